This design comes from an exercise in tuning for small area and a short achievable clock period on the open sky130 flow, not from production work.
Where RTL was checked, it was by simulation tests only, not by an equivalence proof against the original.
Runs are listed by start time; runs that overlapped did not see each other's results, and the first one shown may already differ from the original design.
The series may have gaps, and a smaller design here may also do less where the tests do not look.
For run 24, only the layout was checked, not whether the RTL still works.
No driver is modelled on the clock port, so clocking that relies on it looks cheaper here than on a real chip.

==> flow/run.sh <==
#!/bin/bash
# synth_recipe.tcl (not shown) runs the flow's synth.tcl, then flattens the netlist and writes it again
# the make line also repeats each setting of config.mk as NAME=value (left out here)
make -C /OpenROAD-flow-scripts/flow DESIGN_CONFIG=/design/flow/config.mk WORK_HOME=/design/flow/orfs CLKGATE_MAP_FILE= SYNTH_SCRIPT=/design/flow/synth_recipe.tcl finish
==> flow/constraint.sdc <==
create_clock -name core_clock -period 13.0 [get_ports {clk}]
set_input_delay 2.6000 -clock core_clock [delete_from_list [all_inputs] [get_ports {clk}]]
set_output_delay 2.6000 -clock core_clock [all_outputs]
set_load 0.01 [all_outputs]
==> flow/design.v <==
module rotational_cordic_stage #(parameter rot, i, n) (
  output logic signed [n:0] xprime, yprime,
  output logic signed [15:0] theta_out,
  input logic signed [n:0] x, y,
  input logic signed [15:0] theta
);
logic sigma;
assign sigma = theta[15] === 1;
assign theta_out = sigma ? theta + rot : theta - rot;
assign xprime = sigma ? x + (y >>> i) : x - (y >>> i);
assign yprime = sigma ? y - (x >>> i) : y + (x >>> i);
endmodule
module rotational_cordic (
  output logic data_out_rot,
  output logic [15:0] xprime,
  output logic [15:0] yprime,
  input logic [15:0] x,
  input logic [15:0] y,
  input logic [15:0] theta,
  input logic clk, reset, start
);
parameter logic [255:0] rot_lut = {
	16'd12868,	 
	16'd7596,	 
	16'd4014,	 
	16'd2037,	 
	16'd1023,	 
	16'd512,	 
	16'd256,	 
	16'd128,	 
	16'd64,		 
	16'd32,		 
	16'd16,		 
	16'd8,		 
	16'd4,		 
	16'd2,		 
	16'd1,		 
	16'd0		 
};
parameter k = 0.607252935;
parameter int k_scaled = 9949;	 
parameter stages = 16;
parameter n = 16;
logic signed [n:0] r_x[stages], r_y[stages];
logic signed [15:0] r_theta[stages];
logic r_data_out[stages];
assign r_x[0] = {x[15], x};
assign r_y[0] = {y[15], y};
assign r_theta[0] = theta;
assign r_data_out[0] = start;
logic signed [n:0] x_out[stages], y_out[stages];
logic signed [15:0] theta_out[stages];
assign data_out_rot = r_data_out[stages - 1];
logic signed [n:0] x_prime, y_prime;
assign x_prime = x_out[stages - 1] * k_scaled /  (1 << 14);
assign y_prime = y_out[stages - 1] * k_scaled /  (1 << 14);
assign xprime = {x_prime[n], x_prime[n - 2:0]};
assign yprime = {y_prime[n], y_prime[n - 2:0]};
genvar i;
generate
for (i = 0; i < stages - 1; i++)
begin: registers
	always_ff @(posedge clk, posedge reset)
		if (reset)
		begin
			r_x[i + 1] <= 0;
			r_y[i + 1] <= 0;
			r_theta[i + 1] <= 0;
			r_data_out[i + 1] <= 0;
		end
		else
		begin
			r_x[i + 1] <= x_out[i];
			r_y[i + 1] <= y_out[i];
			r_theta[i + 1] <= theta_out[i];
			r_data_out[i + 1] <= r_data_out[i];
		end
end
for (i = 0; i < stages; i++)
begin: calcStages
	rotational_cordic_stage #(.rot(rot_lut[16*(15-i) +: 16]), .i(i), .n(n)) s0 (
		.x(r_x[i]), .y(r_y[i]), .theta(r_theta[i]),
		.xprime(x_out[i]), .yprime(y_out[i]), .theta_out(theta_out[i]), .*
	);
end
endgenerate
endmodule
==> flow/config.mk <==
export PLATFORM = sky130hd
export DESIGN_NAME = rotational_cordic
export DESIGN_NICKNAME = rotational_cordic
export VERILOG_FILES = /design/flow/design.v
export SDC_FILE = /design/flow/constraint.sdc
export NUM_CORES = 4
export LEC_CHECK = 0
export CAP_MARGIN = 20
export CORE_MARGIN = 2
export CORE_UTILIZATION = 40
export SLEW_MARGIN = 20
==> results of run 1 <==
## synthesized netlist by cell type, drive strengths merged, types with 42 or more instances
cell	number
nand3	59
a21o	223
clkbuf	81
a21oi	612
inv	783
dfrtp	749
o21ai	285
nand2b	44
o21a	65
nand2	322
o21bai	185
a21boi	47
nor3	187
a31oi	42
fa	252
xnor2	689
mux2i	47
ha	966
o41ai	57
nor2	480
xor2	231
nor2b	85
## area by class of cell
type                            instances  share of cell area
Multi-Input combinational cell       5399               0.601
Sequential cell                       749               0.254
Inverter                              789              0.0402
Tap cell                             2189              0.0371
Clock buffer                          116              0.0345
Timing Repair Buffer                  193              0.0237
Clock inverter                         50             0.00960
Antenna cell                            1           0.0000339
## metal layers
layer / wire [um] / vias up / GRT usage
met2: 77800 / 749 / 0.334
met4: 4540 / 0 / 0.0546
met1: 66800 / 23435 / 0.224
met5: 0 / - / 0
li1: - / 24717 / -
met3: 4740 / 231 / 0.0199
## cell families (layout without fill, tap and decap cells)
group / after synthesis / in the layout / synth area share
flops: 749 / 749 / 0.283
simple gates: 1444 / 1444 / 0.104
other cells: 0 / 1 / 0
mux: 71 / 71 / 0.0112
buf+inv: 896 / 1148 / 0.0509
fa+ha+maj: 1219 / 1219 / 0.259
xor+xnor: 922 / 922 / 0.123
compound gates: 1743 / 1743 / 0.169
## what timing repair did
| action | 4_1_cts | 5_1_grt |
|---|---|---|
| pin swaps | 6 | 20 |
| hold buffers | 0 | 0 |
| gates resized for setup | 20 | 72 |
| setup buffers | 4 | 18 |
| setup endpoints to repair | 25 | 28 |
## state kept, by name, summed over array words and instances (netlist names)
name and count:
r_y 255, r_x 254, r_theta 225, r_data_out 15
## worst min-delay path by stage
stage	end	slack (ns)	cells after the start
2_1_floorplan	r_data_out[10]$_DFF_PP0_	0.33	0
3_3_place_gp	r_theta[7][1]$_DFF_PP0_	0.33	0
3_5_place_dp	r_data_out[5]$_DFF_PP0_	0.33	0
4_1_cts	r_data_out[5]$_DFF_PP0_	0.35	0
5_1_grt	r_data_out[3]$_DFF_PP0_	0.35	0
6_report	r_data_out[8]$_DFF_PP0_	0.35	0
## through the flow
| step | TNS, ns | worst slack [ns] | instances | hold WS [ns] |
|---|---|---|---|---|
| after floorplan | 0 | 0.133 | 7044 | 0.331 |
| after global placement | 0 | 0.584 | 9296 | 0.332 |
| after detailed placement | 0 | 0.432 | 9296 | 0.335 |
| after CTS | 0 | 0.00754 | 9466 | 0.347 |
| after global routing | -0.126 | -0.0765 | 9485 | 0.352 |
| final | 0 | 0.398 | 9486 | 0.345 |
## worst max-delay path, delay by kind of cell, from the launching register on
family,cells,cell delay [ns]
AND/OR/NAND/NOR,6,1.70
AO/OA/AOI/OAI,10,1.87
multiplexers,1,0.24
adder cells (fa/ha/maj),10,3.49
flip-flops,1,0.38
XOR/XNOR,3,0.49
buffers and inverters,9,1.12
==> results.py, run 1 <==
metrics = {
    "synth": {
        "synth_edf_count": 0,
        "ys_top_cells_by_area": "dfrtp_1, ha_1, xnor2_1",
        "ys_seq_area_frac": 0.283,
        "synthCells": 7044,
        "synth_area_leader_cell": "dfrtp_1",
        "synthFlopType": "dfrtp_1",
        "synth_cell_types": 89,
        "synth_top_area_frac": 0.283,
        "synth_async_sr_flop_share": 1.00,
        "yosys_warnings": 12,
        "synth-seq-cells": 749,
        "syn_avg_cell_area_um2": 9.39,
        "syn-cell-area_um2": 66200,
    },
    "drt": {
        "vias_per_cell": 5.18,
        "first_pass_iters": 5,
        "ant_nets": 0,
        "vias": 49132,
        "detail_route.wl_per_cell_um": 16.2,
        "detail_route.wirelength_mm": 154,
        "drt_iter0_drc": 2202,
        "drc": 0,
    },
    "critical_path": {
        "r2r-start": "r_theta[14][15]$_DFF_PP0_",
        "r2r_cells": 12,
        "cpMaxStageDelayCell": "fa_1",
        "crit_required_ns": 10.40,
        "start_kind": "register",
        "crit_start": "r_y[15][16]$_DFF_PP0_",
        "r2r_slack_ns": 8.56,
        "cp-endpoint": "xprime[15]",
        "end_kind": "output port",
        "crit_type": "reg2out",
        "critPathMaxStageDelay_ns": 0.56,
        "r2r_end": "r_x[15][15]$_DFF_PP0_",
        "worstPathMaxFanout": 7,
        "worst_ep_arrival_time_ns": 10.00,
    },
    "timing": {
        "rsz0062_at_grt": "yes",
        "fmax_ghz": 0.0794,
        "period_share": 0.969,
        "tightest_slew_ns": 1.07,
        "slew_headroom": 0.285,
        "setup_viol": 0,
        "fin_crit_ns": 12.60,
        "fin_worst_skew_ns": 0.0425,
        "finalHoldViolCount": 0,
        "slew_viol_final": 0,
    },
    "global_route": {
        "grt_use_total": 0.182,
        "grt_pass1_wl_mm": 253,
        "grt_max_degree": 181,
        "grt_overflow": 0,
        "antenna_found_initial": 0,
        "grt_pass1_vias": 49757,
    },
    "layout": {
        "postLayoutCellArea_um2": 73900,
        "fillers": 15642,
        "layout_commonest_cell": "ha_1",
        "final_nets": 8490,
        "drive_above_1_share": 0.0565,
        "multi_input_area_um2": 44400,
        "final_cell_mix": "ha_1, inv_1, dfrtp_1, xnor2_1, a21oi_1",
        "syn_to_final_growth_pct": 11.6,
        "seq_area_um2": 18700,
        "fin_util": 0.449,
    },
    "clocking": {
        "clk_path_buf_depth": 3,
        "cts_root_buffer": "clkbuf_16",
        "cts_tree": "yes",
        "clk_latency_ns": 0.73,
        "numCtsBuffers": 89,
        "clk_pin_slew_worst_paths_ns": 0.06,
        "htreeDepth": 3,
        "clock_sinks": 749,
    },
    "min_path": {
        "min-delay-start": "r_data_out[7]$_DFF_PP0_",
        "worstHoldPathType": "reg2reg",
    },
    "place": {
        "place_congestion": 0.920,
        "io_buffers": 83,
        "dp.final_hpwl_mm": 126,
        "placed_area_um2": 70000,
    },
    "run": {
        "maxCapViolCount": 0,
    },
    "floorplan": {
        "coreArea_um2": 165000,
        "dieArea_um2": 169000,
        "die_x_um": 411,
        "rows": 149,
        "ios": 84,
        "fp.dieH_um": 411,
        "start_util": 0.402,
    },
    "run_status": {
        "status": "complete, no violations",
    },
}
Power of run 1 is left out: the tool's default activity adds up to more than one toggle a clock period on the data nets, which glitch-free logic cannot reach.
--- run 2: outline of the changes from run 1 ---
flow/design.v: 87 -> 4422 lines; modules unchanged: 0
  rotational_cordic: edited, 75 -> 4422 lines, shown in part
  removed: rotational_cordic_stage
==> module rotational_cordic, changes in run 2, first 70 of 4480 lines <==
@@ -8,68 +8,4415 @@
   input logic clk, reset, start
 );
-parameter logic [255:0] rot_lut = {
-	16'd12868,	 
-	16'd7596,	 
-	16'd4014,	 
-	16'd2037,	 
-	16'd1023,	 
-	16'd512,	 
-	16'd256,	 
-	16'd128,	 
-	16'd64,		 
-	16'd32,		 
-	16'd16,		 
-	16'd8,		 
-	16'd4,		 
-	16'd2,		 
-	16'd1,		 
-	16'd0		 
-};
-parameter k = 0.607252935;
-parameter int k_scaled = 9949;	 
-parameter stages = 16;
-parameter n = 16;
-logic signed [n:0] r_x[stages], r_y[stages];
-logic signed [15:0] r_theta[stages];
-logic r_data_out[stages];
-assign r_x[0] = {x[15], x};
-assign r_y[0] = {y[15], y};
-assign r_theta[0] = theta;
-assign r_data_out[0] = start;
-logic signed [n:0] x_out[stages], y_out[stages];
-logic signed [15:0] theta_out[stages];
-assign data_out_rot = r_data_out[stages - 1];
-logic signed [n:0] x_prime, y_prime;
-assign x_prime = x_out[stages - 1] * k_scaled /  (1 << 14);
-assign y_prime = y_out[stages - 1] * k_scaled /  (1 << 14);
-assign xprime = {x_prime[n], x_prime[n - 2:0]};
-assign yprime = {y_prime[n], y_prime[n - 2:0]};
-genvar i;
-generate
-for (i = 0; i < stages - 1; i++)
-begin: registers
-	always_ff @(posedge clk, posedge reset)
-		if (reset)
-		begin
-			r_x[i + 1] <= 0;
-			r_y[i + 1] <= 0;
-			r_theta[i + 1] <= 0;
-			r_data_out[i + 1] <= 0;
-		end
-		else
-		begin
-			r_x[i + 1] <= x_out[i];
-			r_y[i + 1] <= y_out[i];
-			r_theta[i + 1] <= theta_out[i];
-			r_data_out[i + 1] <= r_data_out[i];
-		end
-end
-for (i = 0; i < stages; i++)
-begin: calcStages
-	rotational_cordic_stage #(.rot(rot_lut[16*(15-i) +: 16]), .i(i), .n(n)) s0 (
-		.x(r_x[i]), .y(r_y[i]), .theta(r_theta[i]),
-		.xprime(x_out[i]), .yprime(y_out[i]), .theta_out(theta_out[i]), .*
-	);
+logic v0, n0_v;
+logic signed [16:0] x0, n0_x;
+logic signed [16:0] y0, n0_y;
+logic [15:0] t0, n0_t;
==> run 2 against run 1 <==
  * Still clean on timing, DRC and antenna
  * Maximum frequency rose to 3.1 times the previous value
  * Hold slack worse by 0.024 ns
  * Synthesized cell count fell by 35%
  * Core utilization is 0.65 points higher
  * Via count decreased by 39%
  * Critical path depth decreased by 38
  * Clock skew down 0.016 ns
  * Sequential share of layout area is 5.8 points higher
  * Highest routed layer unchanged
==> results.py, run 2 <==
metrics = {
    "clocking": {
        "clk_pin_slew_worst_paths_ns": 0.06,
        "clk_latency_ns": 0.68,
        "post-cts-setup-buffer-count": 0,
        "numCtsBuffers": 96,
        "clock_sinks": 843,
        "ctsHoldBuffers": 0,
        "cts_tree": "yes",
        "ctsResizeCount": 0,
        "htreeDepth": 3,
        "cts_root_buffer": "clkbuf_16",
        "clk_path_buf_depth": 3,
    },
    "floorplan": {
        "die_x_um": 351,
        "start_util": 0.402,
        "rows": 127,
        "coreArea_um2": 119000,
        "fp.dieH_um": 351,
        "dieArea_um2": 123000,
        "ios": 84,
    },
    "synth": {
        "ys_top_cells_by_area": "dfxtp_1, ha_1, fa_1",
        "synth-seq-cells": 843,
        "synthAdderAreaFrac": 0.279,
        "synthXorXnorAreaFrac": 0.151,
        "yosysMostFrequentCell": "dfxtp_1",
        "synth_async_sr_flop_share": 0.0225,
        "synth_edf_count": 0,
        "synth_top_family_by_area": "adder cells",
        "synth_commonest_cells": "dfxtp_1, ha_1, inv_1",
        "synthFlopType": "dfxtp_1",
        "syn-cell-area_um2": 48100,
        "synth_cell_types": 65,
        "synth_top_area_frac": 0.343,
        "synthCells": 4601,
        "synth-compound-area-share": 0.105,
        "ys_seq_area_frac": 0.353,
        "synth_area_leader_cell": "dfxtp_1",
        "synth_mux_area_frac": 0.00461,
        "yosys_warnings": 1,
        "synth_simple_gate_area_share": 0.0578,
        "syn_avg_cell_area_um2": 10.4,
    },
    "layout": {
        "fin_util": 0.455,
        "final_nets": 5741,
        "syn_to_final_growth_pct": 13.2,
        "antenna_cells": 0,
        "layout_commonest_cell": "dfxtp_1",
        "final_cell_mix": "dfxtp_1, ha_1, inv_1, xnor2_1, xor2_1",
        "drive_above_1_share": 0.0442,
    },
    "critical_path": {
        "start_kind": "register",
        "r2r-start": "t4[15]$_DFF_P_",
        "r2r_end": "t5[7]$_DFF_P_",
        "r2r_slack_ns": 9.43,
        "cpMaxStageDelayCell": "clkdlybuf4s50_1",
        "r2r_cells": 10,
        "worstPathMaxFanout": 1,
        "worst_ep_arrival_time_ns": 1.51,
        "crit_chain": "clkdlybuf4s50_1",
        "end_kind": "output port",
        "crit_buf_inv": 1,
        "critPathMaxStageDelay_ns": 0.53,
        "cp_top_family": "buffers and inverters",
        "crit_required_ns": 10.40,
        "crit_type": "reg2out",
    },
    "timing": {
        "final.setup.worst_slack_ns": 8.89,
        "slew_headroom": 0.326,
        "fin_worst_skew_ns": 0.0270,
        "fmax_ghz": 0.243,
        "slew_viol_final": 0,
        "finalHoldViolCount": 0,
        "tightest_slew_ns": 1.00,
        "finalSetupTns_ns": 0,
        "rsz0062_at_grt": "no",
        "setup_viol": 0,
        "period_share": 0.316,
        "fin_crit_ns": 4.11,
    },
    "drt": {
        "ant_nets": 0,
        "first_pass_iters": 4,
        "drt_iter0_drc": 852,
        "detail_route.wl_per_cell_um": 13.5,
        "vias": 29907,
        "detail_route.wirelength_mm": 86.9,
        "vias_per_cell": 4.63,
        "drc": 0,
    },
    "min_path": {
        "min-delay-start": "t6[6]$_DFF_P_",
        "hold_depth": 0,
        "min_to": "t7[6]$_DFF_P_",
        "worstHoldPathType": "reg2reg",
    },
    "global_route": {
        "grt_overflow": 0,
        "antenna_found_initial": 0,
        "grt_pass1_vias": 30670,
        "grt_pass1_wl_mm": 147,
        "grt_max_degree": 41,
        "grt_use_total": 0.145,
    },
    "place": {
        "dp.final_hpwl_mm": 70.5,
        "io_buffers": 83,
        "place_congestion": 0.827,
        "dp_worst_setup_slack_ns": 9.42,
    },
    "run_status": {
        "status": "complete, no violations",
    },
    "run": {
        "maxCapViolCount": 0,
    },
}
[run 2: changes by cell type in the layout (fill, tap and decap cells not counted), moves of 248 or more]
cell     previous run  this run
a21oi_1           602       354
dfrtp_1           749        19
dfxtp_1             0       819
ha_1              947       679
nand2_1           321        71
nor2_1            478       181
[run 2: kinds of logic (layout without fill, tap and decap cells)]
logic type / after synthesis / after routing
AO/OA/AOI/OAI: 799 / 799
XOR/XNOR: 830 / 830
adder cells (fa/ha/maj): 926 / 926
buffers and inverters: 628 / 870
flip-flops: 843 / 843
multiplexers: 22 / 22
other: 1 / 2
AND/OR/NAND/NOR: 552 / 552
[run 2: metrics by stage]
stage | hold slack (ns) | instances | area, um2
finish | 0.321 | 6456 | 54400
global route | 0.321 | 6456 | 54400
CTS | 0.322 | 6456 | 54400
detailed placement | 0.312 | 6279 | 50900
global placement | 0.310 | 6279 | 50900
floorplan | 0.310 | 4602 | 48100
[run 2: final cells by class]
type / instances / area (um2)
well taps: 1612 / 2020
repair buffers: 105 / 996
clock inverters: 49 / 712
fillers: 11268 / 65100
inverters: 588 / 2210
clock buffers: 128 / 2760
multi-input cells: 3131 / 28700
flip-flops and latches: 843 / 17000
[run 2: worst max path at each step]
| stage | slack, ns | depth (start not counted) | startpoint | endpoint |
|---|---|---|---|---|
| floorplan | 9.51 | 12 | t4[15]$_DFF_P_ | t5[4]$_DFF_P_ |
| global placement | 9.50 | 10 | t4[15]$_DFF_P_ | t5[4]$_DFF_P_ |
| detailed placement | 9.42 | 10 | t4[15]$_DFF_P_ | t5[7]$_DFF_P_ |
| CTS | 8.82 | 1 | xo18[3]$_DFF_P_ | xprime[3] |
| global route | 8.81 | 1 | yo18[2]$_DFF_P_ | yprime[2] |
| finish | 8.89 | 1 | xo18[3]$_DFF_P_ | xprime[3] |
[run 2: layer usage]
metal / vias up / GRT usage / wire length (um)
met1: 13990 / 0.172 / 38000
met3: 123 / 0.0231 / 2240
li1: 15550 / - / -
met5: - / 0 / 0
met4: 0 / 0.0412 / 1980
met2: 244 / 0.268 / 44700
Power of run 2 is left out for the same reason.
==> inputs of run 3 (changes only) <==
==> flow/flow/run.sh (new file) <==
#!/bin/bash
set -euo pipefail
export BUFFER_PORTS_ARGS="-buffer_cell sky130_fd_sc_hd__buf_2"
export SETUP_SLACK_MARGIN=9.4
bash standard.sh finish > standard.log 2>&1
==> flow/standard.sh (new file) <==
#!/bin/bash
# synth_recipe.tcl (not shown) runs the flow's synth.tcl, then flattens the netlist and writes it again
# the make line also repeats each setting of config.mk as NAME=value (left out here)
make -C /OpenROAD-flow-scripts/flow DESIGN_CONFIG=/design/flow/config.mk WORK_HOME=/design/flow/orfs CLKGATE_MAP_FILE= SYNTH_SCRIPT=/design/flow/synth_recipe.tcl "${@:-finish}"
removed: flow/run.sh
==> run 3 against run 2 <==
  * Maximum frequency up 9.8%
  * Non-clock buffer count down 3
  * Sequential cell count unchanged
  * Critical endpoint is now data_out_rot
  * Highest routed layer unchanged
==> results.py, run 3 <==
metrics = {
    "run_status": {
        "status": "complete, no violations",
    },
    "drt": {
        "drt_iter0_drc": 946,
        "vias": 30020,
        "ant_nets": 0,
        "drc": 0,
        "vias_per_cell": 4.65,
        "detail_route.wl_per_cell_um": 13.6,
        "first_pass_iters": 6,
        "detail_route.wirelength_mm": 87.7,
    },
    "synth": {
        "synth_async_sr_flop_share": 0.0225,
        "synth-seq-cells": 843,
        "syn-cell-area_um2": 48100,
        "syn_avg_cell_area_um2": 10.4,
        "yosys_warnings": 1,
        "synth_area_leader_cell": "dfxtp_1",
        "synth_edf_count": 0,
        "ys_seq_area_frac": 0.353,
        "synthCells": 4601,
        "yosysMostFrequentCell": "dfxtp_1",
        "synthFlopType": "dfxtp_1",
        "ys_top_cells_by_area": "dfxtp_1, ha_1, fa_1",
        "synth_commonest_cells": "dfxtp_1, ha_1, inv_1",
        "synth_top_area_frac": 0.343,
        "synth_cell_types": 65,
    },
    "floorplan": {
        "die_x_um": 351,
        "rows": 127,
        "start_util": 0.402,
        "dieArea_um2": 123000,
        "coreArea_um2": 119000,
        "ios": 84,
        "fp.dieH_um": 351,
    },
    "critical_path": {
        "crit_type": "reg2out",
        "crit_required_ns": 10.40,
        "start_kind": "register",
        "crit_buf_inv": 1,
        "crit_chain": "buf_2",
        "end_kind": "output port",
        "worstPathMaxFanout": 1,
        "worst_ep_arrival_time_ns": 1.15,
        "cp_top_family": "flip-flops",
        "critPathMaxStageDelay_ns": 0.35,
        "cpMaxStageDelayCell": "dfrtp_1",
    },
    "clocking": {
        "clk_pin_slew_worst_paths_ns": 0.06,
        "clock_sinks": 843,
        "cts_tree": "yes",
        "cts_root_buffer": "clkbuf_16",
        "clk_latency_ns": 0.72,
        "numCtsBuffers": 97,
        "clk_path_buf_depth": 3,
        "htreeDepth": 3,
    },
    "global_route": {
        "antenna_found_initial": 1,
        "grt_use_total": 0.146,
        "grt_pass1_wl_mm": 147,
        "grt_max_degree": 41,
        "grt_overflow": 0,
        "grt_pass1_vias": 30795,
    },
    "timing": {
        "fmax_ghz": 0.267,
        "period_share": 0.288,
        "fin_worst_skew_ns": 0.0505,
        "fin_crit_ns": 3.75,
        "finalSetupTns_ns": 0,
        "slew_headroom": 0.267,
        "slew_viol_final": 0,
        "tightest_slew_ns": 1.09,
        "rsz0062_at_grt": "yes",
        "setup_viol": 0,
        "finalHoldViolCount": 0,
    },
    "place": {
        "dp.final_hpwl_mm": 70.4,
        "place_congestion": 0.835,
        "place_inst": 6273,
        "io_buffers": 83,
    },
    "layout": {
        "layout.cells.non_filler": 6454,
        "final_cell_mix": "dfxtp_1, ha_1, inv_1, xnor2_1, xor2_1",
        "fin_util": 0.452,
        "final_nets": 5739,
        "layout_commonest_cell": "dfxtp_1",
        "antenna_cells": 0,
        "syn_to_final_growth_pct": 12.4,
        "drive_above_1_share": 0.0657,
    },
    "run": {
        "maxCapViolCount": 0,
    },
    "min_path": {
        "worstHoldPathType": "reg2reg",
    },
}
==> run 3: area by class of cell <==
type	instances	area (um2)
Tap cell	1612	2020
Sequential cell	843	17000
Fill cell	11318	65500
Timing Repair Buffer	102	652
Inverter	588	2210
Multi-Input combinational cell	3131	28800
Clock inverter	45	566
Clock buffer	133	2790
==> run 3: per-layer routing <==
layer	global-route usage	routed length, um	up-vias
li1	-	-	15599
met1	0.173	38800	13984
met2	0.267	44000	276
met3	0.0249	2440	161
met4	0.0469	2470	0
met5	0	0	-
==> run 3: per-stage QoR <==
step                hold WS, ns  instance area [um2]  worst slack, ns
floorplan                 0.310                48100             9.51
global placement          0.310                50500             9.48
detailed placement        0.312                50500             9.44
CTS                       0.276                53900             9.18
global route              0.293                54000             9.16
finish                    0.289                54000             9.25
==> run 3: worst paths after layout <==
kind | start | endpoint | slack [ns] | depth (start not counted)
setup / recovery | v18$_DFF_PP0_ | data_out_rot | 9.25 | 1
hold / removal | t8[1]$_DFF_P_ | t9[1]$_DFF_P_ | 0.29 | 0
setup reg to reg | x16[4]$_DFF_P_ | xk17$_DFF_P_ | 9.68 | 12
hold reg to reg | t8[1]$_DFF_P_ | t9[1]$_DFF_P_ | 0.29 | 0
max in group asynchronous | reset | v17$_DFF_PP0_ | 10.56 | 2
min in group asynchronous | reset | v4$_DFF_PP0_ | 1.97 | 2
==> run 3: timing repair <==
item,CTS,global route
setup buffers,0,3
endpoints found under the setup margin,41,39
resized for setup,14,29
hold buffers,0,0
==> run 3: logic make-up (layout without fill, tap and decap cells) <==
family	after synthesis	after routing	synth area share
and+or+nand+nor	552	552	0.0578
xor gates and xnor gates	830	830	0.151
DFF	843	843	0.353
AOI/OAI and AO/OA	799	799	0.105
adders and majority gates	926	926	0.279
muxes	22	22	0.00461
other	1	2	0.0000780
buffers and inverters	628	868	0.0491
Power of run 3 is left out for the same reason.
==> inputs of run 4 (changes only) <==
==> flow/flow/run.sh (replaced) <==
#!/bin/bash
set -euo pipefail
export BUFFER_PORTS_ARGS="-buffer_cell sky130_fd_sc_hd__buf_2"
bash standard.sh finish > standard.log 2>&1
==> run 4 against run 3 <==
  * Critical path depth did not move
  * Critical path type unchanged
  * Highest routed layer unchanged
  * Hold slack barely moved
  * Die area did not move
  * Still clean
  * Final area fell by 0.34%
==> results.py, run 4 <==
metrics = {
    "synth": {
        "synth_commonest_cells": "dfxtp_1, ha_1, inv_1",
        "ys_seq_area_frac": 0.353,
        "synth_area_leader_cell": "dfxtp_1",
        "yosysMostFrequentCell": "dfxtp_1",
        "syn-cell-area_um2": 48100,
        "synth_cell_types": 65,
        "synthCells": 4601,
        "synth_async_sr_flop_share": 0.0225,
        "synth-seq-cells": 843,
        "yosys_warnings": 1,
        "syn_avg_cell_area_um2": 10.4,
        "synthFlopType": "dfxtp_1",
        "synth_top_area_frac": 0.343,
        "ys_top_cells_by_area": "dfxtp_1, ha_1, fa_1",
        "synth_edf_count": 0,
    },
    "global_route": {
        "grt_use_total": 0.146,
        "grt_overflow": 0,
        "antenna_found_initial": 1,
        "grt_pass1_vias": 30782,
        "grt_max_degree": 41,
        "grt_pass1_wl_mm": 147,
    },
    "drt": {
        "detail_route.wl_per_cell_um": 13.6,
        "drc": 0,
        "vias": 30009,
        "detail_route.wirelength_mm": 87.7,
        "drt_iter0_drc": 882,
        "ant_nets": 0,
        "first_pass_iters": 6,
        "vias_per_cell": 4.65,
    },
    "floorplan": {
        "die_x_um": 351,
        "fp.dieH_um": 351,
        "rows": 127,
        "ios": 84,
        "dieArea_um2": 123000,
        "start_util": 0.402,
        "coreArea_um2": 119000,
    },
    "critical_path": {
        "crit_required_ns": 10.40,
        "start_kind": "register",
        "r2r_end": "t5[6]$_DFF_P_",
        "cp_top_family": "flip-flops",
        "worst_ep_arrival_time_ns": 1.17,
        "worstPathMaxFanout": 1,
        "critPathMaxStageDelay_ns": 0.33,
        "crit_type": "reg2out",
        "r2r_cells": 10,
        "r2r-start": "t4[15]$_DFF_P_",
        "cpMaxStageDelayCell": "dfxtp_1",
        "r2r_slack_ns": 9.41,
        "end_kind": "output port",
        "crit_chain": "buf_2",
        "crit_buf_inv": 1,
    },
    "timing": {
        "setup_viol": 0,
        "finalHoldViolCount": 0,
        "finalSetupTns_ns": 0,
        "tightest_slew_ns": 1.09,
        "slew_headroom": 0.266,
        "slew_viol_final": 0,
        "fmax_ghz": 0.265,
        "period_share": 0.290,
        "rsz0062_at_grt": "no",
        "fin_worst_skew_ns": 0.0505,
        "fin_crit_ns": 3.77,
    },
    "min_path": {
        "min-delay-start": "t8[1]$_DFF_P_",
        "min_to": "t9[1]$_DFF_P_",
        "worstHoldPathType": "reg2reg",
        "hold_depth": 0,
    },
    "run_status": {
        "status": "complete, no violations",
    },
    "clocking": {
        "ctsHoldBuffers": 0,
        "clk_latency_ns": 0.72,
        "clk_path_buf_depth": 3,
        "post-cts-setup-buffer-count": 0,
        "ctsResizeCount": 0,
        "htreeDepth": 3,
        "cts_root_buffer": "clkbuf_16",
        "cts_tree": "yes",
        "clk_pin_slew_worst_paths_ns": 0.06,
        "clock_sinks": 843,
        "numCtsBuffers": 97,
    },
    "place": {
        "dp.final_hpwl_mm": 70.4,
        "place_congestion": 0.835,
        "io_buffers": 83,
        "place_inst": 6273,
    },
    "layout": {
        "layout.cells.non_filler": 6451,
        "layout_commonest_cell": "dfxtp_1",
        "drive_above_1_share": 0.0597,
        "syn_to_final_growth_pct": 12.0,
        "final_cell_mix": "dfxtp_1, ha_1, inv_1, xnor2_1, xor2_1",
        "final_nets": 5736,
        "antenna_cells": 0,
    },
    "run": {
        "maxCapViolCount": 0,
    },
}
run 4: worst max path at each step:
| stage | slack [ns] | cells after the start | end | start |
|---|---|---|---|---|
| finish | 9.23 | 1 | yprime[0] | yo18[0]$_DFF_P_ |
| global route | 9.06 | 10 | t5[6]$_DFF_P_ | t4[15]$_DFF_P_ |
| CTS | 9.14 | 1 | yprime[0] | yo18[0]$_DFF_P_ |
| detailed placement | 9.44 | 8 | xs17[5]$_DFF_P_ | x16[16]$_DFF_P_ |
| global placement | 9.48 | 8 | xs17[5]$_DFF_P_ | x16[16]$_DFF_P_ |
| floorplan | 9.51 | 12 | t5[4]$_DFF_P_ | t4[15]$_DFF_P_ |
run 4: stage by stage:
| stage | worst slack [ns] | hold WS, ns | util | cell area, um2 |
|---|---|---|---|---|
| 6_report | 9.23 | 0.288 | 0.450 | 53800 |
| 5_1_grt | 9.06 | 0.293 | 0.450 | 53800 |
| 4_1_cts | 9.14 | 0.276 | 0.450 | 53800 |
| 3_5_place_dp | 9.44 | 0.312 | 0.422 | 50500 |
| 3_3_place_gp | 9.48 | 0.310 | 0.422 | 50500 |
| 2_1_floorplan | 9.51 | 0.310 | - | 48100 |
run 4: final cells by class:
class / instances / area (um2)
Fill cell: 11339 / 65700
Multi-Input combinational cell: 3131 / 28700
Sequential cell: 843 / 17000
Clock buffer: 133 / 2790
Inverter: 588 / 2210
Tap cell: 1612 / 2020
Clock inverter: 45 / 566
Timing Repair Buffer: 99 / 536
run 4: cells by family after synthesis:
logic type / count (synthesis) / share of synthesized area
compound gates: 799 / 0.105
xor+xnor: 830 / 0.151
fa+ha+maj: 926 / 0.279
buf+inv: 628 / 0.0491
flops: 843 / 0.353
mux: 22 / 0.00461
other cells: 1 / 0.0000780
simple gates: 552 / 0.0578
run 4: per-layer routing:
| metal | GRT usage | share of wire |
|---|---|---|
| met2 | 0.267 | 0.50 |
| met4 | 0.0469 | 0.028 |
| met3 | 0.0249 | 0.028 |
| met1 | 0.173 | 0.44 |
| met5 | 0 | 0 |
Power of run 4 is left out for the same reason.
==> inputs of run 5 (changes only) <==
==> flow/flow/run.sh (replaced) <==
#!/bin/bash
set -euo pipefail
export BUFFER_PORTS_ARGS="-buffer_cell sky130_fd_sc_hd__buf_2"
export SETUP_SLACK_MARGIN=9.4
bash standard.sh finish > standard.log 2>&1
--- a/flow/config.mk
+++ b/flow/config.mk
@@ -8,4 +8,4 @@
 export CAP_MARGIN = 20
 export CORE_MARGIN = 2
-export CORE_UTILIZATION = 40
+export CORE_UTILIZATION = 65
 export SLEW_MARGIN = 20
==> run 5 against run 4 <==
  * Non-clock buffer count fell by 5
  * Synthesized cell count did not move
  * Clock-buffer cell count down 18
  * Core utilization increased by 28 points
  * Critical endpoint is now data_out_rot
  * Largest cell class unchanged
==> results.py, run 5 <==
metrics = {
    "layout": {
        "layout_commonest_cell": "dfxtp_1",
        "fin_util": 0.727,
        "final_nets": 5724,
        "drive_above_1_share": 0.0630,
        "antenna_cells": 0,
        "final_cell_mix": "dfxtp_1, ha_1, inv_1, xnor2_1, xor2_1",
        "syn_to_final_growth_pct": 10.6,
    },
    "timing": {
        "rsz0062_at_grt": "yes",
        "tightest_slew_ns": 1.08,
        "period_share": 0.286,
        "setup_viol": 0,
        "slew_viol_final": 0,
        "slew_headroom": 0.277,
        "fmax_ghz": 0.269,
        "finalHoldViolCount": 0,
        "fin_crit_ns": 3.72,
        "fin_worst_skew_ns": 0.0184,
        "finalSetupTns_ns": 0,
    },
    "synth": {
        "synth_area_leader_cell": "dfxtp_1",
        "synth-seq-cells": 843,
        "synth_mux_area_frac": 0.00461,
        "synth_cell_types": 65,
        "synthXorXnorAreaFrac": 0.151,
        "syn-cell-area_um2": 48100,
        "ys_top_cells_by_area": "dfxtp_1, ha_1, fa_1",
        "synth_async_sr_flop_share": 0.0225,
        "synth-compound-area-share": 0.105,
        "ys_seq_area_frac": 0.353,
        "syn_avg_cell_area_um2": 10.4,
        "synthCells": 4601,
        "yosys_warnings": 1,
        "synth_edf_count": 0,
        "synth_commonest_cells": "dfxtp_1, ha_1, inv_1",
        "synthFlopType": "dfxtp_1",
        "synth_top_family_by_area": "adder cells",
        "yosysMostFrequentCell": "dfxtp_1",
        "synth_simple_gate_area_share": 0.0578,
        "synth_top_area_frac": 0.343,
        "synthAdderAreaFrac": 0.279,
    },
    "drt": {
        "drt_iter0_drc": 1211,
        "detail_route.wirelength_mm": 86.7,
        "first_pass_iters": 15,
        "ant_nets": 0,
        "vias_per_cell": 5.22,
        "drc": 0,
        "detail_route.wl_per_cell_um": 15.0,
        "vias": 30209,
    },
    "floorplan": {
        "die_x_um": 276,
        "fp.dieH_um": 276,
        "ios": 84,
        "coreArea_um2": 73100,
        "dieArea_um2": 76100,
        "start_util": 0.658,
        "rows": 99,
    },
    "critical_path": {
        "cpMaxStageDelayCell": "dfrtp_1",
        "crit_buf_inv": 1,
        "crit_chain": "buf_6",
        "crit_required_ns": 10.40,
        "end_kind": "output port",
        "start_kind": "register",
        "cp_top_family": "flip-flops",
        "crit_type": "reg2out",
        "critPathMaxStageDelay_ns": 0.37,
        "worst_ep_arrival_time_ns": 1.12,
        "worstPathMaxFanout": 1,
    },
    "clocking": {
        "clk_latency_ns": 0.64,
        "post-cts-setup-buffer-count": 0,
        "clk_pin_slew_worst_paths_ns": 0.06,
        "cts_tree": "yes",
        "cts_root_buffer": "clkbuf_16",
        "numCtsBuffers": 90,
        "clk_path_buf_depth": 3,
        "ctsHoldBuffers": 0,
        "clock_sinks": 843,
        "htreeDepth": 3,
    },
    "global_route": {
        "grt_overflow": 0,
        "grt_use_total": 0.234,
        "grt_pass1_wl_mm": 146,
        "grt_pass1_vias": 30970,
        "grt_max_degree": 41,
        "antenna_found_initial": 1,
    },
    "min_path": {
        "worstHoldPathType": "reg2reg",
    },
    "place": {
        "place_congestion": 0.851,
        "dp.final_hpwl_mm": 69.1,
        "io_buffers": 83,
    },
    "run_status": {
        "status": "complete, no violations",
    },
    "run": {
        "maxCapViolCount": 0,
    },
}
[run 5: cell counts after synthesis]
Identical to the previous run, type by type.
[run 5: cell families after synthesis]
kind of cell               Yosys count
AOI/OAI and AO/OA                  799
xor gates and xnor gates           830
adders and majority gates          926
buffers and inverters              628
DFF                                843
muxes                               22
other                                1
and+or+nand+nor                    552
[run 5: stage by stage]
step                      area (um2)  setup WS [ns]  hold WS (ns)  std cells
after floorplan                48100           9.51         0.310       4602
after global placement         49600           9.49         0.310       5614
after detailed placement       49600           9.37         0.312       5615
after CTS                      53000           9.24         0.327       5783
after global routing           53200           9.25         0.326       5783
final                          53200           9.28         0.323       5783
[run 5: timing repair]
action                                  CTS  global route
resized for setup                         3            48
endpoints found under the setup margin   42            54
endpoints found under the hold margin     0             0
[run 5: path summary, 6_finish.rpt]
kind / from / endpoint / slack [ns] / cells past startpoint
max: v18$_DFF_PP0_ / data_out_rot / 9.28 / 1
min: t6[2]$_DFF_P_ / t7[2]$_DFF_P_ / 0.32 / 0
min in group asynchronous: reset / v2$_DFF_PP0_ / 2.06 / 2
max reg2reg: y16[7]$_DFF_P_ / yk17$_DFF_P_ / 9.62 / 12
min reg2reg: t6[2]$_DFF_P_ / t7[2]$_DFF_P_ / 0.32 / 0
max in group asynchronous: reset / v15$_DFF_PP0_ / 10.52 / 2
[run 5: cell type report]
type | count | area [um2]
clock buffer | 115 | 2520
clock inverter | 53 | 818
fill | 5566 | 19900
inverter | 588 | 2210
multi-input combinational | 3131 | 28800
sequential | 843 | 17000
tap | 959 | 1200
timing repair buffer | 94 | 633
[run 5: layer usage]
layer / part of all wire / wire length [um] / vias up / GRT usage
met5: 0 / 0 / - / 0
met4: 0.023 / 1990 / 0 / 0.0664
met3: 0.029 / 2540 / 134 / 0.0316
met2: 0.48 / 41900 / 316 / 0.407
met1: 0.46 / 40300 / 14247 / 0.306
li1: - / - / 15512 / -
[run 5: worst register-to-register path, cell delays in order, from the launching register on]
cell,delay (ns)
dfxtp_1,0.43
inv_1,0.17
fa_1,0.48
ha_1,0.28
inv_1,0.04
fa_1,0.47
inv_1,0.04
ha_1,0.27
ha_1,0.22
a2111oi_0,0.36
o21ai_1,0.15
a221oi_1,0.25
o21ai_1,0.10
Power of run 5 is left out for the same reason.
==> inputs of run 6 (changes only) <==
--- a/flow/config.mk
+++ b/flow/config.mk
@@ -9,3 +9,5 @@
 export CORE_MARGIN = 2
 export CORE_UTILIZATION = 65
+export CTS_CLUSTER_DIAMETER = 45
+export CTS_CLUSTER_SIZE = 32
 export SLEW_MARGIN = 20
==> run 6 against run 5 <==
  * Still clean on timing, DRC and antenna
  * Clock skew grew 0.0076 ns
  * Maximum frequency shrank 0.49%
  * Sequential cell count is the same
  * Synthesized cell count is the same
  * Final area grew 0.62%
  * Sequential share of layout area shrank 0.19 points
  * Hold slack lost 0.0025 ns
  * Synthesized area is the same
==> results.py, run 6 <==
metrics = {
    "drt": {
        "detail_route.wl_per_cell_um": 15.0,
        "vias_per_cell": 5.23,
        "ant_nets": 0,
        "vias": 30358,
        "drt_iter0_drc": 1155,
        "detail_route.wirelength_mm": 87.3,
        "first_pass_iters": 16,
        "drc": 0,
    },
    "global_route": {
        "grt_max_degree": 41,
        "grt_pass1_vias": 31135,
        "grt_use_total": 0.236,
        "grt_pass1_wl_mm": 148,
        "antenna_found_initial": 1,
        "grt_overflow": 0,
    },
    "floorplan": {
        "rows": 99,
        "fp.dieH_um": 276,
        "dieArea_um2": 76100,
        "start_util": 0.658,
        "die_x_um": 276,
        "ios": 84,
        "coreArea_um2": 73100,
    },
    "run": {
        "maxCapViolCount": 0,
    },
    "layout": {
        "multi_input_area_um2": 28800,
        "final_nets": 5736,
        "layout_commonest_cell": "dfxtp_1",
        "seq_area_um2": 17000,
        "drive_above_1_share": 0.0693,
        "syn_to_final_growth_pct": 11.3,
        "final_cell_mix": "dfxtp_1, ha_1, inv_1, xnor2_1, xor2_1",
        "postLayoutCellArea_um2": 53500,
        "antenna_cells": 0,
        "layout.cells.non_filler": 5805,
        "fillers": 5525,
    },
    "synth": {
        "syn-cell-area_um2": 48100,
        "ys_top_cells_by_area": "dfxtp_1, ha_1, fa_1",
        "ys_seq_area_frac": 0.353,
        "synthFlopType": "dfxtp_1",
        "synth_area_leader_cell": "dfxtp_1",
        "synthCells": 4601,
        "syn_avg_cell_area_um2": 10.4,
        "synth_top_area_frac": 0.343,
        "synth_commonest_cells": "dfxtp_1, ha_1, inv_1",
        "yosys_warnings": 1,
        "synth_cell_types": 65,
        "yosysMostFrequentCell": "dfxtp_1",
        "synth_edf_count": 0,
        "synth_async_sr_flop_share": 0.0225,
        "synth-seq-cells": 843,
    },
    "timing": {
        "slew_viol_final": 0,
        "rsz0062_at_grt": "yes",
        "finalSetupTns_ns": 0,
        "final.setup.worst_slack_ns": 9.26,
        "finalHoldViolCount": 0,
        "tightest_slew_ns": 1.08,
        "fmax_ghz": 0.268,
        "period_share": 0.288,
        "setup_viol": 0,
        "fin_worst_skew_ns": 0.0260,
        "fin_crit_ns": 3.74,
        "slew_headroom": 0.282,
    },
    "critical_path": {
        "crit_required_ns": 10.40,
        "crit_type": "reg2out",
        "r2r-start": "y16[4]$_DFF_P_",
        "cp_top_family": "flip-flops",
        "crit_buf_inv": 1,
        "worstPathMaxFanout": 1,
        "crit_start": "v18$_DFF_PP0_",
        "critPathMaxStageDelay_ns": 0.37,
        "worst_ep_arrival_time_ns": 1.14,
        "cpMaxStageDelayCell": "dfrtp_1",
        "crit_chain": "buf_6",
        "cp.depth": 1,
        "r2r_cells": 12,
        "end_kind": "output port",
        "start_kind": "register",
    },
    "place": {
        "dp.final_hpwl_mm": 69.1,
        "place_congestion": 0.851,
        "io_buffers": 83,
        "place_inst": 5615,
        "dp_worst_setup_slack_ns": 9.37,
        "placed_area_um2": 49600,
    },
    "clocking": {
        "clk_pin_slew_worst_paths_ns": 0.07,
        "cts_root_buffer": "clkbuf_16",
        "clk_path_buf_depth": 3,
        "htreeDepth": 3,
        "cts_tree": "yes",
        "numCtsBuffers": 102,
        "clock_sinks": 843,
        "clk_latency_ns": 0.65,
    },
    "run_status": {
        "status": "complete, no violations",
    },
    "min_path": {
        "hold_depth": 0,
        "min-delay-start": "t8[2]$_DFF_P_",
        "worstHoldPathType": "reg2reg",
    },
}
==> run 6: cell counts after synthesis <==
Identical to the previous run, type by type.
==> run 6: logic make-up after synthesis <==
family | Yosys count | synth area share
xor+xnor | 830 | 0.151
buf+inv | 628 | 0.0491
other cells | 1 | 0.0000780
simple gates | 552 | 0.0578
flops | 843 | 0.353
compound gates | 799 | 0.105
fa+ha+maj | 926 | 0.279
mux | 22 | 0.00461
==> run 6: final cells by class <==
type	count	area share
tap	959	0.0224
inverter	588	0.0413
sequential	843	0.318
multi-input combinational	3131	0.538
clock buffer	109	0.0496
timing repair buffer	94	0.0118
clock inverter	81	0.0189
==> run 6: metal layers <==
metal,vias up,part of all wire,track usage
li1,15574,-,-
met1,14341,0.46,0.308
met2,313,0.49,0.408
met3,130,0.030,0.0365
met4,0,0.022,0.0623
met5,-,0,0
==> run 6: what timing repair did <==
item	CTS	global route
cloned	0	0
setup endpoints to repair	42	54
hold buffers	0	0
buffers inserted	0	0
gates resized for setup	5	47
==> run 6: path summary, 6_finish.rpt <==
kind,to,slack (ns)
worst max-delay path,data_out_rot,9.26
worst min-delay path,t9[2]$_DFF_P_,0.32
worst max register to register,yk17$_DFF_P_,9.64
worst min register to register,t9[2]$_DFF_P_,0.32
max in group asynchronous,v7$_DFF_PP0_,10.53
min in group asynchronous,v1$_DFF_PP0_,2.04
==> run 6: through the flow <==
stage	hold slack, ns	util
floorplan	0.310	-
global placement	0.310	0.679
detailed placement	0.312	0.679
CTS	0.320	0.729
global route	0.331	0.732
finish	0.320	0.732
Power of run 6 is left out for the same reason.
==> inputs of run 7 (changes only) <==
--- a/flow/config.mk
+++ b/flow/config.mk
@@ -9,5 +9,5 @@
 export CORE_MARGIN = 2
 export CORE_UTILIZATION = 65
-export CTS_CLUSTER_DIAMETER = 45
-export CTS_CLUSTER_SIZE = 32
+export CTS_CLUSTER_DIAMETER = 60
+export CTS_CLUSTER_SIZE = 25
 export SLEW_MARGIN = 20
==> run 7 against run 6 <==
  * Sequential share of layout area rose by 0.70 points
  * Global-route usage fell by 0.36 points
  * Via count fell by 1.1%
  * Non-clock buffer count rose by 1
  * Synthesized cell count did not move
  * Clock skew rose by 0.0044 ns
  * Setup slack improved by 0.027 ns
  * Synthesized area did not move
==> results.py, run 7 <==
metrics = {
    "run_status": {
        "status": "complete, no violations",
    },
    "drt": {
        "detail_route.wl_per_cell_um": 15.0,
        "first_pass_iters": 16,
        "ant_nets": 0,
        "drt_iter0_drc": 1149,
        "detail_route.wirelength_mm": 85.9,
        "drc": 0,
        "vias": 30032,
        "vias_per_cell": 5.23,
    },
    "global_route": {
        "antenna_found_initial": 1,
        "grt_max_degree": 41,
        "grt_use_total": 0.232,
        "grt_overflow": 0,
        "grt_pass1_vias": 30630,
        "grt_pass1_wl_mm": 145,
    },
    "clocking": {
        "clk_path_buf_depth": 3,
        "numCtsBuffers": 68,
        "cts_root_buffer": "clkbuf_16",
        "clock_sinks": 843,
        "cts_tree": "yes",
        "clk_latency_ns": 0.62,
        "htreeDepth": 3,
        "clk_pin_slew_worst_paths_ns": 0.09,
    },
    "synth": {
        "synthCells": 4601,
        "synth_cell_types": 65,
        "yosysMostFrequentCell": "dfxtp_1",
        "synth_edf_count": 0,
        "ys_top_cells_by_area": "dfxtp_1, ha_1, fa_1",
        "ys_seq_area_frac": 0.353,
        "synth-seq-cells": 843,
        "synth_commonest_cells": "dfxtp_1, ha_1, inv_1",
        "syn_avg_cell_area_um2": 10.4,
        "synthFlopType": "dfxtp_1",
        "synth_area_leader_cell": "dfxtp_1",
        "synth_top_area_frac": 0.343,
        "synth_async_sr_flop_share": 0.0225,
        "yosys_warnings": 1,
        "syn-cell-area_um2": 48100,
    },
    "timing": {
        "fin_worst_skew_ns": 0.0304,
        "final.setup.worst_slack_ns": 9.29,
        "finalSetupTns_ns": 0,
        "setup_viol": 0,
        "fin_crit_ns": 3.71,
        "fmax_ghz": 0.270,
        "rsz0062_at_grt": "yes",
        "slew_viol_final": 0,
        "tightest_slew_ns": 1.07,
        "slew_headroom": 0.281,
        "period_share": 0.285,
        "finalHoldViolCount": 0,
    },
    "layout": {
        "multi_input_area_um2": 28800,
        "fin_util": 0.716,
        "final_nets": 5703,
        "seq_area_um2": 17000,
        "layout.cells.non_filler": 5740,
        "fillers": 5666,
        "antenna_cells": 0,
        "layout_commonest_cell": "dfxtp_1",
        "final_cell_mix": "dfxtp_1, ha_1, inv_1, xnor2_1, xor2_1",
        "drive_above_1_share": 0.0565,
        "syn_to_final_growth_pct": 8.92,
    },
    "critical_path": {
        "cpMaxStageDelayCell": "dfrtp_1",
        "end_kind": "output port",
        "worst_ep_arrival_time_ns": 1.11,
        "start_kind": "register",
        "crit_start": "v18$_DFF_PP0_",
        "crit_type": "reg2out",
        "cp-endpoint": "data_out_rot",
        "r2r-start": "y16[4]$_DFF_P_",
        "cp.depth": 1,
        "r2r_cells": 12,
        "cp_top_family": "flip-flops",
        "crit_chain": "buf_6",
        "crit_buf_inv": 1,
        "worstPathMaxFanout": 1,
        "r2r_end": "yk17$_DFF_P_",
        "r2r_slack_ns": 9.64,
        "crit_required_ns": 10.40,
        "critPathMaxStageDelay_ns": 0.38,
    },
    "place": {
        "dp_worst_setup_slack_ns": 9.37,
        "io_buffers": 83,
        "place_inst": 5615,
        "place_congestion": 0.851,
        "dp.final_hpwl_mm": 69.1,
    },
    "floorplan": {
        "die_x_um": 276,
        "rows": 99,
        "coreArea_um2": 73100,
        "ios": 84,
        "fp.dieH_um": 276,
        "start_util": 0.658,
        "dieArea_um2": 76100,
    },
    "min_path": {
        "worstHoldPathType": "reg2reg",
        "hold_depth": 0,
    },
    "run": {
        "maxCapViolCount": 0,
    },
}
[run 7: cell counts after synthesis]
Identical to the previous run, type by type.
[run 7: what timing repair did]
action	in CTS	in global routing
pin swaps	0	0
setup endpoints to repair	42	52
hold buffers	0	0
gates resized for setup	3	50
setup buffers	0	1
[run 7: how the worst min path moves through the flow]
| stage | startpoint | endpoint | slack [ns] |
|---|---|---|---|
| global placement | t7[1]$_DFF_P_ | t8[1]$_DFF_P_ | 0.31 |
| finish | t8[1]$_DFF_P_ | t9[1]$_DFF_P_ | 0.31 |
| CTS | t8[1]$_DFF_P_ | t9[1]$_DFF_P_ | 0.31 |
| global route | t8[1]$_DFF_P_ | t9[1]$_DFF_P_ | 0.32 |
| detailed placement | t12[0]$_DFF_P_ | t13[0]$_DFF_P_ | 0.31 |
| floorplan | t9[0]$_DFF_P_ | t10[0]$_DFF_P_ | 0.31 |
[run 7: metal layers]
metal  vias to the layer above  track usage  wire, um  part of all wire
met4                         0       0.0628      1720             0.020
met1                     14124        0.306     40000              0.47
met5                         -            0         0                 0
li1                      15468            -         -                 -
met3                       121       0.0290      2590             0.030
met2                       319        0.403     41600              0.48
[run 7: layout make-up]
cell class              instances  share of cell area
clock buffers                  79              0.0357
clock inverters                45              0.0123
flip-flops and latches        843               0.325
inverters                     588              0.0422
multi-input cells            3131               0.549
repair buffers                 95              0.0122
well taps                     959              0.0229
[run 7: cell families after synthesis]
family | Yosys count | synth area share
flops | 843 | 0.353
fa+ha+maj | 926 | 0.279
xor+xnor | 830 | 0.151
other cells | 1 | 0.0000780
compound gates | 799 | 0.105
buf+inv | 628 | 0.0491
simple gates | 552 | 0.0578
mux | 22 | 0.00461
[run 7: per-stage QoR]
step / instance area (um2) / hold WS (ns)
floorplan: 48100 / 0.310
global placement: 49600 / 0.310
detailed placement: 49600 / 0.312
CTS: 52100 / 0.311
global route: 52300 / 0.319
finish: 52300 / 0.312
Power of run 7 is left out for the same reason.
==> inputs of run 8 (changes only) <==
--- a/flow/design.v
+++ b/flow/design.v
@@ -19,13 +19,13 @@
 logic signed [16:0] x2, n2_x;
 logic signed [16:0] y2, n2_y;
-logic [15:0] t2, n2_t;
+logic [14:0] t2, n2_t;
 logic v3, n3_v;
 logic signed [16:0] x3, n3_x;
 logic signed [16:0] y3, n3_y;
-logic [15:0] t3, n3_t;
+logic [14:0] t3, n3_t;
 logic v4, n4_v;
 logic signed [16:0] x4, n4_x;
 logic signed [16:0] y4, n4_y;
-logic [15:0] t4, n4_t;
+logic [13:0] t4, n4_t;
 logic v5, n5_v;
 logic signed [16:0] x5, n5_x;
@@ -346,5 +346,7 @@
 assign ey0 = ey0_p ^ ey0_c[16:0];
 assign n1_x = ex0; assign n1_y = ey0;
-assign n1_t = s0 ? t0 + 16'd12868 : t0 - 16'd12868;
+logic [15:0] ta0; assign ta0 = s0 ? 16'd12868 : 16'd52668;
+logic [15:0] tf0; assign tf0 = t0 + ta0;
+assign n1_t = tf0[15:0];
 assign n2_v = v1;
 logic s1; assign s1 = t1[15];
@@ -604,7 +606,9 @@
 assign ey1 = ey1_p ^ ey1_c[16:0];
 assign n2_x = ex1; assign n2_y = ey1;
-assign n2_t = s1 ? t1 + 16'd7596 : t1 - 16'd7596;
+logic [15:0] ta1; assign ta1 = s1 ? 16'd7596 : 16'd57940;
+logic [15:0] tf1; assign tf1 = t1 + ta1;
+assign n2_t = tf1[14:0];
 assign n3_v = v2;
-logic s2; assign s2 = t2[15];
+logic s2; assign s2 = t2[14];
 logic signed [16:0] hx2, hy2;
 assign hx2 = y2 >>> 2;
@@ -862,7 +866,9 @@
 assign ey2 = ey2_p ^ ey2_c[16:0];
 assign n3_x = ex2; assign n3_y = ey2;
-assign n3_t = s2 ? t2 + 16'd4014 : t2 - 16'd4014;
+logic [14:0] ta2; assign ta2 = s2 ? 15'd4014 : 15'd28754;
+logic [14:0] tf2; assign tf2 = t2 + ta2;
+assign n3_t = tf2[14:0];
 assign n4_v = v3;
-logic s3; assign s3 = t3[15];
+logic s3; assign s3 = t3[14];
 logic signed [16:0] hx3, hy3;
 assign hx3 = y3 >>> 3;
@@ -1120,7 +1126,9 @@
 assign ey3 = ey3_p ^ ey3_c[16:0];
 assign n4_x = ex3; assign n4_y = ey3;
-assign n4_t = s3 ? t3 + 16'd2037 : t3 - 16'd2037;
+logic [14:0] ta3; assign ta3 = s3 ? 15'd2037 : 15'd30731;
+logic [14:0] tf3; assign tf3 = t3 + ta3;
+assign n4_t = tf3[13:0];
 assign n5_v = v4;
-logic s4; assign s4 = t4[15];
+logic s4; assign s4 = t4[13];
 logic signed [16:0] hx4, hy4;
 assign hx4 = y4 >>> 4;
@@ -1378,6 +1386,8 @@
 assign ey4 = ey4_p ^ ey4_c[16:0];
 assign n5_x = ex4; assign n5_y = ey4;
-logic [15:0] t5f; assign t5f = s4 ? t4 + 16'd1023 : t4 - 16'd1023;
-assign n5_t = (t5f[15:10] == 6'b000000 || t5f[15:10] == 6'b111111) ? {~t5f[10], t5f[9:0]} : {11{~t5f[15]}};
+logic [13:0] ta4; assign ta4 = s4 ? 14'd1023 : 14'd15361;
+logic [13:0] tf4; assign tf4 = t4 + ta4;
+logic [13:0] t5f; assign t5f = tf4;
+assign n5_t = (t5f[13:10] == 4'b0000 || t5f[13:10] == 4'b1111) ? {~t5f[10], t5f[9:0]} : {11{~t5f[13]}};
 assign n6_v = v5;
 logic s5; assign s5 = ~t5[10];
@@ -4218,64 +4228,566 @@
 assign n16_x = ex15; assign n16_y = ey15;
 assign n17_v = v16;
-logic signed [31:0] xe; assign xe = x16;
-logic [31:0] xm0; assign xm0 = xe <<< 13;
-logic [31:0] xm1; assign xm1 = xe <<< 11;
-logic [31:0] xm2; assign xm2 = ~(xe <<< 8);
-logic [31:0] xm3; assign xm3 = ~(xe <<< 5);
-logic [31:0] xm4; assign xm4 = ~(xe <<< 2);
-logic [31:0] xm5; assign xm5 = xe <<< 0;
-logic [31:0] xm6; assign xm6 = {18'd0, {14{x16[16]}}} + 32'd3;
-logic [30:0] xk_s1, xk_c1;
-assign xk_s1 = xm0 ^ xm1 ^ xm2;
-assign xk_c1 = (xm0 & xm1) | (xm0 & xm2) | (xm1 & xm2);
-logic [30:0] xk_c1s; assign xk_c1s = {xk_c1[29:0], 1'b0};
-logic [30:0] xk_s2, xk_c2;
-assign xk_s2 = xm3 ^ xm4 ^ xm5;
-assign xk_c2 = (xm3 & xm4) | (xm3 & xm5) | (xm4 & xm5);
-logic [30:0] xk_c2s; assign xk_c2s = {xk_c2[29:0], 1'b0};
-logic [30:0] xk_s3, xk_c3;
-assign xk_s3 = xk_s1 ^ xk_c1s ^ xk_s2;
-assign xk_c3 = (xk_s1 & xk_c1s) | (xk_s1 & xk_s2) | (xk_c1s & xk_s2);
-logic [30:0] xk_c3s; assign xk_c3s = {xk_c3[29:0], 1'b0};
-logic [30:0] xk_s4, xk_c4;
-assign xk_s4 = xk_s3 ^ xk_c3s ^ xk_c2s;
-assign xk_c4 = (xk_s3 & xk_c3s) | (xk_s3 & xk_c2s) | (xk_c3s & xk_c2s);
-logic [30:0] xk_c4s; assign xk_c4s = {xk_c4[29:0], 1'b0};
-logic [30:0] xk_s5, xk_c5;
-assign xk_s5 = xk_s4 ^ xk_c4s ^ xm6;
-assign xk_c5 = (xk_s4 & xk_c4s) | (xk_s4 & xm6) | (xk_c4s & xm6);
-logic [30:0] xk_c5s; assign xk_c5s = {xk_c5[29:0], 1'b0};
-logic [14:0] xlo; assign xlo = {1'b0, xk_s5[13:0]} + {1'b0, xk_c5s[13:0]};
-assign n17_xs = xk_s5[30:14]; assign n17_xc = xk_c5s[30:14]; assign n17_xk = xlo[14];
-logic signed [31:0] ye; assign ye = y16;
-logic [31:0] ym0; assign ym0 = ye <<< 13;
-logic [31:0] ym1; assign ym1 = ye <<< 11;
-logic [31:0] ym2; assign ym2 = ~(ye <<< 8);
-logic [31:0] ym3; assign ym3 = ~(ye <<< 5);
-logic [31:0] ym4; assign ym4 = ~(ye <<< 2);
-logic [31:0] ym5; assign ym5 = ye <<< 0;
-logic [31:0] ym6; assign ym6 = {18'd0, {14{y16[16]}}} + 32'd3;
-logic [30:0] yk_s1, yk_c1;
-assign yk_s1 = ym0 ^ ym1 ^ ym2;
-assign yk_c1 = (ym0 & ym1) | (ym0 & ym2) | (ym1 & ym2);
-logic [30:0] yk_c1s; assign yk_c1s = {yk_c1[29:0], 1'b0};
-logic [30:0] yk_s2, yk_c2;
-assign yk_s2 = ym3 ^ ym4 ^ ym5;
-assign yk_c2 = (ym3 & ym4) | (ym3 & ym5) | (ym4 & ym5);
-logic [30:0] yk_c2s; assign yk_c2s = {yk_c2[29:0], 1'b0};
-logic [30:0] yk_s3, yk_c3;
-assign yk_s3 = yk_s1 ^ yk_c1s ^ yk_s2;
-assign yk_c3 = (yk_s1 & yk_c1s) | (yk_s1 & yk_s2) | (yk_c1s & yk_s2);
-logic [30:0] yk_c3s; assign yk_c3s = {yk_c3[29:0], 1'b0};
-logic [30:0] yk_s4, yk_c4;
-assign yk_s4 = yk_s3 ^ yk_c3s ^ yk_c2s;
-assign yk_c4 = (yk_s3 & yk_c3s) | (yk_s3 & yk_c2s) | (yk_c3s & yk_c2s);
-logic [30:0] yk_c4s; assign yk_c4s = {yk_c4[29:0], 1'b0};
-logic [30:0] yk_s5, yk_c5;
-assign yk_s5 = yk_s4 ^ yk_c4s ^ ym6;
-assign yk_c5 = (yk_s4 & yk_c4s) | (yk_s4 & ym6) | (yk_c4s & ym6);
-logic [30:0] yk_c5s; assign yk_c5s = {yk_c5[29:0], 1'b0};
-logic [14:0] ylo; assign ylo = {1'b0, yk_s5[13:0]} + {1'b0, yk_c5s[13:0]};
-assign n17_ys = yk_s5[30:14]; assign n17_yc = yk_c5s[30:14]; assign n17_yk = ylo[14];
+logic [16:0] xu; assign xu = x16 ^ 17'h10000;
+logic [30:0] xm0; assign xm0 = {1'd0, xu, 13'd0};
+logic [30:0] xm1; assign xm1 = {3'd0, xu, 11'd0};
+logic [30:0] xm2; assign xm2 = {6'd0, ~xu, 8'd0};
+logic [30:0] xm3; assign xm3 = {9'd0, ~xu, 5'd0};
+logic [30:0] xm4; assign xm4 = {12'd0, ~xu, 2'd0};
+logic [30:0] xm5; assign xm5 = {14'd0, xu};
+logic [30:0] xm6; assign xm6 = {17'd0, {14{x16[16]}}};
+logic [30:0] xm7; assign xm7 = 31'd1457193252;
+logic xd_s1, xd_c1;
+assign xd_s1 = xu[0] ^ xu[2];
+assign xd_c1 = xu[0] & xu[2];
+logic xd_s2, xd_c2;
+assign xd_s2 = xu[1] ^ xu[3];
+assign xd_c2 = xu[1] & xu[3];
+logic xd_s3, xd_c3;
+assign xd_s3 = xu[2] ^ xu[4];
+assign xd_c3 = xu[2] & xu[4];
+logic xd_s4, xd_c4;
+assign xd_s4 = xu[3] ^ xu[5] ^ ~xu[8];
+assign xd_c4 = (xu[3] & xu[5]) | (xu[3] & ~xu[8]) | (xu[5] & ~xu[8]);
+logic xd_s5, xd_c5;
+assign xd_s5 = xu[4] ^ xu[6];
+assign xd_c5 = xu[4] & xu[6];
+logic xd_s6, xd_c6;
+assign xd_s6 = ~xu[0] ^ ~xu[3];
+assign xd_c6 = ~xu[0] & ~xu[3];
+logic xd_s7, xd_c7;
+assign xd_s7 = ~xu[1] ^ ~xu[4];
+assign xd_c7 = ~xu[1] & ~xu[4];
+logic xd_s8, xd_c8;
+assign xd_s8 = ~xu[2] ^ ~xu[5];
+assign xd_c8 = ~xu[2] & ~xu[5];
+logic xd_s9, xd_c9;
+assign xd_s9 = ~xu[0] ^ ~xu[3] ^ ~xu[6];
+assign xd_c9 = (~xu[0] & ~xu[3]) | (~xu[0] & ~xu[6]) | (~xu[3] & ~xu[6]);
+logic xd_s10, xd_c10;
+assign xd_s10 = xu[8] ^ x16[16];
+assign xd_c10 = xu[8] & x16[16];
+logic xd_s11, xd_c11;
+assign xd_s11 = ~xu[1] ^ ~xu[4] ^ ~xu[7];
+assign xd_c11 = (~xu[1] & ~xu[4]) | (~xu[1] & ~xu[7]) | (~xu[4] & ~xu[7]);
+logic xd_s12, xd_c12;
+assign xd_s12 = xu[9] ^ x16[16];
+assign xd_c12 = xu[9] & x16[16];
+logic xd_s13, xd_c13;
+assign xd_s13 = ~xu[2] ^ ~xu[5] ^ ~xu[8];
+assign xd_c13 = (~xu[2] & ~xu[5]) | (~xu[2] & ~xu[8]) | (~xu[5] & ~xu[8]);
+logic xd_s14, xd_c14;
+assign xd_s14 = xu[10] ^ x16[16];
+assign xd_c14 = xu[10] & x16[16];
+logic xd_s15, xd_c15;
+assign xd_s15 = xu[0] ^ ~xu[3] ^ ~xu[6];
+assign xd_c15 = (xu[0] & ~xu[3]) | (xu[0] & ~xu[6]) | (~xu[3] & ~xu[6]);
+logic xd_s16, xd_c16;
+assign xd_s16 = ~xu[9] ^ xu[11] ^ x16[16];
+assign xd_c16 = (~xu[9] & xu[11]) | (~xu[9] & x16[16]) | (xu[11] & x16[16]);
+logic xd_s17, xd_c17;
+assign xd_s17 = xu[1] ^ ~xu[4] ^ ~xu[7];
+assign xd_c17 = (xu[1] & ~xu[4]) | (xu[1] & ~xu[7]) | (~xu[4] & ~xu[7]);
+logic xd_s18, xd_c18;
+assign xd_s18 = ~xu[10] ^ xu[12] ^ x16[16];
+assign xd_c18 = (~xu[10] & xu[12]) | (~xu[10] & x16[16]) | (xu[12] & x16[16]);
+logic xd_s19, xd_c19;
+assign xd_s19 = xd_s1 ^ ~xu[5] ^ ~xu[8];
+assign xd_c19 = (xd_s1 & ~xu[5]) | (xd_s1 & ~xu[8]) | (~xu[5] & ~xu[8]);
+logic xd_s20, xd_c20;
+assign xd_s20 = ~xu[11] ^ xu[13] ^ x16[16];
+assign xd_c20 = (~xu[11] & xu[13]) | (~xu[11] & x16[16]) | (xu[13] & x16[16]);
+logic xd_s21, xd_c21;
+assign xd_s21 = xd_s2 ^ ~xu[6] ^ ~xu[9];
+assign xd_c21 = (xd_s2 & ~xu[6]) | (xd_s2 & ~xu[9]) | (~xu[6] & ~xu[9]);
+logic xd_s22, xd_c22;
+assign xd_s22 = ~xu[12] ^ xu[14] ^ xd_c1;
+assign xd_c22 = (~xu[12] & xu[14]) | (~xu[12] & xd_c1) | (xu[14] & xd_c1);
+logic xd_s23, xd_c23;
+assign xd_s23 = xd_s3 ^ ~xu[7] ^ ~xu[10];
+assign xd_c23 = (xd_s3 & ~xu[7]) | (xd_s3 & ~xu[10]) | (~xu[7] & ~xu[10]);
+logic xd_s24, xd_c24;
+assign xd_s24 = ~xu[13] ^ xu[15] ^ xd_c2;
+assign xd_c24 = (~xu[13] & xu[15]) | (~xu[13] & xd_c2) | (xu[15] & xd_c2);
+logic xd_s25, xd_c25;
+assign xd_s25 = xd_s4 ^ ~xu[11] ^ ~xu[14];
+assign xd_c25 = (xd_s4 & ~xu[11]) | (xd_s4 & ~xu[14]) | (~xu[11] & ~xu[14]);
+logic xd_s26, xd_c26;
+assign xd_s26 = xu[16] ^ 1'b1 ^ xd_c3;
+assign xd_c26 = (xu[16] & 1'b1) | (xu[16] & xd_c3) | (1'b1 & xd_c3);
+logic xd_s27, xd_c27;
+assign xd_s27 = xd_s5 ^ ~xu[9] ^ ~xu[12];
+assign xd_c27 = (xd_s5 & ~xu[9]) | (xd_s5 & ~xu[12]) | (~xu[9] & ~xu[12]);
+logic xd_s28, xd_c28;
+assign xd_s28 = ~xu[15] ^ 1'b1 ^ xd_c4;
+assign xd_c28 = (~xu[15] & 1'b1) | (~xu[15] & xd_c4) | (1'b1 & xd_c4);
+logic xd_s29, xd_c29;
+assign xd_s29 = xu[5] ^ xu[7] ^ ~xu[10];
+assign xd_c29 = (xu[5] & xu[7]) | (xu[5] & ~xu[10]) | (xu[7] & ~xu[10]);
+logic xd_s30, xd_c30;
+assign xd_s30 = ~xu[13] ^ ~xu[16] ^ xd_c5;
+assign xd_c30 = (~xu[13] & ~xu[16]) | (~xu[13] & xd_c5) | (~xu[16] & xd_c5);
+logic xd_s31, xd_c31;
+assign xd_s31 = xu[6] ^ xu[8] ^ ~xu[11];
+assign xd_c31 = (xu[6] & xu[8]) | (xu[6] & ~xu[11]) | (xu[8] & ~xu[11]);
+logic xd_s32, xd_c32;
+assign xd_s32 = ~xu[14] ^ 1'b1;
+assign xd_c32 = ~xu[14] & 1'b1;
+logic xd_s33, xd_c33;
+assign xd_s33 = xu[7] ^ xu[9] ^ ~xu[12];
+assign xd_c33 = (xu[7] & xu[9]) | (xu[7] & ~xu[12]) | (xu[9] & ~xu[12]);
+logic xd_s34, xd_c34;
+assign xd_s34 = ~xu[15] ^ 1'b1;
+assign xd_c34 = ~xu[15] & 1'b1;
+logic xd_s35, xd_c35;
+assign xd_s35 = xu[8] ^ xu[10] ^ ~xu[13];
+assign xd_c35 = (xu[8] & xu[10]) | (xu[8] & ~xu[13]) | (xu[10] & ~xu[13]);
+logic xd_s36, xd_c36;
+assign xd_s36 = xu[9] ^ xu[11];
+assign xd_c36 = xu[9] & xu[11];
+logic xd_s37, xd_c37;
+assign xd_s37 = xu[10] ^ xu[12];
+assign xd_c37 = xu[10] & xu[12];
+logic xd_s38, xd_c38;
+assign xd_s38 = ~xu[0] ^ xu[2];
+assign xd_c38 = ~xu[0] & xu[2];
+logic xd_s39, xd_c39;
+assign xd_s39 = ~xu[1] ^ xu[3];
+assign xd_c39 = ~xu[1] & xu[3];
+logic xd_s40, xd_c40;
+assign xd_s40 = ~xu[2] ^ xu[4];
+assign xd_c40 = ~xu[2] & xu[4];
+logic xd_s41, xd_c41;
+assign xd_s41 = xd_s6 ^ xu[5] ^ x16[16];
+assign xd_c41 = (xd_s6 & xu[5]) | (xd_s6 & x16[16]) | (xu[5] & x16[16]);
+logic xd_s42, xd_c42;
+assign xd_s42 = xd_s7 ^ xu[6] ^ x16[16];
+assign xd_c42 = (xd_s7 & xu[6]) | (xd_s7 & x16[16]) | (xu[6] & x16[16]);
+logic xd_s43, xd_c43;
+assign xd_s43 = xd_s8 ^ xu[7] ^ x16[16];
+assign xd_c43 = (xd_s8 & xu[7]) | (xd_s8 & x16[16]) | (xu[7] & x16[16]);
+logic xd_s44, xd_c44;
+assign xd_s44 = xd_s9 ^ xd_s10 ^ 1'b1;
+assign xd_c44 = (xd_s9 & xd_s10) | (xd_s9 & 1'b1) | (xd_s10 & 1'b1);
+logic xd_s45, xd_c45;
+assign xd_s45 = xd_s11 ^ xd_s12 ^ xd_c9;
+assign xd_c45 = (xd_s11 & xd_s12) | (xd_s11 & xd_c9) | (xd_s12 & xd_c9);
+logic xd_s46, xd_c46;
+assign xd_s46 = xd_s13 ^ xd_s14 ^ xd_c11;
+assign xd_c46 = (xd_s13 & xd_s14) | (xd_s13 & xd_c11) | (xd_s14 & xd_c11);
+logic xd_s47, xd_c47;
+assign xd_s47 = xd_s15 ^ xd_s16 ^ xd_c13;
+assign xd_c47 = (xd_s15 & xd_s16) | (xd_s15 & xd_c13) | (xd_s16 & xd_c13);
+logic xd_s48, xd_c48;
+assign xd_s48 = xd_s17 ^ xd_s18 ^ xd_c15;
+assign xd_c48 = (xd_s17 & xd_s18) | (xd_s17 & xd_c15) | (xd_s18 & xd_c15);
+logic xd_s49, xd_c49;
+assign xd_s49 = xd_s19 ^ xd_s20 ^ xd_c17;
+assign xd_c49 = (xd_s19 & xd_s20) | (xd_s19 & xd_c17) | (xd_s20 & xd_c17);
+logic xd_s50, xd_c50;
+assign xd_s50 = xd_s21 ^ xd_s22 ^ xd_c19;
+assign xd_c50 = (xd_s21 & xd_s22) | (xd_s21 & xd_c19) | (xd_s22 & xd_c19);
+logic xd_s51, xd_c51;
+assign xd_s51 = xd_s23 ^ xd_s24 ^ xd_c21;
+assign xd_c51 = (xd_s23 & xd_s24) | (xd_s23 & xd_c21) | (xd_s24 & xd_c21);
+logic xd_s52, xd_c52;
+assign xd_s52 = xd_s25 ^ xd_s26 ^ xd_c23;
+assign xd_c52 = (xd_s25 & xd_s26) | (xd_s25 & xd_c23) | (xd_s26 & xd_c23);
+logic xd_s53, xd_c53;
+assign xd_s53 = xd_s27 ^ xd_s28 ^ xd_c25;
+assign xd_c53 = (xd_s27 & xd_s28) | (xd_s27 & xd_c25) | (xd_s28 & xd_c25);
+logic xd_s54, xd_c54;
+assign xd_s54 = xd_s29 ^ xd_s30 ^ xd_c27;
+assign xd_c54 = (xd_s29 & xd_s30) | (xd_s29 & xd_c27) | (xd_s30 & xd_c27);
+logic xd_s55, xd_c55;
+assign xd_s55 = xd_s31 ^ xd_s32 ^ xd_c29;
+assign xd_c55 = (xd_s31 & xd_s32) | (xd_s31 & xd_c29) | (xd_s32 & xd_c29);
+logic xd_s56, xd_c56;
+assign xd_s56 = xd_s33 ^ xd_s34 ^ xd_c31;
+assign xd_c56 = (xd_s33 & xd_s34) | (xd_s33 & xd_c31) | (xd_s34 & xd_c31);
+logic xd_s57, xd_c57;
+assign xd_s57 = xd_s35 ^ ~xu[16] ^ xd_c33;
+assign xd_c57 = (xd_s35 & ~xu[16]) | (xd_s35 & xd_c33) | (~xu[16] & xd_c33);
+logic xd_s58, xd_c58;
+assign xd_s58 = xd_s36 ^ ~xu[14] ^ 1'b1;
+assign xd_c58 = (xd_s36 & ~xu[14]) | (xd_s36 & 1'b1) | (~xu[14] & 1'b1);
+logic xd_s59, xd_c59;
+assign xd_s59 = xd_s37 ^ ~xu[15] ^ 1'b1;
+assign xd_c59 = (xd_s37 & ~xu[15]) | (xd_s37 & 1'b1) | (~xu[15] & 1'b1);
+logic xd_s60, xd_c60;
+assign xd_s60 = xu[11] ^ xu[13] ^ ~xu[16];
+assign xd_c60 = (xu[11] & xu[13]) | (xu[11] & ~xu[16]) | (xu[13] & ~xu[16]);
+logic xd_s61, xd_c61;
+assign xd_s61 = xu[12] ^ xu[14];
+assign xd_c61 = xu[12] & xu[14];
+logic xd_s62, xd_c62;
+assign xd_s62 = xu[13] ^ xu[15];
+assign xd_c62 = xu[13] & xu[15];
+logic xd_s63, xd_c63;
+assign xd_s63 = xd_s38 ^ x16[16];
+assign xd_c63 = xd_s38 & x16[16];
+logic xd_s64, xd_c64;
+assign xd_s64 = xd_s39 ^ x16[16] ^ xd_c38;
+assign xd_c64 = (xd_s39 & x16[16]) | (xd_s39 & xd_c38) | (x16[16] & xd_c38);
+logic xd_s65, xd_c65;
+assign xd_s65 = xd_s40 ^ x16[16] ^ xd_c39;
+assign xd_c65 = (xd_s40 & x16[16]) | (xd_s40 & xd_c39) | (x16[16] & xd_c39);
+logic xd_s66, xd_c66;
+assign xd_s66 = xd_s41 ^ 1'b1 ^ xd_c40;
+assign xd_c66 = (xd_s41 & 1'b1) | (xd_s41 & xd_c40) | (1'b1 & xd_c40);
+logic xd_s67, xd_c67;
+assign xd_s67 = xd_s42 ^ xd_c6 ^ xd_c41;
+assign xd_c67 = (xd_s42 & xd_c6) | (xd_s42 & xd_c41) | (xd_c6 & xd_c41);
+logic xd_s68, xd_c68;
+assign xd_s68 = xd_s43 ^ xd_c7 ^ xd_c42;
+assign xd_c68 = (xd_s43 & xd_c7) | (xd_s43 & xd_c42) | (xd_c7 & xd_c42);
+logic xd_s69, xd_c69;
+assign xd_s69 = xd_s44 ^ xd_c8 ^ xd_c43;
+assign xd_c69 = (xd_s44 & xd_c8) | (xd_s44 & xd_c43) | (xd_c8 & xd_c43);
+logic xd_s70, xd_c70;
+assign xd_s70 = xd_s45 ^ xd_c10 ^ xd_c44;
+assign xd_c70 = (xd_s45 & xd_c10) | (xd_s45 & xd_c44) | (xd_c10 & xd_c44);
+logic xd_s71, xd_c71;
+assign xd_s71 = xd_s46 ^ xd_c12 ^ xd_c45;
+assign xd_c71 = (xd_s46 & xd_c12) | (xd_s46 & xd_c45) | (xd_c12 & xd_c45);
+logic xd_s72, xd_c72;
+assign xd_s72 = xd_s47 ^ xd_c14 ^ xd_c46;
+assign xd_c72 = (xd_s47 & xd_c14) | (xd_s47 & xd_c46) | (xd_c14 & xd_c46);
+logic xd_s73, xd_c73;
+assign xd_s73 = xd_s48 ^ xd_c16 ^ xd_c47;
+assign xd_c73 = (xd_s48 & xd_c16) | (xd_s48 & xd_c47) | (xd_c16 & xd_c47);
+logic xd_s74, xd_c74;
+assign xd_s74 = xd_s49 ^ xd_c18 ^ xd_c48;
+assign xd_c74 = (xd_s49 & xd_c18) | (xd_s49 & xd_c48) | (xd_c18 & xd_c48);
+logic xd_s75, xd_c75;
+assign xd_s75 = xd_s50 ^ xd_c20 ^ xd_c49;
+assign xd_c75 = (xd_s50 & xd_c20) | (xd_s50 & xd_c49) | (xd_c20 & xd_c49);
+logic xd_s76, xd_c76;
+assign xd_s76 = xd_s51 ^ xd_c22 ^ xd_c50;
+assign xd_c76 = (xd_s51 & xd_c22) | (xd_s51 & xd_c50) | (xd_c22 & xd_c50);
+logic xd_s77, xd_c77;
+assign xd_s77 = xd_s52 ^ xd_c24 ^ xd_c51;
+assign xd_c77 = (xd_s52 & xd_c24) | (xd_s52 & xd_c51) | (xd_c24 & xd_c51);
+logic xd_s78, xd_c78;
+assign xd_s78 = xd_s53 ^ xd_c26 ^ xd_c52;
+assign xd_c78 = (xd_s53 & xd_c26) | (xd_s53 & xd_c52) | (xd_c26 & xd_c52);
+logic xd_s79, xd_c79;
+assign xd_s79 = xd_s54 ^ xd_c28 ^ xd_c53;
+assign xd_c79 = (xd_s54 & xd_c28) | (xd_s54 & xd_c53) | (xd_c28 & xd_c53);
+logic xd_s80, xd_c80;
+assign xd_s80 = xd_s55 ^ xd_c30 ^ xd_c54;
+assign xd_c80 = (xd_s55 & xd_c30) | (xd_s55 & xd_c54) | (xd_c30 & xd_c54);
+logic xd_s81, xd_c81;
+assign xd_s81 = xd_s56 ^ xd_c32 ^ xd_c55;
+assign xd_c81 = (xd_s56 & xd_c32) | (xd_s56 & xd_c55) | (xd_c32 & xd_c55);
+logic xd_s82, xd_c82;
+assign xd_s82 = xd_s57 ^ xd_c34 ^ xd_c56;
+assign xd_c82 = (xd_s57 & xd_c34) | (xd_s57 & xd_c56) | (xd_c34 & xd_c56);
+logic xd_s83, xd_c83;
+assign xd_s83 = xd_s58 ^ xd_c35 ^ xd_c57;
+assign xd_c83 = (xd_s58 & xd_c35) | (xd_s58 & xd_c57) | (xd_c35 & xd_c57);
+logic xd_s84, xd_c84;
+assign xd_s84 = xd_s59 ^ xd_c36 ^ xd_c58;
+assign xd_c84 = (xd_s59 & xd_c36) | (xd_s59 & xd_c58) | (xd_c36 & xd_c58);
+logic xd_s85, xd_c85;
+assign xd_s85 = xd_s60 ^ xd_c37 ^ xd_c59;
+assign xd_c85 = (xd_s60 & xd_c37) | (xd_s60 & xd_c59) | (xd_c37 & xd_c59);
+logic xd_s86, xd_c86;
+assign xd_s86 = xd_s61 ^ 1'b1 ^ xd_c60;
+assign xd_c86 = (xd_s61 & 1'b1) | (xd_s61 & xd_c60) | (1'b1 & xd_c60);
+logic xd_s87, xd_c87;
+assign xd_s87 = xd_s62 ^ 1'b1 ^ xd_c61;
+assign xd_c87 = (xd_s62 & 1'b1) | (xd_s62 & xd_c61) | (1'b1 & xd_c61);
+logic xd_s88, xd_c88;
+assign xd_s88 = xu[14] ^ xu[16] ^ xd_c62;
+assign xd_c88 = (xu[14] & xu[16]) | (xu[14] & xd_c62) | (xu[16] & xd_c62);
+logic xd_s89, xd_c89;
+assign xd_s89 = xu[15] ^ 1'b1;
+assign xd_c89 = xu[15] & 1'b1;
+logic [30:0] xra, xrb;
+assign xra = {1'b1, xu[16], xd_s89, xd_s88, xd_s87, xd_s86, xd_s85, xd_s84, xd_s83, xd_s82, xd_s81, xd_s80, xd_s79, xd_s78, xd_s77, xd_s76, xd_s75, xd_s74, xd_s73, xd_s72, xd_s71, xd_s70, xd_s69, xd_s68, xd_s67, xd_s66, xd_s65, xd_s64, xd_s63, xu[1], xu[0]};
+assign xrb = {1'b0, xd_c89, xd_c88, xd_c87, xd_c86, xd_c85, xd_c84, xd_c83, xd_c82, xd_c81, xd_c80, xd_c79, xd_c78, xd_c77, xd_c76, xd_c75, xd_c74, xd_c73, xd_c72, xd_c71, xd_c70, xd_c69, xd_c68, xd_c67, xd_c66, xd_c65, xd_c64, xd_c63, 1'b1, x16[16], x16[16]};
+logic [14:0] xlo; assign xlo = {1'b0, xra[13:0]} + {1'b0, xrb[13:0]};
+assign n17_xs = xra[30:14]; assign n17_xc = xrb[30:14]; assign n17_xk = xlo[14];
+logic [16:0] yu; assign yu = y16 ^ 17'h10000;
+logic [30:0] ym0; assign ym0 = {1'd0, yu, 13'd0};
+logic [30:0] ym1; assign ym1 = {3'd0, yu, 11'd0};
+logic [30:0] ym2; assign ym2 = {6'd0, ~yu, 8'd0};
+logic [30:0] ym3; assign ym3 = {9'd0, ~yu, 5'd0};
+logic [30:0] ym4; assign ym4 = {12'd0, ~yu, 2'd0};
+logic [30:0] ym5; assign ym5 = {14'd0, yu};
+logic [30:0] ym6; assign ym6 = {17'd0, {14{y16[16]}}};
+logic [30:0] ym7; assign ym7 = 31'd1457193252;
+logic yd_s1, yd_c1;
+assign yd_s1 = yu[0] ^ yu[2];
+assign yd_c1 = yu[0] & yu[2];
+logic yd_s2, yd_c2;
+assign yd_s2 = yu[1] ^ yu[3];
+assign yd_c2 = yu[1] & yu[3];
+logic yd_s3, yd_c3;
+assign yd_s3 = yu[2] ^ yu[4];
+assign yd_c3 = yu[2] & yu[4];
+logic yd_s4, yd_c4;
+assign yd_s4 = yu[3] ^ yu[5] ^ ~yu[8];
+assign yd_c4 = (yu[3] & yu[5]) | (yu[3] & ~yu[8]) | (yu[5] & ~yu[8]);
+logic yd_s5, yd_c5;
+assign yd_s5 = yu[4] ^ yu[6];
+assign yd_c5 = yu[4] & yu[6];
+logic yd_s6, yd_c6;
+assign yd_s6 = ~yu[0] ^ ~yu[3];
+assign yd_c6 = ~yu[0] & ~yu[3];
+logic yd_s7, yd_c7;
+assign yd_s7 = ~yu[1] ^ ~yu[4];
+assign yd_c7 = ~yu[1] & ~yu[4];
+logic yd_s8, yd_c8;
+assign yd_s8 = ~yu[2] ^ ~yu[5];
+assign yd_c8 = ~yu[2] & ~yu[5];
+logic yd_s9, yd_c9;
+assign yd_s9 = ~yu[0] ^ ~yu[3] ^ ~yu[6];
+assign yd_c9 = (~yu[0] & ~yu[3]) | (~yu[0] & ~yu[6]) | (~yu[3] & ~yu[6]);
+logic yd_s10, yd_c10;
+assign yd_s10 = yu[8] ^ y16[16];
+assign yd_c10 = yu[8] & y16[16];
+logic yd_s11, yd_c11;
+assign yd_s11 = ~yu[1] ^ ~yu[4] ^ ~yu[7];
+assign yd_c11 = (~yu[1] & ~yu[4]) | (~yu[1] & ~yu[7]) | (~yu[4] & ~yu[7]);
+logic yd_s12, yd_c12;
+assign yd_s12 = yu[9] ^ y16[16];
+assign yd_c12 = yu[9] & y16[16];
+logic yd_s13, yd_c13;
+assign yd_s13 = ~yu[2] ^ ~yu[5] ^ ~yu[8];
+assign yd_c13 = (~yu[2] & ~yu[5]) | (~yu[2] & ~yu[8]) | (~yu[5] & ~yu[8]);
+logic yd_s14, yd_c14;
+assign yd_s14 = yu[10] ^ y16[16];
+assign yd_c14 = yu[10] & y16[16];
+logic yd_s15, yd_c15;
+assign yd_s15 = yu[0] ^ ~yu[3] ^ ~yu[6];
+assign yd_c15 = (yu[0] & ~yu[3]) | (yu[0] & ~yu[6]) | (~yu[3] & ~yu[6]);
+logic yd_s16, yd_c16;
+assign yd_s16 = ~yu[9] ^ yu[11] ^ y16[16];
+assign yd_c16 = (~yu[9] & yu[11]) | (~yu[9] & y16[16]) | (yu[11] & y16[16]);
+logic yd_s17, yd_c17;
+assign yd_s17 = yu[1] ^ ~yu[4] ^ ~yu[7];
+assign yd_c17 = (yu[1] & ~yu[4]) | (yu[1] & ~yu[7]) | (~yu[4] & ~yu[7]);
+logic yd_s18, yd_c18;
+assign yd_s18 = ~yu[10] ^ yu[12] ^ y16[16];
+assign yd_c18 = (~yu[10] & yu[12]) | (~yu[10] & y16[16]) | (yu[12] & y16[16]);
+logic yd_s19, yd_c19;
+assign yd_s19 = yd_s1 ^ ~yu[5] ^ ~yu[8];
+assign yd_c19 = (yd_s1 & ~yu[5]) | (yd_s1 & ~yu[8]) | (~yu[5] & ~yu[8]);
+logic yd_s20, yd_c20;
+assign yd_s20 = ~yu[11] ^ yu[13] ^ y16[16];
+assign yd_c20 = (~yu[11] & yu[13]) | (~yu[11] & y16[16]) | (yu[13] & y16[16]);
+logic yd_s21, yd_c21;
+assign yd_s21 = yd_s2 ^ ~yu[6] ^ ~yu[9];
+assign yd_c21 = (yd_s2 & ~yu[6]) | (yd_s2 & ~yu[9]) | (~yu[6] & ~yu[9]);
+logic yd_s22, yd_c22;
+assign yd_s22 = ~yu[12] ^ yu[14] ^ yd_c1;
+assign yd_c22 = (~yu[12] & yu[14]) | (~yu[12] & yd_c1) | (yu[14] & yd_c1);
+logic yd_s23, yd_c23;
+assign yd_s23 = yd_s3 ^ ~yu[7] ^ ~yu[10];
+assign yd_c23 = (yd_s3 & ~yu[7]) | (yd_s3 & ~yu[10]) | (~yu[7] & ~yu[10]);
+logic yd_s24, yd_c24;
+assign yd_s24 = ~yu[13] ^ yu[15] ^ yd_c2;
+assign yd_c24 = (~yu[13] & yu[15]) | (~yu[13] & yd_c2) | (yu[15] & yd_c2);
+logic yd_s25, yd_c25;
+assign yd_s25 = yd_s4 ^ ~yu[11] ^ ~yu[14];
+assign yd_c25 = (yd_s4 & ~yu[11]) | (yd_s4 & ~yu[14]) | (~yu[11] & ~yu[14]);
+logic yd_s26, yd_c26;
+assign yd_s26 = yu[16] ^ 1'b1 ^ yd_c3;
+assign yd_c26 = (yu[16] & 1'b1) | (yu[16] & yd_c3) | (1'b1 & yd_c3);
+logic yd_s27, yd_c27;
+assign yd_s27 = yd_s5 ^ ~yu[9] ^ ~yu[12];
+assign yd_c27 = (yd_s5 & ~yu[9]) | (yd_s5 & ~yu[12]) | (~yu[9] & ~yu[12]);
+logic yd_s28, yd_c28;
+assign yd_s28 = ~yu[15] ^ 1'b1 ^ yd_c4;
+assign yd_c28 = (~yu[15] & 1'b1) | (~yu[15] & yd_c4) | (1'b1 & yd_c4);
+logic yd_s29, yd_c29;
+assign yd_s29 = yu[5] ^ yu[7] ^ ~yu[10];
+assign yd_c29 = (yu[5] & yu[7]) | (yu[5] & ~yu[10]) | (yu[7] & ~yu[10]);
+logic yd_s30, yd_c30;
+assign yd_s30 = ~yu[13] ^ ~yu[16] ^ yd_c5;
+assign yd_c30 = (~yu[13] & ~yu[16]) | (~yu[13] & yd_c5) | (~yu[16] & yd_c5);
+logic yd_s31, yd_c31;
+assign yd_s31 = yu[6] ^ yu[8] ^ ~yu[11];
+assign yd_c31 = (yu[6] & yu[8]) | (yu[6] & ~yu[11]) | (yu[8] & ~yu[11]);
+logic yd_s32, yd_c32;
+assign yd_s32 = ~yu[14] ^ 1'b1;
+assign yd_c32 = ~yu[14] & 1'b1;
+logic yd_s33, yd_c33;
+assign yd_s33 = yu[7] ^ yu[9] ^ ~yu[12];
+assign yd_c33 = (yu[7] & yu[9]) | (yu[7] & ~yu[12]) | (yu[9] & ~yu[12]);
+logic yd_s34, yd_c34;
+assign yd_s34 = ~yu[15] ^ 1'b1;
+assign yd_c34 = ~yu[15] & 1'b1;
+logic yd_s35, yd_c35;
+assign yd_s35 = yu[8] ^ yu[10] ^ ~yu[13];
+assign yd_c35 = (yu[8] & yu[10]) | (yu[8] & ~yu[13]) | (yu[10] & ~yu[13]);
+logic yd_s36, yd_c36;
+assign yd_s36 = yu[9] ^ yu[11];
+assign yd_c36 = yu[9] & yu[11];
+logic yd_s37, yd_c37;
+assign yd_s37 = yu[10] ^ yu[12];
+assign yd_c37 = yu[10] & yu[12];
+logic yd_s38, yd_c38;
+assign yd_s38 = ~yu[0] ^ yu[2];
+assign yd_c38 = ~yu[0] & yu[2];
+logic yd_s39, yd_c39;
+assign yd_s39 = ~yu[1] ^ yu[3];
+assign yd_c39 = ~yu[1] & yu[3];
+logic yd_s40, yd_c40;
+assign yd_s40 = ~yu[2] ^ yu[4];
+assign yd_c40 = ~yu[2] & yu[4];
+logic yd_s41, yd_c41;
+assign yd_s41 = yd_s6 ^ yu[5] ^ y16[16];
+assign yd_c41 = (yd_s6 & yu[5]) | (yd_s6 & y16[16]) | (yu[5] & y16[16]);
+logic yd_s42, yd_c42;
+assign yd_s42 = yd_s7 ^ yu[6] ^ y16[16];
+assign yd_c42 = (yd_s7 & yu[6]) | (yd_s7 & y16[16]) | (yu[6] & y16[16]);
+logic yd_s43, yd_c43;
+assign yd_s43 = yd_s8 ^ yu[7] ^ y16[16];
+assign yd_c43 = (yd_s8 & yu[7]) | (yd_s8 & y16[16]) | (yu[7] & y16[16]);
+logic yd_s44, yd_c44;
+assign yd_s44 = yd_s9 ^ yd_s10 ^ 1'b1;
+assign yd_c44 = (yd_s9 & yd_s10) | (yd_s9 & 1'b1) | (yd_s10 & 1'b1);
+logic yd_s45, yd_c45;
+assign yd_s45 = yd_s11 ^ yd_s12 ^ yd_c9;
+assign yd_c45 = (yd_s11 & yd_s12) | (yd_s11 & yd_c9) | (yd_s12 & yd_c9);
+logic yd_s46, yd_c46;
+assign yd_s46 = yd_s13 ^ yd_s14 ^ yd_c11;
+assign yd_c46 = (yd_s13 & yd_s14) | (yd_s13 & yd_c11) | (yd_s14 & yd_c11);
+logic yd_s47, yd_c47;
+assign yd_s47 = yd_s15 ^ yd_s16 ^ yd_c13;
+assign yd_c47 = (yd_s15 & yd_s16) | (yd_s15 & yd_c13) | (yd_s16 & yd_c13);
+logic yd_s48, yd_c48;
+assign yd_s48 = yd_s17 ^ yd_s18 ^ yd_c15;
+assign yd_c48 = (yd_s17 & yd_s18) | (yd_s17 & yd_c15) | (yd_s18 & yd_c15);
+logic yd_s49, yd_c49;
+assign yd_s49 = yd_s19 ^ yd_s20 ^ yd_c17;
+assign yd_c49 = (yd_s19 & yd_s20) | (yd_s19 & yd_c17) | (yd_s20 & yd_c17);
+logic yd_s50, yd_c50;
+assign yd_s50 = yd_s21 ^ yd_s22 ^ yd_c19;
+assign yd_c50 = (yd_s21 & yd_s22) | (yd_s21 & yd_c19) | (yd_s22 & yd_c19);
+logic yd_s51, yd_c51;
+assign yd_s51 = yd_s23 ^ yd_s24 ^ yd_c21;
+assign yd_c51 = (yd_s23 & yd_s24) | (yd_s23 & yd_c21) | (yd_s24 & yd_c21);
+logic yd_s52, yd_c52;
+assign yd_s52 = yd_s25 ^ yd_s26 ^ yd_c23;
+assign yd_c52 = (yd_s25 & yd_s26) | (yd_s25 & yd_c23) | (yd_s26 & yd_c23);
+logic yd_s53, yd_c53;
+assign yd_s53 = yd_s27 ^ yd_s28 ^ yd_c25;
+assign yd_c53 = (yd_s27 & yd_s28) | (yd_s27 & yd_c25) | (yd_s28 & yd_c25);
+logic yd_s54, yd_c54;
+assign yd_s54 = yd_s29 ^ yd_s30 ^ yd_c27;
+assign yd_c54 = (yd_s29 & yd_s30) | (yd_s29 & yd_c27) | (yd_s30 & yd_c27);
+logic yd_s55, yd_c55;
+assign yd_s55 = yd_s31 ^ yd_s32 ^ yd_c29;
+assign yd_c55 = (yd_s31 & yd_s32) | (yd_s31 & yd_c29) | (yd_s32 & yd_c29);
+logic yd_s56, yd_c56;
+assign yd_s56 = yd_s33 ^ yd_s34 ^ yd_c31;
+assign yd_c56 = (yd_s33 & yd_s34) | (yd_s33 & yd_c31) | (yd_s34 & yd_c31);
+logic yd_s57, yd_c57;
+assign yd_s57 = yd_s35 ^ ~yu[16] ^ yd_c33;
+assign yd_c57 = (yd_s35 & ~yu[16]) | (yd_s35 & yd_c33) | (~yu[16] & yd_c33);
+logic yd_s58, yd_c58;
+assign yd_s58 = yd_s36 ^ ~yu[14] ^ 1'b1;
+assign yd_c58 = (yd_s36 & ~yu[14]) | (yd_s36 & 1'b1) | (~yu[14] & 1'b1);
+logic yd_s59, yd_c59;
+assign yd_s59 = yd_s37 ^ ~yu[15] ^ 1'b1;
+assign yd_c59 = (yd_s37 & ~yu[15]) | (yd_s37 & 1'b1) | (~yu[15] & 1'b1);
+logic yd_s60, yd_c60;
+assign yd_s60 = yu[11] ^ yu[13] ^ ~yu[16];
+assign yd_c60 = (yu[11] & yu[13]) | (yu[11] & ~yu[16]) | (yu[13] & ~yu[16]);
+logic yd_s61, yd_c61;
+assign yd_s61 = yu[12] ^ yu[14];
+assign yd_c61 = yu[12] & yu[14];
+logic yd_s62, yd_c62;
+assign yd_s62 = yu[13] ^ yu[15];
+assign yd_c62 = yu[13] & yu[15];
+logic yd_s63, yd_c63;
+assign yd_s63 = yd_s38 ^ y16[16];
+assign yd_c63 = yd_s38 & y16[16];
+logic yd_s64, yd_c64;
+assign yd_s64 = yd_s39 ^ y16[16] ^ yd_c38;
+assign yd_c64 = (yd_s39 & y16[16]) | (yd_s39 & yd_c38) | (y16[16] & yd_c38);
+logic yd_s65, yd_c65;
+assign yd_s65 = yd_s40 ^ y16[16] ^ yd_c39;
+assign yd_c65 = (yd_s40 & y16[16]) | (yd_s40 & yd_c39) | (y16[16] & yd_c39);
+logic yd_s66, yd_c66;
+assign yd_s66 = yd_s41 ^ 1'b1 ^ yd_c40;
+assign yd_c66 = (yd_s41 & 1'b1) | (yd_s41 & yd_c40) | (1'b1 & yd_c40);
+logic yd_s67, yd_c67;
+assign yd_s67 = yd_s42 ^ yd_c6 ^ yd_c41;
+assign yd_c67 = (yd_s42 & yd_c6) | (yd_s42 & yd_c41) | (yd_c6 & yd_c41);
+logic yd_s68, yd_c68;
+assign yd_s68 = yd_s43 ^ yd_c7 ^ yd_c42;
+assign yd_c68 = (yd_s43 & yd_c7) | (yd_s43 & yd_c42) | (yd_c7 & yd_c42);
+logic yd_s69, yd_c69;
+assign yd_s69 = yd_s44 ^ yd_c8 ^ yd_c43;
+assign yd_c69 = (yd_s44 & yd_c8) | (yd_s44 & yd_c43) | (yd_c8 & yd_c43);
+logic yd_s70, yd_c70;
+assign yd_s70 = yd_s45 ^ yd_c10 ^ yd_c44;
+assign yd_c70 = (yd_s45 & yd_c10) | (yd_s45 & yd_c44) | (yd_c10 & yd_c44);
+logic yd_s71, yd_c71;
+assign yd_s71 = yd_s46 ^ yd_c12 ^ yd_c45;
+assign yd_c71 = (yd_s46 & yd_c12) | (yd_s46 & yd_c45) | (yd_c12 & yd_c45);
+logic yd_s72, yd_c72;
+assign yd_s72 = yd_s47 ^ yd_c14 ^ yd_c46;
+assign yd_c72 = (yd_s47 & yd_c14) | (yd_s47 & yd_c46) | (yd_c14 & yd_c46);
+logic yd_s73, yd_c73;
+assign yd_s73 = yd_s48 ^ yd_c16 ^ yd_c47;
+assign yd_c73 = (yd_s48 & yd_c16) | (yd_s48 & yd_c47) | (yd_c16 & yd_c47);
+logic yd_s74, yd_c74;
+assign yd_s74 = yd_s49 ^ yd_c18 ^ yd_c48;
+assign yd_c74 = (yd_s49 & yd_c18) | (yd_s49 & yd_c48) | (yd_c18 & yd_c48);
+logic yd_s75, yd_c75;
+assign yd_s75 = yd_s50 ^ yd_c20 ^ yd_c49;
+assign yd_c75 = (yd_s50 & yd_c20) | (yd_s50 & yd_c49) | (yd_c20 & yd_c49);
+logic yd_s76, yd_c76;
+assign yd_s76 = yd_s51 ^ yd_c22 ^ yd_c50;
+assign yd_c76 = (yd_s51 & yd_c22) | (yd_s51 & yd_c50) | (yd_c22 & yd_c50);
+logic yd_s77, yd_c77;
+assign yd_s77 = yd_s52 ^ yd_c24 ^ yd_c51;
+assign yd_c77 = (yd_s52 & yd_c24) | (yd_s52 & yd_c51) | (yd_c24 & yd_c51);
+logic yd_s78, yd_c78;
+assign yd_s78 = yd_s53 ^ yd_c26 ^ yd_c52;
+assign yd_c78 = (yd_s53 & yd_c26) | (yd_s53 & yd_c52) | (yd_c26 & yd_c52);
+logic yd_s79, yd_c79;
+assign yd_s79 = yd_s54 ^ yd_c28 ^ yd_c53;
+assign yd_c79 = (yd_s54 & yd_c28) | (yd_s54 & yd_c53) | (yd_c28 & yd_c53);
+logic yd_s80, yd_c80;
+assign yd_s80 = yd_s55 ^ yd_c30 ^ yd_c54;
+assign yd_c80 = (yd_s55 & yd_c30) | (yd_s55 & yd_c54) | (yd_c30 & yd_c54);
+logic yd_s81, yd_c81;
+assign yd_s81 = yd_s56 ^ yd_c32 ^ yd_c55;
+assign yd_c81 = (yd_s56 & yd_c32) | (yd_s56 & yd_c55) | (yd_c32 & yd_c55);
+logic yd_s82, yd_c82;
+assign yd_s82 = yd_s57 ^ yd_c34 ^ yd_c56;
+assign yd_c82 = (yd_s57 & yd_c34) | (yd_s57 & yd_c56) | (yd_c34 & yd_c56);
+logic yd_s83, yd_c83;
+assign yd_s83 = yd_s58 ^ yd_c35 ^ yd_c57;
+assign yd_c83 = (yd_s58 & yd_c35) | (yd_s58 & yd_c57) | (yd_c35 & yd_c57);
+logic yd_s84, yd_c84;
+assign yd_s84 = yd_s59 ^ yd_c36 ^ yd_c58;
+assign yd_c84 = (yd_s59 & yd_c36) | (yd_s59 & yd_c58) | (yd_c36 & yd_c58);
+logic yd_s85, yd_c85;
+assign yd_s85 = yd_s60 ^ yd_c37 ^ yd_c59;
+assign yd_c85 = (yd_s60 & yd_c37) | (yd_s60 & yd_c59) | (yd_c37 & yd_c59);
+logic yd_s86, yd_c86;
+assign yd_s86 = yd_s61 ^ 1'b1 ^ yd_c60;
+assign yd_c86 = (yd_s61 & 1'b1) | (yd_s61 & yd_c60) | (1'b1 & yd_c60);
+logic yd_s87, yd_c87;
+assign yd_s87 = yd_s62 ^ 1'b1 ^ yd_c61;
+assign yd_c87 = (yd_s62 & 1'b1) | (yd_s62 & yd_c61) | (1'b1 & yd_c61);
+logic yd_s88, yd_c88;
+assign yd_s88 = yu[14] ^ yu[16] ^ yd_c62;
+assign yd_c88 = (yu[14] & yu[16]) | (yu[14] & yd_c62) | (yu[16] & yd_c62);
+logic yd_s89, yd_c89;
+assign yd_s89 = yu[15] ^ 1'b1;
+assign yd_c89 = yu[15] & 1'b1;
+logic [30:0] yra, yrb;
+assign yra = {1'b1, yu[16], yd_s89, yd_s88, yd_s87, yd_s86, yd_s85, yd_s84, yd_s83, yd_s82, yd_s81, yd_s80, yd_s79, yd_s78, yd_s77, yd_s76, yd_s75, yd_s74, yd_s73, yd_s72, yd_s71, yd_s70, yd_s69, yd_s68, yd_s67, yd_s66, yd_s65, yd_s64, yd_s63, yu[1], yu[0]};
+assign yrb = {1'b0, yd_c89, yd_c88, yd_c87, yd_c86, yd_c85, yd_c84, yd_c83, yd_c82, yd_c81, yd_c80, yd_c79, yd_c78, yd_c77, yd_c76, yd_c75, yd_c74, yd_c73, yd_c72, yd_c71, yd_c70, yd_c69, yd_c68, yd_c67, yd_c66, yd_c65, yd_c64, yd_c63, 1'b1, y16[16], y16[16]};
+logic [14:0] ylo; assign ylo = {1'b0, yra[13:0]} + {1'b0, yrb[13:0]};
+assign n17_ys = yra[30:14]; assign n17_yc = yrb[30:14]; assign n17_yk = ylo[14];
 assign n18_v = v17;
 logic [16:0] xq; assign xq = xs17 + xc17 + {16'd0, xk17};
==> run 8 against run 7 <==
  * Setup slack improved by 0.0055 ns
  * Global-route usage is 0.30 points higher
  * Final area decreased by 0.18%
  * Core utilization is 0.25 points lower
==> results.py, run 8 <==
metrics = {
    "layout": {
        "layout_commonest_cell": "dfxtp_1",
        "drive_above_1_share": 0.0502,
        "fin_util": 0.714,
        "syn_to_final_growth_pct": 8.30,
        "final_cell_mix": "dfxtp_1, inv_1, ha_1, xnor2_1, xor2_1",
        "final_nets": 5836,
    },
    "run": {
        "maxCapViolCount": 0,
    },
    "global_route": {
        "grt_use_total": 0.235,
        "antenna_found_initial": 1,
        "grt_pass1_vias": 31426,
        "grt_max_degree": 42,
        "grt_overflow": 0,
        "grt_pass1_wl_mm": 150,
    },
    "critical_path": {
        "r2r_end": "y1[8]$_DFF_P_",
        "crit_required_ns": 10.40,
        "cp_top_family": "flip-flops",
        "worst_ep_arrival_time_ns": 1.11,
        "crit_type": "reg2out",
        "critPathMaxStageDelay_ns": 0.36,
        "crit_chain": "buf_2",
        "crit_buf_inv": 1,
        "end_kind": "output port",
        "cpMaxStageDelayCell": "dfrtp_1",
        "r2r_cells": 8,
        "r2r_slack_ns": 9.64,
        "start_kind": "register",
        "worstPathMaxFanout": 1,
        "r2r-start": "t0[15]$_DFF_P_",
    },
    "synth": {
        "synthAdderAreaFrac": 0.269,
        "synth_async_sr_flop_share": 0.0228,
        "synth_top_family_by_area": "adder cells",
        "synth_area_leader_cell": "dfxtp_1",
        "ys_seq_area_frac": 0.348,
        "synth_simple_gate_area_share": 0.0938,
        "yosysMostFrequentCell": "dfxtp_1",
        "synth_top_area_frac": 0.339,
        "syn-cell-area_um2": 48200,
        "syn_avg_cell_area_um2": 10.1,
        "synth-seq-cells": 835,
        "ys_top_cells_by_area": "dfxtp_1, ha_1, fa_1",
        "synthFlopType": "dfxtp_1",
        "synth_cell_types": 65,
        "synth_edf_count": 0,
        "synthXorXnorAreaFrac": 0.129,
        "yosys_warnings": 1,
        "synthCells": 4793,
        "synth_mux_area_frac": 0.00438,
        "synth-compound-area-share": 0.101,
        "synth_commonest_cells": "dfxtp_1, inv_1, ha_1",
    },
    "timing": {
        "fmax_ghz": 0.270,
        "fin_crit_ns": 3.71,
        "fin_worst_skew_ns": 0.0385,
        "setup_viol": 0,
        "slew_viol_final": 0,
        "slew_headroom": 0.305,
        "tightest_slew_ns": 1.04,
        "finalHoldViolCount": 0,
        "finalSetupTns_ns": 0,
        "period_share": 0.285,
        "rsz0062_at_grt": "yes",
    },
    "min_path": {
        "hold_depth": 0,
        "min-delay-start": "t11[2]$_DFF_P_",
        "worstHoldPathType": "reg2reg",
        "min_to": "t12[2]$_DFF_P_",
    },
    "floorplan": {
        "coreArea_um2": 73200,
        "dieArea_um2": 76400,
        "fp.dieH_um": 276,
        "ios": 84,
        "die_x_um": 276,
        "rows": 99,
        "start_util": 0.659,
    },
    "drt": {
        "vias_per_cell": 5.34,
        "drc": 0,
        "first_pass_iters": 7,
        "vias": 31615,
        "detail_route.wl_per_cell_um": 15.0,
        "ant_nets": 0,
        "drt_iter0_drc": 1342,
        "detail_route.wirelength_mm": 88.8,
    },
    "clocking": {
        "clk_path_buf_depth": 3,
        "numCtsBuffers": 68,
        "clk_latency_ns": 0.64,
        "htreeDepth": 3,
        "ctsHoldBuffers": 0,
        "clk_pin_slew_worst_paths_ns": 0.09,
        "cts_tree": "yes",
        "clock_sinks": 835,
        "cts_root_buffer": "clkbuf_16",
    },
    "place": {
        "place_congestion": 0.905,
        "io_buffers": 83,
        "dp.final_hpwl_mm": 70.7,
    },
    "run_status": {
        "status": "complete, no violations",
    },
}
## run 8: cell families (layout without fill, tap and decap cells)
kind of cell / Yosys count / in the layout
muxes: 21 / 21
buffers and inverters: 698 / 863
AOI/OAI and AO/OA: 728 / 728
xor gates and xnor gates: 710 / 710
adders and majority gates: 882 / 882
and+or+nand+nor: 919 / 919
DFF: 835 / 835
other: 0 / 1
## run 8: per-stage QoR
| stage | setup slack, ns | hold WS (ns) | instances | cell area (um2) |
|---|---|---|---|---|
| after floorplan | 9.79 | 0.310 | 4793 | 48200 |
| after global placement | 9.39 | 0.310 | 5789 | 49700 |
| after CTS | 9.25 | 0.304 | 5917 | 52200 |
| final | 9.29 | 0.313 | 5918 | 52200 |
| after detailed placement | 9.30 | 0.312 | 5789 | 49700 |
| after global routing | 9.24 | 0.307 | 5917 | 52200 |
## run 8: how the worst max path moves through the flow
| stage | startpoint | endpoint | depth (start not counted) |
|---|---|---|---|
| after global placement | x16[16]$_DFF_P_ | xk17$_DFF_P_ | 10 |
| after floorplan | x16[16]$_DFF_P_ | xk17$_DFF_P_ | 10 |
| final | v18$_DFF_PP0_ | data_out_rot | 1 |
| after CTS | v18$_DFF_PP0_ | data_out_rot | 1 |
| after global routing | v18$_DFF_PP0_ | data_out_rot | 1 |
| after detailed placement | x16[16]$_DFF_P_ | xk17$_DFF_P_ | 10 |
## run 8: what timing repair did
action                                  CTS  global route
setup buffers                             3             0
pin swaps                                 0             0
resized for setup                         4            15
endpoints found under the setup margin   35            44
## run 8: layout make-up
class | count | area, um2
flip-flops and latches | 835 | 16800
repair buffers | 95 | 537
fillers | 5643 | 21000
clock inverters | 46 | 573
inverters | 643 | 2420
diodes | 1 | 2.50
clock buffers | 79 | 1850
multi-input cells | 3260 | 28800
well taps | 959 | 1200
## run 8: metal layers
layer,routed length [um],global-route usage,up-vias
li1,-,-,16337
met1,41500,0.312,14809
met2,42800,0.407,336
met4,2020,0.0645,0
met3,2440,0.0270,133
met5,0,0,-
Power of run 8 is left out for the same reason.
==> inputs of run 9 (changes only) <==
==> flow/flow/run.sh (replaced) <==
#!/bin/bash
set -euo pipefail
export BUFFER_PORTS_ARGS="-buffer_cell sky130_fd_sc_hd__buf_2"
export SETUP_SLACK_MARGIN=9.4
export POST_CTS_TCL="$PWD/flow/recover.tcl"
bash standard.sh finish > standard.log 2>&1
==> flow/flow/recover.tcl (new file) <==
# Downsize cells that have timing slack beyond the setup margin (area/power recovery).
log_cmd estimate_parasitics -placement
log_cmd repair_timing -recover_power 100 -setup_margin $::env(SETUP_SLACK_MARGIN)
set result [catch { detailed_placement } msg]
if { $result != 0 } { error "Detailed placement failed after power recovery: $msg" }
check_placement -verbose
==> run 9 against run 8 <==
  * Register-to-register slack hardly changed
  * Wire length is 0.18% higher
  * Hold slack hardly changed
  * Critical path type unchanged
  * Maximum frequency is 0.19% higher
  * Critical path depth stayed put
  * Final area hardly changed
  * Sequential cell count stayed put
  * Die area stayed put
==> results.py, run 9 <==
metrics = {
    "run_status": {
        "status": "complete, no violations",
    },
    "timing": {
        "rsz0062_at_grt": "yes",
        "setup_viol": 0,
        "fin_worst_skew_ns": 0.0384,
        "fmax_ghz": 0.270,
        "final.setup.worst_slack_ns": 9.30,
        "period_share": 0.284,
        "slew_viol_final": 0,
        "slew_headroom": 0.307,
        "tightest_slew_ns": 1.03,
        "finalSetupTns_ns": 0,
        "finalHoldViolCount": 0,
        "fin_crit_ns": 3.70,
    },
    "synth": {
        "syn-cell-area_um2": 48200,
        "synth-seq-cells": 835,
        "synth_async_sr_flop_share": 0.0228,
        "synthCells": 4793,
        "yosys_warnings": 1,
        "synth_cell_types": 65,
        "synth_edf_count": 0,
        "synth_area_leader_cell": "dfxtp_1",
        "syn_avg_cell_area_um2": 10.1,
        "synthFlopType": "dfxtp_1",
        "synth_commonest_cells": "dfxtp_1, inv_1, ha_1",
        "synth_top_area_frac": 0.339,
        "ys_seq_area_frac": 0.348,
        "yosysMostFrequentCell": "dfxtp_1",
        "ys_top_cells_by_area": "dfxtp_1, ha_1, fa_1",
    },
    "layout": {
        "postLayoutCellArea_um2": 52300,
        "fin_util": 0.714,
        "final_cell_mix": "dfxtp_1, inv_1, ha_1, xnor2_1, xor2_1",
        "fillers": 5643,
        "syn_to_final_growth_pct": 8.38,
        "final_nets": 5841,
        "seq_area_um2": 16800,
        "drive_above_1_share": 0.0500,
        "layout_commonest_cell": "dfxtp_1",
        "multi_input_area_um2": 28800,
    },
    "floorplan": {
        "fp.dieH_um": 276,
        "dieArea_um2": 76400,
        "start_util": 0.659,
        "coreArea_um2": 73200,
        "ios": 84,
        "die_x_um": 276,
        "rows": 99,
    },
    "global_route": {
        "grt_pass1_wl_mm": 150,
        "grt_overflow": 0,
        "antenna_found_initial": 1,
        "grt_use_total": 0.235,
        "grt_pass1_vias": 31435,
        "grt_max_degree": 42,
    },
    "min_path": {
        "min-delay-start": "t11[2]$_DFF_P_",
        "hold_depth": 0,
        "worstHoldPathType": "reg2reg",
        "min_to": "t12[2]$_DFF_P_",
    },
    "place": {
        "dp.final_hpwl_mm": 70.7,
        "place_congestion": 0.905,
        "dp_worst_setup_slack_ns": 9.30,
        "placed_area_um2": 49700,
        "io_buffers": 83,
    },
    "clocking": {
        "clk_pin_slew_worst_paths_ns": 0.09,
        "clock_sinks": 835,
        "clk_latency_ns": 0.64,
        "cts_tree": "yes",
    },
    "run": {
        "maxCapViolCount": 0,
    },
    "critical_path": {
        "crit_type": "reg2out",
        "r2r_end": "y6[16]$_DFF_P_",
        "r2r-start": "t5[10]$_DFF_P_",
        "end_kind": "output port",
        "critPathMaxStageDelay_ns": 0.36,
        "r2r_cells": 10,
        "worstPathMaxFanout": 1,
        "crit_required_ns": 10.40,
        "worst_ep_arrival_time_ns": 1.10,
        "cpMaxStageDelayCell": "dfrtp_1",
        "start_kind": "register",
        "r2r_slack_ns": 9.65,
        "crit_chain": "clkbuf_2",
        "cp_top_family": "flip-flops",
        "crit_buf_inv": 1,
    },
    "drt": {
        "detail_route.wirelength_mm": 89.0,
        "vias": 31661,
        "vias_per_cell": 5.35,
        "drc": 0,
        "detail_route.wl_per_cell_um": 15.0,
        "ant_nets": 0,
        "first_pass_iters": 7,
        "drt_iter0_drc": 1379,
    },
}
## run 9: cell counts after synthesis
Identical to the previous run, type by type.
## run 9: cell type report
| type | count | area share |
|---|---|---|
| Antenna cell | 1 | 0.0000479 |
| Clock buffer | 79 | 0.0353 |
| Timing Repair Buffer | 100 | 0.0113 |
| Inverter | 643 | 0.0462 |
| Sequential cell | 835 | 0.322 |
| Multi-Input combinational cell | 3260 | 0.551 |
| Clock inverter | 46 | 0.0110 |
| Tap cell | 959 | 0.0230 |
## run 9: stage by stage
stage                     std cells  hold slack (ns)
after floorplan                4793            0.310
final                          5923            0.313
after global placement         5789            0.310
after global routing           5922            0.307
after detailed placement       5789            0.312
## run 9: how the worst max path moves through the flow
stage,start,to,slack (ns),cells after the start
floorplan,x16[16]$_DFF_P_,xk17$_DFF_P_,9.79,10
global placement,x16[16]$_DFF_P_,xk17$_DFF_P_,9.39,10
detailed placement,x16[16]$_DFF_P_,xk17$_DFF_P_,9.30,10
global route,v18$_DFF_PP0_,data_out_rot,9.25,1
finish,v18$_DFF_PP0_,data_out_rot,9.30,1
## run 9: logic make-up after synthesis
group	share of synthesized area
xor gates and xnor gates	0.129
muxes	0.00438
DFF	0.348
adders and majority gates	0.269
and+or+nand+nor	0.0938
AOI/OAI and AO/OA	0.101
buffers and inverters	0.0545
## run 9: routing by layer
layer,part of all wire,GRT usage,up-vias
met2,0.48,0.407,332
met3,0.028,0.0268,130
li1,-,-,16344
met1,0.47,0.312,14855
met5,0,0,-
met4,0.022,0.0645,0
Power of run 9 is left out for the same reason.
==> inputs of run 10 (changes only) <==
==> flow/flow/run.sh (replaced) <==
#!/bin/bash
set -euo pipefail
export BUFFER_PORTS_ARGS="-buffer_cell sky130_fd_sc_hd__buf_2"
export SETUP_SLACK_MARGIN=9.4
bash standard.sh finish > standard.log 2>&1
--- a/flow/config.mk
+++ b/flow/config.mk
@@ -8,5 +8,5 @@
 export CAP_MARGIN = 20
 export CORE_MARGIN = 2
-export CORE_UTILIZATION = 65
+export CORE_UTILIZATION = 72
 export CTS_CLUSTER_DIAMETER = 60
 export CTS_CLUSTER_SIZE = 25
removed: flow/flow/recover.tcl
==> run 10 against run 9 <==
  * Non-clock buffer count decreased by 9
  * Core utilization increased by 7.1 points
  * Sequential cell count unchanged
  * Global-route usage increased by 2.7 points
  * Final cell count decreased by 2.0%
  * Synthesized area unchanged
  * Hold slack improved by 0.016 ns
  * Still clean on timing, DRC and antenna
  * Synthesized cell count unchanged
  * Setup slack got worse by 0.031 ns
  * Via count increased by 0.70%
  * Wire length increased by 1.2%
  * Largest cell class unchanged
  * First-iteration DRC count increased by 12%
==> results.py, run 10 <==
metrics = {
    "timing": {
        "fin_worst_skew_ns": 0.0224,
        "fin_crit_ns": 3.73,
        "tightest_slew_ns": 1.05,
        "rsz0062_at_grt": "yes",
        "period_share": 0.287,
        "fmax_ghz": 0.268,
        "slew_headroom": 0.298,
        "setup_viol": 0,
        "finalHoldViolCount": 0,
        "slew_viol_final": 0,
        "finalSetupTns_ns": 0,
    },
    "drt": {
        "vias_per_cell": 5.49,
        "drc": 0,
        "drt_iter0_drc": 1540,
        "vias": 31883,
        "detail_route.wirelength_mm": 90.0,
        "first_pass_iters": 5,
        "ant_nets": 0,
        "detail_route.wl_per_cell_um": 15.5,
    },
    "layout": {
        "fin_util": 0.785,
        "layout_commonest_cell": "dfxtp_1",
        "postLayoutCellArea_um2": 51900,
        "final_cell_mix": "dfxtp_1, inv_1, ha_1, xnor2_1, xor2_1",
        "seq_area_um2": 16800,
        "syn_to_final_growth_pct": 7.62,
        "antenna_cells": 0,
        "drive_above_1_share": 0.0480,
        "final_nets": 5823,
        "fillers": 4572,
        "multi_input_area_um2": 28800,
    },
    "critical_path": {
        "cpMaxStageDelayCell": "dfrtp_1",
        "crit_required_ns": 10.40,
        "crit_chain": "buf_2",
        "start_kind": "register",
        "crit_type": "reg2out",
        "crit_buf_inv": 1,
        "worstPathMaxFanout": 1,
        "cp_top_family": "flip-flops",
        "critPathMaxStageDelay_ns": 0.36,
        "end_kind": "output port",
        "worst_ep_arrival_time_ns": 1.13,
    },
    "place": {
        "place_congestion": 0.915,
        "placed_area_um2": 49600,
        "io_buffers": 83,
        "dp.final_hpwl_mm": 71.5,
    },
    "floorplan": {
        "coreArea_um2": 66100,
        "fp.dieH_um": 263,
        "rows": 94,
        "start_util": 0.730,
        "ios": 84,
        "dieArea_um2": 69100,
        "die_x_um": 263,
    },
    "global_route": {
        "grt_pass1_vias": 32163,
        "grt_use_total": 0.263,
        "antenna_found_initial": 1,
        "grt_pass1_wl_mm": 152,
        "grt_overflow": 0,
        "grt_max_degree": 42,
    },
    "synth": {
        "synth_area_leader_cell": "dfxtp_1",
        "syn-cell-area_um2": 48200,
        "ys_seq_area_frac": 0.348,
        "synth-seq-cells": 835,
        "syn_avg_cell_area_um2": 10.1,
        "synth_edf_count": 0,
        "synthCells": 4793,
        "ys_top_cells_by_area": "dfxtp_1, ha_1, fa_1",
        "synth_cell_types": 65,
        "synth_commonest_cells": "dfxtp_1, inv_1, ha_1",
        "yosysMostFrequentCell": "dfxtp_1",
        "yosys_warnings": 1,
        "synth_async_sr_flop_share": 0.0228,
        "synth_top_area_frac": 0.339,
        "synthFlopType": "dfxtp_1",
    },
    "clocking": {
        "clock_sinks": 835,
        "cts_tree": "yes",
        "clk_path_buf_depth": 3,
        "clk_pin_slew_worst_paths_ns": 0.09,
        "numCtsBuffers": 59,
        "clk_latency_ns": 0.65,
        "ctsHoldBuffers": 0,
        "htreeDepth": 2,
        "cts_root_buffer": "clkbuf_16",
    },
    "run_status": {
        "status": "complete, no violations",
    },
    "run": {
        "maxCapViolCount": 0,
    },
    "min_path": {
        "worstHoldPathType": "reg2reg",
    },
}
-- run 10: cell counts after synthesis --
No cell type changed its count.
-- run 10: cell type report --
cell class	count	area share
Tap cell	864	0.0208
Multi-Input combinational cell	3260	0.556
Sequential cell	835	0.324
Inverter	643	0.0465
Clock buffer	62	0.0295
Timing Repair Buffer	91	0.0100
Clock inverter	49	0.0133
-- run 10: cells by family (layout without fill, tap and decap cells) --
kind of cell | Yosys count | count (layout) | share of synthesized area
simple gates | 919 | 919 | 0.0938
fa+ha+maj | 882 | 882 | 0.269
flops | 835 | 835 | 0.348
compound gates | 728 | 728 | 0.101
xor+xnor | 710 | 710 | 0.129
buf+inv | 698 | 845 | 0.0545
mux | 21 | 21 | 0.00438
-- run 10: worst paths after layout --
kind	slack (ns)	from	to	cells after the start
setup reg to reg	9.63	t9[6]$_DFF_P_	x10[16]$_DFF_P_	8
max in group asynchronous	10.55	reset	v6$_DFF_PP0_	2
hold reg to reg	0.33	t5[2]$_DFF_P_	t6[2]$_DFF_P_	0
min in group asynchronous	2.02	reset	v5$_DFF_PP0_	2
setup / recovery	9.27	v18$_DFF_PP0_	data_out_rot	1
hold / removal	0.33	t5[2]$_DFF_P_	t6[2]$_DFF_P_	0
-- run 10: timing repair --
action / in CTS / in global routing
gates resized for setup: 3 / 20
setup buffers: 0 / 0
setup endpoints to repair: 34 / 52
cloned: 0 / 0
-- run 10: per-layer routing --
metal  GRT usage  wire length (um)  share of wire  vias to the layer above
met4      0.0588              1780          0.020                        2
li1            -                 -              -                    16249
met5           0                13        0.00014                        -
met2       0.455             43400           0.48                      360
met1       0.356             42400           0.47                    15140
met3      0.0290              2460          0.027                      132
-- run 10: metrics by stage --
stage                     hold slack (ns)  std cells  setup WS, ns
after floorplan                     0.310       4793          9.79
after global placement              0.311       5693          9.43
after detailed placement            0.312       5693          9.40
after CTS                           0.328       5804          9.22
after global routing                0.333       5804          9.21
final                               0.329       5804          9.27
Power of run 10 is left out for the same reason.
==> run 11: too many edits to list; what changed since run 10 <==
flow/design.v: 4934 -> 3474 lines; modules unchanged: 0
  rotational_cordic: edited, 4934 -> 3474 lines, shown in part
==> module rotational_cordic, changes in run 11, first 48 of 2068 lines <==
@@ -2430,252 +2430,36 @@
 assign ax9 = hx9 ^ {17{~s9}};
 assign ay9 = hy9 ^ {17{s9}};
-logic [16:0] ex9_p, ex9_g, ex9;
-logic [17:0] ex9_c;
-assign ex9_p = x9 ^ ax9;
-assign ex9_g = x9 & ax9;
-assign ex9_c[0] = ~s9;
-logic ex9_g0;
-assign ex9_g0 = ex9_g[0] | (ex9_p[0] & ~s9);
-logic ex9_bg1, ex9_bp1;
-assign ex9_bg1 = ex9_g[1] | (ex9_p[1] & ex9_g0);
-assign ex9_bp1 = ex9_p[1] & ex9_p[0];
-logic ex9_bg2, ex9_bp2;
-assign ex9_bg2 = ex9_g[3] | (ex9_p[3] & ex9_g[2]);
-assign ex9_bp2 = ex9_p[3] & ex9_p[2];
-logic ex9_bg3, ex9_bp3;
-assign ex9_bg3 = ex9_g[5] | (ex9_p[5] & ex9_g[4]);
-assign ex9_bp3 = ex9_p[5] & ex9_p[4];
-logic ex9_bg4, ex9_bp4;
-assign ex9_bg4 = ex9_g[7] | (ex9_p[7] & ex9_g[6]);
-assign ex9_bp4 = ex9_p[7] & ex9_p[6];
-logic ex9_bg5, ex9_bp5;
-assign ex9_bg5 = ex9_g[9] | (ex9_p[9] & ex9_g[8]);
-assign ex9_bp5 = ex9_p[9] & ex9_p[8];
-logic ex9_bg6, ex9_bp6;
-assign ex9_bg6 = ex9_g[11] | (ex9_p[11] & ex9_g[10]);
-assign ex9_bp6 = ex9_p[11] & ex9_p[10];
-logic ex9_bg7, ex9_bp7;
-assign ex9_bg7 = ex9_g[13] | (ex9_p[13] & ex9_g[12]);
-assign ex9_bp7 = ex9_p[13] & ex9_p[12];
-logic ex9_bg8, ex9_bp8;
-assign ex9_bg8 = ex9_g[15] | (ex9_p[15] & ex9_g[14]);
-assign ex9_bp8 = ex9_p[15] & ex9_p[14];
-logic ex9_bg9, ex9_bp9;
-assign ex9_bg9 = ex9_g[2] | (ex9_p[2] & ex9_bg1);
-assign ex9_bp9 = ex9_p[2] & ex9_bp1;
-logic ex9_bg10, ex9_bp10;
-assign ex9_bg10 = ex9_bg2 | (ex9_bp2 & ex9_bg1);
-assign ex9_bp10 = ex9_bp2 & ex9_bp1;
-logic ex9_bg11, ex9_bp11;
-assign ex9_bg11 = ex9_g[6] | (ex9_p[6] & ex9_bg3);
-assign ex9_bp11 = ex9_p[6] & ex9_bp3;
-logic ex9_bg12, ex9_bp12;
-assign ex9_bg12 = ex9_bg4 | (ex9_bp4 & ex9_bg3);
-assign ex9_bp12 = ex9_bp4 & ex9_bp3;
-logic ex9_bg13, ex9_bp13;
-assign ex9_bg13 = ex9_g[10] | (ex9_p[10] & ex9_bg5);
--- a/flow/config.mk
+++ b/flow/config.mk
@@ -8,5 +8,5 @@
 export CAP_MARGIN = 20
 export CORE_MARGIN = 2
-export CORE_UTILIZATION = 72
+export CORE_UTILIZATION = 65
 export CTS_CLUSTER_DIAMETER = 60
 export CTS_CLUSTER_SIZE = 25
==> run 11 against run 10 <==
  * Wire length shrank 14%
  * Sequential share of layout area grew 1.9 points
  * Die area grew 3.2%
  * Hold slack lost 0.0080 ns
  * Critical path depth is the same
  * Final area shrank 5.5%
  * Clock-buffer cell count grew 8
  * Register-to-register slack lost 0.19 ns
  * Global-route usage shrank 3.8 points
  * Maximum frequency is essentially flat
  * Sequential cell count is the same
  * Setup slack gained 0.00055 ns
  * Critical endpoint unchanged
==> results.py, run 11 <==
metrics = {
    "timing": {
        "tightest_slew_ns": 1.03,
        "fin_worst_skew_ns": 0.0303,
        "fmax_ghz": 0.268,
        "slew_viol_final": 0,
        "final.setup.worst_slack_ns": 9.27,
        "finalHoldViolCount": 0,
        "rsz0062_at_grt": "yes",
        "period_share": 0.287,
        "finalSetupTns_ns": 0,
        "setup_viol": 0,
        "fin_crit_ns": 3.73,
        "slew_headroom": 0.316,
    },
    "critical_path": {
        "crit_chain": "buf_2",
        "end_kind": "output port",
        "r2r_slack_ns": 9.44,
        "r2r_cells": 14,
        "crit_buf_inv": 1,
        "r2r-start": "t14[1]$_DFF_P_",
        "critPathMaxStageDelay_ns": 0.36,
        "cp_top_family": "flip-flops",
        "crit_required_ns": 10.40,
        "cpMaxStageDelayCell": "dfrtp_1",
        "worstPathMaxFanout": 1,
        "worst_ep_arrival_time_ns": 1.13,
        "r2r_end": "x15[16]$_DFF_P_",
        "start_kind": "register",
        "crit_type": "reg2out",
    },
    "drt": {
        "vias_per_cell": 5.12,
        "first_pass_iters": 7,
        "detail_route.wl_per_cell_um": 14.1,
        "ant_nets": 0,
        "detail_route.wirelength_mm": 77.7,
        "drt_iter0_drc": 1038,
        "drc": 0,
        "vias": 28182,
    },
    "clocking": {
        "cts_root_buffer": "clkbuf_16",
        "cts_tree": "yes",
        "htreeDepth": 2,
        "numCtsBuffers": 61,
        "ctsHoldBuffers": 0,
        "clk_path_buf_depth": 3,
        "clk_pin_slew_worst_paths_ns": 0.09,
        "clock_sinks": 835,
        "clk_latency_ns": 0.65,
    },
    "min_path": {
        "worstHoldPathType": "reg2reg",
        "min_to": "t9[5]$_DFF_P_",
        "hold_depth": 0,
        "min-delay-start": "t8[5]$_DFF_P_",
    },
    "place": {
        "place_congestion": 0.843,
        "dp_worst_setup_slack_ns": 9.00,
        "io_buffers": 83,
        "dp.final_hpwl_mm": 61.0,
        "place_inst": 5374,
    },
    "synth": {
        "synth_commonest_cells": "dfxtp_1, inv_1, ha_1",
        "synth_edf_count": 0,
        "synth_top_area_frac": 0.363,
        "ys_top_cells_by_area": "dfxtp_1, ha_1, fa_1",
        "yosys_warnings": 1,
        "synth-seq-cells": 835,
        "ys_seq_area_frac": 0.374,
        "synth_async_sr_flop_share": 0.0228,
        "syn-cell-area_um2": 45000,
        "syn_avg_cell_area_um2": 10.2,
        "synth_cell_types": 69,
        "yosysMostFrequentCell": "dfxtp_1",
        "synthCells": 4412,
        "synth_area_leader_cell": "dfxtp_1",
        "synthFlopType": "dfxtp_1",
    },
    "floorplan": {
        "coreArea_um2": 68600,
        "die_x_um": 267,
        "start_util": 0.655,
        "rows": 96,
        "fp.dieH_um": 267,
        "ios": 84,
        "dieArea_um2": 71300,
    },
    "layout": {
        "final_nets": 5293,
        "fin_util": 0.715,
        "layout.cells.non_filler": 5500,
        "drive_above_1_share": 0.0678,
        "seq_area_um2": 16900,
        "antenna_cells": 0,
        "layout_commonest_cell": "dfxtp_1",
        "syn_to_final_growth_pct": 9.13,
        "fillers": 5256,
        "multi_input_area_um2": 26100,
        "final_cell_mix": "dfxtp_1, inv_1, ha_1, xnor2_1, xor2_1",
    },
    "run_status": {
        "status": "complete, no violations",
    },
    "global_route": {
        "grt_pass1_wl_mm": 133,
        "antenna_found_initial": 0,
        "grt_use_total": 0.225,
        "grt_max_degree": 42,
        "grt_pass1_vias": 28205,
        "grt_overflow": 0,
    },
    "run": {
        "maxCapViolCount": 0,
    },
}
==> run 11: changes by cell type after synthesis, moves of 29 or more <==
cell,previous run,this run
a211oi_1,79,13
inv_1,643,556
nand2_1,213,124
nand3_1,88,48
a21oi_1,184,216
and3_1,50,19
ha_1,625,511
xor2_1,282,327
a31oi_1,64,30
o21ai_1,6,57
o21ai_0,117,88
fa_1,257,215
==> run 11: metrics by stage <==
step	hold WS, ns	cell area [um2]
finish	0.321	49100
floorplan	0.310	45000
global placement	0.310	46400
detailed placement	0.314	46400
CTS	0.314	48700
global route	0.336	49100
==> run 11: worst max path at each step <==
stage | start | end | cells after the start
after floorplan | t14[1]$_DFF_P_ | x15[16]$_DFF_P_ | 15
after global placement | t10[5]$_DFF_P_ | y11[16]$_DFF_P_ | 16
after CTS | v18$_DFF_PP0_ | data_out_rot | 1
after detailed placement | t10[5]$_DFF_P_ | y11[16]$_DFF_P_ | 16
final | v18$_DFF_PP0_ | data_out_rot | 1
after global routing | v18$_DFF_PP0_ | data_out_rot | 1
==> run 11: cell families (layout without fill, tap and decap cells) <==
group,count (synthesis),after routing,synth area share
adder cells (fa/ha/maj),726,726,0.238
AO/OA/AOI/OAI,687,687,0.0957
XOR/XNOR,783,783,0.153
flip-flops,835,835,0.374
buffers and inverters,614,771,0.0513
AND/OR/NAND/NOR,738,738,0.0817
multiplexers,29,29,0.00673
==> run 11: layout make-up <==
cell class                 count  area share
inverter                     556      0.0426
clock buffer                  70      0.0337
sequential                   835       0.344
clock inverter                46      0.0121
multi-input combinational   2963       0.532
tap                          931      0.0237
timing repair buffer          99      0.0123
==> run 11: worst reg2reg max path: stages, from the launching register on <==
cell	delay [ns]
dfxtp_4	0.41
xor2_4	0.20
ha_1	0.28
a21o_1	0.17
a21o_1	0.19
inv_1	0.06
ha_2	0.19
nand2b_4	0.07
or4_4	0.44
or4_4	0.44
or3_4	0.37
nor3_4	0.14
nand2b_1	0.10
mux2_4	0.29
xnor2_2	0.13
==> run 11: timing repair <==
item / 4_1_cts / 5_1_grt
resized for setup: 8 / 83
pin swaps: 0 / 4
setup buffers: 7 / 3
endpoints found under the setup margin: 48 / 95
==> run 11: metal layers <==
layer	vias up	share of wire	global-route usage
li1	14655	-	-
met1	13206	0.47	0.293
met2	234	0.49	0.399
met3	87	0.028	0.0261
met4	0	0.017	0.0492
met5	-	0	0
Power of run 11 is left out for the same reason.
==> inputs of run 12 (changes only) <==
--- a/flow/design.v
+++ b/flow/design.v
@@ -2172,252 +2172,34 @@
 assign ax8 = hx8 ^ {17{~s8}};
 assign ay8 = hy8 ^ {17{s8}};
-logic [16:0] ex8_p, ex8_g, ex8;
-logic [17:0] ex8_c;
-assign ex8_p = x8 ^ ax8;
-assign ex8_g = x8 & ax8;
-assign ex8_c[0] = ~s8;
-logic ex8_g0;
-assign ex8_g0 = ex8_g[0] | (ex8_p[0] & ~s8);
-logic ex8_bg1, ex8_bp1;
-assign ex8_bg1 = ex8_g[1] | (ex8_p[1] & ex8_g0);
-assign ex8_bp1 = ex8_p[1] & ex8_p[0];
-logic ex8_bg2, ex8_bp2;
-assign ex8_bg2 = ex8_g[3] | (ex8_p[3] & ex8_g[2]);
-assign ex8_bp2 = ex8_p[3] & ex8_p[2];
-logic ex8_bg3, ex8_bp3;
-assign ex8_bg3 = ex8_g[5] | (ex8_p[5] & ex8_g[4]);
-assign ex8_bp3 = ex8_p[5] & ex8_p[4];
-logic ex8_bg4, ex8_bp4;
-assign ex8_bg4 = ex8_g[7] | (ex8_p[7] & ex8_g[6]);
-assign ex8_bp4 = ex8_p[7] & ex8_p[6];
-logic ex8_bg5, ex8_bp5;
-assign ex8_bg5 = ex8_g[9] | (ex8_p[9] & ex8_g[8]);
-assign ex8_bp5 = ex8_p[9] & ex8_p[8];
-logic ex8_bg6, ex8_bp6;
-assign ex8_bg6 = ex8_g[11] | (ex8_p[11] & ex8_g[10]);
-assign ex8_bp6 = ex8_p[11] & ex8_p[10];
-logic ex8_bg7, ex8_bp7;
-assign ex8_bg7 = ex8_g[13] | (ex8_p[13] & ex8_g[12]);
-assign ex8_bp7 = ex8_p[13] & ex8_p[12];
-logic ex8_bg8, ex8_bp8;
-assign ex8_bg8 = ex8_g[15] | (ex8_p[15] & ex8_g[14]);
-assign ex8_bp8 = ex8_p[15] & ex8_p[14];
-logic ex8_bg9, ex8_bp9;
-assign ex8_bg9 = ex8_g[2] | (ex8_p[2] & ex8_bg1);
-assign ex8_bp9 = ex8_p[2] & ex8_bp1;
-logic ex8_bg10, ex8_bp10;
-assign ex8_bg10 = ex8_bg2 | (ex8_bp2 & ex8_bg1);
-assign ex8_bp10 = ex8_bp2 & ex8_bp1;
-logic ex8_bg11, ex8_bp11;
-assign ex8_bg11 = ex8_g[6] | (ex8_p[6] & ex8_bg3);
-assign ex8_bp11 = ex8_p[6] & ex8_bp3;
-logic ex8_bg12, ex8_bp12;
-assign ex8_bg12 = ex8_bg4 | (ex8_bp4 & ex8_bg3);
-assign ex8_bp12 = ex8_bp4 & ex8_bp3;
-logic ex8_bg13, ex8_bp13;
-assign ex8_bg13 = ex8_g[10] | (ex8_p[10] & ex8_bg5);
-assign ex8_bp13 = ex8_p[10] & ex8_bp5;
-logic ex8_bg14, ex8_bp14;
-assign ex8_bg14 = ex8_bg6 | (ex8_bp6 & ex8_bg5);
-assign ex8_bp14 = ex8_bp6 & ex8_bp5;
-logic ex8_bg15, ex8_bp15;
-assign ex8_bg15 = ex8_g[14] | (ex8_p[14] & ex8_bg7);
-assign ex8_bp15 = ex8_p[14] & ex8_bp7;
-logic ex8_bg16, ex8_bp16;
-assign ex8_bg16 = ex8_bg8 | (ex8_bp8 & ex8_bg7);
-assign ex8_bp16 = ex8_bp8 & ex8_bp7;
-logic ex8_bg17, ex8_bp17;
-assign ex8_bg17 = ex8_g[4] | (ex8_p[4] & ex8_bg10);
-assign ex8_bp17 = ex8_p[4] & ex8_bp10;
-logic ex8_bg18, ex8_bp18;
-assign ex8_bg18 = ex8_bg3 | (ex8_bp3 & ex8_bg10);
-assign ex8_bp18 = ex8_bp3 & ex8_bp10;
-logic ex8_bg19, ex8_bp19;
-assign ex8_bg19 = ex8_bg11 | (ex8_bp11 & ex8_bg10);
-assign ex8_bp19 = ex8_bp11 & ex8_bp10;
-logic ex8_bg20, ex8_bp20;
-assign ex8_bg20 = ex8_bg12 | (ex8_bp12 & ex8_bg10);
-assign ex8_bp20 = ex8_bp12 & ex8_bp10;
-logic ex8_bg21, ex8_bp21;
-assign ex8_bg21 = ex8_g[12] | (ex8_p[12] & ex8_bg14);
-assign ex8_bp21 = ex8_p[12] & ex8_bp14;
-logic ex8_bg22, ex8_bp22;
-assign ex8_bg22 = ex8_bg7 | (ex8_bp7 & ex8_bg14);
-assign ex8_bp22 = ex8_bp7 & ex8_bp14;
-logic ex8_bg23, ex8_bp23;
-assign ex8_bg23 = ex8_bg15 | (ex8_bp15 & ex8_bg14);
-assign ex8_bp23 = ex8_bp15 & ex8_bp14;
-logic ex8_bg24, ex8_bp24;
-assign ex8_bg24 = ex8_bg16 | (ex8_bp16 & ex8_bg14);
-assign ex8_bp24 = ex8_bp16 & ex8_bp14;
-logic ex8_bg25, ex8_bp25;
-assign ex8_bg25 = ex8_g[8] | (ex8_p[8] & ex8_bg20);
-assign ex8_bp25 = ex8_p[8] & ex8_bp20;
-logic ex8_bg26, ex8_bp26;
-assign ex8_bg26 = ex8_bg5 | (ex8_bp5 & ex8_bg20);
-assign ex8_bp26 = ex8_bp5 & ex8_bp20;
-logic ex8_bg27, ex8_bp27;
-assign ex8_bg27 = ex8_bg13 | (ex8_bp13 & ex8_bg20);
-assign ex8_bp27 = ex8_bp13 & ex8_bp20;
-logic ex8_bg28, ex8_bp28;
-assign ex8_bg28 = ex8_bg14 | (ex8_bp14 & ex8_bg20);
-assign ex8_bp28 = ex8_bp14 & ex8_bp20;
-logic ex8_bg29, ex8_bp29;
-assign ex8_bg29 = ex8_bg21 | (ex8_bp21 & ex8_bg20);
-assign ex8_bp29 = ex8_bp21 & ex8_bp20;
-logic ex8_bg30, ex8_bp30;
-assign ex8_bg30 = ex8_bg22 | (ex8_bp22 & ex8_bg20);
-assign ex8_bp30 = ex8_bp22 & ex8_bp20;
-logic ex8_bg31, ex8_bp31;
-assign ex8_bg31 = ex8_bg23 | (ex8_bp23 & ex8_bg20);
-assign ex8_bp31 = ex8_bp23 & ex8_bp20;
-logic ex8_bg32, ex8_bp32;
-assign ex8_bg32 = ex8_bg24 | (ex8_bp24 & ex8_bg20);
-assign ex8_bp32 = ex8_bp24 & ex8_bp20;
-logic ex8_bg33, ex8_bp33;
-assign ex8_bg33 = ex8_g[16] | (ex8_p[16] & ex8_bg32);
-assign ex8_bp33 = ex8_p[16] & ex8_bp32;
-assign ex8_c[1] = ex8_g0;
-assign ex8_c[2] = ex8_bg1;
-assign ex8_c[3] = ex8_bg9;
-assign ex8_c[4] = ex8_bg10;
-assign ex8_c[5] = ex8_bg17;
-assign ex8_c[6] = ex8_bg18;
-assign ex8_c[7] = ex8_bg19;
-assign ex8_c[8] = ex8_bg20;
-assign ex8_c[9] = ex8_bg25;
-assign ex8_c[10] = ex8_bg26;
-assign ex8_c[11] = ex8_bg27;
-assign ex8_c[12] = ex8_bg28;
-assign ex8_c[13] = ex8_bg29;
-assign ex8_c[14] = ex8_bg30;
-assign ex8_c[15] = ex8_bg31;
-assign ex8_c[16] = ex8_bg32;
-assign ex8_c[17] = ex8_bg33;
-assign ex8 = ex8_p ^ ex8_c[16:0];
-logic [16:0] ey8_p, ey8_g, ey8;
-logic [17:0] ey8_c;
-assign ey8_p = y8 ^ ay8;
-assign ey8_g = y8 & ay8;
-assign ey8_c[0] = s8;
-logic ey8_g0;
-assign ey8_g0 = ey8_g[0] | (ey8_p[0] & s8);
-logic ey8_bg1, ey8_bp1;
-assign ey8_bg1 = ey8_g[1] | (ey8_p[1] & ey8_g0);
-assign ey8_bp1 = ey8_p[1] & ey8_p[0];
-logic ey8_bg2, ey8_bp2;
-assign ey8_bg2 = ey8_g[3] | (ey8_p[3] & ey8_g[2]);
-assign ey8_bp2 = ey8_p[3] & ey8_p[2];
-logic ey8_bg3, ey8_bp3;
-assign ey8_bg3 = ey8_g[5] | (ey8_p[5] & ey8_g[4]);
-assign ey8_bp3 = ey8_p[5] & ey8_p[4];
-logic ey8_bg4, ey8_bp4;
-assign ey8_bg4 = ey8_g[7] | (ey8_p[7] & ey8_g[6]);
-assign ey8_bp4 = ey8_p[7] & ey8_p[6];
-logic ey8_bg5, ey8_bp5;
-assign ey8_bg5 = ey8_g[9] | (ey8_p[9] & ey8_g[8]);
-assign ey8_bp5 = ey8_p[9] & ey8_p[8];
-logic ey8_bg6, ey8_bp6;
-assign ey8_bg6 = ey8_g[11] | (ey8_p[11] & ey8_g[10]);
-assign ey8_bp6 = ey8_p[11] & ey8_p[10];
-logic ey8_bg7, ey8_bp7;
-assign ey8_bg7 = ey8_g[13] | (ey8_p[13] & ey8_g[12]);
-assign ey8_bp7 = ey8_p[13] & ey8_p[12];
-logic ey8_bg8, ey8_bp8;
-assign ey8_bg8 = ey8_g[15] | (ey8_p[15] & ey8_g[14]);
-assign ey8_bp8 = ey8_p[15] & ey8_p[14];
-logic ey8_bg9, ey8_bp9;
-assign ey8_bg9 = ey8_g[2] | (ey8_p[2] & ey8_bg1);
-assign ey8_bp9 = ey8_p[2] & ey8_bp1;
-logic ey8_bg10, ey8_bp10;
-assign ey8_bg10 = ey8_bg2 | (ey8_bp2 & ey8_bg1);
-assign ey8_bp10 = ey8_bp2 & ey8_bp1;
-logic ey8_bg11, ey8_bp11;
-assign ey8_bg11 = ey8_g[6] | (ey8_p[6] & ey8_bg3);
-assign ey8_bp11 = ey8_p[6] & ey8_bp3;
-logic ey8_bg12, ey8_bp12;
-assign ey8_bg12 = ey8_bg4 | (ey8_bp4 & ey8_bg3);
-assign ey8_bp12 = ey8_bp4 & ey8_bp3;
-logic ey8_bg13, ey8_bp13;
-assign ey8_bg13 = ey8_g[10] | (ey8_p[10] & ey8_bg5);
-assign ey8_bp13 = ey8_p[10] & ey8_bp5;
-logic ey8_bg14, ey8_bp14;
-assign ey8_bg14 = ey8_bg6 | (ey8_bp6 & ey8_bg5);
-assign ey8_bp14 = ey8_bp6 & ey8_bp5;
-logic ey8_bg15, ey8_bp15;
-assign ey8_bg15 = ey8_g[14] | (ey8_p[14] & ey8_bg7);
-assign ey8_bp15 = ey8_p[14] & ey8_bp7;
-logic ey8_bg16, ey8_bp16;
-assign ey8_bg16 = ey8_bg8 | (ey8_bp8 & ey8_bg7);
-assign ey8_bp16 = ey8_bp8 & ey8_bp7;
-logic ey8_bg17, ey8_bp17;
-assign ey8_bg17 = ey8_g[4] | (ey8_p[4] & ey8_bg10);
-assign ey8_bp17 = ey8_p[4] & ey8_bp10;
-logic ey8_bg18, ey8_bp18;
-assign ey8_bg18 = ey8_bg3 | (ey8_bp3 & ey8_bg10);
-assign ey8_bp18 = ey8_bp3 & ey8_bp10;
-logic ey8_bg19, ey8_bp19;
-assign ey8_bg19 = ey8_bg11 | (ey8_bp11 & ey8_bg10);
-assign ey8_bp19 = ey8_bp11 & ey8_bp10;
-logic ey8_bg20, ey8_bp20;
-assign ey8_bg20 = ey8_bg12 | (ey8_bp12 & ey8_bg10);
-assign ey8_bp20 = ey8_bp12 & ey8_bp10;
-logic ey8_bg21, ey8_bp21;
-assign ey8_bg21 = ey8_g[12] | (ey8_p[12] & ey8_bg14);
-assign ey8_bp21 = ey8_p[12] & ey8_bp14;
-logic ey8_bg22, ey8_bp22;
-assign ey8_bg22 = ey8_bg7 | (ey8_bp7 & ey8_bg14);
-assign ey8_bp22 = ey8_bp7 & ey8_bp14;
-logic ey8_bg23, ey8_bp23;
-assign ey8_bg23 = ey8_bg15 | (ey8_bp15 & ey8_bg14);
-assign ey8_bp23 = ey8_bp15 & ey8_bp14;
-logic ey8_bg24, ey8_bp24;
-assign ey8_bg24 = ey8_bg16 | (ey8_bp16 & ey8_bg14);
-assign ey8_bp24 = ey8_bp16 & ey8_bp14;
-logic ey8_bg25, ey8_bp25;
-assign ey8_bg25 = ey8_g[8] | (ey8_p[8] & ey8_bg20);
-assign ey8_bp25 = ey8_p[8] & ey8_bp20;
-logic ey8_bg26, ey8_bp26;
-assign ey8_bg26 = ey8_bg5 | (ey8_bp5 & ey8_bg20);
-assign ey8_bp26 = ey8_bp5 & ey8_bp20;
-logic ey8_bg27, ey8_bp27;
-assign ey8_bg27 = ey8_bg13 | (ey8_bp13 & ey8_bg20);
-assign ey8_bp27 = ey8_bp13 & ey8_bp20;
-logic ey8_bg28, ey8_bp28;
-assign ey8_bg28 = ey8_bg14 | (ey8_bp14 & ey8_bg20);
-assign ey8_bp28 = ey8_bp14 & ey8_bp20;
-logic ey8_bg29, ey8_bp29;
-assign ey8_bg29 = ey8_bg21 | (ey8_bp21 & ey8_bg20);
-assign ey8_bp29 = ey8_bp21 & ey8_bp20;
-logic ey8_bg30, ey8_bp30;
-assign ey8_bg30 = ey8_bg22 | (ey8_bp22 & ey8_bg20);
-assign ey8_bp30 = ey8_bp22 & ey8_bp20;
-logic ey8_bg31, ey8_bp31;
-assign ey8_bg31 = ey8_bg23 | (ey8_bp23 & ey8_bg20);
-assign ey8_bp31 = ey8_bp23 & ey8_bp20;
-logic ey8_bg32, ey8_bp32;
-assign ey8_bg32 = ey8_bg24 | (ey8_bp24 & ey8_bg20);
-assign ey8_bp32 = ey8_bp24 & ey8_bp20;
-logic ey8_bg33, ey8_bp33;
-assign ey8_bg33 = ey8_g[16] | (ey8_p[16] & ey8_bg32);
-assign ey8_bp33 = ey8_p[16] & ey8_bp32;
-assign ey8_c[1] = ey8_g0;
-assign ey8_c[2] = ey8_bg1;
-assign ey8_c[3] = ey8_bg9;
-assign ey8_c[4] = ey8_bg10;
-assign ey8_c[5] = ey8_bg17;
-assign ey8_c[6] = ey8_bg18;
-assign ey8_c[7] = ey8_bg19;
-assign ey8_c[8] = ey8_bg20;
-assign ey8_c[9] = ey8_bg25;
-assign ey8_c[10] = ey8_bg26;
-assign ey8_c[11] = ey8_bg27;
-assign ey8_c[12] = ey8_bg28;
-assign ey8_c[13] = ey8_bg29;
-assign ey8_c[14] = ey8_bg30;
-assign ey8_c[15] = ey8_bg31;
-assign ey8_c[16] = ey8_bg32;
-assign ey8_c[17] = ey8_bg33;
-assign ey8 = ey8_p ^ ey8_c[16:0];
+logic [16:0] ex8;
+logic [9:0] ex8_lo;
+assign ex8_lo = {1'b0, x8[8:0]} + {1'b0, ax8[8:0]} + {9'd0, ~s8};
+logic ex8_inc, ex8_dec;
+assign ex8_inc = ex8_lo[9] & ~ax8[16];
+assign ex8_dec = ~ex8_lo[9] & ax8[16];
+assign ex8[8:0] = ex8_lo[8:0];
+assign ex8[9] = x8[9] ^ (ex8_inc | ex8_dec);
+assign ex8[10] = x8[10] ^ ((ex8_inc & (&x8[9:9])) | (ex8_dec & ~(|x8[9:9])));
+assign ex8[11] = x8[11] ^ ((ex8_inc & (&x8[10:9])) | (ex8_dec & ~(|x8[10:9])));
+assign ex8[12] = x8[12] ^ ((ex8_inc & (&x8[11:9])) | (ex8_dec & ~(|x8[11:9])));
+assign ex8[13] = x8[13] ^ ((ex8_inc & (&x8[12:9])) | (ex8_dec & ~(|x8[12:9])));
+assign ex8[14] = x8[14] ^ ((ex8_inc & (&x8[13:9])) | (ex8_dec & ~(|x8[13:9])));
+assign ex8[15] = x8[15] ^ ((ex8_inc & (&x8[14:9])) | (ex8_dec & ~(|x8[14:9])));
+assign ex8[16] = x8[16] ^ ((ex8_inc & (&x8[15:9])) | (ex8_dec & ~(|x8[15:9])));
+logic [16:0] ey8;
+logic [9:0] ey8_lo;
+assign ey8_lo = {1'b0, y8[8:0]} + {1'b0, ay8[8:0]} + {9'd0, s8};
+logic ey8_inc, ey8_dec;
+assign ey8_inc = ey8_lo[9] & ~ay8[16];
+assign ey8_dec = ~ey8_lo[9] & ay8[16];
+assign ey8[8:0] = ey8_lo[8:0];
+assign ey8[9] = y8[9] ^ (ey8_inc | ey8_dec);
+assign ey8[10] = y8[10] ^ ((ey8_inc & (&y8[9:9])) | (ey8_dec & ~(|y8[9:9])));
+assign ey8[11] = y8[11] ^ ((ey8_inc & (&y8[10:9])) | (ey8_dec & ~(|y8[10:9])));
+assign ey8[12] = y8[12] ^ ((ey8_inc & (&y8[11:9])) | (ey8_dec & ~(|y8[11:9])));
+assign ey8[13] = y8[13] ^ ((ey8_inc & (&y8[12:9])) | (ey8_dec & ~(|y8[12:9])));
+assign ey8[14] = y8[14] ^ ((ey8_inc & (&y8[13:9])) | (ey8_dec & ~(|y8[13:9])));
+assign ey8[15] = y8[15] ^ ((ey8_inc & (&y8[14:9])) | (ey8_dec & ~(|y8[14:9])));
+assign ey8[16] = y8[16] ^ ((ey8_inc & (&y8[15:9])) | (ey8_dec & ~(|y8[15:9])));
 assign n9_x = ex8; assign n9_y = ey8;
 assign n9_t = t8[6:0];
==> run 12 against run 11 <==
  * Synthesized area rose by 1.1%
  * First-iteration DRC count rose by 10%
  * Final cell count rose by 2.0%
  * Clock skew fell by 0.0062 ns
  * Setup slack got worse by 0.010 ns
  * Still clean on timing, DRC and antenna
  * Maximum frequency fell by 0.27%
  * Global-route usage rose by 0.55 points
  * Register-to-register slack improved by 0.14 ns
==> results.py, run 12 <==
metrics = {
    "critical_path": {
        "crit_type": "reg2out",
        "worst_ep_arrival_time_ns": 1.14,
        "start_kind": "register",
        "cp_top_family": "flip-flops",
        "critPathMaxStageDelay_ns": 0.36,
        "end_kind": "output port",
        "crit_buf_inv": 1,
        "worstPathMaxFanout": 1,
        "cpMaxStageDelayCell": "dfrtp_1",
        "crit_required_ns": 10.40,
        "crit_chain": "buf_2",
    },
    "timing": {
        "fin_worst_skew_ns": 0.0241,
        "fmax_ghz": 0.267,
        "fin_crit_ns": 3.74,
        "tightest_slew_ns": 0.729,
        "final.setup.worst_slack_ns": 9.26,
        "rsz0062_at_grt": "yes",
        "setup_viol": 0,
        "slew_headroom": 0.508,
        "period_share": 0.288,
        "slew_viol_final": 0,
        "finalHoldViolCount": 0,
        "finalSetupTns_ns": 0,
    },
    "floorplan": {
        "dieArea_um2": 72100,
        "rows": 96,
        "coreArea_um2": 68900,
        "fp.dieH_um": 268,
        "die_x_um": 268,
        "ios": 84,
        "start_util": 0.659,
    },
    "synth": {
        "synth_commonest_cells": "dfxtp_1, inv_1, ha_1",
        "syn_avg_cell_area_um2": 10.0,
        "yosysMostFrequentCell": "dfxtp_1",
        "ys_seq_area_frac": 0.370,
        "syn-cell-area_um2": 45500,
        "synth_cell_types": 66,
        "synthFlopType": "dfxtp_1",
        "synth-seq-cells": 835,
        "ys_top_cells_by_area": "dfxtp_1, ha_1, fa_1",
        "synthCells": 4527,
        "yosys_warnings": 1,
        "synth_edf_count": 0,
        "synth_top_area_frac": 0.359,
        "synth_area_leader_cell": "dfxtp_1",
        "synth_async_sr_flop_share": 0.0228,
    },
    "run": {
        "maxCapViolCount": 0,
    },
    "layout": {
        "fillers": 5412,
        "antenna_cells": 0,
        "layout_commonest_cell": "dfxtp_1",
        "drive_above_1_share": 0.0612,
        "syn_to_final_growth_pct": 8.45,
        "postLayoutCellArea_um2": 49300,
        "final_nets": 5392,
        "layout.cells.non_filler": 5608,
        "final_cell_mix": "dfxtp_1, inv_1, ha_1, xnor2_1, xor2_1",
    },
    "drt": {
        "first_pass_iters": 6,
        "ant_nets": 0,
        "vias_per_cell": 5.22,
        "drc": 0,
        "drt_iter0_drc": 1142,
        "detail_route.wl_per_cell_um": 14.4,
        "detail_route.wirelength_mm": 81.0,
        "vias": 29299,
    },
    "clocking": {
        "cts_tree": "yes",
        "cts_root_buffer": "clkbuf_16",
        "clk_latency_ns": 0.65,
        "numCtsBuffers": 59,
        "htreeDepth": 2,
        "clk_pin_slew_worst_paths_ns": 0.09,
        "clock_sinks": 835,
        "clk_path_buf_depth": 3,
    },
    "global_route": {
        "grt_pass1_vias": 29273,
        "antenna_found_initial": 1,
        "grt_pass1_wl_mm": 137,
        "grt_max_degree": 42,
        "grt_overflow": 0,
        "grt_use_total": 0.230,
    },
    "min_path": {
        "worstHoldPathType": "reg2reg",
    },
    "place": {
        "dp_worst_setup_slack_ns": 9.28,
        "placed_area_um2": 46900,
        "place_congestion": 0.865,
        "place_inst": 5488,
        "dp.final_hpwl_mm": 63.8,
        "io_buffers": 83,
    },
    "run_status": {
        "status": "complete, no violations",
    },
}
-- run 12: cell types whose count changed after synthesis, moves of 15 or more --
cell	before	now
o21ai_0	88	141
o21bai_1	33	50
o31a_1	15	0
nand2b_1	92	61
o21ai_1	57	0
nor4_1	13	29
nor3_1	83	106
a211oi_1	13	30
a21boi_0	5	26
a21o_1	74	55
inv_1	556	584
a21oi_1	216	200
nand2_1	124	155
-- run 12: routing by layer --
metal | GRT usage | part of all wire | vias up
met1 | 0.308 | 0.47 | 13726
met3 | 0.0258 | 0.028 | 121
met5 | 0 | 0 | -
met2 | 0.400 | 0.48 | 300
li1 | - | - | 15152
met4 | 0.0533 | 0.021 | 0
-- run 12: kinds of logic after synthesis --
group,share of synthesized area
xor+xnor,0.147
mux,0.00784
flops,0.370
buf+inv,0.0533
fa+ha+maj,0.230
compound gates,0.102
simple gates,0.0903
-- run 12: path summary, 6_finish.rpt --
kind	startpoint	endpoint	slack, ns	depth (start not counted)
max	v18$_DFF_PP0_	data_out_rot	9.26	1
min	t9[4]$_DFF_P_	t10[4]$_DFF_P_	0.31	0
max reg2reg	t14[1]$_DFF_P_	y15[16]$_DFF_P_	9.58	13
min reg2reg	t9[4]$_DFF_P_	t10[4]$_DFF_P_	0.31	0
max in group asynchronous	reset	v0$_DFF_PP0_	10.52	2
min in group asynchronous	reset	v15$_DFF_PP0_	2.04	2
-- run 12: repair_timing --
action                     CTS  global route
setup endpoints to repair   47            99
buffers inserted             2             9
hold buffers                 0             0
gates resized for setup     10            58
-- run 12: stage by stage --
| stage | util | hold WS [ns] |
|---|---|---|
| 2_1_floorplan | - | 0.310 |
| 5_1_grt | 0.715 | 0.316 |
| 4_1_cts | 0.711 | 0.324 |
| 3_5_place_dp | 0.680 | 0.312 |
| 6_report | 0.715 | 0.315 |
| 3_3_place_gp | 0.680 | 0.310 |
-- run 12: layout make-up --
cell class,instances,area (um2),share of cell area
Inverter,584,2200,0.0446
Clock buffer,67,1580,0.0320
Clock inverter,42,539,0.0109
Tap cell,931,1160,0.0236
Sequential cell,835,16900,0.342
Multi-Input combinational cell,3047,26300,0.534
Timing Repair Buffer,102,629,0.0128
Power of run 12 is left out for the same reason.
==> inputs of run 13 (changes only) <==
==> flow/design.v: back to that of run 11 <==
--- a/flow/config.mk
+++ b/flow/config.mk
@@ -9,5 +9,5 @@
 export CORE_MARGIN = 2
 export CORE_UTILIZATION = 65
-export CTS_CLUSTER_DIAMETER = 60
-export CTS_CLUSTER_SIZE = 25
+export CTS_CLUSTER_DIAMETER = 50
+export CTS_CLUSTER_SIZE = 20
 export SLEW_MARGIN = 20
==> run 13 against run 12 <==
  * First-iteration DRC count decreased by 12%
  * Setup slack improved by 0.041 ns
  * Critical path depth is the same
  * Maximum frequency increased by 1.1%
  * Clock skew up 0.0040 ns
  * Final cell count fell by 1.1%
  * Critical endpoint unchanged
  * Highest routed layer unchanged
==> results.py, run 13 <==
metrics = {
    "global_route": {
        "gr-usage-met1": 0.293,
        "grt_pass1_wl_mm": 133,
        "grt_overflow": 0,
        "grt_max_degree": 42,
        "grt_pass1_vias": 28603,
        "grtUsageMet3": 0.0313,
        "grtUsageMet2": 0.401,
        "antenna_found_initial": 0,
        "grt_use_total": 0.227,
        "busiest_layer": "met2",
    },
    "drt": {
        "vias_per_cell": 5.12,
        "vias": 28379,
        "first_pass_iters": 5,
        "drc": 0,
        "detail_route.wirelength_mm": 78.4,
        "detail_route.wl_per_cell_um": 14.1,
        "ant_nets": 0,
        "drt_iter0_drc": 1008,
    },
    "synth": {
        "synthFlopType": "dfxtp_1",
        "synthCells": 4412,
        "syn_avg_cell_area_um2": 10.2,
        "synth_area_leader_cell": "dfxtp_1",
        "ys_seq_area_frac": 0.374,
        "syn-cell-area_um2": 45000,
        "synth_async_sr_flop_share": 0.0228,
        "yosys_warnings": 1,
        "synth_commonest_cells": "dfxtp_1, inv_1, ha_1",
        "synth-seq-cells": 835,
        "synth_edf_count": 0,
        "synth_cell_types": 69,
        "synth_top_area_frac": 0.363,
        "ys_top_cells_by_area": "dfxtp_1, ha_1, fa_1",
        "yosysMostFrequentCell": "dfxtp_1",
    },
    "timing": {
        "finalHoldViolCount": 0,
        "fin_crit_ns": 3.70,
        "final.setup.worst_slack_ns": 9.30,
        "period_share": 0.284,
        "whs_ns": 0.320,
        "rsz0062_at_grt": "yes",
        "fmax_ghz": 0.270,
        "fin_worst_skew_ns": 0.0281,
        "tightest_slew_ns": 1.01,
        "setup_viol": 0,
        "slew_headroom": 0.327,
        "slew_viol_final": 0,
        "finalSetupTns_ns": 0,
    },
    "floorplan": {
        "start_util": 0.655,
        "dieArea_um2": 71300,
        "die_x_um": 267,
        "coreArea_um2": 68600,
        "fp.dieH_um": 267,
        "ios": 84,
        "rows": 96,
    },
    "layout": {
        "final_nets": 5319,
        "antenna_cells": 0,
        "fillers": 5131,
        "syn_to_final_growth_pct": 11.0,
        "layout_commonest_cell": "dfxtp_1",
        "drive_above_1_share": 0.0756,
        "final_cell_mix": "dfxtp_1, inv_1, ha_1, xnor2_1, xor2_1",
        "postLayoutCellArea_um2": 49900,
    },
    "place": {
        "placed_area_um2": 46400,
        "place_congestion": 0.843,
        "dp.final_hpwl_mm": 61.0,
        "dp_worst_setup_slack_ns": 9.00,
        "io_buffers": 83,
    },
    "critical_path": {
        "r2r_cells": 13,
        "crit_chain": "buf_2",
        "worst_ep_arrival_time_ns": 1.10,
        "end_kind": "output port",
        "start_kind": "register",
        "crit_required_ns": 10.40,
        "critPathMaxStageDelay_ns": 0.35,
        "crit_type": "reg2out",
        "crit_buf_inv": 1,
        "cp.depth": 1,
        "cpMaxStageDelayCell": "dfrtp_1",
        "cp_top_family": "flip-flops",
        "worstPathMaxFanout": 1,
    },
    "clocking": {
        "clock_sinks": 835,
        "cts_root_buffer": "clkbuf_16",
        "numCtsBuffers": 87,
        "clk_path_buf_depth": 3,
        "clk_pin_slew_worst_paths_ns": 0.07,
        "cts_tree": "yes",
        "htreeDepth": 3,
        "clk_latency_ns": 0.64,
    },
    "run": {
        "maxCapViolCount": 0,
    },
    "min_path": {
        "worstHoldPathType": "reg2reg",
        "hold_depth": 0,
    },
    "run_status": {
        "status": "complete, no violations",
    },
}
[run 13: cell types whose count changed after synthesis, moves of 23 or more]
| cell | previous run | this run |
|---|---|---|
| nand2b_1 | 61 | 92 |
| nand2_1 | 155 | 124 |
| o21ai_1 | 0 | 57 |
| inv_1 | 584 | 556 |
| o21ai_0 | 141 | 88 |
| nor3_1 | 106 | 83 |
[run 13: logic make-up (layout without fill, tap and decap cells)]
logic type / after synthesis / after routing / share of synthesized area
flops: 835 / 835 / 0.374
compound gates: 687 / 687 / 0.0957
mux: 29 / 29 / 0.00673
xor+xnor: 783 / 783 / 0.153
fa+ha+maj: 726 / 726 / 0.238
simple gates: 738 / 738 / 0.0817
buf+inv: 614 / 819 / 0.0513
[run 13: timing repair]
action / CTS / global route
resized for setup: 9 / 75
pin swaps: 0 / 3
buffers inserted: 2 / 8
hold buffers: 0 / 0
endpoints found under the setup margin: 46 / 95
[run 13: path summary, 6_finish.rpt]
check	startpoint	to	slack, ns
setup / recovery	v18$_DFF_PP0_	data_out_rot	9.30
setup reg to reg	t14[1]$_DFF_P_	x15[16]$_DFF_P_	9.47
min in group asynchronous	reset	v15$_DFF_PP0_	2.06
hold / removal	t0[1]$_DFF_P_	t1[1]$_DFF_P_	0.32
hold reg to reg	t0[1]$_DFF_P_	t1[1]$_DFF_P_	0.32
max in group asynchronous	reset	v16$_DFF_PP0_	10.48
[run 13: metal layers]
layer,wire length [um],vias to the layer above
met4,1590,0
met1,36700,13307
met2,38100,238
met3,1950,116
met5,0,-
li1,-,14718
[run 13: area by class of cell]
| type | count | area (um2) | area share |
|---|---|---|---|
| well taps | 931 | 1160 | 0.0233 |
| multi-input cells | 2963 | 26000 | 0.521 |
| inverters | 556 | 2090 | 0.0419 |
| repair buffers | 99 | 599 | 0.0120 |
| clock inverters | 66 | 903 | 0.0181 |
| flip-flops and latches | 835 | 16900 | 0.338 |
| clock buffers | 98 | 2280 | 0.0457 |
[run 13: per-stage QoR]
| stage | cells | util |
|---|---|---|
| after floorplan | 4412 | - |
| after global placement | 5374 | 0.676 |
| after detailed placement | 5374 | 0.676 |
| after CTS | 5540 | 0.723 |
| after global routing | 5548 | 0.728 |
| final | 5548 | 0.728 |
Power of run 13 is left out for the same reason.
==> inputs of run 14 (changes only) <==
--- a/flow/config.mk
+++ b/flow/config.mk
@@ -9,5 +9,6 @@
 export CORE_MARGIN = 2
 export CORE_UTILIZATION = 65
-export CTS_CLUSTER_DIAMETER = 50
-export CTS_CLUSTER_SIZE = 20
+export CTS_BUF_LIST = sky130_fd_sc_hd__clkbuf_8 sky130_fd_sc_hd__clkbuf_16
+export CTS_CLUSTER_DIAMETER = 60
+export CTS_CLUSTER_SIZE = 25
 export SLEW_MARGIN = 20
==> run 14 against run 13 <==
  * Non-clock buffer count unchanged
  * Wire length down 0.79%
  * Still clean on timing, DRC and antenna
  * Global-route usage down 0.24 points
  * Critical endpoint unchanged
  * Critical path type unchanged
  * Register-to-register slack worse by 0.03 ns
  * Via count down 0.76%
  * Die area unchanged
  * Sequential share of layout area up 0.57 points
  * Sequential cell count unchanged
  * Maximum frequency down 0.82%
  * Critical path depth unchanged
==> results.py, run 14 <==
metrics = {
    "run_status": {
        "status": "complete, no violations",
    },
    "clocking": {
        "cts_tree": "yes",
        "clk_latency_ns": 0.65,
        "clock_sinks": 835,
        "clk_path_buf_depth": 3,
        "numCtsBuffers": 61,
        "clk_pin_slew_worst_paths_ns": 0.09,
        "htreeDepth": 2,
        "cts_root_buffer": "clkbuf_16",
        "ctsHoldBuffers": 0,
    },
    "synth": {
        "synth_top_area_frac": 0.363,
        "syn_avg_cell_area_um2": 10.2,
        "synth_edf_count": 0,
        "synth_commonest_cells": "dfxtp_1, inv_1, ha_1",
        "synthFlopType": "dfxtp_1",
        "yosysMostFrequentCell": "dfxtp_1",
        "ys_seq_area_frac": 0.374,
        "synth_area_leader_cell": "dfxtp_1",
        "syn-cell-area_um2": 45000,
        "ys_top_cells_by_area": "dfxtp_1, ha_1, fa_1",
        "synth_async_sr_flop_share": 0.0228,
        "synthCells": 4412,
        "synth_cell_types": 69,
        "yosys_warnings": 1,
        "synth-seq-cells": 835,
    },
    "drt": {
        "ant_nets": 0,
        "detail_route.wl_per_cell_um": 14.1,
        "vias_per_cell": 5.12,
        "drt_iter0_drc": 1004,
        "vias": 28162,
        "detail_route.wirelength_mm": 77.8,
        "drc": 0,
        "first_pass_iters": 5,
    },
    "layout": {
        "final_nets": 5293,
        "final_cell_mix": "dfxtp_1, inv_1, ha_1, xnor2_1, xor2_1",
        "layout_commonest_cell": "dfxtp_1",
        "seq_area_um2": 16900,
        "drive_above_1_share": 0.0678,
        "syn_to_final_growth_pct": 9.13,
        "fillers": 5256,
        "antenna_cells": 0,
        "multi_input_area_um2": 26100,
    },
    "global_route": {
        "grt_pass1_wl_mm": 133,
        "antenna_found_initial": 0,
        "grt_use_total": 0.225,
        "grt_max_degree": 42,
        "grt_pass1_vias": 28207,
        "grt_overflow": 0,
    },
    "critical_path": {
        "cpMaxStageDelayCell": "dfrtp_1",
        "crit_required_ns": 10.40,
        "cp_top_family": "flip-flops",
        "crit_type": "reg2out",
        "start_kind": "register",
        "worstPathMaxFanout": 1,
        "critPathMaxStageDelay_ns": 0.36,
        "end_kind": "output port",
        "worst_ep_arrival_time_ns": 1.13,
        "crit_buf_inv": 1,
        "crit_chain": "buf_2",
    },
    "timing": {
        "rsz0062_at_grt": "yes",
        "slew_viol_final": 0,
        "period_share": 0.287,
        "fin_crit_ns": 3.73,
        "finalHoldViolCount": 0,
        "fmax_ghz": 0.268,
        "slew_headroom": 0.314,
        "finalSetupTns_ns": 0,
        "fin_worst_skew_ns": 0.0305,
        "setup_viol": 0,
        "tightest_slew_ns": 1.03,
    },
    "min_path": {
        "worstHoldPathType": "reg2reg",
    },
    "place": {
        "io_buffers": 83,
        "place_congestion": 0.843,
        "dp.final_hpwl_mm": 61.0,
    },
    "floorplan": {
        "start_util": 0.655,
        "ios": 84,
        "coreArea_um2": 68600,
        "dieArea_um2": 71300,
        "rows": 96,
        "die_x_um": 267,
        "fp.dieH_um": 267,
    },
    "run": {
        "maxCapViolCount": 0,
    },
}
[run 14: metal layers]
metal,global-route usage,part of all wire
met1,0.293,0.47
met3,0.0261,0.026
met5,0,0
met4,0.0492,0.017
met2,0.399,0.49
[run 14: path summary, 6_finish.rpt]
kind / start / to / slack (ns) / depth (start not counted)
max: v18$_DFF_PP0_ / data_out_rot / 9.27 / 1
min: t8[5]$_DFF_P_ / t9[5]$_DFF_P_ / 0.32 / 0
max reg2reg: t14[1]$_DFF_P_ / x15[16]$_DFF_P_ / 9.44 / 14
min reg2reg: t8[5]$_DFF_P_ / t9[5]$_DFF_P_ / 0.32 / 0
max in group asynchronous: reset / v0$_DFF_PP0_ / 10.52 / 2
min in group asynchronous: reset / v18$_DFF_PP0_ / 2.05 / 2
[run 14: layout make-up]
class | instances | share of cell area
clock buffer | 67 | 0.0335
sequential | 835 | 0.344
inverter | 556 | 0.0426
tap | 931 | 0.0237
clock inverter | 49 | 0.0124
multi-input combinational | 2963 | 0.532
timing repair buffer | 99 | 0.0123
[run 14: logic make-up after synthesis]
family	count (synthesis)	share of synthesized area
AO/OA/AOI/OAI	687	0.0957
XOR/XNOR	783	0.153
adder cells (fa/ha/maj)	726	0.238
buffers and inverters	614	0.0513
flip-flops	835	0.374
multiplexers	29	0.00673
AND/OR/NAND/NOR	738	0.0817
[run 14: repair_timing]
item / 4_1_cts / 5_1_grt
cloned: 0 / 0
resized for setup: 8 / 83
pin swaps: 0 / 4
hold endpoints to repair: 0 / 0
setup endpoints to repair: 48 / 95
setup buffers: 7 / 3
[run 14: stage by stage]
step / instances / utilization / hold slack, ns / worst slack (ns) / cell area, um2
detailed placement: 5374 / 0.676 / 0.314 / 9.00 / 46400
CTS: 5497 / 0.710 / 0.314 / 9.22 / 48700
global route: 5500 / 0.715 / 0.336 / 9.22 / 49100
global placement: 5374 / 0.676 / 0.310 / 9.08 / 46400
floorplan: 4412 / - / 0.310 / 9.45 / 45000
finish: 5500 / 0.715 / 0.321 / 9.27 / 49100
Power of run 14 is left out for the same reason.
==> inputs of run 15 (changes only) <==
--- a/flow/config.mk
+++ b/flow/config.mk
@@ -8,6 +8,5 @@
 export CAP_MARGIN = 20
 export CORE_MARGIN = 2
-export CORE_UTILIZATION = 65
-export CTS_BUF_LIST = sky130_fd_sc_hd__clkbuf_8 sky130_fd_sc_hd__clkbuf_16
+export CORE_UTILIZATION = 75
 export CTS_CLUSTER_DIAMETER = 60
 export CTS_CLUSTER_SIZE = 25
==> run 15 against run 14 <==
  * Setup slack lost 0.012 ns
  * Sequential cell count did not move
  * Non-clock buffer count grew 5
  * Register-to-register slack hardly changed
  * Critical endpoint unchanged
==> results.py, run 15 <==
metrics = {
    "critical_path": {
        "end_kind": "output port",
        "cp.depth": 1,
        "r2r_slack_ns": 9.43,
        "crit_chain": "buf_2",
        "r2r-start": "t14[1]$_DFF_P_",
        "crit_required_ns": 10.40,
        "r2r_cells": 14,
        "start_kind": "register",
        "cp-endpoint": "data_out_rot",
        "cp_top_family": "flip-flops",
        "crit_buf_inv": 1,
        "cpMaxStageDelayCell": "dfrtp_1",
        "crit_type": "reg2out",
        "worst_ep_arrival_time_ns": 1.14,
        "crit_start": "v18$_DFF_PP0_",
        "worstPathMaxFanout": 1,
        "critPathMaxStageDelay_ns": 0.38,
        "r2r_end": "x15[16]$_DFF_P_",
    },
    "layout": {
        "syn_to_final_growth_pct": 7.80,
        "final_cell_mix": "dfxtp_1, inv_1, ha_1, xnor2_1, xor2_1",
        "antenna_cells": 0,
        "final_nets": 5290,
        "drive_above_1_share": 0.0621,
        "layout.cells.non_filler": 5327,
        "fillers": 3715,
        "layout_commonest_cell": "dfxtp_1",
    },
    "drt": {
        "drt_iter0_drc": 1343,
        "detail_route.wl_per_cell_um": 15.0,
        "ant_nets": 0,
        "vias": 28778,
        "first_pass_iters": 5,
        "drc": 0,
        "vias_per_cell": 5.40,
        "detail_route.wirelength_mm": 80.1,
    },
    "global_route": {
        "grt_use_total": 0.262,
        "grt_max_degree": 42,
        "antenna_found_initial": 0,
        "grt_pass1_vias": 29377,
        "grt_pass1_wl_mm": 136,
        "grt_overflow": 0,
    },
    "place": {
        "dp.final_hpwl_mm": 61.7,
        "place_congestion": 0.893,
        "io_buffers": 83,
        "place_inst": 5216,
    },
    "clocking": {
        "htreeDepth": 2,
        "numCtsBuffers": 53,
        "clk_pin_slew_worst_paths_ns": 0.09,
        "ctsHoldBuffers": 0,
        "cts_tree": "yes",
        "clk_path_buf_depth": 3,
        "clock_sinks": 835,
        "clk_latency_ns": 0.63,
        "cts_root_buffer": "clkbuf_16",
    },
    "floorplan": {
        "rows": 89,
        "coreArea_um2": 59100,
        "dieArea_um2": 61900,
        "start_util": 0.760,
        "die_x_um": 249,
        "fp.dieH_um": 249,
        "ios": 84,
    },
    "timing": {
        "period_share": 0.288,
        "finalSetupTns_ns": 0,
        "fin_crit_ns": 3.74,
        "slew_headroom": 0.328,
        "slew_viol_final": 0,
        "rsz0062_at_grt": "yes",
        "setup_viol": 0,
        "fmax_ghz": 0.267,
        "fin_worst_skew_ns": 0.0288,
        "tightest_slew_ns": 1.01,
        "finalHoldViolCount": 0,
    },
    "synth": {
        "synth_top_area_frac": 0.363,
        "synth_edf_count": 0,
        "yosys_warnings": 1,
        "syn-cell-area_um2": 45000,
        "yosysMostFrequentCell": "dfxtp_1",
        "synthFlopType": "dfxtp_1",
        "synthCells": 4412,
        "synth_area_leader_cell": "dfxtp_1",
        "synth_async_sr_flop_share": 0.0228,
        "ys_seq_area_frac": 0.374,
        "syn_avg_cell_area_um2": 10.2,
        "synth_commonest_cells": "dfxtp_1, inv_1, ha_1",
        "synth-seq-cells": 835,
        "ys_top_cells_by_area": "dfxtp_1, ha_1, fa_1",
        "synth_cell_types": 69,
    },
    "run": {
        "maxCapViolCount": 0,
    },
    "run_status": {
        "status": "complete, no violations",
    },
    "min_path": {
        "worstHoldPathType": "reg2reg",
    },
}
## run 15: cell counts after synthesis
Identical to the previous run, type by type.
## run 15: worst min path at each step
| stage | startpoint | end | slack [ns] | cells past startpoint |
|---|---|---|---|---|
| 2_1_floorplan | t9[0]$_DFF_P_ | t10[0]$_DFF_P_ | 0.31 | 0 |
| 3_3_place_gp | t6[0]$_DFF_P_ | t7[0]$_DFF_P_ | 0.31 | 0 |
| 3_5_place_dp | t2[0]$_DFF_P_ | t3[0]$_DFF_P_ | 0.31 | 0 |
| 4_1_cts | t12[1]$_DFF_P_ | t13[1]$_DFF_P_ | 0.33 | 0 |
| 5_1_grt | t12[1]$_DFF_P_ | t13[1]$_DFF_P_ | 0.33 | 0 |
| 6_report | t11[2]$_DFF_P_ | t12[2]$_DFF_P_ | 0.33 | 0 |
## run 15: worst reg2reg max path, stage by stage (launching register included)
cell	delay [ns]
dfxtp_4	0.41
xor2_4	0.20
ha_1	0.27
a21o_1	0.16
a21o_1	0.20
inv_1	0.08
ha_2	0.20
nand2b_4	0.06
or4_4	0.43
or4_4	0.44
or3_4	0.37
nor3_4	0.14
nand2b_1	0.09
mux2_4	0.28
xnor2_2	0.12
## run 15: per-layer routing
| layer | vias to the layer above | wire (um) | GRT usage | part of all wire |
|---|---|---|---|---|
| met5 | - | 0 | 0 | 0 |
| met2 | 291 | 40400 | 0.480 | 0.50 |
| li1 | 14628 | - | - | - |
| met4 | 0 | 1650 | 0.0635 | 0.021 |
| met3 | 114 | 1850 | 0.0266 | 0.023 |
| met1 | 13745 | 36100 | 0.332 | 0.45 |
## run 15: timing repair
| action | CTS | global route |
|---|---|---|
| endpoints found under the setup margin | 50 | 94 |
| resized for setup | 13 | 62 |
| pin swaps | 0 | 6 |
| setup buffers | 3 | 12 |
## run 15: layout make-up
class | count | area [um2] | share of cell area
multi-input combinational | 2963 | 26000 | 0.537
tap | 773 | 967 | 0.0200
timing repair buffer | 104 | 624 | 0.0129
clock inverter | 39 | 508 | 0.0105
inverter | 556 | 2090 | 0.0431
sequential | 835 | 16900 | 0.348
clock buffer | 57 | 1390 | 0.0288
## run 15: through the flow
stage	utilization	hold slack [ns]	area, um2	setup WS [ns]
2_1_floorplan	-	0.310	45000	9.45
3_3_place_gp	0.781	0.310	46200	9.10
3_5_place_dp	0.781	0.312	46200	9.01
4_1_cts	0.814	0.328	48100	9.22
5_1_grt	0.820	0.329	48500	9.18
6_report	0.820	0.328	48500	9.26
## run 15: logic make-up after synthesis
kind of cell,synth area share
flip-flops,0.374
XOR/XNOR,0.153
AND/OR/NAND/NOR,0.0817
adder cells (fa/ha/maj),0.238
AO/OA/AOI/OAI,0.0957
buffers and inverters,0.0513
multiplexers,0.00673
Power of run 15 is left out for the same reason.
==> inputs of run 16 (changes only) <==
--- a/flow/config.mk
+++ b/flow/config.mk
@@ -8,6 +8,7 @@
 export CAP_MARGIN = 20
 export CORE_MARGIN = 2
-export CORE_UTILIZATION = 75
+export CORE_UTILIZATION = 65
 export CTS_CLUSTER_DIAMETER = 60
 export CTS_CLUSTER_SIZE = 25
+export PLACE_DENSITY = 0.85
 export SLEW_MARGIN = 20
==> run 16 against run 15 <==
  * Highest routed layer unchanged
  * Core utilization is 11 points lower
  * Synthesized area stayed put
  * Largest cell class unchanged
  * Critical endpoint unchanged
  * Via count is 1.3% higher
  * Critical path depth stayed put
  * Hold slack worse by 0.020 ns
  * Global-route usage is 2.9 points lower
==> results.py, run 16 <==
metrics = {
    "critical_path": {
        "crit_chain": "buf_2",
        "crit_required_ns": 10.40,
        "cpMaxStageDelayCell": "dfrtp_1",
        "crit_type": "reg2out",
        "worst_ep_arrival_time_ns": 1.13,
        "start_kind": "register",
        "end_kind": "output port",
        "worstPathMaxFanout": 1,
        "cp_top_family": "flip-flops",
        "critPathMaxStageDelay_ns": 0.36,
        "crit_buf_inv": 1,
    },
    "clocking": {
        "clk_pin_slew_worst_paths_ns": 0.09,
        "htreeDepth": 2,
        "clock_sinks": 835,
        "clk_path_buf_depth": 3,
        "clk_latency_ns": 0.66,
        "cts_root_buffer": "clkbuf_16",
        "numCtsBuffers": 56,
        "cts_tree": "yes",
        "ctsHoldBuffers": 0,
    },
    "timing": {
        "tightest_slew_ns": 0.983,
        "setup_viol": 0,
        "period_share": 0.287,
        "finalSetupTns_ns": 0,
        "fmax_ghz": 0.268,
        "rsz0062_at_grt": "yes",
        "finalHoldViolCount": 0,
        "slew_viol_final": 0,
        "slew_headroom": 0.344,
        "fin_crit_ns": 3.73,
        "fin_worst_skew_ns": 0.0385,
    },
    "drt": {
        "detail_route.wl_per_cell_um": 14.7,
        "drc": 0,
        "vias": 29145,
        "detail_route.wirelength_mm": 80.7,
        "vias_per_cell": 5.31,
        "ant_nets": 0,
        "drt_iter0_drc": 1475,
        "first_pass_iters": 6,
    },
    "synth": {
        "synthCells": 4412,
        "syn_avg_cell_area_um2": 10.2,
        "synth-seq-cells": 835,
        "synth_async_sr_flop_share": 0.0228,
        "yosysMostFrequentCell": "dfxtp_1",
        "ys_top_cells_by_area": "dfxtp_1, ha_1, fa_1",
        "synth_cell_types": 69,
        "synth_area_leader_cell": "dfxtp_1",
        "synthFlopType": "dfxtp_1",
        "yosys_warnings": 1,
        "synth_edf_count": 0,
        "synth_commonest_cells": "dfxtp_1, inv_1, ha_1",
        "ys_seq_area_frac": 0.374,
        "syn-cell-area_um2": 45000,
        "synth_top_area_frac": 0.363,
    },
    "global_route": {
        "grt_use_total": 0.234,
        "antenna_found_initial": 0,
        "grt_overflow": 0,
        "grt_pass1_vias": 30848,
        "grt_pass1_wl_mm": 139,
        "grt_max_degree": 42,
    },
    "floorplan": {
        "rows": 96,
        "start_util": 0.655,
        "die_x_um": 267,
        "dieArea_um2": 71300,
        "fp.dieH_um": 267,
        "coreArea_um2": 68600,
        "ios": 84,
    },
    "min_path": {
        "worstHoldPathType": "reg2reg",
    },
    "place": {
        "io_buffers": 83,
        "place_congestion": 0.884,
        "dp.final_hpwl_mm": 61.6,
    },
    "run_status": {
        "status": "complete, no violations",
    },
    "layout": {
        "final_nets": 5287,
        "drive_above_1_share": 0.0669,
        "layout_commonest_cell": "dfxtp_1",
        "fillers": 4694,
        "final_cell_mix": "dfxtp_1, inv_1, ha_1, xnor2_1, xor2_1",
        "antenna_cells": 0,
        "syn_to_final_growth_pct": 8.89,
    },
    "run": {
        "maxCapViolCount": 0,
    },
}
run 16: cell count changes in the layout (fill, tap and decap cells not counted), sizes merged:
| cell | before | now |
|---|---|---|
| buf | 104 | 98 |
| inv | 579 | 575 |
| clkinvlp | 2 | 5 |
| clkinv | 12 | 18 |
| clkbuf | 57 | 59 |
| bufinv | 2 | 5 |
run 16: final cells by class:
class / instances / area, um2 / area share
multi-input combinational: 2963 / 26100 / 0.533
sequential: 835 / 16900 / 0.345
inverter: 556 / 2090 / 0.0427
clock buffer: 59 / 1430 / 0.0293
tap: 931 / 1160 / 0.0238
clock inverter: 47 / 697 / 0.0142
timing repair buffer: 98 / 586 / 0.0120
run 16: path summary, 6_finish.rpt:
check / start / end / slack [ns] / cells after the start
setup reg to reg: t14[1]$_DFF_P_ / x15[16]$_DFF_P_ / 9.43 / 14
hold reg to reg: t7[7]$_DFF_P_ / t8[7]$_DFF_P_ / 0.31 / 0
setup / recovery: v18$_DFF_PP0_ / data_out_rot / 9.27 / 1
min in group asynchronous: reset / v1$_DFF_PP0_ / 2.03 / 2
hold / removal: t7[7]$_DFF_P_ / t8[7]$_DFF_P_ / 0.31 / 0
max in group asynchronous: reset / v12$_DFF_PP0_ / 10.52 / 2
run 16: kinds of logic (layout without fill, tap and decap cells):
kind of cell	count (synthesis)	in the layout	synth area share
buffers and inverters	614	760	0.0513
AOI/OAI and AO/OA	687	687	0.0957
DFF	835	835	0.374
and+or+nand+nor	738	738	0.0817
adders and majority gates	726	726	0.238
xor gates and xnor gates	783	783	0.153
muxes	29	29	0.00673
run 16: layer usage:
metal,routed length (um),part of all wire,track usage
met1,33200,0.41,0.264
met2,43000,0.53,0.454
met3,2220,0.028,0.0290
met4,2280,0.028,0.0705
met5,0,0,0
run 16: metrics by stage:
step	setup WS, ns	hold WS [ns]	std cells	area, um2	util
after floorplan	9.45	0.310	4412	45000	-
after global placement	9.11	0.310	5373	46400	0.676
after detailed placement	9.02	0.312	5373	46400	0.676
after CTS	9.23	0.309	5487	48600	0.709
after global routing	9.20	0.311	5489	49000	0.714
final	9.27	0.309	5489	49000	0.714
run 16: what timing repair did:
| item | CTS | global route |
|---|---|---|
| setup buffers | 8 | 2 |
| endpoints found under the hold margin | 0 | 0 |
| pin swaps | 0 | 3 |
| setup endpoints to repair | 55 | 79 |
| gates resized for setup | 19 | 82 |
Power of run 16 is left out for the same reason.
==> inputs of run 17 (changes only) <==
--- a/flow/config.mk
+++ b/flow/config.mk
@@ -8,7 +8,6 @@
 export CAP_MARGIN = 20
 export CORE_MARGIN = 2
-export CORE_UTILIZATION = 65
-export CTS_CLUSTER_DIAMETER = 60
-export CTS_CLUSTER_SIZE = 25
-export PLACE_DENSITY = 0.85
+export CORE_UTILIZATION = 75
+export CTS_CLUSTER_DIAMETER = 80
+export CTS_CLUSTER_SIZE = 35
 export SLEW_MARGIN = 20
==> run 17 against run 16 <==
  * Still clean on timing, DRC and antenna
  * Wire length is 2.2% lower
  * Hold slack improved by 0.014 ns
  * Sequential cell count unchanged
  * Clock skew decreased by 0.010 ns
  * Synthesized area is the same
  * Synthesized cell count unchanged
  * Maximum frequency fell by 0.55%
  * Critical path type unchanged
  * Critical endpoint unchanged
==> results.py, run 17 <==
metrics = {
    "layout": {
        "antenna_cells": 0,
        "syn_to_final_growth_pct": 6.57,
        "final_cell_mix": "dfxtp_1, inv_1, ha_1, xnor2_1, xor2_1",
        "drive_above_1_share": 0.0553,
        "layout_commonest_cell": "dfxtp_1",
        "final_nets": 5273,
        "fillers": 3788,
    },
    "synth": {
        "synth_cell_types": 69,
        "synth_top_area_frac": 0.363,
        "synth_edf_count": 0,
        "ys_seq_area_frac": 0.374,
        "synth_commonest_cells": "dfxtp_1, inv_1, ha_1",
        "synth_async_sr_flop_share": 0.0228,
        "syn-cell-area_um2": 45000,
        "syn_avg_cell_area_um2": 10.2,
        "yosys_warnings": 1,
        "synthCells": 4412,
        "ys_top_cells_by_area": "dfxtp_1, ha_1, fa_1",
        "synth_area_leader_cell": "dfxtp_1",
        "synth-seq-cells": 835,
        "yosysMostFrequentCell": "dfxtp_1",
        "synthFlopType": "dfxtp_1",
    },
    "timing": {
        "slew_headroom": 0.330,
        "fmax_ghz": 0.266,
        "fin_worst_skew_ns": 0.0286,
        "finalSetupTns_ns": 0,
        "setup_viol": 0,
        "period_share": 0.289,
        "finalHoldViolCount": 0,
        "rsz0062_at_grt": "yes",
        "tightest_slew_ns": 1.01,
        "fin_crit_ns": 3.75,
        "slew_viol_final": 0,
    },
    "drt": {
        "vias_per_cell": 5.39,
        "vias": 28543,
        "detail_route.wl_per_cell_um": 14.9,
        "drt_iter0_drc": 1285,
        "first_pass_iters": 5,
        "detail_route.wirelength_mm": 79.0,
        "ant_nets": 0,
        "drc": 0,
    },
    "run_status": {
        "status": "complete, no violations",
    },
    "clocking": {
        "clk_latency_ns": 0.61,
        "clk_path_buf_depth": 3,
        "htreeDepth": 2,
        "numCtsBuffers": 37,
        "clock_sinks": 835,
        "clk_pin_slew_worst_paths_ns": 0.11,
        "ctsHoldBuffers": 0,
        "cts_tree": "yes",
        "cts_root_buffer": "clkbuf_16",
    },
    "critical_path": {
        "critPathMaxStageDelay_ns": 0.42,
        "cpMaxStageDelayCell": "dfrtp_1",
        "crit_type": "reg2out",
        "worstPathMaxFanout": 1,
        "crit_required_ns": 10.40,
        "crit_buf_inv": 1,
        "end_kind": "output port",
        "start_kind": "register",
        "worst_ep_arrival_time_ns": 1.15,
        "crit_chain": "buf_6",
        "cp_top_family": "flip-flops",
    },
    "global_route": {
        "antenna_found_initial": 0,
        "grt_use_total": 0.259,
        "grt_max_degree": 42,
        "grtUsageMet3": 0.0262,
        "grt_pass1_wl_mm": 134,
        "gr-usage-met1": 0.331,
        "grt_pass1_vias": 28942,
        "busiest_layer": "met2",
        "grtUsageMet2": 0.472,
        "grt_overflow": 0,
    },
    "floorplan": {
        "ios": 84,
        "start_util": 0.760,
        "coreArea_um2": 59100,
        "dieArea_um2": 61900,
        "fp.dieH_um": 249,
        "rows": 89,
        "die_x_um": 249,
    },
    "run": {
        "maxCapViolCount": 0,
    },
    "min_path": {
        "worstHoldPathType": "reg2reg",
    },
    "place": {
        "place_congestion": 0.893,
        "io_buffers": 83,
        "dp.final_hpwl_mm": 61.7,
    },
}
[run 17: timing repair]
action,CTS,global route
pin swaps,0,5
setup buffers,4,10
gates resized for setup,17,59
setup endpoints to repair,50,95
[run 17: final cells by class]
| type | count | area (um2) | share of cell area |
|---|---|---|---|
| Clock inverter | 21 | 340 | 0.00710 |
| Multi-Input combinational cell | 2963 | 26000 | 0.543 |
| Inverter | 556 | 2090 | 0.0436 |
| Timing Repair Buffer | 103 | 629 | 0.0131 |
| Tap cell | 773 | 967 | 0.0202 |
| Sequential cell | 835 | 16900 | 0.352 |
| Clock buffer | 43 | 1010 | 0.0211 |
[run 17: final timing paths]
path                       slack (ns)             from         endpoint  cells after the start
max in group asynchronous       10.44            reset    v12$_DFF_PP0_                      2
min in group asynchronous        2.10            reset     v2$_DFF_PP0_                      2
setup reg to reg                 9.46  y14[14]$_DFF_P_  x15[16]$_DFF_P_                     13
hold / removal                   0.32    t8[3]$_DFF_P_    t9[3]$_DFF_P_                      0
hold reg to reg                  0.32    t8[3]$_DFF_P_    t9[3]$_DFF_P_                      0
setup / recovery                 9.25    v18$_DFF_PP0_     data_out_rot                      1
[run 17: metal layers]
metal	share of wire	vias to the layer above	wire [um]
met1	0.45	13551	35600
met5	0	-	0
li1	-	14570	-
met2	0.50	317	39500
met4	0.021	0	1700
met3	0.027	105	2160
[run 17: metrics by stage]
stage | cell area [um2] | worst slack (ns) | util | hold WS (ns) | instances
after floorplan | 45000 | 9.45 | - | 0.310 | 4412
after global placement | 46200 | 9.10 | 0.781 | 0.310 | 5216
after detailed placement | 46200 | 9.01 | 0.781 | 0.312 | 5216
after CTS | 47600 | 9.22 | 0.805 | 0.322 | 5284
after global routing | 47900 | 9.21 | 0.810 | 0.323 | 5294
final | 47900 | 9.25 | 0.810 | 0.322 | 5294
[run 17: cell families after synthesis]
| logic type | Yosys count | synth area share |
|---|---|---|
| AO/OA/AOI/OAI | 687 | 0.0957 |
| flip-flops | 835 | 0.374 |
| XOR/XNOR | 783 | 0.153 |
| AND/OR/NAND/NOR | 738 | 0.0817 |
| adder cells (fa/ha/maj) | 726 | 0.238 |
| buffers and inverters | 614 | 0.0513 |
| multiplexers | 29 | 0.00673 |
Power of run 17 is left out for the same reason.
==> inputs of run 18 (changes only) <==
--- a/flow/config.mk
+++ b/flow/config.mk
@@ -9,5 +9,5 @@
 export CORE_MARGIN = 2
 export CORE_UTILIZATION = 75
-export CTS_CLUSTER_DIAMETER = 80
-export CTS_CLUSTER_SIZE = 35
+export CTS_CLUSTER_DIAMETER = 100
+export CTS_CLUSTER_SIZE = 30
 export SLEW_MARGIN = 20
==> run 18 against run 17 <==
  * Sequential cell count did not move
  * Maximum frequency rose by 1.5%
  * Hold slack improved by 0.0058 ns
  * Non-clock buffer count fell by 1
  * Synthesized cell count did not move
  * Clock skew fell by 0.0031 ns
  * Largest cell class unchanged
==> results.py, run 18 <==
metrics = {
    "run_status": {
        "status": "complete, no violations",
    },
    "floorplan": {
        "coreArea_um2": 59100,
        "rows": 89,
        "ios": 84,
        "die_x_um": 249,
        "dieArea_um2": 61900,
        "start_util": 0.760,
        "fp.dieH_um": 249,
    },
    "synth": {
        "synth_edf_count": 0,
        "synthFlopType": "dfxtp_1",
        "synth_commonest_cells": "dfxtp_1, inv_1, ha_1",
        "synth_simple_gate_area_share": 0.0817,
        "synthXorXnorAreaFrac": 0.153,
        "synthCells": 4412,
        "synth-seq-cells": 835,
        "ys_seq_area_frac": 0.374,
        "yosys_warnings": 1,
        "synth-compound-area-share": 0.0957,
        "syn_avg_cell_area_um2": 10.2,
        "synth_top_family_by_area": "adder cells",
        "synth_top_area_frac": 0.363,
        "syn-cell-area_um2": 45000,
        "synth_area_leader_cell": "dfxtp_1",
        "yosysMostFrequentCell": "dfxtp_1",
        "ys_top_cells_by_area": "dfxtp_1, ha_1, fa_1",
        "synthAdderAreaFrac": 0.238,
        "synth_async_sr_flop_share": 0.0228,
        "synth_cell_types": 69,
        "synth_mux_area_frac": 0.00674,
    },
    "timing": {
        "period_share": 0.284,
        "rsz0062_at_grt": "yes",
        "fin_crit_ns": 3.70,
        "finalSetupTns_ns": 0,
        "setup_viol": 0,
        "fmax_ghz": 0.270,
        "slew_headroom": 0.286,
        "finalHoldViolCount": 0,
        "tightest_slew_ns": 1.07,
        "fin_worst_skew_ns": 0.0255,
        "slew_viol_final": 0,
    },
    "clocking": {
        "clk_path_buf_depth": 3,
        "cts_root_buffer": "clkbuf_16",
        "cts_tree": "yes",
        "htreeDepth": 2,
        "clk_latency_ns": 0.60,
        "numCtsBuffers": 35,
        "clk_pin_slew_worst_paths_ns": 0.11,
        "clock_sinks": 835,
    },
    "critical_path": {
        "start_kind": "register",
        "cp_top_family": "flip-flops",
        "worst_ep_arrival_time_ns": 1.10,
        "critPathMaxStageDelay_ns": 0.37,
        "crit_buf_inv": 1,
        "crit_required_ns": 10.40,
        "crit_type": "reg2out",
        "crit_chain": "buf_2",
        "worstPathMaxFanout": 1,
        "end_kind": "output port",
        "cpMaxStageDelayCell": "dfrtp_1",
    },
    "drt": {
        "detail_route.wirelength_mm": 78.6,
        "ant_nets": 0,
        "drt_iter0_drc": 1326,
        "vias_per_cell": 5.40,
        "detail_route.wl_per_cell_um": 14.9,
        "vias": 28484,
        "first_pass_iters": 5,
        "drc": 0,
    },
    "layout": {
        "antenna_cells": 0,
        "syn_to_final_growth_pct": 5.79,
        "multi_input_area_um2": 26000,
        "final_cell_mix": "dfxtp_1, inv_1, ha_1, xnor2_1, xor2_1",
        "final_nets": 5270,
        "drive_above_1_share": 0.0500,
        "fillers": 3852,
        "seq_area_um2": 16900,
        "layout_commonest_cell": "dfxtp_1",
    },
    "global_route": {
        "antenna_found_initial": 0,
        "grt_use_total": 0.258,
        "grt_max_degree": 42,
        "grt_overflow": 0,
        "grt_pass1_vias": 28829,
        "grt_pass1_wl_mm": 134,
    },
    "place": {
        "io_buffers": 83,
        "dp.final_hpwl_mm": 61.7,
        "place_congestion": 0.893,
    },
    "run": {
        "maxCapViolCount": 0,
    },
    "min_path": {
        "worstHoldPathType": "reg2reg",
    },
}
## run 18: cell counts after synthesis
Identical to the previous run, type by type.
## run 18: metrics by stage
step / util / area [um2] / setup slack [ns] / cells / hold WS [ns]
2_1_floorplan: - / 45000 / 9.45 / 4412 / 0.310
3_3_place_gp: 0.781 / 46200 / 9.10 / 5216 / 0.310
3_5_place_dp: 0.781 / 46200 / 9.01 / 5216 / 0.312
4_1_cts: 0.800 / 47300 / 9.27 / 5267 / 0.331
5_1_grt: 0.804 / 47600 / 9.23 / 5276 / 0.333
6_report: 0.804 / 47600 / 9.30 / 5276 / 0.328
## run 18: worst paths after layout
check                               start         endpoint  slack (ns)  depth (start not counted)
max in group asynchronous           reset     v1$_DFF_PP0_       10.42                          2
max reg2reg                t14[1]$_DFF_P_  x15[16]$_DFF_P_        9.44                         14
min in group asynchronous           reset    v16$_DFF_PP0_        2.11                          2
max                         v18$_DFF_PP0_     data_out_rot        9.30                          1
min                        t12[1]$_DFF_P_   t13[1]$_DFF_P_        0.33                          0
min reg2reg                t12[1]$_DFF_P_   t13[1]$_DFF_P_        0.33                          0
## run 18: per-layer routing
layer / GRT usage / vias up / part of all wire
met5: 0 / - / 0
li1: - / 14553 / -
met2: 0.470 / 271 / 0.50
met1: 0.328 / 13546 / 0.46
met3: 0.0277 / 114 / 0.023
met4: 0.0599 / 0 / 0.022
## run 18: layout make-up
| class | instances | area share |
|---|---|---|
| Sequential cell | 835 | 0.355 |
| Tap cell | 773 | 0.0203 |
| Inverter | 556 | 0.0440 |
| Clock buffer | 41 | 0.0200 |
| Clock inverter | 6 | 0.00205 |
| Timing Repair Buffer | 102 | 0.0129 |
| Multi-Input combinational cell | 2963 | 0.546 |
## run 18: cell families (layout without fill, tap and decap cells)
group	Yosys count	in the layout
compound gates	687	687
xor+xnor	783	783
fa+ha+maj	726	726
buf+inv	614	705
flops	835	835
mux	29	29
simple gates	738	738
## run 18: timing repair
item,4_1_cts,5_1_grt
pin swaps,0,4
gates resized for setup,14,53
hold buffers,0,0
hold endpoints to repair,0,0
setup endpoints to repair,48,94
setup buffers,4,9
Power of run 18 is left out for the same reason.
==> inputs of run 19 (changes only) <==
--- a/flow/config.mk
+++ b/flow/config.mk
@@ -9,5 +9,5 @@
 export CORE_MARGIN = 2
 export CORE_UTILIZATION = 75
-export CTS_CLUSTER_DIAMETER = 100
+export CTS_CLUSTER_DIAMETER = 130
 export CTS_CLUSTER_SIZE = 30
 export SLEW_MARGIN = 20
==> run 19 against run 18 <==
  * First-iteration DRC count decreased by 2.4%
  * Synthesized cell count unchanged
  * Clock-buffer cell count decreased by 7
  * Non-clock buffer count unchanged
  * Sequential share of layout area increased by 0.20 points
  * Hold slack got worse by 0.0042 ns
  * Core utilization decreased by 0.46 points
  * Synthesized area unchanged
  * Critical path depth unchanged
  * Maximum frequency decreased by 1.1%
==> results.py, run 19 <==
metrics = {
    "run_status": {
        "status": "complete, no violations",
    },
    "critical_path": {
        "worstPathMaxFanout": 1,
        "r2r_end": "x15[16]$_DFF_P_",
        "crit_start": "v18$_DFF_PP0_",
        "cp_top_family": "flip-flops",
        "end_kind": "output port",
        "worst_ep_arrival_time_ns": 1.14,
        "r2r_slack_ns": 9.45,
        "critPathMaxStageDelay_ns": 0.37,
        "cp.depth": 1,
        "cp-endpoint": "data_out_rot",
        "crit_type": "reg2out",
        "crit_chain": "buf_2",
        "start_kind": "register",
        "crit_buf_inv": 1,
        "r2r-start": "t14[1]$_DFF_P_",
        "r2r_cells": 14,
        "crit_required_ns": 10.40,
        "cpMaxStageDelayCell": "dfrtp_1",
    },
    "synth": {
        "synth_commonest_cells": "dfxtp_1, inv_1, ha_1",
        "yosys_warnings": 1,
        "ys_seq_area_frac": 0.374,
        "yosysMostFrequentCell": "dfxtp_1",
        "ys_top_cells_by_area": "dfxtp_1, ha_1, fa_1",
        "syn_avg_cell_area_um2": 10.2,
        "synth_top_area_frac": 0.363,
        "syn-cell-area_um2": 45000,
        "synth_edf_count": 0,
        "synth_area_leader_cell": "dfxtp_1",
        "synth-seq-cells": 835,
        "synthCells": 4412,
        "synthFlopType": "dfxtp_1",
        "synth_cell_types": 69,
        "synth_async_sr_flop_share": 0.0228,
    },
    "layout": {
        "layout_commonest_cell": "dfxtp_1",
        "antenna_cells": 0,
        "syn_to_final_growth_pct": 5.18,
        "final_cell_mix": "dfxtp_1, inv_1, ha_1, xnor2_1, xor2_1",
        "drive_above_1_share": 0.0474,
        "final_nets": 5266,
    },
    "timing": {
        "slew_headroom": 0.290,
        "setup_viol": 0,
        "finalSetupTns_ns": 0,
        "fin_worst_skew_ns": 0.0178,
        "finalHoldViolCount": 0,
        "slew_viol_final": 0,
        "period_share": 0.288,
        "rsz0062_at_grt": "yes",
        "fmax_ghz": 0.268,
        "tightest_slew_ns": 1.07,
        "fin_crit_ns": 3.74,
    },
    "drt": {
        "drc": 0,
        "ant_nets": 0,
        "vias": 28386,
        "wl_met2_mm": 39.0,
        "vias_per_cell": 5.39,
        "detail_route.wl_per_cell_um": 14.7,
        "detail_route.wirelength_mm": 77.3,
        "routed.top_layer": "met4",
        "first_pass_iters": 5,
        "drt_iter0_drc": 1294,
        "wl_met1_mm": 35.0,
        "met3_length_mm": 2.01,
    },
    "clocking": {
        "cts_root_buffer": "clkbuf_16",
        "htreeDepth": 1,
        "clk_latency_ns": 0.64,
        "clk_path_buf_depth": 3,
        "clock_sinks": 835,
        "numCtsBuffers": 31,
        "clk_pin_slew_worst_paths_ns": 0.11,
        "ctsHoldBuffers": 0,
        "cts_tree": "yes",
    },
    "place": {
        "place_congestion": 0.893,
        "io_buffers": 83,
        "dp.final_hpwl_mm": 61.7,
    },
    "min_path": {
        "min-delay-start": "t1[0]$_DFF_P_",
        "worstHoldPathType": "reg2reg",
    },
    "floorplan": {
        "die_x_um": 249,
        "start_util": 0.760,
        "coreArea_um2": 59100,
        "rows": 89,
        "dieArea_um2": 61900,
        "ios": 84,
        "fp.dieH_um": 249,
    },
    "global_route": {
        "antenna_found_initial": 0,
        "grt_pass1_wl_mm": 133,
        "grt_use_total": 0.253,
        "grt_overflow": 0,
        "grt_pass1_vias": 28683,
        "grt_max_degree": 42,
    },
    "run": {
        "maxCapViolCount": 0,
    },
}
## run 19: cell counts after synthesis
No cell type changed its count.
## run 19: layer usage
| layer | GRT usage | up-vias |
|---|---|---|
| li1 | - | 14525 |
| met1 | 0.326 | 13501 |
| met2 | 0.467 | 280 |
| met3 | 0.0229 | 80 |
| met4 | 0.0469 | 0 |
| met5 | 0 | - |
## run 19: cells by family after synthesis
family / synth area share
and+or+nand+nor: 0.0817
DFF: 0.374
buffers and inverters: 0.0513
xor gates and xnor gates: 0.153
muxes: 0.00673
AOI/OAI and AO/OA: 0.0957
adders and majority gates: 0.238
## run 19: through the flow
stage	setup WS (ns)	hold slack (ns)	util	cells	instance area, um2
6_report	9.26	0.324	0.800	5264	47300
5_1_grt	9.22	0.328	0.800	5264	47300
4_1_cts	9.22	0.326	0.796	5260	47100
3_5_place_dp	9.01	0.312	0.781	5216	46200
3_3_place_gp	9.10	0.310	0.781	5216	46200
2_1_floorplan	9.45	0.310	-	4412	45000
## run 19: worst min path at each step
stage	to	slack, ns	cells past startpoint
floorplan	t10[0]$_DFF_P_	0.31	0
global placement	t7[0]$_DFF_P_	0.31	0
detailed placement	t3[0]$_DFF_P_	0.31	0
CTS	t13[1]$_DFF_P_	0.33	0
global route	t13[1]$_DFF_P_	0.33	0
finish	t2[0]$_DFF_P_	0.32	0
## run 19: area by class of cell
| cell class | count | area (um2) |
|---|---|---|
| Tap cell | 773 | 967 |
| Multi-Input combinational cell | 2963 | 26000 |
| Clock inverter | 1 | 7.51 |
| Sequential cell | 835 | 16900 |
| Inverter | 556 | 2090 |
| Clock buffer | 34 | 787 |
| Timing Repair Buffer | 102 | 612 |
| Fill cell | 3931 | 11800 |
## run 19: timing repair
action / 4_1_cts / 5_1_grt
pin swaps: 0 / 3
endpoints found under the setup margin: 49 / 92
gates resized for setup: 13 / 52
buffers inserted: 9 / 4
Power of run 19 is left out for the same reason.
==> inputs of run 20 (changes only) <==
--- a/flow/config.mk
+++ b/flow/config.mk
@@ -8,6 +8,6 @@
 export CAP_MARGIN = 20
 export CORE_MARGIN = 2
-export CORE_UTILIZATION = 75
-export CTS_CLUSTER_DIAMETER = 130
+export CORE_UTILIZATION = 80
+export CTS_CLUSTER_DIAMETER = 100
 export CTS_CLUSTER_SIZE = 30
 export SLEW_MARGIN = 20
==> run 20 against run 19 <==
  * Die area is 6.2% lower
  * Sequential share of layout area hardly changed
  * Final cell count is 0.40% lower
  * Non-clock buffer count increased by 2
  * Critical path depth stayed put
  * Sequential cell count unchanged
  * Core utilization is 5.8 points higher
  * Global-route usage increased by 2.5 points
  * Register-to-register slack about the same
  * Final area grew 0.27%
  * Wire length up 4.6%
  * Hold slack gained 0.0074 ns
  * Critical path type unchanged
==> results.py, run 20 <==
metrics = {
    "timing": {
        "fin_crit_ns": 3.75,
        "fmax_ghz": 0.267,
        "period_share": 0.289,
        "slew_headroom": 0.299,
        "slew_viol_final": 0,
        "finalSetupTns_ns": 0,
        "fin_worst_skew_ns": 0.0145,
        "finalHoldViolCount": 0,
        "tightest_slew_ns": 1.05,
        "rsz0062_at_grt": "yes",
        "setup_viol": 0,
    },
    "critical_path": {
        "cp_top_family": "flip-flops",
        "crit_chain": "buf_2",
        "r2r_cells": 14,
        "start_kind": "register",
        "critPathMaxStageDelay_ns": 0.38,
        "r2r_end": "x15[16]$_DFF_P_",
        "end_kind": "output port",
        "r2r-start": "t14[1]$_DFF_P_",
        "worstPathMaxFanout": 1,
        "crit_required_ns": 10.40,
        "cpMaxStageDelayCell": "dfrtp_1",
        "r2r_slack_ns": 9.45,
        "crit_type": "reg2out",
        "crit_buf_inv": 1,
        "worst_ep_arrival_time_ns": 1.15,
    },
    "synth": {
        "yosysMostFrequentCell": "dfxtp_1",
        "synth-seq-cells": 835,
        "synth_edf_count": 0,
        "synthFlopType": "dfxtp_1",
        "ys_seq_area_frac": 0.374,
        "ys_top_cells_by_area": "dfxtp_1, ha_1, fa_1",
        "synth_cell_types": 69,
        "synth_async_sr_flop_share": 0.0228,
        "syn-cell-area_um2": 45000,
        "yosys_warnings": 1,
        "synth_commonest_cells": "dfxtp_1, inv_1, ha_1",
        "synthCells": 4412,
        "synth_area_leader_cell": "dfxtp_1",
        "syn_avg_cell_area_um2": 10.2,
        "synth_top_area_frac": 0.363,
    },
    "run_status": {
        "status": "complete, no violations",
    },
    "min_path": {
        "min_to": "t9[4]$_DFF_P_",
        "min-delay-start": "t8[4]$_DFF_P_",
        "worstHoldPathType": "reg2reg",
        "hold_depth": 0,
    },
    "global_route": {
        "grt_use_total": 0.279,
        "antenna_found_initial": 0,
        "grt_pass1_vias": 29653,
        "grt_max_degree": 42,
        "grt_overflow": 0,
        "grt_pass1_wl_mm": 134,
    },
    "floorplan": {
        "ios": 84,
        "coreArea_um2": 55300,
        "fp.dieH_um": 241,
        "dieArea_um2": 58100,
        "rows": 86,
        "die_x_um": 241,
        "start_util": 0.813,
    },
    "clocking": {
        "htreeDepth": 1,
        "numCtsBuffers": 31,
        "cts_tree": "yes",
        "clk_latency_ns": 0.64,
        "ctsHoldBuffers": 0,
        "clk_path_buf_depth": 3,
        "clk_pin_slew_worst_paths_ns": 0.11,
        "clock_sinks": 835,
        "cts_root_buffer": "clkbuf_16",
    },
    "run": {
        "maxCapViolCount": 0,
    },
    "place": {
        "io_buffers": 83,
        "placed_area_um2": 46100,
        "dp.final_hpwl_mm": 63.0,
        "place_congestion": 0.909,
    },
    "layout": {
        "drive_above_1_share": 0.0536,
        "postLayoutCellArea_um2": 47400,
        "final_cell_mix": "dfxtp_1, inv_1, ha_1, xnor2_1, xor2_1",
        "layout_commonest_cell": "dfxtp_1",
        "syn_to_final_growth_pct": 5.47,
        "final_nets": 5268,
        "antenna_cells": 0,
        "fillers": 3097,
    },
    "drt": {
        "vias_per_cell": 5.51,
        "drt_iter0_drc": 1360,
        "detail_route.wl_per_cell_um": 15.4,
        "detail_route.wirelength_mm": 80.9,
        "vias": 28866,
        "ant_nets": 0,
        "first_pass_iters": 5,
        "drc": 0,
    },
}
## run 20: cell counts after synthesis
Identical to the previous run, type by type.
## run 20: cell type report
cell class              instances  area, um2  area share
multi-input cells            2963      26000       0.549
flip-flops and latches        835      16900       0.356
inverters                     556       2090      0.0442
well taps                     748        936      0.0197
clock buffers                  35        801      0.0169
repair buffers                104        659      0.0139
clock inverters                 2       13.8    0.000290
## run 20: timing repair
action                     in CTS  in global routing
setup endpoints to repair      52                 96
gates resized for setup        13                 91
setup buffers                   4                 13
pin swaps                       0                  8
## run 20: worst max-delay path by stage
stage / from / endpoint / slack (ns) / cells past startpoint
detailed placement: t10[5]$_DFF_P_ / y11[16]$_DFF_P_ / 9.02 / 16
CTS: v18$_DFF_PP0_ / data_out_rot / 9.21 / 1
floorplan: t14[1]$_DFF_P_ / x15[16]$_DFF_P_ / 9.45 / 15
global route: v18$_DFF_PP0_ / data_out_rot / 9.20 / 1
global placement: t10[5]$_DFF_P_ / y11[16]$_DFF_P_ / 9.11 / 16
finish: v18$_DFF_PP0_ / data_out_rot / 9.25 / 1
## run 20: worst reg2reg max path, stage by stage, from the launching register on
cell and delay [ns]:
dfxtp_4 0.40, xor2_2 0.19, ha_1 0.28, a21o_1 0.16, a21o_1 0.19, inv_1 0.07, ha_2 0.19, nand2b_4 0.06
or4_4 0.44, or4_4 0.45, or3_4 0.37, nor3_4 0.14, nand2b_1 0.10, mux2_4 0.29, xnor2_2 0.12
## run 20: logic make-up (layout without fill, tap and decap cells)
group	count (synthesis)	after routing	share of synthesized area
muxes	29	29	0.00673
DFF	835	835	0.374
AOI/OAI and AO/OA	687	687	0.0957
buffers and inverters	614	697	0.0513
xor gates and xnor gates	783	783	0.153
and+or+nand+nor	738	738	0.0817
adders and majority gates	726	726	0.238
## run 20: per-layer routing
| layer | GRT usage | wire length, um | vias up | part of all wire |
|---|---|---|---|---|
| met5 | 0 | 0 | - | 0 |
| met4 | 0.0741 | 1840 | 0 | 0.023 |
| met3 | 0.0281 | 2310 | 126 | 0.029 |
| met2 | 0.519 | 41800 | 402 | 0.52 |
| met1 | 0.344 | 35000 | 13804 | 0.43 |
| li1 | - | - | 14534 | - |
## run 20: metrics by stage
stage	setup WS, ns	util	hold slack [ns]	instances
after floorplan	9.45	-	0.310	4412
after global placement	9.11	0.834	0.310	5189
after detailed placement	9.02	0.834	0.312	5189
after CTS	9.21	0.850	0.320	5230
after global routing	9.20	0.857	0.324	5243
final	9.25	0.857	0.331	5243
Power of run 20 is left out for the same reason.
==> inputs of run 21 (changes only) <==
==> flow/flow/run.sh (replaced) <==
#!/bin/bash
set -euo pipefail
export BUFFER_PORTS_ARGS="-buffer_cell sky130_fd_sc_hd__buf_2"
export SETUP_SLACK_MARGIN=9.3
export POST_CTS_TCL="$PWD/flow/recover.tcl"
bash standard.sh finish > standard.log 2>&1
==> flow/flow/recover.tcl (new file) <==
# Downsize cells that have timing slack beyond the setup margin (area/power recovery).
log_cmd estimate_parasitics -placement
log_cmd repair_timing -recover_power 100 -setup_margin $::env(SETUP_SLACK_MARGIN)
set result [catch { detailed_placement } msg]
if { $result != 0 } { error "Detailed placement failed after power recovery: $msg" }
check_placement -verbose
--- a/flow/config.mk
+++ b/flow/config.mk
@@ -8,5 +8,5 @@
 export CAP_MARGIN = 20
 export CORE_MARGIN = 2
-export CORE_UTILIZATION = 80
+export CORE_UTILIZATION = 75
 export CTS_CLUSTER_DIAMETER = 100
 export CTS_CLUSTER_SIZE = 30
==> run 21 against run 20 <==
  * Still clean on timing, DRC and antenna
  * Synthesized cell count unchanged
  * Setup slack improved by 0.052 ns
  * Wire length is 3.3% lower
  * Hold slack got worse by 0.0011 ns
  * Register-to-register slack got worse by 0.08 ns
  * Core utilization decreased by 5.2 points
  * Clock skew rose by 0.0024 ns
  * Global-route usage decreased by 2.2 points
  * First-iteration DRC count fell by 20%
  * Critical path type unchanged
==> results.py, run 21 <==
metrics = {
    "run_status": {
        "status": "complete, no violations",
    },
    "floorplan": {
        "die_x_um": 249,
        "fp.dieH_um": 249,
        "start_util": 0.760,
        "ios": 84,
        "dieArea_um2": 61900,
        "coreArea_um2": 59100,
        "rows": 89,
    },
    "clocking": {
        "clk_pin_slew_worst_paths_ns": 0.11,
        "clk_latency_ns": 0.60,
        "clock_sinks": 835,
        "cts_tree": "yes",
    },
    "drt": {
        "detail_route.wl_per_cell_um": 14.8,
        "ant_nets": 0,
        "drc": 0,
        "detail_route.wirelength_mm": 78.2,
        "vias_per_cell": 5.38,
        "first_pass_iters": 5,
        "vias": 28457,
        "drt_iter0_drc": 1088,
    },
    "critical_path": {
        "crit_required_ns": 10.40,
        "worst_ep_arrival_time_ns": 1.10,
        "cpMaxStageDelayCell": "dfrtp_1",
        "critPathMaxStageDelay_ns": 0.38,
        "cp_top_family": "flip-flops",
        "crit_buf_inv": 1,
        "start_kind": "register",
        "end_kind": "output port",
        "crit_chain": "clkbuf_2",
        "crit_type": "reg2out",
        "worstPathMaxFanout": 1,
    },
    "timing": {
        "finalHoldViolCount": 0,
        "fin_crit_ns": 3.70,
        "fin_worst_skew_ns": 0.0169,
        "tightest_slew_ns": 0.801,
        "final.setup.worst_slack_ns": 9.30,
        "rsz0062_at_grt": "yes",
        "slew_viol_final": 0,
        "setup_viol": 0,
        "slew_headroom": 0.462,
        "fmax_ghz": 0.270,
        "period_share": 0.284,
        "finalSetupTns_ns": 0,
    },
    "layout": {
        "drive_above_1_share": 0.0496,
        "layout_commonest_cell": "dfxtp_1",
        "final_nets": 5277,
        "fin_util": 0.805,
        "antenna_cells": 0,
        "syn_to_final_growth_pct": 5.88,
        "layout.cells.non_filler": 5288,
        "final_cell_mix": "dfxtp_1, inv_1, ha_1, xnor2_1, xor2_1",
    },
    "place": {
        "io_buffers": 83,
        "dp.final_hpwl_mm": 61.7,
        "place_congestion": 0.897,
        "place_inst": 5215,
        "dp_worst_setup_slack_ns": 8.93,
    },
    "synth": {
        "synth-seq-cells": 835,
        "yosys_warnings": 1,
        "yosysMostFrequentCell": "dfxtp_1",
        "syn-cell-area_um2": 45000,
        "synth_cell_types": 69,
        "synthCells": 4412,
        "synth_async_sr_flop_share": 0.0228,
        "ys_seq_area_frac": 0.374,
        "synth_edf_count": 0,
        "synth_top_area_frac": 0.363,
        "synth_area_leader_cell": "dfxtp_1",
        "ys_top_cells_by_area": "dfxtp_1, ha_1, fa_1",
        "syn_avg_cell_area_um2": 10.2,
        "synthFlopType": "dfxtp_1",
        "synth_commonest_cells": "dfxtp_1, inv_1, ha_1",
    },
    "global_route": {
        "grt_use_total": 0.257,
        "grt_max_degree": 42,
        "grt_pass1_wl_mm": 134,
        "grt_pass1_vias": 29251,
        "antenna_found_initial": 0,
        "grt_overflow": 0,
    },
    "min_path": {
        "worstHoldPathType": "reg2reg",
    },
    "run": {
        "maxCapViolCount": 0,
    },
}
-- run 21: kinds of logic (layout without fill, tap and decap cells) --
group           count (synthesis)  after routing  synth area share
flops                         835            835             0.374
xor+xnor                      783            783             0.153
simple gates                  738            738            0.0817
fa+ha+maj                     726            726             0.238
compound gates                687            687            0.0957
buf+inv                       614            717            0.0513
mux                            29             29           0.00673
-- run 21: through the flow --
stage	hold slack [ns]	area, um2
after global routing	0.329	47600
after global placement	0.310	46200
after detailed placement	0.312	46200
after floorplan	0.310	45000
final	0.330	47600
-- run 21: final cells by class --
cell class	instances	area, um2
Clock buffer	43	958
Clock inverter	9	104
Fill cell	3828	11500
Inverter	556	2090
Multi-Input combinational cell	2963	25900
Sequential cell	835	16900
Tap cell	773	967
Timing Repair Buffer	109	689
-- run 21: final timing paths --
| path | from | end | slack [ns] | depth (start not counted) |
|---|---|---|---|---|
| min in group asynchronous | reset | v16$_DFF_PP0_ | 2.09 | 2 |
| max reg2reg | x14[15]$_DFF_P_ | y15[16]$_DFF_P_ | 9.37 | 14 |
| max | v18$_DFF_PP0_ | data_out_rot | 9.30 | 1 |
| max in group asynchronous | reset | v4$_DFF_PP0_ | 10.47 | 2 |
| min | t7[3]$_DFF_P_ | t8[3]$_DFF_P_ | 0.33 | 0 |
| min reg2reg | t7[3]$_DFF_P_ | t8[3]$_DFF_P_ | 0.33 | 0 |
-- run 21: routing by layer --
metal  wire, um  track usage
met1      35600        0.326
met3       1760       0.0277
met2      39100        0.471
met5          0            0
met4       1690       0.0592
Power of run 21 is left out for the same reason.
==> inputs of run 22 (changes only) <==
==> flow/flow/run.sh (replaced) <==
#!/bin/bash
set -euo pipefail
export BUFFER_PORTS_ARGS="-buffer_cell sky130_fd_sc_hd__buf_2"
export SETUP_SLACK_MARGIN=9.4
bash standard.sh finish > standard.log 2>&1
--- a/flow/config.mk
+++ b/flow/config.mk
@@ -6,8 +6,8 @@
 export NUM_CORES = 4
 export LEC_CHECK = 0
-export CAP_MARGIN = 20
+export CAP_MARGIN = 0
 export CORE_MARGIN = 2
 export CORE_UTILIZATION = 75
 export CTS_CLUSTER_DIAMETER = 100
 export CTS_CLUSTER_SIZE = 30
-export SLEW_MARGIN = 20
+export SLEW_MARGIN = 0
removed: flow/flow/recover.tcl
==> run 22 against run 21 <==
  * Global-route usage barely moved
  * Clock skew grew 0.0086 ns
  * Final cell count decreased by 0.23%
  * First-iteration DRC count increased by 22%
  * Critical endpoint unchanged
  * Hold slack worse by 0.0021 ns
  * Non-clock buffer count down 7
  * Highest routed layer unchanged
  * Still clean
  * Core utilization decreased by 0.070 points
  * Synthesized cell count unchanged
  * Maximum frequency hardly changed
  * Register-to-register slack improved by 0.07 ns
  * Clock-buffer cell count down 2
==> results.py, run 22 <==
metrics = {
    "run_status": {
        "status": "complete, no violations",
    },
    "floorplan": {
        "die_x_um": 249,
        "dieArea_um2": 61900,
        "ios": 84,
        "coreArea_um2": 59100,
        "rows": 89,
        "start_util": 0.760,
        "fp.dieH_um": 249,
    },
    "synth": {
        "synth_top_area_frac": 0.363,
        "syn-cell-area_um2": 45000,
        "synthFlopType": "dfxtp_1",
        "synth_commonest_cells": "dfxtp_1, inv_1, ha_1",
        "yosysMostFrequentCell": "dfxtp_1",
        "syn_avg_cell_area_um2": 10.2,
        "synthCells": 4412,
        "synth_cell_types": 69,
        "synth_area_leader_cell": "dfxtp_1",
        "ys_seq_area_frac": 0.374,
        "synth-seq-cells": 835,
        "ys_top_cells_by_area": "dfxtp_1, ha_1, fa_1",
        "synth_edf_count": 0,
        "yosys_warnings": 1,
        "synth_async_sr_flop_share": 0.0228,
    },
    "clocking": {
        "clk_path_buf_depth": 3,
        "numCtsBuffers": 35,
        "cts_tree": "yes",
        "clk_pin_slew_worst_paths_ns": 0.11,
        "clk_latency_ns": 0.60,
        "htreeDepth": 2,
        "clock_sinks": 835,
        "cts_root_buffer": "clkbuf_16",
    },
    "place": {
        "place_congestion": 0.893,
        "io_buffers": 83,
        "place_inst": 5216,
        "placed_area_um2": 46200,
        "dp.final_hpwl_mm": 61.7,
    },
    "timing": {
        "finalSetupTns_ns": 0,
        "tightest_slew_ns": 1.07,
        "setup_viol": 0,
        "fmax_ghz": 0.270,
        "fin_worst_skew_ns": 0.0255,
        "rsz0062_at_grt": "yes",
        "slew_viol_final": 0,
        "whs_ns": 0.328,
        "slew_headroom": 0.286,
        "finalHoldViolCount": 0,
        "period_share": 0.284,
        "fin_crit_ns": 3.70,
    },
    "global_route": {
        "grt_pass1_wl_mm": 134,
        "antenna_found_initial": 0,
        "grt_max_degree": 42,
        "grt_pass1_vias": 28829,
        "grt_use_total": 0.258,
        "grt_overflow": 0,
    },
    "layout": {
        "antenna_cells": 0,
        "fillers": 3852,
        "final_nets": 5270,
        "postLayoutCellArea_um2": 47600,
        "layout_commonest_cell": "dfxtp_1",
        "syn_to_final_growth_pct": 5.79,
        "seq_area_um2": 16900,
        "drive_above_1_share": 0.0500,
        "layout.cells.non_filler": 5276,
        "final_cell_mix": "dfxtp_1, inv_1, ha_1, xnor2_1, xor2_1",
        "multi_input_area_um2": 26000,
    },
    "critical_path": {
        "worstPathMaxFanout": 1,
        "worst_ep_arrival_time_ns": 1.10,
        "critPathMaxStageDelay_ns": 0.37,
        "r2r_cells": 14,
        "crit_required_ns": 10.40,
        "crit_type": "reg2out",
        "crit_buf_inv": 1,
        "start_kind": "register",
        "cp_top_family": "flip-flops",
        "end_kind": "output port",
        "cpMaxStageDelayCell": "dfrtp_1",
        "crit_chain": "buf_2",
        "cp.depth": 1,
    },
    "drt": {
        "vias": 28484,
        "vias_per_cell": 5.40,
        "drt_iter0_drc": 1326,
        "drc": 0,
        "first_pass_iters": 5,
        "detail_route.wl_per_cell_um": 14.9,
        "detail_route.wirelength_mm": 78.6,
        "ant_nets": 0,
    },
    "min_path": {
        "hold_depth": 0,
        "worstHoldPathType": "reg2reg",
    },
    "run": {
        "maxCapViolCount": 0,
    },
}
run 22: cell counts after synthesis:
No cell type changed its count.
run 22: worst paths after layout:
path	startpoint	to	slack (ns)
max reg2reg	t14[1]$_DFF_P_	x15[16]$_DFF_P_	9.44
max in group asynchronous	reset	v1$_DFF_PP0_	10.42
min	t12[1]$_DFF_P_	t13[1]$_DFF_P_	0.33
min in group asynchronous	reset	v16$_DFF_PP0_	2.11
max	v18$_DFF_PP0_	data_out_rot	9.30
min reg2reg	t12[1]$_DFF_P_	t13[1]$_DFF_P_	0.33
run 22: logic make-up (layout without fill, tap and decap cells):
group,count (synthesis),count (layout),synth area share
and+or+nand+nor,738,738,0.0817
xor gates and xnor gates,783,783,0.153
muxes,29,29,0.00673
adders and majority gates,726,726,0.238
buffers and inverters,614,705,0.0513
AOI/OAI and AO/OA,687,687,0.0957
DFF,835,835,0.374
run 22: routing by layer:
| layer | part of all wire | vias up | global-route usage |
|---|---|---|---|
| met1 | 0.46 | 13546 | 0.328 |
| met3 | 0.023 | 114 | 0.0277 |
| met4 | 0.022 | 0 | 0.0599 |
| li1 | - | 14553 | - |
| met5 | 0 | - | 0 |
| met2 | 0.50 | 271 | 0.470 |
run 22: layout make-up:
type,instances,area share
inverter,556,0.0440
clock buffer,41,0.0200
clock inverter,6,0.00205
timing repair buffer,102,0.0129
tap,773,0.0203
sequential,835,0.355
multi-input combinational,2963,0.546
run 22: metrics by stage:
stage | util | setup WS, ns
2_1_floorplan | - | 9.45
3_3_place_gp | 0.781 | 9.10
3_5_place_dp | 0.781 | 9.01
4_1_cts | 0.800 | 9.27
5_1_grt | 0.804 | 9.23
6_report | 0.804 | 9.30
run 22: repair_timing:
| action | in CTS | in global routing |
|---|---|---|
| pin swaps | 0 | 4 |
| buffers inserted | 4 | 9 |
| hold buffers | 0 | 0 |
| resized for setup | 14 | 53 |
| setup endpoints to repair | 48 | 94 |
Power of run 22 is left out for the same reason.
==> inputs of run 23 (changes only) <==
==> flow/design.v: back to that of run 12 <==
--- a/flow/config.mk
+++ b/flow/config.mk
@@ -6,8 +6,8 @@
 export NUM_CORES = 4
 export LEC_CHECK = 0
-export CAP_MARGIN = 0
+export CAP_MARGIN = 20
 export CORE_MARGIN = 2
 export CORE_UTILIZATION = 75
 export CTS_CLUSTER_DIAMETER = 100
 export CTS_CLUSTER_SIZE = 30
-export SLEW_MARGIN = 0
+export SLEW_MARGIN = 20
==> run 23 against run 22 <==
  * Still clean
  * Hold slack better by 0.0018 ns
  * Synthesized area is 1.1% higher
  * Setup slack better by 0.010 ns
  * First-iteration DRC count grew 1.2%
  * Global-route usage increased by 0.78 points
  * Synthesized cell count grew 2.6%
  * Wire length grew 4.0%
  * Critical path type unchanged
  * Highest routed layer unchanged
==> results.py, run 23 <==
metrics = {
    "run_status": {
        "status": "complete, no violations",
    },
    "clocking": {
        "clk_latency_ns": 0.60,
        "cts_tree": "yes",
        "numCtsBuffers": 36,
        "clock_sinks": 835,
        "htreeDepth": 2,
        "cts_root_buffer": "clkbuf_16",
        "clk_pin_slew_worst_paths_ns": 0.10,
        "clk_path_buf_depth": 3,
    },
    "synth": {
        "synth_cell_types": 66,
        "synth_area_leader_cell": "dfxtp_1",
        "synth_edf_count": 0,
        "yosysMostFrequentCell": "dfxtp_1",
        "synth-seq-cells": 835,
        "synthFlopType": "dfxtp_1",
        "syn-cell-area_um2": 45500,
        "ys_seq_area_frac": 0.370,
        "yosys_warnings": 1,
        "synth_async_sr_flop_share": 0.0228,
        "syn_avg_cell_area_um2": 10.0,
        "synth_top_area_frac": 0.359,
        "ys_top_cells_by_area": "dfxtp_1, ha_1, fa_1",
        "synth_commonest_cells": "dfxtp_1, inv_1, ha_1",
        "synthCells": 4527,
    },
    "critical_path": {
        "crit_type": "reg2out",
        "cp_top_family": "flip-flops",
        "crit_required_ns": 10.40,
        "start_kind": "register",
        "r2r_cells": 17,
        "end_kind": "output port",
        "crit_buf_inv": 1,
        "worst_ep_arrival_time_ns": 1.09,
        "cpMaxStageDelayCell": "dfrtp_1",
        "crit_chain": "buf_2",
        "critPathMaxStageDelay_ns": 0.37,
        "worstPathMaxFanout": 1,
        "cp.depth": 1,
    },
    "timing": {
        "fmax_ghz": 0.271,
        "period_share": 0.284,
        "slew_viol_final": 0,
        "tightest_slew_ns": 0.825,
        "finalHoldViolCount": 0,
        "slew_headroom": 0.444,
        "final.setup.worst_slack_ns": 9.31,
        "fin_crit_ns": 3.69,
        "setup_viol": 0,
        "finalSetupTns_ns": 0,
        "fin_worst_skew_ns": 0.0291,
        "rsz0062_at_grt": "yes",
    },
    "drt": {
        "detail_route.wl_per_cell_um": 15.1,
        "detail_route.wirelength_mm": 81.7,
        "drt_iter0_drc": 1342,
        "drc": 0,
        "first_pass_iters": 5,
        "vias": 29707,
        "vias_per_cell": 5.49,
        "ant_nets": 0,
    },
    "layout": {
        "layout_commonest_cell": "dfxtp_1",
        "antenna_cells": 0,
        "postLayoutCellArea_um2": 48200,
        "final_nets": 5373,
        "fillers": 3945,
        "fin_util": 0.801,
        "syn_to_final_growth_pct": 6.01,
        "drive_above_1_share": 0.0530,
        "final_cell_mix": "dfxtp_1, inv_1, ha_1, xnor2_1, xor2_1",
    },
    "place": {
        "placed_area_um2": 46700,
        "io_buffers": 83,
        "place_congestion": 0.889,
        "dp.final_hpwl_mm": 64.8,
        "dp_worst_setup_slack_ns": 9.09,
    },
    "global_route": {
        "grt_pass1_vias": 30048,
        "antenna_found_initial": 0,
        "grt_use_total": 0.265,
        "grt_pass1_wl_mm": 139,
        "grt_max_degree": 42,
        "grt_overflow": 0,
    },
    "floorplan": {
        "start_util": 0.756,
        "fp.dieH_um": 250,
        "coreArea_um2": 60100,
        "rows": 90,
        "die_x_um": 250,
        "dieArea_um2": 62600,
        "ios": 84,
    },
    "min_path": {
        "worstHoldPathType": "reg2reg",
        "hold_depth": 0,
    },
    "run": {
        "maxCapViolCount": 0,
    },
}
## run 23: cell count changes in the layout (fill, tap and decap cells not counted), sizes merged, moves of 14 or more
cell / previous run / this run
nand2: 124 / 155
xor2: 327 / 313
a21boi: 7 / 26
o21a: 81 / 67
inv: 559 / 587
nor3: 85 / 106
o31a: 15 / 0
a211oi: 13 / 31
o21bai: 33 / 50
a21o: 74 / 55
a21oi: 217 / 200
nor4: 13 / 32
nand2b: 94 / 64
## run 23: stage by stage
stage	cells	hold slack [ns]
floorplan	4527	0.310
CTS	5389	0.333
finish	5409	0.330
global placement	5334	0.309
detailed placement	5334	0.312
global route	5409	0.336
## run 23: area by class of cell
type,count,area [um2],share of cell area
timing repair buffer,106,643,0.0133
sequential,835,16900,0.350
clock buffer,42,945,0.0196
tap,782,978,0.0203
multi-input combinational,3047,26400,0.547
inverter,584,2200,0.0456
clock inverter,13,193,0.00400
## run 23: timing repair
item,CTS,global route
hold buffers,0,0
buffers inserted,0,20
pin swaps,0,6
resized for setup,20,62
setup endpoints to repair,61,108
hold endpoints to repair,0,0
## run 23: per-layer routing
layer / vias to the layer above / GRT usage / part of all wire / wire length [um]
met5: - / 0 / 0 / 0
met4: 0 / 0.0695 / 0.023 / 1910
met3: 133 / 0.0268 / 0.032 / 2620
met2: 417 / 0.474 / 0.49 / 40100
met1: 14060 / 0.344 / 0.45 / 37100
li1: 15097 / - / - / -
## run 23: kinds of logic after synthesis
kind of cell,Yosys count,synth area share
flip-flops,835,0.370
AND/OR/NAND/NOR,819,0.0903
XOR/XNOR,762,0.147
AO/OA/AOI/OAI,719,0.102
adder cells (fa/ha/maj),712,0.230
buffers and inverters,645,0.0533
multiplexers,35,0.00784
## run 23: path summary, 6_finish.rpt
kind	slack, ns	startpoint	end
worst max-delay path	9.31	v18$_DFF_PP0_	data_out_rot
worst min-delay path	0.33	t5[3]$_DFF_P_	t6[3]$_DFF_P_
worst min register to register	0.33	t5[3]$_DFF_P_	t6[3]$_DFF_P_
max in group asynchronous	10.48	reset	v14$_DFF_PP0_
min in group asynchronous	2.09	reset	v7$_DFF_PP0_
worst max register to register	9.55	t9[6]$_DFF_P_	x10[16]$_DFF_P_
Power of run 23 is left out for the same reason.
==> inputs of run 24 (changes only) <==
--- a/flow/design.v
+++ b/flow/design.v
@@ -2172,34 +2172,252 @@
 assign ax8 = hx8 ^ {17{~s8}};
 assign ay8 = hy8 ^ {17{s8}};
-logic [16:0] ex8;
-logic [9:0] ex8_lo;
-assign ex8_lo = {1'b0, x8[8:0]} + {1'b0, ax8[8:0]} + {9'd0, ~s8};
-logic ex8_inc, ex8_dec;
-assign ex8_inc = ex8_lo[9] & ~ax8[16];
-assign ex8_dec = ~ex8_lo[9] & ax8[16];
-assign ex8[8:0] = ex8_lo[8:0];
-assign ex8[9] = x8[9] ^ (ex8_inc | ex8_dec);
-assign ex8[10] = x8[10] ^ ((ex8_inc & (&x8[9:9])) | (ex8_dec & ~(|x8[9:9])));
-assign ex8[11] = x8[11] ^ ((ex8_inc & (&x8[10:9])) | (ex8_dec & ~(|x8[10:9])));
-assign ex8[12] = x8[12] ^ ((ex8_inc & (&x8[11:9])) | (ex8_dec & ~(|x8[11:9])));
-assign ex8[13] = x8[13] ^ ((ex8_inc & (&x8[12:9])) | (ex8_dec & ~(|x8[12:9])));
-assign ex8[14] = x8[14] ^ ((ex8_inc & (&x8[13:9])) | (ex8_dec & ~(|x8[13:9])));
-assign ex8[15] = x8[15] ^ ((ex8_inc & (&x8[14:9])) | (ex8_dec & ~(|x8[14:9])));
-assign ex8[16] = x8[16] ^ ((ex8_inc & (&x8[15:9])) | (ex8_dec & ~(|x8[15:9])));
-logic [16:0] ey8;
-logic [9:0] ey8_lo;
-assign ey8_lo = {1'b0, y8[8:0]} + {1'b0, ay8[8:0]} + {9'd0, s8};
-logic ey8_inc, ey8_dec;
-assign ey8_inc = ey8_lo[9] & ~ay8[16];
-assign ey8_dec = ~ey8_lo[9] & ay8[16];
-assign ey8[8:0] = ey8_lo[8:0];
-assign ey8[9] = y8[9] ^ (ey8_inc | ey8_dec);
-assign ey8[10] = y8[10] ^ ((ey8_inc & (&y8[9:9])) | (ey8_dec & ~(|y8[9:9])));
-assign ey8[11] = y8[11] ^ ((ey8_inc & (&y8[10:9])) | (ey8_dec & ~(|y8[10:9])));
-assign ey8[12] = y8[12] ^ ((ey8_inc & (&y8[11:9])) | (ey8_dec & ~(|y8[11:9])));
-assign ey8[13] = y8[13] ^ ((ey8_inc & (&y8[12:9])) | (ey8_dec & ~(|y8[12:9])));
-assign ey8[14] = y8[14] ^ ((ey8_inc & (&y8[13:9])) | (ey8_dec & ~(|y8[13:9])));
-assign ey8[15] = y8[15] ^ ((ey8_inc & (&y8[14:9])) | (ey8_dec & ~(|y8[14:9])));
-assign ey8[16] = y8[16] ^ ((ey8_inc & (&y8[15:9])) | (ey8_dec & ~(|y8[15:9])));
+logic [16:0] ex8_p, ex8_g, ex8;
+logic [17:0] ex8_c;
+assign ex8_p = x8 ^ ax8;
+assign ex8_g = x8 & ax8;
+assign ex8_c[0] = ~s8;
+logic ex8_g0;
+assign ex8_g0 = ex8_g[0] | (ex8_p[0] & ~s8);
+logic ex8_bg1, ex8_bp1;
+assign ex8_bg1 = ex8_g[1] | (ex8_p[1] & ex8_g0);
+assign ex8_bp1 = ex8_p[1] & ex8_p[0];
+logic ex8_bg2, ex8_bp2;
+assign ex8_bg2 = ex8_g[3] | (ex8_p[3] & ex8_g[2]);
+assign ex8_bp2 = ex8_p[3] & ex8_p[2];
+logic ex8_bg3, ex8_bp3;
+assign ex8_bg3 = ex8_g[5] | (ex8_p[5] & ex8_g[4]);
+assign ex8_bp3 = ex8_p[5] & ex8_p[4];
+logic ex8_bg4, ex8_bp4;
+assign ex8_bg4 = ex8_g[7] | (ex8_p[7] & ex8_g[6]);
+assign ex8_bp4 = ex8_p[7] & ex8_p[6];
+logic ex8_bg5, ex8_bp5;
+assign ex8_bg5 = ex8_g[9] | (ex8_p[9] & ex8_g[8]);
+assign ex8_bp5 = ex8_p[9] & ex8_p[8];
+logic ex8_bg6, ex8_bp6;
+assign ex8_bg6 = ex8_g[11] | (ex8_p[11] & ex8_g[10]);
+assign ex8_bp6 = ex8_p[11] & ex8_p[10];
+logic ex8_bg7, ex8_bp7;
+assign ex8_bg7 = ex8_g[13] | (ex8_p[13] & ex8_g[12]);
+assign ex8_bp7 = ex8_p[13] & ex8_p[12];
+logic ex8_bg8, ex8_bp8;
+assign ex8_bg8 = ex8_g[15] | (ex8_p[15] & ex8_g[14]);
+assign ex8_bp8 = ex8_p[15] & ex8_p[14];
+logic ex8_bg9, ex8_bp9;
+assign ex8_bg9 = ex8_g[2] | (ex8_p[2] & ex8_bg1);
+assign ex8_bp9 = ex8_p[2] & ex8_bp1;
+logic ex8_bg10, ex8_bp10;
+assign ex8_bg10 = ex8_bg2 | (ex8_bp2 & ex8_bg1);
+assign ex8_bp10 = ex8_bp2 & ex8_bp1;
+logic ex8_bg11, ex8_bp11;
+assign ex8_bg11 = ex8_g[6] | (ex8_p[6] & ex8_bg3);
+assign ex8_bp11 = ex8_p[6] & ex8_bp3;
+logic ex8_bg12, ex8_bp12;
+assign ex8_bg12 = ex8_bg4 | (ex8_bp4 & ex8_bg3);
+assign ex8_bp12 = ex8_bp4 & ex8_bp3;
+logic ex8_bg13, ex8_bp13;
+assign ex8_bg13 = ex8_g[10] | (ex8_p[10] & ex8_bg5);
+assign ex8_bp13 = ex8_p[10] & ex8_bp5;
+logic ex8_bg14, ex8_bp14;
+assign ex8_bg14 = ex8_bg6 | (ex8_bp6 & ex8_bg5);
+assign ex8_bp14 = ex8_bp6 & ex8_bp5;
+logic ex8_bg15, ex8_bp15;
+assign ex8_bg15 = ex8_g[14] | (ex8_p[14] & ex8_bg7);
+assign ex8_bp15 = ex8_p[14] & ex8_bp7;
+logic ex8_bg16, ex8_bp16;
+assign ex8_bg16 = ex8_bg8 | (ex8_bp8 & ex8_bg7);
+assign ex8_bp16 = ex8_bp8 & ex8_bp7;
+logic ex8_bg17, ex8_bp17;
+assign ex8_bg17 = ex8_g[4] | (ex8_p[4] & ex8_bg10);
+assign ex8_bp17 = ex8_p[4] & ex8_bp10;
+logic ex8_bg18, ex8_bp18;
+assign ex8_bg18 = ex8_bg3 | (ex8_bp3 & ex8_bg10);
+assign ex8_bp18 = ex8_bp3 & ex8_bp10;
+logic ex8_bg19, ex8_bp19;
+assign ex8_bg19 = ex8_bg11 | (ex8_bp11 & ex8_bg10);
+assign ex8_bp19 = ex8_bp11 & ex8_bp10;
+logic ex8_bg20, ex8_bp20;
+assign ex8_bg20 = ex8_bg12 | (ex8_bp12 & ex8_bg10);
+assign ex8_bp20 = ex8_bp12 & ex8_bp10;
+logic ex8_bg21, ex8_bp21;
+assign ex8_bg21 = ex8_g[12] | (ex8_p[12] & ex8_bg14);
+assign ex8_bp21 = ex8_p[12] & ex8_bp14;
+logic ex8_bg22, ex8_bp22;
+assign ex8_bg22 = ex8_bg7 | (ex8_bp7 & ex8_bg14);
+assign ex8_bp22 = ex8_bp7 & ex8_bp14;
+logic ex8_bg23, ex8_bp23;
+assign ex8_bg23 = ex8_bg15 | (ex8_bp15 & ex8_bg14);
+assign ex8_bp23 = ex8_bp15 & ex8_bp14;
+logic ex8_bg24, ex8_bp24;
+assign ex8_bg24 = ex8_bg16 | (ex8_bp16 & ex8_bg14);
+assign ex8_bp24 = ex8_bp16 & ex8_bp14;
+logic ex8_bg25, ex8_bp25;
+assign ex8_bg25 = ex8_g[8] | (ex8_p[8] & ex8_bg20);
+assign ex8_bp25 = ex8_p[8] & ex8_bp20;
+logic ex8_bg26, ex8_bp26;
+assign ex8_bg26 = ex8_bg5 | (ex8_bp5 & ex8_bg20);
+assign ex8_bp26 = ex8_bp5 & ex8_bp20;
+logic ex8_bg27, ex8_bp27;
+assign ex8_bg27 = ex8_bg13 | (ex8_bp13 & ex8_bg20);
+assign ex8_bp27 = ex8_bp13 & ex8_bp20;
+logic ex8_bg28, ex8_bp28;
+assign ex8_bg28 = ex8_bg14 | (ex8_bp14 & ex8_bg20);
+assign ex8_bp28 = ex8_bp14 & ex8_bp20;
+logic ex8_bg29, ex8_bp29;
+assign ex8_bg29 = ex8_bg21 | (ex8_bp21 & ex8_bg20);
+assign ex8_bp29 = ex8_bp21 & ex8_bp20;
+logic ex8_bg30, ex8_bp30;
+assign ex8_bg30 = ex8_bg22 | (ex8_bp22 & ex8_bg20);
+assign ex8_bp30 = ex8_bp22 & ex8_bp20;
+logic ex8_bg31, ex8_bp31;
+assign ex8_bg31 = ex8_bg23 | (ex8_bp23 & ex8_bg20);
+assign ex8_bp31 = ex8_bp23 & ex8_bp20;
+logic ex8_bg32, ex8_bp32;
+assign ex8_bg32 = ex8_bg24 | (ex8_bp24 & ex8_bg20);
+assign ex8_bp32 = ex8_bp24 & ex8_bp20;
+logic ex8_bg33, ex8_bp33;
+assign ex8_bg33 = ex8_g[16] | (ex8_p[16] & ex8_bg32);
+assign ex8_bp33 = ex8_p[16] & ex8_bp32;
+assign ex8_c[1] = ex8_g0;
+assign ex8_c[2] = ex8_bg1;
+assign ex8_c[3] = ex8_bg9;
+assign ex8_c[4] = ex8_bg10;
+assign ex8_c[5] = ex8_bg17;
+assign ex8_c[6] = ex8_bg18;
+assign ex8_c[7] = ex8_bg19;
+assign ex8_c[8] = ex8_bg20;
+assign ex8_c[9] = ex8_bg25;
+assign ex8_c[10] = ex8_bg26;
+assign ex8_c[11] = ex8_bg27;
+assign ex8_c[12] = ex8_bg28;
+assign ex8_c[13] = ex8_bg29;
+assign ex8_c[14] = ex8_bg30;
+assign ex8_c[15] = ex8_bg31;
+assign ex8_c[16] = ex8_bg32;
+assign ex8_c[17] = ex8_bg33;
+assign ex8 = ex8_p ^ ex8_c[16:0];
+logic [16:0] ey8_p, ey8_g, ey8;
+logic [17:0] ey8_c;
+assign ey8_p = y8 ^ ay8;
+assign ey8_g = y8 & ay8;
+assign ey8_c[0] = s8;
+logic ey8_g0;
+assign ey8_g0 = ey8_g[0] | (ey8_p[0] & s8);
+logic ey8_bg1, ey8_bp1;
+assign ey8_bg1 = ey8_g[1] | (ey8_p[1] & ey8_g0);
+assign ey8_bp1 = ey8_p[1] & ey8_p[0];
+logic ey8_bg2, ey8_bp2;
+assign ey8_bg2 = ey8_g[3] | (ey8_p[3] & ey8_g[2]);
+assign ey8_bp2 = ey8_p[3] & ey8_p[2];
+logic ey8_bg3, ey8_bp3;
+assign ey8_bg3 = ey8_g[5] | (ey8_p[5] & ey8_g[4]);
+assign ey8_bp3 = ey8_p[5] & ey8_p[4];
+logic ey8_bg4, ey8_bp4;
+assign ey8_bg4 = ey8_g[7] | (ey8_p[7] & ey8_g[6]);
+assign ey8_bp4 = ey8_p[7] & ey8_p[6];
+logic ey8_bg5, ey8_bp5;
+assign ey8_bg5 = ey8_g[9] | (ey8_p[9] & ey8_g[8]);
+assign ey8_bp5 = ey8_p[9] & ey8_p[8];
+logic ey8_bg6, ey8_bp6;
+assign ey8_bg6 = ey8_g[11] | (ey8_p[11] & ey8_g[10]);
+assign ey8_bp6 = ey8_p[11] & ey8_p[10];
+logic ey8_bg7, ey8_bp7;
+assign ey8_bg7 = ey8_g[13] | (ey8_p[13] & ey8_g[12]);
+assign ey8_bp7 = ey8_p[13] & ey8_p[12];
+logic ey8_bg8, ey8_bp8;
+assign ey8_bg8 = ey8_g[15] | (ey8_p[15] & ey8_g[14]);
+assign ey8_bp8 = ey8_p[15] & ey8_p[14];
+logic ey8_bg9, ey8_bp9;
+assign ey8_bg9 = ey8_g[2] | (ey8_p[2] & ey8_bg1);
+assign ey8_bp9 = ey8_p[2] & ey8_bp1;
+logic ey8_bg10, ey8_bp10;
+assign ey8_bg10 = ey8_bg2 | (ey8_bp2 & ey8_bg1);
+assign ey8_bp10 = ey8_bp2 & ey8_bp1;
+logic ey8_bg11, ey8_bp11;
+assign ey8_bg11 = ey8_g[6] | (ey8_p[6] & ey8_bg3);
+assign ey8_bp11 = ey8_p[6] & ey8_bp3;
+logic ey8_bg12, ey8_bp12;
+assign ey8_bg12 = ey8_bg4 | (ey8_bp4 & ey8_bg3);
+assign ey8_bp12 = ey8_bp4 & ey8_bp3;
+logic ey8_bg13, ey8_bp13;
+assign ey8_bg13 = ey8_g[10] | (ey8_p[10] & ey8_bg5);
+assign ey8_bp13 = ey8_p[10] & ey8_bp5;
+logic ey8_bg14, ey8_bp14;
+assign ey8_bg14 = ey8_bg6 | (ey8_bp6 & ey8_bg5);
+assign ey8_bp14 = ey8_bp6 & ey8_bp5;
+logic ey8_bg15, ey8_bp15;
+assign ey8_bg15 = ey8_g[14] | (ey8_p[14] & ey8_bg7);
+assign ey8_bp15 = ey8_p[14] & ey8_bp7;
+logic ey8_bg16, ey8_bp16;
+assign ey8_bg16 = ey8_bg8 | (ey8_bp8 & ey8_bg7);
+assign ey8_bp16 = ey8_bp8 & ey8_bp7;
+logic ey8_bg17, ey8_bp17;
+assign ey8_bg17 = ey8_g[4] | (ey8_p[4] & ey8_bg10);
+assign ey8_bp17 = ey8_p[4] & ey8_bp10;
+logic ey8_bg18, ey8_bp18;
+assign ey8_bg18 = ey8_bg3 | (ey8_bp3 & ey8_bg10);
+assign ey8_bp18 = ey8_bp3 & ey8_bp10;
+logic ey8_bg19, ey8_bp19;
+assign ey8_bg19 = ey8_bg11 | (ey8_bp11 & ey8_bg10);
+assign ey8_bp19 = ey8_bp11 & ey8_bp10;
+logic ey8_bg20, ey8_bp20;
+assign ey8_bg20 = ey8_bg12 | (ey8_bp12 & ey8_bg10);
+assign ey8_bp20 = ey8_bp12 & ey8_bp10;
+logic ey8_bg21, ey8_bp21;
+assign ey8_bg21 = ey8_g[12] | (ey8_p[12] & ey8_bg14);
+assign ey8_bp21 = ey8_p[12] & ey8_bp14;
+logic ey8_bg22, ey8_bp22;
+assign ey8_bg22 = ey8_bg7 | (ey8_bp7 & ey8_bg14);
+assign ey8_bp22 = ey8_bp7 & ey8_bp14;
+logic ey8_bg23, ey8_bp23;
+assign ey8_bg23 = ey8_bg15 | (ey8_bp15 & ey8_bg14);
+assign ey8_bp23 = ey8_bp15 & ey8_bp14;
+logic ey8_bg24, ey8_bp24;
+assign ey8_bg24 = ey8_bg16 | (ey8_bp16 & ey8_bg14);
+assign ey8_bp24 = ey8_bp16 & ey8_bp14;
+logic ey8_bg25, ey8_bp25;
+assign ey8_bg25 = ey8_g[8] | (ey8_p[8] & ey8_bg20);
+assign ey8_bp25 = ey8_p[8] & ey8_bp20;
+logic ey8_bg26, ey8_bp26;
+assign ey8_bg26 = ey8_bg5 | (ey8_bp5 & ey8_bg20);
+assign ey8_bp26 = ey8_bp5 & ey8_bp20;
+logic ey8_bg27, ey8_bp27;
+assign ey8_bg27 = ey8_bg13 | (ey8_bp13 & ey8_bg20);
+assign ey8_bp27 = ey8_bp13 & ey8_bp20;
+logic ey8_bg28, ey8_bp28;
+assign ey8_bg28 = ey8_bg14 | (ey8_bp14 & ey8_bg20);
+assign ey8_bp28 = ey8_bp14 & ey8_bp20;
+logic ey8_bg29, ey8_bp29;
+assign ey8_bg29 = ey8_bg21 | (ey8_bp21 & ey8_bg20);
+assign ey8_bp29 = ey8_bp21 & ey8_bp20;
+logic ey8_bg30, ey8_bp30;
+assign ey8_bg30 = ey8_bg22 | (ey8_bp22 & ey8_bg20);
+assign ey8_bp30 = ey8_bp22 & ey8_bp20;
+logic ey8_bg31, ey8_bp31;
+assign ey8_bg31 = ey8_bg23 | (ey8_bp23 & ey8_bg20);
+assign ey8_bp31 = ey8_bp23 & ey8_bp20;
+logic ey8_bg32, ey8_bp32;
+assign ey8_bg32 = ey8_bg24 | (ey8_bp24 & ey8_bg20);
+assign ey8_bp32 = ey8_bp24 & ey8_bp20;
+logic ey8_bg33, ey8_bp33;
+assign ey8_bg33 = ey8_g[16] | (ey8_p[16] & ey8_bg32);
+assign ey8_bp33 = ey8_p[16] & ey8_bp32;
+assign ey8_c[1] = ey8_g0;
+assign ey8_c[2] = ey8_bg1;
+assign ey8_c[3] = ey8_bg9;
+assign ey8_c[4] = ey8_bg10;
+assign ey8_c[5] = ey8_bg17;
+assign ey8_c[6] = ey8_bg18;
+assign ey8_c[7] = ey8_bg19;
+assign ey8_c[8] = ey8_bg20;
+assign ey8_c[9] = ey8_bg25;
+assign ey8_c[10] = ey8_bg26;
+assign ey8_c[11] = ey8_bg27;
+assign ey8_c[12] = ey8_bg28;
+assign ey8_c[13] = ey8_bg29;
+assign ey8_c[14] = ey8_bg30;
+assign ey8_c[15] = ey8_bg31;
+assign ey8_c[16] = ey8_bg32;
+assign ey8_c[17] = ey8_bg33;
+assign ey8 = ey8_p ^ ey8_c[16:0];
 assign n9_x = ex8; assign n9_y = ey8;
 assign n9_t = t8[6:0];
@@ -2212,36 +2430,252 @@
 assign ax9 = hx9 ^ {17{~s9}};
 assign ay9 = hy9 ^ {17{s9}};
-logic [16:0] ex9;
-logic [8:0] ex9_lo;
-assign ex9_lo = {1'b0, x9[7:0]} + {1'b0, ax9[7:0]} + {8'd0, ~s9};
-logic ex9_inc, ex9_dec;
-assign ex9_inc = ex9_lo[8] & ~ax9[16];
-assign ex9_dec = ~ex9_lo[8] & ax9[16];
-assign ex9[7:0] = ex9_lo[7:0];
-assign ex9[8] = x9[8] ^ (ex9_inc | ex9_dec);
-assign ex9[9] = x9[9] ^ ((ex9_inc & (&x9[8:8])) | (ex9_dec & ~(|x9[8:8])));
-assign ex9[10] = x9[10] ^ ((ex9_inc & (&x9[9:8])) | (ex9_dec & ~(|x9[9:8])));
-assign ex9[11] = x9[11] ^ ((ex9_inc & (&x9[10:8])) | (ex9_dec & ~(|x9[10:8])));
-assign ex9[12] = x9[12] ^ ((ex9_inc & (&x9[11:8])) | (ex9_dec & ~(|x9[11:8])));
-assign ex9[13] = x9[13] ^ ((ex9_inc & (&x9[12:8])) | (ex9_dec & ~(|x9[12:8])));
-assign ex9[14] = x9[14] ^ ((ex9_inc & (&x9[13:8])) | (ex9_dec & ~(|x9[13:8])));
-assign ex9[15] = x9[15] ^ ((ex9_inc & (&x9[14:8])) | (ex9_dec & ~(|x9[14:8])));
-assign ex9[16] = x9[16] ^ ((ex9_inc & (&x9[15:8])) | (ex9_dec & ~(|x9[15:8])));
-logic [16:0] ey9;
-logic [8:0] ey9_lo;
-assign ey9_lo = {1'b0, y9[7:0]} + {1'b0, ay9[7:0]} + {8'd0, s9};
-logic ey9_inc, ey9_dec;
-assign ey9_inc = ey9_lo[8] & ~ay9[16];
-assign ey9_dec = ~ey9_lo[8] & ay9[16];
-assign ey9[7:0] = ey9_lo[7:0];
-assign ey9[8] = y9[8] ^ (ey9_inc | ey9_dec);
-assign ey9[9] = y9[9] ^ ((ey9_inc & (&y9[8:8])) | (ey9_dec & ~(|y9[8:8])));
-assign ey9[10] = y9[10] ^ ((ey9_inc & (&y9[9:8])) | (ey9_dec & ~(|y9[9:8])));
-assign ey9[11] = y9[11] ^ ((ey9_inc & (&y9[10:8])) | (ey9_dec & ~(|y9[10:8])));
-assign ey9[12] = y9[12] ^ ((ey9_inc & (&y9[11:8])) | (ey9_dec & ~(|y9[11:8])));
-assign ey9[13] = y9[13] ^ ((ey9_inc & (&y9[12:8])) | (ey9_dec & ~(|y9[12:8])));
-assign ey9[14] = y9[14] ^ ((ey9_inc & (&y9[13:8])) | (ey9_dec & ~(|y9[13:8])));
-assign ey9[15] = y9[15] ^ ((ey9_inc & (&y9[14:8])) | (ey9_dec & ~(|y9[14:8])));
-assign ey9[16] = y9[16] ^ ((ey9_inc & (&y9[15:8])) | (ey9_dec & ~(|y9[15:8])));
+logic [16:0] ex9_p, ex9_g, ex9;
+logic [17:0] ex9_c;
+assign ex9_p = x9 ^ ax9;
+assign ex9_g = x9 & ax9;
+assign ex9_c[0] = ~s9;
+logic ex9_g0;
+assign ex9_g0 = ex9_g[0] | (ex9_p[0] & ~s9);
+logic ex9_bg1, ex9_bp1;
+assign ex9_bg1 = ex9_g[1] | (ex9_p[1] & ex9_g0);
+assign ex9_bp1 = ex9_p[1] & ex9_p[0];
+logic ex9_bg2, ex9_bp2;
+assign ex9_bg2 = ex9_g[3] | (ex9_p[3] & ex9_g[2]);
+assign ex9_bp2 = ex9_p[3] & ex9_p[2];
+logic ex9_bg3, ex9_bp3;
+assign ex9_bg3 = ex9_g[5] | (ex9_p[5] & ex9_g[4]);
+assign ex9_bp3 = ex9_p[5] & ex9_p[4];
+logic ex9_bg4, ex9_bp4;
+assign ex9_bg4 = ex9_g[7] | (ex9_p[7] & ex9_g[6]);
+assign ex9_bp4 = ex9_p[7] & ex9_p[6];
+logic ex9_bg5, ex9_bp5;
+assign ex9_bg5 = ex9_g[9] | (ex9_p[9] & ex9_g[8]);
+assign ex9_bp5 = ex9_p[9] & ex9_p[8];
+logic ex9_bg6, ex9_bp6;
+assign ex9_bg6 = ex9_g[11] | (ex9_p[11] & ex9_g[10]);
+assign ex9_bp6 = ex9_p[11] & ex9_p[10];
+logic ex9_bg7, ex9_bp7;
+assign ex9_bg7 = ex9_g[13] | (ex9_p[13] & ex9_g[12]);
+assign ex9_bp7 = ex9_p[13] & ex9_p[12];
+logic ex9_bg8, ex9_bp8;
+assign ex9_bg8 = ex9_g[15] | (ex9_p[15] & ex9_g[14]);
+assign ex9_bp8 = ex9_p[15] & ex9_p[14];
+logic ex9_bg9, ex9_bp9;
+assign ex9_bg9 = ex9_g[2] | (ex9_p[2] & ex9_bg1);
+assign ex9_bp9 = ex9_p[2] & ex9_bp1;
+logic ex9_bg10, ex9_bp10;
+assign ex9_bg10 = ex9_bg2 | (ex9_bp2 & ex9_bg1);
+assign ex9_bp10 = ex9_bp2 & ex9_bp1;
+logic ex9_bg11, ex9_bp11;
+assign ex9_bg11 = ex9_g[6] | (ex9_p[6] & ex9_bg3);
+assign ex9_bp11 = ex9_p[6] & ex9_bp3;
+logic ex9_bg12, ex9_bp12;
+assign ex9_bg12 = ex9_bg4 | (ex9_bp4 & ex9_bg3);
+assign ex9_bp12 = ex9_bp4 & ex9_bp3;
+logic ex9_bg13, ex9_bp13;
+assign ex9_bg13 = ex9_g[10] | (ex9_p[10] & ex9_bg5);
+assign ex9_bp13 = ex9_p[10] & ex9_bp5;
+logic ex9_bg14, ex9_bp14;
+assign ex9_bg14 = ex9_bg6 | (ex9_bp6 & ex9_bg5);
+assign ex9_bp14 = ex9_bp6 & ex9_bp5;
+logic ex9_bg15, ex9_bp15;
+assign ex9_bg15 = ex9_g[14] | (ex9_p[14] & ex9_bg7);
+assign ex9_bp15 = ex9_p[14] & ex9_bp7;
+logic ex9_bg16, ex9_bp16;
+assign ex9_bg16 = ex9_bg8 | (ex9_bp8 & ex9_bg7);
+assign ex9_bp16 = ex9_bp8 & ex9_bp7;
+logic ex9_bg17, ex9_bp17;
+assign ex9_bg17 = ex9_g[4] | (ex9_p[4] & ex9_bg10);
+assign ex9_bp17 = ex9_p[4] & ex9_bp10;
+logic ex9_bg18, ex9_bp18;
+assign ex9_bg18 = ex9_bg3 | (ex9_bp3 & ex9_bg10);
+assign ex9_bp18 = ex9_bp3 & ex9_bp10;
+logic ex9_bg19, ex9_bp19;
+assign ex9_bg19 = ex9_bg11 | (ex9_bp11 & ex9_bg10);
+assign ex9_bp19 = ex9_bp11 & ex9_bp10;
+logic ex9_bg20, ex9_bp20;
+assign ex9_bg20 = ex9_bg12 | (ex9_bp12 & ex9_bg10);
+assign ex9_bp20 = ex9_bp12 & ex9_bp10;
+logic ex9_bg21, ex9_bp21;
+assign ex9_bg21 = ex9_g[12] | (ex9_p[12] & ex9_bg14);
+assign ex9_bp21 = ex9_p[12] & ex9_bp14;
+logic ex9_bg22, ex9_bp22;
+assign ex9_bg22 = ex9_bg7 | (ex9_bp7 & ex9_bg14);
+assign ex9_bp22 = ex9_bp7 & ex9_bp14;
+logic ex9_bg23, ex9_bp23;
+assign ex9_bg23 = ex9_bg15 | (ex9_bp15 & ex9_bg14);
+assign ex9_bp23 = ex9_bp15 & ex9_bp14;
+logic ex9_bg24, ex9_bp24;
+assign ex9_bg24 = ex9_bg16 | (ex9_bp16 & ex9_bg14);
+assign ex9_bp24 = ex9_bp16 & ex9_bp14;
+logic ex9_bg25, ex9_bp25;
+assign ex9_bg25 = ex9_g[8] | (ex9_p[8] & ex9_bg20);
+assign ex9_bp25 = ex9_p[8] & ex9_bp20;
+logic ex9_bg26, ex9_bp26;
+assign ex9_bg26 = ex9_bg5 | (ex9_bp5 & ex9_bg20);
+assign ex9_bp26 = ex9_bp5 & ex9_bp20;
+logic ex9_bg27, ex9_bp27;
+assign ex9_bg27 = ex9_bg13 | (ex9_bp13 & ex9_bg20);
+assign ex9_bp27 = ex9_bp13 & ex9_bp20;
+logic ex9_bg28, ex9_bp28;
+assign ex9_bg28 = ex9_bg14 | (ex9_bp14 & ex9_bg20);
+assign ex9_bp28 = ex9_bp14 & ex9_bp20;
+logic ex9_bg29, ex9_bp29;
+assign ex9_bg29 = ex9_bg21 | (ex9_bp21 & ex9_bg20);
+assign ex9_bp29 = ex9_bp21 & ex9_bp20;
+logic ex9_bg30, ex9_bp30;
+assign ex9_bg30 = ex9_bg22 | (ex9_bp22 & ex9_bg20);
+assign ex9_bp30 = ex9_bp22 & ex9_bp20;
+logic ex9_bg31, ex9_bp31;
+assign ex9_bg31 = ex9_bg23 | (ex9_bp23 & ex9_bg20);
+assign ex9_bp31 = ex9_bp23 & ex9_bp20;
+logic ex9_bg32, ex9_bp32;
+assign ex9_bg32 = ex9_bg24 | (ex9_bp24 & ex9_bg20);
+assign ex9_bp32 = ex9_bp24 & ex9_bp20;
+logic ex9_bg33, ex9_bp33;
+assign ex9_bg33 = ex9_g[16] | (ex9_p[16] & ex9_bg32);
+assign ex9_bp33 = ex9_p[16] & ex9_bp32;
+assign ex9_c[1] = ex9_g0;
+assign ex9_c[2] = ex9_bg1;
+assign ex9_c[3] = ex9_bg9;
+assign ex9_c[4] = ex9_bg10;
+assign ex9_c[5] = ex9_bg17;
+assign ex9_c[6] = ex9_bg18;
+assign ex9_c[7] = ex9_bg19;
+assign ex9_c[8] = ex9_bg20;
+assign ex9_c[9] = ex9_bg25;
+assign ex9_c[10] = ex9_bg26;
+assign ex9_c[11] = ex9_bg27;
+assign ex9_c[12] = ex9_bg28;
+assign ex9_c[13] = ex9_bg29;
+assign ex9_c[14] = ex9_bg30;
+assign ex9_c[15] = ex9_bg31;
+assign ex9_c[16] = ex9_bg32;
+assign ex9_c[17] = ex9_bg33;
+assign ex9 = ex9_p ^ ex9_c[16:0];
+logic [16:0] ey9_p, ey9_g, ey9;
+logic [17:0] ey9_c;
+assign ey9_p = y9 ^ ay9;
+assign ey9_g = y9 & ay9;
+assign ey9_c[0] = s9;
+logic ey9_g0;
+assign ey9_g0 = ey9_g[0] | (ey9_p[0] & s9);
+logic ey9_bg1, ey9_bp1;
+assign ey9_bg1 = ey9_g[1] | (ey9_p[1] & ey9_g0);
+assign ey9_bp1 = ey9_p[1] & ey9_p[0];
+logic ey9_bg2, ey9_bp2;
+assign ey9_bg2 = ey9_g[3] | (ey9_p[3] & ey9_g[2]);
+assign ey9_bp2 = ey9_p[3] & ey9_p[2];
+logic ey9_bg3, ey9_bp3;
+assign ey9_bg3 = ey9_g[5] | (ey9_p[5] & ey9_g[4]);
+assign ey9_bp3 = ey9_p[5] & ey9_p[4];
+logic ey9_bg4, ey9_bp4;
+assign ey9_bg4 = ey9_g[7] | (ey9_p[7] & ey9_g[6]);
+assign ey9_bp4 = ey9_p[7] & ey9_p[6];
+logic ey9_bg5, ey9_bp5;
+assign ey9_bg5 = ey9_g[9] | (ey9_p[9] & ey9_g[8]);
+assign ey9_bp5 = ey9_p[9] & ey9_p[8];
+logic ey9_bg6, ey9_bp6;
+assign ey9_bg6 = ey9_g[11] | (ey9_p[11] & ey9_g[10]);
+assign ey9_bp6 = ey9_p[11] & ey9_p[10];
+logic ey9_bg7, ey9_bp7;
+assign ey9_bg7 = ey9_g[13] | (ey9_p[13] & ey9_g[12]);
+assign ey9_bp7 = ey9_p[13] & ey9_p[12];
+logic ey9_bg8, ey9_bp8;
+assign ey9_bg8 = ey9_g[15] | (ey9_p[15] & ey9_g[14]);
+assign ey9_bp8 = ey9_p[15] & ey9_p[14];
+logic ey9_bg9, ey9_bp9;
+assign ey9_bg9 = ey9_g[2] | (ey9_p[2] & ey9_bg1);
+assign ey9_bp9 = ey9_p[2] & ey9_bp1;
+logic ey9_bg10, ey9_bp10;
+assign ey9_bg10 = ey9_bg2 | (ey9_bp2 & ey9_bg1);
+assign ey9_bp10 = ey9_bp2 & ey9_bp1;
+logic ey9_bg11, ey9_bp11;
+assign ey9_bg11 = ey9_g[6] | (ey9_p[6] & ey9_bg3);
+assign ey9_bp11 = ey9_p[6] & ey9_bp3;
+logic ey9_bg12, ey9_bp12;
+assign ey9_bg12 = ey9_bg4 | (ey9_bp4 & ey9_bg3);
+assign ey9_bp12 = ey9_bp4 & ey9_bp3;
+logic ey9_bg13, ey9_bp13;
+assign ey9_bg13 = ey9_g[10] | (ey9_p[10] & ey9_bg5);
+assign ey9_bp13 = ey9_p[10] & ey9_bp5;
+logic ey9_bg14, ey9_bp14;
+assign ey9_bg14 = ey9_bg6 | (ey9_bp6 & ey9_bg5);
+assign ey9_bp14 = ey9_bp6 & ey9_bp5;
+logic ey9_bg15, ey9_bp15;
+assign ey9_bg15 = ey9_g[14] | (ey9_p[14] & ey9_bg7);
+assign ey9_bp15 = ey9_p[14] & ey9_bp7;
+logic ey9_bg16, ey9_bp16;
+assign ey9_bg16 = ey9_bg8 | (ey9_bp8 & ey9_bg7);
+assign ey9_bp16 = ey9_bp8 & ey9_bp7;
+logic ey9_bg17, ey9_bp17;
+assign ey9_bg17 = ey9_g[4] | (ey9_p[4] & ey9_bg10);
+assign ey9_bp17 = ey9_p[4] & ey9_bp10;
+logic ey9_bg18, ey9_bp18;
+assign ey9_bg18 = ey9_bg3 | (ey9_bp3 & ey9_bg10);
+assign ey9_bp18 = ey9_bp3 & ey9_bp10;
+logic ey9_bg19, ey9_bp19;
+assign ey9_bg19 = ey9_bg11 | (ey9_bp11 & ey9_bg10);
+assign ey9_bp19 = ey9_bp11 & ey9_bp10;
+logic ey9_bg20, ey9_bp20;
+assign ey9_bg20 = ey9_bg12 | (ey9_bp12 & ey9_bg10);
+assign ey9_bp20 = ey9_bp12 & ey9_bp10;
+logic ey9_bg21, ey9_bp21;
+assign ey9_bg21 = ey9_g[12] | (ey9_p[12] & ey9_bg14);
+assign ey9_bp21 = ey9_p[12] & ey9_bp14;
+logic ey9_bg22, ey9_bp22;
+assign ey9_bg22 = ey9_bg7 | (ey9_bp7 & ey9_bg14);
+assign ey9_bp22 = ey9_bp7 & ey9_bp14;
+logic ey9_bg23, ey9_bp23;
+assign ey9_bg23 = ey9_bg15 | (ey9_bp15 & ey9_bg14);
+assign ey9_bp23 = ey9_bp15 & ey9_bp14;
+logic ey9_bg24, ey9_bp24;
+assign ey9_bg24 = ey9_bg16 | (ey9_bp16 & ey9_bg14);
+assign ey9_bp24 = ey9_bp16 & ey9_bp14;
+logic ey9_bg25, ey9_bp25;
+assign ey9_bg25 = ey9_g[8] | (ey9_p[8] & ey9_bg20);
+assign ey9_bp25 = ey9_p[8] & ey9_bp20;
+logic ey9_bg26, ey9_bp26;
+assign ey9_bg26 = ey9_bg5 | (ey9_bp5 & ey9_bg20);
+assign ey9_bp26 = ey9_bp5 & ey9_bp20;
+logic ey9_bg27, ey9_bp27;
+assign ey9_bg27 = ey9_bg13 | (ey9_bp13 & ey9_bg20);
+assign ey9_bp27 = ey9_bp13 & ey9_bp20;
+logic ey9_bg28, ey9_bp28;
+assign ey9_bg28 = ey9_bg14 | (ey9_bp14 & ey9_bg20);
+assign ey9_bp28 = ey9_bp14 & ey9_bp20;
+logic ey9_bg29, ey9_bp29;
+assign ey9_bg29 = ey9_bg21 | (ey9_bp21 & ey9_bg20);
+assign ey9_bp29 = ey9_bp21 & ey9_bp20;
+logic ey9_bg30, ey9_bp30;
+assign ey9_bg30 = ey9_bg22 | (ey9_bp22 & ey9_bg20);
+assign ey9_bp30 = ey9_bp22 & ey9_bp20;
+logic ey9_bg31, ey9_bp31;
+assign ey9_bg31 = ey9_bg23 | (ey9_bp23 & ey9_bg20);
+assign ey9_bp31 = ey9_bp23 & ey9_bp20;
+logic ey9_bg32, ey9_bp32;
+assign ey9_bg32 = ey9_bg24 | (ey9_bp24 & ey9_bg20);
+assign ey9_bp32 = ey9_bp24 & ey9_bp20;
+logic ey9_bg33, ey9_bp33;
+assign ey9_bg33 = ey9_g[16] | (ey9_p[16] & ey9_bg32);
+assign ey9_bp33 = ey9_p[16] & ey9_bp32;
+assign ey9_c[1] = ey9_g0;
+assign ey9_c[2] = ey9_bg1;
+assign ey9_c[3] = ey9_bg9;
+assign ey9_c[4] = ey9_bg10;
+assign ey9_c[5] = ey9_bg17;
+assign ey9_c[6] = ey9_bg18;
+assign ey9_c[7] = ey9_bg19;
+assign ey9_c[8] = ey9_bg20;
+assign ey9_c[9] = ey9_bg25;
+assign ey9_c[10] = ey9_bg26;
+assign ey9_c[11] = ey9_bg27;
+assign ey9_c[12] = ey9_bg28;
+assign ey9_c[13] = ey9_bg29;
+assign ey9_c[14] = ey9_bg30;
+assign ey9_c[15] = ey9_bg31;
+assign ey9_c[16] = ey9_bg32;
+assign ey9_c[17] = ey9_bg33;
+assign ey9 = ey9_p ^ ey9_c[16:0];
 assign n10_x = ex9; assign n10_y = ey9;
 assign n10_t = t9[5:0];
==> run 24 against run 23 <==
  * Still clean
  * Final cell count is 1.3% lower
  * Hold slack worse by 0.0049 ns
  * Global-route usage is 0.68 points lower
  * Clock-buffer cell count is 2 higher
  * Clock skew is 0.0025 ns higher
  * First-iteration DRC count is 5.2% lower
  * Wire length is 2.7% lower
  * Die area is 0.13% higher
  * Critical path depth stayed put
  * Synthesized cell count is 1.4% lower
  * Core utilization is 0.11 points lower
  * Highest routed layer unchanged
==> results.py, run 24 <==
metrics = {
    "critical_path": {
        "worstPathMaxFanout": 1,
        "start_kind": "register",
        "crit_buf_inv": 1,
        "r2r_slack_ns": 9.60,
        "crit_type": "reg2out",
        "worst_ep_arrival_time_ns": 1.09,
        "crit_required_ns": 10.40,
        "cp_top_family": "flip-flops",
        "crit_chain": "buf_2",
        "end_kind": "output port",
        "cpMaxStageDelayCell": "dfrtp_1",
        "critPathMaxStageDelay_ns": 0.37,
    },
    "global_route": {
        "antenna_found_initial": 0,
        "grt_use_total": 0.259,
        "grt_pass1_wl_mm": 135,
        "grt_pass1_vias": 29428,
        "grt_max_degree": 42,
        "grt_overflow": 0,
    },
    "run": {
        "maxCapViolCount": 0,
    },
    "timing": {
        "rsz0062_at_grt": "yes",
        "slew_viol_final": 0,
        "fmax_ghz": 0.271,
        "fin_crit_ns": 3.69,
        "finalSetupTns_ns": 0,
        "finalHoldViolCount": 0,
        "fin_worst_skew_ns": 0.0316,
        "slew_headroom": 0.320,
        "setup_viol": 0,
        "tightest_slew_ns": 1.02,
        "period_share": 0.284,
    },
    "layout": {
        "final_nets": 5336,
        "seq_area_um2": 16900,
        "syn_to_final_growth_pct": 5.72,
        "multi_input_area_um2": 26400,
        "layout.cells.non_filler": 5339,
        "antenna_cells": 0,
        "layout_commonest_cell": "dfxtp_1",
        "final_cell_mix": "dfxtp_1, inv_1, ha_1, xnor2_1, xor2_1",
        "fillers": 3962,
        "drive_above_1_share": 0.0474,
        "postLayoutCellArea_um2": 48100,
    },
    "synth": {
        "synth-seq-cells": 835,
        "yosys_warnings": 1,
        "synth_commonest_cells": "dfxtp_1, inv_1, ha_1",
        "syn-cell-area_um2": 45500,
        "yosysMostFrequentCell": "dfxtp_1",
        "synthCells": 4462,
        "syn_avg_cell_area_um2": 10.2,
        "ys_top_cells_by_area": "dfxtp_1, ha_1, fa_1",
        "ys_seq_area_frac": 0.369,
        "synth_edf_count": 0,
        "synthFlopType": "dfxtp_1",
        "synth_top_area_frac": 0.359,
        "synth_cell_types": 59,
        "synth_area_leader_cell": "dfxtp_1",
        "synth_async_sr_flop_share": 0.0228,
    },
    "place": {
        "dp.final_hpwl_mm": 63.0,
        "place_inst": 5277,
        "place_congestion": 0.890,
        "placed_area_um2": 46800,
        "io_buffers": 83,
    },
    "drt": {
        "vias_per_cell": 5.42,
        "detail_route.wl_per_cell_um": 14.9,
        "drt_iter0_drc": 1272,
        "first_pass_iters": 7,
        "ant_nets": 0,
        "vias": 28923,
        "drc": 0,
        "detail_route.wirelength_mm": 79.5,
    },
    "floorplan": {
        "ios": 84,
        "fp.dieH_um": 250,
        "coreArea_um2": 60100,
        "rows": 90,
        "start_util": 0.757,
        "dieArea_um2": 62700,
        "die_x_um": 250,
    },
    "clocking": {
        "htreeDepth": 2,
        "clk_path_buf_depth": 3,
        "ctsHoldBuffers": 0,
        "clk_pin_slew_worst_paths_ns": 0.11,
        "cts_root_buffer": "clkbuf_16",
        "clk_latency_ns": 0.60,
        "cts_tree": "yes",
        "numCtsBuffers": 35,
        "clock_sinks": 835,
    },
    "run_status": {
        "status": "complete, no violations",
    },
    "min_path": {
        "worstHoldPathType": "reg2reg",
    },
}
==> run 24: kinds of logic after synthesis <==
| family | count (synthesis) | synth area share |
|---|---|---|
| adders and majority gates | 742 | 0.240 |
| xor gates and xnor gates | 798 | 0.154 |
| AOI/OAI and AO/OA | 747 | 0.102 |
| and+or+nand+nor | 667 | 0.0752 |
| DFF | 835 | 0.369 |
| muxes | 27 | 0.00605 |
| buffers and inverters | 646 | 0.0533 |
==> run 24: repair_timing <==
| action | 4_1_cts | 5_1_grt |
|---|---|---|
| setup buffers | 3 | 8 |
| setup endpoints to repair | 59 | 89 |
| gates resized for setup | 15 | 42 |
==> run 24: area by class of cell <==
class | count | area share
clock buffer | 44 | 0.0202
clock inverter | 7 | 0.00247
inverter | 590 | 0.0462
multi-input combinational | 2981 | 0.548
sequential | 835 | 0.350
tap | 782 | 0.0203
timing repair buffer | 100 | 0.0121
==> run 24: worst paths after layout <==
check / to / from / cells after the start
worst max-delay path: data_out_rot / v18$_DFF_PP0_ / 1
worst min-delay path: t13[0]$_DFF_P_ / t12[0]$_DFF_P_ / 0
worst max register to register: x14[16]$_DFF_P_ / y13[13]$_DFF_P_ / 13
worst min register to register: t13[0]$_DFF_P_ / t12[0]$_DFF_P_ / 0
max in group asynchronous: v16$_DFF_PP0_ / reset / 2
min in group asynchronous: v3$_DFF_PP0_ / reset / 2
==> run 24: layer usage <==
| layer | up-vias | routed length, um | global-route usage |
|---|---|---|---|
| met5 | - | 0 | 0 |
| met4 | 0 | 1810 | 0.0654 |
| met3 | 107 | 2090 | 0.0273 |
| met2 | 293 | 39700 | 0.469 |
| met1 | 13686 | 35900 | 0.330 |
| li1 | 14837 | - | - |
==> run 24: through the flow <==
step	hold WS (ns)	setup slack [ns]	utilization
2_1_floorplan	0.310	9.41	-
3_3_place_gp	0.310	9.08	0.778
3_5_place_dp	0.312	8.99	0.778
4_1_cts	0.325	9.26	0.797
5_1_grt	0.336	9.26	0.800
6_report	0.325	9.31	0.800
Power of run 24 is left out for the same reason.
==> inputs of run 25 (changes only) <==
==> flow/design.v: back to that of run 11 <==
--- a/flow/config.mk
+++ b/flow/config.mk
@@ -9,5 +9,5 @@
 export CORE_MARGIN = 2
 export CORE_UTILIZATION = 75
-export CTS_CLUSTER_DIAMETER = 100
-export CTS_CLUSTER_SIZE = 30
+export CTS_CLUSTER_DIAMETER = 90
+export CTS_CLUSTER_SIZE = 32
 export SLEW_MARGIN = 20
==> run 25 against run 24 <==
  * Synthesized cell count shrank 1.1%
  * Critical path type unchanged
  * Non-clock buffer count stayed put
  * Largest cell class unchanged
  * Critical path depth is the same
  * Sequential share of layout area is 0.31 points higher
  * Synthesized area decreased by 1.2%
  * Critical endpoint unchanged
  * Sequential cell count is the same
  * Final cell count down 0.92%
  * Register-to-register slack worse by 0.16 ns
  * Setup slack about the same
  * Still clean
==> results.py, run 25 <==
metrics = {
    "place": {
        "place_congestion": 0.893,
        "dp_worst_setup_slack_ns": 9.01,
        "place_inst": 5216,
        "io_buffers": 83,
        "dp.final_hpwl_mm": 61.7,
        "placed_area_um2": 46200,
    },
    "layout": {
        "drive_above_1_share": 0.0536,
        "final_cell_mix": "dfxtp_1, inv_1, ha_1, xnor2_1, xor2_1",
        "postLayoutCellArea_um2": 47700,
        "layout.cells.non_filler": 5290,
        "layout_commonest_cell": "dfxtp_1",
        "syn_to_final_growth_pct": 6.19,
        "antenna_cells": 0,
        "final_nets": 5270,
    },
    "critical_path": {
        "start_kind": "register",
        "crit_required_ns": 10.40,
        "r2r_end": "x15[16]$_DFF_P_",
        "crit_start": "v18$_DFF_PP0_",
        "end_kind": "output port",
        "crit_type": "reg2out",
        "crit_buf_inv": 1,
        "r2r_cells": 14,
        "worstPathMaxFanout": 1,
        "r2r_slack_ns": 9.44,
        "cp_top_family": "flip-flops",
        "crit_chain": "buf_2",
        "cp.depth": 1,
        "worst_ep_arrival_time_ns": 1.09,
        "r2r-start": "t14[1]$_DFF_P_",
        "cpMaxStageDelayCell": "dfrtp_1",
        "critPathMaxStageDelay_ns": 0.37,
    },
    "synth": {
        "synth_area_leader_cell": "dfxtp_1",
        "yosysMostFrequentCell": "dfxtp_1",
        "syn-cell-area_um2": 45000,
        "synth-compound-area-share": 0.0957,
        "synthFlopType": "dfxtp_1",
        "synth_commonest_cells": "dfxtp_1, inv_1, ha_1",
        "synth_top_family_by_area": "adder cells",
        "synth_simple_gate_area_share": 0.0817,
        "ys_seq_area_frac": 0.374,
        "synthAdderAreaFrac": 0.238,
        "synth_mux_area_frac": 0.00674,
        "syn_avg_cell_area_um2": 10.2,
        "yosys_warnings": 1,
        "ys_top_cells_by_area": "dfxtp_1, ha_1, fa_1",
        "synth_top_area_frac": 0.363,
        "synth-seq-cells": 835,
        "synthXorXnorAreaFrac": 0.153,
        "synth_edf_count": 0,
        "synth_async_sr_flop_share": 0.0228,
        "synthCells": 4412,
        "synth_cell_types": 69,
    },
    "floorplan": {
        "coreArea_um2": 59100,
        "dieArea_um2": 61900,
        "fp.dieH_um": 249,
        "start_util": 0.760,
        "die_x_um": 249,
        "ios": 84,
        "rows": 89,
    },
    "global_route": {
        "grt_max_degree": 42,
        "grt_overflow": 0,
        "antenna_found_initial": 0,
        "grt_use_total": 0.258,
        "grt_pass1_wl_mm": 134,
        "grt_pass1_vias": 28900,
    },
    "drt": {
        "drc": 0,
        "first_pass_iters": 5,
        "vias": 28515,
        "vias_per_cell": 5.39,
        "drt_iter0_drc": 1380,
        "detail_route.wirelength_mm": 78.7,
        "ant_nets": 0,
        "detail_route.wl_per_cell_um": 14.9,
    },
    "clocking": {
        "clk_latency_ns": 0.59,
        "cts_tree": "yes",
        "clock_sinks": 835,
        "clk_path_buf_depth": 3,
        "clk_pin_slew_worst_paths_ns": 0.11,
        "numCtsBuffers": 37,
        "htreeDepth": 2,
        "cts_root_buffer": "clkbuf_16",
    },
    "timing": {
        "rsz0062_at_grt": "yes",
        "fin_crit_ns": 3.69,
        "period_share": 0.284,
        "slew_viol_final": 0,
        "setup_viol": 0,
        "finalSetupTns_ns": 0,
        "fmax_ghz": 0.271,
        "fin_worst_skew_ns": 0.0239,
        "slew_headroom": 0.323,
        "tightest_slew_ns": 1.02,
        "final.setup.worst_slack_ns": 9.31,
        "finalHoldViolCount": 0,
    },
    "run_status": {
        "status": "complete, no violations",
    },
    "min_path": {
        "hold_depth": 0,
        "min_to": "t8[4]$_DFF_P_",
        "worstHoldPathType": "reg2reg",
        "min-delay-start": "t7[4]$_DFF_P_",
    },
    "run": {
        "maxCapViolCount": 0,
    },
}
run 25: layer usage:
metal	vias to the layer above	GRT usage	part of all wire	wire length [um]
li1	14557	-	-	-
met1	13585	0.330	0.45	35800
met2	279	0.473	0.50	39500
met3	94	0.0261	0.024	1890
met4	0	0.0590	0.019	1530
met5	-	0	0	0
run 25: worst max-delay path by stage:
stage | slack (ns) | endpoint
2_1_floorplan | 9.45 | x15[16]$_DFF_P_
3_3_place_gp | 9.10 | y11[16]$_DFF_P_
5_1_grt | 9.20 | y10[16]$_DFF_P_
3_5_place_dp | 9.01 | y11[16]$_DFF_P_
4_1_cts | 9.26 | data_out_rot
6_report | 9.31 | data_out_rot
run 25: logic make-up (layout without fill, tap and decap cells):
logic type / after synthesis / count (layout)
XOR/XNOR: 783 / 783
AO/OA/AOI/OAI: 687 / 687
flip-flops: 835 / 835
buffers and inverters: 614 / 719
AND/OR/NAND/NOR: 738 / 738
adder cells (fa/ha/maj): 726 / 726
multiplexers: 29 / 29
run 25: metrics by stage:
stage	hold WS [ns]	utilization
6_report	0.336	0.807
3_3_place_gp	0.310	0.781
5_1_grt	0.336	0.807
4_1_cts	0.338	0.803
2_1_floorplan	0.310	-
3_5_place_dp	0.312	0.781
run 25: worst register-to-register path, stage by stage, from the launching register on:
cell and delay [ns]:
dfxtp_4 0.41, xor2_4 0.19, ha_1 0.27, a21o_1 0.16, a21o_1 0.20, inv_1 0.07, ha_2 0.20, nand2b_4 0.07
or4_4 0.44, or4_4 0.44, or3_4 0.37, nor3_4 0.14, nand2b_1 0.09, mux2_4 0.28, xnor2_2 0.12
run 25: cell type report:
type,instances,area (um2)
clock inverter,20,253
clock buffer,43,978
tap,773,967
multi-input combinational,2963,26000
inverter,556,2090
sequential,835,16900
fill,3826,11400
timing repair buffer,100,597
run 25: repair_timing:
action                                  CTS  global route
endpoints found under the setup margin   49            98
pin swaps                                 0             3
setup buffers                             3             8
gates resized for setup                  13            60
hold buffers                              0             0
endpoints found under the hold margin     0             0
Power of run 25 is left out for the same reason.
==> inputs of run 26 (changes only) <==
--- a/flow/config.mk
+++ b/flow/config.mk
@@ -9,5 +9,5 @@
 export CORE_MARGIN = 2
 export CORE_UTILIZATION = 75
-export CTS_CLUSTER_DIAMETER = 90
-export CTS_CLUSTER_SIZE = 32
+export CTS_CLUSTER_DIAMETER = 120
+export CTS_CLUSTER_SIZE = 28
 export SLEW_MARGIN = 20
==> run 26 against run 25 <==
  * Clock skew fell by 0.0045 ns
  * Maximum frequency hardly changed
  * Highest routed layer unchanged
  * Non-clock buffer count grew 2
  * Final cell count shrank 0.38%
  * Synthesized cell count unchanged
  * Core utilization decreased by 0.47 points
  * Global-route usage fell by 0.22 points
  * Critical path depth unchanged
  * Clock-buffer cell count is 3 lower
  * Wire length shrank 1.2%
  * Hold slack got worse by 0.013 ns
  * First-iteration DRC count fell by 10%
==> results.py, run 26 <==
metrics = {
    "place": {
        "io_buffers": 83,
        "place_congestion": 0.893,
        "dp.final_hpwl_mm": 61.7,
    },
    "synth": {
        "synth_top_family_by_area": "adder cells",
        "ys_top_cells_by_area": "dfxtp_1, ha_1, fa_1",
        "synthFlopType": "dfxtp_1",
        "ys_seq_area_frac": 0.374,
        "synth_commonest_cells": "dfxtp_1, inv_1, ha_1",
        "synthCells": 4412,
        "synth_simple_gate_area_share": 0.0817,
        "syn-cell-area_um2": 45000,
        "yosys_warnings": 1,
        "synth_top_area_frac": 0.363,
        "synth_area_leader_cell": "dfxtp_1",
        "synth_async_sr_flop_share": 0.0228,
        "synth_edf_count": 0,
        "synth-seq-cells": 835,
        "synth_mux_area_frac": 0.00674,
        "syn_avg_cell_area_um2": 10.2,
        "synthXorXnorAreaFrac": 0.153,
        "synthAdderAreaFrac": 0.238,
        "synth_cell_types": 69,
        "yosysMostFrequentCell": "dfxtp_1",
        "synth-compound-area-share": 0.0957,
    },
    "clocking": {
        "clock_sinks": 835,
        "clk_latency_ns": 0.59,
        "cts_root_buffer": "clkbuf_16",
        "clk_path_buf_depth": 3,
        "cts_tree": "yes",
        "ctsHoldBuffers": 0,
        "htreeDepth": 2,
        "clk_pin_slew_worst_paths_ns": 0.10,
        "numCtsBuffers": 35,
    },
    "min_path": {
        "worstHoldPathType": "reg2reg",
    },
    "critical_path": {
        "crit_chain": "buf_2",
        "crit_buf_inv": 1,
        "start_kind": "register",
        "crit_type": "reg2out",
        "critPathMaxStageDelay_ns": 0.37,
        "end_kind": "output port",
        "cpMaxStageDelayCell": "dfrtp_1",
        "worst_ep_arrival_time_ns": 1.09,
        "worstPathMaxFanout": 1,
        "cp_top_family": "flip-flops",
        "crit_required_ns": 10.40,
    },
    "timing": {
        "fmax_ghz": 0.271,
        "slew_headroom": 0.273,
        "rsz0062_at_grt": "yes",
        "finalHoldViolCount": 0,
        "slew_viol_final": 0,
        "fin_crit_ns": 3.69,
        "period_share": 0.284,
        "tightest_slew_ns": 1.09,
        "fin_worst_skew_ns": 0.0194,
        "finalSetupTns_ns": 0,
        "setup_viol": 0,
    },
    "global_route": {
        "grt_use_total": 0.256,
        "grt_pass1_vias": 28798,
        "antenna_found_initial": 0,
        "grt_overflow": 0,
        "grt_max_degree": 42,
        "grt_pass1_wl_mm": 133,
    },
    "layout": {
        "fillers": 3884,
        "antenna_cells": 0,
        "final_nets": 5270,
        "syn_to_final_growth_pct": 5.58,
        "final_cell_mix": "dfxtp_1, inv_1, ha_1, xnor2_1, xor2_1",
        "seq_area_um2": 16900,
        "multi_input_area_um2": 26000,
        "layout_commonest_cell": "dfxtp_1",
        "drive_above_1_share": 0.0491,
    },
    "floorplan": {
        "dieArea_um2": 61900,
        "start_util": 0.760,
        "rows": 89,
        "fp.dieH_um": 249,
        "coreArea_um2": 59100,
        "die_x_um": 249,
        "ios": 84,
    },
    "run_status": {
        "status": "complete, no violations",
    },
    "drt": {
        "detail_route.wirelength_mm": 77.8,
        "drt_iter0_drc": 1241,
        "drc": 0,
        "vias_per_cell": 5.39,
        "ant_nets": 0,
        "detail_route.wl_per_cell_um": 14.8,
        "first_pass_iters": 5,
        "vias": 28394,
    },
    "run": {
        "maxCapViolCount": 0,
    },
}
[run 26: changes by cell type in the layout (fill, tap and decap cells not counted), moves of 3 or more]
cell / previous run / this run
inv_8: 5 / 0
clkbuf_8: 3 / 0
clkinvlp_4: 5 / 2
inv_12: 3 / 0
[run 26: routing by layer]
metal | global-route usage | share of wire | vias to the layer above
met4 | 0.0537 | 0.017 | 0
met3 | 0.0292 | 0.026 | 90
met5 | 0 | 0 | -
met1 | 0.328 | 0.46 | 13493
met2 | 0.467 | 0.50 | 278
li1 | - | - | 14533
[run 26: path summary, 6_finish.rpt]
kind                                 from              end  slack [ns]  cells after the start
hold reg to reg            t12[1]$_DFF_P_   t13[1]$_DFF_P_        0.32                      0
setup reg to reg           t14[1]$_DFF_P_  x15[16]$_DFF_P_        9.44                     14
min in group asynchronous           reset    v18$_DFF_PP0_        2.11                      2
setup / recovery            v18$_DFF_PP0_     data_out_rot        9.31                      1
max in group asynchronous           reset     v4$_DFF_PP0_       10.43                      2
hold / removal             t12[1]$_DFF_P_   t13[1]$_DFF_P_        0.32                      0
[run 26: logic make-up after synthesis]
logic type / after synthesis
buffers and inverters: 614
muxes: 29
DFF: 835
adders and majority gates: 726
AOI/OAI and AO/OA: 687
and+or+nand+nor: 738
xor gates and xnor gates: 783
[run 26: final cells by class]
cell class                 instances  share of cell area
clock buffer                      40              0.0197
clock inverter                     1            0.000158
inverter                         556              0.0440
multi-input combinational       2963               0.547
sequential                       835               0.355
tap                              773              0.0204
timing repair buffer             102              0.0129
[run 26: stage by stage]
stage,instance area [um2],hold slack [ns],setup slack [ns],std cells,util
2_1_floorplan,45000,0.310,9.45,4412,-
3_3_place_gp,46200,0.310,9.10,5216,0.781
3_5_place_dp,46200,0.312,9.01,5216,0.781
4_1_cts,47200,0.331,9.27,5262,0.798
5_1_grt,47500,0.333,9.23,5270,0.803
6_report,47500,0.323,9.31,5270,0.803
[run 26: what timing repair did]
item / in CTS / in global routing
hold endpoints to repair: 0 / 0
buffers inserted: 5 / 8
resized for setup: 15 / 55
endpoints found under the setup margin: 49 / 87
pin swaps: 0 / 3
[run 26: worst reg2reg max path, delay by kind of cell, from the launching register on]
| family | cells | cell delay (ns) |
|---|---|---|
| AOI/OAI and AO/OA | 2 | 0.35 |
| xor gates and xnor gates | 2 | 0.32 |
| adders and majority gates | 2 | 0.47 |
| buffers and inverters | 1 | 0.07 |
| DFF | 1 | 0.40 |
| muxes | 1 | 0.29 |
| and+or+nand+nor | 6 | 1.55 |
Power of run 26 is left out for the same reason.
==> inputs of run 27 (changes only) <==
==> flow/flow/run.sh (replaced) <==
#!/bin/bash
set -euo pipefail
export BUFFER_PORTS_ARGS="-buffer_cell sky130_fd_sc_hd__buf_2"
bash standard.sh finish > standard.log 2>&1
==> run 27 against run 26 <==
  * Clock-buffer cell count unchanged
  * Core utilization decreased by 0.59 points
  * Sequential cell count unchanged
  * Maximum frequency decreased by 6.6%
  * Critical path depth increased by 15
  * Non-clock buffer count decreased by 13
  * Critical path type is now reg2reg
  * Largest cell class unchanged
==> results.py, run 27 <==
metrics = {
    "place": {
        "place_congestion": 0.902,
        "io_buffers": 83,
        "placed_area_um2": 46200,
        "dp.final_hpwl_mm": 61.2,
        "dp_worst_setup_slack_ns": 9.07,
    },
    "timing": {
        "setup_viol": 0,
        "whs_ns": 0.331,
        "fin_crit_ns": 3.95,
        "finalHoldViolCount": 0,
        "finalSetupTns_ns": 0,
        "slew_headroom": 0.297,
        "slew_viol_final": 0,
        "fmax_ghz": 0.253,
        "fin_worst_skew_ns": 0.0156,
        "tightest_slew_ns": 1.05,
        "rsz0062_at_grt": "no",
        "period_share": 0.304,
        "final.setup.worst_slack_ns": 9.05,
    },
    "global_route": {
        "grtUsageMet2": 0.465,
        "grt_use_total": 0.256,
        "gr-usage-met1": 0.327,
        "grt_pass1_vias": 29032,
        "grt_overflow": 0,
        "busiest_layer": "met2",
        "grt_max_degree": 42,
        "antenna_found_initial": 0,
        "grt_pass1_wl_mm": 133,
        "grtUsageMet3": 0.0300,
    },
    "clocking": {
        "numCtsBuffers": 35,
        "cts_tree": "yes",
        "clk_pin_slew_worst_paths_ns": 0.10,
        "ctsResizeCount": 0,
        "cts_root_buffer": "clkbuf_16",
        "htreeDepth": 2,
        "clk_latency_ns": 0.59,
        "clock_sinks": 835,
        "clk_path_buf_depth": 3,
        "ctsHoldBuffers": 0,
        "post-cts-setup-buffer-count": 0,
    },
    "min_path": {
        "worstHoldPathType": "reg2reg",
        "min_to": "t9[5]$_DFF_P_",
        "min-delay-start": "t8[5]$_DFF_P_",
        "hold_depth": 0,
    },
    "floorplan": {
        "coreArea_um2": 59100,
        "die_x_um": 249,
        "fp.dieH_um": 249,
        "start_util": 0.760,
        "ios": 84,
        "dieArea_um2": 61900,
        "rows": 89,
    },
    "synth": {
        "synth_edf_count": 0,
        "synth_cell_types": 69,
        "synth-seq-cells": 835,
        "synth_async_sr_flop_share": 0.0228,
        "synth_commonest_cells": "dfxtp_1, inv_1, ha_1",
        "yosysMostFrequentCell": "dfxtp_1",
        "ys_top_cells_by_area": "dfxtp_1, ha_1, fa_1",
        "ys_seq_area_frac": 0.374,
        "syn-cell-area_um2": 45000,
        "synth_area_leader_cell": "dfxtp_1",
        "synth_top_area_frac": 0.363,
        "synthCells": 4412,
        "yosys_warnings": 1,
        "syn_avg_cell_area_um2": 10.2,
        "synthFlopType": "dfxtp_1",
    },
    "critical_path": {
        "cpMaxStageDelayCell": "dfxtp_1",
        "critPathMaxStageDelay_ns": 0.80,
        "r2r_slack_ns": 9.05,
        "crit_type": "reg2reg",
        "start_kind": "register",
        "r2r_cells": 16,
        "worstPathMaxFanout": 14,
        "worst_ep_arrival_time_ns": 4.44,
        "crit_required_ns": 13.48,
        "end_kind": "register",
        "crit_chain": "xnor2_1, ha_1, a21o_1, a21oi_1, o21bai_1, a21o_1, a31o_2, inv_1, ha_1, or3b_1, or3_1, nor3_1, nand2b_1, nor3_1, a21oi_1, xnor2_1",
        "r2r_end": "y11[16]$_DFF_P_",
        "r2r-start": "t10[5]$_DFF_P_",
    },
    "drt": {
        "drt_iter0_drc": 1188,
        "first_pass_iters": 5,
        "vias_per_cell": 5.37,
        "vias": 28228,
        "ant_nets": 0,
        "detail_route.wirelength_mm": 76.7,
        "drc": 0,
        "detail_route.wl_per_cell_um": 14.6,
    },
    "layout": {
        "drive_above_1_share": 0.0359,
        "syn_to_final_growth_pct": 4.81,
        "antenna_cells": 0,
        "postLayoutCellArea_um2": 47100,
        "final_nets": 5257,
        "layout_commonest_cell": "dfxtp_1",
        "final_cell_mix": "dfxtp_1, inv_1, ha_1, xnor2_1, xor2_1",
    },
    "run_status": {
        "status": "complete, no violations",
    },
    "run": {
        "maxCapViolCount": 0,
    },
}
-- run 27: logic make-up (layout without fill, tap and decap cells) --
kind of cell,Yosys count,count (layout),synth area share
adders and majority gates,726,726,0.238
and+or+nand+nor,738,738,0.0817
DFF,835,835,0.374
AOI/OAI and AO/OA,687,687,0.0957
muxes,29,29,0.00673
buffers and inverters,614,686,0.0513
xor gates and xnor gates,783,783,0.153
-- run 27: how the worst max path moves through the flow --
| stage | startpoint | to | slack, ns | cells after the start |
|---|---|---|---|---|
| 6_report | t10[5]$_DFF_P_ | y11[16]$_DFF_P_ | 9.05 | 16 |
| 5_1_grt | t10[5]$_DFF_P_ | y11[16]$_DFF_P_ | 8.68 | 16 |
| 4_1_cts | t10[5]$_DFF_P_ | y11[16]$_DFF_P_ | 9.04 | 16 |
| 3_5_place_dp | t10[5]$_DFF_P_ | y11[16]$_DFF_P_ | 9.07 | 16 |
| 3_3_place_gp | t10[5]$_DFF_P_ | y11[16]$_DFF_P_ | 9.10 | 16 |
| 2_1_floorplan | t10[5]$_DFF_P_ | x11[16]$_DFF_P_ | 9.27 | 19 |
-- run 27: layout make-up --
| class | instances | area (um2) |
|---|---|---|
| Inverter | 556 | 2090 |
| Sequential cell | 835 | 16800 |
| Multi-Input combinational cell | 2963 | 25800 |
| Timing Repair Buffer | 89 | 460 |
| Fill cell | 3967 | 12000 |
| Clock buffer | 40 | 937 |
| Clock inverter | 1 | 7.51 |
| Tap cell | 773 | 967 |
-- run 27: per-stage QoR --
stage	instances	util
global route	5257	0.797
finish	5257	0.797
floorplan	4412	-
CTS	5257	0.797
detailed placement	5216	0.781
global placement	5216	0.781
-- run 27: metal layers --
metal  part of all wire  vias to the layer above
met5                  0                        -
li1                   -                    14533
met3              0.027                       97
met1               0.45                    13343
met4              0.021                        0
met2               0.50                      255
-- run 27: critical path, delay by kind of cell, from the launching register on --
kind                       cells  cell delay (ns)
AOI/OAI and AO/OA              6             1.00
DFF                            1             0.80
xor gates and xnor gates       2             0.31
buffers and inverters          1             0.06
and+or+nand+nor                5             1.22
adders and majority gates      2             0.44
Power of run 27 is left out for the same reason.

-- re-timing with driven ports --
In the flow no input, the clock included, has a driving cell. The finished layouts below were timed again as built, in two steps. Step 1, drivers: a clkbuf_16 drives clk and a buf_2 each remaining input, both assumed. Step 2 also shifts input and output timing later by t, the mid clock arrival at the registers, as if the neighbouring blocks saw the same clock. Slacks: ideal ports / drivers / drivers and shift; pairs: ideal ports / drivers.
run | t (ns) | setup slack, ns | pins driven straight from the clock port
run 1 | 0.769 | 0.398 / 0.325 / 1.094 | 1
run 2 | 0.737 | 8.887 / 8.819 / 9.426 | 1
run 3 | 0.764 | 9.253 / 9.183 / 9.682 | 1
run 4 | 0.764 | 9.230 / 9.159 / 9.414 | 1
run 5 | 0.697 | 9.281 / 9.211 / 9.617 | 1
run 6 | 0.706 | 9.262 / 9.195 / 9.639 | 1
run 7 | 0.672 | 9.289 / 9.221 / 9.636 | 1
run 8 | 0.686 | 9.295 / 9.229 / 9.645 | 1
run 9 | 0.686 | 9.302 / 9.236 / 9.653 | 1
run 10 | 0.706 | 9.271 / 9.205 / 9.632 | 1
run 11 | 0.708 | 9.272 / 9.203 / 9.438 | 1
run 12 | 0.699 | 9.262 / 9.195 / 9.578 | 1
run 13 | 0.694 | 9.302 / 9.236 / 9.469 | 1
run 14 | 0.708 | 9.272 / 9.203 / 9.438 | 1
run 15 | 0.681 | 9.259 / 9.195 / 9.430 | 1
run 16 | 0.701 | 9.268 / 9.208 / 9.427 | 1
run 17 | 0.659 | 9.247 / 9.184 / 9.456 | 1
run 18 | 0.649 | 9.303 / 9.242 / 9.440 | 1
run 19 | 0.691 | 9.262 / 9.200 / 9.451 | 1
run 20 | 0.700 | 9.249 / 9.185 / 9.449 | 1
run 21 | 0.657 | 9.302 / 9.240 / 9.366 | 1
run 22 | 0.649 | 9.303 / 9.242 / 9.440 | 1
run 23 | 0.647 | 9.313 / 9.248 / 9.547 | 1
run 24 | 0.652 | 9.306 / 9.241 / 9.598 | 1
run 25 | 0.643 | 9.307 / 9.245 / 9.439 | 1
run 26 | 0.647 | 9.310 / 9.244 / 9.444 | 1
run 27 | 0.649 | 9.047 / 9.047 / 9.047 | 1
After both steps every run listed still meets setup and hold.
